Source: an optimization exercise on an open RTL-to-GDS flow (aim: small area, a short achievable clock period and few clock cycles per item). Production flows keep margins and buffers that such runs may drop.
At most, simulation tests tie the RTL to the original design; equivalence was not proved.
Order is by start time. A run may have started before the one above it ended, and the first run may already hold edits.
Some runs may be left out. An edit can pass the tests and still lose a function that they never use.
Function not checked in runs 2 to 5, 8 to 11, 22 and 25: the RTL went through the layout flow alone.
Power is estimated from default activity; no workload was simulated.

**design/flow/run.sh**
```bash
#!/bin/bash
# synth_recipe.tcl (not shown) runs the flow's synth.tcl, then flattens the netlist and writes it again
# the make line also repeats each setting of config.mk as NAME=value (left out here)
make -C /OpenROAD-flow-scripts/flow DESIGN_CONFIG=/design/flow/config.mk WORK_HOME=/design/flow/orfs CLKGATE_MAP_FILE= SYNTH_SCRIPT=/design/flow/synth_recipe.tcl finish
```
**design/flow/config.mk**
```make
export PLATFORM = sky130hd
export DESIGN_NAME = mul_fu
export DESIGN_NICKNAME = mul_fu
export VERILOG_FILES = /design/flow/design.v
export SDC_FILE = /design/flow/constraint.sdc
export NUM_CORES = 4
export LEC_CHECK = 0
export CAP_MARGIN = 20
export CORE_MARGIN = 2
export CORE_UTILIZATION = 40
export SLEW_MARGIN = 20
```
**design/flow/constraint.sdc**
```tcl
create_clock -name core_clock -period 10.0 [get_ports {clk}]
set_input_delay 2.0000 -clock core_clock [delete_from_list [all_inputs] [get_ports {clk}]]
set_output_delay 2.0000 -clock core_clock [all_outputs]
set_load 0.01 [all_outputs]
```
**design/flow/design.v**
```verilog
module sequential_multiplier #(
    parameter WIDTH = 32
) (
    input  logic clk, rst_n,
    input  logic [WIDTH-1:0] op_a, op_b,
    input  logic en,
    output logic ready,
    output logic [2*WIDTH-1:0] res
);
    logic load, add, shift, decrement;
    logic [WIDTH-1:0] M, Q;  
    logic C;  
    logic [WIDTH-1:0] A;     
    logic [$clog2(WIDTH)-1:0] P;  
    always_ff @ (posedge clk) begin
        if (load) begin
            P <= WIDTH;
            A <= 0;
            C <= 0;
            M <= op_a;
            Q <= op_b;
        end
        if (add) {C, A} <= A + M;
        if (shift) {C, A, Q} <= {C, A, Q} >> 1;
        if (decrement) P <= P-1;
    end
    assign res = {A, Q};
    typedef enum logic [1:0] { S_IDLE, S_ADD, S_SHIFT } state_t;
    state_t [2: 0] state, next_state;
    always_ff @(posedge clk) begin
        if (!rst_n) 
            state <= S_IDLE;
        else        
            state <= next_state;
    end
    always_comb begin
        next_state = S_IDLE;
        load = '0;
        add = '0;
        shift = '0;
        decrement = '0;
        ready = '0;
        case (state)
            S_IDLE: begin
                ready = 1'b1;
                if (en) begin
                    load = 1'b1;
                    next_state = S_ADD;
                end else 
                    next_state = S_IDLE;
            end
            S_ADD: begin
                decrement = 1'b1;
                if (Q[0]) add = 1'b1;
                next_state = S_SHIFT;
            end
            S_SHIFT: begin
                shift = 1'b1;
                if (P == 0) 
                    next_state = S_IDLE;
                else 
                    next_state = S_ADD;
            end
            default: next_state = S_IDLE;
        endcase
    end
endmodule
module alu_mul #(
    parameter TAG_WIDTH = 7
) (
    input  logic clk, rst_n,
    input  logic                 in_valid,
    input  logic [3:0]           in_ctrl,
    input  logic [31:0]          in_a,
    input  logic [31:0]          in_b,
    input  logic [TAG_WIDTH-1:0] in_tag,
    output logic free,
    output logic                 cdb_req,
    output logic [TAG_WIDTH-1:0] cdb_tag,
    output logic [31:0]          cdb_data,
    input  logic                 cdb_grant
);
    localparam logic [3:0] ALU_MUL = 4'd1;
    logic [31:0] a, b;
    logic valid_i;
    always_comb begin : u_alias_block
        a = in_a;
        b = in_b;
        valid_i = in_valid;
    end
    logic [31:0] result, result_reg;
    logic [TAG_WIDTH-1:0] tag_out;
    logic valid_out;
    logic [3:0] ctrl_q;
    logic [TAG_WIDTH-1:0] tag_q;
    logic start, load, mul_rdy, busy;
    logic [63:0] product;
    sequential_multiplier #( .WIDTH(32)) u_multiplier (
        .clk(clk), .rst_n(rst_n),
        .op_a(a), .op_b(b),
        .en(start),
        .ready(mul_rdy),
        .res(product)
    );
    always_ff @(posedge clk) begin : r_issue_hold
        if (start) begin
            ctrl_q <= in_ctrl;
            tag_q  <= in_tag;
        end
    end
    always_comb begin : u_alu_mul
        case (ctrl_q)
            ALU_MUL:  result = product[31:0];
            default:  result = 32'b0;
        endcase
    end
    always_ff @(posedge clk) begin : r_result_out
        if (!rst_n) begin
            result_reg <= '0;
            tag_out <= '0;
        end else if (load) begin
            result_reg <= result;
            tag_out <= tag_q;
        end
    end
    always_ff @(posedge clk) begin
        if (!rst_n) begin
            valid_out <= '0;
        end else if (cdb_grant) begin
            valid_out <= '0;
        end else if (load) begin
            valid_out <= '1;
        end
    end
    typedef enum logic [1:0] { S_IDLE, S_EXEC, S_LOAD } state_t;
    state_t [2: 0] state, next_state;
    always_ff @(posedge clk) begin
        if (!rst_n)
            state <= S_IDLE;
        else
            state <= next_state;
    end
    always_comb begin
        next_state = S_IDLE;
        load = 1'b0;
        free = 1'b0;
        start = 1'b0;
        case (state)
            S_IDLE: begin
                free = 1'b1;
                if (valid_i) begin
                    start = 1'b1;
                    next_state = S_EXEC;
                end else begin
                    next_state = S_IDLE;
                end
            end
            S_EXEC: begin
                if (mul_rdy && valid_out == 1'b0) begin
                    next_state = S_LOAD;
                end else begin
                    next_state = S_EXEC;
                end
            end
            S_LOAD: begin
                load = 1'b1;
                next_state = S_IDLE;
            end
            default: next_state = S_IDLE;
        endcase
    end
    always_comb begin : u_cdb_input
        cdb_tag  = tag_out;
        cdb_data = result_reg;
        cdb_req  = valid_out;
    end
endmodule : alu_mul
module mul_fu (
    input  logic        clk,
    input  logic        rst_n,
    input  logic        in_valid,
    input  logic [3:0]  in_ctrl,
    input  logic [31:0] in_a,
    input  logic [31:0] in_b,
    input  logic [6:0]  in_tag,
    output logic        in_ready,
    output logic        out_req,
    output logic [6:0]  out_tag,
    output logic [31:0] out_data,
    input  logic        out_grant
);
    alu_mul #(.TAG_WIDTH(7)) u_alu_mul (
        .clk(clk), .rst_n(rst_n),
        .in_valid(in_valid), .in_ctrl(in_ctrl), .in_a(in_a), .in_b(in_b), .in_tag(in_tag),
        .free(in_ready),
        .cdb_req(out_req), .cdb_tag(out_tag), .cdb_data(out_data), .cdb_grant(out_grant)
    );
endmodule
```
==> impl_results.md, run 1 <==
- Non-Filler Instances: 1032
- Final antenna-violating net count: 0
- Vias in the first global route: 5495
- Simple-gate portion of the synthesized area: 0.119
- Die Ht: 141 um
- Port bufs: 119
- Endpoints failing hold: 0
- Lkg Pwr: 0.00344 uW
- Yosys warns: 2
- Compound-Gate Fraction of Synth Area: 0.151
- Setup TNS Final: 0 ns
- Clock sink count: 157
- WS Path Type: in2reg
- Global route total overflow: 0
- Ant diodes: 0
- Drt total wl: 17.5 mm
- Clk root buf: clkbuf_16
- Adder-cell share of the synthesized area: 0.0574
- Wire length per cell: 16.9 um
- # nets final: 898
- Post-cts sizing count: 0
- Multi-input logic area: 3120 um^2
- Hold-fix buffers, CTS: 0
- Avg Cell Area, Syn: 11.2 um^2
- CTS tree: yes
- # placed instances: 1000
- Clock latency (worst-skew pair): 0.43 ns
- EDFF count, synth: 112
- Yosys reg bits: 157
- Via/cell ratio: 5.34
- Pre-antenna DRT Iters: 5
- Slew margin rel.: 0.482
- Layout cells sized above 1: 0.110
- RSZ-0062 raised after global routing: no
- Most used DFF post-synth: edfxtp_1
- Slew Limit Fails: 0
- Worst-path cell chain: clkdlybuf4s50_1 > and2_1 > nor2_1 > or2_2 > nand2_1 > buf_4
- Req. time, crit path: 10.07 ns
- Worst Hold Class: reg2reg
- Final Wtd Congestion: 0.907
- Fill cells: 1641
- Post-synthesis sequential area ratio: 0.566
- Maximum vdd ir drop: 120 uV
- Worst EP arrival: 3.86 ns
- CP max FO: 32
- Worst-Margin Slew: 0.778 ns
- DR iter-0 viols: 334
- Cell variety after synth: 59
- Min Tclk post-route: 3.80 ns
- Post-DP HPWL: 12.2 mm
- Synth async-reset ratio: 0
- Worst path slowest cell: and2_1
- Number of post-CTS setup repair buffers: 0
- Num rows: 50
- Startpoint Class: primary input
- Layout Cell Area excl Fill: 9560 um^2
- DIE WIDTH: 141 um
- Largest family of logic cells by synthesized area: compound AO/OA/AOI/OAI gates
- Crit. End Element: flop
- Area after DPL: 8980 um^2
- Post-synthesis mux area share: 0.0511
- FF+latch area: 4260 um^2
- Initial core utilization: 0.406
- Ports: 120
- CTS buffer count: 17
- Synthesized cell area: 7540 um^2
- Maxcap violations: 0
- Outcome: no timing/DRC/antenna violations
- First-pass GRT wire length: 28.4 mm
- Largest net degree at the start of global routing: 65
- Maximum clock rate: 263 MHz
- Final period util: 0.380
- Vias: 5512
- Syn Inst Count: 671
- Clock buffer depth: 2
- Initial antenna violation count: 0
- GR Util All Layers: 0.179
- Clk slew on worst S/H paths: 0.06 ns
- Die area: 20000 um^2
- H-Tree Depth: 4
- Xor and xnor area share after synthesis: 0.0325
- Power per Cell Area: 191 nW/um^2
- # setup viols final: 0
- Clock Skews: 0.0132 ns
- Core footprint: 18600 um^2
- Area delta synth->final: 26.8%
- Max stage delay on crit path: 0.52 ns
- Final routed DRC violation total: 0
stage by stage:
stage               utilization  power (uW)  worst slack, ns  hold slack [ns]
floorplan                     -        1080             4.69            0.461
global placement          0.483        1190             5.75            0.444
detailed placement        0.483        1200             5.72            0.451
CTS                       0.514        1840             6.17            0.460
global route              0.514        1910             6.00            0.472
finish                    0.514        1820             6.20            0.457
routing by layer:
| layer | track usage | part of all wire |
|---|---|---|
| met5 | 0 | 0 |
| met3 | 0.0435 | 0.051 |
| met2 | 0.295 | 0.47 |
| met1 | 0.238 | 0.47 |
| met4 | 0.0468 | 0.011 |
synth_stat cells, types with 2 or more instances:
master    number  share of area
and3_1         2         0.0017
nand3_1       13         0.0086
o21a_1         4         0.0040
nor2_1        72          0.036
or2_2          2         0.0017
o21ai_2        2         0.0023
inv_1         11         0.0055
o31ai_1        2         0.0020
a221oi_1       2         0.0023
nor4_1         3         0.0025
nand2_1       73          0.036
buf_2          6         0.0040
a21oi_1       42          0.028
mux2_2        32          0.048
edfxtp_1     112           0.45
a22oi_1       33          0.033
clkbuf_1      26          0.013
a21o_1        12          0.012
o21bai_1       3         0.0030
nor2b_1        5         0.0041
nor3_1         8         0.0053
a31oi_1        4         0.0033
and2_1         3         0.0025
a32o_1         3         0.0040
a211oi_1       2         0.0020
nand4_1        7         0.0058
nand2b_1       6         0.0050
xnor2_1        9          0.010
o21ai_0       24          0.016
or3_1          5         0.0041
dfxtp_1       45           0.12
a41oi_1        3         0.0035
ha_1          33          0.055
o211ai_1       2         0.0020
a21oi_2        2         0.0023
o21ai_1       17          0.011
xor2_1        19          0.022
area by class of cell:
| type | count | share of cell area |
|---|---|---|
| Tap cell | 234 | 0.0306 |
| Clock inverter | 15 | 0.0156 |
| Multi-Input combinational cell | 470 | 0.327 |
| Clock buffer | 17 | 0.0445 |
| Inverter | 12 | 0.00471 |
| Sequential cell | 157 | 0.446 |
| Timing Repair Buffer | 127 | 0.132 |
path summary, 6_finish.rpt:
check                                               endpoint  depth (start not counted)  slack, ns                   startpoint
worst max register to register  u_alu_mul.u_multiplier.A[28]                         10       7.06  u_alu_mul.u_multiplier.M[0]
worst min-delay path                    u_alu_mul.tag_out[4]                          2       0.46         u_alu_mul.tag_out[4]
worst max-delay path            u_alu_mul.u_multiplier.A[29]                          6       6.20                     in_valid
worst min register to register          u_alu_mul.tag_out[4]                          2       0.46         u_alu_mul.tag_out[4]
worst max-delay path: cells and delay by family:
kind / cells / cell delay, ns
simple gates: 4 / 0.97
buf+inv: 2 / 0.88
report_power, final:
group	internal, uW	total (uW)	switching (uW)
Sequential	773	802	30.0
Clock	351	632	282
Combinational	160	387	227
Total	1280	1820	538
cell usage in the layout, fill, tap and decap left out, types with 9 or more instances in the layout:
cell	n
dfxtp_1	45
clkdlybuf4s50_1	119
clkbuf_16	17
nand3_1	13
a22oi_1	33
edfxtp_1	112
nor2_1	71
nand2_1	73
a21o_1	12
mux2_2	32
o21ai_0	24
inv_1	11
xnor2_1	9
o21ai_1	17
a21oi_1	42
ha_1	33
xor2_1	19
cell families (layout without fill, tap and decap cells):
kind of cell    after synthesis  in the layout
simple gates                203            203
compound gates              171            171
flops                       157            157
buf+inv                      44            171
fa+ha+maj                    34             34
mux                          34             34
xor+xnor                     28             28
Testbench counts, summed over its fixed seeds: cycles 137,225, items 2,048.
==> run 2, diff against run 1 <==
==> design/flow/design.v (replaced) <==
module mul_core (
    input  logic [31:0] a,
    input  logic [31:0] b,
    output logic [92-1:0] mid_d,
    input  logic [92-1:0] mid_q,
    output logic [31:0] row0,
    output logic [31:0] row1
);
    logic one0;
    logic two0;
    logic neg0;
    logic [31:0] pp0;
    logic one1;
    logic two1;
    logic neg1;
    logic [29:0] pp1;
    logic one2;
    logic two2;
    logic neg2;
    logic [27:0] pp2;
    logic one3;
    logic two3;
    logic neg3;
    logic [25:0] pp3;
    logic one4;
    logic two4;
    logic neg4;
    logic [23:0] pp4;
    logic one5;
    logic two5;
    logic neg5;
    logic [21:0] pp5;
    logic one6;
    logic two6;
    logic neg6;
    logic [19:0] pp6;
    logic one7;
    logic two7;
    logic neg7;
    logic [17:0] pp7;
    logic one8;
    logic two8;
    logic neg8;
    logic [15:0] pp8;
    logic one9;
    logic two9;
    logic neg9;
    logic [13:0] pp9;
    logic one10;
    logic two10;
    logic neg10;
    logic [11:0] pp10;
    logic one11;
    logic two11;
    logic neg11;
    logic [9:0] pp11;
    logic one12;
    logic two12;
    logic neg12;
    logic [7:0] pp12;
    logic one13;
    logic two13;
    logic neg13;
    logic [5:0] pp13;
    logic one14;
    logic two14;
    logic neg14;
    logic [3:0] pp14;
    logic one15;
    logic two15;
    logic neg15;
    logic [1:0] pp15;
    logic hs0;
    logic hc0;
    logic hs1;
    logic hc1;
    logic fs2;
    logic fc2;
    logic hs3;
    logic hc3;
    logic fs4;
    logic fc4;
    logic hs5;
    logic hc5;
    logic fs6;
    logic fc6;
    logic fs7;
    logic fc7;
    logic hs8;
    logic hc8;
    logic fs9;
    logic fc9;
    logic fs10;
    logic fc10;
    logic hs11;
    logic hc11;
    logic fs12;
    logic fc12;
    logic fs13;
    logic fc13;
    logic fs14;
    logic fc14;
    logic hs15;
    logic hc15;
    logic fs16;
    logic fc16;
    logic fs17;
    logic fc17;
    logic fs18;
    logic fc18;
    logic hs19;
    logic hc19;
    logic hs20;
    logic hc20;
    logic hs21;
    logic hc21;
    logic fs22;
    logic fc22;
    logic hs23;
    logic hc23;
    logic fs24;
    logic fc24;
    logic hs25;
    logic hc25;
    logic fs26;
    logic fc26;
    logic fs27;
    logic fc27;
    logic hs28;
    logic hc28;
    logic fs29;
    logic fc29;
    logic fs30;
    logic fc30;
    logic hs31;
    logic hc31;
    logic fs32;
    logic fc32;
    logic fs33;
    logic fc33;
    logic fs34;
    logic fc34;
    logic hs35;
    logic hc35;
    logic fs36;
    logic fc36;
    logic fs37;
    logic fc37;
    logic fs38;
    logic fc38;
    logic hs39;
    logic hc39;
    logic fs40;
    logic fc40;
    logic fs41;
    logic fc41;
    logic fs42;
    logic fc42;
    logic fs43;
    logic fc43;
    logic fs44;
    logic fc44;
    logic fs45;
    logic fc45;
    logic fs46;
    logic fc46;
    logic fs47;
    logic fc47;
    logic fs48;
    logic fc48;
    logic fs49;
    logic fc49;
    logic fs50;
    logic fc50;
    logic fs51;
    logic fc51;
    logic fs52;
    logic fc52;
    logic fs53;
    logic fc53;
    logic fs54;
    logic fc54;
    logic fs55;
    logic fc55;
    logic fs56;
    logic fc56;
    logic fs57;
    logic fc57;
    logic fs58;
    logic fc58;
    logic fs59;
    logic fc59;
    logic fs60;
    logic fc60;
    logic fs61;
    logic fc61;
    logic fs62;
    logic fc62;
    logic fs63;
    logic fc63;
    logic fs64;
    logic fc64;
    logic fs65;
    logic fc65;
    logic fs66;
    logic fc66;
    logic fs67;
    logic fc67;
    logic fs68;
    logic fc68;
    logic fs69;
    logic fc69;
    logic fs70;
    logic fc70;
    logic fs71;
    logic fc71;
    logic hs72;
    logic hc72;
    logic hs73;
    logic hc73;
    logic fs74;
    logic fc74;
    logic hs75;
    logic hc75;
    logic fs76;
    logic fc76;
    logic hs77;
    logic hc77;
    logic fs78;
    logic fc78;
    logic fs79;
    logic fc79;
    logic hs80;
    logic hc80;
    logic fs81;
    logic fc81;
    logic fs82;
    logic fc82;
    logic hs83;
    logic hc83;
    logic fs84;
    logic fc84;
    logic fs85;
    logic fc85;
    logic fs86;
    logic fc86;
    logic fs87;
    logic fc87;
    logic fs88;
    logic fc88;
    logic fs89;
    logic fc89;
    logic fs90;
    logic fc90;
    logic fs91;
    logic fc91;
    logic fs92;
    logic fc92;
    logic fs93;
    logic fc93;
    logic fs94;
    logic fc94;
    logic fs95;
    logic fc95;
    logic fs96;
    logic fc96;
    logic fs97;
    logic fc97;
    logic fs98;
    logic fc98;
    logic fs99;
    logic fc99;
    logic fs100;
    logic fc100;
    logic fs101;
    logic fc101;
    logic fs102;
    logic fc102;
    logic fs103;
    logic fc103;
    logic fs104;
    logic fc104;
    logic fs105;
    logic fc105;
    logic fs106;
    logic fc106;
    logic fs107;
    logic fc107;
    logic fs108;
    logic fc108;
    logic fs109;
    logic fc109;
    logic fs110;
    logic fc110;
    logic fs111;
    logic fc111;
    logic fs112;
    logic fc112;
    logic fs113;
    logic fc113;
    logic fs114;
    logic fc114;
    logic fs115;
    logic fc115;
    logic fs116;
    logic fc116;
    logic fs117;
    logic fc117;
    logic fs118;
    logic fc118;
    logic fs119;
    logic fc119;
    logic fs120;
    logic fc120;
    logic fs121;
    logic fc121;
    logic fs122;
    logic fc122;
    logic fs123;
    logic fc123;
    logic fs124;
    logic fc124;
    logic fs125;
    logic fc125;
    logic fs126;
    logic fc126;
    logic fs127;
    logic fc127;
    logic fs128;
    logic fc128;
    logic fs129;
    logic fc129;
    logic fs130;
    logic fc130;
    logic fs131;
    logic fc131;
    logic hs132;
    logic hc132;
    logic hs133;
    logic hc133;
    logic fs134;
    logic fc134;
    logic hs135;
    logic hc135;
    logic fs136;
    logic fc136;
    logic hs137;
    logic hc137;
    logic fs138;
    logic fc138;
    logic fs139;
    logic fc139;
    logic fs140;
    logic fc140;
    logic fs141;
    logic fc141;
    logic fs142;
    logic fc142;
    logic fs143;
    logic fc143;
    logic fs144;
    logic fc144;
    logic fs145;
    logic fc145;
    logic fs146;
    logic fc146;
    logic fs147;
    logic fc147;
    logic fs148;
    logic fc148;
    logic fs149;
    logic fc149;
    logic fs150;
    logic fc150;
    logic fs151;
    logic fc151;
    logic fs152;
    logic fc152;
    logic fs153;
    logic fc153;
    logic fs154;
    logic fc154;
    logic fs155;
    logic fc155;
    logic fs156;
    logic fc156;
    logic fs157;
    logic fc157;
    logic fs158;
    logic fc158;
    logic fs159;
    logic fc159;
    logic fs160;
    logic fc160;
    logic fs161;
    logic fc161;
    logic fs162;
    logic fc162;
    logic fs163;
    logic fc163;
    logic fs164;
    logic fc164;
    logic fs165;
    logic fc165;
    logic fs166;
    logic fc166;
    logic fs167;
    logic fc167;
    logic fs168;
    logic fc168;
    logic fs169;
    logic fc169;
    logic fs170;
    logic fc170;
    logic fs171;
    logic fc171;
    logic fs172;
    logic fc172;
    logic fs173;
    logic fc173;
    logic fs174;
    logic fc174;
    logic fs175;
    logic fc175;
    logic fs176;
    logic fc176;
    logic fs177;
    logic fc177;
    logic fs178;
    logic fc178;
    logic fs179;
    logic fc179;
    logic fs180;
    logic fc180;
    logic fs181;
    logic fc181;
    logic hs182;
    logic hc182;
    logic hs183;
    logic hc183;
    logic fs184;
    logic fc184;
    logic fs185;
    logic fc185;
    logic fs186;
    logic fc186;
    logic fs187;
    logic fc187;
    logic fs188;
    logic fc188;
    logic fs189;
    logic fc189;
    logic fs190;
    logic fc190;
    logic fs191;
    logic fc191;
    logic fs192;
    logic fc192;
    logic fs193;
    logic fc193;
    logic fs194;
    logic fc194;
    logic fs195;
    logic fc195;
    logic fs196;
    logic fc196;
    logic fs197;
    logic fc197;
    logic fs198;
    logic fc198;
    logic fs199;
    logic fc199;
    logic fs200;
    logic fc200;
    logic fs201;
    logic fc201;
    logic fs202;
    logic fc202;
    logic fs203;
    logic fc203;
    logic fs204;
    logic fc204;
    logic fs205;
    logic fc205;
    logic fs206;
    logic fc206;
    logic fs207;
    logic fc207;
    logic fs208;
    logic fc208;
    logic fs209;
    logic fc209;
    logic hs210;
    logic hc210;
    logic hs211;
    logic hc211;
    logic fs212;
    logic fc212;
    logic fs213;
    logic fc213;
    logic fs214;
    logic fc214;
    logic fs215;
    logic fc215;
    logic fs216;
    logic fc216;
    logic fs217;
    logic fc217;
    logic fs218;
    logic fc218;
    logic fs219;
    logic fc219;
    logic fs220;
    logic fc220;
    logic fs221;
    logic fc221;
    logic fs222;
    logic fc222;
    logic fs223;
    logic fc223;
    logic fs224;
    logic fc224;
    logic fs225;
    logic fc225;
    logic fs226;
    logic fc226;
    logic fs227;
    logic fc227;
    logic fs228;
    logic fc228;
    logic fs229;
    logic fc229;
    logic fs230;
    logic fc230;
    logic fs231;
    logic fc231;
    logic fs232;
    logic fc232;
    logic fs233;
    logic fc233;
    logic fs234;
    logic fc234;
    logic fs235;
    logic fc235;
    logic fs236;
    logic fc236;
    logic fs237;
    logic fc237;
    logic fs238;
    logic fc238;
    logic fs239;
    logic fc239;
    assign one0 = b[0] ^ 1'b0;
    assign two0 = (b[1] & ~b[0] & ~1'b0) | (~b[1] & b[0] & 1'b0);
    assign neg0 = b[1];
    assign pp0[0] = (one0 & a[0]) ^ neg0;
    assign pp0[1] = ((one0 & a[1]) | (two0 & a[0])) ^ neg0;
    assign pp0[2] = ((one0 & a[2]) | (two0 & a[1])) ^ neg0;
    assign pp0[3] = ((one0 & a[3]) | (two0 & a[2])) ^ neg0;
    assign pp0[4] = ((one0 & a[4]) | (two0 & a[3])) ^ neg0;
    assign pp0[5] = ((one0 & a[5]) | (two0 & a[4])) ^ neg0;
    assign pp0[6] = ((one0 & a[6]) | (two0 & a[5])) ^ neg0;
    assign pp0[7] = ((one0 & a[7]) | (two0 & a[6])) ^ neg0;
    assign pp0[8] = ((one0 & a[8]) | (two0 & a[7])) ^ neg0;
    assign pp0[9] = ((one0 & a[9]) | (two0 & a[8])) ^ neg0;
    assign pp0[10] = ((one0 & a[10]) | (two0 & a[9])) ^ neg0;
    assign pp0[11] = ((one0 & a[11]) | (two0 & a[10])) ^ neg0;
    assign pp0[12] = ((one0 & a[12]) | (two0 & a[11])) ^ neg0;
    assign pp0[13] = ((one0 & a[13]) | (two0 & a[12])) ^ neg0;
    assign pp0[14] = ((one0 & a[14]) | (two0 & a[13])) ^ neg0;
    assign pp0[15] = ((one0 & a[15]) | (two0 & a[14])) ^ neg0;
    assign pp0[16] = ((one0 & a[16]) | (two0 & a[15])) ^ neg0;
    assign pp0[17] = ((one0 & a[17]) | (two0 & a[16])) ^ neg0;
    assign pp0[18] = ((one0 & a[18]) | (two0 & a[17])) ^ neg0;
    assign pp0[19] = ((one0 & a[19]) | (two0 & a[18])) ^ neg0;
    assign pp0[20] = ((one0 & a[20]) | (two0 & a[19])) ^ neg0;
    assign pp0[21] = ((one0 & a[21]) | (two0 & a[20])) ^ neg0;
    assign pp0[22] = ((one0 & a[22]) | (two0 & a[21])) ^ neg0;
    assign pp0[23] = ((one0 & a[23]) | (two0 & a[22])) ^ neg0;
    assign pp0[24] = ((one0 & a[24]) | (two0 & a[23])) ^ neg0;
    assign pp0[25] = ((one0 & a[25]) | (two0 & a[24])) ^ neg0;
    assign pp0[26] = ((one0 & a[26]) | (two0 & a[25])) ^ neg0;
    assign pp0[27] = ((one0 & a[27]) | (two0 & a[26])) ^ neg0;
    assign pp0[28] = ((one0 & a[28]) | (two0 & a[27])) ^ neg0;
    assign pp0[29] = ((one0 & a[29]) | (two0 & a[28])) ^ neg0;
    assign pp0[30] = ((one0 & a[30]) | (two0 & a[29])) ^ neg0;
    assign pp0[31] = ((one0 & a[31]) | (two0 & a[30])) ^ neg0;
    assign one1 = b[2] ^ b[1];
    assign two1 = (b[3] & ~b[2] & ~b[1]) | (~b[3] & b[2] & b[1]);
    assign neg1 = b[3];
    assign pp1[0] = (one1 & a[0]) ^ neg1;
    assign pp1[1] = ((one1 & a[1]) | (two1 & a[0])) ^ neg1;
    assign pp1[2] = ((one1 & a[2]) | (two1 & a[1])) ^ neg1;
    assign pp1[3] = ((one1 & a[3]) | (two1 & a[2])) ^ neg1;
    assign pp1[4] = ((one1 & a[4]) | (two1 & a[3])) ^ neg1;
    assign pp1[5] = ((one1 & a[5]) | (two1 & a[4])) ^ neg1;
    assign pp1[6] = ((one1 & a[6]) | (two1 & a[5])) ^ neg1;
    assign pp1[7] = ((one1 & a[7]) | (two1 & a[6])) ^ neg1;
    assign pp1[8] = ((one1 & a[8]) | (two1 & a[7])) ^ neg1;
    assign pp1[9] = ((one1 & a[9]) | (two1 & a[8])) ^ neg1;
    assign pp1[10] = ((one1 & a[10]) | (two1 & a[9])) ^ neg1;
    assign pp1[11] = ((one1 & a[11]) | (two1 & a[10])) ^ neg1;
    assign pp1[12] = ((one1 & a[12]) | (two1 & a[11])) ^ neg1;
    assign pp1[13] = ((one1 & a[13]) | (two1 & a[12])) ^ neg1;
    assign pp1[14] = ((one1 & a[14]) | (two1 & a[13])) ^ neg1;
    assign pp1[15] = ((one1 & a[15]) | (two1 & a[14])) ^ neg1;
    assign pp1[16] = ((one1 & a[16]) | (two1 & a[15])) ^ neg1;
    assign pp1[17] = ((one1 & a[17]) | (two1 & a[16])) ^ neg1;
    assign pp1[18] = ((one1 & a[18]) | (two1 & a[17])) ^ neg1;
    assign pp1[19] = ((one1 & a[19]) | (two1 & a[18])) ^ neg1;
    assign pp1[20] = ((one1 & a[20]) | (two1 & a[19])) ^ neg1;
    assign pp1[21] = ((one1 & a[21]) | (two1 & a[20])) ^ neg1;
    assign pp1[22] = ((one1 & a[22]) | (two1 & a[21])) ^ neg1;
    assign pp1[23] = ((one1 & a[23]) | (two1 & a[22])) ^ neg1;
    assign pp1[24] = ((one1 & a[24]) | (two1 & a[23])) ^ neg1;
    assign pp1[25] = ((one1 & a[25]) | (two1 & a[24])) ^ neg1;
    assign pp1[26] = ((one1 & a[26]) | (two1 & a[25])) ^ neg1;
    assign pp1[27] = ((one1 & a[27]) | (two1 & a[26])) ^ neg1;
    assign pp1[28] = ((one1 & a[28]) | (two1 & a[27])) ^ neg1;
    assign pp1[29] = ((one1 & a[29]) | (two1 & a[28])) ^ neg1;
    assign one2 = b[4] ^ b[3];
    assign two2 = (b[5] & ~b[4] & ~b[3]) | (~b[5] & b[4] & b[3]);
    assign neg2 = b[5];
    assign pp2[0] = (one2 & a[0]) ^ neg2;
    assign pp2[1] = ((one2 & a[1]) | (two2 & a[0])) ^ neg2;
    assign pp2[2] = ((one2 & a[2]) | (two2 & a[1])) ^ neg2;
    assign pp2[3] = ((one2 & a[3]) | (two2 & a[2])) ^ neg2;
    assign pp2[4] = ((one2 & a[4]) | (two2 & a[3])) ^ neg2;
    assign pp2[5] = ((one2 & a[5]) | (two2 & a[4])) ^ neg2;
    assign pp2[6] = ((one2 & a[6]) | (two2 & a[5])) ^ neg2;
    assign pp2[7] = ((one2 & a[7]) | (two2 & a[6])) ^ neg2;
    assign pp2[8] = ((one2 & a[8]) | (two2 & a[7])) ^ neg2;
    assign pp2[9] = ((one2 & a[9]) | (two2 & a[8])) ^ neg2;
    assign pp2[10] = ((one2 & a[10]) | (two2 & a[9])) ^ neg2;
    assign pp2[11] = ((one2 & a[11]) | (two2 & a[10])) ^ neg2;
    assign pp2[12] = ((one2 & a[12]) | (two2 & a[11])) ^ neg2;
    assign pp2[13] = ((one2 & a[13]) | (two2 & a[12])) ^ neg2;
    assign pp2[14] = ((one2 & a[14]) | (two2 & a[13])) ^ neg2;
    assign pp2[15] = ((one2 & a[15]) | (two2 & a[14])) ^ neg2;
    assign pp2[16] = ((one2 & a[16]) | (two2 & a[15])) ^ neg2;
    assign pp2[17] = ((one2 & a[17]) | (two2 & a[16])) ^ neg2;
    assign pp2[18] = ((one2 & a[18]) | (two2 & a[17])) ^ neg2;
    assign pp2[19] = ((one2 & a[19]) | (two2 & a[18])) ^ neg2;
    assign pp2[20] = ((one2 & a[20]) | (two2 & a[19])) ^ neg2;
    assign pp2[21] = ((one2 & a[21]) | (two2 & a[20])) ^ neg2;
    assign pp2[22] = ((one2 & a[22]) | (two2 & a[21])) ^ neg2;
    assign pp2[23] = ((one2 & a[23]) | (two2 & a[22])) ^ neg2;
    assign pp2[24] = ((one2 & a[24]) | (two2 & a[23])) ^ neg2;
    assign pp2[25] = ((one2 & a[25]) | (two2 & a[24])) ^ neg2;
    assign pp2[26] = ((one2 & a[26]) | (two2 & a[25])) ^ neg2;
    assign pp2[27] = ((one2 & a[27]) | (two2 & a[26])) ^ neg2;
    assign one3 = b[6] ^ b[5];
    assign two3 = (b[7] & ~b[6] & ~b[5]) | (~b[7] & b[6] & b[5]);
    assign neg3 = b[7];
    assign pp3[0] = (one3 & a[0]) ^ neg3;
    assign pp3[1] = ((one3 & a[1]) | (two3 & a[0])) ^ neg3;
    assign pp3[2] = ((one3 & a[2]) | (two3 & a[1])) ^ neg3;
    assign pp3[3] = ((one3 & a[3]) | (two3 & a[2])) ^ neg3;
    assign pp3[4] = ((one3 & a[4]) | (two3 & a[3])) ^ neg3;
    assign pp3[5] = ((one3 & a[5]) | (two3 & a[4])) ^ neg3;
    assign pp3[6] = ((one3 & a[6]) | (two3 & a[5])) ^ neg3;
    assign pp3[7] = ((one3 & a[7]) | (two3 & a[6])) ^ neg3;
    assign pp3[8] = ((one3 & a[8]) | (two3 & a[7])) ^ neg3;
    assign pp3[9] = ((one3 & a[9]) | (two3 & a[8])) ^ neg3;
    assign pp3[10] = ((one3 & a[10]) | (two3 & a[9])) ^ neg3;
    assign pp3[11] = ((one3 & a[11]) | (two3 & a[10])) ^ neg3;
    assign pp3[12] = ((one3 & a[12]) | (two3 & a[11])) ^ neg3;
    assign pp3[13] = ((one3 & a[13]) | (two3 & a[12])) ^ neg3;
    assign pp3[14] = ((one3 & a[14]) | (two3 & a[13])) ^ neg3;
    assign pp3[15] = ((one3 & a[15]) | (two3 & a[14])) ^ neg3;
    assign pp3[16] = ((one3 & a[16]) | (two3 & a[15])) ^ neg3;
    assign pp3[17] = ((one3 & a[17]) | (two3 & a[16])) ^ neg3;
    assign pp3[18] = ((one3 & a[18]) | (two3 & a[17])) ^ neg3;
    assign pp3[19] = ((one3 & a[19]) | (two3 & a[18])) ^ neg3;
    assign pp3[20] = ((one3 & a[20]) | (two3 & a[19])) ^ neg3;
    assign pp3[21] = ((one3 & a[21]) | (two3 & a[20])) ^ neg3;
    assign pp3[22] = ((one3 & a[22]) | (two3 & a[21])) ^ neg3;
    assign pp3[23] = ((one3 & a[23]) | (two3 & a[22])) ^ neg3;
    assign pp3[24] = ((one3 & a[24]) | (two3 & a[23])) ^ neg3;
    assign pp3[25] = ((one3 & a[25]) | (two3 & a[24])) ^ neg3;
    assign one4 = b[8] ^ b[7];
    assign two4 = (b[9] & ~b[8] & ~b[7]) | (~b[9] & b[8] & b[7]);
    assign neg4 = b[9];
    assign pp4[0] = (one4 & a[0]) ^ neg4;
    assign pp4[1] = ((one4 & a[1]) | (two4 & a[0])) ^ neg4;
    assign pp4[2] = ((one4 & a[2]) | (two4 & a[1])) ^ neg4;
    assign pp4[3] = ((one4 & a[3]) | (two4 & a[2])) ^ neg4;
    assign pp4[4] = ((one4 & a[4]) | (two4 & a[3])) ^ neg4;
    assign pp4[5] = ((one4 & a[5]) | (two4 & a[4])) ^ neg4;
    assign pp4[6] = ((one4 & a[6]) | (two4 & a[5])) ^ neg4;
    assign pp4[7] = ((one4 & a[7]) | (two4 & a[6])) ^ neg4;
    assign pp4[8] = ((one4 & a[8]) | (two4 & a[7])) ^ neg4;
    assign pp4[9] = ((one4 & a[9]) | (two4 & a[8])) ^ neg4;
    assign pp4[10] = ((one4 & a[10]) | (two4 & a[9])) ^ neg4;
    assign pp4[11] = ((one4 & a[11]) | (two4 & a[10])) ^ neg4;
    assign pp4[12] = ((one4 & a[12]) | (two4 & a[11])) ^ neg4;
    assign pp4[13] = ((one4 & a[13]) | (two4 & a[12])) ^ neg4;
    assign pp4[14] = ((one4 & a[14]) | (two4 & a[13])) ^ neg4;
    assign pp4[15] = ((one4 & a[15]) | (two4 & a[14])) ^ neg4;
    assign pp4[16] = ((one4 & a[16]) | (two4 & a[15])) ^ neg4;
    assign pp4[17] = ((one4 & a[17]) | (two4 & a[16])) ^ neg4;
    assign pp4[18] = ((one4 & a[18]) | (two4 & a[17])) ^ neg4;
    assign pp4[19] = ((one4 & a[19]) | (two4 & a[18])) ^ neg4;
    assign pp4[20] = ((one4 & a[20]) | (two4 & a[19])) ^ neg4;
    assign pp4[21] = ((one4 & a[21]) | (two4 & a[20])) ^ neg4;
    assign pp4[22] = ((one4 & a[22]) | (two4 & a[21])) ^ neg4;
    assign pp4[23] = ((one4 & a[23]) | (two4 & a[22])) ^ neg4;
    assign one5 = b[10] ^ b[9];
    assign two5 = (b[11] & ~b[10] & ~b[9]) | (~b[11] & b[10] & b[9]);
    assign neg5 = b[11];
    assign pp5[0] = (one5 & a[0]) ^ neg5;
    assign pp5[1] = ((one5 & a[1]) | (two5 & a[0])) ^ neg5;
    assign pp5[2] = ((one5 & a[2]) | (two5 & a[1])) ^ neg5;
    assign pp5[3] = ((one5 & a[3]) | (two5 & a[2])) ^ neg5;
    assign pp5[4] = ((one5 & a[4]) | (two5 & a[3])) ^ neg5;
    assign pp5[5] = ((one5 & a[5]) | (two5 & a[4])) ^ neg5;
    assign pp5[6] = ((one5 & a[6]) | (two5 & a[5])) ^ neg5;
    assign pp5[7] = ((one5 & a[7]) | (two5 & a[6])) ^ neg5;
    assign pp5[8] = ((one5 & a[8]) | (two5 & a[7])) ^ neg5;
    assign pp5[9] = ((one5 & a[9]) | (two5 & a[8])) ^ neg5;
    assign pp5[10] = ((one5 & a[10]) | (two5 & a[9])) ^ neg5;
    assign pp5[11] = ((one5 & a[11]) | (two5 & a[10])) ^ neg5;
    assign pp5[12] = ((one5 & a[12]) | (two5 & a[11])) ^ neg5;
    assign pp5[13] = ((one5 & a[13]) | (two5 & a[12])) ^ neg5;
    assign pp5[14] = ((one5 & a[14]) | (two5 & a[13])) ^ neg5;
    assign pp5[15] = ((one5 & a[15]) | (two5 & a[14])) ^ neg5;
    assign pp5[16] = ((one5 & a[16]) | (two5 & a[15])) ^ neg5;
    assign pp5[17] = ((one5 & a[17]) | (two5 & a[16])) ^ neg5;
    assign pp5[18] = ((one5 & a[18]) | (two5 & a[17])) ^ neg5;
    assign pp5[19] = ((one5 & a[19]) | (two5 & a[18])) ^ neg5;
    assign pp5[20] = ((one5 & a[20]) | (two5 & a[19])) ^ neg5;
    assign pp5[21] = ((one5 & a[21]) | (two5 & a[20])) ^ neg5;
    assign one6 = b[12] ^ b[11];
    assign two6 = (b[13] & ~b[12] & ~b[11]) | (~b[13] & b[12] & b[11]);
    assign neg6 = b[13];
    assign pp6[0] = (one6 & a[0]) ^ neg6;
    assign pp6[1] = ((one6 & a[1]) | (two6 & a[0])) ^ neg6;
    assign pp6[2] = ((one6 & a[2]) | (two6 & a[1])) ^ neg6;
    assign pp6[3] = ((one6 & a[3]) | (two6 & a[2])) ^ neg6;
    assign pp6[4] = ((one6 & a[4]) | (two6 & a[3])) ^ neg6;
    assign pp6[5] = ((one6 & a[5]) | (two6 & a[4])) ^ neg6;
    assign pp6[6] = ((one6 & a[6]) | (two6 & a[5])) ^ neg6;
    assign pp6[7] = ((one6 & a[7]) | (two6 & a[6])) ^ neg6;
    assign pp6[8] = ((one6 & a[8]) | (two6 & a[7])) ^ neg6;
    assign pp6[9] = ((one6 & a[9]) | (two6 & a[8])) ^ neg6;
    assign pp6[10] = ((one6 & a[10]) | (two6 & a[9])) ^ neg6;
    assign pp6[11] = ((one6 & a[11]) | (two6 & a[10])) ^ neg6;
    assign pp6[12] = ((one6 & a[12]) | (two6 & a[11])) ^ neg6;
    assign pp6[13] = ((one6 & a[13]) | (two6 & a[12])) ^ neg6;
    assign pp6[14] = ((one6 & a[14]) | (two6 & a[13])) ^ neg6;
    assign pp6[15] = ((one6 & a[15]) | (two6 & a[14])) ^ neg6;
    assign pp6[16] = ((one6 & a[16]) | (two6 & a[15])) ^ neg6;
    assign pp6[17] = ((one6 & a[17]) | (two6 & a[16])) ^ neg6;
    assign pp6[18] = ((one6 & a[18]) | (two6 & a[17])) ^ neg6;
    assign pp6[19] = ((one6 & a[19]) | (two6 & a[18])) ^ neg6;
    assign one7 = b[14] ^ b[13];
    assign two7 = (b[15] & ~b[14] & ~b[13]) | (~b[15] & b[14] & b[13]);
    assign neg7 = b[15];
    assign pp7[0] = (one7 & a[0]) ^ neg7;
    assign pp7[1] = ((one7 & a[1]) | (two7 & a[0])) ^ neg7;
    assign pp7[2] = ((one7 & a[2]) | (two7 & a[1])) ^ neg7;
    assign pp7[3] = ((one7 & a[3]) | (two7 & a[2])) ^ neg7;
    assign pp7[4] = ((one7 & a[4]) | (two7 & a[3])) ^ neg7;
    assign pp7[5] = ((one7 & a[5]) | (two7 & a[4])) ^ neg7;
    assign pp7[6] = ((one7 & a[6]) | (two7 & a[5])) ^ neg7;
    assign pp7[7] = ((one7 & a[7]) | (two7 & a[6])) ^ neg7;
    assign pp7[8] = ((one7 & a[8]) | (two7 & a[7])) ^ neg7;
    assign pp7[9] = ((one7 & a[9]) | (two7 & a[8])) ^ neg7;
    assign pp7[10] = ((one7 & a[10]) | (two7 & a[9])) ^ neg7;
    assign pp7[11] = ((one7 & a[11]) | (two7 & a[10])) ^ neg7;
    assign pp7[12] = ((one7 & a[12]) | (two7 & a[11])) ^ neg7;
    assign pp7[13] = ((one7 & a[13]) | (two7 & a[12])) ^ neg7;
    assign pp7[14] = ((one7 & a[14]) | (two7 & a[13])) ^ neg7;
    assign pp7[15] = ((one7 & a[15]) | (two7 & a[14])) ^ neg7;
    assign pp7[16] = ((one7 & a[16]) | (two7 & a[15])) ^ neg7;
    assign pp7[17] = ((one7 & a[17]) | (two7 & a[16])) ^ neg7;
    assign one8 = b[16] ^ b[15];
    assign two8 = (b[17] & ~b[16] & ~b[15]) | (~b[17] & b[16] & b[15]);
    assign neg8 = b[17];
    assign pp8[0] = (one8 & a[0]) ^ neg8;
    assign pp8[1] = ((one8 & a[1]) | (two8 & a[0])) ^ neg8;
    assign pp8[2] = ((one8 & a[2]) | (two8 & a[1])) ^ neg8;
    assign pp8[3] = ((one8 & a[3]) | (two8 & a[2])) ^ neg8;
    assign pp8[4] = ((one8 & a[4]) | (two8 & a[3])) ^ neg8;
    assign pp8[5] = ((one8 & a[5]) | (two8 & a[4])) ^ neg8;
    assign pp8[6] = ((one8 & a[6]) | (two8 & a[5])) ^ neg8;
    assign pp8[7] = ((one8 & a[7]) | (two8 & a[6])) ^ neg8;
    assign pp8[8] = ((one8 & a[8]) | (two8 & a[7])) ^ neg8;
    assign pp8[9] = ((one8 & a[9]) | (two8 & a[8])) ^ neg8;
    assign pp8[10] = ((one8 & a[10]) | (two8 & a[9])) ^ neg8;
    assign pp8[11] = ((one8 & a[11]) | (two8 & a[10])) ^ neg8;
    assign pp8[12] = ((one8 & a[12]) | (two8 & a[11])) ^ neg8;
    assign pp8[13] = ((one8 & a[13]) | (two8 & a[12])) ^ neg8;
    assign pp8[14] = ((one8 & a[14]) | (two8 & a[13])) ^ neg8;
    assign pp8[15] = ((one8 & a[15]) | (two8 & a[14])) ^ neg8;
    assign one9 = b[18] ^ b[17];
    assign two9 = (b[19] & ~b[18] & ~b[17]) | (~b[19] & b[18] & b[17]);
    assign neg9 = b[19];
    assign pp9[0] = (one9 & a[0]) ^ neg9;
    assign pp9[1] = ((one9 & a[1]) | (two9 & a[0])) ^ neg9;
    assign pp9[2] = ((one9 & a[2]) | (two9 & a[1])) ^ neg9;
    assign pp9[3] = ((one9 & a[3]) | (two9 & a[2])) ^ neg9;
    assign pp9[4] = ((one9 & a[4]) | (two9 & a[3])) ^ neg9;
    assign pp9[5] = ((one9 & a[5]) | (two9 & a[4])) ^ neg9;
    assign pp9[6] = ((one9 & a[6]) | (two9 & a[5])) ^ neg9;
    assign pp9[7] = ((one9 & a[7]) | (two9 & a[6])) ^ neg9;
    assign pp9[8] = ((one9 & a[8]) | (two9 & a[7])) ^ neg9;
    assign pp9[9] = ((one9 & a[9]) | (two9 & a[8])) ^ neg9;
    assign pp9[10] = ((one9 & a[10]) | (two9 & a[9])) ^ neg9;
    assign pp9[11] = ((one9 & a[11]) | (two9 & a[10])) ^ neg9;
    assign pp9[12] = ((one9 & a[12]) | (two9 & a[11])) ^ neg9;
    assign pp9[13] = ((one9 & a[13]) | (two9 & a[12])) ^ neg9;
    assign one10 = b[20] ^ b[19];
    assign two10 = (b[21] & ~b[20] & ~b[19]) | (~b[21] & b[20] & b[19]);
    assign neg10 = b[21];
    assign pp10[0] = (one10 & a[0]) ^ neg10;
    assign pp10[1] = ((one10 & a[1]) | (two10 & a[0])) ^ neg10;
    assign pp10[2] = ((one10 & a[2]) | (two10 & a[1])) ^ neg10;
    assign pp10[3] = ((one10 & a[3]) | (two10 & a[2])) ^ neg10;
    assign pp10[4] = ((one10 & a[4]) | (two10 & a[3])) ^ neg10;
    assign pp10[5] = ((one10 & a[5]) | (two10 & a[4])) ^ neg10;
    assign pp10[6] = ((one10 & a[6]) | (two10 & a[5])) ^ neg10;
    assign pp10[7] = ((one10 & a[7]) | (two10 & a[6])) ^ neg10;
    assign pp10[8] = ((one10 & a[8]) | (two10 & a[7])) ^ neg10;
    assign pp10[9] = ((one10 & a[9]) | (two10 & a[8])) ^ neg10;
    assign pp10[10] = ((one10 & a[10]) | (two10 & a[9])) ^ neg10;
    assign pp10[11] = ((one10 & a[11]) | (two10 & a[10])) ^ neg10;
    assign one11 = b[22] ^ b[21];
    assign two11 = (b[23] & ~b[22] & ~b[21]) | (~b[23] & b[22] & b[21]);
    assign neg11 = b[23];
    assign pp11[0] = (one11 & a[0]) ^ neg11;
    assign pp11[1] = ((one11 & a[1]) | (two11 & a[0])) ^ neg11;
    assign pp11[2] = ((one11 & a[2]) | (two11 & a[1])) ^ neg11;
    assign pp11[3] = ((one11 & a[3]) | (two11 & a[2])) ^ neg11;
    assign pp11[4] = ((one11 & a[4]) | (two11 & a[3])) ^ neg11;
    assign pp11[5] = ((one11 & a[5]) | (two11 & a[4])) ^ neg11;
    assign pp11[6] = ((one11 & a[6]) | (two11 & a[5])) ^ neg11;
    assign pp11[7] = ((one11 & a[7]) | (two11 & a[6])) ^ neg11;
    assign pp11[8] = ((one11 & a[8]) | (two11 & a[7])) ^ neg11;
    assign pp11[9] = ((one11 & a[9]) | (two11 & a[8])) ^ neg11;
    assign one12 = b[24] ^ b[23];
    assign two12 = (b[25] & ~b[24] & ~b[23]) | (~b[25] & b[24] & b[23]);
    assign neg12 = b[25];
    assign pp12[0] = (one12 & a[0]) ^ neg12;
    assign pp12[1] = ((one12 & a[1]) | (two12 & a[0])) ^ neg12;
    assign pp12[2] = ((one12 & a[2]) | (two12 & a[1])) ^ neg12;
    assign pp12[3] = ((one12 & a[3]) | (two12 & a[2])) ^ neg12;
    assign pp12[4] = ((one12 & a[4]) | (two12 & a[3])) ^ neg12;
    assign pp12[5] = ((one12 & a[5]) | (two12 & a[4])) ^ neg12;
    assign pp12[6] = ((one12 & a[6]) | (two12 & a[5])) ^ neg12;
    assign pp12[7] = ((one12 & a[7]) | (two12 & a[6])) ^ neg12;
    assign one13 = b[26] ^ b[25];
    assign two13 = (b[27] & ~b[26] & ~b[25]) | (~b[27] & b[26] & b[25]);
    assign neg13 = b[27];
    assign pp13[0] = (one13 & a[0]) ^ neg13;
    assign pp13[1] = ((one13 & a[1]) | (two13 & a[0])) ^ neg13;
    assign pp13[2] = ((one13 & a[2]) | (two13 & a[1])) ^ neg13;
    assign pp13[3] = ((one13 & a[3]) | (two13 & a[2])) ^ neg13;
    assign pp13[4] = ((one13 & a[4]) | (two13 & a[3])) ^ neg13;
    assign pp13[5] = ((one13 & a[5]) | (two13 & a[4])) ^ neg13;
    assign one14 = b[28] ^ b[27];
    assign two14 = (b[29] & ~b[28] & ~b[27]) | (~b[29] & b[28] & b[27]);
    assign neg14 = b[29];
    assign pp14[0] = (one14 & a[0]) ^ neg14;
    assign pp14[1] = ((one14 & a[1]) | (two14 & a[0])) ^ neg14;
    assign pp14[2] = ((one14 & a[2]) | (two14 & a[1])) ^ neg14;
    assign pp14[3] = ((one14 & a[3]) | (two14 & a[2])) ^ neg14;
    assign one15 = b[30] ^ b[29];
    assign two15 = (b[31] & ~b[30] & ~b[29]) | (~b[31] & b[30] & b[29]);
    assign neg15 = b[31];
    assign pp15[0] = (one15 & a[0]) ^ neg15;
    assign pp15[1] = ((one15 & a[1]) | (two15 & a[0])) ^ neg15;
    assign hs0 = pp0[24] ^ pp1[22];
    assign hc0 = pp0[24] & pp1[22];
    assign hs1 = pp0[25] ^ pp1[23];
    assign hc1 = pp0[25] & pp1[23];
    assign fs2 = pp0[26] ^ pp1[24] ^ pp2[22];
    assign fc2 = (pp0[26] & pp1[24]) | (pp0[26] & pp2[22]) | (pp1[24] & pp2[22]);
    assign hs3 = pp3[20] ^ pp4[18];
    assign hc3 = pp3[20] & pp4[18];
    assign fs4 = pp0[27] ^ pp1[25] ^ pp2[23];
    assign fc4 = (pp0[27] & pp1[25]) | (pp0[27] & pp2[23]) | (pp1[25] & pp2[23]);
    assign hs5 = pp3[21] ^ pp4[19];
    assign hc5 = pp3[21] & pp4[19];
    assign fs6 = pp0[28] ^ pp1[26] ^ pp2[24];
    assign fc6 = (pp0[28] & pp1[26]) | (pp0[28] & pp2[24]) | (pp1[26] & pp2[24]);
    assign fs7 = pp3[22] ^ pp4[20] ^ pp5[18];
    assign fc7 = (pp3[22] & pp4[20]) | (pp3[22] & pp5[18]) | (pp4[20] & pp5[18]);
    assign hs8 = pp6[16] ^ pp7[14];
    assign hc8 = pp6[16] & pp7[14];
    assign fs9 = pp0[29] ^ pp1[27] ^ pp2[25];
    assign fc9 = (pp0[29] & pp1[27]) | (pp0[29] & pp2[25]) | (pp1[27] & pp2[25]);
    assign fs10 = pp3[23] ^ pp4[21] ^ pp5[19];
    assign fc10 = (pp3[23] & pp4[21]) | (pp3[23] & pp5[19]) | (pp4[21] & pp5[19]);
    assign hs11 = pp6[17] ^ pp7[15];
    assign hc11 = pp6[17] & pp7[15];
    assign fs12 = pp0[30] ^ pp1[28] ^ pp2[26];
    assign fc12 = (pp0[30] & pp1[28]) | (pp0[30] & pp2[26]) | (pp1[28] & pp2[26]);
    assign fs13 = pp3[24] ^ pp4[22] ^ pp5[20];
    assign fc13 = (pp3[24] & pp4[22]) | (pp3[24] & pp5[20]) | (pp4[22] & pp5[20]);
    assign fs14 = pp6[18] ^ pp7[16] ^ pp8[14];
    assign fc14 = (pp6[18] & pp7[16]) | (pp6[18] & pp8[14]) | (pp7[16] & pp8[14]);
    assign hs15 = pp9[12] ^ pp10[10];
    assign hc15 = pp9[12] & pp10[10];
    assign fs16 = pp0[31] ^ pp1[29] ^ pp2[27];
    assign fc16 = (pp0[31] & pp1[29]) | (pp0[31] & pp2[27]) | (pp1[29] & pp2[27]);
    assign fs17 = pp3[25] ^ pp4[23] ^ pp5[21];
    assign fc17 = (pp3[25] & pp4[23]) | (pp3[25] & pp5[21]) | (pp4[23] & pp5[21]);
    assign fs18 = pp6[19] ^ pp7[17] ^ pp8[15];
    assign fc18 = (pp6[19] & pp7[17]) | (pp6[19] & pp8[15]) | (pp7[17] & pp8[15]);
    assign hs19 = pp9[13] ^ pp10[11];
    assign hc19 = pp9[13] & pp10[11];
    assign hs20 = pp0[16] ^ pp1[14];
    assign hc20 = pp0[16] & pp1[14];
    assign hs21 = pp0[17] ^ pp1[15];
    assign hc21 = pp0[17] & pp1[15];
    assign fs22 = pp0[18] ^ pp1[16] ^ pp2[14];
    assign fc22 = (pp0[18] & pp1[16]) | (pp0[18] & pp2[14]) | (pp1[16] & pp2[14]);
    assign hs23 = pp3[12] ^ pp4[10];
    assign hc23 = pp3[12] & pp4[10];
    assign fs24 = pp0[19] ^ pp1[17] ^ pp2[15];
    assign fc24 = (pp0[19] & pp1[17]) | (pp0[19] & pp2[15]) | (pp1[17] & pp2[15]);
    assign hs25 = pp3[13] ^ pp4[11];
    assign hc25 = pp3[13] & pp4[11];
    assign fs26 = pp0[20] ^ pp1[18] ^ pp2[16];
    assign fc26 = (pp0[20] & pp1[18]) | (pp0[20] & pp2[16]) | (pp1[18] & pp2[16]);
    assign fs27 = pp3[14] ^ pp4[12] ^ pp5[10];
    assign fc27 = (pp3[14] & pp4[12]) | (pp3[14] & pp5[10]) | (pp4[12] & pp5[10]);
    assign hs28 = pp6[8] ^ pp7[6];
    assign hc28 = pp6[8] & pp7[6];
    assign fs29 = pp0[21] ^ pp1[19] ^ pp2[17];
    assign fc29 = (pp0[21] & pp1[19]) | (pp0[21] & pp2[17]) | (pp1[19] & pp2[17]);
    assign fs30 = pp3[15] ^ pp4[13] ^ pp5[11];
    assign fc30 = (pp3[15] & pp4[13]) | (pp3[15] & pp5[11]) | (pp4[13] & pp5[11]);
    assign hs31 = pp6[9] ^ pp7[7];
    assign hc31 = pp6[9] & pp7[7];
    assign fs32 = pp0[22] ^ pp1[20] ^ pp2[18];
    assign fc32 = (pp0[22] & pp1[20]) | (pp0[22] & pp2[18]) | (pp1[20] & pp2[18]);
    assign fs33 = pp3[16] ^ pp4[14] ^ pp5[12];
    assign fc33 = (pp3[16] & pp4[14]) | (pp3[16] & pp5[12]) | (pp4[14] & pp5[12]);
    assign fs34 = pp6[10] ^ pp7[8] ^ pp8[6];
    assign fc34 = (pp6[10] & pp7[8]) | (pp6[10] & pp8[6]) | (pp7[8] & pp8[6]);
    assign hs35 = pp9[4] ^ pp10[2];
    assign hc35 = pp9[4] & pp10[2];
    assign fs36 = pp0[23] ^ pp1[21] ^ pp2[19];
    assign fc36 = (pp0[23] & pp1[21]) | (pp0[23] & pp2[19]) | (pp1[21] & pp2[19]);
    assign fs37 = pp3[17] ^ pp4[15] ^ pp5[13];
    assign fc37 = (pp3[17] & pp4[15]) | (pp3[17] & pp5[13]) | (pp4[15] & pp5[13]);
    assign fs38 = pp6[11] ^ pp7[9] ^ pp8[7];
    assign fc38 = (pp6[11] & pp7[9]) | (pp6[11] & pp8[7]) | (pp7[9] & pp8[7]);
    assign hs39 = pp9[5] ^ pp10[3];
    assign hc39 = pp9[5] & pp10[3];
    assign fs40 = pp2[20] ^ pp3[18] ^ pp4[16];
    assign fc40 = (pp2[20] & pp3[18]) | (pp2[20] & pp4[16]) | (pp3[18] & pp4[16]);
    assign fs41 = pp5[14] ^ pp6[12] ^ pp7[10];
    assign fc41 = (pp5[14] & pp6[12]) | (pp5[14] & pp7[10]) | (pp6[12] & pp7[10]);
    assign fs42 = pp8[8] ^ pp9[6] ^ pp10[4];
    assign fc42 = (pp8[8] & pp9[6]) | (pp8[8] & pp10[4]) | (pp9[6] & pp10[4]);
    assign fs43 = pp11[2] ^ pp12[0] ^ neg12;
    assign fc43 = (pp11[2] & pp12[0]) | (pp11[2] & neg12) | (pp12[0] & neg12);
    assign fs44 = hc0 ^ pp2[21] ^ pp3[19];
    assign fc44 = (hc0 & pp2[21]) | (hc0 & pp3[19]) | (pp2[21] & pp3[19]);
    assign fs45 = pp4[17] ^ pp5[15] ^ pp6[13];
    assign fc45 = (pp4[17] & pp5[15]) | (pp4[17] & pp6[13]) | (pp5[15] & pp6[13]);
    assign fs46 = pp7[11] ^ pp8[9] ^ pp9[7];
    assign fc46 = (pp7[11] & pp8[9]) | (pp7[11] & pp9[7]) | (pp8[9] & pp9[7]);
    assign fs47 = pp10[5] ^ pp11[3] ^ pp12[1];
    assign fc47 = (pp10[5] & pp11[3]) | (pp10[5] & pp12[1]) | (pp11[3] & pp12[1]);
    assign fs48 = hc1 ^ pp5[16] ^ pp6[14];
    assign fc48 = (hc1 & pp5[16]) | (hc1 & pp6[14]) | (pp5[16] & pp6[14]);
    assign fs49 = pp7[12] ^ pp8[10] ^ pp9[8];
    assign fc49 = (pp7[12] & pp8[10]) | (pp7[12] & pp9[8]) | (pp8[10] & pp9[8]);
    assign fs50 = pp10[6] ^ pp11[4] ^ pp12[2];
    assign fc50 = (pp10[6] & pp11[4]) | (pp10[6] & pp12[2]) | (pp11[4] & pp12[2]);
    assign fs51 = pp13[0] ^ neg13 ^ fs2;
    assign fc51 = (pp13[0] & neg13) | (pp13[0] & fs2) | (neg13 & fs2);
    assign fs52 = fc2 ^ hc3 ^ pp5[17];
    assign fc52 = (fc2 & hc3) | (fc2 & pp5[17]) | (hc3 & pp5[17]);
    assign fs53 = pp6[15] ^ pp7[13] ^ pp8[11];
    assign fc53 = (pp6[15] & pp7[13]) | (pp6[15] & pp8[11]) | (pp7[13] & pp8[11]);
    assign fs54 = pp9[9] ^ pp10[7] ^ pp11[5];
    assign fc54 = (pp9[9] & pp10[7]) | (pp9[9] & pp11[5]) | (pp10[7] & pp11[5]);
    assign fs55 = pp12[3] ^ pp13[1] ^ fs4;
    assign fc55 = (pp12[3] & pp13[1]) | (pp12[3] & fs4) | (pp13[1] & fs4);
    assign fs56 = fc4 ^ hc5 ^ pp8[12];
    assign fc56 = (fc4 & hc5) | (fc4 & pp8[12]) | (hc5 & pp8[12]);
    assign fs57 = pp9[10] ^ pp10[8] ^ pp11[6];
    assign fc57 = (pp9[10] & pp10[8]) | (pp9[10] & pp11[6]) | (pp10[8] & pp11[6]);
    assign fs58 = pp12[4] ^ pp13[2] ^ pp14[0];
    assign fc58 = (pp12[4] & pp13[2]) | (pp12[4] & pp14[0]) | (pp13[2] & pp14[0]);
    assign fs59 = neg14 ^ fs6 ^ fs7;
    assign fc59 = (neg14 & fs6) | (neg14 & fs7) | (fs6 & fs7);
    assign fs60 = fc6 ^ fc7 ^ hc8;
    assign fc60 = (fc6 & fc7) | (fc6 & hc8) | (fc7 & hc8);
    assign fs61 = pp8[13] ^ pp9[11] ^ pp10[9];
    assign fc61 = (pp8[13] & pp9[11]) | (pp8[13] & pp10[9]) | (pp9[11] & pp10[9]);
    assign fs62 = pp11[7] ^ pp12[5] ^ pp13[3];
    assign fc62 = (pp11[7] & pp12[5]) | (pp11[7] & pp13[3]) | (pp12[5] & pp13[3]);
    assign fs63 = pp14[1] ^ fs9 ^ fs10;
    assign fc63 = (pp14[1] & fs9) | (pp14[1] & fs10) | (fs9 & fs10);
    assign fs64 = fc9 ^ fc10 ^ hc11;
    assign fc64 = (fc9 & fc10) | (fc9 & hc11) | (fc10 & hc11);
    assign fs65 = pp11[8] ^ pp12[6] ^ pp13[4];
    assign fc65 = (pp11[8] & pp12[6]) | (pp11[8] & pp13[4]) | (pp12[6] & pp13[4]);
    assign fs66 = pp14[2] ^ pp15[0] ^ neg15;
    assign fc66 = (pp14[2] & pp15[0]) | (pp14[2] & neg15) | (pp15[0] & neg15);
    assign fs67 = fs12 ^ fs13 ^ fs14;
    assign fc67 = (fs12 & fs13) | (fs12 & fs14) | (fs13 & fs14);
    assign fs68 = fc12 ^ fc13 ^ fc14;
    assign fc68 = (fc12 & fc13) | (fc12 & fc14) | (fc13 & fc14);
    assign fs69 = hc15 ^ pp11[9] ^ pp12[7];
    assign fc69 = (hc15 & pp11[9]) | (hc15 & pp12[7]) | (pp11[9] & pp12[7]);
    assign fs70 = pp13[5] ^ pp14[3] ^ pp15[1];
    assign fc70 = (pp13[5] & pp14[3]) | (pp13[5] & pp15[1]) | (pp14[3] & pp15[1]);
    assign fs71 = fs16 ^ fs17 ^ fs18;
    assign fc71 = (fs16 & fs17) | (fs16 & fs18) | (fs17 & fs18);
    assign hs72 = pp0[10] ^ pp1[8];
    assign hc72 = pp0[10] & pp1[8];
    assign hs73 = pp0[11] ^ pp1[9];
    assign hc73 = pp0[11] & pp1[9];
    assign fs74 = pp0[12] ^ pp1[10] ^ pp2[8];
    assign fc74 = (pp0[12] & pp1[10]) | (pp0[12] & pp2[8]) | (pp1[10] & pp2[8]);
    assign hs75 = pp3[6] ^ pp4[4];
    assign hc75 = pp3[6] & pp4[4];
    assign fs76 = pp0[13] ^ pp1[11] ^ pp2[9];
    assign fc76 = (pp0[13] & pp1[11]) | (pp0[13] & pp2[9]) | (pp1[11] & pp2[9]);
    assign hs77 = pp3[7] ^ pp4[5];
    assign hc77 = pp3[7] & pp4[5];
    assign fs78 = pp0[14] ^ pp1[12] ^ pp2[10];
    assign fc78 = (pp0[14] & pp1[12]) | (pp0[14] & pp2[10]) | (pp1[12] & pp2[10]);
    assign fs79 = pp3[8] ^ pp4[6] ^ pp5[4];
    assign fc79 = (pp3[8] & pp4[6]) | (pp3[8] & pp5[4]) | (pp4[6] & pp5[4]);
    assign hs80 = pp6[2] ^ pp7[0];
    assign hc80 = pp6[2] & pp7[0];
    assign fs81 = pp0[15] ^ pp1[13] ^ pp2[11];
    assign fc81 = (pp0[15] & pp1[13]) | (pp0[15] & pp2[11]) | (pp1[13] & pp2[11]);
    assign fs82 = pp3[9] ^ pp4[7] ^ pp5[5];
    assign fc82 = (pp3[9] & pp4[7]) | (pp3[9] & pp5[5]) | (pp4[7] & pp5[5]);
    assign hs83 = pp6[3] ^ pp7[1];
    assign hc83 = pp6[3] & pp7[1];
    assign fs84 = pp2[12] ^ pp3[10] ^ pp4[8];
    assign fc84 = (pp2[12] & pp3[10]) | (pp2[12] & pp4[8]) | (pp3[10] & pp4[8]);
    assign fs85 = pp5[6] ^ pp6[4] ^ pp7[2];
    assign fc85 = (pp5[6] & pp6[4]) | (pp5[6] & pp7[2]) | (pp6[4] & pp7[2]);
    assign fs86 = pp8[0] ^ neg8 ^ hs20;
    assign fc86 = (pp8[0] & neg8) | (pp8[0] & hs20) | (neg8 & hs20);
    assign fs87 = hc20 ^ pp2[13] ^ pp3[11];
    assign fc87 = (hc20 & pp2[13]) | (hc20 & pp3[11]) | (pp2[13] & pp3[11]);
    assign fs88 = pp4[9] ^ pp5[7] ^ pp6[5];
    assign fc88 = (pp4[9] & pp5[7]) | (pp4[9] & pp6[5]) | (pp5[7] & pp6[5]);
    assign fs89 = pp7[3] ^ pp8[1] ^ hs21;
    assign fc89 = (pp7[3] & pp8[1]) | (pp7[3] & hs21) | (pp8[1] & hs21);
    assign fs90 = hc21 ^ pp5[8] ^ pp6[6];
    assign fc90 = (hc21 & pp5[8]) | (hc21 & pp6[6]) | (pp5[8] & pp6[6]);
    assign fs91 = pp7[4] ^ pp8[2] ^ pp9[0];
    assign fc91 = (pp7[4] & pp8[2]) | (pp7[4] & pp9[0]) | (pp8[2] & pp9[0]);
    assign fs92 = neg9 ^ fs22 ^ hs23;
    assign fc92 = (neg9 & fs22) | (neg9 & hs23) | (fs22 & hs23);
    assign fs93 = fc22 ^ hc23 ^ pp5[9];
    assign fc93 = (fc22 & hc23) | (fc22 & pp5[9]) | (hc23 & pp5[9]);
    assign fs94 = pp6[7] ^ pp7[5] ^ pp8[3];
    assign fc94 = (pp6[7] & pp7[5]) | (pp6[7] & pp8[3]) | (pp7[5] & pp8[3]);
    assign fs95 = pp9[1] ^ fs24 ^ hs25;
    assign fc95 = (pp9[1] & fs24) | (pp9[1] & hs25) | (fs24 & hs25);
    assign fs96 = fc24 ^ hc25 ^ pp8[4];
    assign fc96 = (fc24 & hc25) | (fc24 & pp8[4]) | (hc25 & pp8[4]);
    assign fs97 = pp9[2] ^ pp10[0] ^ neg10;
    assign fc97 = (pp9[2] & pp10[0]) | (pp9[2] & neg10) | (pp10[0] & neg10);
    assign fs98 = fs26 ^ fs27 ^ hs28;
    assign fc98 = (fs26 & fs27) | (fs26 & hs28) | (fs27 & hs28);
    assign fs99 = fc26 ^ fc27 ^ hc28;
    assign fc99 = (fc26 & fc27) | (fc26 & hc28) | (fc27 & hc28);
    assign fs100 = pp8[5] ^ pp9[3] ^ pp10[1];
    assign fc100 = (pp8[5] & pp9[3]) | (pp8[5] & pp10[1]) | (pp9[3] & pp10[1]);
    assign fs101 = fs29 ^ fs30 ^ hs31;
    assign fc101 = (fs29 & fs30) | (fs29 & hs31) | (fs30 & hs31);
    assign fs102 = fc29 ^ fc30 ^ hc31;
    assign fc102 = (fc29 & fc30) | (fc29 & hc31) | (fc30 & hc31);
    assign fs103 = pp11[0] ^ neg11 ^ fs32;
    assign fc103 = (pp11[0] & neg11) | (pp11[0] & fs32) | (neg11 & fs32);
    assign fs104 = fs33 ^ fs34 ^ hs35;
    assign fc104 = (fs33 & fs34) | (fs33 & hs35) | (fs34 & hs35);
    assign fs105 = fc32 ^ fc33 ^ fc34;
    assign fc105 = (fc32 & fc33) | (fc32 & fc34) | (fc33 & fc34);
    assign fs106 = hc35 ^ pp11[1] ^ fs36;
    assign fc106 = (hc35 & pp11[1]) | (hc35 & fs36) | (pp11[1] & fs36);
    assign fs107 = fs37 ^ fs38 ^ hs39;
    assign fc107 = (fs37 & fs38) | (fs37 & hs39) | (fs38 & hs39);
    assign fs108 = fc36 ^ fc37 ^ fc38;
    assign fc108 = (fc36 & fc37) | (fc36 & fc38) | (fc37 & fc38);
    assign fs109 = hc39 ^ hs0 ^ fs40;
    assign fc109 = (hc39 & hs0) | (hc39 & fs40) | (hs0 & fs40);
    assign fs110 = fs41 ^ fs42 ^ fs43;
    assign fc110 = (fs41 & fs42) | (fs41 & fs43) | (fs42 & fs43);
    assign fs111 = fc40 ^ fc41 ^ fc42;
    assign fc111 = (fc40 & fc41) | (fc40 & fc42) | (fc41 & fc42);
    assign fs112 = fc43 ^ hs1 ^ fs44;
    assign fc112 = (fc43 & hs1) | (fc43 & fs44) | (hs1 & fs44);
    assign fs113 = fs45 ^ fs46 ^ fs47;
    assign fc113 = (fs45 & fs46) | (fs45 & fs47) | (fs46 & fs47);
    assign fs114 = fc44 ^ fc45 ^ fc46;
    assign fc114 = (fc44 & fc45) | (fc44 & fc46) | (fc45 & fc46);
    assign fs115 = fc47 ^ hs3 ^ fs48;
    assign fc115 = (fc47 & hs3) | (fc47 & fs48) | (hs3 & fs48);
    assign fs116 = fs49 ^ fs50 ^ fs51;
    assign fc116 = (fs49 & fs50) | (fs49 & fs51) | (fs50 & fs51);
    assign fs117 = fc48 ^ fc49 ^ fc50;
    assign fc117 = (fc48 & fc49) | (fc48 & fc50) | (fc49 & fc50);
    assign fs118 = fc51 ^ hs5 ^ fs52;
    assign fc118 = (fc51 & hs5) | (fc51 & fs52) | (hs5 & fs52);
    assign fs119 = fs53 ^ fs54 ^ fs55;
    assign fc119 = (fs53 & fs54) | (fs53 & fs55) | (fs54 & fs55);
    assign fs120 = fc52 ^ fc53 ^ fc54;
    assign fc120 = (fc52 & fc53) | (fc52 & fc54) | (fc53 & fc54);
    assign fs121 = fc55 ^ hs8 ^ fs56;
    assign fc121 = (fc55 & hs8) | (fc55 & fs56) | (hs8 & fs56);
    assign fs122 = fs57 ^ fs58 ^ fs59;
    assign fc122 = (fs57 & fs58) | (fs57 & fs59) | (fs58 & fs59);
    assign fs123 = fc56 ^ fc57 ^ fc58;
    assign fc123 = (fc56 & fc57) | (fc56 & fc58) | (fc57 & fc58);
    assign fs124 = fc59 ^ hs11 ^ fs60;
    assign fc124 = (fc59 & hs11) | (fc59 & fs60) | (hs11 & fs60);
    assign fs125 = fs61 ^ fs62 ^ fs63;
    assign fc125 = (fs61 & fs62) | (fs61 & fs63) | (fs62 & fs63);
    assign fs126 = fc60 ^ fc61 ^ fc62;
    assign fc126 = (fc60 & fc61) | (fc60 & fc62) | (fc61 & fc62);
    assign fs127 = fc63 ^ hs15 ^ fs64;
    assign fc127 = (fc63 & hs15) | (fc63 & fs64) | (hs15 & fs64);
    assign fs128 = fs65 ^ fs66 ^ fs67;
    assign fc128 = (fs65 & fs66) | (fs65 & fs67) | (fs66 & fs67);
    assign fs129 = fc64 ^ fc65 ^ fc66;
    assign fc129 = (fc64 & fc65) | (fc64 & fc66) | (fc65 & fc66);
    assign fs130 = fc67 ^ hs19 ^ fs68;
    assign fc130 = (fc67 & hs19) | (fc67 & fs68) | (hs19 & fs68);
    assign fs131 = fs69 ^ fs70 ^ fs71;
    assign fc131 = (fs69 & fs70) | (fs69 & fs71) | (fs70 & fs71);
    assign hs132 = pp0[6] ^ pp1[4];
    assign hc132 = pp0[6] & pp1[4];
    assign hs133 = pp0[7] ^ pp1[5];
    assign hc133 = pp0[7] & pp1[5];
    assign fs134 = pp0[8] ^ pp1[6] ^ pp2[4];
    assign fc134 = (pp0[8] & pp1[6]) | (pp0[8] & pp2[4]) | (pp1[6] & pp2[4]);
    assign hs135 = pp3[2] ^ pp4[0];
    assign hc135 = pp3[2] & pp4[0];
    assign fs136 = pp0[9] ^ pp1[7] ^ pp2[5];
    assign fc136 = (pp0[9] & pp1[7]) | (pp0[9] & pp2[5]) | (pp1[7] & pp2[5]);
    assign hs137 = pp3[3] ^ pp4[1];
    assign hc137 = pp3[3] & pp4[1];
    assign fs138 = pp2[6] ^ pp3[4] ^ pp4[2];
    assign fc138 = (pp2[6] & pp3[4]) | (pp2[6] & pp4[2]) | (pp3[4] & pp4[2]);
    assign fs139 = pp5[0] ^ neg5 ^ hs72;
    assign fc139 = (pp5[0] & neg5) | (pp5[0] & hs72) | (neg5 & hs72);
    assign fs140 = hc72 ^ pp2[7] ^ pp3[5];
    assign fc140 = (hc72 & pp2[7]) | (hc72 & pp3[5]) | (pp2[7] & pp3[5]);
    assign fs141 = pp4[3] ^ pp5[1] ^ hs73;
    assign fc141 = (pp4[3] & pp5[1]) | (pp4[3] & hs73) | (pp5[1] & hs73);
    assign fs142 = hc73 ^ pp5[2] ^ pp6[0];
    assign fc142 = (hc73 & pp5[2]) | (hc73 & pp6[0]) | (pp5[2] & pp6[0]);
    assign fs143 = neg6 ^ fs74 ^ hs75;
    assign fc143 = (neg6 & fs74) | (neg6 & hs75) | (fs74 & hs75);
    assign fs144 = fc74 ^ hc75 ^ pp5[3];
    assign fc144 = (fc74 & hc75) | (fc74 & pp5[3]) | (hc75 & pp5[3]);
    assign fs145 = pp6[1] ^ fs76 ^ hs77;
    assign fc145 = (pp6[1] & fs76) | (pp6[1] & hs77) | (fs76 & hs77);
    assign fs146 = fc76 ^ hc77 ^ neg7;
    assign fc146 = (fc76 & hc77) | (fc76 & neg7) | (hc77 & neg7);
    assign fs147 = fs78 ^ fs79 ^ hs80;
    assign fc147 = (fs78 & fs79) | (fs78 & hs80) | (fs79 & hs80);
    assign fs148 = fc78 ^ fc79 ^ hc80;
    assign fc148 = (fc78 & fc79) | (fc78 & hc80) | (fc79 & hc80);
    assign fs149 = fs81 ^ fs82 ^ hs83;
    assign fc149 = (fs81 & fs82) | (fs81 & hs83) | (fs82 & hs83);
    assign fs150 = fc81 ^ fc82 ^ hc83;
    assign fc150 = (fc81 & fc82) | (fc81 & hc83) | (fc82 & hc83);
    assign fs151 = fs84 ^ fs85 ^ fs86;
    assign fc151 = (fs84 & fs85) | (fs84 & fs86) | (fs85 & fs86);
    assign fs152 = fc84 ^ fc85 ^ fc86;
    assign fc152 = (fc84 & fc85) | (fc84 & fc86) | (fc85 & fc86);
    assign fs153 = fs87 ^ fs88 ^ fs89;
    assign fc153 = (fs87 & fs88) | (fs87 & fs89) | (fs88 & fs89);
    assign fs154 = fc87 ^ fc88 ^ fc89;
    assign fc154 = (fc87 & fc88) | (fc87 & fc89) | (fc88 & fc89);
    assign fs155 = fs90 ^ fs91 ^ fs92;
    assign fc155 = (fs90 & fs91) | (fs90 & fs92) | (fs91 & fs92);
    assign fs156 = fc90 ^ fc91 ^ fc92;
    assign fc156 = (fc90 & fc91) | (fc90 & fc92) | (fc91 & fc92);
    assign fs157 = fs93 ^ fs94 ^ fs95;
    assign fc157 = (fs93 & fs94) | (fs93 & fs95) | (fs94 & fs95);
    assign fs158 = fc93 ^ fc94 ^ fc95;
    assign fc158 = (fc93 & fc94) | (fc93 & fc95) | (fc94 & fc95);
    assign fs159 = fs96 ^ fs97 ^ fs98;
    assign fc159 = (fs96 & fs97) | (fs96 & fs98) | (fs97 & fs98);
    assign fs160 = fc96 ^ fc97 ^ fc98;
    assign fc160 = (fc96 & fc97) | (fc96 & fc98) | (fc97 & fc98);
    assign fs161 = fs99 ^ fs100 ^ fs101;
    assign fc161 = (fs99 & fs100) | (fs99 & fs101) | (fs100 & fs101);
    assign fs162 = fc99 ^ fc100 ^ fc101;
    assign fc162 = (fc99 & fc100) | (fc99 & fc101) | (fc100 & fc101);
    assign fs163 = fs102 ^ fs103 ^ fs104;
    assign fc163 = (fs102 & fs103) | (fs102 & fs104) | (fs103 & fs104);
    assign fs164 = fc102 ^ fc103 ^ fc104;
    assign fc164 = (fc102 & fc103) | (fc102 & fc104) | (fc103 & fc104);
    assign fs165 = fs105 ^ fs106 ^ fs107;
    assign fc165 = (fs105 & fs106) | (fs105 & fs107) | (fs106 & fs107);
    assign fs166 = fc105 ^ fc106 ^ fc107;
    assign fc166 = (fc105 & fc106) | (fc105 & fc107) | (fc106 & fc107);
    assign fs167 = fs108 ^ fs109 ^ fs110;
    assign fc167 = (fs108 & fs109) | (fs108 & fs110) | (fs109 & fs110);
    assign fs168 = fc108 ^ fc109 ^ fc110;
    assign fc168 = (fc108 & fc109) | (fc108 & fc110) | (fc109 & fc110);
    assign fs169 = fs111 ^ fs112 ^ fs113;
    assign fc169 = (fs111 & fs112) | (fs111 & fs113) | (fs112 & fs113);
    assign fs170 = fc111 ^ fc112 ^ fc113;
    assign fc170 = (fc111 & fc112) | (fc111 & fc113) | (fc112 & fc113);
    assign fs171 = fs114 ^ fs115 ^ fs116;
    assign fc171 = (fs114 & fs115) | (fs114 & fs116) | (fs115 & fs116);
    assign fs172 = fc114 ^ fc115 ^ fc116;
    assign fc172 = (fc114 & fc115) | (fc114 & fc116) | (fc115 & fc116);
    assign fs173 = fs117 ^ fs118 ^ fs119;
    assign fc173 = (fs117 & fs118) | (fs117 & fs119) | (fs118 & fs119);
    assign fs174 = fc117 ^ fc118 ^ fc119;
    assign fc174 = (fc117 & fc118) | (fc117 & fc119) | (fc118 & fc119);
    assign fs175 = fs120 ^ fs121 ^ fs122;
    assign fc175 = (fs120 & fs121) | (fs120 & fs122) | (fs121 & fs122);
    assign fs176 = fc120 ^ fc121 ^ fc122;
    assign fc176 = (fc120 & fc121) | (fc120 & fc122) | (fc121 & fc122);
    assign fs177 = fs123 ^ fs124 ^ fs125;
    assign fc177 = (fs123 & fs124) | (fs123 & fs125) | (fs124 & fs125);
    assign fs178 = fc123 ^ fc124 ^ fc125;
    assign fc178 = (fc123 & fc124) | (fc123 & fc125) | (fc124 & fc125);
    assign fs179 = fs126 ^ fs127 ^ fs128;
    assign fc179 = (fs126 & fs127) | (fs126 & fs128) | (fs127 & fs128);
    assign fs180 = fc126 ^ fc127 ^ fc128;
    assign fc180 = (fc126 & fc127) | (fc126 & fc128) | (fc127 & fc128);
    assign fs181 = fs129 ^ fs130 ^ fs131;
    assign fc181 = (fs129 & fs130) | (fs129 & fs131) | (fs130 & fs131);
    assign hs182 = pp0[4] ^ pp1[2];
    assign hc182 = pp0[4] & pp1[2];
    assign hs183 = pp0[5] ^ pp1[3];
    assign hc183 = pp0[5] & pp1[3];
    assign fs184 = pp2[2] ^ pp3[0] ^ neg3;
    assign fc184 = (pp2[2] & pp3[0]) | (pp2[2] & neg3) | (pp3[0] & neg3);
    assign fs185 = hc132 ^ pp2[3] ^ pp3[1];
    assign fc185 = (hc132 & pp2[3]) | (hc132 & pp3[1]) | (pp2[3] & pp3[1]);
    assign fs186 = hc133 ^ neg4 ^ fs134;
    assign fc186 = (hc133 & neg4) | (hc133 & fs134) | (neg4 & fs134);
    assign fs187 = fc134 ^ hc135 ^ fs136;
    assign fc187 = (fc134 & hc135) | (fc134 & fs136) | (hc135 & fs136);
    assign fs188 = fc136 ^ hc137 ^ fs138;
    assign fc188 = (fc136 & hc137) | (fc136 & fs138) | (hc137 & fs138);
    assign fs189 = fc138 ^ fc139 ^ fs140;
    assign fc189 = (fc138 & fc139) | (fc138 & fs140) | (fc139 & fs140);
    assign fs190 = fc140 ^ fc141 ^ fs142;
    assign fc190 = (fc140 & fc141) | (fc140 & fs142) | (fc141 & fs142);
    assign fs191 = fc142 ^ fc143 ^ fs144;
    assign fc191 = (fc142 & fc143) | (fc142 & fs144) | (fc143 & fs144);
    assign fs192 = fc144 ^ fc145 ^ fs146;
    assign fc192 = (fc144 & fc145) | (fc144 & fs146) | (fc145 & fs146);
    assign fs193 = fc146 ^ fc147 ^ fs148;
    assign fc193 = (fc146 & fc147) | (fc146 & fs148) | (fc147 & fs148);
    assign fs194 = fc148 ^ fc149 ^ fs150;
    assign fc194 = (fc148 & fc149) | (fc148 & fs150) | (fc149 & fs150);
    assign fs195 = fc150 ^ fc151 ^ fs152;
    assign fc195 = (fc150 & fc151) | (fc150 & fs152) | (fc151 & fs152);
    assign fs196 = fc152 ^ fc153 ^ fs154;
    assign fc196 = (fc152 & fc153) | (fc152 & fs154) | (fc153 & fs154);
    assign fs197 = fc154 ^ fc155 ^ fs156;
    assign fc197 = (fc154 & fc155) | (fc154 & fs156) | (fc155 & fs156);
    assign fs198 = fc156 ^ fc157 ^ fs158;
    assign fc198 = (fc156 & fc157) | (fc156 & fs158) | (fc157 & fs158);
    assign fs199 = fc158 ^ fc159 ^ fs160;
    assign fc199 = (fc158 & fc159) | (fc158 & fs160) | (fc159 & fs160);
    assign fs200 = fc160 ^ fc161 ^ fs162;
    assign fc200 = (fc160 & fc161) | (fc160 & fs162) | (fc161 & fs162);
    assign fs201 = fc162 ^ fc163 ^ fs164;
    assign fc201 = (fc162 & fc163) | (fc162 & fs164) | (fc163 & fs164);
    assign fs202 = fc164 ^ fc165 ^ fs166;
    assign fc202 = (fc164 & fc165) | (fc164 & fs166) | (fc165 & fs166);
    assign fs203 = fc166 ^ fc167 ^ fs168;
    assign fc203 = (fc166 & fc167) | (fc166 & fs168) | (fc167 & fs168);
    assign fs204 = fc168 ^ fc169 ^ fs170;
    assign fc204 = (fc168 & fc169) | (fc168 & fs170) | (fc169 & fs170);
    assign fs205 = fc170 ^ fc171 ^ fs172;
    assign fc205 = (fc170 & fc171) | (fc170 & fs172) | (fc171 & fs172);
    assign fs206 = fc172 ^ fc173 ^ fs174;
    assign fc206 = (fc172 & fc173) | (fc172 & fs174) | (fc173 & fs174);
    assign fs207 = fc174 ^ fc175 ^ fs176;
    assign fc207 = (fc174 & fc175) | (fc174 & fs176) | (fc175 & fs176);
    assign fs208 = fc176 ^ fc177 ^ fs178;
    assign fc208 = (fc176 & fc177) | (fc176 & fs178) | (fc177 & fs178);
    assign fs209 = fc178 ^ fc179 ^ fs180;
    assign fc209 = (fc178 & fc179) | (fc178 & fs180) | (fc179 & fs180);
    assign mid_d[0] = pp0[0];
    assign mid_d[1] = neg0;
    assign mid_d[2] = pp0[1];
    assign mid_d[3] = pp0[2];
    assign mid_d[4] = pp1[0];
    assign mid_d[5] = neg1;
    assign mid_d[6] = pp0[3];
    assign mid_d[7] = pp1[1];
    assign mid_d[8] = pp2[0];
    assign mid_d[9] = neg2;
    assign mid_d[10] = hs182;
    assign mid_d[11] = hc182;
    assign mid_d[12] = pp2[1];
    assign mid_d[13] = hs183;
    assign mid_d[14] = hc183;
    assign mid_d[15] = hs132;
    assign mid_d[16] = fs184;
    assign mid_d[17] = fc184;
    assign mid_d[18] = hs133;
    assign mid_d[19] = fs185;
    assign mid_d[20] = fc185;
    assign mid_d[21] = hs135;
    assign mid_d[22] = fs186;
    assign mid_d[23] = fc186;
    assign mid_d[24] = hs137;
    assign mid_d[25] = fs187;
    assign mid_d[26] = fc187;
    assign mid_d[27] = fs139;
    assign mid_d[28] = fs188;
    assign mid_d[29] = fc188;
    assign mid_d[30] = fs141;
    assign mid_d[31] = fs189;
    assign mid_d[32] = fc189;
    assign mid_d[33] = fs143;
    assign mid_d[34] = fs190;
    assign mid_d[35] = fc190;
    assign mid_d[36] = fs145;
    assign mid_d[37] = fs191;
    assign mid_d[38] = fc191;
    assign mid_d[39] = fs147;
    assign mid_d[40] = fs192;
    assign mid_d[41] = fc192;
    assign mid_d[42] = fs149;
    assign mid_d[43] = fs193;
    assign mid_d[44] = fc193;
    assign mid_d[45] = fs151;
    assign mid_d[46] = fs194;
    assign mid_d[47] = fc194;
    assign mid_d[48] = fs153;
    assign mid_d[49] = fs195;
    assign mid_d[50] = fc195;
    assign mid_d[51] = fs155;
    assign mid_d[52] = fs196;
    assign mid_d[53] = fc196;
    assign mid_d[54] = fs157;
    assign mid_d[55] = fs197;
    assign mid_d[56] = fc197;
    assign mid_d[57] = fs159;
    assign mid_d[58] = fs198;
    assign mid_d[59] = fc198;
    assign mid_d[60] = fs161;
    assign mid_d[61] = fs199;
    assign mid_d[62] = fc199;
    assign mid_d[63] = fs163;
    assign mid_d[64] = fs200;
    assign mid_d[65] = fc200;
    assign mid_d[66] = fs165;
    assign mid_d[67] = fs201;
    assign mid_d[68] = fc201;
    assign mid_d[69] = fs167;
    assign mid_d[70] = fs202;
    assign mid_d[71] = fc202;
    assign mid_d[72] = fs169;
    assign mid_d[73] = fs203;
    assign mid_d[74] = fc203;
    assign mid_d[75] = fs171;
    assign mid_d[76] = fs204;
    assign mid_d[77] = fc204;
    assign mid_d[78] = fs173;
    assign mid_d[79] = fs205;
    assign mid_d[80] = fc205;
    assign mid_d[81] = fs175;
    assign mid_d[82] = fs206;
    assign mid_d[83] = fc206;
    assign mid_d[84] = fs177;
    assign mid_d[85] = fs207;
    assign mid_d[86] = fc207;
    assign mid_d[87] = fs179;
    assign mid_d[88] = fs208;
    assign mid_d[89] = fc208;
    assign mid_d[90] = fs181;
    assign mid_d[91] = fs209;
    assign hs210 = mid_q[3] ^ mid_q[4];
    assign hc210 = mid_q[3] & mid_q[4];
    assign hs211 = mid_q[6] ^ mid_q[7];
    assign hc211 = mid_q[6] & mid_q[7];
    assign fs212 = mid_q[8] ^ mid_q[9] ^ mid_q[10];
    assign fc212 = (mid_q[8] & mid_q[9]) | (mid_q[8] & mid_q[10]) | (mid_q[9] & mid_q[10]);
    assign fs213 = mid_q[11] ^ mid_q[12] ^ mid_q[13];
    assign fc213 = (mid_q[11] & mid_q[12]) | (mid_q[11] & mid_q[13]) | (mid_q[12] & mid_q[13]);
    assign fs214 = mid_q[14] ^ mid_q[15] ^ mid_q[16];
    assign fc214 = (mid_q[14] & mid_q[15]) | (mid_q[14] & mid_q[16]) | (mid_q[15] & mid_q[16]);
    assign fs215 = mid_q[17] ^ mid_q[18] ^ mid_q[19];
    assign fc215 = (mid_q[17] & mid_q[18]) | (mid_q[17] & mid_q[19]) | (mid_q[18] & mid_q[19]);
    assign fs216 = mid_q[20] ^ mid_q[21] ^ mid_q[22];
    assign fc216 = (mid_q[20] & mid_q[21]) | (mid_q[20] & mid_q[22]) | (mid_q[21] & mid_q[22]);
    assign fs217 = mid_q[23] ^ mid_q[24] ^ mid_q[25];
    assign fc217 = (mid_q[23] & mid_q[24]) | (mid_q[23] & mid_q[25]) | (mid_q[24] & mid_q[25]);
    assign fs218 = mid_q[26] ^ mid_q[27] ^ mid_q[28];
    assign fc218 = (mid_q[26] & mid_q[27]) | (mid_q[26] & mid_q[28]) | (mid_q[27] & mid_q[28]);
    assign fs219 = mid_q[29] ^ mid_q[30] ^ mid_q[31];
    assign fc219 = (mid_q[29] & mid_q[30]) | (mid_q[29] & mid_q[31]) | (mid_q[30] & mid_q[31]);
    assign fs220 = mid_q[32] ^ mid_q[33] ^ mid_q[34];
    assign fc220 = (mid_q[32] & mid_q[33]) | (mid_q[32] & mid_q[34]) | (mid_q[33] & mid_q[34]);
    assign fs221 = mid_q[35] ^ mid_q[36] ^ mid_q[37];
    assign fc221 = (mid_q[35] & mid_q[36]) | (mid_q[35] & mid_q[37]) | (mid_q[36] & mid_q[37]);
    assign fs222 = mid_q[38] ^ mid_q[39] ^ mid_q[40];
    assign fc222 = (mid_q[38] & mid_q[39]) | (mid_q[38] & mid_q[40]) | (mid_q[39] & mid_q[40]);
    assign fs223 = mid_q[41] ^ mid_q[42] ^ mid_q[43];
    assign fc223 = (mid_q[41] & mid_q[42]) | (mid_q[41] & mid_q[43]) | (mid_q[42] & mid_q[43]);
    assign fs224 = mid_q[44] ^ mid_q[45] ^ mid_q[46];
    assign fc224 = (mid_q[44] & mid_q[45]) | (mid_q[44] & mid_q[46]) | (mid_q[45] & mid_q[46]);
    assign fs225 = mid_q[47] ^ mid_q[48] ^ mid_q[49];
    assign fc225 = (mid_q[47] & mid_q[48]) | (mid_q[47] & mid_q[49]) | (mid_q[48] & mid_q[49]);
    assign fs226 = mid_q[50] ^ mid_q[51] ^ mid_q[52];
    assign fc226 = (mid_q[50] & mid_q[51]) | (mid_q[50] & mid_q[52]) | (mid_q[51] & mid_q[52]);
    assign fs227 = mid_q[53] ^ mid_q[54] ^ mid_q[55];
    assign fc227 = (mid_q[53] & mid_q[54]) | (mid_q[53] & mid_q[55]) | (mid_q[54] & mid_q[55]);
    assign fs228 = mid_q[56] ^ mid_q[57] ^ mid_q[58];
    assign fc228 = (mid_q[56] & mid_q[57]) | (mid_q[56] & mid_q[58]) | (mid_q[57] & mid_q[58]);
    assign fs229 = mid_q[59] ^ mid_q[60] ^ mid_q[61];
    assign fc229 = (mid_q[59] & mid_q[60]) | (mid_q[59] & mid_q[61]) | (mid_q[60] & mid_q[61]);
    assign fs230 = mid_q[62] ^ mid_q[63] ^ mid_q[64];
    assign fc230 = (mid_q[62] & mid_q[63]) | (mid_q[62] & mid_q[64]) | (mid_q[63] & mid_q[64]);
    assign fs231 = mid_q[65] ^ mid_q[66] ^ mid_q[67];
    assign fc231 = (mid_q[65] & mid_q[66]) | (mid_q[65] & mid_q[67]) | (mid_q[66] & mid_q[67]);
    assign fs232 = mid_q[68] ^ mid_q[69] ^ mid_q[70];
    assign fc232 = (mid_q[68] & mid_q[69]) | (mid_q[68] & mid_q[70]) | (mid_q[69] & mid_q[70]);
    assign fs233 = mid_q[71] ^ mid_q[72] ^ mid_q[73];
    assign fc233 = (mid_q[71] & mid_q[72]) | (mid_q[71] & mid_q[73]) | (mid_q[72] & mid_q[73]);
    assign fs234 = mid_q[74] ^ mid_q[75] ^ mid_q[76];
    assign fc234 = (mid_q[74] & mid_q[75]) | (mid_q[74] & mid_q[76]) | (mid_q[75] & mid_q[76]);
    assign fs235 = mid_q[77] ^ mid_q[78] ^ mid_q[79];
    assign fc235 = (mid_q[77] & mid_q[78]) | (mid_q[77] & mid_q[79]) | (mid_q[78] & mid_q[79]);
    assign fs236 = mid_q[80] ^ mid_q[81] ^ mid_q[82];
    assign fc236 = (mid_q[80] & mid_q[81]) | (mid_q[80] & mid_q[82]) | (mid_q[81] & mid_q[82]);
    assign fs237 = mid_q[83] ^ mid_q[84] ^ mid_q[85];
    assign fc237 = (mid_q[83] & mid_q[84]) | (mid_q[83] & mid_q[85]) | (mid_q[84] & mid_q[85]);
    assign fs238 = mid_q[86] ^ mid_q[87] ^ mid_q[88];
    assign fc238 = (mid_q[86] & mid_q[87]) | (mid_q[86] & mid_q[88]) | (mid_q[87] & mid_q[88]);
    assign fs239 = mid_q[89] ^ mid_q[90] ^ mid_q[91];
    assign fc239 = (mid_q[89] & mid_q[90]) | (mid_q[89] & mid_q[91]) | (mid_q[90] & mid_q[91]);
    assign row0[0] = mid_q[0];
    assign row1[0] = mid_q[1];
    assign row0[1] = mid_q[2];
    assign row1[1] = 1'b0;
    assign row0[2] = mid_q[5];
    assign row1[2] = hs210;
    assign row0[3] = hc210;
    assign row1[3] = hs211;
    assign row0[4] = hc211;
    assign row1[4] = fs212;
    assign row0[5] = fc212;
    assign row1[5] = fs213;
    assign row0[6] = fc213;
    assign row1[6] = fs214;
    assign row0[7] = fc214;
    assign row1[7] = fs215;
    assign row0[8] = fc215;
    assign row1[8] = fs216;
    assign row0[9] = fc216;
    assign row1[9] = fs217;
    assign row0[10] = fc217;
    assign row1[10] = fs218;
    assign row0[11] = fc218;
    assign row1[11] = fs219;
    assign row0[12] = fc219;
    assign row1[12] = fs220;
    assign row0[13] = fc220;
    assign row1[13] = fs221;
    assign row0[14] = fc221;
    assign row1[14] = fs222;
    assign row0[15] = fc222;
    assign row1[15] = fs223;
    assign row0[16] = fc223;
    assign row1[16] = fs224;
    assign row0[17] = fc224;
    assign row1[17] = fs225;
    assign row0[18] = fc225;
    assign row1[18] = fs226;
    assign row0[19] = fc226;
    assign row1[19] = fs227;
    assign row0[20] = fc227;
    assign row1[20] = fs228;
    assign row0[21] = fc228;
    assign row1[21] = fs229;
    assign row0[22] = fc229;
    assign row1[22] = fs230;
    assign row0[23] = fc230;
    assign row1[23] = fs231;
    assign row0[24] = fc231;
    assign row1[24] = fs232;
    assign row0[25] = fc232;
    assign row1[25] = fs233;
    assign row0[26] = fc233;
    assign row1[26] = fs234;
    assign row0[27] = fc234;
    assign row1[27] = fs235;
    assign row0[28] = fc235;
    assign row1[28] = fs236;
    assign row0[29] = fc236;
    assign row1[29] = fs237;
    assign row0[30] = fc237;
    assign row1[30] = fs238;
    assign row0[31] = fc238;
    assign row1[31] = fs239;
endmodule
module mul_fu (
    input  logic        clk,
    input  logic        rst_n,
    input  logic        in_valid,
    input  logic [3:0]  in_ctrl,
    input  logic [31:0] in_a,
    input  logic [31:0] in_b,
    input  logic [6:0]  in_tag,
    output logic        in_ready,
    output logic        out_req,
    output logic [6:0]  out_tag,
    output logic [31:0] out_data,
    input  logic        out_grant
);
    localparam logic [3:0] ALU_MUL = 4'd1;
    localparam int MIDW = 92;
    logic              s1_v, s2_v, q0_v, q1_v;
    logic [31:0]       s1_a, s1_b;
    logic [6:0]        s1_tag, s2_tag, q0_tag, q1_tag;
    logic [MIDW-1:0]   s2_mid;
    logic [31:0]       q0_data, q1_data;
    logic [2:0]        cnt;
    logic              rdy;
    logic [MIDW-1:0]   mid_d;
    logic [31:0]       row0, row1, res;
    mul_core u_core (
        .a(s1_a), .b(s1_b), .mid_d(mid_d), .mid_q(s2_mid), .row0(row0), .row1(row1)
    );
    assign res = row0 + row1;
    logic acc, del, s2_move, s1_en, s2_en, q0_en;
    assign acc     = in_valid & rdy;
    assign del     = q0_v & out_grant;
    assign s2_move = s2_v & ~q1_v;            
    assign s2_en   = ~s2_v | s2_move;
    assign s1_en   = ~s1_v | s2_en;
    assign q0_en   = ~q0_v | del;
    always_ff @(posedge clk) begin
        if (!rst_n) begin
            s1_v <= 1'b0;
            s2_v <= 1'b0;
            q0_v <= 1'b0;
            q1_v <= 1'b0;
            cnt  <= 3'd0;
            rdy  <= 1'b1;
        end else begin
            if (s1_en) s1_v <= acc;
            if (s2_en) s2_v <= s1_v;
            if (q0_en) q0_v <= q1_v | s2_v;
            q1_v <= q1_v ? ~del : (s2_move & q0_v & ~del);
            cnt  <= cnt + {2'b0, acc} - {2'b0, del};
            rdy  <= (cnt + {2'b0, acc} - {2'b0, del}) != 3'd4;
        end
    end
    always_ff @(posedge clk) begin
        if (s1_en) begin
            s1_a   <= (in_ctrl == ALU_MUL) ? in_a : 32'd0;
            s1_b   <= in_b;
            s1_tag <= in_tag;
        end
        if (s2_en) begin
            s2_mid <= mid_d;
            s2_tag <= s1_tag;
        end
        if (!q1_v) begin
            q1_data <= res;
            q1_tag  <= s2_tag;
        end
        if (q0_en) begin
            q0_data <= q1_v ? q1_data : res;
            q0_tag  <= q1_v ? q1_tag  : s2_tag;
        end
    end
    assign in_ready = rdy;
    assign out_req  = q0_v;
    assign out_tag  = q0_tag;
    assign out_data = q0_data;
endmodule
==> run 2 against run 1 <==
Net effect:
- still clean on timing, DRC and antenna
- die area rose to 3.2 times the previous value
- critical path depth grew 8
- first-iteration DRC count increased to 7.4 times the previous value
- highest routed layer unchanged
==> impl_results.md, run 2 <==
- Cell variety after synth: 75 (+27%)
- CTS tree: yes
- Ant diodes: 0 (unchanged)
- Synth area leader: edfxtp_1
- Clk root buf: clkbuf_16
- Wire length per cell: 22.8 um (+35%)
- Xor and xnor area share after synthesis: 0.0471 (+0.0146)
- Avg Cell Area, Syn: 8.61 um^2 (-23%)
- Lkg Pwr: 0.00984 uW (+190%)
- GR Util All Layers: 0.252 (+0.0728)
- Largest net degree at the start of global routing: 91 (+40%)
- Most frequent cell after synthesis: a21oi_1
- Simple-gate portion of the synthesized area: 0.112 (-0.00708)
- Post-DP HPWL: 56.9 mm (+370%)
- Via/cell ratio: 6.07 (+14%)
- Min Tclk post-route: 5.57 ns (+1.77 ns)
- Crit. End Element: flop
- Area delta synth->final: 9.86%
- Worst Reg2Reg Path Length in Cells: 14 (+4)
- Worst setup margin: 4.43 ns (-1.77 ns)
- Largest reg by FF count: s2_mid
- Outcome: no timing/DRC/antenna violations
- # setup viols final: 0 (unchanged)
- Setup WS pre-CTS: 4.55 ns (-1.17 ns)
- Maximum vdd ir drop: 198 uV (+65%)
- Setup TNS Final: 0 ns (unchanged)
- Share of the synthesized area in the top cell type: 0.254 (-0.192)
- DR iter-0 viols: 2474 (+640%)
- Clock latency (worst-skew pair): 0.61 ns (+0.18 ns)
- Routed met3 length: 6.96 mm (+670%)
- WHS Endpoint: s2_tag[0]
- Met2 wire len: 37.1 mm (+350%)
- First-pass GRT wire length: 124 mm (+330%)
- Vias: 21700 (+290%)
- Initial core utilization: 0.403 (-0.00302)
- Clock Skews: 0.0131 ns (-0.0000699 ns)
- Reg-to-Reg End: s2_mid[91]
- Max reg flops: 92
- Worst EP arrival: 5.92 ns (+2.06 ns)
- Post-synthesis mux area share: 0.00800 (-0.0431)
- Adder-cell share of the synthesized area: 0.197 (+0.140)
- Clk slew on worst S/H paths: 0.06 ns (about the same)
- Num rows: 91 (+82%)
- Most used DFF post-synth: edfxtp_1
- Clock sink count: 256 (+63%)
- Die area: 63800 um^2 (+220%)
- Hold path startpoint: s1_tag[0]
- CTS buffer count: 31 (+14)
- Hold-fix buffers, CTS: 0 (unchanged)
- Initial antenna violation count: 0 (unchanged)
- Yosys reg bits: 256 (+63%)
- Final routed DRC violation total: 0 (unchanged)
- Clock buffer depth: 3 (+1)
- Final antenna-violating net count: 0 (unchanged)
- Ports: 120 (unchanged)
- # nets final: 3092 (+240%)
- Reg2reg setup slack: 4.43 ns (-2.63 ns)
- Hold Path Stages: 0 (-2)
- Port bufs: 119 (unchanged)
- Slew margin rel.: 0.170 (-0.312)
- Endpoints failing hold: 0 (unchanged)
- Req. time, crit path: 10.36 ns (+0.29 ns)
- Top Metal Used: met4
- Worst-Margin Slew: 1.24 ns (+0.460 ns)
- H-Tree Depth: 1 (-3)
- Largest cells by area after synthesis: edfxtp_1 (25%), fa_1 (15%), a21oi_1 (7.9%), dfxtp_1 (3.8%), nand2_1 (3.6%)
- Layout cells sized above 1: 0.0538 (-0.0565)
- Final Wtd Congestion: 0.909 (+0.23%)
- Post-synth top cells: a21oi_1 (388), nand2_1 (236), nor2_1 (231)
- Post-synthesis sequential area ratio: 0.292 (-0.274)
- Pre-antenna DRT Iters: 6 (+1)
- CP max FO: 53 (+66%)
- RSZ-0062 raised after global routing: no
- Maximum clock rate: 180 MHz (-32%)
- Final period util: 0.557 (+0.177)
- Core footprint: 61400 um^2 (+230%)
- Drt total wl: 81.6 mm (+370%)
- Global route total overflow: 0 (unchanged)
- WS Path Type: reg2reg
- Largest family of logic cells by synthesized area: compound AO/OA/AOI/OAI gates
- Slew Limit Fails: 0 (unchanged)
- EDFF count, synth: 209 (+87%)
- Worst Hold Class: reg2reg
- Reg-to-Reg Start: s1_b[5]
- Compound-Gate Fraction of Synth Area: 0.266 (+0.114)
- Synth async-reset ratio: 0 (unchanged)
- Power per Cell Area: 260 nW/um^2 (+36%)
- Startpoint Class: flop
- Worst hold margin: 0.416 ns (-0.0409 ns)
- Post-Route M1 WL: 33.9 mm (+320%)
- Die Ht: 253 um (+79%)
- Post-cts sizing count: 0 (unchanged)
- Number of post-CTS setup repair buffers: 0 (unchanged)
- Yosys warns: 1 (-1)
- Commonest non-fill, non-tap cell in the layout: a21oi_1
- Post-layout util: 0.442 (-0.0719)
- DIE WIDTH: 253 um (+79%)
- Most frequent cells in the layout: a21oi_1 (388), nand2_1 (235), nor2_1 (230)
- Syn Inst Count: 2871 (+330%)
- Synthesized cell area: 24700 um^2 (+230%)
- Maxcap violations: 0 (unchanged)
- Vias in the first global route: 19900 (+260%)
## run 2: cell count changes after synthesis, moves of 104 or more
cell | before | now
a211oi_1 | 2 | 106
clkbuf_1 | 26 | 214
o21ai_0 | 24 | 161
fa_1 | 1 | 189
a21oi_1 | 42 | 388
nor2_1 | 72 | 231
inv_1 | 11 | 177
nand2_1 | 73 | 236
## run 2: per-layer routing
layer | up-vias | GRT usage
li1 | 9999 | -
met4 | 0 | 0.101
met2 | 1135 | 0.401
met5 | - | 0
met1 | 10400 | 0.346
met3 | 175 | 0.0350
## run 2: worst max path at each step
stage	slack (ns)	startpoint	cells past startpoint	end
finish	4.43	s1_b[5]	14	s2_mid[91]
global route	4.11	s1_b[5]	14	s2_mid[91]
CTS	4.47	s1_b[5]	14	s2_mid[91]
detailed placement	4.55	s1_b[5]	14	s2_mid[91]
global placement	4.55	s1_b[5]	14	s2_mid[91]
floorplan	5.70	s1_b[1]	12	s2_mid[88]
## run 2: metrics by stage
step	power, uW	cell area [um^2]	cells
global route	7670	27200	3577
floorplan	4770	24700	2871
finish	7060	27200	3577
global placement	5820	26100	3519
detailed placement	5910	26100	3519
CTS	7100	27100	3577
## run 2: layout make-up
type | instances | area [um^2]
multi-input cells | 2114 | 15600
fillers | 5895 | 34200
clock inverters | 23 | 220
clock buffers | 35 | 832
well taps | 790 | 988
flip-flops and latches | 256 | 7220
inverters | 188 | 706
repair buffers | 171 | 1580
## run 2: report_power, final
part	total, uW	internal [uW]	leakage (uW)	switching [uW]
logic	4010	1710	0.00665	2300
clock network	1160	679	0.000521	484
registers	1880	1740	0.00266	146
total	7060	4130	0.00984	2930
## run 2: cell families after synthesis
| family | count (synthesis) |
|---|---|
| fa+ha+maj | 282 |
| compound gates | 1051 |
| buf+inv | 501 |
| xor+xnor | 133 |
| flops | 256 |
| mux | 18 |
| simple gates | 630 |
## run 2: worst max-delay path: stages (launching register included)
cell      delay (ns)
edfxtp_1        1.00
buf_4           0.60
buf_4           0.55
nor2b_1         0.36
nand2_1         0.08
o21ai_0         0.09
nand2_1         0.08
o221ai_1        0.13
fa_1            0.56
fa_1            0.59
fa_1            0.43
fa_1            0.39
xnor2_1         0.18
xnor2_1         0.16
xnor2_1         0.09
==> run 3, diff against run 2 <==
--- a/design/flow/design.v
+++ b/design/flow/design.v
@@ -2,6 +2,6 @@
     input  logic [31:0] a,
     input  logic [31:0] b,
-    output logic [92-1:0] mid_d,
-    input  logic [92-1:0] mid_q,
+    output logic [119-1:0] mid_d,
+    input  logic [119-1:0] mid_q,
     output logic [31:0] row0,
     output logic [31:0] row1
@@ -1235,60 +1235,4 @@
     assign fs181 = fs129 ^ fs130 ^ fs131;
     assign fc181 = (fs129 & fs130) | (fs129 & fs131) | (fs130 & fs131);
-    assign hs182 = pp0[4] ^ pp1[2];
-    assign hc182 = pp0[4] & pp1[2];
-    assign hs183 = pp0[5] ^ pp1[3];
-    assign hc183 = pp0[5] & pp1[3];
-    assign fs184 = pp2[2] ^ pp3[0] ^ neg3;
-    assign fc184 = (pp2[2] & pp3[0]) | (pp2[2] & neg3) | (pp3[0] & neg3);
-    assign fs185 = hc132 ^ pp2[3] ^ pp3[1];
-    assign fc185 = (hc132 & pp2[3]) | (hc132 & pp3[1]) | (pp2[3] & pp3[1]);
-    assign fs186 = hc133 ^ neg4 ^ fs134;
-    assign fc186 = (hc133 & neg4) | (hc133 & fs134) | (neg4 & fs134);
-    assign fs187 = fc134 ^ hc135 ^ fs136;
-    assign fc187 = (fc134 & hc135) | (fc134 & fs136) | (hc135 & fs136);
-    assign fs188 = fc136 ^ hc137 ^ fs138;
-    assign fc188 = (fc136 & hc137) | (fc136 & fs138) | (hc137 & fs138);
-    assign fs189 = fc138 ^ fc139 ^ fs140;
-    assign fc189 = (fc138 & fc139) | (fc138 & fs140) | (fc139 & fs140);
-    assign fs190 = fc140 ^ fc141 ^ fs142;
-    assign fc190 = (fc140 & fc141) | (fc140 & fs142) | (fc141 & fs142);
-    assign fs191 = fc142 ^ fc143 ^ fs144;
-    assign fc191 = (fc142 & fc143) | (fc142 & fs144) | (fc143 & fs144);
-    assign fs192 = fc144 ^ fc145 ^ fs146;
-    assign fc192 = (fc144 & fc145) | (fc144 & fs146) | (fc145 & fs146);
-    assign fs193 = fc146 ^ fc147 ^ fs148;
-    assign fc193 = (fc146 & fc147) | (fc146 & fs148) | (fc147 & fs148);
-    assign fs194 = fc148 ^ fc149 ^ fs150;
-    assign fc194 = (fc148 & fc149) | (fc148 & fs150) | (fc149 & fs150);
-    assign fs195 = fc150 ^ fc151 ^ fs152;
-    assign fc195 = (fc150 & fc151) | (fc150 & fs152) | (fc151 & fs152);
-    assign fs196 = fc152 ^ fc153 ^ fs154;
-    assign fc196 = (fc152 & fc153) | (fc152 & fs154) | (fc153 & fs154);
-    assign fs197 = fc154 ^ fc155 ^ fs156;
-    assign fc197 = (fc154 & fc155) | (fc154 & fs156) | (fc155 & fs156);
-    assign fs198 = fc156 ^ fc157 ^ fs158;
-    assign fc198 = (fc156 & fc157) | (fc156 & fs158) | (fc157 & fs158);
-    assign fs199 = fc158 ^ fc159 ^ fs160;
-    assign fc199 = (fc158 & fc159) | (fc158 & fs160) | (fc159 & fs160);
-    assign fs200 = fc160 ^ fc161 ^ fs162;
-    assign fc200 = (fc160 & fc161) | (fc160 & fs162) | (fc161 & fs162);
-    assign fs201 = fc162 ^ fc163 ^ fs164;
-    assign fc201 = (fc162 & fc163) | (fc162 & fs164) | (fc163 & fs164);
-    assign fs202 = fc164 ^ fc165 ^ fs166;
-    assign fc202 = (fc164 & fc165) | (fc164 & fs166) | (fc165 & fs166);
-    assign fs203 = fc166 ^ fc167 ^ fs168;
-    assign fc203 = (fc166 & fc167) | (fc166 & fs168) | (fc167 & fs168);
-    assign fs204 = fc168 ^ fc169 ^ fs170;
-    assign fc204 = (fc168 & fc169) | (fc168 & fs170) | (fc169 & fs170);
-    assign fs205 = fc170 ^ fc171 ^ fs172;
-    assign fc205 = (fc170 & fc171) | (fc170 & fs172) | (fc171 & fs172);
-    assign fs206 = fc172 ^ fc173 ^ fs174;
-    assign fc206 = (fc172 & fc173) | (fc172 & fs174) | (fc173 & fs174);
-    assign fs207 = fc174 ^ fc175 ^ fs176;
-    assign fc207 = (fc174 & fc175) | (fc174 & fs176) | (fc175 & fs176);
-    assign fs208 = fc176 ^ fc177 ^ fs178;
-    assign fc208 = (fc176 & fc177) | (fc176 & fs178) | (fc177 & fs178);
-    assign fs209 = fc178 ^ fc179 ^ fs180;
-    assign fc209 = (fc178 & fc179) | (fc178 & fs180) | (fc179 & fs180);
     assign mid_d[0] = pp0[0];
     assign mid_d[1] = neg0;
@@ -1299,148 +1243,231 @@
     assign mid_d[6] = pp0[3];
     assign mid_d[7] = pp1[1];
-    assign mid_d[8] = pp2[0];
-    assign mid_d[9] = neg2;
-    assign mid_d[10] = hs182;
-    assign mid_d[11] = hc182;
-    assign mid_d[12] = pp2[1];
-    assign mid_d[13] = hs183;
-    assign mid_d[14] = hc183;
-    assign mid_d[15] = hs132;
-    assign mid_d[16] = fs184;
-    assign mid_d[17] = fc184;
-    assign mid_d[18] = hs133;
-    assign mid_d[19] = fs185;
-    assign mid_d[20] = fc185;
-    assign mid_d[21] = hs135;
-    assign mid_d[22] = fs186;
-    assign mid_d[23] = fc186;
-    assign mid_d[24] = hs137;
-    assign mid_d[25] = fs187;
-    assign mid_d[26] = fc187;
-    assign mid_d[27] = fs139;
-    assign mid_d[28] = fs188;
-    assign mid_d[29] = fc188;
-    assign mid_d[30] = fs141;
-    assign mid_d[31] = fs189;
-    assign mid_d[32] = fc189;
-    assign mid_d[33] = fs143;
-    assign mid_d[34] = fs190;
-    assign mid_d[35] = fc190;
-    assign mid_d[36] = fs145;
-    assign mid_d[37] = fs191;
-    assign mid_d[38] = fc191;
-    assign mid_d[39] = fs147;
-    assign mid_d[40] = fs192;
-    assign mid_d[41] = fc192;
-    assign mid_d[42] = fs149;
-    assign mid_d[43] = fs193;
-    assign mid_d[44] = fc193;
-    assign mid_d[45] = fs151;
-    assign mid_d[46] = fs194;
-    assign mid_d[47] = fc194;
-    assign mid_d[48] = fs153;
-    assign mid_d[49] = fs195;
-    assign mid_d[50] = fc195;
-    assign mid_d[51] = fs155;
-    assign mid_d[52] = fs196;
-    assign mid_d[53] = fc196;
-    assign mid_d[54] = fs157;
-    assign mid_d[55] = fs197;
-    assign mid_d[56] = fc197;
-    assign mid_d[57] = fs159;
-    assign mid_d[58] = fs198;
-    assign mid_d[59] = fc198;
-    assign mid_d[60] = fs161;
-    assign mid_d[61] = fs199;
-    assign mid_d[62] = fc199;
-    assign mid_d[63] = fs163;
-    assign mid_d[64] = fs200;
-    assign mid_d[65] = fc200;
-    assign mid_d[66] = fs165;
-    assign mid_d[67] = fs201;
-    assign mid_d[68] = fc201;
-    assign mid_d[69] = fs167;
-    assign mid_d[70] = fs202;
-    assign mid_d[71] = fc202;
-    assign mid_d[72] = fs169;
-    assign mid_d[73] = fs203;
-    assign mid_d[74] = fc203;
-    assign mid_d[75] = fs171;
-    assign mid_d[76] = fs204;
-    assign mid_d[77] = fc204;
-    assign mid_d[78] = fs173;
-    assign mid_d[79] = fs205;
-    assign mid_d[80] = fc205;
-    assign mid_d[81] = fs175;
-    assign mid_d[82] = fs206;
-    assign mid_d[83] = fc206;
-    assign mid_d[84] = fs177;
-    assign mid_d[85] = fs207;
-    assign mid_d[86] = fc207;
-    assign mid_d[87] = fs179;
-    assign mid_d[88] = fs208;
-    assign mid_d[89] = fc208;
-    assign mid_d[90] = fs181;
-    assign mid_d[91] = fs209;
+    assign mid_d[8] = pp0[4];
+    assign mid_d[9] = pp1[2];
+    assign mid_d[10] = pp2[0];
+    assign mid_d[11] = neg2;
+    assign mid_d[12] = pp0[5];
+    assign mid_d[13] = pp1[3];
+    assign mid_d[14] = pp2[1];
+    assign mid_d[15] = pp2[2];
+    assign mid_d[16] = pp3[0];
+    assign mid_d[17] = neg3;
+    assign mid_d[18] = hs132;
+    assign mid_d[19] = hc132;
+    assign mid_d[20] = pp2[3];
+    assign mid_d[21] = pp3[1];
+    assign mid_d[22] = hs133;
+    assign mid_d[23] = hc133;
+    assign mid_d[24] = neg4;
+    assign mid_d[25] = fs134;
+    assign mid_d[26] = hs135;
+    assign mid_d[27] = fc134;
+    assign mid_d[28] = hc135;
+    assign mid_d[29] = fs136;
+    assign mid_d[30] = hs137;
+    assign mid_d[31] = fc136;
+    assign mid_d[32] = hc137;
+    assign mid_d[33] = fs138;
+    assign mid_d[34] = fs139;
+    assign mid_d[35] = fc138;
+    assign mid_d[36] = fc139;
+    assign mid_d[37] = fs140;
+    assign mid_d[38] = fs141;
+    assign mid_d[39] = fc140;
+    assign mid_d[40] = fc141;
+    assign mid_d[41] = fs142;
+    assign mid_d[42] = fs143;
+    assign mid_d[43] = fc142;
+    assign mid_d[44] = fc143;
+    assign mid_d[45] = fs144;
+    assign mid_d[46] = fs145;
+    assign mid_d[47] = fc144;
+    assign mid_d[48] = fc145;
+    assign mid_d[49] = fs146;
+    assign mid_d[50] = fs147;
+    assign mid_d[51] = fc146;
+    assign mid_d[52] = fc147;
+    assign mid_d[53] = fs148;
+    assign mid_d[54] = fs149;
+    assign mid_d[55] = fc148;
+    assign mid_d[56] = fc149;
+    assign mid_d[57] = fs150;
+    assign mid_d[58] = fs151;
+    assign mid_d[59] = fc150;
+    assign mid_d[60] = fc151;
+    assign mid_d[61] = fs152;
+    assign mid_d[62] = fs153;
+    assign mid_d[63] = fc152;
+    assign mid_d[64] = fc153;
+    assign mid_d[65] = fs154;
+    assign mid_d[66] = fs155;
+    assign mid_d[67] = fc154;
+    assign mid_d[68] = fc155;
+    assign mid_d[69] = fs156;
+    assign mid_d[70] = fs157;
+    assign mid_d[71] = fc156;
+    assign mid_d[72] = fc157;
+    assign mid_d[73] = fs158;
+    assign mid_d[74] = fs159;
+    assign mid_d[75] = fc158;
+    assign mid_d[76] = fc159;
+    assign mid_d[77] = fs160;
+    assign mid_d[78] = fs161;
+    assign mid_d[79] = fc160;
+    assign mid_d[80] = fc161;
+    assign mid_d[81] = fs162;
+    assign mid_d[82] = fs163;
+    assign mid_d[83] = fc162;
+    assign mid_d[84] = fc163;
+    assign mid_d[85] = fs164;
+    assign mid_d[86] = fs165;
+    assign mid_d[87] = fc164;
+    assign mid_d[88] = fc165;
+    assign mid_d[89] = fs166;
+    assign mid_d[90] = fs167;
+    assign mid_d[91] = fc166;
+    assign mid_d[92] = fc167;
+    assign mid_d[93] = fs168;
+    assign mid_d[94] = fs169;
+    assign mid_d[95] = fc168;
+    assign mid_d[96] = fc169;
+    assign mid_d[97] = fs170;
+    assign mid_d[98] = fs171;
+    assign mid_d[99] = fc170;
+    assign mid_d[100] = fc171;
+    assign mid_d[101] = fs172;
+    assign mid_d[102] = fs173;
+    assign mid_d[103] = fc172;
+    assign mid_d[104] = fc173;
+    assign mid_d[105] = fs174;
+    assign mid_d[106] = fs175;
+    assign mid_d[107] = fc174;
+    assign mid_d[108] = fc175;
+    assign mid_d[109] = fs176;
+    assign mid_d[110] = fs177;
+    assign mid_d[111] = fc176;
+    assign mid_d[112] = fc177;
+    assign mid_d[113] = fs178;
+    assign mid_d[114] = fs179;
+    assign mid_d[115] = fc178;
+    assign mid_d[116] = fc179;
+    assign mid_d[117] = fs180;
+    assign mid_d[118] = fs181;
+    assign hs182 = mid_q[8] ^ mid_q[9];
+    assign hc182 = mid_q[8] & mid_q[9];
+    assign hs183 = mid_q[12] ^ mid_q[13];
+    assign hc183 = mid_q[12] & mid_q[13];
+    assign fs184 = mid_q[15] ^ mid_q[16] ^ mid_q[17];
+    assign fc184 = (mid_q[15] & mid_q[16]) | (mid_q[15] & mid_q[17]) | (mid_q[16] & mid_q[17]);
+    assign fs185 = mid_q[19] ^ mid_q[20] ^ mid_q[21];
+    assign fc185 = (mid_q[19] & mid_q[20]) | (mid_q[19] & mid_q[21]) | (mid_q[20] & mid_q[21]);
+    assign fs186 = mid_q[23] ^ mid_q[24] ^ mid_q[25];
+    assign fc186 = (mid_q[23] & mid_q[24]) | (mid_q[23] & mid_q[25]) | (mid_q[24] & mid_q[25]);
+    assign fs187 = mid_q[27] ^ mid_q[28] ^ mid_q[29];
+    assign fc187 = (mid_q[27] & mid_q[28]) | (mid_q[27] & mid_q[29]) | (mid_q[28] & mid_q[29]);
+    assign fs188 = mid_q[31] ^ mid_q[32] ^ mid_q[33];
+    assign fc188 = (mid_q[31] & mid_q[32]) | (mid_q[31] & mid_q[33]) | (mid_q[32] & mid_q[33]);
+    assign fs189 = mid_q[35] ^ mid_q[36] ^ mid_q[37];
+    assign fc189 = (mid_q[35] & mid_q[36]) | (mid_q[35] & mid_q[37]) | (mid_q[36] & mid_q[37]);
+    assign fs190 = mid_q[39] ^ mid_q[40] ^ mid_q[41];
+    assign fc190 = (mid_q[39] & mid_q[40]) | (mid_q[39] & mid_q[41]) | (mid_q[40] & mid_q[41]);
+    assign fs191 = mid_q[43] ^ mid_q[44] ^ mid_q[45];
+    assign fc191 = (mid_q[43] & mid_q[44]) | (mid_q[43] & mid_q[45]) | (mid_q[44] & mid_q[45]);
+    assign fs192 = mid_q[47] ^ mid_q[48] ^ mid_q[49];
+    assign fc192 = (mid_q[47] & mid_q[48]) | (mid_q[47] & mid_q[49]) | (mid_q[48] & mid_q[49]);
+    assign fs193 = mid_q[51] ^ mid_q[52] ^ mid_q[53];
+    assign fc193 = (mid_q[51] & mid_q[52]) | (mid_q[51] & mid_q[53]) | (mid_q[52] & mid_q[53]);
+    assign fs194 = mid_q[55] ^ mid_q[56] ^ mid_q[57];
+    assign fc194 = (mid_q[55] & mid_q[56]) | (mid_q[55] & mid_q[57]) | (mid_q[56] & mid_q[57]);
+    assign fs195 = mid_q[59] ^ mid_q[60] ^ mid_q[61];
+    assign fc195 = (mid_q[59] & mid_q[60]) | (mid_q[59] & mid_q[61]) | (mid_q[60] & mid_q[61]);
+    assign fs196 = mid_q[63] ^ mid_q[64] ^ mid_q[65];
+    assign fc196 = (mid_q[63] & mid_q[64]) | (mid_q[63] & mid_q[65]) | (mid_q[64] & mid_q[65]);
+    assign fs197 = mid_q[67] ^ mid_q[68] ^ mid_q[69];
+    assign fc197 = (mid_q[67] & mid_q[68]) | (mid_q[67] & mid_q[69]) | (mid_q[68] & mid_q[69]);
+    assign fs198 = mid_q[71] ^ mid_q[72] ^ mid_q[73];
+    assign fc198 = (mid_q[71] & mid_q[72]) | (mid_q[71] & mid_q[73]) | (mid_q[72] & mid_q[73]);
+    assign fs199 = mid_q[75] ^ mid_q[76] ^ mid_q[77];
+    assign fc199 = (mid_q[75] & mid_q[76]) | (mid_q[75] & mid_q[77]) | (mid_q[76] & mid_q[77]);
+    assign fs200 = mid_q[79] ^ mid_q[80] ^ mid_q[81];
+    assign fc200 = (mid_q[79] & mid_q[80]) | (mid_q[79] & mid_q[81]) | (mid_q[80] & mid_q[81]);
+    assign fs201 = mid_q[83] ^ mid_q[84] ^ mid_q[85];
+    assign fc201 = (mid_q[83] & mid_q[84]) | (mid_q[83] & mid_q[85]) | (mid_q[84] & mid_q[85]);
+    assign fs202 = mid_q[87] ^ mid_q[88] ^ mid_q[89];
+    assign fc202 = (mid_q[87] & mid_q[88]) | (mid_q[87] & mid_q[89]) | (mid_q[88] & mid_q[89]);
+    assign fs203 = mid_q[91] ^ mid_q[92] ^ mid_q[93];
+    assign fc203 = (mid_q[91] & mid_q[92]) | (mid_q[91] & mid_q[93]) | (mid_q[92] & mid_q[93]);
+    assign fs204 = mid_q[95] ^ mid_q[96] ^ mid_q[97];
+    assign fc204 = (mid_q[95] & mid_q[96]) | (mid_q[95] & mid_q[97]) | (mid_q[96] & mid_q[97]);
+    assign fs205 = mid_q[99] ^ mid_q[100] ^ mid_q[101];
+    assign fc205 = (mid_q[99] & mid_q[100]) | (mid_q[99] & mid_q[101]) | (mid_q[100] & mid_q[101]);
+    assign fs206 = mid_q[103] ^ mid_q[104] ^ mid_q[105];
+    assign fc206 = (mid_q[103] & mid_q[104]) | (mid_q[103] & mid_q[105]) | (mid_q[104] & mid_q[105]);
+    assign fs207 = mid_q[107] ^ mid_q[108] ^ mid_q[109];
+    assign fc207 = (mid_q[107] & mid_q[108]) | (mid_q[107] & mid_q[109]) | (mid_q[108] & mid_q[109]);
+    assign fs208 = mid_q[111] ^ mid_q[112] ^ mid_q[113];
+    assign fc208 = (mid_q[111] & mid_q[112]) | (mid_q[111] & mid_q[113]) | (mid_q[112] & mid_q[113]);
+    assign fs209 = mid_q[115] ^ mid_q[116] ^ mid_q[117];
+    assign fc209 = (mid_q[115] & mid_q[116]) | (mid_q[115] & mid_q[117]) | (mid_q[116] & mid_q[117]);
     assign hs210 = mid_q[3] ^ mid_q[4];
     assign hc210 = mid_q[3] & mid_q[4];
     assign hs211 = mid_q[6] ^ mid_q[7];
     assign hc211 = mid_q[6] & mid_q[7];
-    assign fs212 = mid_q[8] ^ mid_q[9] ^ mid_q[10];
-    assign fc212 = (mid_q[8] & mid_q[9]) | (mid_q[8] & mid_q[10]) | (mid_q[9] & mid_q[10]);
-    assign fs213 = mid_q[11] ^ mid_q[12] ^ mid_q[13];
-    assign fc213 = (mid_q[11] & mid_q[12]) | (mid_q[11] & mid_q[13]) | (mid_q[12] & mid_q[13]);
-    assign fs214 = mid_q[14] ^ mid_q[15] ^ mid_q[16];
-    assign fc214 = (mid_q[14] & mid_q[15]) | (mid_q[14] & mid_q[16]) | (mid_q[15] & mid_q[16]);
-    assign fs215 = mid_q[17] ^ mid_q[18] ^ mid_q[19];
-    assign fc215 = (mid_q[17] & mid_q[18]) | (mid_q[17] & mid_q[19]) | (mid_q[18] & mid_q[19]);
-    assign fs216 = mid_q[20] ^ mid_q[21] ^ mid_q[22];
-    assign fc216 = (mid_q[20] & mid_q[21]) | (mid_q[20] & mid_q[22]) | (mid_q[21] & mid_q[22]);
-    assign fs217 = mid_q[23] ^ mid_q[24] ^ mid_q[25];
-    assign fc217 = (mid_q[23] & mid_q[24]) | (mid_q[23] & mid_q[25]) | (mid_q[24] & mid_q[25]);
-    assign fs218 = mid_q[26] ^ mid_q[27] ^ mid_q[28];
-    assign fc218 = (mid_q[26] & mid_q[27]) | (mid_q[26] & mid_q[28]) | (mid_q[27] & mid_q[28]);
-    assign fs219 = mid_q[29] ^ mid_q[30] ^ mid_q[31];
-    assign fc219 = (mid_q[29] & mid_q[30]) | (mid_q[29] & mid_q[31]) | (mid_q[30] & mid_q[31]);
-    assign fs220 = mid_q[32] ^ mid_q[33] ^ mid_q[34];
-    assign fc220 = (mid_q[32] & mid_q[33]) | (mid_q[32] & mid_q[34]) | (mid_q[33] & mid_q[34]);
-    assign fs221 = mid_q[35] ^ mid_q[36] ^ mid_q[37];
-    assign fc221 = (mid_q[35] & mid_q[36]) | (mid_q[35] & mid_q[37]) | (mid_q[36] & mid_q[37]);
-    assign fs222 = mid_q[38] ^ mid_q[39] ^ mid_q[40];
-    assign fc222 = (mid_q[38] & mid_q[39]) | (mid_q[38] & mid_q[40]) | (mid_q[39] & mid_q[40]);
-    assign fs223 = mid_q[41] ^ mid_q[42] ^ mid_q[43];
-    assign fc223 = (mid_q[41] & mid_q[42]) | (mid_q[41] & mid_q[43]) | (mid_q[42] & mid_q[43]);
-    assign fs224 = mid_q[44] ^ mid_q[45] ^ mid_q[46];
-    assign fc224 = (mid_q[44] & mid_q[45]) | (mid_q[44] & mid_q[46]) | (mid_q[45] & mid_q[46]);
-    assign fs225 = mid_q[47] ^ mid_q[48] ^ mid_q[49];
-    assign fc225 = (mid_q[47] & mid_q[48]) | (mid_q[47] & mid_q[49]) | (mid_q[48] & mid_q[49]);
-    assign fs226 = mid_q[50] ^ mid_q[51] ^ mid_q[52];
-    assign fc226 = (mid_q[50] & mid_q[51]) | (mid_q[50] & mid_q[52]) | (mid_q[51] & mid_q[52]);
-    assign fs227 = mid_q[53] ^ mid_q[54] ^ mid_q[55];
-    assign fc227 = (mid_q[53] & mid_q[54]) | (mid_q[53] & mid_q[55]) | (mid_q[54] & mid_q[55]);
-    assign fs228 = mid_q[56] ^ mid_q[57] ^ mid_q[58];
-    assign fc228 = (mid_q[56] & mid_q[57]) | (mid_q[56] & mid_q[58]) | (mid_q[57] & mid_q[58]);
-    assign fs229 = mid_q[59] ^ mid_q[60] ^ mid_q[61];
-    assign fc229 = (mid_q[59] & mid_q[60]) | (mid_q[59] & mid_q[61]) | (mid_q[60] & mid_q[61]);
-    assign fs230 = mid_q[62] ^ mid_q[63] ^ mid_q[64];
-    assign fc230 = (mid_q[62] & mid_q[63]) | (mid_q[62] & mid_q[64]) | (mid_q[63] & mid_q[64]);
-    assign fs231 = mid_q[65] ^ mid_q[66] ^ mid_q[67];
-    assign fc231 = (mid_q[65] & mid_q[66]) | (mid_q[65] & mid_q[67]) | (mid_q[66] & mid_q[67]);
-    assign fs232 = mid_q[68] ^ mid_q[69] ^ mid_q[70];
-    assign fc232 = (mid_q[68] & mid_q[69]) | (mid_q[68] & mid_q[70]) | (mid_q[69] & mid_q[70]);
-    assign fs233 = mid_q[71] ^ mid_q[72] ^ mid_q[73];
-    assign fc233 = (mid_q[71] & mid_q[72]) | (mid_q[71] & mid_q[73]) | (mid_q[72] & mid_q[73]);
-    assign fs234 = mid_q[74] ^ mid_q[75] ^ mid_q[76];
-    assign fc234 = (mid_q[74] & mid_q[75]) | (mid_q[74] & mid_q[76]) | (mid_q[75] & mid_q[76]);
-    assign fs235 = mid_q[77] ^ mid_q[78] ^ mid_q[79];
-    assign fc235 = (mid_q[77] & mid_q[78]) | (mid_q[77] & mid_q[79]) | (mid_q[78] & mid_q[79]);
-    assign fs236 = mid_q[80] ^ mid_q[81] ^ mid_q[82];
-    assign fc236 = (mid_q[80] & mid_q[81]) | (mid_q[80] & mid_q[82]) | (mid_q[81] & mid_q[82]);
-    assign fs237 = mid_q[83] ^ mid_q[84] ^ mid_q[85];
-    assign fc237 = (mid_q[83] & mid_q[84]) | (mid_q[83] & mid_q[85]) | (mid_q[84] & mid_q[85]);
-    assign fs238 = mid_q[86] ^ mid_q[87] ^ mid_q[88];
-    assign fc238 = (mid_q[86] & mid_q[87]) | (mid_q[86] & mid_q[88]) | (mid_q[87] & mid_q[88]);
-    assign fs239 = mid_q[89] ^ mid_q[90] ^ mid_q[91];
-    assign fc239 = (mid_q[89] & mid_q[90]) | (mid_q[89] & mid_q[91]) | (mid_q[90] & mid_q[91]);
+    assign fs212 = mid_q[10] ^ mid_q[11] ^ hs182;
+    assign fc212 = (mid_q[10] & mid_q[11]) | (mid_q[10] & hs182) | (mid_q[11] & hs182);
+    assign fs213 = hc182 ^ mid_q[14] ^ hs183;
+    assign fc213 = (hc182 & mid_q[14]) | (hc182 & hs183) | (mid_q[14] & hs183);
+    assign fs214 = hc183 ^ mid_q[18] ^ fs184;
+    assign fc214 = (hc183 & mid_q[18]) | (hc183 & fs184) | (mid_q[18] & fs184);
+    assign fs215 = fc184 ^ mid_q[22] ^ fs185;
+    assign fc215 = (fc184 & mid_q[22]) | (fc184 & fs185) | (mid_q[22] & fs185);
+    assign fs216 = fc185 ^ mid_q[26] ^ fs186;
+    assign fc216 = (fc185 & mid_q[26]) | (fc185 & fs186) | (mid_q[26] & fs186);
+    assign fs217 = fc186 ^ mid_q[30] ^ fs187;
+    assign fc217 = (fc186 & mid_q[30]) | (fc186 & fs187) | (mid_q[30] & fs187);
+    assign fs218 = fc187 ^ mid_q[34] ^ fs188;
+    assign fc218 = (fc187 & mid_q[34]) | (fc187 & fs188) | (mid_q[34] & fs188);
+    assign fs219 = fc188 ^ mid_q[38] ^ fs189;
+    assign fc219 = (fc188 & mid_q[38]) | (fc188 & fs189) | (mid_q[38] & fs189);
+    assign fs220 = fc189 ^ mid_q[42] ^ fs190;
+    assign fc220 = (fc189 & mid_q[42]) | (fc189 & fs190) | (mid_q[42] & fs190);
+    assign fs221 = fc190 ^ mid_q[46] ^ fs191;
+    assign fc221 = (fc190 & mid_q[46]) | (fc190 & fs191) | (mid_q[46] & fs191);
+    assign fs222 = fc191 ^ mid_q[50] ^ fs192;
+    assign fc222 = (fc191 & mid_q[50]) | (fc191 & fs192) | (mid_q[50] & fs192);
+    assign fs223 = fc192 ^ mid_q[54] ^ fs193;
+    assign fc223 = (fc192 & mid_q[54]) | (fc192 & fs193) | (mid_q[54] & fs193);
+    assign fs224 = fc193 ^ mid_q[58] ^ fs194;
+    assign fc224 = (fc193 & mid_q[58]) | (fc193 & fs194) | (mid_q[58] & fs194);
+    assign fs225 = fc194 ^ mid_q[62] ^ fs195;
+    assign fc225 = (fc194 & mid_q[62]) | (fc194 & fs195) | (mid_q[62] & fs195);
+    assign fs226 = fc195 ^ mid_q[66] ^ fs196;
+    assign fc226 = (fc195 & mid_q[66]) | (fc195 & fs196) | (mid_q[66] & fs196);
+    assign fs227 = fc196 ^ mid_q[70] ^ fs197;
+    assign fc227 = (fc196 & mid_q[70]) | (fc196 & fs197) | (mid_q[70] & fs197);
+    assign fs228 = fc197 ^ mid_q[74] ^ fs198;
+    assign fc228 = (fc197 & mid_q[74]) | (fc197 & fs198) | (mid_q[74] & fs198);
+    assign fs229 = fc198 ^ mid_q[78] ^ fs199;
+    assign fc229 = (fc198 & mid_q[78]) | (fc198 & fs199) | (mid_q[78] & fs199);
+    assign fs230 = fc199 ^ mid_q[82] ^ fs200;
+    assign fc230 = (fc199 & mid_q[82]) | (fc199 & fs200) | (mid_q[82] & fs200);
+    assign fs231 = fc200 ^ mid_q[86] ^ fs201;
+    assign fc231 = (fc200 & mid_q[86]) | (fc200 & fs201) | (mid_q[86] & fs201);
+    assign fs232 = fc201 ^ mid_q[90] ^ fs202;
+    assign fc232 = (fc201 & mid_q[90]) | (fc201 & fs202) | (mid_q[90] & fs202);
+    assign fs233 = fc202 ^ mid_q[94] ^ fs203;
+    assign fc233 = (fc202 & mid_q[94]) | (fc202 & fs203) | (mid_q[94] & fs203);
+    assign fs234 = fc203 ^ mid_q[98] ^ fs204;
+    assign fc234 = (fc203 & mid_q[98]) | (fc203 & fs204) | (mid_q[98] & fs204);
+    assign fs235 = fc204 ^ mid_q[102] ^ fs205;
+    assign fc235 = (fc204 & mid_q[102]) | (fc204 & fs205) | (mid_q[102] & fs205);
+    assign fs236 = fc205 ^ mid_q[106] ^ fs206;
+    assign fc236 = (fc205 & mid_q[106]) | (fc205 & fs206) | (mid_q[106] & fs206);
+    assign fs237 = fc206 ^ mid_q[110] ^ fs207;
+    assign fc237 = (fc206 & mid_q[110]) | (fc206 & fs207) | (mid_q[110] & fs207);
+    assign fs238 = fc207 ^ mid_q[114] ^ fs208;
+    assign fc238 = (fc207 & mid_q[114]) | (fc207 & fs208) | (mid_q[114] & fs208);
+    assign fs239 = fc208 ^ mid_q[118] ^ fs209;
+    assign fc239 = (fc208 & mid_q[118]) | (fc208 & fs209) | (mid_q[118] & fs209);
     assign row0[0] = mid_q[0];
     assign row1[0] = mid_q[1];
@@ -1523,5 +1550,5 @@
 );
     localparam logic [3:0] ALU_MUL = 4'd1;
-    localparam int MIDW = 92;
+    localparam int MIDW = 119;
     logic              s1_v, s2_v, q0_v, q1_v;
     logic [31:0]       s1_a, s1_b;
==> run 3 against run 2 <==
Net effect:
- still clean on timing, DRC and antenna
- clock power grew 21%
- synthesized area grew 5.5%
- sequential share of layout area grew 1.3 points
- largest cell class unchanged
- largest power group unchanged
==> impl_results.md, run 3 <==
- Outcome: no timing/DRC/antenna violations
- Hold-fix buffers, CTS: 0 (unchanged)
- Most frequent cells in the layout: nand2_1 (445), a21oi_1 (335), edfxtp_1 (236)
- Cell variety after synth: 69 (-8.0%)
- Worst Reg2Reg Path Length in Cells: 16 (+2)
- Share of the synthesized area in the top cell type: 0.272 (+0.0178)
- Post-synth top cells: nand2_1 (446), a21oi_1 (335), clkbuf_1 (245)
- Switch share: 0.425 (+0.00997)
- Worst Hold Class: reg2reg
- Post-DP HPWL: 55.5 mm (-2.6%)
- Largest reg by FF count: s2_mid
- Switching Power: 3490 uW (+19%)
- H-Tree Depth: 2 (+1)
- Clock sink count: 283 (+11%)
- Min Tclk post-route: 4.99 ns (-0.576 ns)
- Final period util: 0.499 (-0.0576)
- Post-layout util: 0.447 (+0.00473)
- Crit. End Element: flop
- Clock buffer depth: 3 (unchanged)
- Met3 GRT Util: 0.0265 (-0.00856)
- Reg-to-Reg End: s2_mid[118]
- GR Util All Layers: 0.232 (-0.0194)
- # setup viols final: 0 (unchanged)
- Power per Cell Area: 285 nW/um^2 (+9.5%)
- Endpoints failing hold: 0 (unchanged)
- Num rows: 93 (+2.2%)
- Final Wtd Congestion: 0.895 (-1.6%)
- Via/cell ratio: 5.81 (-4.4%)
- Synth area leader: edfxtp_1
- Post-cts sizing count: 0 (unchanged)
- CP max FO: 101 (+91%)
- DR iter-0 viols: 1965 (-21%)
- Setup TNS Final: 0 ns (unchanged)
- Number of post-CTS setup repair buffers: 0 (unchanged)
- Vias: 22200 (+2.0%)
- Final antenna-violating net count: 0 (unchanged)
- Register share of total power: 0.248 (-0.019)
- Vias in the first global route: 20800 (+4.3%)
- Fill cells: 6202 (+5.2%)
- Commonest non-fill, non-tap cell in the layout: nand2_1
- Clock latency (worst-skew pair): 0.58 ns (-0.03 ns)
- Hold Path Stages: 0 (unchanged)
- Synth async-reset ratio: 0 (unchanged)
- P_int: 4720 uW (+14%)
- WS Path Type: reg2reg
- Layout cells sized above 1: 0.0493 (-0.00451)
- Req. time, crit path: 10.32 ns (-0.04 ns)
- Clock power share: 0.171 (+0.006)
- Reg-to-Reg Start: s1_b[3]
- Die area: 67200 um^2 (+5.4%)
- Area delta synth->final: 10.6%
- Reg2reg setup slack: 5.01 ns (+0.58 ns)
- Core footprint: 64500 um^2 (+5.0%)
- Slew margin rel.: 0.322 (+0.152)
- Avg Cell Area, Syn: 8.55 um^2 (-0.66%)
- Startpoint Class: flop
- Die Ht: 259 um (+2.7%)
- Met2 Use GR: 0.383 (-0.0177)
- Clock Skews: 0.0226 ns (+0.00951 ns)
- Worst hold margin: 0.425 ns (+0.00952 ns)
- Hold path startpoint: s1_tag[6]
- GR Layer Usage met1: 0.316 (-0.0296)
- CTS buffer count: 37 (+19%)
- DIE WIDTH: 259 um (+2.7%)
- Worst-Margin Slew: 1.02 ns (-0.221 ns)
- CTS tree: yes
- Combinational group share of total power: 0.581 (+0.012)
- Initial antenna violation count: 0 (unchanged)
- Synthesized cell area: 26100 um^2 (+5.5%)
- Most used DFF post-synth: edfxtp_1
- Final routed DRC violation total: 0 (unchanged)
- Yosys warns: 1 (unchanged)
- Largest cells by area after synthesis: edfxtp_1 (27%), fa_1 (15%), a21oi_1 (6.4%), nand2_1 (6.4%), o21ai_0 (3.8%)
- Drt total wl: 78.6 mm (-3.6%)
- Yosys reg bits: 283 (+11%)
- Maxcap violations: 0 (unchanged)
- Initial core utilization: 0.404 (+0.00177)
- Ant diodes: 0 (unchanged)
- Worst EP arrival: 5.31 ns (-0.61 ns)
- EDFF count, synth: 236 (+13%)
- Maximum clock rate: 200 MHz (+12%)
- Clk slew on worst S/H paths: 0.06 ns (about the same)
- # nets final: 3264 (+5.6%)
- Port bufs: 119 (unchanged)
- Ports: 120 (unchanged)
- Syn Inst Count: 3049 (+6.2%)
- Post-synthesis sequential area ratio: 0.308 (+0.0159)
- Lkg Pwr: 0.0104 uW (+5.7%)
- Maximum vdd ir drop: 309 uV (+56%)
- WHS Endpoint: s2_tag[6]
- Wire length per cell: 20.6 um (-9.7%)
- Most frequent cell after synthesis: nand2_1
- Pre-antenna DRT Iters: 6 (unchanged)
- Largest net degree at the start of global routing: 183 (+100%)
- RSZ-0062 raised after global routing: no
- Slew Limit Fails: 0 (unchanged)
- Clk root buf: clkbuf_16
- Global route total overflow: 0 (unchanged)
- First-pass GRT wire length: 123 mm (-0.90%)
- Layer with the highest usage: met2
- Max reg flops: 119 (+29%)
## run 3: how the worst max path moves through the flow
stage / from / end / slack [ns] / cells after the start
finish: s1_b[3] / s2_mid[118] / 5.01 / 16
global route: s1_b[3] / s2_mid[118] / 4.64 / 16
CTS: s1_b[3] / s2_mid[118] / 5.05 / 16
detailed placement: s1_b[3] / s2_mid[118] / 5.07 / 16
global placement: s1_b[3] / s2_mid[118] / 5.10 / 16
floorplan: q1_v / s2_mid[0] / 5.70 / 4
## run 3: stage by stage
| stage | worst slack, ns | total power [uW] | cell area, um^2 | cells |
|---|---|---|---|---|
| final | 5.01 | 8210 | 28800 | 3816 |
| after global routing | 4.64 | 8920 | 28800 | 3816 |
| after CTS | 5.05 | 8250 | 28800 | 3815 |
| after detailed placement | 5.07 | 6810 | 27500 | 3748 |
| after global placement | 5.10 | 6650 | 27500 | 3748 |
| after floorplan | 5.70 | 5420 | 26100 | 3049 |
## run 3: final cells by class
cell class / count / area (um^2) / area share
multi-input cells: 2246 / 16100 / 0.559
flip-flops and latches: 283 / 8030 / 0.279
repair buffers: 168 / 1580 / 0.0548
well taps: 855 / 1070 / 0.0371
clock buffers: 45 / 996 / 0.0346
inverters: 197 / 739 / 0.0257
clock inverters: 22 / 302 / 0.0105
## run 3: metal layers
metal,wire length (um),share of wire,vias to the layer above
met4,2810,0.036,0
met5,0,0,-
met3,4610,0.059,141
met2,37000,0.47,824
met1,34200,0.44,10800
li1,-,-,10400
## run 3: worst max-delay path, cell delays in order (launching register included)
cell	delay, ns
edfxtp_1	0.31
buf_4	0.48
buf_4	0.84
and2_1	0.25
a21oi_1	0.08
o22ai_1	0.15
a21oi_1	0.09
fa_1	0.49
fa_1	0.45
xnor2_1	0.21
xnor2_1	0.11
xnor2_1	0.30
xnor2_1	0.18
xnor2_1	0.12
xnor2_1	0.23
xnor2_1	0.16
xnor3_1	0.23
## run 3: cell families after synthesis
kind of cell               share of synthesized area
AOI/OAI and AO/OA                              0.213
and+or+nand+nor                                0.148
buffers and inverters                         0.0755
adders and majority gates                      0.212
DFF                                            0.308
xor gates and xnor gates                      0.0334
muxes                                        0.00984
## run 3: power groups by stage
| stage | clock network [uW] | registers [uW] | logic, uW |
|---|---|---|---|
| 3_3_place_gp | 0 | 2050 | 4590 |
| 6_report | 1400 | 2030 | 4770 |
| 2_1_floorplan | 0 | 2040 | 3380 |
| 5_1_grt | 1490 | 2070 | 5360 |
| 3_5_place_dp | 0 | 2060 | 4750 |
| 4_1_cts | 1440 | 2040 | 4770 |
--- run 4: outline of the changes from run 3 ---
design/flow/design.v: 1613 -> 1276 lines; modules unchanged: 0
  mul_core: edited, 1536 -> 1175 lines, shown in part
  mul_fu: edited, 77 -> 90 lines, not shown
  fa_c: new, 4 lines
  ha_c: new, 4 lines
  bsel: new, 3 lines
==> module mul_core, changes in run 4, first 90 of 2679 lines <==
@@ -1,1473 +1,1112 @@
 module mul_core (
     input  logic [31:0] a,
-    input  logic [31:0] b,
-    output logic [119-1:0] mid_d,
-    input  logic [119-1:0] mid_q,
+    input  logic [15:0] one,
+    input  logic [15:0] two,
+    input  logic [15:0] neg,
+    output logic [92-1:0] mid_d,
+    input  logic [92-1:0] mid_q,
     output logic [31:0] row0,
     output logic [31:0] row1
 );
-    logic one0;
-    logic two0;
-    logic neg0;
     logic [31:0] pp0;
-    logic one1;
-    logic two1;
-    logic neg1;
     logic [29:0] pp1;
-    logic one2;
-    logic two2;
-    logic neg2;
     logic [27:0] pp2;
-    logic one3;
-    logic two3;
-    logic neg3;
     logic [25:0] pp3;
-    logic one4;
-    logic two4;
-    logic neg4;
     logic [23:0] pp4;
-    logic one5;
-    logic two5;
-    logic neg5;
     logic [21:0] pp5;
-    logic one6;
-    logic two6;
-    logic neg6;
     logic [19:0] pp6;
-    logic one7;
-    logic two7;
-    logic neg7;
     logic [17:0] pp7;
-    logic one8;
-    logic two8;
-    logic neg8;
     logic [15:0] pp8;
-    logic one9;
-    logic two9;
-    logic neg9;
     logic [13:0] pp9;
-    logic one10;
-    logic two10;
-    logic neg10;
     logic [11:0] pp10;
-    logic one11;
-    logic two11;
-    logic neg11;
     logic [9:0] pp11;
-    logic one12;
-    logic two12;
-    logic neg12;
     logic [7:0] pp12;
-    logic one13;
-    logic two13;
-    logic neg13;
     logic [5:0] pp13;
-    logic one14;
-    logic two14;
-    logic neg14;
     logic [3:0] pp14;
-    logic one15;
-    logic two15;
-    logic neg15;
     logic [1:0] pp15;
-    logic hs0;
-    logic hc0;
-    logic hs1;
-    logic hc1;
-    logic fs2;
-    logic fc2;
-    logic hs3;
-    logic hc3;
-    logic fs4;
-    logic fc4;
-    logic hs5;
-    logic hc5;
==> module fa_c as of run 4 <==
module fa_c (input logic x, y, z, output logic s, c);
    assign s = x ^ y ^ z;
    assign c = (x & y) | (x & z) | (y & z);
endmodule
==> module ha_c as of run 4 <==
module ha_c (input logic x, y, output logic s, c);
    assign s = x ^ y;
    assign c = x & y;
endmodule
==> module bsel as of run 4 <==
module bsel (input logic one, two, neg, a1, a0, output logic p);
    assign p = ((one & a1) | (two & a0)) ^ neg;
endmodule
--- a/design/flow/config.mk
+++ b/design/flow/config.mk
@@ -6,6 +6,9 @@
 export NUM_CORES = 4
 export LEC_CHECK = 0
+export ABC_CLOCK_PERIOD_IN_PS = 2500
 export CAP_MARGIN = 20
 export CORE_MARGIN = 2
 export CORE_UTILIZATION = 40
 export SLEW_MARGIN = 20
+export SYNTH_HIERARCHICAL = 1
+export SYNTH_MINIMUM_KEEP_SIZE = 0
==> run 4 against run 3 <==
Net effect:
- total power shrank 16%
- fmax rose by 18%
- register-to-register slack improved by 0.75 ns
- critical endpoint is now s2_mid[91]
- clock-buffer cell count is 5 lower
- largest power group unchanged
- still clean on timing, DRC and antenna
- via count shrank 40%
- worst setup slack gained 0.75 ns
- sequential share of layout area rose by 3.3 points
- highest routed layer is now met5
- combinational power fell by 22%
==> impl_results.md, run 4 <==
- Layer with the highest usage: met2
- Port bufs: 119 (unchanged)
- Initial antenna violation count: 1 (+1)
- Setup TNS Final: 0 ns (unchanged)
- Via/cell ratio: 5.36 (-7.6%)
- RSZ-0062 raised after global routing: no
- CTS buffer count: 31 (-16%)
- Yosys reg bits: 272 (-3.9%)
- Post-synthesis sequential area ratio: 0.346 (+0.0378)
- Avg Cell Area, Syn: 13.4 um^2 (+56%)
- Commonest non-fill, non-tap cell in the layout: xnor2_1
- Maxcap violations: 0 (unchanged)
- GR Util All Layers: 0.196 (-0.0370)
- Initial core utilization: 0.404 (about the same)
- Switching Power: 2800 uW (-20%)
- Slew margin rel.: 0.340 (+0.0174)
- Syn Inst Count: 1665 (-45%)
- Setup WS pre-CTS: 5.66 ns (+0.595 ns)
- Worst-Margin Slew: 0.990 ns (-0.0261 ns)
- Largest cells by area after synthesis: edfxtp_1 (30%), fa_1 (19%), a22oi_2 (15%), xnor2_1 (11%), buf_4 (5.3%)
- Most frequent cell after synthesis: xnor2_1
- Synthesized cell area: 22300 um^2 (-15%)
- Xor and xnor area share after synthesis: 0.122 (+0.0885)
- Largest net degree at the start of global routing: 93 (-49%)
- Die Ht: 240 um (-7.5%)
- Share of the synthesized area in the top cell type: 0.303 (+0.0316)
- Synth async-reset ratio: 0 (unchanged)
- Final Power: 6890 uW (-16%)
- First-pass GRT wire length: 85.5 mm (-30%)
- Clock sink count: 272 (-3.9%)
- Clk root buf: clkbuf_16
- P_int: 4090 uW (-13%)
- Clock buffer depth: 3 (unchanged)
- Final antenna-violating net count: 0 (unchanged)
- Most frequent cells in the layout: xnor2_1 (285), a22oi_2 (272), edfxtp_1 (225)
- Worst Reg2Reg Path Length in Cells: 7 (-9)
- Hold-fix buffers, CTS: 0 (unchanged)
- WS Path Type: reg2reg
- Most used DFF post-synth: edfxtp_1
- Layout cells sized above 1: 0.228 (+0.179)
- Power per Cell Area: 279 nW/um^2 (-2.1%)
- EDFF count, synth: 225 (-4.7%)
- Post-DP HPWL: 38.5 mm (-31%)
- Post-layout util: 0.448 (+0.00112)
- Endpoints failing hold: 0 (unchanged)
- Switch share: 0.406 (-0.0184)
- Maximum clock rate: 236 MHz (+18%)
- Min Tclk post-route: 4.25 ns (-0.748 ns)
- Final period util: 0.425 (-0.0748)
- Simple-gate portion of the synthesized area: 0.0467 (-0.101)
- Lkg Pwr: 0.00811 uW (-22%)
- Hold Path Stages: 0 (unchanged)
- Post-cts sizing count: 0 (unchanged)
- Maximum vdd ir drop: 178 uV (-43%)
- Synth area leader: edfxtp_1
- Num rows: 86 (-7.5%)
- Drt total wl: 55.2 mm (-30%)
- Register share of total power: 0.284 (+0.036)
- Met2 Use GR: 0.319 (-0.0637)
- Core footprint: 55100 um^2 (-15%)
- Vias: 13300 (-40%)
- Post-synthesis mux area share: 0.00500 (-0.00484)
- Largest reg by FF count: s2_mid
- Post-synth top cells: xnor2_1 (285), a22oi_2 (272), edfxtp_1 (225)
- Req. time, crit path: 10.34 ns (+0.02 ns)
- Worst setup margin: 5.75 ns (+0.748 ns)
- Final Wtd Congestion: 0.836 (-6.5%)
- Worst EP arrival: 4.58 ns (-0.73 ns)
- # setup viols final: 0 (unchanged)
- GR Layer Usage met1: 0.262 (-0.0543)
- DIE WIDTH: 240 um (-7.5%)
- Final routed DRC violation total: 0 (unchanged)
- Vias in the first global route: 14100 (-32%)
- Adder-cell share of the synthesized area: 0.226 (+0.0139)
- Clock latency (worst-skew pair): 0.61 ns (+0.03 ns)
- Compound-Gate Fraction of Synth Area: 0.196 (-0.0167)
- Largest family of logic cells by synthesized area: adder cells
- Worst Hold Class: reg2reg
- Ant diodes: 0 (unchanged)
- Clk slew on worst S/H paths: 0.07 ns (about the same)
- Cell variety after synth: 59 (-14%)
- Outcome: no timing/DRC/antenna violations
- Ports: 120 (unchanged)
- Max reg flops: 92 (-23%)
- Fill cells: 5057 (-18%)
- CP max FO: 18 (-82%)
- CTS tree: yes
- H-Tree Depth: 1 (-1)
- DR iter-0 viols: 840 (-57%)
- Pre-antenna DRT Iters: 5 (-1)
- Global route total overflow: 0 (unchanged)
- Met3 GRT Util: 0.0393 (+0.0128)
- Wire length per cell: 22.3 um (+8.3%)
- Area delta synth->final: 10.9%
- Yosys warns: 7 (+6)
- Worst hold margin: 0.407 ns (-0.0178 ns)
- Crit. End Element: flop
- Number of post-CTS setup repair buffers: 0 (unchanged)
- Startpoint Class: flop
- Combinational group share of total power: 0.541 (-0.040)
- # nets final: 2056 (-37%)
- Die area: 57600 um^2 (-14%)
- Slew Limit Fails: 0 (unchanged)
- Clock Skews: 0.0218 ns (-0.000863 ns)
- Clock power share: 0.175 (+0.004)
[run 4: cell count changes after synthesis, moves of 58 or more]
cell      change
nor2_1      -132
a21oi_1     -304
maj3_1       -95
clkbuf_1    -229
buf_4       +155
nand2_1     -397
a22oi_2     +272
a221oi_1     -58
xnor2_1     +222
o21ai_0     -162
nor2b_1      -69
buf_1        -62
o22ai_1     -101
inv_1       -181
[run 4: path summary, 6_finish.rpt]
check | from | end | slack, ns
setup / recovery | s1_one[7] | s2_mid[91] | 5.75
hold / removal | s1_tag[1] | s2_tag[1] | 0.41
setup reg to reg | s1_one[7] | s2_mid[91] | 5.75
hold reg to reg | s1_tag[1] | s2_tag[1] | 0.41
[run 4: stage by stage]
step	cells	area, um^2
after floorplan	1681	22300
after global placement	2414	23600
after detailed placement	2414	23600
after CTS	2472	24600
after global routing	2475	24700
final	2475	24700
[run 4: modules after synthesis, one instance, submodules excluded]
module	cells inside	copies in the design
mul_core	157	1
fa_c	1	210
bsel	2	272
ha_c	1	30
mul_fu	724	1
[run 4: worst max-delay path, cell delays in order, from the launching register on]
cell and delay (ns):
edfxtp_1 1.00, a22oi_2 0.19, xnor2_1 0.30, fa_1 0.47
fa_1 0.61, fa_1 0.47, fa_1 0.43, fa_1 0.49
[run 4: metal layers]
layer | vias up | part of all wire
li1 | 6009 | -
met1 | 6782 | 0.45
met2 | 384 | 0.46
met3 | 101 | 0.062
met4 | 2 | 0.031
met5 | - | 0.00016
[run 4: area by class of cell]
| class | instances | area, um^2 | area share |
|---|---|---|---|
| clock buffers | 40 | 860 | 0.0348 |
| clock inverters | 18 | 229 | 0.00927 |
| inverters | 13 | 48.8 | 0.00198 |
| multi-input cells | 1220 | 13400 | 0.541 |
| flip-flops and latches | 272 | 7700 | 0.312 |
| well taps | 748 | 936 | 0.0379 |
| repair buffers | 164 | 1560 | 0.0632 |
[run 4: power by group through the flow]
stage	sequential [uW]	clock, uW	combinational, uW
2_1_floorplan	2050	0	3180
3_3_place_gp	1980	0	3600
3_5_place_dp	1990	0	3690
4_1_cts	1970	1240	3710
5_1_grt	2000	1280	4170
6_report	1960	1200	3730
[run 4: kinds of logic (layout without fill, tap and decap cells)]
| group | after synthesis | after routing |
|---|---|---|
| AO/OA/AOI/OAI | 416 | 416 |
| XOR/XNOR | 310 | 310 |
| adder cells (fa/ha/maj) | 275 | 275 |
| buffers and inverters | 189 | 235 |
| flip-flops | 272 | 272 |
| multiplexers | 10 | 10 |
| other | 1 | 17 |
| AND/OR/NAND/NOR | 192 | 192 |
==> run 5, diff against run 4 <==
--- a/design/flow/design.v
+++ b/design/flow/design.v
@@ -4,6 +4,6 @@
     input  logic [15:0] two,
     input  logic [15:0] neg,
-    output logic [92-1:0] mid_d,
-    input  logic [92-1:0] mid_q,
+    output logic [119-1:0] mid_d,
+    input  logic [119-1:0] mid_q,
     output logic [31:0] row0,
     output logic [31:0] row1
@@ -959,32 +959,4 @@
     fa_c u_fa181 (.x(c127), .y(c128), .z(c129), .s(s181), .c(c181));
     fa_c u_fa182 (.x(s130), .y(s131), .z(s132), .s(s182), .c(c182));
-    ha_c u_ha183 (.x(pp0[4]), .y(pp1[2]), .s(s183), .c(c183));
-    ha_c u_ha184 (.x(pp0[5]), .y(pp1[3]), .s(s184), .c(c184));
-    fa_c u_fa185 (.x(pp2[2]), .y(pp3[0]), .z(neg[3]), .s(s185), .c(c185));
-    fa_c u_fa186 (.x(c133), .y(pp2[3]), .z(pp3[1]), .s(s186), .c(c186));
-    fa_c u_fa187 (.x(c134), .y(neg[4]), .z(s135), .s(s187), .c(c187));
-    fa_c u_fa188 (.x(c135), .y(c136), .z(s137), .s(s188), .c(c188));
-    fa_c u_fa189 (.x(c137), .y(c138), .z(s139), .s(s189), .c(c189));
-    fa_c u_fa190 (.x(c139), .y(c140), .z(s141), .s(s190), .c(c190));
-    fa_c u_fa191 (.x(c141), .y(c142), .z(s143), .s(s191), .c(c191));
-    fa_c u_fa192 (.x(c143), .y(c144), .z(s145), .s(s192), .c(c192));
-    fa_c u_fa193 (.x(c145), .y(c146), .z(s147), .s(s193), .c(c193));
-    fa_c u_fa194 (.x(c147), .y(c148), .z(s149), .s(s194), .c(c194));
-    fa_c u_fa195 (.x(c149), .y(c150), .z(s151), .s(s195), .c(c195));
-    fa_c u_fa196 (.x(c151), .y(c152), .z(s153), .s(s196), .c(c196));
-    fa_c u_fa197 (.x(c153), .y(c154), .z(s155), .s(s197), .c(c197));
-    fa_c u_fa198 (.x(c155), .y(c156), .z(s157), .s(s198), .c(c198));
-    fa_c u_fa199 (.x(c157), .y(c158), .z(s159), .s(s199), .c(c199));
-    fa_c u_fa200 (.x(c159), .y(c160), .z(s161), .s(s200), .c(c200));
-    fa_c u_fa201 (.x(c161), .y(c162), .z(s163), .s(s201), .c(c201));
-    fa_c u_fa202 (.x(c163), .y(c164), .z(s165), .s(s202), .c(c202));
-    fa_c u_fa203 (.x(c165), .y(c166), .z(s167), .s(s203), .c(c203));
-    fa_c u_fa204 (.x(c167), .y(c168), .z(s169), .s(s204), .c(c204));
-    fa_c u_fa205 (.x(c169), .y(c170), .z(s171), .s(s205), .c(c205));
-    fa_c u_fa206 (.x(c171), .y(c172), .z(s173), .s(s206), .c(c206));
-    fa_c u_fa207 (.x(c173), .y(c174), .z(s175), .s(s207), .c(c207));
-    fa_c u_fa208 (.x(c175), .y(c176), .z(s177), .s(s208), .c(c208));
-    fa_c u_fa209 (.x(c177), .y(c178), .z(s179), .s(s209), .c(c209));
-    fa_c u_fa210 (.x(c179), .y(c180), .z(s181), .s(s210), .c(c210));
     assign mid_d[0] = pp0[0];
     assign mid_d[1] = neg[0];
@@ -995,118 +967,173 @@
     assign mid_d[6] = pp0[3];
     assign mid_d[7] = pp1[1];
-    assign mid_d[8] = pp2[0];
-    assign mid_d[9] = neg[2];
-    assign mid_d[10] = s183;
-    assign mid_d[11] = c183;
-    assign mid_d[12] = pp2[1];
-    assign mid_d[13] = s184;
-    assign mid_d[14] = c184;
-    assign mid_d[15] = s133;
-    assign mid_d[16] = s185;
-    assign mid_d[17] = c185;
-    assign mid_d[18] = s134;
-    assign mid_d[19] = s186;
-    assign mid_d[20] = c186;
-    assign mid_d[21] = s136;
-    assign mid_d[22] = s187;
-    assign mid_d[23] = c187;
-    assign mid_d[24] = s138;
-    assign mid_d[25] = s188;
-    assign mid_d[26] = c188;
-    assign mid_d[27] = s140;
-    assign mid_d[28] = s189;
-    assign mid_d[29] = c189;
-    assign mid_d[30] = s142;
-    assign mid_d[31] = s190;
-    assign mid_d[32] = c190;
-    assign mid_d[33] = s144;
-    assign mid_d[34] = s191;
-    assign mid_d[35] = c191;
-    assign mid_d[36] = s146;
-    assign mid_d[37] = s192;
-    assign mid_d[38] = c192;
-    assign mid_d[39] = s148;
-    assign mid_d[40] = s193;
-    assign mid_d[41] = c193;
-    assign mid_d[42] = s150;
-    assign mid_d[43] = s194;
-    assign mid_d[44] = c194;
-    assign mid_d[45] = s152;
-    assign mid_d[46] = s195;
-    assign mid_d[47] = c195;
-    assign mid_d[48] = s154;
-    assign mid_d[49] = s196;
-    assign mid_d[50] = c196;
-    assign mid_d[51] = s156;
-    assign mid_d[52] = s197;
-    assign mid_d[53] = c197;
-    assign mid_d[54] = s158;
-    assign mid_d[55] = s198;
-    assign mid_d[56] = c198;
-    assign mid_d[57] = s160;
-    assign mid_d[58] = s199;
-    assign mid_d[59] = c199;
-    assign mid_d[60] = s162;
-    assign mid_d[61] = s200;
-    assign mid_d[62] = c200;
-    assign mid_d[63] = s164;
-    assign mid_d[64] = s201;
-    assign mid_d[65] = c201;
-    assign mid_d[66] = s166;
-    assign mid_d[67] = s202;
-    assign mid_d[68] = c202;
-    assign mid_d[69] = s168;
-    assign mid_d[70] = s203;
-    assign mid_d[71] = c203;
-    assign mid_d[72] = s170;
-    assign mid_d[73] = s204;
-    assign mid_d[74] = c204;
-    assign mid_d[75] = s172;
-    assign mid_d[76] = s205;
-    assign mid_d[77] = c205;
-    assign mid_d[78] = s174;
-    assign mid_d[79] = s206;
-    assign mid_d[80] = c206;
-    assign mid_d[81] = s176;
-    assign mid_d[82] = s207;
-    assign mid_d[83] = c207;
-    assign mid_d[84] = s178;
-    assign mid_d[85] = s208;
-    assign mid_d[86] = c208;
-    assign mid_d[87] = s180;
-    assign mid_d[88] = s209;
-    assign mid_d[89] = c209;
-    assign mid_d[90] = s182;
-    assign mid_d[91] = s210;
+    assign mid_d[8] = pp0[4];
+    assign mid_d[9] = pp1[2];
+    assign mid_d[10] = pp2[0];
+    assign mid_d[11] = neg[2];
+    assign mid_d[12] = pp0[5];
+    assign mid_d[13] = pp1[3];
+    assign mid_d[14] = pp2[1];
+    assign mid_d[15] = pp2[2];
+    assign mid_d[16] = pp3[0];
+    assign mid_d[17] = neg[3];
+    assign mid_d[18] = s133;
+    assign mid_d[19] = c133;
+    assign mid_d[20] = pp2[3];
+    assign mid_d[21] = pp3[1];
+    assign mid_d[22] = s134;
+    assign mid_d[23] = c134;
+    assign mid_d[24] = neg[4];
+    assign mid_d[25] = s135;
+    assign mid_d[26] = s136;
+    assign mid_d[27] = c135;
+    assign mid_d[28] = c136;
+    assign mid_d[29] = s137;
+    assign mid_d[30] = s138;
+    assign mid_d[31] = c137;
+    assign mid_d[32] = c138;
+    assign mid_d[33] = s139;
+    assign mid_d[34] = s140;
+    assign mid_d[35] = c139;
+    assign mid_d[36] = c140;
+    assign mid_d[37] = s141;
+    assign mid_d[38] = s142;
+    assign mid_d[39] = c141;
+    assign mid_d[40] = c142;
+    assign mid_d[41] = s143;
+    assign mid_d[42] = s144;
+    assign mid_d[43] = c143;
+    assign mid_d[44] = c144;
+    assign mid_d[45] = s145;
+    assign mid_d[46] = s146;
+    assign mid_d[47] = c145;
+    assign mid_d[48] = c146;
+    assign mid_d[49] = s147;
+    assign mid_d[50] = s148;
+    assign mid_d[51] = c147;
+    assign mid_d[52] = c148;
+    assign mid_d[53] = s149;
+    assign mid_d[54] = s150;
+    assign mid_d[55] = c149;
+    assign mid_d[56] = c150;
+    assign mid_d[57] = s151;
+    assign mid_d[58] = s152;
+    assign mid_d[59] = c151;
+    assign mid_d[60] = c152;
+    assign mid_d[61] = s153;
+    assign mid_d[62] = s154;
+    assign mid_d[63] = c153;
+    assign mid_d[64] = c154;
+    assign mid_d[65] = s155;
+    assign mid_d[66] = s156;
+    assign mid_d[67] = c155;
+    assign mid_d[68] = c156;
+    assign mid_d[69] = s157;
+    assign mid_d[70] = s158;
+    assign mid_d[71] = c157;
+    assign mid_d[72] = c158;
+    assign mid_d[73] = s159;
+    assign mid_d[74] = s160;
+    assign mid_d[75] = c159;
+    assign mid_d[76] = c160;
+    assign mid_d[77] = s161;
+    assign mid_d[78] = s162;
+    assign mid_d[79] = c161;
+    assign mid_d[80] = c162;
+    assign mid_d[81] = s163;
+    assign mid_d[82] = s164;
+    assign mid_d[83] = c163;
+    assign mid_d[84] = c164;
+    assign mid_d[85] = s165;
+    assign mid_d[86] = s166;
+    assign mid_d[87] = c165;
+    assign mid_d[88] = c166;
+    assign mid_d[89] = s167;
+    assign mid_d[90] = s168;
+    assign mid_d[91] = c167;
+    assign mid_d[92] = c168;
+    assign mid_d[93] = s169;
+    assign mid_d[94] = s170;
+    assign mid_d[95] = c169;
+    assign mid_d[96] = c170;
+    assign mid_d[97] = s171;
+    assign mid_d[98] = s172;
+    assign mid_d[99] = c171;
+    assign mid_d[100] = c172;
+    assign mid_d[101] = s173;
+    assign mid_d[102] = s174;
+    assign mid_d[103] = c173;
+    assign mid_d[104] = c174;
+    assign mid_d[105] = s175;
+    assign mid_d[106] = s176;
+    assign mid_d[107] = c175;
+    assign mid_d[108] = c176;
+    assign mid_d[109] = s177;
+    assign mid_d[110] = s178;
+    assign mid_d[111] = c177;
+    assign mid_d[112] = c178;
+    assign mid_d[113] = s179;
+    assign mid_d[114] = s180;
+    assign mid_d[115] = c179;
+    assign mid_d[116] = c180;
+    assign mid_d[117] = s181;
+    assign mid_d[118] = s182;
+    ha_c u_ha183 (.x(mid_q[8]), .y(mid_q[9]), .s(s183), .c(c183));
+    ha_c u_ha184 (.x(mid_q[12]), .y(mid_q[13]), .s(s184), .c(c184));
+    fa_c u_fa185 (.x(mid_q[15]), .y(mid_q[16]), .z(mid_q[17]), .s(s185), .c(c185));
+    fa_c u_fa186 (.x(mid_q[19]), .y(mid_q[20]), .z(mid_q[21]), .s(s186), .c(c186));
+    fa_c u_fa187 (.x(mid_q[23]), .y(mid_q[24]), .z(mid_q[25]), .s(s187), .c(c187));
+    fa_c u_fa188 (.x(mid_q[27]), .y(mid_q[28]), .z(mid_q[29]), .s(s188), .c(c188));
+    fa_c u_fa189 (.x(mid_q[31]), .y(mid_q[32]), .z(mid_q[33]), .s(s189), .c(c189));
+    fa_c u_fa190 (.x(mid_q[35]), .y(mid_q[36]), .z(mid_q[37]), .s(s190), .c(c190));
+    fa_c u_fa191 (.x(mid_q[39]), .y(mid_q[40]), .z(mid_q[41]), .s(s191), .c(c191));
+    fa_c u_fa192 (.x(mid_q[43]), .y(mid_q[44]), .z(mid_q[45]), .s(s192), .c(c192));
+    fa_c u_fa193 (.x(mid_q[47]), .y(mid_q[48]), .z(mid_q[49]), .s(s193), .c(c193));
+    fa_c u_fa194 (.x(mid_q[51]), .y(mid_q[52]), .z(mid_q[53]), .s(s194), .c(c194));
+    fa_c u_fa195 (.x(mid_q[55]), .y(mid_q[56]), .z(mid_q[57]), .s(s195), .c(c195));
+    fa_c u_fa196 (.x(mid_q[59]), .y(mid_q[60]), .z(mid_q[61]), .s(s196), .c(c196));
+    fa_c u_fa197 (.x(mid_q[63]), .y(mid_q[64]), .z(mid_q[65]), .s(s197), .c(c197));
+    fa_c u_fa198 (.x(mid_q[67]), .y(mid_q[68]), .z(mid_q[69]), .s(s198), .c(c198));
+    fa_c u_fa199 (.x(mid_q[71]), .y(mid_q[72]), .z(mid_q[73]), .s(s199), .c(c199));
+    fa_c u_fa200 (.x(mid_q[75]), .y(mid_q[76]), .z(mid_q[77]), .s(s200), .c(c200));
+    fa_c u_fa201 (.x(mid_q[79]), .y(mid_q[80]), .z(mid_q[81]), .s(s201), .c(c201));
+    fa_c u_fa202 (.x(mid_q[83]), .y(mid_q[84]), .z(mid_q[85]), .s(s202), .c(c202));
+    fa_c u_fa203 (.x(mid_q[87]), .y(mid_q[88]), .z(mid_q[89]), .s(s203), .c(c203));
+    fa_c u_fa204 (.x(mid_q[91]), .y(mid_q[92]), .z(mid_q[93]), .s(s204), .c(c204));
+    fa_c u_fa205 (.x(mid_q[95]), .y(mid_q[96]), .z(mid_q[97]), .s(s205), .c(c205));
+    fa_c u_fa206 (.x(mid_q[99]), .y(mid_q[100]), .z(mid_q[101]), .s(s206), .c(c206));
+    fa_c u_fa207 (.x(mid_q[103]), .y(mid_q[104]), .z(mid_q[105]), .s(s207), .c(c207));
+    fa_c u_fa208 (.x(mid_q[107]), .y(mid_q[108]), .z(mid_q[109]), .s(s208), .c(c208));
+    fa_c u_fa209 (.x(mid_q[111]), .y(mid_q[112]), .z(mid_q[113]), .s(s209), .c(c209));
+    fa_c u_fa210 (.x(mid_q[115]), .y(mid_q[116]), .z(mid_q[117]), .s(s210), .c(c210));
     ha_c u_ha211 (.x(mid_q[3]), .y(mid_q[4]), .s(s211), .c(c211));
     ha_c u_ha212 (.x(mid_q[6]), .y(mid_q[7]), .s(s212), .c(c212));
-    fa_c u_fa213 (.x(mid_q[8]), .y(mid_q[9]), .z(mid_q[10]), .s(s213), .c(c213));
-    fa_c u_fa214 (.x(mid_q[11]), .y(mid_q[12]), .z(mid_q[13]), .s(s214), .c(c214));
-    fa_c u_fa215 (.x(mid_q[14]), .y(mid_q[15]), .z(mid_q[16]), .s(s215), .c(c215));
-    fa_c u_fa216 (.x(mid_q[17]), .y(mid_q[18]), .z(mid_q[19]), .s(s216), .c(c216));
-    fa_c u_fa217 (.x(mid_q[20]), .y(mid_q[21]), .z(mid_q[22]), .s(s217), .c(c217));
-    fa_c u_fa218 (.x(mid_q[23]), .y(mid_q[24]), .z(mid_q[25]), .s(s218), .c(c218));
-    fa_c u_fa219 (.x(mid_q[26]), .y(mid_q[27]), .z(mid_q[28]), .s(s219), .c(c219));
-    fa_c u_fa220 (.x(mid_q[29]), .y(mid_q[30]), .z(mid_q[31]), .s(s220), .c(c220));
-    fa_c u_fa221 (.x(mid_q[32]), .y(mid_q[33]), .z(mid_q[34]), .s(s221), .c(c221));
-    fa_c u_fa222 (.x(mid_q[35]), .y(mid_q[36]), .z(mid_q[37]), .s(s222), .c(c222));
-    fa_c u_fa223 (.x(mid_q[38]), .y(mid_q[39]), .z(mid_q[40]), .s(s223), .c(c223));
-    fa_c u_fa224 (.x(mid_q[41]), .y(mid_q[42]), .z(mid_q[43]), .s(s224), .c(c224));
-    fa_c u_fa225 (.x(mid_q[44]), .y(mid_q[45]), .z(mid_q[46]), .s(s225), .c(c225));
-    fa_c u_fa226 (.x(mid_q[47]), .y(mid_q[48]), .z(mid_q[49]), .s(s226), .c(c226));
-    fa_c u_fa227 (.x(mid_q[50]), .y(mid_q[51]), .z(mid_q[52]), .s(s227), .c(c227));
-    fa_c u_fa228 (.x(mid_q[53]), .y(mid_q[54]), .z(mid_q[55]), .s(s228), .c(c228));
-    fa_c u_fa229 (.x(mid_q[56]), .y(mid_q[57]), .z(mid_q[58]), .s(s229), .c(c229));
-    fa_c u_fa230 (.x(mid_q[59]), .y(mid_q[60]), .z(mid_q[61]), .s(s230), .c(c230));
-    fa_c u_fa231 (.x(mid_q[62]), .y(mid_q[63]), .z(mid_q[64]), .s(s231), .c(c231));
-    fa_c u_fa232 (.x(mid_q[65]), .y(mid_q[66]), .z(mid_q[67]), .s(s232), .c(c232));
-    fa_c u_fa233 (.x(mid_q[68]), .y(mid_q[69]), .z(mid_q[70]), .s(s233), .c(c233));
-    fa_c u_fa234 (.x(mid_q[71]), .y(mid_q[72]), .z(mid_q[73]), .s(s234), .c(c234));
-    fa_c u_fa235 (.x(mid_q[74]), .y(mid_q[75]), .z(mid_q[76]), .s(s235), .c(c235));
-    fa_c u_fa236 (.x(mid_q[77]), .y(mid_q[78]), .z(mid_q[79]), .s(s236), .c(c236));
-    fa_c u_fa237 (.x(mid_q[80]), .y(mid_q[81]), .z(mid_q[82]), .s(s237), .c(c237));
-    fa_c u_fa238 (.x(mid_q[83]), .y(mid_q[84]), .z(mid_q[85]), .s(s238), .c(c238));
-    fa_c u_fa239 (.x(mid_q[86]), .y(mid_q[87]), .z(mid_q[88]), .s(s239), .c(c239));
-    fa_c u_fa240 (.x(mid_q[89]), .y(mid_q[90]), .z(mid_q[91]), .s(s240), .c(c240));
+    fa_c u_fa213 (.x(mid_q[10]), .y(mid_q[11]), .z(s183), .s(s213), .c(c213));
+    fa_c u_fa214 (.x(c183), .y(mid_q[14]), .z(s184), .s(s214), .c(c214));
+    fa_c u_fa215 (.x(c184), .y(mid_q[18]), .z(s185), .s(s215), .c(c215));
+    fa_c u_fa216 (.x(c185), .y(mid_q[22]), .z(s186), .s(s216), .c(c216));
+    fa_c u_fa217 (.x(c186), .y(mid_q[26]), .z(s187), .s(s217), .c(c217));
+    fa_c u_fa218 (.x(c187), .y(mid_q[30]), .z(s188), .s(s218), .c(c218));
+    fa_c u_fa219 (.x(c188), .y(mid_q[34]), .z(s189), .s(s219), .c(c219));
+    fa_c u_fa220 (.x(c189), .y(mid_q[38]), .z(s190), .s(s220), .c(c220));
+    fa_c u_fa221 (.x(c190), .y(mid_q[42]), .z(s191), .s(s221), .c(c221));
+    fa_c u_fa222 (.x(c191), .y(mid_q[46]), .z(s192), .s(s222), .c(c222));
+    fa_c u_fa223 (.x(c192), .y(mid_q[50]), .z(s193), .s(s223), .c(c223));
+    fa_c u_fa224 (.x(c193), .y(mid_q[54]), .z(s194), .s(s224), .c(c224));
+    fa_c u_fa225 (.x(c194), .y(mid_q[58]), .z(s195), .s(s225), .c(c225));
+    fa_c u_fa226 (.x(c195), .y(mid_q[62]), .z(s196), .s(s226), .c(c226));
+    fa_c u_fa227 (.x(c196), .y(mid_q[66]), .z(s197), .s(s227), .c(c227));
+    fa_c u_fa228 (.x(c197), .y(mid_q[70]), .z(s198), .s(s228), .c(c228));
+    fa_c u_fa229 (.x(c198), .y(mid_q[74]), .z(s199), .s(s229), .c(c229));
+    fa_c u_fa230 (.x(c199), .y(mid_q[78]), .z(s200), .s(s230), .c(c230));
+    fa_c u_fa231 (.x(c200), .y(mid_q[82]), .z(s201), .s(s231), .c(c231));
+    fa_c u_fa232 (.x(c201), .y(mid_q[86]), .z(s202), .s(s232), .c(c232));
+    fa_c u_fa233 (.x(c202), .y(mid_q[90]), .z(s203), .s(s233), .c(c233));
+    fa_c u_fa234 (.x(c203), .y(mid_q[94]), .z(s204), .s(s234), .c(c234));
+    fa_c u_fa235 (.x(c204), .y(mid_q[98]), .z(s205), .s(s235), .c(c235));
+    fa_c u_fa236 (.x(c205), .y(mid_q[102]), .z(s206), .s(s236), .c(c236));
+    fa_c u_fa237 (.x(c206), .y(mid_q[106]), .z(s207), .s(s237), .c(c237));
+    fa_c u_fa238 (.x(c207), .y(mid_q[110]), .z(s208), .s(s238), .c(c238));
+    fa_c u_fa239 (.x(c208), .y(mid_q[114]), .z(s209), .s(s239), .c(c239));
+    fa_c u_fa240 (.x(c209), .y(mid_q[118]), .z(s210), .s(s240), .c(c240));
     assign row0[0] = mid_q[0];
     assign row1[0] = mid_q[1];
@@ -1189,5 +1216,5 @@
 );
     localparam logic [3:0] ALU_MUL = 4'd1;
-    localparam int MIDW = 92;
+    localparam int MIDW = 119;
     logic              s1_v, s2_v, q0_v, q1_v;
     logic [31:0]       s1_a;
==> run 5 against run 4 <==
Net effect:
- worst hold slack better by 0.014 ns
- clock-buffer cell count up 5
- clock skew down 0.0011 ns
- routed wire length up 5.3%
- via count up 3.8%
- cell count up 2.0%
- fmax up 8.3%
- sequential share of layout area up 2.0 points
- largest power group unchanged
==> impl_results.md, run 5 <==
- Lkg Pwr: 0.00847 uW (+4.5%)
- Most frequent cells in the layout: xnor2_1 (285), a22oi_2 (272), edfxtp_1 (252)
- Setup TNS Final: 0 ns (unchanged)
- Final Wtd Congestion: 0.835 (-0.19%)
- Hold-fix buffers, CTS: 0 (unchanged)
- Pre-antenna DRT Iters: 6 (+1)
- RSZ-0062 raised after global routing: no
- DR iter-0 viols: 1149 (+37%)
- Yosys warns: 7 (unchanged)
- Reg-to-Reg End: s2_mid[114]
- Post-synthesis sequential area ratio: 0.365 (+0.0198)
- Post-layout util: 0.446 (-0.00272)
- First-pass GRT wire length: 89.8 mm (+5.1%)
- Die Ht: 245 um (+2.2%)
- Post-cts sizing count: 0 (unchanged)
- Maxcap violations: 0 (unchanged)
- Final period util: 0.392 (-0.0324)
- Hold Path Stages: 0 (unchanged)
- Most used DFF post-synth: edfxtp_1
- Endpoints failing hold: 0 (unchanged)
- Worst setup margin: 6.08 ns (+0.324 ns)
- Num rows: 88 (+2.3%)
- Clock sink count: 299 (+9.9%)
- Final antenna-violating net count: 0 (unchanged)
- DIE WIDTH: 245 um (+2.2%)
- Synth area leader: edfxtp_1
- Clock latency (worst-skew pair): 0.56 ns (-0.05 ns)
- Wire length per cell: 23.0 um (+3.2%)
- Ports: 120 (unchanged)
- Clock buffer depth: 3 (unchanged)
- Synthesized cell area: 23300 um^2 (+4.6%)
- Via/cell ratio: 5.46 (+1.7%)
- EDFF count, synth: 252 (+12%)
- Clock Skews: 0.0206 ns (-0.00114 ns)
- Port bufs: 119 (unchanged)
- Avg Cell Area, Syn: 13.5 um^2 (+1.3%)
- CTS tree: yes
- Outcome: no timing/DRC/antenna violations
- WS Path Type: reg2reg
- Vias: 13800 (+3.8%)
- Req. time, crit path: 10.29 ns (-0.05 ns)
- CP max FO: 18 (unchanged)
- Slew margin rel.: 0.185 (-0.155)
- Slew Limit Fails: 0 (unchanged)
- Worst Reg2Reg Path Length in Cells: 6 (-1)
- Drt total wl: 58.2 mm (+5.3%)
- # setup viols final: 0 (unchanged)
- Largest reg by FF count: s2_mid
- # nets final: 2087 (+1.5%)
- Worst-Margin Slew: 1.22 ns (+0.232 ns)
- Crit. End Element: flop
- Maximum clock rate: 255 MHz (+8.3%)
- Die area: 60100 um^2 (+4.5%)
- Worst Hold Class: reg2reg
- Ant diodes: 0 (unchanged)
- Layout Cell Area excl Fill: 25700 um^2 (+3.9%)
- Area after DPL: 24400 um^2 (+3.6%)
- Post-DP HPWL: 38.5 mm (-0.12%)
- P_int: 4800 uW (+17%)
- Reg2reg setup slack: 6.08 ns (+0.32 ns)
- Clock power share: 0.167 (-0.008)
- Power per Cell Area: 322 nW/um^2 (+16%)
- Area delta synth->final: 10.2%
- Switching Power: 3460 uW (+24%)
- Maximum vdd ir drop: 252 uV (+42%)
- Max reg flops: 119 (+29%)
- Final routed DRC violation total: 0 (unchanged)
- Synth async-reset ratio: 0 (unchanged)
- Clk root buf: clkbuf_16
- Hold path startpoint: s1_tag[0]
- Worst EP arrival: 4.21 ns (-0.37 ns)
- Largest cells by area after synthesis: edfxtp_1 (33%), fa_1 (18%), a22oi_2 (15%), xnor2_1 (11%), buf_4 (5.9%)
- Switch share: 0.419 (+0.0124)
- CTS buffer count: 36 (+16%)
- Global route total overflow: 0 (unchanged)
- Reg-to-Reg Start: s1_a[14]
- Syn Inst Count: 1719 (+3.2%)
- Vias in the first global route: 14600 (+3.9%)
- Largest net degree at the start of global routing: 78 (-16%)
- Register share of total power: 0.260 (-0.024)
- Clk slew on worst S/H paths: 0.07 ns (about the same)
- Most frequent cell after synthesis: xnor2_1
- Cell variety after synth: 59 (unchanged)
- Startpoint Class: flop
- Min Tclk post-route: 3.92 ns (-0.324 ns)
- Commonest non-fill, non-tap cell in the layout: xnor2_1
- Combinational group share of total power: 0.573 (+0.032)
- Yosys reg bits: 299 (+9.9%)
- Number of post-CTS setup repair buffers: 0 (unchanged)
- Core footprint: 57600 um^2 (+4.5%)
- Share of the synthesized area in the top cell type: 0.325 (+0.0216)
- Post-synth top cells: xnor2_1 (285), a22oi_2 (272), edfxtp_1 (252)
- Initial core utilization: 0.404 (about the same)
- Layout cells sized above 1: 0.225 (-0.00314)
- GR Util All Layers: 0.196 (+0.000856)
- Initial antenna violation count: 0 (-1)
- H-Tree Depth: 2 (+1)
- WHS Endpoint: s2_tag[0]
- Setup WS pre-CTS: 5.87 ns (+0.208 ns)
==> run 5: cell count changes after synthesis <==
cell      change
edfxtp_1     +27
buf_4        +27
==> run 5: worst max-delay path, cell delays in order (launching register included) <==
cell and delay, ns:
edfxtp_1 1.16, a22oi_2 0.19, xnor2_1 0.25, fa_1 0.48
fa_1 0.61, fa_1 0.47, fa_1 0.49
==> run 5: final cells by class <==
cell class,count,area (um^2)
fill,5155,31900
multi-input combinational,1220,13400
sequential,299,8510
timing repair buffer,163,1530
clock buffer,45,997
tap,765,957
clock inverter,20,246
inverter,13,48.8
==> run 5: power groups by stage <==
stage               Clock (uW)  Combinational, uW  Sequential (uW)
floorplan                    0               3960             2240
global placement             0               4570             2170
detailed placement           0               4700             2180
CTS                       1410               4730             2160
global route              1460               5320             2190
finish                    1380               4730             2150
==> run 5: worst max-delay path by stage <==
stage | from | end
final | s1_a[14] | s2_mid[114]
after global routing | s2_mid[32] | q0_data[25]
after CTS | s2_mid[32] | q0_data[29]
after detailed placement | out_grant | rdy
after global placement | out_grant | rdy
after floorplan | q1_v | s2_mid[0]
==> run 5: layer usage <==
metal	global-route usage	up-vias	routed length [um]
met5	0	-	0
met4	0.0621	0	1520
met3	0.0319	95	3420
met2	0.312	487	26700
met1	0.274	7060	26500
li1	-	6135	-
==> run 5: modules after synthesis, one instance, submodules excluded <==
module	flip-flops and latches	cells inside	times used	area [um^2]
mul_fu	299	751	1	11500
mul_core	0	184	1	1380
bsel	0	2	272	21.3
fa_c	0	1	210	20.0
ha_c	0	1	30	12.5
==> run 5: per-stage QoR <==
step | total power, uW | hold slack [ns] | std cells
5_1_grt | 8970 | 0.426 | 2525
6_report | 8260 | 0.422 | 2525
2_1_floorplan | 6200 | 0.400 | 1735
3_3_place_gp | 6740 | 0.404 | 2459
4_1_cts | 8300 | 0.418 | 2524
3_5_place_dp | 6880 | 0.405 | 2459
==> run 5: logic make-up (layout without fill, tap and decap cells) <==
group / after synthesis / after routing / share of synthesized area
compound gates: 416 / 416 / 0.188
xor+xnor: 310 / 310 / 0.117
flops: 299 / 299 / 0.365
fa+ha+maj: 275 / 275 / 0.216
buf+inv: 216 / 241 / 0.0643
simple gates: 192 / 192 / 0.0447
mux: 10 / 10 / 0.00478
other cells: 1 / 17 / 0.000161
==> run 6, diff against run 5 <==
--- a/design/flow/design.v
+++ b/design/flow/design.v
@@ -1223,5 +1223,5 @@
     logic [MIDW-1:0]   s2_mid;
     logic [31:0]       q0_data, q1_data;
-    logic [2:0]        cnt;
+    logic [3:0]        occ;     
     logic              rdy;
     logic [MIDW-1:0]   mid_d;
@@ -1248,4 +1248,10 @@
     assign s1_en   = ~s1_v | s2_en;
     assign q0_en   = ~q0_v | del;
+    logic [3:0] occ_next;
+    always_comb begin
+        occ_next = occ;
+        if (acc & ~del) occ_next = {occ[2:0], 1'b1};
+        if (del & ~acc) occ_next = {1'b0, occ[3:1]};
+    end
     always_ff @(posedge clk) begin
         if (!rst_n) begin
@@ -1254,5 +1260,5 @@
             q0_v <= 1'b0;
             q1_v <= 1'b0;
-            cnt  <= 3'd0;
+            occ  <= 4'd0;
             rdy  <= 1'b1;
         end else begin
@@ -1261,6 +1267,6 @@
             if (q0_en) q0_v <= q1_v | s2_v;
             q1_v <= q1_v ? ~del : (s2_move & q0_v & ~del);
-            cnt  <= cnt + {2'b0, acc} - {2'b0, del};
-            rdy  <= (cnt + {2'b0, acc} - {2'b0, del}) != 3'd4;
+            occ  <= occ_next;
+            rdy  <= ~occ_next[3];
         end
     end
--- a/design/flow/config.mk
+++ b/design/flow/config.mk
@@ -7,8 +7,8 @@
 export LEC_CHECK = 0
 export ABC_CLOCK_PERIOD_IN_PS = 2500
-export CAP_MARGIN = 20
+export CAP_MARGIN = 70
 export CORE_MARGIN = 2
 export CORE_UTILIZATION = 40
-export SLEW_MARGIN = 20
+export SLEW_MARGIN = 85
 export SYNTH_HIERARCHICAL = 1
 export SYNTH_MINIMUM_KEEP_SIZE = 0
==> run 6 against run 5 <==
Net effect:
- still clean
- clock skew decreased by 0.0024 ns
- cell count grew 14%
- total power increased by 45%
- sequential cell count increased by 1
- highest routed layer is now met5
==> impl_results.md, run 6 <==
- Outcome: no timing/DRC/antenna violations
- Yosys reg bits: 300 (+0.33%)
- Clk root buf: clkbuf_16
- Reg2reg setup slack: 0.79 ns (-5.29 ns)
- Ports: 120 (unchanged)
- Commonest non-fill, non-tap cell in the layout: a22oi_2
- Synth async-reset ratio: 0 (unchanged)
- Setup WS pre-CTS: 3.24 ns (-2.63 ns)
- GR Util All Layers: 0.221 (+0.0248)
- CP max FO: 6 (-12)
- Number of post-CTS setup repair buffers: 0 (unchanged)
- Yosys warns: 7 (unchanged)
- GR Layer Usage met1: 0.280 (+0.00517)
- Worst EP arrival: 9.71 ns (+5.50 ns)
- WS Path Type: reg2reg
- Via/cell ratio: 5.40 (-0.97%)
- Post-cts sizing count: 0 (unchanged)
- Post-synthesis mux area share: 0.00677 (+0.00198)
- Clock buffer depth: 3 (unchanged)
- Final routed DRC violation total: 0 (unchanged)
- Post-synth top cells: xnor2_1 (286), a22oi_2 (272), edfxtp_1 (252)
- Die area: 60700 um^2 (+0.87%)
- Req. time, crit path: 10.50 ns (+0.21 ns)
- Worst setup margin: 0.787 ns (-5.29 ns)
- Post-synthesis sequential area ratio: 0.363 (-0.00236)
- DR iter-0 viols: 1121 (-2.4%)
- Crit. End Element: flop
- Area delta synth->final: 33.2%
- Power per Cell Area: 383 nW/um^2 (+19%)
- DIE WIDTH: 246 um (+0.44%)
- RSZ-0062 raised after global routing: no
- Global route total overflow: 0 (unchanged)
- Maxcap violations: 0 (unchanged)
- Synthesized cell area: 23500 um^2 (+0.89%)
- Clk slew on worst S/H paths: 0.06 ns (about the same)
- Min Tclk post-route: 9.21 ns (+5.29 ns)
- Final Power: 12000 uW (+45%)
- Layer with the highest usage: met2
- Worst Reg2Reg Path Length in Cells: 22 (+16)
- Slew Limit Fails: 0 (unchanged)
- Met3 GRT Util: 0.0358 (+0.00391)
- Clock Skews: 0.0182 ns (-0.00243 ns)
- Layout cells sized above 1: 0.428 (+0.203)
- Most frequent cells in the layout: a22oi_2 (272), edfxtp_1 (252), fa_1 (208)
- Drt total wl: 67.2 mm (+15%)
- Simple-gate portion of the synthesized area: 0.0459 (+0.00121)
- Vias in the first global route: 16900 (+15%)
- Compound-Gate Fraction of Synth Area: 0.190 (+0.00213)
- Met2 Use GR: 0.385 (+0.0730)
- Share of the synthesized area in the top cell type: 0.322 (-0.00286)
- Maximum vdd ir drop: 468 uV (+85%)
- P_int: 6790 uW (+41%)
- Worst Hold Class: reg2reg
- Final antenna-violating net count: 0 (unchanged)
- CTS tree: yes
- Num rows: 88 (unchanged)
- Initial antenna violation count: 3 (+3)
- Non-Filler Instances: 2880 (+14%)
- Xor and xnor area share after synthesis: 0.116 (-0.00103)
- Switch share: 0.434 (+0.0151)
- First-pass GRT wire length: 101 mm (+13%)
- Final period util: 0.921 (+0.529)
- # nets final: 2439 (+17%)
- Combinational group share of total power: 0.711 (+0.138)
- Clock latency (worst-skew pair): 0.57 ns (about the same)
- Syn Inst Count: 1738 (+1.1%)
- Port bufs: 119 (unchanged)
- Most used DFF post-synth: edfxtp_1
- Maximum clock rate: 109 MHz (-57%)
- Adder-cell share of the synthesized area: 0.213 (-0.00275)
- Switching Power: 5200 uW (+50%)
- Final Wtd Congestion: 0.859 (+2.9%)
- Startpoint Class: flop
- Avg Cell Area, Syn: 13.5 um^2 (-0.22%)
- Largest family of logic cells by synthesized area: adder cells
- Largest net degree at the start of global routing: 33 (-58%)
- Wire length per cell: 23.3 um (+1.3%)
- Pre-antenna DRT Iters: 5 (-1)
- Endpoints failing hold: 0 (unchanged)
- EDFF count, synth: 252 (unchanged)
- Synth area leader: edfxtp_1
- Die Ht: 246 um (+0.44%)
- Core footprint: 57900 um^2 (+0.57%)
- Max reg flops: 119 (unchanged)
- # placed instances: 2792 (+14%)
- Clock sink count: 300 (+0.33%)
- Setup TNS Final: 0 ns (unchanged)
- Most frequent cell after synthesis: xnor2_1
- Clock power share: 0.111 (-0.056)
- Vias: 15600 (+13%)
- Largest cells by area after synthesis: edfxtp_1 (32%), fa_1 (18%), a22oi_2 (14%), xnor2_1 (11%), buf_4 (5.8%)
- # setup viols final: 0 (unchanged)
- Hold-fix buffers, CTS: 0 (unchanged)
- Post-DP HPWL: 54.1 mm (+41%)
- Register share of total power: 0.178 (-0.082)
- CTS buffer count: 37 (+2.8%)
- Initial core utilization: 0.406 (+0.00126)
- Largest reg by FF count: s2_mid
- Lkg Pwr: 0.0114 uW (+34%)
- H-Tree Depth: 2 (unchanged)
- Hold Path Stages: 0 (unchanged)
- Cell variety after synth: 73 (+24%)
run 6: changes by cell type after synthesis, sizes merged, moves of 4 or more:
cell / delta
nand3: -8
nand2: +8
nor4: +4
and3: +5
o21ai: +9
o21a: -5
nand4: -7
buf: +6
clkbuf: -4
run 6: critical path, cell delays in order (launching register included):
cell	delay [ns]
edfxtp_1	0.39
fa_1	0.53
fa_1	0.53
ha_2	0.34
and3_1	0.23
and3_4	0.23
a2111oi_4	0.35
clkdlybuf4s50_1	0.55
clkdlybuf4s50_1	0.50
clkdlybuf4s50_1	0.49
clkdlybuf4s50_1	0.50
clkdlybuf4s50_1	0.49
clkdlybuf4s50_1	0.48
clkdlybuf4s50_1	0.51
clkdlybuf4s50_1	0.48
clkdlybuf4s50_1	0.47
clkdlybuf4s50_1	0.50
clkdlybuf4s50_1	0.51
o21ai_2	0.08
o21ai_4	0.18
nand4b_1	0.17
o311ai_4	0.09
clkdlybuf4s50_1	0.54
run 6: cell type report:
cell class	count	area, um^2
flip-flops and latches	300	8530
clock inverters	16	141
well taps	765	957
clock buffers	51	1090
fillers	4705	26600
inverters	13	51.3
diodes	1	2.50
repair buffers	498	4820
multi-input cells	1236	15700
run 6: stage by stage:
step / hold slack, ns / area (um^2) / utilization
global route: 0.422 / 31300 / 0.540
detailed placement: 0.405 / 28900 / 0.498
finish: 0.417 / 31300 / 0.540
global placement: 0.404 / 24600 / 0.425
CTS: 0.419 / 30100 / 0.520
floorplan: 0.400 / 23500 / -
run 6: worst paths after layout:
path / start / endpoint
worst max register to register: s2_mid[20] / q1_data[28]
worst min register to register: s1_tag[3] / s2_tag[3]
worst min-delay path: s1_tag[3] / s2_tag[3]
worst max-delay path: s2_mid[20] / q1_data[28]
run 6: logic make-up (layout without fill, tap and decap cells):
| kind of cell | after synthesis | after routing |
|---|---|---|
| simple gates | 193 | 193 |
| compound gates | 428 | 428 |
| mux | 14 | 14 |
| flops | 300 | 300 |
| buf+inv | 218 | 578 |
| other cells | 1 | 18 |
| fa+ha+maj | 274 | 274 |
| xor+xnor | 310 | 310 |
run 6: modules after synthesis, one instance, submodules excluded:
module | cell area [um^2] | cells | copies in the design
bsel | 21.3 | 2 | 272
fa_c | 20.0 | 1 | 210
ha_c | 12.5 | 1 | 30
mul_fu | 11700 | 770 | 1
mul_core | 1380 | 184 | 1
run 6: power groups by stage:
stage                     Sequential, uW  Clock, uW  Combinational (uW)
final                               2130       1340                8530
after global routing                2170       1410                9110
after CTS                           2140       1360                7380
after detailed placement            2160          0                7350
after global placement              2170          0                5090
after floorplan                     2240          0                4230
run 6: routing by layer:
layer  vias up  part of all wire
li1       6886                 -
met1      7976              0.41
met2       554              0.50
met3       140             0.055
met4         6             0.030
met5         -           0.00076
Testbench counts for the RTL of run 6, summed over its fixed seeds: cycles 2,374, items 2,048.
==> run 7, diff against run 6 <==
--- a/design/flow/config.mk
+++ b/design/flow/config.mk
@@ -7,8 +7,8 @@
 export LEC_CHECK = 0
 export ABC_CLOCK_PERIOD_IN_PS = 2500
-export CAP_MARGIN = 70
+export CAP_MARGIN = 50
 export CORE_MARGIN = 2
 export CORE_UTILIZATION = 40
-export SLEW_MARGIN = 85
+export SLEW_MARGIN = 70
 export SYNTH_HIERARCHICAL = 1
 export SYNTH_MINIMUM_KEEP_SIZE = 0
==> run 7 against run 6 <==
Net effect:
- sequential cell count stayed put
- clock power is 5% lower
- sequential share of layout area is 4.9 points higher
- cell count is 9.7% lower
- first-iteration DRC count is 3.8% lower
- routed wire length is 5.0% lower
- worst setup slack better by 5.5 ns
- final area is 15% lower
- critical path depth is 12 lower
- combinational power is 37% lower
- clock-buffer cell count is 1 lower
- critical path type unchanged
==> impl_results.md, run 7 <==
- Combinational group share of total power: 0.612 (-0.099)
- Largest reg by FF count: s2_mid
- Req. time, crit path: 10.30 ns (-0.20 ns)
- Crit. End Element: flop
- # nets final: 2164 (-11%)
- Synth area leader: edfxtp_1
- Lkg Pwr: 0.00894 uW (-21%)
- Post-cts sizing count: 0 (unchanged)
- Worst Path Buf+Inv: 0 (-12)
- Outcome: no timing/DRC/antenna violations
- Yosys reg bits: 300 (unchanged)
- Clock buffer depth: 3 (unchanged)
- Global route total overflow: 0 (unchanged)
- Worst Hold Class: reg2reg
- Simple-gate portion of the synthesized area: 0.0459 (unchanged)
- Post-DP HPWL: 44.0 mm (-19%)
- Worst EP arrival: 4.04 ns (-5.67 ns)
- Switching Power: 3850 uW (-26%)
- Power per Cell Area: 331 nW/um^2 (-14%)
- Most frequent cells in the layout: xnor2_1 (283), a22oi_2 (272), edfxtp_1 (252)
- P_int: 4920 uW (-27%)
- CP max FO: 6 (unchanged)
- Via/cell ratio: 5.56 (+2.8%)
- Area delta synth->final: 12.8%
- Maxcap violations: 0 (unchanged)
- Xor and xnor area share after synthesis: 0.116 (unchanged)
- Initial core utilization: 0.406 (unchanged)
- Final Wtd Congestion: 0.859 (unchanged)
- Cell variety after synth: 73 (unchanged)
- Maximum clock rate: 267 MHz (+150%)
- Min Tclk post-route: 3.74 ns (-5.47 ns)
- Syn Inst Count: 1738 (unchanged)
- Largest net degree at the start of global routing: 56 (+70%)
- Adder-cell share of the synthesized area: 0.213 (unchanged)
- DR iter-0 viols: 1078 (-3.8%)
- Largest cells by area after synthesis: edfxtp_1 (32%), fa_1 (18%), a22oi_2 (14%), xnor2_1 (11%), buf_4 (5.8%)
- Vias in the first global route: 15800 (-6.3%)
- Final period util: 0.374 (-0.547)
- Pre-antenna DRT Iters: 5 (unchanged)
- Setup TNS Final: 0 ns (unchanged)
- FF+latch area: 8530 um^2 (about the same)
- Wire length per cell: 24.5 um (+5.2%)
- Ant diodes: 0 (-1)
- Drt total wl: 63.8 mm (-5.0%)
- Clock Skews: 0.0255 ns (+0.00728 ns)
- Crit path max-delay family: adder cells
- Port bufs: 119 (unchanged)
- Post-synth top cells: xnor2_1 (286), a22oi_2 (272), edfxtp_1 (252)
- Die area: 60700 um^2 (unchanged)
- CTS tree: yes
- H-Tree Depth: 2 (unchanged)
- Endpoints failing hold: 0 (unchanged)
- Hold-fix buffers, CTS: 0 (unchanged)
- # setup viols final: 0 (unchanged)
- GR Util All Layers: 0.215 (-0.00655)
- Clk slew on worst S/H paths: 0.06 ns (about the same)
- EDFF count, synth: 252 (unchanged)
- Clk root buf: clkbuf_16
- Worst hold margin: 0.414 ns (-0.00287 ns)
- Clock power share: 0.145 (+0.034)
- Most used DFF post-synth: edfxtp_1
- Maximum vdd ir drop: 238 uV (-49%)
- DIE WIDTH: 246 um (unchanged)
- Register share of total power: 0.243 (+0.065)
- Fill cells: 5237 (+11%)
- Setup WS pre-CTS: 6.34 ns (+3.10 ns)
- Largest family of logic cells by synthesized area: adder cells
- Worst setup margin: 6.26 ns (+5.47 ns)
- First-pass GRT wire length: 97.2 mm (-3.9%)
- Worst path slowest cell: fa_1
- Commonest non-fill, non-tap cell in the layout: xnor2_1
- CTS buffer count: 36 (-2.7%)
- Initial antenna violation count: 1 (-2)
- Vias: 14400 (-7.2%)
- Layout cells sized above 1: 0.260 (-0.168)
- Multi-input logic area: 13600 um^2 (-13%)
- Post-synthesis mux area share: 0.00677 (unchanged)
- Clock latency (worst-skew pair): 0.55 ns (-0.02 ns)
- Switch share: 0.439 (+0.00481)
- Compound-Gate Fraction of Synth Area: 0.190 (unchanged)
- Share of the synthesized area in the top cell type: 0.322 (unchanged)
- Die Ht: 246 um (unchanged)
- Yosys warns: 7 (unchanged)
- Max stage delay on crit path: 0.60 ns (+0.05 ns)
- Most Frequent Cell on Critical Path: fa_1
- Slew Limit Fails: 0 (unchanged)
- Avg Cell Area, Syn: 13.5 um^2 (unchanged)
- RSZ-0062 raised after global routing: no
- Most frequent cell after synthesis: xnor2_1
- Ports: 120 (unchanged)
- Final Power: 8770 uW (-27%)
- Number of post-CTS setup repair buffers: 0 (unchanged)
- WS Path Type: reg2reg
- Synthesized cell area: 23500 um^2 (unchanged)
- Post-synthesis sequential area ratio: 0.363 (unchanged)
- Num rows: 88 (unchanged)
- Core footprint: 57900 um^2 (unchanged)
- Synth async-reset ratio: 0 (unchanged)
- Final antenna-violating net count: 0 (unchanged)
- Clock sink count: 300 (unchanged)
- Max reg flops: 119 (unchanged)
- Final routed DRC violation total: 0 (unchanged)
- Startpoint Class: flop
- Worst-path cell chain: fa_1 > fa_1 > ha_1 > and3_1 > and3_4 > a211oi_2 > o311ai_2 > o21ai_1 > xnor2_1 > mux2_2
[run 7: power by group through the flow]
stage               registers (uW)  logic (uW)  clock network [uW]
detailed placement            2160        5260                   0
finish                        2130        5370                1270
global placement              2170        5090                   0
CTS                           2140        5290                1310
global route                  2170        5890                1350
floorplan                     2240        4230                   0
[run 7: worst paths after layout]
kind | start | endpoint | slack (ns) | cells after the start
max | s2_mid[20] | q0_data[20] | 6.26 | 10
min | s1_tag[4] | s2_tag[4] | 0.41 | 0
max reg2reg | s2_mid[20] | q0_data[20] | 6.26 | 10
min reg2reg | s1_tag[4] | s2_tag[4] | 0.41 | 0
[run 7: cell type report]
| type | count | area share |
|---|---|---|
| clock buffers | 50 | 0.0375 |
| flip-flops and latches | 300 | 0.322 |
| inverters | 13 | 0.00184 |
| well taps | 765 | 0.0361 |
| repair buffers | 224 | 0.0838 |
| multi-input cells | 1236 | 0.513 |
| clock inverters | 12 | 0.00534 |
[run 7: Yosys stat by module (local to each module, per instance)]
module / times used / cells inside
mul_fu: 1 / 770
mul_core: 1 / 184
bsel: 272 / 2
fa_c: 210 / 1
ha_c: 30 / 1
[run 7: metrics by stage]
stage	util	instance area (um^2)	std cells
4_1_cts	0.456	26400	2595
6_report	0.457	26500	2600
5_1_grt	0.457	26500	2600
3_3_place_gp	0.425	24600	2479
2_1_floorplan	-	23500	1754
3_5_place_dp	0.436	25300	2533
[run 7: logic make-up (layout without fill, tap and decap cells)]
group           count (synthesis)  count (layout)
mux                            14              14
xor+xnor                      310             310
other cells                     1              17
simple gates                  193             193
buf+inv                       218             299
compound gates                428             428
flops                         300             300
fa+ha+maj                     274             274
[run 7: layer usage]
| layer | part of all wire | GRT usage |
|---|---|---|
| met5 | 0.00017 | 0 |
| met4 | 0.034 | 0.0811 |
| met3 | 0.055 | 0.0337 |
| met2 | 0.49 | 0.366 |
| met1 | 0.42 | 0.275 |
==> run 8, diff against run 7 <==
--- a/design/flow/design.v
+++ b/design/flow/design.v
@@ -1226,9 +1226,9 @@
     logic              rdy;
     logic [MIDW-1:0]   mid_d;
-    logic [31:0]       row0, row1, res;
+    logic [31:0]       row0, row1, q0_d;
     mul_core u_core (
         .a(s1_a), .one(s1_one), .two(s1_two), .neg(s1_neg), .mid_d(mid_d), .mid_q(s2_mid), .row0(row0), .row1(row1)
     );
-    assign res = row0 + row1;
+    add_or_hold u_add (.x(row0), .y(row1), .hold(q1_v), .h(q1_data), .s(q0_d));
     logic [15:0] enc_one, enc_two, enc_neg;
     logic [32:0] bx;
@@ -1284,9 +1284,9 @@
         end
         if (!q1_v) begin
-            q1_data <= res;
+            q1_data <= q0_d;
             q1_tag  <= s2_tag;
         end
         if (q0_en) begin
-            q0_data <= q1_v ? q1_data : res;
+            q0_data <= q0_d;
             q0_tag  <= q1_v ? q1_tag  : s2_tag;
         end
@@ -1297,4 +1297,31 @@
     assign out_data = q0_data;
 endmodule
+module add_or_hold (
+    input  logic [31:0] x,
+    input  logic [31:0] y,
+    input  logic        hold,
+    input  logic [31:0] h,
+    output logic [31:0] s
+);
+    logic [31:0] p, g;
+    logic [31:0] gl [6];
+    logic [31:0] pl [6];
+    assign p = x ^ y;
+    assign g = x & y & {32{~hold}};
+    assign gl[0] = g;
+    assign pl[0] = p;
+    for (genvar l = 0; l < 5; l++) begin : g_lvl
+        for (genvar i = 0; i < 32; i++) begin : g_bit
+            if (i >= (1 << l)) begin : g_op
+                assign gl[l+1][i] = gl[l][i] | (pl[l][i] & gl[l][i - (1 << l)]);
+                assign pl[l+1][i] = pl[l][i] & pl[l][i - (1 << l)];
+            end else begin : g_pass
+                assign gl[l+1][i] = gl[l][i];
+                assign pl[l+1][i] = pl[l][i];
+            end
+        end
+    end
+    assign s = (hold ? h : p) ^ {gl[5][30:0], 1'b0};
+endmodule
 module fa_c (input logic x, y, z, output logic s, c);
     assign s = x ^ y ^ z;
==> design/flow/flow/run.sh (new file) <==
#!/bin/bash
# Standard ORFS layout (standard.sh), with the port buffers made plain
# buffers (buf_2) instead of the delay buffer buffer_ports picks by default.
set -euo pipefail
bash standard.sh synth > synth.log 2>&1
bash standard.sh BUFFER_PORTS_ARGS="-buffer_cell sky130_fd_sc_hd__buf_2" finish > layout.log 2>&1
==> design/flow/standard.sh (new file) <==
#!/bin/bash
# synth_recipe.tcl (not shown) runs the flow's synth.tcl, then flattens the netlist and writes it again
# the make line also repeats each setting of config.mk as NAME=value (left out here)
make -C /OpenROAD-flow-scripts/flow DESIGN_CONFIG=/design/flow/config.mk WORK_HOME=/design/flow/orfs CLKGATE_MAP_FILE= SYNTH_SCRIPT=/design/flow/synth_recipe.tcl "${@:-finish}"
removed: design/flow/run.sh
==> run 8 against run 7 <==
Net effect:
- sequential share of layout area up 1.5 points
- routed wire length down 7.0%
- first-iteration DRC count down 19%
- clock skew up 0.014 ns
- combinational power down 13%
- global-route usage down 1.9 points
- worst hold slack better by 0.0041 ns
- total power down 5.3%
- synthesized cell count down 1.6%
- die area up 0.95%
- sequential power up 8%
- final area down 0.97%
- largest cell class unchanged
- highest routed layer is now met4
==> impl_results.md, run 8 <==
- Setup TNS Final: 0 ns (unchanged)
- Number of post-CTS setup repair buffers: 0 (unchanged)
- Hold Path Stages: 0 (unchanged)
- Worst Hold Class: reg2reg
- Synth area leader: edfxtp_1
- Most frequent cell after synthesis: xnor2_1
- Largest net degree at the start of global routing: 62 (+11%)
- Reg2reg setup slack: 6.12 ns (-0.14 ns)
- EDFF count, synth: 284 (+13%)
- Vias: 14100 (-2.4%)
- Post-cts sizing count: 0 (unchanged)
- Crit. End Element: flop
- Final routed DRC violation total: 0 (unchanged)
- Layout Cell Area excl Fill: 26200 um^2 (-0.97%)
- Min Tclk post-route: 3.88 ns (+0.136 ns)
- Ant diodes: 0 (unchanged)
- CTS buffer count: 36 (unchanged)
- First-pass GRT wire length: 90.5 mm (-6.9%)
- Cell variety after synth: 58 (-21%)
- Global route total overflow: 0 (unchanged)
- Post-layout util: 0.446 (-0.0112)
- WS Path Type: reg2reg
- Worst EP arrival: 4.15 ns (+0.11 ns)
- Drt total wl: 59.3 mm (-7.0%)
- Power per Cell Area: 317 nW/um^2 (-4.4%)
- Worst path slowest cell: fa_1
- Commonest non-fill, non-tap cell in the layout: xnor2_1
- Yosys warns: 10 (+3)
- Vias in the first global route: 14900 (-6.1%)
- GR Util All Layers: 0.196 (-0.0186)
- # setup viols final: 0 (unchanged)
- Worst setup margin: 6.12 ns (-0.136 ns)
- Initial antenna violation count: 0 (-1)
- Share of the synthesized area in the top cell type: 0.360 (+0.0374)
- Reg-to-Reg Start: s2_mid[40]
- Core footprint: 58800 um^2 (+1.5%)
- Max stage delay on crit path: 0.57 ns (-0.03 ns)
- Slew Limit Fails: 0 (unchanged)
- Outcome: no timing/DRC/antenna violations
- Non-Filler Instances: 2597 (-0.12%)
- Initial core utilization: 0.403 (-0.00222)
- Post-DP HPWL: 41.6 mm (-5.5%)
- Most frequent cells in the layout: xnor2_1 (288), edfxtp_1 (284), a22oi_2 (272)
- Reg-to-Reg End: q0_data[31]
- Wire length per cell: 22.8 um (-6.9%)
- Post-synthesis sequential area ratio: 0.373 (+0.0100)
- # placed instances: 2527 (-0.24%)
- Largest reg by FF count: s2_mid
- WHS Endpoint: s2_tag[2]
- Port bufs: 119 (unchanged)
- Synth async-reset ratio: 0 (unchanged)
- CTS tree: yes
- Synthesized cell area: 23700 um^2 (+0.96%)
- Hold-fix buffers, CTS: 0 (unchanged)
- Maximum vdd ir drop: 210 uV (-12%)
- Yosys reg bits: 300 (unchanged)
- Syn Inst Count: 1711 (-1.6%)
- Maximum clock rate: 258 MHz (-3.5%)
- Max reg flops: 119 (unchanged)
- Die Ht: 247 um (+0.47%)
- Ports: 120 (unchanged)
- # nets final: 2151 (-0.60%)
- Final antenna-violating net count: 0 (unchanged)
- Most used DFF post-synth: edfxtp_1
- Layout cells sized above 1: 0.331 (+0.0712)
- Setup WS pre-CTS: 6.15 ns (-0.196 ns)
- Req. time, crit path: 10.28 ns (-0.02 ns)
- Pre-antenna DRT Iters: 5 (unchanged)
- Area delta synth->final: 10.6%
- Via/cell ratio: 5.43 (-2.3%)
- Num rows: 89 (+1.1%)
- Endpoints failing hold: 0 (unchanged)
- CP max FO: 8 (+2)
- Clk slew on worst S/H paths: 0.06 ns (about the same)
- Final Wtd Congestion: 0.843 (-1.9%)
- Hold path startpoint: s1_tag[2]
- Clock buffer depth: 3 (unchanged)
- Clock Skews: 0.0399 ns (+0.0145 ns)
- Avg Cell Area, Syn: 13.9 um^2 (+2.6%)
- RSZ-0062 raised after global routing: no
- DR iter-0 viols: 877 (-19%)
- Area after DPL: 24900 um^2 (-1.4%)
- Worst-path cell chain: fa_1 > fa_1 > ha_1 > a21oi_1 > o22ai_1 > a211oi_1 > o211ai_1 > buf_1 > o22ai_1 > mux2i_1 > xnor2_1
- DIE WIDTH: 247 um (+0.47%)
- H-Tree Depth: 2 (unchanged)
- Clk root buf: clkbuf_16
- Clock latency (worst-skew pair): 0.57 ns (+0.02 ns)
- Clock sink count: 300 (unchanged)
- Startpoint Class: flop
- Largest cells by area after synthesis: edfxtp_1 (36%), fa_1 (18%), a22oi_2 (14%), xnor2_1 (11%), buf_4 (5.8%)
- Post-synth top cells: xnor2_1 (291), edfxtp_1 (284), a22oi_2 (272)
- Worst Reg2Reg Path Length in Cells: 11 (+1)
- Die area: 61200 um^2 (+0.95%)
- Lkg Pwr: 0.00892 uW (-0.17%)
- Final period util: 0.388 (+0.0136)
- Maxcap violations: 0 (unchanged)
==> run 8: cell count changes after synthesis, sizes merged, moves of 10 or more <==
cell	delta
a21oi	+10
dfxtp	-32
edfxtp	+32
mux2i	+21
nand2	-23
o21ai	-10
==> run 8: cells by family after synthesis <==
group	share of synthesized area
compound gates	0.181
xor+xnor	0.118
fa+ha+maj	0.211
buf+inv	0.0631
flops	0.373
mux	0.0140
other cells	0.000158
simple gates	0.0395
==> run 8: per-stage QoR <==
step           hold slack [ns]  power (uW)
5_1_grt                  0.426        8930
3_3_place_gp             0.401        6810
3_5_place_dp             0.405        6960
2_1_floorplan            0.400        6270
4_1_cts                  0.420        8330
6_report                 0.418        8300
==> run 8: worst max-delay path: cells and delay by family, from the launching register on <==
kind | cells | cell delay, ns
buffers and inverters | 1 | 0.17
XOR/XNOR | 1 | 0.11
AO/OA/AOI/OAI | 5 | 1.24
adder cells (fa/ha/maj) | 3 | 1.42
flip-flops | 1 | 0.39
multiplexers | 1 | 0.26
==> run 8: layer usage <==
| metal | track usage | part of all wire | up-vias | routed length (um) |
|---|---|---|---|---|
| met5 | 0 | 0 | - | 0 |
| met4 | 0.0671 | 0.033 | 0 | 1930 |
| met3 | 0.0336 | 0.056 | 97 | 3330 |
| met2 | 0.319 | 0.47 | 450 | 27800 |
| met1 | 0.265 | 0.44 | 7264 | 26300 |
| li1 | - | - | 6289 | - |
==> run 8: report_power, final <==
group / leakage, uW / switching, uW / internal (uW)
clock: 0.000589 / 542 / 797
sequential: 0.00322 / 154 / 2160
combinational: 0.00512 / 2770 / 1890
==> run 8: final cells by class <==
| cell class | count | area [um^2] |
|---|---|---|
| clock buffers | 45 | 965 |
| clock inverters | 19 | 250 |
| fillers | 5301 | 32600 |
| inverters | 14 | 52.6 |
| multi-input cells | 1215 | 13500 |
| flip-flops and latches | 300 | 8850 |
| well taps | 773 | 967 |
| repair buffers | 231 | 1650 |
==> run 8: per-module statistics from Yosys, one instance, submodules excluded <==
module / flip-flops and latches / cell area (um^2)
add_or_hold: 0 / 2140
bsel: 0 / 21.3
mul_fu: 300 / 9830
ha_c: 0 / 12.5
mul_core: 0 / 1380
fa_c: 0 / 20.0
==> run 8: how the worst max path moves through the flow <==
stage	start	endpoint	slack, ns	cells after the start
3_5_place_dp	s2_mid[40]	q0_data[31]	6.15	11
3_3_place_gp	s2_mid[40]	q0_data[31]	6.25	10
4_1_cts	s2_mid[40]	q0_data[31]	6.12	11
5_1_grt	s2_mid[40]	q0_data[31]	5.95	11
2_1_floorplan	s1_one[0]	s2_mid[106]	6.09	7
6_report	s2_mid[40]	q0_data[31]	6.12	11
==> run 9, diff against run 8 <==
==> design/flow/run.sh (new file) <==
#!/bin/bash
# synth_recipe.tcl (not shown) runs the flow's synth.tcl, then flattens the netlist and writes it again
# the make line also repeats each setting of config.mk as NAME=value (left out here)
make -C /OpenROAD-flow-scripts/flow DESIGN_CONFIG=/design/flow/config.mk WORK_HOME=/design/flow/orfs CLKGATE_MAP_FILE= SYNTH_SCRIPT=/design/flow/synth_recipe.tcl finish
removed: design/flow/flow/run.sh
removed: design/flow/standard.sh
==> run 9 against run 8 <==
Net effect:
- still clean on timing, DRC and antenna
- fmax shrank 1.2%
- die area is the same
- routed wire length grew 0.60%
- combinational power grew 2%
- utilization grew 1.2 points
- register-to-register slack lost 0.05 ns
- cell count grew 0.27%
- worst setup slack lost 0.046 ns
- critical path type unchanged
==> impl_results.md, run 9 <==
- Syn Inst Count: 1711 (unchanged)
- Clock latency (worst-skew pair): 0.58 ns (about the same)
- First-pass GRT wire length: 92.1 mm (+1.8%)
- Setup WS pre-CTS: 6.18 ns (+0.0322 ns)
- DR iter-0 viols: 797 (-9.1%)
- Endpoints failing hold: 0 (unchanged)
- Cell variety after synth: 58 (unchanged)
- Maximum clock rate: 255 MHz (-1.2%)
- Share of the synthesized area in the top cell type: 0.360 (unchanged)
- DIE WIDTH: 247 um (unchanged)
- Final Wtd Congestion: 0.835 (-0.96%)
- Crit. End Element: flop
- RSZ-0062 raised after global routing: no
- CTS buffer count: 37 (+2.8%)
- Global route total overflow: 0 (unchanged)
- Avg Cell Area, Syn: 13.9 um^2 (unchanged)
- Die area: 61200 um^2 (unchanged)
- Reg-to-Reg Start: s2_mid[40]
- GR Util All Layers: 0.199 (+0.00316)
- Most used DFF post-synth: edfxtp_1
- Via/cell ratio: 5.41 (-0.38%)
- Largest cells by area after synthesis: edfxtp_1 (36%), fa_1 (18%), a22oi_2 (14%), xnor2_1 (11%), buf_4 (5.8%)
- Post-synth top cells: xnor2_1 (291), edfxtp_1 (284), a22oi_2 (272)
- Critical Path Source: s2_mid[40]
- Outcome: no timing/DRC/antenna violations
- Lkg Pwr: 0.00899 uW (+0.69%)
- Final period util: 0.392 (+0.00458)
- Clk root buf: clkbuf_16
- Post-DP HPWL: 41.8 mm (+0.52%)
- EDFF count, synth: 284 (unchanged)
- Num rows: 89 (unchanged)
- Final routed DRC violation total: 0 (unchanged)
- Number of post-CTS setup repair buffers: 0 (unchanged)
- Max reg flops: 119 (unchanged)
- Power per Cell Area: 311 nW/um^2 (-1.7%)
- Ports: 120 (unchanged)
- Port bufs: 119 (unchanged)
- CTS tree: yes
- Worst Hold Class: reg2reg
- Drt total wl: 59.7 mm (+0.60%)
- Most frequent cell after synthesis: xnor2_1
- Largest reg by FF count: s2_mid
- Max stage delay on crit path: 0.57 ns (about the same)
- FF+latch area: 8850 um^2 (unchanged)
- Fill cells: 5269 (-0.60%)
- Post-synthesis sequential area ratio: 0.373 (unchanged)
- Vias in the first global route: 15200 (+2.1%)
- Layout cells sized above 1: 0.268 (-0.0635)
- Vias: 14100 (-0.11%)
- WS Path Type: reg2reg
- Worst EP arrival: 4.19 ns (+0.04 ns)
- Hold-fix buffers, CTS: 0 (unchanged)
- Req. time, crit path: 10.27 ns (about the same)
- # setup viols final: 0 (unchanged)
- Min Tclk post-route: 3.92 ns (+0.0458 ns)
- Synthesized cell area: 23700 um^2 (unchanged)
- Largest net degree at the start of global routing: 58 (-6.5%)
- Die Ht: 247 um (unchanged)
- Initial core utilization: 0.403 (unchanged)
- Yosys reg bits: 300 (unchanged)
- Wire length per cell: 22.9 um (+0.33%)
- Commonest non-fill, non-tap cell in the layout: xnor2_1
- Maximum vdd ir drop: 284 uV (+35%)
- Clock Skews: 0.0542 ns (+0.0142 ns)
- Synth area leader: edfxtp_1
- Pre-antenna DRT Iters: 5 (unchanged)
- # nets final: 2155 (+0.19%)
- Clock sink count: 300 (unchanged)
- Worst-path cell chain: fa_1 > fa_1 > ha_1 > a21oi_1 > o22ai_1 > a211oi_1 > o211ai_1 > buf_1 > o22ai_1 > mux2i_1 > xnor2_1
- Area delta synth->final: 13.6%
- Post-layout util: 0.458 (+0.0121)
- Post-cts sizing count: 0 (unchanged)
- Synth async-reset ratio: 0 (unchanged)
- Worst hold margin: 0.419 ns (+0.00101 ns)
- Slew Limit Fails: 0 (unchanged)
- Yosys warns: 10 (unchanged)
- CP max FO: 8 (unchanged)
- Clk slew on worst S/H paths: 0.06 ns (about the same)
- Worst setup margin: 6.08 ns (-0.0458 ns)
- Maxcap violations: 0 (unchanged)
- Setup TNS Final: 0 ns (unchanged)
- Hold path startpoint: s1_tag[4]
- Core footprint: 58800 um^2 (unchanged)
- Non-Filler Instances: 2604 (+0.27%)
- Ant diodes: 0 (unchanged)
- Initial antenna violation count: 1 (+1)
- Startpoint Class: flop
- Multi-input logic area: 13500 um^2 (unchanged)
- # placed instances: 2531 (+0.16%)
- H-Tree Depth: 2 (unchanged)
- Final antenna-violating net count: 0 (unchanged)
- Worst path slowest cell: fa_1
- Most frequent cells in the layout: xnor2_1 (288), edfxtp_1 (284), a22oi_2 (272)
- Clock buffer depth: 3 (unchanged)
run 9: per-module statistics from Yosys (local to each module, per instance):
module,area (um^2),cells,flip-flops and latches
add_or_hold,2140,304,0
bsel,21.3,2,0
fa_c,20.0,1,0
ha_c,12.5,1,0
mul_fu,9830,439,300
mul_core,1380,184,0
run 9: layout make-up:
cell class | instances | area share
Clock buffer | 48 | 0.0374
Tap cell | 773 | 0.0359
Multi-Input combinational cell | 1215 | 0.501
Inverter | 14 | 0.00195
Timing Repair Buffer | 234 | 0.0870
Sequential cell | 300 | 0.329
Clock inverter | 20 | 0.00845
run 9: worst max-delay path, delay by kind of cell, from the launching register on:
family                     cells  cell delay [ns]
buffers and inverters          1             0.19
AOI/OAI and AO/OA              5             1.26
adders and majority gates      3             1.41
xor gates and xnor gates       1             0.10
muxes                          1             0.27
DFF                            1             0.40
run 9: power by group:
part	total, uW	switching [uW]	internal, uW
Combinational	4730	2760	1960
Clock	1350	552	797
Sequential	2310	157	2160
Total	8390	3470	4920
run 9: cells by family (layout without fill, tap and decap cells):
kind of cell               Yosys count  after routing  share of synthesized area
AOI/OAI and AO/OA                  411            411                      0.181
xor gates and xnor gates           320            320                      0.118
adders and majority gates          274            274                      0.211
buffers and inverters              212            316                     0.0631
DFF                                300            300                      0.373
muxes                               32             32                     0.0140
other                                1             17                   0.000158
and+or+nand+nor                    161            161                     0.0395
run 9: layer usage:
layer  GRT usage  vias up  routed length [um]
met2       0.326      372               28200
met5           0        -                   0
met4      0.0717        0                1850
met1       0.265     7306               26700
li1            -     6305                   -
met3      0.0354      101                2960
run 9: final timing paths:
check / end / slack [ns] / depth (start not counted)
max: q0_data[31] / 6.08 / 11
min: s2_tag[4] / 0.42 / 0
max reg2reg: q0_data[31] / 6.08 / 11
min reg2reg: s2_tag[4] / 0.42 / 0
run 9: stage by stage:
step | area [um^2] | power (uW)
after floorplan | 23800 | 6270
after global placement | 24800 | 6880
after detailed placement | 25600 | 7030
after CTS | 26800 | 8410
after global routing | 26900 | 9020
final | 26900 | 8390
--- run 10: outline of the changes from run 9 ---
design/flow/design.v: 1336 -> 1627 lines; modules unchanged: 3
  mul_core: edited, 1202 -> 1490 lines, shown in part
  mul_fu: edited, 96 -> 96 lines, not shown
  oai22: new, 3 lines
  xor2: new, 3 lines
  removed: bsel
==> module mul_core, changes in run 10, first 53 of 867 lines <==
@@ -1,6 +1,6 @@
 module mul_core (
-    input  logic [31:0] a,
-    input  logic [15:0] one,
-    input  logic [15:0] two,
+    input  logic [31:0] an,
+    input  logic [15:0] onen,
+    input  logic [15:0] twon,
     input  logic [15:0] neg,
     output logic [119-1:0] mid_d,
@@ -9,19 +9,35 @@
     output logic [31:0] row1
 );
+    logic [31:0] sel0;
     logic [31:0] pp0;
+    logic [29:0] sel1;
     logic [29:0] pp1;
+    logic [27:0] sel2;
     logic [27:0] pp2;
+    logic [25:0] sel3;
     logic [25:0] pp3;
+    logic [23:0] sel4;
     logic [23:0] pp4;
+    logic [21:0] sel5;
     logic [21:0] pp5;
+    logic [19:0] sel6;
     logic [19:0] pp6;
+    logic [17:0] sel7;
     logic [17:0] pp7;
+    logic [15:0] sel8;
     logic [15:0] pp8;
+    logic [13:0] sel9;
     logic [13:0] pp9;
+    logic [11:0] sel10;
     logic [11:0] pp10;
+    logic [9:0] sel11;
     logic [9:0] pp11;
+    logic [7:0] sel12;
     logic [7:0] pp12;
+    logic [5:0] sel13;
     logic [5:0] pp13;
+    logic [3:0] sel14;
     logic [3:0] pp14;
+    logic [1:0] sel15;
     logic [1:0] pp15;
     logic s1;
@@ -505,276 +521,548 @@
     logic s240;
     logic c240;
-    bsel u_bs0_0 (.one(one[0]), .two(two[0]), .neg(neg[0]), .a1(a[0]), .a0(1'b0), .p(pp0[0]));
-    bsel u_bs0_1 (.one(one[0]), .two(two[0]), .neg(neg[0]), .a1(a[1]), .a0(a[0]), .p(pp0[1]));
-    bsel u_bs0_2 (.one(one[0]), .two(two[0]), .neg(neg[0]), .a1(a[2]), .a0(a[1]), .p(pp0[2]));
-    bsel u_bs0_3 (.one(one[0]), .two(two[0]), .neg(neg[0]), .a1(a[3]), .a0(a[2]), .p(pp0[3]));
==> module oai22 as of run 10 <==
module oai22 (input logic a, b, c, d, output logic y);
    assign y = ~((a | b) & (c | d));
endmodule
==> module xor2 as of run 10 <==
module xor2 (input logic a, b, output logic y);
    assign y = a ^ b;
endmodule
removed: design/flow/run.sh
==> design/flow/flow/run.sh (new file) <==
#!/bin/bash
# Standard ORFS layout (standard.sh), with the port buffers made plain
# buffers (buf_2) instead of the delay buffer buffer_ports picks by default.
set -euo pipefail
bash standard.sh synth > synth.log 2>&1
bash standard.sh BUFFER_PORTS_ARGS="-buffer_cell sky130_fd_sc_hd__buf_2" finish > layout.log 2>&1
==> design/flow/standard.sh (new file) <==
#!/bin/bash
# synth_recipe.tcl (not shown) runs the flow's synth.tcl, then flattens the netlist and writes it again
# the make line also repeats each setting of config.mk as NAME=value (left out here)
make -C /OpenROAD-flow-scripts/flow DESIGN_CONFIG=/design/flow/config.mk WORK_HOME=/design/flow/orfs CLKGATE_MAP_FILE= SYNTH_SCRIPT=/design/flow/synth_recipe.tcl "${@:-finish}"
--- a/design/flow/config.mk
+++ b/design/flow/config.mk
@@ -10,4 +10,5 @@
 export CORE_MARGIN = 2
 export CORE_UTILIZATION = 40
+export CTS_BUF_LIST = sky130_fd_sc_hd__clkbuf_4 sky130_fd_sc_hd__clkbuf_8
 export SLEW_MARGIN = 70
 export SYNTH_HIERARCHICAL = 1
==> run 10 against run 9 <==
Net effect:
- clock power fell by 13%
- first-iteration DRC count rose by 56%
- utilization fell by 1.6 points
- synthesized area fell by 8.3%
- sequential share of layout area rose by 3.0 points
- non-clock buffer count fell by 12
- final area fell by 12%
- sequential cell count did not move
- worst hold slack improved by 0.0013 ns
- combinational power fell by 1%
- critical path type unchanged
- largest power group unchanged
==> impl_results.md, run 10 <==
- Outcome: no timing/DRC/antenna violations
- Num rows: 85 (-4.5%)
- Lkg Pwr: 0.00938 uW (+4.4%)
- Drt total wl: 57.3 mm (-3.9%)
- Clock Skews: 0.0511 ns (-0.00308 ns)
- EDFF count, synth: 252 (-11%)
- Power per Cell Area: 335 nW/um^2 (+7.7%)
- Post-synthesis sequential area ratio: 0.392 (+0.0190)
- Worst Hold Class: reg2reg
- Number of post-CTS setup repair buffers: 0 (unchanged)
- DIE WIDTH: 237 um (-4.2%)
- Yosys warns: 10 (unchanged)
- Ant diodes: 0 (unchanged)
- Post-cts sizing count: 0 (unchanged)
- Avg Cell Area, Syn: 12.5 um^2 (-10%)
- Max reg flops: 119 (unchanged)
- Maximum vdd ir drop: 247 uV (-13%)
- Synthesized cell area: 21700 um^2 (-8.3%)
- Die Ht: 237 um (-4.2%)
- Vias in the first global route: 15100 (-0.31%)
- Maximum clock rate: 277 MHz (+8.6%)
- Hold Path Stages: 0 (unchanged)
- Setup WS pre-CTS: 6.38 ns (+0.204 ns)
- # nets final: 2170 (+0.70%)
- Core footprint: 53800 um^2 (-8.5%)
- CTS tree: yes
- Wire length per cell: 22.5 um (-2.0%)
- Via/cell ratio: 5.61 (+3.7%)
- Hold-fix buffers, CTS: 0 (unchanged)
- Worst setup margin: 6.39 ns (+0.309 ns)
- Yosys reg bits: 300 (unchanged)
- Post-DP HPWL: 41.2 mm (-1.4%)
- Most frequent cells in the layout: xor2_1 (287), o22ai_1 (265), edfxtp_1 (252)
- Endpoints failing hold: 0 (unchanged)
- Slew Limit Fails: 0 (unchanged)
- Final routed DRC violation total: 0 (unchanged)
- Clock latency (worst-skew pair): 0.68 ns (+0.10 ns)
- Worst EP arrival: 4.09 ns (-0.10 ns)
- Cell variety after synth: 65 (+12%)
- Synth async-reset ratio: 0 (unchanged)
- Maxcap violations: 0 (unchanged)
- Startpoint Class: flop
- Final Power: 7970 uW (-5.0%)
- First-pass GRT wire length: 88.5 mm (-4.0%)
- Req. time, crit path: 10.47 ns (+0.20 ns)
- Min Tclk post-route: 3.61 ns (-0.309 ns)
- Initial core utilization: 0.404 (+0.000791)
- Ports: 120 (unchanged)
- Final antenna-violating net count: 0 (unchanged)
- Clock sink count: 300 (unchanged)
- Worst Reg2Reg Path Length in Cells: 9 (-2)
- GR Util All Layers: 0.205 (+0.00545)
- Largest cells by area after synthesis: edfxtp_1 (35%), fa_1 (19%), xor2_1 (12%), o22ai_1 (7.6%), buf_4 (6.3%)
- Share of the synthesized area in the top cell type: 0.348 (-0.0117)
- Port bufs: 119 (unchanged)
- H-Tree Depth: 2 (unchanged)
- CP max FO: 8 (unchanged)
- Die area: 56200 um^2 (-8.2%)
- Most used DFF post-synth: edfxtp_1
- Worst path slowest cell: fa_1
- Most frequent cell after synthesis: xor2_1
- Most Frequent Cell on Critical Path: fa_1
- Clk root buf: clkbuf_8
- Final Wtd Congestion: 0.893 (+7.0%)
- Largest reg by FF count: s2_mid
- Crit. End Element: flop
- Area delta synth->final: 9.36%
- # setup viols final: 0 (unchanged)
- Commonest non-fill, non-tap cell in the layout: xor2_1
- Synth area leader: edfxtp_1
- Vias: 14300 (+1.6%)
- Post-synth top cells: xor2_1 (287), o22ai_1 (265), edfxtp_1 (252)
- Worst-path cell chain: fa_1 > fa_1 > ha_1 > a21oi_1 > o22ai_1 > nor2_1 > a2111o_1 > and4_1 > a211oi_2
- WS Path Type: reg2reg
- Global route total overflow: 0 (unchanged)
- Initial antenna violation count: 2 (+1)
- Layout cells sized above 1: 0.183 (-0.0844)
- RSZ-0062 raised after global routing: no
- Clk slew on worst S/H paths: 0.06 ns (about the same)
- Largest net degree at the start of global routing: 42 (-28%)
- DR iter-0 viols: 1247 (+56%)
- Syn Inst Count: 1745 (+2.0%)
- Final period util: 0.361 (-0.0309)
- CTS buffer count: 53 (+43%)
- Setup TNS Final: 0 ns (unchanged)
- Max stage delay on crit path: 0.57 ns (about the same)
- Pre-antenna DRT Iters: 5 (unchanged)
- Clock buffer depth: 3 (unchanged)
-- run 10: cell types whose count changed in the layout (fill, tap and decap cells not counted), sizes merged, moves of 107 or more --
cell	change
buf	+107
o22ai	+259
clkdlybuf4s50	-119
a22oi	-271
xor2	+258
xnor2	-257
-- run 10: final timing paths --
check	startpoint	end	slack, ns
max	s2_mid[36]	q0_data[20]	6.39
min	s1_tag[0]	s2_tag[0]	0.42
max reg2reg	s2_mid[36]	q0_data[20]	6.39
min reg2reg	s1_tag[0]	s2_tag[0]	0.42
-- run 10: cell type report --
cell class / instances / area [um^2]
fill: 5031 / 30000
clock buffer: 66 / 846
multi-input combinational: 1227 / 11800
inverter: 13 / 48.8
clock inverter: 28 / 236
timing repair buffer: 222 / 1490
sequential: 300 / 8530
tap: 696 / 871
-- run 10: through the flow --
stage	std cells	cell area (um^2)	util	hold slack [ns]
4_1_cts	2547	23600	0.439	0.422
3_5_place_dp	2453	22600	0.419	0.405
6_report	2552	23800	0.442	0.421
5_1_grt	2552	23800	0.442	0.434
3_3_place_gp	2390	22000	0.409	0.403
2_1_floorplan	1745	21700	-	0.400
-- run 10: cells by family (layout without fill, tap and decap cells) --
logic type / after synthesis / in the layout / share of synthesized area
simple gates: 211 / 211 / 0.0482
buf+inv: 218 / 329 / 0.0717
xor+xnor: 321 / 321 / 0.129
mux: 36 / 36 / 0.0171
fa+ha+maj: 274 / 274 / 0.230
other cells: 1 / 1 / 0.000172
compound gates: 384 / 384 / 0.111
flops: 300 / 300 / 0.392
-- run 10: Yosys stat by module, one instance, submodules excluded --
module / cells inside / area [um^2] / flip-flops and latches / copies in the design
ha_c: 1 / 12.5 / 0 / 30
mul_fu: 439 / 9410 / 300 / 1
oai22: 1 / 6.26 / 0 / 256
add_or_hold: 336 / 2300 / 0 / 1
xor2: 1 / 8.76 / 0 / 272
mul_core: 202 / 1470 / 0 / 1
fa_c: 1 / 20.0 / 0 / 210
-- run 10: layer usage --
| metal | share of wire | vias up | GRT usage |
|---|---|---|---|
| met5 | 0.00023 | - | 0 |
| met4 | 0.042 | 2 | 0.0947 |
| met3 | 0.072 | 149 | 0.0417 |
| met2 | 0.45 | 672 | 0.320 |
| met1 | 0.44 | 7134 | 0.275 |
| li1 | - | 6359 | - |
-- run 10: report_power, final --
group          internal (uW)  switching, uW  leakage [uW]
Combinational           1890           2780       0.00583
Sequential              1980            149       0.00298
Clock                    640            536      0.000567
-- run 10: worst max-delay path: cells and delay by family (launching register included) --
kind                     cells  cell delay [ns]
AO/OA/AOI/OAI                4             1.22
flip-flops                   1             0.39
AND/OR/NAND/NOR              2             0.33
adder cells (fa/ha/maj)      3             1.48
==> run 11, diff against run 10 <==
--- a/design/flow/config.mk
+++ b/design/flow/config.mk
@@ -10,5 +10,4 @@
 export CORE_MARGIN = 2
 export CORE_UTILIZATION = 40
-export CTS_BUF_LIST = sky130_fd_sc_hd__clkbuf_4 sky130_fd_sc_hd__clkbuf_8
 export SLEW_MARGIN = 70
 export SYNTH_HIERARCHICAL = 1
==> run 11 against run 10 <==
Net effect:
- combinational power is essentially flat
- synthesized cell count is the same
- non-clock buffer count is the same
- first-iteration DRC count grew 7.7%
- cell count shrank 1.2%
- sequential share of layout area shrank 0.098 points
- via count shrank 0.40%
- global-route usage is essentially flat
- fmax shrank 0.27%
- critical path type unchanged
- clock-buffer cell count shrank 23
- still clean on timing, DRC and antenna
==> impl_results.md, run 11 <==
- Outcome: no timing/DRC/antenna violations
- Slew Limit Fails: 0 (unchanged)
- Ant diodes: 0 (unchanged)
- Fill cells: 4997 (-0.68%)
- Met2 Use GR: 0.324 (+0.00374)
- Ports: 120 (unchanged)
- GR Layer Usage met1: 0.276 (+0.00117)
- Cell variety after synth: 65 (unchanged)
- Startpoint Class: flop
- Largest cells by area after synthesis: edfxtp_1 (35%), fa_1 (19%), xor2_1 (12%), o22ai_1 (7.6%), buf_4 (6.3%)
- Largest reg by FF count: s2_mid
- WS Path Type: reg2reg
- Clock latency (worst-skew pair): 0.56 ns (-0.12 ns)
- Most frequent cells in the layout: xor2_1 (287), o22ai_1 (265), edfxtp_1 (252)
- Commonest non-fill, non-tap cell in the layout: xor2_1
- Die area: 56200 um^2 (unchanged)
- Wire length per cell: 22.7 um (+1.3%)
- Most Frequent Cell on Critical Path: fa_1
- Worst path slowest cell: fa_1
- Syn Inst Count: 1745 (unchanged)
- # setup viols final: 0 (unchanged)
- Most frequent cell after synthesis: xor2_1
- RSZ-0062 raised after global routing: no
- Via/cell ratio: 5.66 (+0.83%)
- Vias: 14300 (-0.40%)
- Switch share: 0.429 (-0.00534)
- Pre-antenna DRT Iters: 5 (unchanged)
- Core footprint: 53800 um^2 (unchanged)
- Post-synthesis sequential area ratio: 0.392 (unchanged)
- # placed instances: 2453 (unchanged)
- Final period util: 0.362 (+0.000981)
- Final routed DRC violation total: 0 (unchanged)
- Max reg flops: 119 (unchanged)
- Layout cells sized above 1: 0.170 (-0.0133)
- Worst-path cell chain: buf_2 > o22ai_1 > xor2_1 > fa_1 > fa_1 > fa_1 > fa_1
- First-pass GRT wire length: 88.3 mm (-0.16%)
- CP max FO: 6 (-2)
- Hold-fix buffers, CTS: 0 (unchanged)
- Met3 GRT Util: 0.0346 (-0.00708)
- Synth async-reset ratio: 0 (unchanged)
- Synth area leader: edfxtp_1
- Combinational group share of total power: 0.578 (-0.007)
- Global route total overflow: 0 (unchanged)
- Register share of total power: 0.264 (-0.003)
- Vias in the first global route: 15000 (-1.1%)
- Clock sink count: 300 (unchanged)
- Layer with the highest usage: met2
- Clk slew on worst S/H paths: 0.06 ns (about the same)
- Endpoints failing hold: 0 (unchanged)
- Largest net degree at the start of global routing: 42 (unchanged)
- Yosys reg bits: 300 (unchanged)
- Num rows: 85 (unchanged)
- Final Wtd Congestion: 0.893 (unchanged)
- Final Power: 8060 uW (+1.2%)
- Clock buffer depth: 3 (unchanged)
- Maximum clock rate: 276 MHz (-0.27%)
- Clk root buf: clkbuf_16
- DR iter-0 viols: 1343 (+7.7%)
- # nets final: 2152 (-0.83%)
- Clock power share: 0.158 (+0.010)
- Worst Hold Class: reg2reg
- Max stage delay on crit path: 0.55 ns (-0.02 ns)
- Maximum vdd ir drop: 248 uV (+0.30%)
- Number of post-CTS setup repair buffers: 0 (unchanged)
- Yosys warns: 10 (unchanged)
- DIE WIDTH: 237 um (unchanged)
- Clock Skews: 0.0169 ns (-0.0343 ns)
- Drt total wl: 57.3 mm (about the same)
- Port bufs: 119 (unchanged)
- Avg Cell Area, Syn: 12.5 um^2 (unchanged)
- Worst setup margin: 6.38 ns (-0.00981 ns)
- Lkg Pwr: 0.00937 uW (about the same)
- Non-Filler Instances: 2521 (-1.2%)
- Setup WS pre-CTS: 6.38 ns (unchanged)
- Final antenna-violating net count: 0 (unchanged)
- Min Tclk post-route: 3.62 ns (+0.00981 ns)
- Post-synth top cells: xor2_1 (287), o22ai_1 (265), edfxtp_1 (252)
- Switching Power: 3460 uW (about the same)
- Maxcap violations: 0 (unchanged)
- Area delta synth->final: 9.65%
- Setup TNS Final: 0 ns (unchanged)
- Initial core utilization: 0.404 (unchanged)
- Post-cts sizing count: 0 (unchanged)
- Power per Cell Area: 338 nW/um^2 (+0.88%)
- Req. time, crit path: 10.29 ns (-0.18 ns)
- EDFF count, synth: 252 (unchanged)
- Synthesized cell area: 21700 um^2 (unchanged)
- CTS tree: yes
- H-Tree Depth: 2 (unchanged)
- Worst Path Buf+Inv: 1 (+1)
- Die Ht: 237 um (unchanged)
- Post-DP HPWL: 41.2 mm (unchanged)
- Worst EP arrival: 3.91 ns (-0.18 ns)
- CTS buffer count: 35 (-34%)
- Crit path max-delay family: adder cells
- Initial antenna violation count: 2 (unchanged)
- Share of the synthesized area in the top cell type: 0.348 (unchanged)
- Most used DFF post-synth: edfxtp_1
- GR Util All Layers: 0.204 (-0.000254)
- P_int: 4600 uW (+2.1%)
- Crit. End Element: flop
-- run 11: cell counts after synthesis --
Identical to the previous run, type by type.
-- run 11: through the flow --
step,hold WS [ns],cell area [um^2],util
floorplan,0.400,21700,-
global route,0.430,23800,0.443
CTS,0.420,23700,0.440
detailed placement,0.405,22600,0.419
finish,0.418,23800,0.443
global placement,0.403,22000,0.409
-- run 11: layout make-up --
class | instances | area [um^2] | area share
multi-input combinational | 1227 | 11800 | 0.493
sequential | 300 | 8530 | 0.358
timing repair buffer | 222 | 1510 | 0.0631
clock buffer | 43 | 946 | 0.0397
tap | 696 | 871 | 0.0365
clock inverter | 20 | 189 | 0.00792
inverter | 13 | 48.8 | 0.00205
-- run 11: power by group through the flow --
stage                     Combinational (uW)  Clock, uW  Sequential, uW
after floorplan                         3860          0            2210
after CTS                               4620       1310            2140
after global routing                    5270       1340            2170
after detailed placement                4600          0            2160
final                                   4660       1270            2130
after global placement                  4440          0            2180
-- run 11: worst reg2reg max path, stage by stage (launching register included) --
cell      delay (ns)
edfxtp_1        0.52
buf_2           0.23
o22ai_1         0.20
xor2_1          0.39
fa_1            0.52
fa_1            0.50
fa_1            0.55
fa_1            0.45
-- run 11: worst paths after layout --
kind              startpoint           to  slack (ns)  cells past startpoint
setup / recovery   s1_an[23]  s2_mid[110]        6.38                      7
hold / removal     s1_tag[0]    s2_tag[0]        0.42                      0
setup reg to reg   s1_an[23]  s2_mid[110]        6.38                      7
hold reg to reg    s1_tag[0]    s2_tag[0]        0.42                      0
-- run 11: cell families after synthesis --
logic type / share of synthesized area
AOI/OAI and AO/OA: 0.111
xor gates and xnor gates: 0.129
DFF: 0.392
adders and majority gates: 0.230
buffers and inverters: 0.0717
and+or+nand+nor: 0.0482
muxes: 0.0171
other: 0.000172
-- run 11: per-module statistics from Yosys (local to each module, per instance) --
module | flops+latches | cell area, um^2 | cells | copies in the design
ha_c | 0 | 12.5 | 1 | 30
xor2 | 0 | 8.76 | 1 | 272
mul_core | 0 | 1470 | 202 | 1
fa_c | 0 | 20.0 | 1 | 210
mul_fu | 300 | 9410 | 439 | 1
oai22 | 0 | 6.26 | 1 | 256
add_or_hold | 0 | 2300 | 336 | 1
-- run 11: layer usage --
layer | up-vias | wire (um)
met2 | 657 | 26100
met4 | 2 | 2240
met1 | 7154 | 25000
li1 | 6316 | -
met3 | 130 | 3970
met5 | - | 13
==> run 12, diff against run 11 <==
--- a/design/flow/design.v
+++ b/design/flow/design.v
@@ -1592,23 +1592,678 @@
     output logic [31:0] s
 );
-    logic [31:0] p, g;
-    logic [31:0] gl [6];
-    logic [31:0] pl [6];
-    assign p = x ^ y;
-    assign g = x & y & {32{~hold}};
-    assign gl[0] = g;
-    assign pl[0] = p;
-    for (genvar l = 0; l < 5; l++) begin : g_lvl
-        for (genvar i = 0; i < 32; i++) begin : g_bit
-            if (i >= (1 << l)) begin : g_op
-                assign gl[l+1][i] = gl[l][i] | (pl[l][i] & gl[l][i - (1 << l)]);
-                assign pl[l+1][i] = pl[l][i] & pl[l][i - (1 << l)];
-            end else begin : g_pass
-                assign gl[l+1][i] = gl[l][i];
-                assign pl[l+1][i] = pl[l][i];
-            end
-        end
-    end
-    assign s = (hold ? h : p) ^ {gl[5][30:0], 1'b0};
+    logic n1;
+    logic n2;
+    logic n3;
+    logic n4;
+    logic n5;
+    logic n6;
+    logic n7;
+    logic n8;
+    logic n9;
+    logic n10;
+    logic n11;
+    logic n12;
+    logic n13;
+    logic n14;
+    logic n15;
+    logic n16;
+    logic n17;
+    logic n18;
+    logic n19;
+    logic n20;
+    logic n21;
+    logic n22;
+    logic n23;
+    logic n24;
+    logic n25;
+    logic n26;
+    logic n27;
+    logic n28;
+    logic n29;
+    logic n30;
+    logic n31;
+    logic n32;
+    logic n33;
+    logic n34;
+    logic n35;
+    logic n36;
+    logic n37;
+    logic n38;
+    logic n39;
+    logic n40;
+    logic n41;
+    logic n42;
+    logic n43;
+    logic n44;
+    logic n45;
+    logic n46;
+    logic n47;
+    logic n48;
+    logic n49;
+    logic n50;
+    logic n51;
+    logic n52;
+    logic n53;
+    logic n54;
+    logic n55;
+    logic n56;
+    logic n57;
+    logic n58;
+    logic n59;
+    logic n60;
+    logic n61;
+    logic n62;
+    logic n63;
+    logic n64;
+    logic n65;
+    logic n66;
+    logic n67;
+    logic n68;
+    logic n69;
+    logic n70;
+    logic n71;
+    logic n72;
+    logic n73;
+    logic n74;
+    logic n75;
+    logic n76;
+    logic n77;
+    logic n78;
+    logic n79;
+    logic n80;
+    logic n81;
+    logic n82;
+    logic n83;
+    logic n84;
+    logic n85;
+    logic n86;
+    logic n87;
+    logic n88;
+    logic n89;
+    logic n90;
+    logic n91;
+    logic n92;
+    logic n93;
+    logic n94;
+    logic n95;
+    logic n96;
+    logic n97;
+    logic n98;
+    logic n99;
+    logic n100;
+    logic n101;
+    logic n102;
+    logic n103;
+    logic n104;
+    logic n105;
+    logic n106;
+    logic n107;
+    logic n108;
+    logic n109;
+    logic n110;
+    logic n111;
+    logic n112;
+    logic n113;
+    logic n114;
+    logic n115;
+    logic n116;
+    logic n117;
+    logic n118;
+    logic n119;
+    logic n120;
+    logic n121;
+    logic n122;
+    logic n123;
+    logic n124;
+    logic n125;
+    logic n126;
+    logic n127;
+    logic n128;
+    logic n129;
+    logic n130;
+    logic n131;
+    logic n132;
+    logic n133;
+    logic n134;
+    logic n135;
+    logic n136;
+    logic n137;
+    logic n138;
+    logic n139;
+    logic n140;
+    logic n141;
+    logic n142;
+    logic n143;
+    logic n144;
+    logic n145;
+    logic n146;
+    logic n147;
+    logic n148;
+    logic n149;
+    logic n150;
+    logic n151;
+    logic n152;
+    logic n153;
+    logic n154;
+    logic n155;
+    logic n156;
+    logic n157;
+    logic n158;
+    logic n159;
+    logic n160;
+    logic n161;
+    logic n162;
+    logic n163;
+    logic n164;
+    logic n165;
+    logic n166;
+    logic n167;
+    logic n168;
+    logic n169;
+    logic n170;
+    logic n171;
+    logic n172;
+    logic n173;
+    logic n174;
+    logic n175;
+    logic n176;
+    logic n177;
+    logic n178;
+    logic n179;
+    logic n180;
+    logic n181;
+    logic n182;
+    logic n183;
+    logic n184;
+    logic n185;
+    logic n186;
+    logic n187;
+    logic n188;
+    logic n189;
+    logic n190;
+    logic n191;
+    logic n192;
+    logic n193;
+    logic n194;
+    logic n195;
+    logic n196;
+    logic n197;
+    logic n198;
+    logic n199;
+    logic n200;
+    logic n201;
+    logic n202;
+    logic n203;
+    logic n204;
+    logic n205;
+    logic n206;
+    logic n207;
+    logic n208;
+    logic n209;
+    logic n210;
+    logic n211;
+    logic n212;
+    logic n213;
+    logic n214;
+    logic n215;
+    logic n216;
+    logic n217;
+    logic n218;
+    logic n219;
+    logic n220;
+    logic n221;
+    logic n222;
+    logic n223;
+    logic n224;
+    logic n225;
+    logic n226;
+    logic n227;
+    logic n228;
+    logic n229;
+    logic n230;
+    logic n231;
+    logic n232;
+    logic n233;
+    logic n234;
+    logic n235;
+    logic n236;
+    logic n237;
+    logic n238;
+    logic n239;
+    logic n240;
+    logic n241;
+    logic n242;
+    logic n243;
+    logic n244;
+    logic n245;
+    logic n246;
+    logic n247;
+    logic n248;
+    logic n249;
+    logic n250;
+    logic n251;
+    logic n252;
+    logic n253;
+    logic n254;
+    logic n255;
+    logic n256;
+    logic n257;
+    logic n258;
+    logic n259;
+    logic n260;
+    logic n261;
+    logic n262;
+    logic n263;
+    logic n264;
+    logic n265;
+    logic n266;
+    logic n267;
+    logic n268;
+    logic n269;
+    logic n270;
+    logic n271;
+    logic n272;
+    logic n273;
+    logic n274;
+    logic n275;
+    logic n276;
+    logic n277;
+    logic n278;
+    logic n279;
+    logic n280;
+    logic n281;
+    logic n282;
+    logic n283;
+    logic n284;
+    logic n285;
+    logic n286;
+    logic n287;
+    logic n288;
+    logic n289;
+    logic n290;
+    logic n291;
+    logic n292;
+    logic n293;
+    logic n294;
+    logic n295;
+    logic n296;
+    logic n297;
+    logic n298;
+    logic n299;
+    logic n300;
+    logic n301;
+    logic n302;
+    logic n303;
+    logic n304;
+    logic n305;
+    logic n306;
+    logic n307;
+    logic n308;
+    logic n309;
+    logic n310;
+    logic n311;
+    logic n312;
+    logic n313;
+    logic n314;
+    logic n315;
+    logic n316;
+    logic n317;
+    logic n318;
+    logic n319;
+    logic n320;
+    logic n321;
+    gen_g u_g0 (.x(x[0]), .y(y[0]), .hold(hold), .g(n1));
+    xor2 u_p0 (.a(x[0]), .b(y[0]), .y(n2));
+    gen_g u_g1 (.x(x[1]), .y(y[1]), .hold(hold), .g(n3));
+    xor2 u_p1 (.a(x[1]), .b(y[1]), .y(n4));
+    gen_g u_g2 (.x(x[2]), .y(y[2]), .hold(hold), .g(n5));
+    xor2 u_p2 (.a(x[2]), .b(y[2]), .y(n6));
+    gen_g u_g3 (.x(x[3]), .y(y[3]), .hold(hold), .g(n7));
+    xor2 u_p3 (.a(x[3]), .b(y[3]), .y(n8));
+    gen_g u_g4 (.x(x[4]), .y(y[4]), .hold(hold), .g(n9));
+    xor2 u_p4 (.a(x[4]), .b(y[4]), .y(n10));
+    gen_g u_g5 (.x(x[5]), .y(y[5]), .hold(hold), .g(n11));
+    xor2 u_p5 (.a(x[5]), .b(y[5]), .y(n12));
+    gen_g u_g6 (.x(x[6]), .y(y[6]), .hold(hold), .g(n13));
+    xor2 u_p6 (.a(x[6]), .b(y[6]), .y(n14));
+    gen_g u_g7 (.x(x[7]), .y(y[7]), .hold(hold), .g(n15));
+    xor2 u_p7 (.a(x[7]), .b(y[7]), .y(n16));
+    gen_g u_g8 (.x(x[8]), .y(y[8]), .hold(hold), .g(n17));
+    xor2 u_p8 (.a(x[8]), .b(y[8]), .y(n18));
+    gen_g u_g9 (.x(x[9]), .y(y[9]), .hold(hold), .g(n19));
+    xor2 u_p9 (.a(x[9]), .b(y[9]), .y(n20));
+    gen_g u_g10 (.x(x[10]), .y(y[10]), .hold(hold), .g(n21));
+    xor2 u_p10 (.a(x[10]), .b(y[10]), .y(n22));
+    gen_g u_g11 (.x(x[11]), .y(y[11]), .hold(hold), .g(n23));
+    xor2 u_p11 (.a(x[11]), .b(y[11]), .y(n24));
+    gen_g u_g12 (.x(x[12]), .y(y[12]), .hold(hold), .g(n25));
+    xor2 u_p12 (.a(x[12]), .b(y[12]), .y(n26));
+    gen_g u_g13 (.x(x[13]), .y(y[13]), .hold(hold), .g(n27));
+    xor2 u_p13 (.a(x[13]), .b(y[13]), .y(n28));
+    gen_g u_g14 (.x(x[14]), .y(y[14]), .hold(hold), .g(n29));
+    xor2 u_p14 (.a(x[14]), .b(y[14]), .y(n30));
+    gen_g u_g15 (.x(x[15]), .y(y[15]), .hold(hold), .g(n31));
+    xor2 u_p15 (.a(x[15]), .b(y[15]), .y(n32));
+    gen_g u_g16 (.x(x[16]), .y(y[16]), .hold(hold), .g(n33));
+    xor2 u_p16 (.a(x[16]), .b(y[16]), .y(n34));
+    gen_g u_g17 (.x(x[17]), .y(y[17]), .hold(hold), .g(n35));
+    xor2 u_p17 (.a(x[17]), .b(y[17]), .y(n36));
+    gen_g u_g18 (.x(x[18]), .y(y[18]), .hold(hold), .g(n37));
+    xor2 u_p18 (.a(x[18]), .b(y[18]), .y(n38));
+    gen_g u_g19 (.x(x[19]), .y(y[19]), .hold(hold), .g(n39));
+    xor2 u_p19 (.a(x[19]), .b(y[19]), .y(n40));
+    gen_g u_g20 (.x(x[20]), .y(y[20]), .hold(hold), .g(n41));
+    xor2 u_p20 (.a(x[20]), .b(y[20]), .y(n42));
+    gen_g u_g21 (.x(x[21]), .y(y[21]), .hold(hold), .g(n43));
+    xor2 u_p21 (.a(x[21]), .b(y[21]), .y(n44));
+    gen_g u_g22 (.x(x[22]), .y(y[22]), .hold(hold), .g(n45));
+    xor2 u_p22 (.a(x[22]), .b(y[22]), .y(n46));
+    gen_g u_g23 (.x(x[23]), .y(y[23]), .hold(hold), .g(n47));
+    xor2 u_p23 (.a(x[23]), .b(y[23]), .y(n48));
+    gen_g u_g24 (.x(x[24]), .y(y[24]), .hold(hold), .g(n49));
+    xor2 u_p24 (.a(x[24]), .b(y[24]), .y(n50));
+    gen_g u_g25 (.x(x[25]), .y(y[25]), .hold(hold), .g(n51));
+    xor2 u_p25 (.a(x[25]), .b(y[25]), .y(n52));
+    gen_g u_g26 (.x(x[26]), .y(y[26]), .hold(hold), .g(n53));
+    xor2 u_p26 (.a(x[26]), .b(y[26]), .y(n54));
+    gen_g u_g27 (.x(x[27]), .y(y[27]), .hold(hold), .g(n55));
+    xor2 u_p27 (.a(x[27]), .b(y[27]), .y(n56));
+    gen_g u_g28 (.x(x[28]), .y(y[28]), .hold(hold), .g(n57));
+    xor2 u_p28 (.a(x[28]), .b(y[28]), .y(n58));
+    gen_g u_g29 (.x(x[29]), .y(y[29]), .hold(hold), .g(n59));
+    xor2 u_p29 (.a(x[29]), .b(y[29]), .y(n60));
+    gen_g u_g30 (.x(x[30]), .y(y[30]), .hold(hold), .g(n61));
+    xor2 u_p30 (.a(x[30]), .b(y[30]), .y(n62));
+    gen_g u_g31 (.x(x[31]), .y(y[31]), .hold(hold), .g(n63));
+    xor2 u_p31 (.a(x[31]), .b(y[31]), .y(n64));
+    aoi21 u_n65 (.a(n3), .b(n4), .c(n1), .y(n65));
+    aoi21 u_n66 (.a(n5), .b(n6), .c(n3), .y(n66));
+    nand2c u_n67 (.a(n6), .b(n4), .y(n67));
+    aoi21 u_n68 (.a(n7), .b(n8), .c(n5), .y(n68));
+    nand2c u_n69 (.a(n8), .b(n6), .y(n69));
+    aoi21 u_n70 (.a(n9), .b(n10), .c(n7), .y(n70));
+    nand2c u_n71 (.a(n10), .b(n8), .y(n71));
+    aoi21 u_n72 (.a(n11), .b(n12), .c(n9), .y(n72));
+    nand2c u_n73 (.a(n12), .b(n10), .y(n73));
+    aoi21 u_n74 (.a(n13), .b(n14), .c(n11), .y(n74));
+    nand2c u_n75 (.a(n14), .b(n12), .y(n75));
+    aoi21 u_n76 (.a(n15), .b(n16), .c(n13), .y(n76));
+    nand2c u_n77 (.a(n16), .b(n14), .y(n77));
+    aoi21 u_n78 (.a(n17), .b(n18), .c(n15), .y(n78));
+    nand2c u_n79 (.a(n18), .b(n16), .y(n79));
+    aoi21 u_n80 (.a(n19), .b(n20), .c(n17), .y(n80));
+    nand2c u_n81 (.a(n20), .b(n18), .y(n81));
+    aoi21 u_n82 (.a(n21), .b(n22), .c(n19), .y(n82));
+    nand2c u_n83 (.a(n22), .b(n20), .y(n83));
+    aoi21 u_n84 (.a(n23), .b(n24), .c(n21), .y(n84));
+    nand2c u_n85 (.a(n24), .b(n22), .y(n85));
+    aoi21 u_n86 (.a(n25), .b(n26), .c(n23), .y(n86));
+    nand2c u_n87 (.a(n26), .b(n24), .y(n87));
+    aoi21 u_n88 (.a(n27), .b(n28), .c(n25), .y(n88));
+    nand2c u_n89 (.a(n28), .b(n26), .y(n89));
+    aoi21 u_n90 (.a(n29), .b(n30), .c(n27), .y(n90));
+    nand2c u_n91 (.a(n30), .b(n28), .y(n91));
+    aoi21 u_n92 (.a(n31), .b(n32), .c(n29), .y(n92));
+    nand2c u_n93 (.a(n32), .b(n30), .y(n93));
+    aoi21 u_n94 (.a(n33), .b(n34), .c(n31), .y(n94));
+    nand2c u_n95 (.a(n34), .b(n32), .y(n95));
+    aoi21 u_n96 (.a(n35), .b(n36), .c(n33), .y(n96));
+    nand2c u_n97 (.a(n36), .b(n34), .y(n97));
+    aoi21 u_n98 (.a(n37), .b(n38), .c(n35), .y(n98));
+    nand2c u_n99 (.a(n38), .b(n36), .y(n99));
+    aoi21 u_n100 (.a(n39), .b(n40), .c(n37), .y(n100));
+    nand2c u_n101 (.a(n40), .b(n38), .y(n101));
+    aoi21 u_n102 (.a(n41), .b(n42), .c(n39), .y(n102));
+    nand2c u_n103 (.a(n42), .b(n40), .y(n103));
+    aoi21 u_n104 (.a(n43), .b(n44), .c(n41), .y(n104));
+    nand2c u_n105 (.a(n44), .b(n42), .y(n105));
+    aoi21 u_n106 (.a(n45), .b(n46), .c(n43), .y(n106));
+    nand2c u_n107 (.a(n46), .b(n44), .y(n107));
+    aoi21 u_n108 (.a(n47), .b(n48), .c(n45), .y(n108));
+    nand2c u_n109 (.a(n48), .b(n46), .y(n109));
+    aoi21 u_n110 (.a(n49), .b(n50), .c(n47), .y(n110));
+    nand2c u_n111 (.a(n50), .b(n48), .y(n111));
+    aoi21 u_n112 (.a(n51), .b(n52), .c(n49), .y(n112));
+    nand2c u_n113 (.a(n52), .b(n50), .y(n113));
+    aoi21 u_n114 (.a(n53), .b(n54), .c(n51), .y(n114));
+    nand2c u_n115 (.a(n54), .b(n52), .y(n115));
+    aoi21 u_n116 (.a(n55), .b(n56), .c(n53), .y(n116));
+    nand2c u_n117 (.a(n56), .b(n54), .y(n117));
+    aoi21 u_n118 (.a(n57), .b(n58), .c(n55), .y(n118));
+    nand2c u_n119 (.a(n58), .b(n56), .y(n119));
+    aoi21 u_n120 (.a(n59), .b(n60), .c(n57), .y(n120));
+    nand2c u_n121 (.a(n60), .b(n58), .y(n121));
+    aoi21 u_n122 (.a(n61), .b(n62), .c(n59), .y(n122));
+    nand2c u_n123 (.a(n62), .b(n60), .y(n123));
+    inv1 u_n125 (.a(n1), .y(n125));
+    oai21 u_n124 (.a(n66), .b(n67), .c(n125), .y(n124));
+    oai21 u_n126 (.a(n68), .b(n69), .c(n65), .y(n126));
+    oai21 u_n127 (.a(n70), .b(n71), .c(n66), .y(n127));
+    nor2c u_n128 (.a(n71), .b(n67), .y(n128));
+    oai21 u_n129 (.a(n72), .b(n73), .c(n68), .y(n129));
+    nor2c u_n130 (.a(n73), .b(n69), .y(n130));
+    oai21 u_n131 (.a(n74), .b(n75), .c(n70), .y(n131));
+    nor2c u_n132 (.a(n75), .b(n71), .y(n132));
+    oai21 u_n133 (.a(n76), .b(n77), .c(n72), .y(n133));
+    nor2c u_n134 (.a(n77), .b(n73), .y(n134));
+    oai21 u_n135 (.a(n78), .b(n79), .c(n74), .y(n135));
+    nor2c u_n136 (.a(n79), .b(n75), .y(n136));
+    oai21 u_n137 (.a(n80), .b(n81), .c(n76), .y(n137));
+    nor2c u_n138 (.a(n81), .b(n77), .y(n138));
+    oai21 u_n139 (.a(n82), .b(n83), .c(n78), .y(n139));
+    nor2c u_n140 (.a(n83), .b(n79), .y(n140));
+    oai21 u_n141 (.a(n84), .b(n85), .c(n80), .y(n141));
+    nor2c u_n142 (.a(n85), .b(n81), .y(n142));
+    oai21 u_n143 (.a(n86), .b(n87), .c(n82), .y(n143));
+    nor2c u_n144 (.a(n87), .b(n83), .y(n144));
+    oai21 u_n145 (.a(n88), .b(n89), .c(n84), .y(n145));
+    nor2c u_n146 (.a(n89), .b(n85), .y(n146));
+    oai21 u_n147 (.a(n90), .b(n91), .c(n86), .y(n147));
+    nor2c u_n148 (.a(n91), .b(n87), .y(n148));
+    oai21 u_n149 (.a(n92), .b(n93), .c(n88), .y(n149));
+    nor2c u_n150 (.a(n93), .b(n89), .y(n150));
+    oai21 u_n151 (.a(n94), .b(n95), .c(n90), .y(n151));
+    nor2c u_n152 (.a(n95), .b(n91), .y(n152));
+    oai21 u_n153 (.a(n96), .b(n97), .c(n92), .y(n153));
+    nor2c u_n154 (.a(n97), .b(n93), .y(n154));
+    oai21 u_n155 (.a(n98), .b(n99), .c(n94), .y(n155));
+    nor2c u_n156 (.a(n99), .b(n95), .y(n156));
+    oai21 u_n157 (.a(n100), .b(n101), .c(n96), .y(n157));
+    nor2c u_n158 (.a(n101), .b(n97), .y(n158));
+    oai21 u_n159 (.a(n102), .b(n103), .c(n98), .y(n159));
+    nor2c u_n160 (.a(n103), .b(n99), .y(n160));
+    oai21 u_n161 (.a(n104), .b(n105), .c(n100), .y(n161));
+    nor2c u_n162 (.a(n105), .b(n101), .y(n162));
+    oai21 u_n163 (.a(n106), .b(n107), .c(n102), .y(n163));
+    nor2c u_n164 (.a(n107), .b(n103), .y(n164));
+    oai21 u_n165 (.a(n108), .b(n109), .c(n104), .y(n165));
+    nor2c u_n166 (.a(n109), .b(n105), .y(n166));
+    oai21 u_n167 (.a(n110), .b(n111), .c(n106), .y(n167));
+    nor2c u_n168 (.a(n111), .b(n107), .y(n168));
+    oai21 u_n169 (.a(n112), .b(n113), .c(n108), .y(n169));
+    nor2c u_n170 (.a(n113), .b(n109), .y(n170));
+    oai21 u_n171 (.a(n114), .b(n115), .c(n110), .y(n171));
+    nor2c u_n172 (.a(n115), .b(n111), .y(n172));
+    oai21 u_n173 (.a(n116), .b(n117), .c(n112), .y(n173));
+    nor2c u_n174 (.a(n117), .b(n113), .y(n174));
+    oai21 u_n175 (.a(n118), .b(n119), .c(n114), .y(n175));
+    nor2c u_n176 (.a(n119), .b(n115), .y(n176));
+    oai21 u_n177 (.a(n120), .b(n121), .c(n116), .y(n177));
+    nor2c u_n178 (.a(n121), .b(n117), .y(n178));
+    oai21 u_n179 (.a(n122), .b(n123), .c(n118), .y(n179));
+    nor2c u_n180 (.a(n123), .b(n119), .y(n180));
+    aoi21 u_n181 (.a(n127), .b(n128), .c(n1), .y(n181));
+    inv1 u_n183 (.a(n65), .y(n183));
+    aoi21 u_n182 (.a(n129), .b(n130), .c(n183), .y(n182));
+    aoi21 u_n184 (.a(n131), .b(n132), .c(n124), .y(n184));
+    aoi21 u_n185 (.a(n133), .b(n134), .c(n126), .y(n185));
+    aoi21 u_n186 (.a(n135), .b(n136), .c(n127), .y(n186));
+    nand2c u_n187 (.a(n136), .b(n128), .y(n187));
+    aoi21 u_n188 (.a(n137), .b(n138), .c(n129), .y(n188));
+    nand2c u_n189 (.a(n138), .b(n130), .y(n189));
+    aoi21 u_n190 (.a(n139), .b(n140), .c(n131), .y(n190));
+    nand2c u_n191 (.a(n140), .b(n132), .y(n191));
+    aoi21 u_n192 (.a(n141), .b(n142), .c(n133), .y(n192));
+    nand2c u_n193 (.a(n142), .b(n134), .y(n193));
+    aoi21 u_n194 (.a(n143), .b(n144), .c(n135), .y(n194));
+    nand2c u_n195 (.a(n144), .b(n136), .y(n195));
+    aoi21 u_n196 (.a(n145), .b(n146), .c(n137), .y(n196));
+    nand2c u_n197 (.a(n146), .b(n138), .y(n197));
+    aoi21 u_n198 (.a(n147), .b(n148), .c(n139), .y(n198));
+    nand2c u_n199 (.a(n148), .b(n140), .y(n199));
+    aoi21 u_n200 (.a(n149), .b(n150), .c(n141), .y(n200));
+    nand2c u_n201 (.a(n150), .b(n142), .y(n201));
+    aoi21 u_n202 (.a(n151), .b(n152), .c(n143), .y(n202));
+    nand2c u_n203 (.a(n152), .b(n144), .y(n203));
+    aoi21 u_n204 (.a(n153), .b(n154), .c(n145), .y(n204));
+    nand2c u_n205 (.a(n154), .b(n146), .y(n205));
+    aoi21 u_n206 (.a(n155), .b(n156), .c(n147), .y(n206));
+    nand2c u_n207 (.a(n156), .b(n148), .y(n207));
+    aoi21 u_n208 (.a(n157), .b(n158), .c(n149), .y(n208));
+    nand2c u_n209 (.a(n158), .b(n150), .y(n209));
+    aoi21 u_n210 (.a(n159), .b(n160), .c(n151), .y(n210));
+    nand2c u_n211 (.a(n160), .b(n152), .y(n211));
+    aoi21 u_n212 (.a(n161), .b(n162), .c(n153), .y(n212));
+    nand2c u_n213 (.a(n162), .b(n154), .y(n213));
+    aoi21 u_n214 (.a(n163), .b(n164), .c(n155), .y(n214));
+    nand2c u_n215 (.a(n164), .b(n156), .y(n215));
+    aoi21 u_n216 (.a(n165), .b(n166), .c(n157), .y(n216));
+    nand2c u_n217 (.a(n166), .b(n158), .y(n217));
+    aoi21 u_n218 (.a(n167), .b(n168), .c(n159), .y(n218));
+    nand2c u_n219 (.a(n168), .b(n160), .y(n219));
+    aoi21 u_n220 (.a(n169), .b(n170), .c(n161), .y(n220));
+    nand2c u_n221 (.a(n170), .b(n162), .y(n221));
+    aoi21 u_n222 (.a(n171), .b(n172), .c(n163), .y(n222));
+    nand2c u_n223 (.a(n172), .b(n164), .y(n223));
+    aoi21 u_n224 (.a(n173), .b(n174), .c(n165), .y(n224));
+    nand2c u_n225 (.a(n174), .b(n166), .y(n225));
+    aoi21 u_n226 (.a(n175), .b(n176), .c(n167), .y(n226));
+    nand2c u_n227 (.a(n176), .b(n168), .y(n227));
+    aoi21 u_n228 (.a(n177), .b(n178), .c(n169), .y(n228));
+    nand2c u_n229 (.a(n178), .b(n170), .y(n229));
+    aoi21 u_n230 (.a(n179), .b(n180), .c(n171), .y(n230));
+    nand2c u_n231 (.a(n180), .b(n172), .y(n231));
+    oai21 u_n232 (.a(n186), .b(n187), .c(n125), .y(n232));
+    oai21 u_n233 (.a(n188), .b(n189), .c(n65), .y(n233));
+    inv1 u_n235 (.a(n124), .y(n235));
+    oai21 u_n234 (.a(n190), .b(n191), .c(n235), .y(n234));
+    inv1 u_n237 (.a(n126), .y(n237));
+    oai21 u_n236 (.a(n192), .b(n193), .c(n237), .y(n236));
+    oai21 u_n238 (.a(n194), .b(n195), .c(n181), .y(n238));
+    oai21 u_n239 (.a(n196), .b(n197), .c(n182), .y(n239));
+    oai21 u_n240 (.a(n198), .b(n199), .c(n184), .y(n240));
+    oai21 u_n241 (.a(n200), .b(n201), .c(n185), .y(n241));
+    oai21 u_n242 (.a(n202), .b(n203), .c(n186), .y(n242));
+    nor2c u_n243 (.a(n203), .b(n187), .y(n243));
+    oai21 u_n244 (.a(n204), .b(n205), .c(n188), .y(n244));
+    nor2c u_n245 (.a(n205), .b(n189), .y(n245));
+    oai21 u_n246 (.a(n206), .b(n207), .c(n190), .y(n246));
+    nor2c u_n247 (.a(n207), .b(n191), .y(n247));
+    oai21 u_n248 (.a(n208), .b(n209), .c(n192), .y(n248));
+    nor2c u_n249 (.a(n209), .b(n193), .y(n249));
+    oai21 u_n250 (.a(n210), .b(n211), .c(n194), .y(n250));
+    nor2c u_n251 (.a(n211), .b(n195), .y(n251));
+    oai21 u_n252 (.a(n212), .b(n213), .c(n196), .y(n252));
+    nor2c u_n253 (.a(n213), .b(n197), .y(n253));
+    oai21 u_n254 (.a(n214), .b(n215), .c(n198), .y(n254));
+    nor2c u_n255 (.a(n215), .b(n199), .y(n255));
+    oai21 u_n256 (.a(n216), .b(n217), .c(n200), .y(n256));
+    nor2c u_n257 (.a(n217), .b(n201), .y(n257));
+    oai21 u_n258 (.a(n218), .b(n219), .c(n202), .y(n258));
+    nor2c u_n259 (.a(n219), .b(n203), .y(n259));
+    oai21 u_n260 (.a(n220), .b(n221), .c(n204), .y(n260));
+    nor2c u_n261 (.a(n221), .b(n205), .y(n261));
+    oai21 u_n262 (.a(n222), .b(n223), .c(n206), .y(n262));
+    nor2c u_n263 (.a(n223), .b(n207), .y(n263));
+    oai21 u_n264 (.a(n224), .b(n225), .c(n208), .y(n264));
+    nor2c u_n265 (.a(n225), .b(n209), .y(n265));
+    oai21 u_n266 (.a(n226), .b(n227), .c(n210), .y(n266));
+    nor2c u_n267 (.a(n227), .b(n211), .y(n267));
+    oai21 u_n268 (.a(n228), .b(n229), .c(n212), .y(n268));
+    nor2c u_n269 (.a(n229), .b(n213), .y(n269));
+    oai21 u_n270 (.a(n230), .b(n231), .c(n214), .y(n270));
+    nor2c u_n271 (.a(n231), .b(n215), .y(n271));
+    aoi21 u_n272 (.a(n242), .b(n243), .c(n1), .y(n272));
+    aoi21 u_n273 (.a(n244), .b(n245), .c(n183), .y(n273));
+    aoi21 u_n274 (.a(n246), .b(n247), .c(n124), .y(n274));
+    aoi21 u_n275 (.a(n248), .b(n249), .c(n126), .y(n275));
+    inv1 u_n277 (.a(n181), .y(n277));
+    aoi21 u_n276 (.a(n250), .b(n251), .c(n277), .y(n276));
+    inv1 u_n279 (.a(n182), .y(n279));
+    aoi21 u_n278 (.a(n252), .b(n253), .c(n279), .y(n278));
+    inv1 u_n281 (.a(n184), .y(n281));
+    aoi21 u_n280 (.a(n254), .b(n255), .c(n281), .y(n280));
+    inv1 u_n283 (.a(n185), .y(n283));
+    aoi21 u_n282 (.a(n256), .b(n257), .c(n283), .y(n282));
+    aoi21 u_n284 (.a(n258), .b(n259), .c(n232), .y(n284));
+    aoi21 u_n285 (.a(n260), .b(n261), .c(n233), .y(n285));
+    aoi21 u_n286 (.a(n262), .b(n263), .c(n234), .y(n286));
+    aoi21 u_n287 (.a(n264), .b(n265), .c(n236), .y(n287));
+    aoi21 u_n288 (.a(n266), .b(n267), .c(n238), .y(n288));
+    aoi21 u_n289 (.a(n268), .b(n269), .c(n239), .y(n289));
+    aoi21 u_n290 (.a(n270), .b(n271), .c(n240), .y(n290));
+    mux2c u_x0 (.s(hold), .a(n2), .b(h[0]), .y(s[0]));
+    mux2i u_x1 (.s(hold), .a(n4), .b(h[1]), .y(n291));
+    xnor2 u_s1 (.a(n291), .b(n1), .y(s[1]));
+    mux2i u_x2 (.s(hold), .a(n6), .b(h[2]), .y(n292));
+    xor2 u_s2 (.a(n292), .b(n65), .y(s[2]));
+    mux2i u_x3 (.s(hold), .a(n8), .b(h[3]), .y(n293));
+    xnor2 u_s3 (.a(n293), .b(n124), .y(s[3]));
+    mux2i u_x4 (.s(hold), .a(n10), .b(h[4]), .y(n294));
+    xnor2 u_s4 (.a(n294), .b(n126), .y(s[4]));
+    mux2i u_x5 (.s(hold), .a(n12), .b(h[5]), .y(n295));
+    xor2 u_s5 (.a(n295), .b(n181), .y(s[5]));
+    mux2i u_x6 (.s(hold), .a(n14), .b(h[6]), .y(n296));
+    xor2 u_s6 (.a(n296), .b(n182), .y(s[6]));
+    mux2i u_x7 (.s(hold), .a(n16), .b(h[7]), .y(n297));
+    xor2 u_s7 (.a(n297), .b(n184), .y(s[7]));
+    mux2i u_x8 (.s(hold), .a(n18), .b(h[8]), .y(n298));
+    xor2 u_s8 (.a(n298), .b(n185), .y(s[8]));
+    mux2i u_x9 (.s(hold), .a(n20), .b(h[9]), .y(n299));
+    xnor2 u_s9 (.a(n299), .b(n232), .y(s[9]));
+    mux2i u_x10 (.s(hold), .a(n22), .b(h[10]), .y(n300));
+    xnor2 u_s10 (.a(n300), .b(n233), .y(s[10]));
+    mux2i u_x11 (.s(hold), .a(n24), .b(h[11]), .y(n301));
+    xnor2 u_s11 (.a(n301), .b(n234), .y(s[11]));
+    mux2i u_x12 (.s(hold), .a(n26), .b(h[12]), .y(n302));
+    xnor2 u_s12 (.a(n302), .b(n236), .y(s[12]));
+    mux2i u_x13 (.s(hold), .a(n28), .b(h[13]), .y(n303));
+    xnor2 u_s13 (.a(n303), .b(n238), .y(s[13]));
+    mux2i u_x14 (.s(hold), .a(n30), .b(h[14]), .y(n304));
+    xnor2 u_s14 (.a(n304), .b(n239), .y(s[14]));
+    mux2i u_x15 (.s(hold), .a(n32), .b(h[15]), .y(n305));
+    xnor2 u_s15 (.a(n305), .b(n240), .y(s[15]));
+    mux2i u_x16 (.s(hold), .a(n34), .b(h[16]), .y(n306));
+    xnor2 u_s16 (.a(n306), .b(n241), .y(s[16]));
+    mux2i u_x17 (.s(hold), .a(n36), .b(h[17]), .y(n307));
+    xor2 u_s17 (.a(n307), .b(n272), .y(s[17]));
+    mux2i u_x18 (.s(hold), .a(n38), .b(h[18]), .y(n308));
+    xor2 u_s18 (.a(n308), .b(n273), .y(s[18]));
+    mux2i u_x19 (.s(hold), .a(n40), .b(h[19]), .y(n309));
+    xor2 u_s19 (.a(n309), .b(n274), .y(s[19]));
+    mux2i u_x20 (.s(hold), .a(n42), .b(h[20]), .y(n310));
+    xor2 u_s20 (.a(n310), .b(n275), .y(s[20]));
+    mux2i u_x21 (.s(hold), .a(n44), .b(h[21]), .y(n311));
+    xor2 u_s21 (.a(n311), .b(n276), .y(s[21]));
+    mux2i u_x22 (.s(hold), .a(n46), .b(h[22]), .y(n312));
+    xor2 u_s22 (.a(n312), .b(n278), .y(s[22]));
+    mux2i u_x23 (.s(hold), .a(n48), .b(h[23]), .y(n313));
+    xor2 u_s23 (.a(n313), .b(n280), .y(s[23]));
+    mux2i u_x24 (.s(hold), .a(n50), .b(h[24]), .y(n314));
+    xor2 u_s24 (.a(n314), .b(n282), .y(s[24]));
+    mux2i u_x25 (.s(hold), .a(n52), .b(h[25]), .y(n315));
+    xor2 u_s25 (.a(n315), .b(n284), .y(s[25]));
+    mux2i u_x26 (.s(hold), .a(n54), .b(h[26]), .y(n316));
+    xor2 u_s26 (.a(n316), .b(n285), .y(s[26]));
+    mux2i u_x27 (.s(hold), .a(n56), .b(h[27]), .y(n317));
+    xor2 u_s27 (.a(n317), .b(n286), .y(s[27]));
+    mux2i u_x28 (.s(hold), .a(n58), .b(h[28]), .y(n318));
+    xor2 u_s28 (.a(n318), .b(n287), .y(s[28]));
+    mux2i u_x29 (.s(hold), .a(n60), .b(h[29]), .y(n319));
+    xor2 u_s29 (.a(n319), .b(n288), .y(s[29]));
+    mux2i u_x30 (.s(hold), .a(n62), .b(h[30]), .y(n320));
+    xor2 u_s30 (.a(n320), .b(n289), .y(s[30]));
+    mux2i u_x31 (.s(hold), .a(n64), .b(h[31]), .y(n321));
+    xor2 u_s31 (.a(n321), .b(n290), .y(s[31]));
 endmodule
 module fa_c (input logic x, y, z, output logic s, c);
@@ -1626,2 +2281,29 @@
     assign y = a ^ b;
 endmodule
+module xnor2 (input logic a, b, output logic y);
+    assign y = ~(a ^ b);
+endmodule
+module inv1 (input logic a, output logic y);
+    assign y = ~a;
+endmodule
+module nand2c (input logic a, b, output logic y);
+    assign y = ~(a & b);
+endmodule
+module nor2c (input logic a, b, output logic y);
+    assign y = ~(a | b);
+endmodule
+module aoi21 (input logic a, b, c, output logic y);
+    assign y = ~(a | (b & c));
+endmodule
+module oai21 (input logic a, b, c, output logic y);
+    assign y = ~(a & (b | c));
+endmodule
+module gen_g (input logic x, y, hold, output logic g);
+    assign g = x & y & ~hold;
+endmodule
+module mux2c (input logic s, a, b, output logic y);
+    assign y = s ? b : a;
+endmodule
+module mux2i (input logic s, a, b, output logic y);
+    assign y = ~(s ? b : a);
+endmodule
--- a/design/flow/config.mk
+++ b/design/flow/config.mk
@@ -10,4 +10,5 @@
 export CORE_MARGIN = 2
 export CORE_UTILIZATION = 40
+export CTS_BUF_LIST = sky130_fd_sc_hd__clkbuf_4 sky130_fd_sc_hd__clkbuf_8
 export SLEW_MARGIN = 70
 export SYNTH_HIERARCHICAL = 1
==> run 12 against run 11 <==
Net effect:
- register-to-register slack better by 0.05 ns
- global-route usage is 0.60 points higher
- fmax is 1.5% higher
- synthesized cell count is 0.92% higher
- critical path depth stayed put
- total power is 1.5% higher
- sequential cell count stayed put
==> impl_results.md, run 12 <==
- First-pass GRT wire length: 90.6 mm (+2.6%)
- Clock buffer depth: 3 (unchanged)
- GR Util All Layers: 0.210 (+0.00599)
- Die area: 56500 um^2 (+0.53%)
- Worst EP arrival: 3.95 ns (+0.04 ns)
- Most frequent cell after synthesis: xor2_1
- Final Power: 8180 uW (+1.5%)
- WS Path Type: reg2reg
- Die Ht: 238 um (+0.27%)
- Worst Hold Class: reg2reg
- Post-layout util: 0.446 (+0.00268)
- Maximum vdd ir drop: 211 uV (-15%)
- Maximum clock rate: 280 MHz (+1.5%)
- EDFF count, synth: 252 (unchanged)
- Synth area leader: edfxtp_1
- Final routed DRC violation total: 0 (unchanged)
- Setup TNS Final: 0 ns (unchanged)
- # placed instances: 2483 (+1.2%)
- Post-DP HPWL: 42.5 mm (+3.2%)
- CTS tree: yes
- # setup viols final: 0 (unchanged)
- CTS buffer count: 52 (+49%)
- H-Tree Depth: 2 (unchanged)
- Worst path slowest cell: fa_1
- Cell variety after synth: 34 (-48%)
- # nets final: 2167 (+0.70%)
- Clock latency (worst-skew pair): 0.65 ns (+0.09 ns)
- Endpoints failing hold: 0 (unchanged)
- Avg Cell Area, Syn: 12.4 um^2 (-0.37%)
- Yosys reg bits: 300 (unchanged)
- Wire length per cell: 22.8 um (+0.15%)
- Global route total overflow: 0 (unchanged)
- Clock Skews: 0.0334 ns (+0.0165 ns)
- Share of the synthesized area in the top cell type: 0.346 (-0.00187)
- Final Wtd Congestion: 0.904 (+1.2%)
- Final period util: 0.357 (-0.00531)
- Core footprint: 53900 um^2 (+0.20%)
- Initial core utilization: 0.405 (+0.00138)
- Clock sink count: 300 (unchanged)
- Worst-path cell chain: buf_2 > o22ai_1 > xor2_1 > fa_1 > fa_1 > fa_1 > fa_1
- Startpoint Class: flop
- Most frequent cells in the layout: xor2_1 (299), o22ai_1 (256), edfxtp_1 (252)
- Commonest non-fill, non-tap cell in the layout: xor2_1
- Largest net degree at the start of global routing: 50 (+19%)
- DIE WIDTH: 238 um (+0.27%)
- RSZ-0062 raised after global routing: no
- CP Capture Point: s2_mid[114]
- Fill cells: 4969 (-0.56%)
- Post-synth top cells: xor2_1 (324), o22ai_1 (256), edfxtp_1 (252)
- Power per Cell Area: 340 nW/um^2 (+0.69%)
- Largest cells by area after synthesis: edfxtp_1 (35%), fa_1 (19%), xor2_1 (13%), o22ai_1 (7.3%), buf_4 (6.3%)
- Drt total wl: 58.9 mm (+2.7%)
- Worst hold margin: 0.412 ns (-0.00598 ns)
- Via/cell ratio: 5.54 (-2.1%)
- Reg-to-Reg End: s2_mid[114]
- Worst Path Buf+Inv: 1 (unchanged)
- Ports: 120 (unchanged)
- Vias in the first global route: 15200 (+1.6%)
- Crit. End Element: flop
- Logic depth of the worst path, buffers included: 7 (unchanged)
- Initial antenna violation count: 2 (unchanged)
- Synthesized cell area: 21900 um^2 (+0.54%)
- Largest reg by FF count: s2_mid
- Max reg flops: 119 (unchanged)
- Min Tclk post-route: 3.57 ns (-0.0531 ns)
- Hold-fix buffers, CTS: 0 (unchanged)
- Hold Path Stages: 0 (unchanged)
- Reg2reg setup slack: 6.43 ns (+0.05 ns)
- Port bufs: 119 (unchanged)
- Slew Limit Fails: 0 (unchanged)
- Post-cts sizing count: 0 (unchanged)
- Lkg Pwr: 0.00931 uW (-0.63%)
- Area delta synth->final: 9.94%
- Reg-to-Reg Start: s1_an[13]
- Syn Inst Count: 1761 (+0.92%)
- Clk root buf: clkbuf_8
- Yosys warns: 7 (-3)
- Req. time, crit path: 10.38 ns (+0.09 ns)
- Final antenna-violating net count: 0 (unchanged)
- Max stage delay on crit path: 0.60 ns (+0.05 ns)
- Synth async-reset ratio: 0 (unchanged)
- Num rows: 85 (unchanged)
- Number of post-CTS setup repair buffers: 0 (unchanged)
- Crit path max-delay family: adder cells
- Worst Reg2Reg Path Length in Cells: 7 (unchanged)
- Outcome: no timing/DRC/antenna violations
- Pre-antenna DRT Iters: 6 (+1)
- Layout cells sized above 1: 0.224 (+0.0542)
- Critical Path Source: s1_an[13]
- CP max FO: 10 (+4)
- Maxcap violations: 0 (unchanged)
- Clk slew on worst S/H paths: 0.06 ns (about the same)
- Post-synthesis sequential area ratio: 0.390 (-0.00211)
- Most Frequent Cell on Critical Path: fa_1
- DR iter-0 viols: 1139 (-15%)
- Non-Filler Instances: 2585 (+2.5%)
- Vias: 14300 (+0.38%)
- Most used DFF post-synth: edfxtp_1
-- run 12: cell count changes after synthesis, sizes merged, moves of 12 or more --
cell / delta
nand2: +12
nor2: +13
and3b: +31
a21oi: +39
o21ai: +31
ha: -31
xor2: +37
-- run 12: area by class of cell --
| type | count | area (um^2) | area share |
|---|---|---|---|
| Sequential cell | 300 | 8530 | 0.355 |
| Clock inverter | 25 | 175 | 0.00729 |
| Inverter | 15 | 56.3 | 0.00234 |
| Clock buffer | 72 | 885 | 0.0368 |
| Tap cell | 696 | 871 | 0.0362 |
| Antenna cell | 1 | 2.50 | 0.000104 |
| Multi-Input combinational cell | 1257 | 12100 | 0.502 |
| Timing Repair Buffer | 219 | 1440 | 0.0601 |
-- run 12: kinds of logic after synthesis --
group | Yosys count | synth area share
buf+inv | 204 | 0.0684
mux | 41 | 0.0195
flops | 300 | 0.390
compound gates | 404 | 0.120
other cells | 1 | 0.000172
xor+xnor | 350 | 0.140
simple gates | 218 | 0.0506
fa+ha+maj | 243 | 0.211
-- run 12: per-stage QoR --
step                      cell area [um^2]  setup slack, ns
final                                24000             6.43
after CTS                            23900             6.46
after global placement               22200             6.35
after floorplan                      21900             4.74
after global routing                 24000             6.29
after detailed placement             22800             6.48
-- run 12: power by group --
group	total, uW	switching (uW)	internal, uW
Sequential	2130	155	1980
Combinational	4900	3120	1780
Clock	1150	530	625
-- run 12: Yosys stat by module (local to each module, per instance), excerpt --
module	area (um^2)	copies in the design	cells	flops+latches
xnor2	8.76	11	1	0
nor2c	3.75	42	1	0
mux2c	15.0	1	1	0
gen_g	8.76	31	1	0
mul_fu	9410	1	439	300
mul_core	1470	1	202	0
oai22	6.26	256	1	0
-- run 12: layer usage --
layer  part of all wire  global-route usage  wire length, um
met1               0.43               0.282            25100
met2               0.46               0.335            27000
met3              0.077              0.0411             4520
met4              0.038              0.0871             2240
met5            0.00022                   0               13
-- run 12: worst reg2reg max path, stage by stage (launching register included) --
cell and delay [ns]:
edfxtp_1 0.53, buf_2 0.26, o22ai_1 0.19, xor2_1 0.28
fa_1 0.50, fa_1 0.60, fa_1 0.46, fa_1 0.48
-- run 12: how the worst min path moves through the flow --
stage / to / startpoint
5_1_grt: s2_tag[2] / s1_tag[2]
3_5_place_dp: s2_tag[6] / s1_tag[6]
4_1_cts: s2_tag[6] / s1_tag[6]
3_3_place_gp: s2_tag[5] / s1_tag[5]
6_report: s2_tag[6] / s1_tag[6]
2_1_floorplan: s2_tag[0] / s1_tag[0]
Testbench counts for the RTL of run 12, summed over its fixed seeds: cycles 2,374, items 2,048.
==> run 13, diff against run 12 <==
--- a/design/flow/config.mk
+++ b/design/flow/config.mk
@@ -9,5 +9,5 @@
 export CAP_MARGIN = 50
 export CORE_MARGIN = 2
-export CORE_UTILIZATION = 40
+export CORE_UTILIZATION = 60
 export CTS_BUF_LIST = sky130_fd_sc_hd__clkbuf_4 sky130_fd_sc_hd__clkbuf_8
 export SLEW_MARGIN = 70
==> run 13 against run 12 <==
Net effect:
- fmax fell by 3.6%
- non-clock buffer count stayed put
- final area decreased by 1.6%
- cell count fell by 9.4%
- worst setup slack worse by 0.13 ns
- worst hold slack improved by 0.0065 ns
- sequential cell count stayed put
- combinational power decreased by 4%
- largest power group unchanged
==> impl_results.md, run 13 <==
- Register share of total power: 0.264 (+0.004)
- Pre-antenna DRT Iters: 5 (-1)
- CTS tree: yes
- First-pass GRT wire length: 85.0 mm (-6.2%)
- Maximum clock rate: 270 MHz (-3.6%)
- Combinational group share of total power: 0.587 (-0.011)
- Worst Reg2Reg Path Length in Cells: 9 (+2)
- Synth area leader: edfxtp_1
- FF+latch area: 8530 um^2 (unchanged)
- Multi-input logic area: 12000 um^2 (-0.56%)
- DIE WIDTH: 195 um (-18%)
- Share of the synthesized area in the top cell type: 0.346 (unchanged)
- GR Util All Layers: 0.294 (+0.0831)
- Die area: 38000 um^2 (-33%)
- Worst path slowest cell: fa_1
- Post-synth top cells: xor2_1 (324), o22ai_1 (256), edfxtp_1 (252)
- Most frequent cells in the layout: xor2_1 (308), o22ai_1 (256), edfxtp_1 (252)
- Clock buffer depth: 3 (unchanged)
- Lkg Pwr: 0.00930 uW (-0.13%)
- Switching Power: 3640 uW (-4.2%)
- Syn Inst Count: 1761 (unchanged)
- Fill cells: 2757 (-45%)
- Global route total overflow: 0 (unchanged)
- Req. time, crit path: 10.36 ns (-0.02 ns)
- Post-DP HPWL: 39.3 mm (-7.6%)
- CP Capture Point: s2_mid[114]
- CTS buffer count: 50 (-3.8%)
- Slew Limit Fails: 0 (unchanged)
- Clock power share: 0.148 (+0.007)
- Reg-to-Reg End: s2_mid[114]
- Synth async-reset ratio: 0 (unchanged)
- Yosys warns: 7 (unchanged)
- Number of post-CTS setup repair buffers: 0 (unchanged)
- # nets final: 2165 (-0.092%)
- Wire length per cell: 23.6 um (+3.7%)
- Area delta synth->final: 8.17%
- H-Tree Depth: 2 (unchanged)
- Ports: 120 (unchanged)
- Initial core utilization: 0.612 (+0.206)
- Worst EP arrival: 4.07 ns (+0.12 ns)
- Ant diodes: 0 (-1)
- Synthesized cell area: 21900 um^2 (unchanged)
- Power per Cell Area: 339 nW/um^2 (-0.37%)
- DR iter-0 viols: 1356 (+19%)
- P_int: 4380 uW (about the same)
- Vias: 14400 (+0.69%)
- Worst-path cell chain: buf_2 > buf_4 > buf_2 > o22ai_1 > xor2_1 > fa_1 > fa_1 > fa_1 > fa_1
- Final Wtd Congestion: 0.944 (+4.5%)
- Startpoint Class: flop
- CP max FO: 8 (-2)
- Cell variety after synth: 34 (unchanged)
- WS Path Type: reg2reg
- Core footprint: 35700 um^2 (-34%)
- Layout cells sized above 1: 0.220 (-0.00395)
- Largest net degree at the start of global routing: 48 (-4.0%)
- Endpoints failing hold: 0 (unchanged)
- Clk root buf: clkbuf_8
- Worst setup margin: 6.30 ns (-0.133 ns)
- Largest reg by FF count: s2_mid
- Max reg flops: 119 (unchanged)
- Maxcap violations: 0 (unchanged)
- Post-synthesis sequential area ratio: 0.390 (unchanged)
- Most used DFF post-synth: edfxtp_1
- Clock sink count: 300 (unchanged)
- Port bufs: 119 (unchanged)
- Worst Hold Class: reg2reg
- Reg-to-Reg Start: s1_twon[5]
- Vias in the first global route: 14900 (-1.8%)
- Num rows: 69 (-19%)
- Min Tclk post-route: 3.70 ns (+0.133 ns)
- Via/cell ratio: 6.15 (+11%)
- Commonest non-fill, non-tap cell in the layout: xor2_1
- Crit path max-delay family: adder cells
- Hold path startpoint: s1_tag[3]
- Post-cts sizing count: 0 (unchanged)
- Switch share: 0.454 (-0.0106)
- Die Ht: 195 um (-18%)
- Largest cells by area after synthesis: edfxtp_1 (35%), fa_1 (19%), xor2_1 (13%), o22ai_1 (7.3%), buf_4 (6.3%)
- Drt total wl: 55.3 mm (-6.1%)
- Setup WS pre-CTS: 6.32 ns (-0.155 ns)
- Outcome: no timing/DRC/antenna violations
- Clock Skews: 0.0184 ns (-0.0150 ns)
- Final routed DRC violation total: 0 (unchanged)
- Clock latency (worst-skew pair): 0.64 ns (about the same)
- Maximum vdd ir drop: 227 uV (+7.6%)
- Hold-fix buffers, CTS: 0 (unchanged)
- Crit. End Element: flop
- # setup viols final: 0 (unchanged)
- Clk slew on worst S/H paths: 0.06 ns (about the same)
- Final antenna-violating net count: 0 (unchanged)
- Reg2reg setup slack: 6.30 ns (-0.13 ns)
- Setup TNS Final: 0 ns (unchanged)
- Critical Path Source: s1_twon[5]
- Most frequent cell after synthesis: xor2_1
- Most Frequent Cell on Critical Path: fa_1
- Max stage delay on crit path: 0.63 ns (+0.03 ns)
- Yosys reg bits: 300 (unchanged)
- Avg Cell Area, Syn: 12.4 um^2 (unchanged)
- Logic depth of the worst path, buffers included: 9 (+2)
- Worst Path Buf+Inv: 3 (+2)
- RSZ-0062 raised after global routing: no
- EDFF count, synth: 252 (unchanged)
- Initial antenna violation count: 0 (-2)
- Final period util: 0.370 (+0.0133)
==> run 13: cell types whose count changed in the layout (fill, tap and decap cells not counted), sizes merged <==
cell / change
clkinv: -8
clkdlybuf4s18: +1
clkbuf: -1
inv: +1
diode: -1
bufinv: +2
clkinvlp: -2
==> run 13: through the flow <==
step            util  hold slack [ns]  instances  area, um^2  total power, uW
2_1_floorplan      -            0.400       1761       21900             6030
3_3_place_gp   0.612            0.402       2187       21900             6620
3_5_place_dp   0.629            0.410       2249       22500             6800
4_1_cts        0.660            0.422       2339       23600             8020
5_1_grt        0.662            0.421       2342       23700             8620
6_report       0.662            0.418       2342       23700             8020
==> run 13: layout make-up <==
| class | count | share of cell area |
|---|---|---|
| multi-input cells | 1257 | 0.508 |
| flip-flops and latches | 300 | 0.361 |
| repair buffers | 219 | 0.0586 |
| clock buffers | 72 | 0.0379 |
| well taps | 461 | 0.0244 |
| clock inverters | 18 | 0.00831 |
| inverters | 15 | 0.00238 |
==> run 13: worst reg2reg max path, stage by stage, from the launching register on <==
cell	delay, ns
edfxtp_1	0.46
buf_2	0.22
buf_4	0.17
buf_2	0.18
o22ai_1	0.16
xor2_1	0.21
fa_1	0.47
fa_1	0.63
fa_1	0.46
fa_1	0.48
==> run 13: cells by family (layout without fill, tap and decap cells) <==
group                    after synthesis  after routing  share of synthesized area
XOR/XNOR                             350            350                      0.140
AO/OA/AOI/OAI                        404            404                      0.120
multiplexers                          41             41                     0.0195
flip-flops                           300            300                      0.390
AND/OR/NAND/NOR                      218            218                     0.0506
adder cells (fa/ha/maj)              243            243                      0.211
buffers and inverters                204            324                     0.0684
other                                  1              1                   0.000172
==> run 13: power by group through the flow <==
stage               registers (uW)  clock network (uW)  logic (uW)
global placement              2170                   0        4450
finish                        2120                1190        4710
floorplan                     2200                   0        3830
detailed placement            2150                   0        4650
CTS                           2130                1220        4670
global route                  2160                1270        5190
==> run 13: worst min-delay path by stage <==
stage,to,depth (start not counted)
floorplan,s2_tag[0],0
global placement,s2_tag[4],0
detailed placement,s2_tag[0],0
CTS,s2_tag[3],0
global route,s2_tag[3],0
finish,s2_tag[3],0
==> run 13: per-module statistics from Yosys (local to each module, per instance), excerpt <==
module | flops+latches | copies in the design
aoi21 | 0 | 72
gen_g | 0 | 31
ha_c | 0 | 30
mul_fu | 300 | 1
mux2i | 0 | 31
nor2c | 0 | 42
oai22 | 0 | 256
xnor2 | 0 | 11
xor2 | 0 | 324
==> run 13: per-layer routing <==
metal | track usage | routed length, um | up-vias
met1 | 0.401 | 23100 | 7214
met5 | 0 | 0 | -
met3 | 0.0566 | 4500 | 120
li1 | - | - | 6352
met2 | 0.472 | 26000 | 726
met4 | 0.107 | 1700 | 0
==> run 14, diff against run 13 <==
--- a/design/flow/config.mk
+++ b/design/flow/config.mk
@@ -7,9 +7,9 @@
 export LEC_CHECK = 0
 export ABC_CLOCK_PERIOD_IN_PS = 2500
-export CAP_MARGIN = 50
+export CAP_MARGIN = 30
 export CORE_MARGIN = 2
-export CORE_UTILIZATION = 60
+export CORE_UTILIZATION = 40
 export CTS_BUF_LIST = sky130_fd_sc_hd__clkbuf_4 sky130_fd_sc_hd__clkbuf_8
-export SLEW_MARGIN = 70
+export SLEW_MARGIN = 50
 export SYNTH_HIERARCHICAL = 1
 export SYNTH_MINIMUM_KEEP_SIZE = 0
==> run 14 against run 13 <==
Net effect:
- worst setup slack gained 0.16 ns
- clock skew rose by 0.015 ns
- critical path type unchanged
- sequential power about the same
- first-iteration DRC count shrank 12%
- worst hold slack got worse by 0.0052 ns
- still clean
==> impl_results.md, run 14 <==
- Worst path slowest cell: edfxtp_1
- Crit. End Element: flop
- Commonest non-fill, non-tap cell in the layout: xor2_1
- CP Capture Point: s2_mid[114]
- Most Frequent Cell on Critical Path: fa_1
- Reg2reg setup slack: 6.46 ns (+0.16 ns)
- Area delta synth->final: 6.75%
- Worst EP arrival: 3.91 ns (-0.16 ns)
- First-pass GRT wire length: 89.0 mm (+4.8%)
- Num rows: 85 (+23%)
- Setup TNS Final: 0 ns (unchanged)
- Outcome: no timing/DRC/antenna violations
- Worst-Margin Slew: 0.731 ns
- Final Wtd Congestion: 0.904 (-4.3%)
- Wire length per cell: 23.0 um (-2.7%)
- Yosys reg bits: 300 (unchanged)
- Most frequent cell after synthesis: xor2_1
- Vias: 14000 (-2.6%)
- Ports: 120 (unchanged)
- DIE WIDTH: 238 um (+22%)
- Worst Reg2Reg Path Length in Cells: 6 (-3)
- Largest cells by area after synthesis: edfxtp_1 (35%), fa_1 (19%), xor2_1 (13%), o22ai_1 (7.3%), buf_4 (6.3%)
- Initial core utilization: 0.405 (-0.206)
- Slew Limit Fails: 0 (unchanged)
- Yosys warns: 7 (unchanged)
- Reg-to-Reg End: s2_mid[114]
- GR Util All Layers: 0.207 (-0.0864)
- Global route total overflow: 0 (unchanged)
- Layout cells sized above 1: 0.183 (-0.0374)
- Final routed DRC violation total: 0 (unchanged)
- Req. time, crit path: 10.37 ns (about the same)
- Power per Cell Area: 340 nW/um^2 (+0.30%)
- Post-synthesis sequential area ratio: 0.390 (unchanged)
- Largest reg by FF count: s2_mid
- Vias in the first global route: 14800 (-0.76%)
- Clock buffer depth: 3 (unchanged)
- Number of post-CTS setup repair buffers: 0 (unchanged)
- H-Tree Depth: 2 (unchanged)
- Maxcap violations: 0 (unchanged)
- CTS tree: yes
- Clock latency (worst-skew pair): 0.65 ns (about the same)
- Worst Path Buf+Inv: 0 (-3)
- Post-cts sizing count: 0 (unchanged)
- Die Ht: 238 um (+22%)
- Most frequent cells in the layout: xor2_1 (324), o22ai_1 (256), edfxtp_1 (252)
- Logic depth of the worst path, buffers included: 6 (-3)
- Final antenna-violating net count: 0 (unchanged)
- Clock sink count: 300 (unchanged)
- # setup viols final: 0 (unchanged)
- Clk slew on worst S/H paths: 0.06 ns (about the same)
- Synthesized cell area: 21900 um^2 (unchanged)
- Via/cell ratio: 5.56 (-9.7%)
- Reg-to-Reg Start: s1_an[19]
- Final period util: 0.354 (-0.0163)
- Drt total wl: 58.0 mm (+4.9%)
- Maximum clock rate: 282 MHz (+4.6%)
- DR iter-0 viols: 1189 (-12%)
- RSZ-0062 raised after global routing: no
- Post-DP HPWL: 41.1 mm (+4.8%)
- Pre-antenna DRT Iters: 5 (unchanged)
- WS Path Type: reg2reg
- CTS buffer count: 54 (+8.0%)
- Initial antenna violation count: 2 (+2)
- Lkg Pwr: 0.00900 uW (-3.2%)
- Clk root buf: clkbuf_8
- Max reg flops: 119 (unchanged)
- EDFF count, synth: 252 (unchanged)
- Maximum vdd ir drop: 206 uV (-9.0%)
- Min Tclk post-route: 3.54 ns (-0.163 ns)
- Clock Skews: 0.0333 ns (+0.0149 ns)
- Synth area leader: edfxtp_1
- Avg Cell Area, Syn: 12.4 um^2 (unchanged)
- Die area: 56500 um^2 (+49%)
- Max stage delay on crit path: 0.78 ns (+0.15 ns)
- Slew margin rel.: 0.513
- Hold-fix buffers, CTS: 0 (unchanged)
- Port bufs: 119 (unchanged)
- Crit path max-delay family: adder cells
- Most used DFF post-synth: edfxtp_1
- Share of the synthesized area in the top cell type: 0.346 (unchanged)
- Worst Hold Class: reg2reg
- CP max FO: 13 (+5)
- Final Power: 7940 uW (-1.0%)
- # nets final: 2114 (-2.4%)
- Core footprint: 53900 um^2 (+51%)
- Syn Inst Count: 1761 (unchanged)
- Worst hold margin: 0.413 ns (-0.00521 ns)
- Endpoints failing hold: 0 (unchanged)
- Synth async-reset ratio: 0 (unchanged)
- Post-synth top cells: xor2_1 (324), o22ai_1 (256), edfxtp_1 (252)
- Largest net degree at the start of global routing: 84 (+75%)
- Cell variety after synth: 34 (unchanged)
- Critical Path Source: s1_an[19]
- Worst-path cell chain: o22ai_1 > xor2_1 > fa_1 > fa_1 > fa_1 > fa_1
- Startpoint Class: flop
run 14: cell count changes in the layout (fill, tap and decap cells not counted), sizes merged:
cell	change
diode	+2
clkdlybuf4s18	-1
bufinv	-2
clkbuf	-3
clkinv	+7
buf	-53
inv	-1
run 14: routing by layer:
metal	GRT usage	wire length, um	share of wire
met3	0.0485	4420	0.076
met1	0.280	25200	0.43
met5	0	0	0
met2	0.317	26100	0.45
met4	0.0921	2270	0.039
run 14: how the worst min path moves through the flow:
stage / cells past startpoint / to / startpoint / slack [ns]
3_3_place_gp: 0 / s2_tag[5] / s1_tag[5] / 0.40
3_5_place_dp: 0 / s2_tag[6] / s1_tag[6] / 0.40
4_1_cts: 0 / s2_tag[1] / s1_tag[1] / 0.41
5_1_grt: 0 / s2_tag[1] / s1_tag[1] / 0.43
6_report: 0 / s2_tag[1] / s1_tag[1] / 0.41
2_1_floorplan: 0 / s2_tag[0] / s1_tag[0] / 0.40
run 14: cell families (layout without fill, tap and decap cells):
family | after synthesis | count (layout) | synth area share
simple gates | 218 | 218 | 0.0506
mux | 41 | 41 | 0.0195
other cells | 1 | 3 | 0.000172
xor+xnor | 350 | 350 | 0.140
buf+inv | 204 | 271 | 0.0684
fa+ha+maj | 243 | 243 | 0.211
flops | 300 | 300 | 0.390
compound gates | 404 | 404 | 0.120
run 14: cell type report:
type / instances / area (um^2)
Multi-Input combinational cell: 1257 / 11900
Tap cell: 696 / 871
Clock inverter: 22 / 149
Inverter: 15 / 56.3
Antenna cell: 2 / 5.00
Sequential cell: 300 / 8530
Clock buffer: 70 / 876
Timing Repair Buffer: 164 / 975
Fill cell: 5042 / 30600
run 14: Yosys stat by module (local to each module, per instance), a selection:
module	times used	cell area [um^2]	cells inside
mul_fu	1	9410	439
aoi21	72	8.76	1
mux2i	31	10.0	1
mux2c	1	15.0	1
mul_core	1	1470	202
inv1	8	3.75	1
xnor2	11	8.76	1
nor2c	42	3.75	1
ha_c	30	12.5	1
oai22	256	6.26	1
fa_c	210	20.0	1
run 14: per-stage QoR:
step                std cells  instance area [um^2]  utilization  setup WS [ns]
global placement         2419                 22200        0.411           6.35
finish                   2526                 23300        0.433           6.46
global route             2525                 23300        0.433           6.34
detailed placement       2429                 22300        0.413           6.54
CTS                      2521                 23300        0.432           6.50
floorplan                1761                 21900            -           4.74
run 14: where the power goes:
group,internal [uW],switching (uW),leakage (uW)
Sequential,1980,173,0.00298
Clock,616,513,0.000536
Combinational,1660,3000,0.00549
Total,4260,3680,0.00900
==> run 15, diff against run 14 <==
--- a/design/flow/config.mk
+++ b/design/flow/config.mk
@@ -7,9 +7,9 @@
 export LEC_CHECK = 0
 export ABC_CLOCK_PERIOD_IN_PS = 2500
-export CAP_MARGIN = 30
+export CAP_MARGIN = 20
 export CORE_MARGIN = 2
-export CORE_UTILIZATION = 40
+export CORE_UTILIZATION = 60
 export CTS_BUF_LIST = sky130_fd_sc_hd__clkbuf_4 sky130_fd_sc_hd__clkbuf_8
-export SLEW_MARGIN = 50
+export SLEW_MARGIN = 20
 export SYNTH_HIERARCHICAL = 1
 export SYNTH_MINIMUM_KEEP_SIZE = 0
==> run 15 against run 14 <==
Net effect:
- worst setup slack worse by 0.092 ns
- cell count down 10%
- synthesized cell count is the same
- via count grew 0.46%
- clock-buffer cell count is 6 higher
- utilization rose by 21 points
- sequential power barely moved
- clock power is 7% lower
- critical endpoint unchanged
- critical path type unchanged
==> impl_results.md, run 15 <==
- Clk slew on worst S/H paths: 0.06 ns (about the same)
- Number of post-CTS setup repair buffers: 0 (unchanged)
- Most frequent cells in the layout: xor2_1 (324), o22ai_1 (256), edfxtp_1 (252)
- Die area: 38000 um^2 (-33%)
- Xor and xnor area share after synthesis: 0.140 (unchanged)
- Setup TNS Final: 0 ns (unchanged)
- Simple-gate portion of the synthesized area: 0.0506 (unchanged)
- Post-synth top cells: xor2_1 (324), o22ai_1 (256), edfxtp_1 (252)
- Worst Hold Class: reg2reg
- RSZ-0062 raised after global routing: no
- Layout cells sized above 1: 0.182 (-0.00115)
- Cell variety after synth: 34 (unchanged)
- Switch share: 0.459 (-0.00472)
- H-Tree Depth: 2 (unchanged)
- Final routed DRC violation total: 0 (unchanged)
- GR Util All Layers: 0.291 (+0.0843)
- Clock sink count: 300 (unchanged)
- Combinational group share of total power: 0.588 (about the same)
- Post-synthesis mux area share: 0.0195 (unchanged)
- P_int: 4210 uW (-1.2%)
- Worst-Margin Slew: 1.08 ns (+0.350 ns)
- CTS buffer count: 48 (-11%)
- Outcome: no timing/DRC/antenna violations
- Reg-to-Reg End: s2_mid[114]
- Ports: 120 (unchanged)
- Commonest non-fill, non-tap cell in the layout: xor2_1
- Area delta synth->final: 4.51%
- Clock buffer depth: 3 (unchanged)
- Worst hold margin: 0.419 ns (+0.00579 ns)
- Reg2reg setup slack: 6.37 ns (-0.09 ns)
- Num rows: 69 (-19%)
- First-pass GRT wire length: 84.4 mm (-5.3%)
- EDFF count, synth: 252 (unchanged)
- Hold Path Stages: 0 (unchanged)
- Synth async-reset ratio: 0 (unchanged)
- Maximum clock rate: 275 MHz (-2.5%)
- Final Wtd Congestion: 0.944 (+4.5%)
- # setup viols final: 0 (unchanged)
- Vias in the first global route: 14600 (-1.2%)
- Compound-Gate Fraction of Synth Area: 0.120 (unchanged)
- WS Path Type: reg2reg
- Post-DP HPWL: 37.6 mm (-8.7%)
- Layout Cell Area excl Fill: 22900 um^2 (-2.1%)
- Largest reg by FF count: s2_mid
- Worst Reg2Reg Path Length in Cells: 6 (unchanged)
- Min Tclk post-route: 3.63 ns (+0.0915 ns)
- # nets final: 2098 (-0.76%)
- Maxcap violations: 0 (unchanged)
- Clock power share: 0.135 (-0.007)
- Crit. End Element: flop
- Max stage delay on crit path: 0.94 ns (+0.16 ns)
- Post-layout util: 0.639 (+0.206)
- Syn Inst Count: 1761 (unchanged)
- Clk root buf: clkbuf_8
- Hold path startpoint: s1_tag[6]
- Initial core utilization: 0.612 (+0.206)
- CP max FO: 21 (+8)
- Worst EP arrival: 3.98 ns (+0.07 ns)
- Slew margin rel.: 0.279 (-0.233)
- Worst-path cell chain: o22ai_1 > xor2_1 > fa_1 > fa_1 > fa_1 > fa_1
- Most frequent cell after synthesis: xor2_1
- Power per Cell Area: 340 nW/um^2 (about the same)
- Initial antenna violation count: 0 (-2)
- Share of the synthesized area in the top cell type: 0.346 (unchanged)
- Pre-antenna DRT Iters: 6 (+1)
- Core footprint: 35700 um^2 (-34%)
- Vias: 14100 (+0.46%)
- Final period util: 0.363 (+0.00915)
- Endpoints failing hold: 0 (unchanged)
- Drt total wl: 54.6 mm (-6.0%)
- Largest family of logic cells by synthesized area: adder cells
- Req. time, crit path: 10.35 ns (-0.02 ns)
- Register share of total power: 0.277 (+0.006)
- Avg Cell Area, Syn: 12.4 um^2 (unchanged)
- Wire length per cell: 24.0 um (+4.5%)
- CTS tree: yes
- Startpoint Class: flop
- Synthesized cell area: 21900 um^2 (unchanged)
- Yosys reg bits: 300 (unchanged)
- Synth area leader: edfxtp_1
- Hold-fix buffers, CTS: 0 (unchanged)
- Die Ht: 195 um (-18%)
- Yosys warns: 7 (unchanged)
- Fill cells: 2822 (-44%)
- Switching Power: 3570 uW (-3.1%)
- DR iter-0 viols: 1434 (+21%)
- Worst path slowest cell: edfxtp_1
- Post-synthesis sequential area ratio: 0.390 (unchanged)
- Max reg flops: 119 (unchanged)
- Via/cell ratio: 6.20 (+12%)
- Most Frequent Cell on Critical Path: fa_1
- Lkg Pwr: 0.00893 uW (-0.84%)
- Slew Limit Fails: 0 (unchanged)
- Most used DFF post-synth: edfxtp_1
- Reg-to-Reg Start: s1_twon[5]
- Adder-cell share of the synthesized area: 0.211 (unchanged)
- Clock latency (worst-skew pair): 0.62 ns (-0.03 ns)
- Maximum vdd ir drop: 231 uV (+12%)
- Area after DPL: 21900 um^2 (-1.6%)
- Final antenna-violating net count: 0 (unchanged)
- Largest cells by area after synthesis: edfxtp_1 (35%), fa_1 (19%), xor2_1 (13%), o22ai_1 (7.3%), buf_4 (6.3%)
- Port bufs: 119 (unchanged)
- Clock Skews: 0.0323 ns (-0.00107 ns)
- DIE WIDTH: 195 um (-18%)
- WHS Endpoint: s2_tag[6]
- Post-cts sizing count: 0 (unchanged)
- Global route total overflow: 0 (unchanged)
- Ant diodes: 0 (-2)
- Largest net degree at the start of global routing: 81 (-3.6%)
## run 15: cell types whose count changed in the layout (fill, tap and decap cells not counted), moves of 2 or more
cell,before,now
bufinv_16,2,0
buf_6,2,0
clkbuf_4,14,22
buf_4,40,35
diode_2,2,0
clkbuf_8,57,54
clkinv_1,13,2
## run 15: power by group through the flow
stage	Combinational [uW]	Sequential [uW]	Clock, uW
final	4570	2150	1050
after CTS	4550	2160	1080
after global placement	4450	2170	0
after global routing	5020	2190	1140
after detailed placement	4540	2180	0
after floorplan	3830	2200	0
## run 15: worst max-delay path, delay by kind of cell (launching register included)
family	cells	cell delay, ns
xor gates and xnor gates	1	0.21
DFF	1	0.94
AOI/OAI and AO/OA	1	0.17
adders and majority gates	4	2.05
## run 15: worst max path at each step
stage	startpoint	end	slack (ns)	depth (start not counted)
global placement	s1_neg[7]	s2_mid[114]	6.42	5
CTS	s1_onen[4]	s2_mid[114]	6.40	6
floorplan	q1_v	s2_mid[0]	4.74	2
finish	s1_twon[5]	s2_mid[114]	6.37	6
detailed placement	s1_onen[4]	s2_mid[114]	6.38	6
global route	s1_twon[5]	s2_mid[106]	6.27	6
## run 15: Yosys stat by module (local to each module, per instance), excerpt
module | flops+latches | area (um^2) | cells inside
inv1 | 0 | 3.75 | 1
mux2i | 0 | 10.0 | 1
oai21 | 0 | 5.00 | 1
nand2c | 0 | 3.75 | 1
fa_c | 0 | 20.0 | 1
oai22 | 0 | 6.26 | 1
mul_core | 0 | 1470 | 202
## run 15: per-stage QoR
step / std cells / worst slack, ns / total power, uW
floorplan: 1761 / 4.74 / 6030
global placement: 2187 / 6.42 / 6620
detailed placement: 2187 / 6.38 / 6730
CTS: 2273 / 6.40 / 7790
global route: 2273 / 6.27 / 8350
finish: 2273 / 6.37 / 7780
## run 15: cell families (layout without fill, tap and decap cells)
group	Yosys count	in the layout
adders and majority gates	243	243
xor gates and xnor gates	350	350
DFF	300	300
AOI/OAI and AO/OA	404	404
muxes	41	41
other	1	1
and+or+nand+nor	218	218
buffers and inverters	204	255
## run 15: area by class of cell
class / instances / area [um^2] / area share
clock buffers: 76 / 908 / 0.0398
clock inverters: 10 / 56.3 / 0.00246
well taps: 461 / 577 / 0.0252
inverters: 15 / 56.3 / 0.00246
flip-flops and latches: 300 / 8530 / 0.373
multi-input cells: 1257 / 11900 / 0.519
repair buffers: 154 / 858 / 0.0376
## run 15: per-layer routing
layer	vias to the layer above	track usage	wire length (um)
met1	7078	0.401	23400
met5	-	0	0
met2	685	0.464	25500
met4	0	0.110	1590
met3	117	0.0547	4050
li1	6220	-	-
==> run 16, diff against run 15 <==
--- a/design/flow/config.mk
+++ b/design/flow/config.mk
@@ -7,9 +7,10 @@
 export LEC_CHECK = 0
 export ABC_CLOCK_PERIOD_IN_PS = 2500
-export CAP_MARGIN = 20
+export CAP_MARGIN = 30
 export CORE_MARGIN = 2
-export CORE_UTILIZATION = 60
+export CORE_UTILIZATION = 70
 export CTS_BUF_LIST = sky130_fd_sc_hd__clkbuf_4 sky130_fd_sc_hd__clkbuf_8
-export SLEW_MARGIN = 20
+export PLACE_DENSITY = 0.75
+export SLEW_MARGIN = 50
 export SYNTH_HIERARCHICAL = 1
 export SYNTH_MINIMUM_KEEP_SIZE = 0
==> run 16 against run 15 <==
Net effect:
- non-clock buffer count rose by 9
- final area rose by 0.31%
- largest cell class unchanged
- still clean on timing, DRC and antenna
- global-route usage rose by 3.9 points
==> impl_results.md, run 16 <==
- Adder-cell share of the synthesized area: 0.211 (unchanged)
- DIE WIDTH: 181 um (-7.3%)
- Yosys reg bits: 300 (unchanged)
- Critical Path Source: s1_onen[0]
- Req. time, crit path: 10.30 ns (-0.05 ns)
- Crit path max-delay family: adder cells
- Worst setup margin: 6.42 ns (+0.0548 ns)
- Synth area leader: edfxtp_1
- Reg-to-Reg End: s2_mid[98]
- Synthesized cell area: 21900 um^2 (unchanged)
- Via/cell ratio: 6.49 (+4.6%)
- Die Ht: 181 um (-7.3%)
- # nets final: 2108 (+0.48%)
- Post-layout util: 0.747 (+0.108)
- Die area: 32700 um^2 (-14%)
- Max reg flops: 119 (unchanged)
- Vias: 14400 (+2.0%)
- Largest reg by FF count: s2_mid
- DR iter-0 viols: 1587 (+11%)
- Worst Hold Class: reg2reg
- EDFF count, synth: 252 (unchanged)
- Most used DFF post-synth: edfxtp_1
- Most frequent cell after synthesis: xor2_1
- Routed met3 length: 4.84 mm (+20%)
- Setup WS pre-CTS: 6.44 ns (+0.0626 ns)
- Setup TNS Final: 0 ns (unchanged)
- Top Metal Used: met4
- Ports: 120 (unchanged)
- Slew Limit Fails: 0 (unchanged)
- FF+latch area: 8530 um^2 (unchanged)
- Xor and xnor area share after synthesis: 0.140 (unchanged)
- Met2 wire len: 25.1 mm (-1.8%)
- Slew margin rel.: 0.503 (+0.224)
- # setup viols final: 0 (unchanged)
- Num rows: 64 (-7.2%)
- Maximum clock rate: 280 MHz (+1.5%)
- Post-DP HPWL: 36.7 mm (-2.3%)
- Post-Route M1 WL: 21.0 mm (-10%)
- Drt total wl: 53.2 mm (-2.4%)
- Pre-antenna DRT Iters: 6 (unchanged)
- Largest family of logic cells by synthesized area: adder cells
- Wire length per cell: 24.0 um (about the same)
- Ant diodes: 0 (unchanged)
- CP Capture Point: s2_mid[98]
- RSZ-0062 raised after global routing: no
- Final antenna-violating net count: 0 (unchanged)
- Startpoint Class: flop
- Power per Cell Area: 341 nW/um^2 (+0.17%)
- Worst path slowest cell: fa_1
- Worst Path Buf+Inv: 1 (+1)
- Post-cts sizing count: 0 (unchanged)
- Multi-input logic area: 11900 um^2 (about the same)
- Post-synthesis mux area share: 0.0195 (unchanged)
- Clk slew on worst S/H paths: 0.06 ns (about the same)
- Avg Cell Area, Syn: 12.4 um^2 (unchanged)
- Clk root buf: clkbuf_8
- Most Frequent Cell on Critical Path: fa_1
- Global route total overflow: 0 (unchanged)
- Most frequent cells in the layout: xor2_1 (324), o22ai_1 (256), edfxtp_1 (252)
- Yosys warns: 7 (unchanged)
- Clock latency (worst-skew pair): 0.59 ns (-0.03 ns)
- Largest cells by area after synthesis: edfxtp_1 (35%), fa_1 (19%), xor2_1 (13%), o22ai_1 (7.3%), buf_4 (6.3%)
- Worst EP arrival: 3.88 ns (-0.10 ns)
- Max stage delay on crit path: 0.58 ns (-0.36 ns)
- Worst-Margin Slew: 0.745 ns (-0.336 ns)
- Worst hold margin: 0.423 ns (+0.00389 ns)
- Outcome: no timing/DRC/antenna violations
- Final Wtd Congestion: 0.940 (-0.43%)
- Clock buffer depth: 3 (unchanged)
- Area delta synth->final: 4.84%
- First-pass GRT wire length: 83.3 mm (-1.3%)
- CTS buffer count: 49 (+2.1%)
- Logic depth of the worst path, buffers included: 7 (+1)
- Clock sink count: 300 (unchanged)
- WS Path Type: reg2reg
- Number of post-CTS setup repair buffers: 0 (unchanged)
- Initial core utilization: 0.713 (+0.101)
- Simple-gate portion of the synthesized area: 0.0506 (unchanged)
- Post-synth top cells: xor2_1 (324), o22ai_1 (256), edfxtp_1 (252)
- Commonest non-fill, non-tap cell in the layout: xor2_1
- CP max FO: 32 (+52%)
- Hold-fix buffers, CTS: 0 (unchanged)
- Final period util: 0.358 (-0.00548)
- Lkg Pwr: 0.00900 uW (+0.85%)
- Clock Skews: 0.0225 ns (-0.00974 ns)
- Compound-Gate Fraction of Synth Area: 0.120 (unchanged)
- Endpoints failing hold: 0 (unchanged)
- Worst Reg2Reg Path Length in Cells: 7 (+1)
- Cell variety after synth: 34 (unchanged)
- Post-synthesis sequential area ratio: 0.390 (unchanged)
- Reg2reg setup slack: 6.42 ns (+0.05 ns)
- Syn Inst Count: 1761 (unchanged)
- H-Tree Depth: 2 (unchanged)
- Synth async-reset ratio: 0 (unchanged)
- Layout cells sized above 1: 0.183 (+0.00120)
- Worst-path cell chain: buf_4 > o22ai_1 > xor2_1 > fa_1 > fa_1 > fa_1 > fa_1
- Min Tclk post-route: 3.58 ns (-0.0548 ns)
- Crit. End Element: flop
- CTS tree: yes
- Maxcap violations: 0 (unchanged)
- Core footprint: 30700 um^2 (-14%)
- Vias in the first global route: 15200 (+3.8%)
- Maximum vdd ir drop: 270 uV (+17%)
- Share of the synthesized area in the top cell type: 0.346 (unchanged)
- Port bufs: 119 (unchanged)
- Initial antenna violation count: 1 (+1)
- Fill cells: 2110 (-25%)
- GR Util All Layers: 0.330 (+0.0388)
- Largest net degree at the start of global routing: 86 (+6.2%)
- Final routed DRC violation total: 0 (unchanged)
- Reg-to-Reg Start: s1_onen[0]
run 16: cells by family after synthesis:
kind of cell,count (synthesis)
adder cells (fa/ha/maj),243
AND/OR/NAND/NOR,218
AO/OA/AOI/OAI,404
multiplexers,41
flip-flops,300
XOR/XNOR,350
other,1
buffers and inverters,204
run 16: worst min-delay path by stage:
stage                     startpoint        end  slack (ns)  depth (start not counted)
after CTS                  s1_tag[4]  s2_tag[4]        0.42                          0
final                      s1_tag[5]  s2_tag[5]        0.42                          0
after global placement     s1_tag[2]  s2_tag[2]        0.40                          0
after global routing       s1_tag[1]  s2_tag[1]        0.44                          0
after detailed placement   s1_tag[4]  s2_tag[4]        0.40                          0
after floorplan            s1_tag[0]  s2_tag[0]        0.40                          0
run 16: final cells by class:
cell class | count | share of cell area
Timing Repair Buffer | 163 | 0.0416
Clock buffer | 73 | 0.0403
Multi-Input combinational cell | 1257 | 0.518
Tap cell | 396 | 0.0216
Inverter | 15 | 0.00246
Sequential cell | 300 | 0.372
Clock inverter | 14 | 0.00398
run 16: stage by stage:
step	power, uW	instances	area [um^2]
2_1_floorplan	6030	1761	21900
3_3_place_gp	6550	2119	21800
3_5_place_dp	6720	2126	21900
4_1_cts	7810	2213	22900
5_1_grt	8360	2218	22900
6_report	7810	2218	22900
run 16: power breakdown:
group          switching (uW)  internal [uW]
Combinational            2920           1660
Sequential                166           1980
Clock                     480            614
run 16: metal layers:
layer  global-route usage  vias up
li1                     -     6250
met5                    0        -
met1                0.443     7069
met4                0.150        0
met2                0.527      865
met3               0.0653      201
run 16: per-module statistics from Yosys (local to each module, per instance), a selection:
module / cells inside / flip-flops and latches
mux2i: 1 / 0
mul_core: 202 / 0
aoi21: 1 / 0
oai21: 1 / 0
gen_g: 1 / 0
inv1: 1 / 0
xnor2: 1 / 0
mux2c: 1 / 0
mul_fu: 439 / 300
xor2: 1 / 0
oai22: 1 / 0
ha_c: 1 / 0
==> run 17, diff against run 16 <==
--- a/design/flow/config.mk
+++ b/design/flow/config.mk
@@ -9,7 +9,8 @@
 export CAP_MARGIN = 30
 export CORE_MARGIN = 2
-export CORE_UTILIZATION = 70
+export CORE_UTILIZATION = 60
 export CTS_BUF_LIST = sky130_fd_sc_hd__clkbuf_4 sky130_fd_sc_hd__clkbuf_8
-export PLACE_DENSITY = 0.75
+export CTS_CLUSTER_DIAMETER = 50
+export CTS_CLUSTER_SIZE = 16
 export SLEW_MARGIN = 50
 export SYNTH_HIERARCHICAL = 1
==> run 17 against run 16 <==
Net effect:
- still clean on timing, DRC and antenna
- critical path depth stayed put
- global-route usage is 4.0 points lower
- fmax grew 1.4%
- combinational power about the same
- non-clock buffer count up 4
- final area is 0.55% lower
- via count shrank 1.5%
- cell count up 2.0%
- synthesized area did not move
- critical path type unchanged
- largest cell class unchanged
- largest power group unchanged
==> impl_results.md, run 17 <==
- Outcome: no timing/DRC/antenna violations
- Initial antenna violation count: 0 (-1)
- Num rows: 69 (+7.8%)
- Initial core utilization: 0.612 (-0.101)
- Max reg flops: 119 (unchanged)
- Yosys reg bits: 300 (unchanged)
- Max stage delay on crit path: 0.62 ns (+0.04 ns)
- Vias: 14200 (-1.5%)
- Req. time, crit path: 10.33 ns (+0.03 ns)
- Area delta synth->final: 4.26%
- Pre-antenna DRT Iters: 6 (unchanged)
- Clk slew on worst S/H paths: 0.10 ns (+0.04 ns)
- CTS tree: yes
- Maxcap violations: 0 (unchanged)
- Most used DFF post-synth: edfxtp_1
- Crit path max-delay family: adder cells
- Syn Inst Count: 1761 (unchanged)
- GR Util All Layers: 0.291 (-0.0396)
- Power per Cell Area: 337 nW/um^2 (-1.3%)
- Largest family of logic cells by synthesized area: adder cells
- Via/cell ratio: 6.26 (-3.4%)
- Wire length per cell: 24.0 um (-0.20%)
- Post-synth top cells: xor2_1 (324), o22ai_1 (256), edfxtp_1 (252)
- H-Tree Depth: 2 (unchanged)
- DR iter-0 viols: 1512 (-4.7%)
- DIE WIDTH: 195 um (+7.8%)
- Share of the synthesized area in the top cell type: 0.346 (unchanged)
- Synth area leader: edfxtp_1
- Final antenna-violating net count: 0 (unchanged)
- Port bufs: 119 (unchanged)
- Hold-fix buffers, CTS: 0 (unchanged)
- Layer with the highest usage: met2
- Setup TNS Final: 0 ns (unchanged)
- Worst-Margin Slew: 0.728 ns (-0.0169 ns)
- Synthesized cell area: 21900 um^2 (unchanged)
- Xor and xnor area share after synthesis: 0.140 (unchanged)
- Yosys warns: 7 (unchanged)
- RSZ-0062 raised after global routing: no
- Min Tclk post-route: 3.53 ns (-0.0498 ns)
- Lkg Pwr: 0.00889 uW (-1.3%)
- Final routed DRC violation total: 0 (unchanged)
- Ports: 120 (unchanged)
- Clock Skews: 0.0296 ns (+0.00711 ns)
- Final period util: 0.353 (-0.00498)
- Final Wtd Congestion: 0.944 (+0.44%)
- EDFF count, synth: 252 (unchanged)
- Compound-Gate Fraction of Synth Area: 0.120 (unchanged)
- Slew Limit Fails: 0 (unchanged)
- Met2 Use GR: 0.458 (-0.0695)
- Ant diodes: 0 (unchanged)
- Clock sink count: 300 (unchanged)
- Crit. End Element: flop
- Global route total overflow: 0 (unchanged)
- Post-synthesis sequential area ratio: 0.390 (unchanged)
- Post-DP HPWL: 37.8 mm (+3.1%)
- GR Layer Usage met1: 0.406 (-0.0368)
- Most Frequent Cell on Critical Path: fa_1
- Worst Path Buf+Inv: 1 (unchanged)
- Worst-path cell chain: buf_4 > o22ai_1 > xor2_1 > fa_1 > fa_1 > fa_1 > fa_1
- Post-cts sizing count: 0 (unchanged)
- Vias in the first global route: 14600 (-3.9%)
- First-pass GRT wire length: 83.9 mm (+0.77%)
- Synth async-reset ratio: 0 (unchanged)
- Slew margin rel.: 0.514 (+0.0112)
- Worst path slowest cell: fa_1
- Most frequent cell after synthesis: xor2_1
- Post-synthesis mux area share: 0.0195 (unchanged)
- Largest net degree at the start of global routing: 81 (-5.8%)
- Number of post-CTS setup repair buffers: 0 (unchanged)
- Adder-cell share of the synthesized area: 0.211 (unchanged)
- Commonest non-fill, non-tap cell in the layout: xor2_1
- Most frequent cells in the layout: xor2_1 (324), o22ai_1 (256), edfxtp_1 (252)
- WS Path Type: reg2reg
- Cell variety after synth: 34 (unchanged)
- Largest reg by FF count: s2_mid
- Die Ht: 195 um (+7.8%)
- Largest cells by area after synthesis: edfxtp_1 (35%), fa_1 (19%), xor2_1 (13%), o22ai_1 (7.3%), buf_4 (6.3%)
- # nets final: 2098 (-0.47%)
- Worst setup margin: 6.47 ns (+0.0498 ns)
- Clock latency (worst-skew pair): 0.61 ns (+0.02 ns)
- Maximum vdd ir drop: 230 uV (-15%)
- # setup viols final: 0 (unchanged)
- Clock buffer depth: 3 (unchanged)
- Core footprint: 35700 um^2 (+17%)
- Drt total wl: 54.2 mm (+1.8%)
- Worst EP arrival: 3.86 ns (-0.02 ns)
- Setup WS pre-CTS: 6.41 ns (-0.0296 ns)
- Startpoint Class: flop
- CTS buffer count: 35 (-29%)
- CP max FO: 13 (-59%)
- Worst Hold Class: reg2reg
- Maximum clock rate: 283 MHz (+1.4%)
- Endpoints failing hold: 0 (unchanged)
- Layout cells sized above 1: 0.176 (-0.00630)
- Simple-gate portion of the synthesized area: 0.0506 (unchanged)
- Final Power: 7670 uW (-1.8%)
- Die area: 38000 um^2 (+16%)
- Met3 GRT Util: 0.0423 (-0.0230)
- Clk root buf: clkbuf_8
- Avg Cell Area, Syn: 12.4 um^2 (unchanged)
[run 17: cell counts after synthesis]
Identical to the previous run, type by type.
[run 17: worst paths after layout]
| kind | slack, ns | end | cells past startpoint | startpoint |
|---|---|---|---|---|
| worst min register to register | 0.43 | s2_tag[6] | 0 | s1_tag[6] |
| worst max register to register | 6.47 | s2_mid[114] | 7 | s1_twon[5] |
| worst min-delay path | 0.43 | s2_tag[6] | 0 | s1_tag[6] |
| worst max-delay path | 6.47 | s2_mid[114] | 7 | s1_twon[5] |
[run 17: cells by family (layout without fill, tap and decap cells)]
| group | count (synthesis) | in the layout |
|---|---|---|
| AO/OA/AOI/OAI | 404 | 404 |
| XOR/XNOR | 350 | 350 |
| adder cells (fa/ha/maj) | 243 | 243 |
| buffers and inverters | 204 | 245 |
| flip-flops | 300 | 300 |
| multiplexers | 41 | 41 |
| other | 1 | 1 |
| AND/OR/NAND/NOR | 218 | 218 |
[run 17: modules after synthesis, one instance, submodules excluded, excerpt]
module    times used  cells  flip-flops and latches
xnor2             11      1                       0
mul_core           1    202                       0
ha_c              30      1                       0
oai22            256      1                       0
mux2c              1      1                       0
aoi21             72      1                       0
oai21             52      1                       0
mux2i             31      1                       0
gen_g             31      1                       0
[run 17: cell type report]
type	instances	area (um^2)
clock inverters	24	269
fillers	2772	12900
well taps	461	577
repair buffers	167	970
flip-flops and latches	300	8530
inverters	15	56.3
clock buffers	39	524
multi-input cells	1257	11900
[run 17: power breakdown]
group / switching [uW] / leakage, uW / internal [uW]
logic: 2920 / 0.00550 / 1650
clock network: 503 / 0.000407 / 459
registers: 165 / 0.00298 / 1970
total: 3590 / 0.00889 / 4080
[run 17: stage by stage]
| stage | instance area, um^2 | utilization | hold slack, ns | instances |
|---|---|---|---|---|
| 4_1_cts | 22800 | 0.637 | 0.436 | 2260 |
| 6_report | 22800 | 0.638 | 0.431 | 2263 |
| 3_5_place_dp | 22000 | 0.615 | 0.410 | 2197 |
| 2_1_floorplan | 21900 | - | 0.400 | 1761 |
| 5_1_grt | 22800 | 0.638 | 0.438 | 2263 |
| 3_3_place_gp | 21900 | 0.612 | 0.402 | 2187 |
[run 17: routing by layer]
metal / up-vias / share of wire
met1: 7066 / 0.42
met2: 733 / 0.47
met5: - / 0
met3: 139 / 0.075
li1: 6233 / -
met4: 0 / 0.036
==> run 18, diff against run 17 <==
--- a/design/flow/config.mk
+++ b/design/flow/config.mk
@@ -10,7 +10,7 @@
 export CORE_MARGIN = 2
 export CORE_UTILIZATION = 60
-export CTS_BUF_LIST = sky130_fd_sc_hd__clkbuf_4 sky130_fd_sc_hd__clkbuf_8
-export CTS_CLUSTER_DIAMETER = 50
-export CTS_CLUSTER_SIZE = 16
+export CTS_BUF_LIST = sky130_fd_sc_hd__clkbuf_8 sky130_fd_sc_hd__clkbuf_16
+export CTS_CLUSTER_DIAMETER = 60
+export CTS_CLUSTER_SIZE = 20
 export SLEW_MARGIN = 50
 export SYNTH_HIERARCHICAL = 1
==> run 18 against run 17 <==
Net effect:
- still clean
- utilization grew 0.17 points
- via count shrank 0.65%
- worst setup slack lost 0.0085 ns
- critical path depth is the same
- sequential power is essentially flat
- non-clock buffer count is the same
- final area grew 0.27%
- clock power grew 5%
- clock skew shrank 0.016 ns
- synthesized area is the same
- first-iteration DRC count shrank 3.6%
- register-to-register slack is essentially flat
- critical path type unchanged
==> impl_results.md, run 18 <==
- DR iter-0 viols: 1458 (-3.6%)
- Share of the synthesized area in the top cell type: 0.346 (unchanged)
- Num rows: 69 (unchanged)
- Largest net degree at the start of global routing: 81 (unchanged)
- WS Path Type: reg2reg
- Post-synthesis sequential area ratio: 0.390 (unchanged)
- Ant diodes: 0 (unchanged)
- EDFF count, synth: 252 (unchanged)
- Startpoint Class: flop
- Reg-to-Reg Start: s1_twon[5]
- Die Ht: 195 um (unchanged)
- GR Util All Layers: 0.288 (-0.00266)
- Reg-to-Reg End: s2_mid[114]
- Synthesized cell area: 21900 um^2 (unchanged)
- Req. time, crit path: 10.30 ns (-0.03 ns)
- Multi-input logic area: 11900 um^2 (unchanged)
- Maximum vdd ir drop: 239 uV (+3.9%)
- Clk slew on worst S/H paths: 0.08 ns (-0.02 ns)
- RSZ-0062 raised after global routing: no
- First-pass GRT wire length: 83.8 mm (-0.17%)
- Ports: 120 (unchanged)
- Slew Limit Fails: 0 (unchanged)
- Yosys warns: 7 (unchanged)
- Largest cells by area after synthesis: edfxtp_1 (35%), fa_1 (19%), xor2_1 (13%), o22ai_1 (7.3%), buf_4 (6.3%)
- FF+latch area: 8530 um^2 (unchanged)
- Most used DFF post-synth: edfxtp_1
- Area delta synth->final: 4.54%
- Initial antenna violation count: 0 (unchanged)
- Clock latency (worst-skew pair): 0.56 ns (-0.05 ns)
- # setup viols final: 0 (unchanged)
- Setup TNS Final: 0 ns (unchanged)
- Number of post-CTS setup repair buffers: 0 (unchanged)
- Worst-path cell chain: buf_4 > o22ai_1 > xor2_1 > fa_1 > fa_1 > fa_1 > fa_1
- Clock sink count: 300 (unchanged)
- Port bufs: 119 (unchanged)
- Largest reg by FF count: s2_mid
- Most Frequent Cell on Critical Path: fa_1
- Reg2reg setup slack: 6.46 ns (about the same)
- Synth area leader: edfxtp_1
- Non-Filler Instances: 2246 (-0.75%)
- Power per Cell Area: 338 nW/um^2 (+0.46%)
- Maxcap violations: 0 (unchanged)
- CP Capture Point: s2_mid[114]
- # nets final: 2088 (-0.48%)
- Via/cell ratio: 6.27 (+0.10%)
- Synth async-reset ratio: 0 (unchanged)
- Lkg Pwr: 0.00890 uW (+0.15%)
- Clk root buf: clkbuf_16
- Post-DP HPWL: 37.8 mm (unchanged)
- CP max FO: 13 (unchanged)
- DIE WIDTH: 195 um (unchanged)
- Worst Hold Class: reg2reg
- Global route total overflow: 0 (unchanged)
- Post-synth top cells: xor2_1 (324), o22ai_1 (256), edfxtp_1 (252)
- Max stage delay on crit path: 0.62 ns (about the same)
- Vias in the first global route: 14500 (-0.71%)
- Endpoints failing hold: 0 (unchanged)
- Crit. End Element: flop
- H-Tree Depth: 1 (-1)
- Worst Reg2Reg Path Length in Cells: 7 (unchanged)
- Final period util: 0.354 (+0.000854)
- Hold-fix buffers, CTS: 0 (unchanged)
- Drt total wl: 54.1 mm (-0.26%)
- Maximum clock rate: 283 MHz (-0.24%)
- Cell variety after synth: 34 (unchanged)
- Worst-Margin Slew: 0.725 ns (-0.00300 ns)
- Final routed DRC violation total: 0 (unchanged)
- CTS tree: yes
- Vias: 14100 (-0.65%)
- Die area: 38000 um^2 (unchanged)
- Max reg flops: 119 (unchanged)
- Initial core utilization: 0.612 (unchanged)
- Syn Inst Count: 1761 (unchanged)
- Slew margin rel.: 0.516 (+0.00200)
- CTS buffer count: 25 (-29%)
- Worst path slowest cell: edfxtp_1
- Outcome: no timing/DRC/antenna violations
- Fill cells: 2756 (-0.58%)
- Most frequent cells in the layout: xor2_1 (324), o22ai_1 (256), edfxtp_1 (252)
- Avg Cell Area, Syn: 12.4 um^2 (unchanged)
- Yosys reg bits: 300 (unchanged)
- Most frequent cell after synthesis: xor2_1
- # placed instances: 2197 (unchanged)
- Layout cells sized above 1: 0.170 (-0.00672)
- Worst EP arrival: 3.84 ns (-0.02 ns)
- Final Wtd Congestion: 0.944 (unchanged)
- Post-layout util: 0.640 (+0.00172)
- Post-cts sizing count: 0 (unchanged)
- Clock Skews: 0.0136 ns (-0.0160 ns)
- Core footprint: 35700 um^2 (unchanged)
- Wire length per cell: 24.1 um (+0.50%)
- Final antenna-violating net count: 0 (unchanged)
- Pre-antenna DRT Iters: 5 (-1)
- Min Tclk post-route: 3.54 ns (+0.00854 ns)
- Final Power: 7730 uW (+0.73%)
- Critical Path Source: s1_twon[5]
- Commonest non-fill, non-tap cell in the layout: xor2_1
- Clock buffer depth: 3 (unchanged)
==> run 18: cell counts after synthesis <==
Identical to the previous run, type by type.
==> run 18: modules after synthesis (local to each module, per instance), a selection <==
module  cells inside  times used  flip-flops and latches
mux2c              1           1                       0
nand2c             1          52                       0
ha_c               1          30                       0
nor2c              1          42                       0
fa_c               1         210                       0
mul_fu           439           1                     300
==> run 18: layout make-up <==
| class | instances | area share |
|---|---|---|
| Clock buffer | 27 | 0.0291 |
| Clock inverter | 19 | 0.00832 |
| Timing Repair Buffer | 167 | 0.0424 |
| Multi-Input combinational cell | 1257 | 0.519 |
| Tap cell | 461 | 0.0252 |
| Sequential cell | 300 | 0.373 |
| Inverter | 15 | 0.00246 |
==> run 18: worst min path at each step <==
stage | start | endpoint | slack (ns) | cells past startpoint
after floorplan | s1_tag[0] | s2_tag[0] | 0.40 | 0
after global placement | s1_tag[4] | s2_tag[4] | 0.40 | 0
after detailed placement | s1_tag[0] | s2_tag[0] | 0.41 | 0
after CTS | s1_tag[3] | s2_tag[3] | 0.43 | 0
after global routing | s1_tag[3] | s2_tag[3] | 0.43 | 0
final | s1_tag[6] | s2_tag[6] | 0.42 | 0
==> run 18: cells by family (layout without fill, tap and decap cells) <==
kind of cell	count (synthesis)	in the layout	synth area share
AO/OA/AOI/OAI	404	404	0.120
XOR/XNOR	350	350	0.140
adder cells (fa/ha/maj)	243	243	0.211
buffers and inverters	204	228	0.0684
flip-flops	300	300	0.390
multiplexers	41	41	0.0195
other	1	1	0.000172
AND/OR/NAND/NOR	218	218	0.0506
==> run 18: power by group <==
group / internal, uW / switching [uW]
sequential: 1970 / 165
clock: 507 / 504
combinational: 1650 / 2930
==> run 18: metal layers <==
metal / vias to the layer above / global-route usage / share of wire
met5: - / 0 / 0
met4: 0 / 0.0930 / 0.033
met3: 119 / 0.0382 / 0.076
met2: 735 / 0.465 / 0.47
met1: 7025 / 0.408 / 0.42
li1: 6200 / - / -
==> run 18: metrics by stage <==
stage	hold WS [ns]	cell area (um^2)	setup slack [ns]
6_report	0.424	22900	6.46
5_1_grt	0.427	22900	6.35
4_1_cts	0.426	22800	6.38
3_5_place_dp	0.410	22000	6.41
3_3_place_gp	0.402	21900	6.42
2_1_floorplan	0.400	21900	4.74
==> run 18: critical path: cells and delay by family (launching register included) <==
family / cells / cell delay (ns)
AOI/OAI and AO/OA: 1 / 0.10
adders and majority gates: 4 / 2.05
buffers and inverters: 1 / 0.29
xor gates and xnor gates: 1 / 0.19
DFF: 1 / 0.62
==> run 19, diff against run 18 <==
--- a/design/flow/config.mk
+++ b/design/flow/config.mk
@@ -10,7 +10,5 @@
 export CORE_MARGIN = 2
 export CORE_UTILIZATION = 60
-export CTS_BUF_LIST = sky130_fd_sc_hd__clkbuf_8 sky130_fd_sc_hd__clkbuf_16
-export CTS_CLUSTER_DIAMETER = 60
-export CTS_CLUSTER_SIZE = 20
+export CTS_BUF_LIST = sky130_fd_sc_hd__clkbuf_4 sky130_fd_sc_hd__clkbuf_8
 export SLEW_MARGIN = 50
 export SYNTH_HIERARCHICAL = 1
==> run 19 against run 18 <==
Net effect:
- clock-buffer cell count increased by 49
- first-iteration DRC count decreased by 4.1%
- non-clock buffer count unchanged
- register-to-register slack improved by 0.04 ns
- sequential cell count unchanged
- cell count increased by 1.9%
- synthesized cell count unchanged
- final area increased by 0.59%
==> impl_results.md, run 19 <==
- Port bufs: 119 (unchanged)
- Hold Path Stages: 0 (unchanged)
- Wire length per cell: 23.7 um (-1.4%)
- Global route total overflow: 0 (unchanged)
- EDFF count, synth: 252 (unchanged)
- Worst hold margin: 0.418 ns (-0.00573 ns)
- Most used DFF post-synth: edfxtp_1
- Worst Reg2Reg Path Length in Cells: 7 (unchanged)
- Req. time, crit path: 10.37 ns (+0.07 ns)
- # nets final: 2113 (+1.2%)
- Cell variety after synth: 34 (unchanged)
- Ant diodes: 0 (unchanged)
- Final routed DRC violation total: 0 (unchanged)
- Setup WS pre-CTS: 6.41 ns (unchanged)
- Clock sink count: 300 (unchanged)
- CTS buffer count: 50 (+100%)
- Initial core utilization: 0.612 (unchanged)
- Hold-fix buffers, CTS: 0 (unchanged)
- Pre-antenna DRT Iters: 6 (+1)
- Die area: 38000 um^2 (unchanged)
- Number of post-CTS setup repair buffers: 0 (unchanged)
- Final Wtd Congestion: 0.944 (unchanged)
- Worst Hold Class: reg2reg
- H-Tree Depth: 2 (+1)
- # setup viols final: 0 (unchanged)
- Drt total wl: 54.4 mm (+0.51%)
- Lkg Pwr: 0.00901 uW (+1.2%)
- Worst setup margin: 6.50 ns (+0.0382 ns)
- First-pass GRT wire length: 84.0 mm (+0.23%)
- Ports: 120 (unchanged)
- Maximum vdd ir drop: 242 uV (+1.2%)
- Avg Cell Area, Syn: 12.4 um^2 (unchanged)
- Clock power share: 0.138 (+0.007)
- Crit. End Element: flop
- Power per Cell Area: 338 nW/um^2 (about the same)
- # placed instances: 2197 (unchanged)
- Clock buffer depth: 3 (unchanged)
- Core footprint: 35700 um^2 (unchanged)
- Largest cells by area after synthesis: edfxtp_1 (35%), fa_1 (19%), xor2_1 (13%), o22ai_1 (7.3%), buf_4 (6.3%)
- Clock latency (worst-skew pair): 0.63 ns (+0.07 ns)
- Outcome: no timing/DRC/antenna violations
- GR Util All Layers: 0.291 (+0.00265)
- Startpoint Class: flop
- Maximum clock rate: 286 MHz (+1.1%)
- Most Frequent Cell on Critical Path: fa_1
- Num rows: 69 (unchanged)
- Slew margin rel.: 0.510 (-0.00666)
- Most frequent cell after synthesis: xor2_1
- DR iter-0 viols: 1398 (-4.1%)
- Worst-path cell chain: buf_4 > o22ai_1 > xor2_1 > fa_1 > fa_1 > fa_1 > fa_1
- Clk slew on worst S/H paths: 0.06 ns (-0.02 ns)
- Worst path slowest cell: fa_1
- Slew Limit Fails: 0 (unchanged)
- CTS tree: yes
- Layout cells sized above 1: 0.185 (+0.0152)
- Most frequent cells in the layout: xor2_1 (324), o22ai_1 (256), edfxtp_1 (252)
- Min Tclk post-route: 3.50 ns (-0.0382 ns)
- Initial antenna violation count: 0 (unchanged)
- Commonest non-fill, non-tap cell in the layout: xor2_1
- Die Ht: 195 um (unchanged)
- Yosys warns: 7 (unchanged)
- Final period util: 0.350 (-0.00382)
- DIE WIDTH: 195 um (unchanged)
- Non-Filler Instances: 2289 (+1.9%)
- Synthesized cell area: 21900 um^2 (unchanged)
- Vias: 14200 (+0.77%)
- Max reg flops: 119 (unchanged)
- Clk root buf: clkbuf_8
- Worst EP arrival: 3.86 ns (+0.02 ns)
- Share of the synthesized area in the top cell type: 0.346 (unchanged)
- Final antenna-violating net count: 0 (unchanged)
- Largest net degree at the start of global routing: 81 (unchanged)
- Endpoints failing hold: 0 (unchanged)
- Setup TNS Final: 0 ns (unchanged)
- Switching Power: 3560 uW (-0.95%)
- Worst-Margin Slew: 0.735 ns (+0.0100 ns)
- Synth async-reset ratio: 0 (unchanged)
- Max stage delay on crit path: 0.62 ns (about the same)
- Post-DP HPWL: 37.8 mm (unchanged)
- Maxcap violations: 0 (unchanged)
- Synth area leader: edfxtp_1
- Area delta synth->final: 5.16%
- Clock Skews: 0.0405 ns (+0.0269 ns)
- Post-cts sizing count: 0 (unchanged)
- Via/cell ratio: 6.20 (-1.1%)
- WS Path Type: reg2reg
- Post-layout util: 0.643 (+0.00374)
- P_int: 4220 uW (+2.0%)
- Largest reg by FF count: s2_mid
- Register share of total power: 0.275 (-0.002)
- RSZ-0062 raised after global routing: no
- CP max FO: 13 (unchanged)
- Post-synthesis sequential area ratio: 0.390 (unchanged)
- Syn Inst Count: 1761 (unchanged)
- Switch share: 0.458 (-0.00729)
- Yosys reg bits: 300 (unchanged)
- Post-synth top cells: xor2_1 (324), o22ai_1 (256), edfxtp_1 (252)
- Combinational group share of total power: 0.587 (-0.005)
- Vias in the first global route: 14700 (+1.5%)
## run 19: metrics by stage
step                area, um^2  power, uW
finish                   23000       7780
detailed placement       22000       6720
global route             23000       8380
CTS                      23000       7820
floorplan                21900       6030
global placement         21900       6620
## run 19: per-module statistics from Yosys (local to each module, per instance), a selection
| module | copies in the design | cell area, um^2 | flip-flops and latches |
|---|---|---|---|
| mux2i | 31 | 10.0 | 0 |
| mul_core | 1 | 1470 | 0 |
| nor2c | 42 | 3.75 | 0 |
| xor2 | 324 | 8.76 | 0 |
| gen_g | 31 | 8.76 | 0 |
| aoi21 | 72 | 8.76 | 0 |
| xnor2 | 11 | 8.76 | 0 |
| oai22 | 256 | 6.26 | 0 |
| oai21 | 52 | 5.00 | 0 |
| mul_fu | 1 | 9410 | 300 |
| mux2c | 1 | 15.0 | 0 |
| inv1 | 8 | 3.75 | 0 |
| ha_c | 30 | 12.5 | 0 |
| fa_c | 210 | 20.0 | 0 |
## run 19: worst max-delay path: cells and delay by family (launching register included)
family | cells | cell delay (ns)
adder cells (fa/ha/maj) | 4 | 2.05
flip-flops | 1 | 0.61
buffers and inverters | 1 | 0.29
XOR/XNOR | 1 | 0.19
AO/OA/AOI/OAI | 1 | 0.10
## run 19: power by group through the flow
stage	registers [uW]	clock network (uW)	logic, uW
after floorplan	2200	0	3830
after global placement	2170	0	4450
after detailed placement	2170	0	4550
after CTS	2150	1100	4570
after global routing	2180	1150	5060
final	2140	1070	4570
## run 19: path summary, 6_finish.rpt
path                    from           to  slack [ns]
setup / recovery  s1_twon[5]  s2_mid[114]        6.50
hold / removal     s1_tag[1]    s2_tag[1]        0.42
setup reg to reg  s1_twon[5]  s2_mid[114]        6.50
hold reg to reg    s1_tag[1]    s2_tag[1]        0.42
## run 19: final cells by class
cell class,instances,area [um^2]
clock buffer,76,927
clock inverter,13,61.3
fill,2773,12700
inverter,15,56.3
multi-input combinational,1257,11900
sequential,300,8530
tap,461,577
timing repair buffer,167,970
## run 19: logic make-up (layout without fill, tap and decap cells)
group / count (synthesis) / count (layout) / synth area share
other cells: 1 / 1 / 0.000172
compound gates: 404 / 404 / 0.120
flops: 300 / 300 / 0.390
mux: 41 / 41 / 0.0195
buf+inv: 204 / 271 / 0.0684
fa+ha+maj: 243 / 243 / 0.211
simple gates: 218 / 218 / 0.0506
xor+xnor: 350 / 350 / 0.140
## run 19: routing by layer
metal | up-vias | track usage | wire length (um)
li1 | 6262 | - | -
met2 | 759 | 0.461 | 25400
met3 | 126 | 0.0486 | 4520
met4 | 0 | 0.119 | 1780
met1 | 7040 | 0.402 | 22700
met5 | - | 0 | 0
==> run 20, diff against run 19 <==
--- a/design/flow/config.mk
+++ b/design/flow/config.mk
@@ -10,5 +10,7 @@
 export CORE_MARGIN = 2
 export CORE_UTILIZATION = 60
-export CTS_BUF_LIST = sky130_fd_sc_hd__clkbuf_4 sky130_fd_sc_hd__clkbuf_8
+export CTS_BUF_LIST = sky130_fd_sc_hd__clkbuf_16
+export CTS_CLUSTER_DIAMETER = 60
+export CTS_CLUSTER_SIZE = 24
 export SLEW_MARGIN = 50
 export SYNTH_HIERARCHICAL = 1
==> run 20 against run 19 <==
Net effect:
- total power is 0.37% lower
- critical path depth is 1 lower
- routed wire length is 0.47% lower
- global-route usage is 0.34 points lower
- die area stayed put
- utilization is 0.31 points lower
- register-to-register slack worse by 0.02 ns
- via count is 0.90% lower
- non-clock buffer count stayed put
- critical endpoint is now s2_mid[102]
- highest routed layer unchanged
==> impl_results.md, run 20 <==
- Ports: 120 (unchanged)
- Final routed DRC violation total: 0 (unchanged)
- Setup WS pre-CTS: 6.41 ns (unchanged)
- Port bufs: 119 (unchanged)
- Power per Cell Area: 339 nW/um^2 (+0.11%)
- Most used DFF post-synth: edfxtp_1
- Met3 GRT Util: 0.0382 (-0.0104)
- Register share of total power: 0.276 (about the same)
- Slew margin rel.: 0.502 (-0.00773)
- Largest family of logic cells by synthesized area: adder cells
- Worst-Margin Slew: 0.747 ns (+0.0116 ns)
- Maximum clock rate: 285 MHz (-0.48%)
- Vias in the first global route: 14500 (-1.6%)
- Initial antenna violation count: 0 (unchanged)
- Switching Power: 3600 uW (+1.1%)
- Core footprint: 35700 um^2 (unchanged)
- Ant diodes: 0 (unchanged)
- First-pass GRT wire length: 83.6 mm (-0.47%)
- Synth area leader: edfxtp_1
- Cell variety after synth: 34 (unchanged)
- Hold-fix buffers, CTS: 0 (unchanged)
- GR Layer Usage met1: 0.407 (+0.00496)
- Final Wtd Congestion: 0.944 (unchanged)
- Layout cells sized above 1: 0.169 (-0.0157)
- WS Path Type: reg2reg
- Setup TNS Final: 0 ns (unchanged)
- Critical Path Source: s1_neg[0]
- Switch share: 0.465 (+0.00694)
- CTS buffer count: 25 (-50%)
- Hold Path Stages: 0 (unchanged)
- Largest cells by area after synthesis: edfxtp_1 (35%), fa_1 (19%), xor2_1 (13%), o22ai_1 (7.3%), buf_4 (6.3%)
- Min Tclk post-route: 3.51 ns (+0.0167 ns)
- Non-Filler Instances: 2246 (-1.9%)
- Reg-to-Reg Start: s1_neg[0]
- Simple-gate portion of the synthesized area: 0.0506 (unchanged)
- Via/cell ratio: 6.26 (+1.0%)
- Outcome: no timing/DRC/antenna violations
- Combinational group share of total power: 0.591 (+0.004)
- Clock power share: 0.134 (-0.004)
- Maxcap violations: 0 (unchanged)
- Reg-to-Reg End: s2_mid[102]
- GR Util All Layers: 0.287 (-0.00345)
- Post-synthesis sequential area ratio: 0.390 (unchanged)
- Avg Cell Area, Syn: 12.4 um^2 (unchanged)
- Max reg flops: 119 (unchanged)
- Drt total wl: 54.1 mm (-0.47%)
- Xor and xnor area share after synthesis: 0.140 (unchanged)
- Slew Limit Fails: 0 (unchanged)
- # placed instances: 2197 (unchanged)
- H-Tree Depth: 1 (-1)
- # nets final: 2088 (-1.2%)
- Final Power: 7750 uW (-0.37%)
- DIE WIDTH: 195 um (unchanged)
- Post-synth top cells: xor2_1 (324), o22ai_1 (256), edfxtp_1 (252)
- Hold path startpoint: s1_tag[3]
- Initial core utilization: 0.612 (unchanged)
- Startpoint Class: flop
- Lkg Pwr: 0.00891 uW (-1.1%)
- Maximum vdd ir drop: 239 uV (-1.4%)
- Endpoints failing hold: 0 (unchanged)
- Wire length per cell: 24.1 um (+1.4%)
- Synthesized cell area: 21900 um^2 (unchanged)
- Clock latency (worst-skew pair): 0.56 ns (-0.07 ns)
- WHS Endpoint: s2_tag[3]
- Compound-Gate Fraction of Synth Area: 0.120 (unchanged)
- Final period util: 0.351 (+0.00167)
- Clock Skews: 0.0203 ns (-0.0203 ns)
- Yosys warns: 7 (unchanged)
- Share of the synthesized area in the top cell type: 0.346 (unchanged)
- Yosys reg bits: 300 (unchanged)
- Die Ht: 195 um (unchanged)
- Most frequent cell after synthesis: xor2_1
- Post-cts sizing count: 0 (unchanged)
- Clk slew on worst S/H paths: 0.08 ns (+0.02 ns)
- Post-DP HPWL: 37.8 mm (unchanged)
- Worst EP arrival: 3.81 ns (-0.05 ns)
- Die area: 38000 um^2 (unchanged)
- Num rows: 69 (unchanged)
- Vias: 14100 (-0.90%)
- DR iter-0 viols: 1407 (+0.64%)
- Adder-cell share of the synthesized area: 0.211 (unchanged)
- Crit. End Element: flop
- CTS tree: yes
- Largest net degree at the start of global routing: 81 (unchanged)
- Synth async-reset ratio: 0 (unchanged)
- Met2 Use GR: 0.462 (+0.00159)
- Global route total overflow: 0 (unchanged)
- EDFF count, synth: 252 (unchanged)
- Worst setup margin: 6.49 ns (-0.0167 ns)
- Reg2reg setup slack: 6.49 ns (-0.02 ns)
- Syn Inst Count: 1761 (unchanged)
- Clock buffer depth: 3 (unchanged)
- Largest reg by FF count: s2_mid
- # setup viols final: 0 (unchanged)
- Worst Hold Class: reg2reg
- Worst Reg2Reg Path Length in Cells: 6 (-1)
- Most frequent cells in the layout: xor2_1 (324), o22ai_1 (256), edfxtp_1 (252)
- Post-synthesis mux area share: 0.0195 (unchanged)
- Area delta synth->final: 4.65%
- Post-layout util: 0.640 (-0.00308)
- Final antenna-violating net count: 0 (unchanged)
- Clock sink count: 300 (unchanged)
- CP max FO: 33 (+20)
- Pre-antenna DRT Iters: 7 (+1)
- Commonest non-fill, non-tap cell in the layout: xor2_1
- Req. time, crit path: 10.30 ns (-0.07 ns)
- Number of post-CTS setup repair buffers: 0 (unchanged)
- Clk root buf: clkbuf_16
- Layer with the highest usage: met2
- RSZ-0062 raised after global routing: no
- P_int: 4150 uW (-1.6%)
==> run 20: cell counts after synthesis <==
Identical to the previous run, type by type.
==> run 20: worst max-delay path by stage <==
stage	endpoint	slack (ns)	cells past startpoint
2_1_floorplan	s2_mid[0]	4.74	2
3_3_place_gp	s2_mid[114]	6.42	5
3_5_place_dp	s2_mid[114]	6.41	6
4_1_cts	s2_mid[114]	6.39	6
5_1_grt	s2_mid[114]	6.38	6
6_report	s2_mid[102]	6.49	6
==> run 20: kinds of logic after synthesis <==
kind of cell | Yosys count
buf+inv | 204
compound gates | 404
flops | 300
xor+xnor | 350
fa+ha+maj | 243
simple gates | 218
mux | 41
other cells | 1
==> run 20: final cells by class <==
type                            count  area (um^2)
Sequential cell                   300         8530
Fill cell                        2759        12900
Tap cell                          461          577
Timing Repair Buffer              167          970
Clock buffer                       25          626
Inverter                           15         56.3
Multi-Input combinational cell   1257        11900
Clock inverter                     21          253
==> run 20: Yosys stat by module, one instance, submodules excluded, a selection <==
| module | flops+latches | times used |
|---|---|---|
| inv1 | 0 | 8 |
| nand2c | 0 | 52 |
| mul_fu | 300 | 1 |
| xor2 | 0 | 324 |
| oai21 | 0 | 52 |
| gen_g | 0 | 31 |
| nor2c | 0 | 42 |
==> run 20: per-stage QoR <==
step                area [um^2]  hold WS (ns)
floorplan                 21900         0.400
global placement          21900         0.402
finish                    22900         0.420
CTS                       22900         0.423
global route              22900         0.426
detailed placement        22000         0.410
==> run 20: worst max-delay path: stages, from the launching register on <==
cell and delay [ns]:
edfxtp_1 0.33, buf_4 0.57, xor2_1 0.32, fa_1 0.51, fa_1 0.51, fa_1 0.55
fa_1 0.44
==> run 20: routing by layer <==
| layer | wire (um) | part of all wire |
|---|---|---|
| met5 | 0 | 0 |
| met4 | 1840 | 0.034 |
| met3 | 3880 | 0.072 |
| met2 | 25300 | 0.47 |
| met1 | 23100 | 0.43 |
==> run 20: power by group through the flow <==
stage,clock (uW),sequential (uW),combinational (uW)
finish,1030,2140,4580
global placement,0,2170,4450
floorplan,0,2200,3830
CTS,1060,2140,4570
global route,1100,2170,5050
detailed placement,0,2170,4550
==> run 21, diff against run 20 <==
--- a/design/flow/config.mk
+++ b/design/flow/config.mk
@@ -10,7 +10,7 @@
 export CORE_MARGIN = 2
 export CORE_UTILIZATION = 60
-export CTS_BUF_LIST = sky130_fd_sc_hd__clkbuf_16
-export CTS_CLUSTER_DIAMETER = 60
-export CTS_CLUSTER_SIZE = 24
+export CTS_BUF_LIST = sky130_fd_sc_hd__clkbuf_8 sky130_fd_sc_hd__clkbuf_16
+export CTS_CLUSTER_DIAMETER = 80
+export CTS_CLUSTER_SIZE = 30
 export SLEW_MARGIN = 50
 export SYNTH_HIERARCHICAL = 1
==> run 21 against run 20 <==
Net effect:
- still clean
- non-clock buffer count stayed put
- sequential share of layout area up 0.52 points
- sequential power barely moved
- clock power decreased by 23%
- total power decreased by 3.5%
- final area shrank 1.4%
- largest power group unchanged
- synthesized cell count is the same
- global-route usage is 0.23 points lower
- first-iteration DRC count up 1.6%
==> impl_results.md, run 21 <==
- Clock sink count: 300 (unchanged)
- Switch share: 0.468 (+0.00281)
- EDFF count, synth: 252 (unchanged)
- Synthesized cell area: 21900 um^2 (unchanged)
- Post-Route M1 WL: 22.6 mm (-2.1%)
- Slew margin rel.: 0.517 (+0.0152)
- Final period util: 0.354 (+0.00278)
- Number of post-CTS setup repair buffers: 0 (unchanged)
- GR Util All Layers: 0.285 (-0.00230)
- DR iter-0 viols: 1430 (+1.6%)
- Commonest non-fill, non-tap cell in the layout: xor2_1
- Met2 wire len: 25.1 mm (-0.68%)
- Vias in the first global route: 14400 (-0.61%)
- Maximum clock rate: 282 MHz (-0.78%)
- Clk root buf: clkbuf_16
- Worst Hold Class: reg2reg
- CP max FO: 33 (unchanged)
- Ant diodes: 0 (unchanged)
- WS Path Type: reg2reg
- Endpoints failing hold: 0 (unchanged)
- Hold Path Stages: 0 (unchanged)
- Syn Inst Count: 1761 (unchanged)
- Lkg Pwr: 0.00876 uW (-1.7%)
- Clk slew on worst S/H paths: 0.11 ns (+0.03 ns)
- Clock power share: 0.105 (-0.029)
- Combinational group share of total power: 0.609 (+0.018)
- Area after DPL: 22000 um^2 (unchanged)
- First-pass GRT wire length: 83.1 mm (-0.52%)
- Most frequent cells in the layout: xor2_1 (324), o22ai_1 (256), edfxtp_1 (252)
- Synth async-reset ratio: 0 (unchanged)
- Initial core utilization: 0.612 (unchanged)
- Worst Reg2Reg Path Length in Cells: 6 (unchanged)
- Slew Limit Fails: 0 (unchanged)
- Post-synth top cells: xor2_1 (324), o22ai_1 (256), edfxtp_1 (252)
- # nets final: 2079 (-0.43%)
- Wire length per cell: 24.1 um (about the same)
- Largest cells by area after synthesis: edfxtp_1 (35%), fa_1 (19%), xor2_1 (13%), o22ai_1 (7.3%), buf_4 (6.3%)
- Ports: 120 (unchanged)
- Most used DFF post-synth: edfxtp_1
- FF+latch area: 8530 um^2 (unchanged)
- Clock latency (worst-skew pair): 0.54 ns (-0.02 ns)
- Largest reg by FF count: s2_mid
- Vias: 14000 (-0.13%)
- Share of the synthesized area in the top cell type: 0.346 (unchanged)
- Most frequent cell after synthesis: xor2_1
- Clock buffer depth: 3 (unchanged)
- Power per Cell Area: 331 nW/um^2 (-2.2%)
- P_int: 3980 uW (-4.0%)
- Drt total wl: 53.7 mm (-0.74%)
- Final Wtd Congestion: 0.944 (unchanged)
- Routed met3 length: 4.17 mm (+7.4%)
- Post-DP HPWL: 37.8 mm (unchanged)
- Via/cell ratio: 6.30 (+0.68%)
- Maxcap violations: 0 (unchanged)
- Hold-fix buffers, CTS: 0 (unchanged)
- Die Ht: 195 um (unchanged)
- Switching Power: 3490 uW (-2.9%)
- Cell variety after synth: 34 (unchanged)
- Avg Cell Area, Syn: 12.4 um^2 (unchanged)
- Post-synthesis sequential area ratio: 0.390 (unchanged)
- Multi-input logic area: 11900 um^2 (unchanged)
- # setup viols final: 0 (unchanged)
- Startpoint Class: flop
- Outcome: no timing/DRC/antenna violations
- Global route total overflow: 0 (unchanged)
- Worst-Margin Slew: 0.724 ns (-0.0228 ns)
- Post-cts sizing count: 0 (unchanged)
- Req. time, crit path: 10.25 ns (-0.05 ns)
- Yosys reg bits: 300 (unchanged)
- CTS buffer count: 16 (-36%)
- Max reg flops: 119 (unchanged)
- Initial antenna violation count: 0 (unchanged)
- Core footprint: 35700 um^2 (unchanged)
- Layout Cell Area excl Fill: 22600 um^2 (-1.4%)
- RSZ-0062 raised after global routing: no
- Clock Skews: 0.0342 ns (+0.0139 ns)
- DIE WIDTH: 195 um (unchanged)
- Final routed DRC violation total: 0 (unchanged)
- Port bufs: 119 (unchanged)
- Yosys warns: 7 (unchanged)
- Top Metal Used: met4
- CTS tree: yes
- Die area: 38000 um^2 (unchanged)
- Layout cells sized above 1: 0.160 (-0.00903)
- Final antenna-violating net count: 0 (unchanged)
- Post-layout util: 0.631 (-0.00875)
- Setup TNS Final: 0 ns (unchanged)
- Worst EP arrival: 3.80 ns (about the same)
- Pre-antenna DRT Iters: 5 (-2)
- Maximum vdd ir drop: 235 uV (-1.5%)
- Register share of total power: 0.286 (+0.010)
- Min Tclk post-route: 3.54 ns (+0.0278 ns)
- Largest net degree at the start of global routing: 81 (unchanged)
- H-Tree Depth: 1 (unchanged)
- Synth area leader: edfxtp_1
- Fill cells: 2784 (+0.91%)
- Crit. End Element: flop
- Num rows: 69 (unchanged)
- Area delta synth->final: 3.22%
## run 21: changes by cell type in the layout (fill, tap and decap cells not counted)
cell	delta
clkinv_4	-2
clkinv_8	-3
inv_1	+1
inv_6	-1
clkinv_2	-1
clkbuf_16	-8
inv_16	-1
inv_8	-2
inv_12	-1
clkinvlp_4	-1
clkinv_16	+1
## run 21: cell families after synthesis
kind of cell | share of synthesized area
mux | 0.0195
compound gates | 0.120
simple gates | 0.0506
xor+xnor | 0.140
buf+inv | 0.0684
fa+ha+maj | 0.211
other cells | 0.000172
flops | 0.390
## run 21: power by group through the flow
stage          logic, uW  clock network, uW  registers, uW
6_report            4550                788           2140
5_1_grt             5050                850           2170
4_1_cts             4560                810           2140
3_5_place_dp        4550                  0           2170
3_3_place_gp        4450                  0           2170
2_1_floorplan       3830                  0           2200
## run 21: worst max-delay path: stages (launching register included)
cell and delay [ns]:
edfxtp_1 0.34, buf_4 0.56, xor2_1 0.32, fa_1 0.51, fa_1 0.52, fa_1 0.55
fa_1 0.44
## run 21: area by class of cell
type	instances	area share
clock inverter	11	0.00621
clock buffer	17	0.0188
inverter	15	0.00249
multi-input combinational	1257	0.526
tap	461	0.0256
sequential	300	0.378
timing repair buffer	167	0.0430
## run 21: stage by stage
step / hold slack [ns] / power [uW] / worst slack (ns) / std cells
global placement: 0.402 / 6620 / 6.42 / 2187
global route: 0.440 / 8070 / 6.34 / 2228
CTS: 0.435 / 7520 / 6.38 / 2225
finish: 0.431 / 7480 / 6.46 / 2228
detailed placement: 0.410 / 6720 / 6.41 / 2197
floorplan: 0.400 / 6030 / 4.74 / 1761
## run 21: path summary, 6_finish.rpt
check / start / end / slack (ns)
worst min-delay path: s1_tag[6] / s2_tag[6] / 0.43
worst max-delay path: s1_neg[0] / s2_mid[102] / 6.46
worst max register to register: s1_neg[0] / s2_mid[102] / 6.46
worst min register to register: s1_tag[6] / s2_tag[6] / 0.43
## run 21: Yosys stat by module (local to each module, per instance), excerpt
module,cells inside,times used
mul_fu,439,1
oai21,1,52
nand2c,1,52
gen_g,1,31
mux2i,1,31
nor2c,1,42
xor2,1,324
xnor2,1,11
mul_core,202,1
ha_c,1,30
aoi21,1,72
mux2c,1,1
inv1,1,8
oai22,1,256
## run 21: metal layers
layer | global-route usage | vias up
met4 | 0.0944 | 0
met1 | 0.405 | 7025
met5 | 0 | -
met3 | 0.0356 | 126
met2 | 0.459 | 725
li1 | - | 6166
==> run 22: too many edits to list; what changed since run 21 <==
design/flow/design.v: 2309 -> 2280 lines; modules unchanged: 14
  mul_core: edited, 1490 -> 1461 lines, shown in part
  mul_fu: edited, 96 -> 96 lines
==> module mul_core, changes in run 22, first 35 of 830 lines <==
@@ -4,6 +4,6 @@
     input  logic [15:0] twon,
     input  logic [15:0] neg,
-    output logic [119-1:0] mid_d,
-    input  logic [119-1:0] mid_q,
+    output logic [87-1:0] mid_d,
+    input  logic [87-1:0] mid_q,
     output logic [31:0] row0,
     output logic [31:0] row1
@@ -521,4 +521,6 @@
     logic s240;
     logic c240;
+    logic s241;
+    logic c241;
     assign sel0[0] = ~(onen[0] | an[0]);
     oai22 u_sel0_1 (.a(onen[0]), .b(an[1]), .c(twon[0]), .d(an[0]), .y(sel0[1]));
@@ -1065,426 +1067,395 @@
     xor2 u_neg15_0 (.a(sel15[0]), .b(neg[15]), .y(pp15[0]));
     xor2 u_neg15_1 (.a(sel15[1]), .b(neg[15]), .y(pp15[1]));
-    ha_c u_ha1 (.x(pp0[24]), .y(pp1[22]), .s(s1), .c(c1));
-    ha_c u_ha2 (.x(pp0[25]), .y(pp1[23]), .s(s2), .c(c2));
-    fa_c u_fa3 (.x(pp0[26]), .y(pp1[24]), .z(pp2[22]), .s(s3), .c(c3));
-    ha_c u_ha4 (.x(pp3[20]), .y(pp4[18]), .s(s4), .c(c4));
-    fa_c u_fa5 (.x(pp0[27]), .y(pp1[25]), .z(pp2[23]), .s(s5), .c(c5));
-    ha_c u_ha6 (.x(pp3[21]), .y(pp4[19]), .s(s6), .c(c6));
-    fa_c u_fa7 (.x(pp0[28]), .y(pp1[26]), .z(pp2[24]), .s(s7), .c(c7));
-    fa_c u_fa8 (.x(pp3[22]), .y(pp4[20]), .z(pp5[18]), .s(s8), .c(c8));
-    ha_c u_ha9 (.x(pp6[16]), .y(pp7[14]), .s(s9), .c(c9));
-    fa_c u_fa10 (.x(pp0[29]), .y(pp1[27]), .z(pp2[25]), .s(s10), .c(c10));
-    fa_c u_fa11 (.x(pp3[23]), .y(pp4[21]), .z(pp5[19]), .s(s11), .c(c11));
-    ha_c u_ha12 (.x(pp6[17]), .y(pp7[15]), .s(s12), .c(c12));
-    fa_c u_fa13 (.x(pp0[30]), .y(pp1[28]), .z(pp2[26]), .s(s13), .c(c13));
-    fa_c u_fa14 (.x(pp3[24]), .y(pp4[22]), .z(pp5[20]), .s(s14), .c(c14));
-    fa_c u_fa15 (.x(pp6[18]), .y(pp7[16]), .z(pp8[14]), .s(s15), .c(c15));
-    ha_c u_ha16 (.x(pp9[12]), .y(pp10[10]), .s(s16), .c(c16));
==> module mul_fu, changes in run 22 <==
@@ -14,5 +14,5 @@
 );
     localparam logic [3:0] ALU_MUL = 4'd1;
-    localparam int MIDW = 119;
+    localparam int MIDW = 87;
     logic              s1_v, s2_v, q0_v, q1_v;
     logic [31:0]       s1_an;
--- a/design/flow/config.mk
+++ b/design/flow/config.mk
@@ -10,7 +10,5 @@
 export CORE_MARGIN = 2
 export CORE_UTILIZATION = 60
-export CTS_BUF_LIST = sky130_fd_sc_hd__clkbuf_8 sky130_fd_sc_hd__clkbuf_16
-export CTS_CLUSTER_DIAMETER = 80
-export CTS_CLUSTER_SIZE = 30
+export CTS_BUF_LIST = sky130_fd_sc_hd__clkbuf_4 sky130_fd_sc_hd__clkbuf_8
 export SLEW_MARGIN = 50
 export SYNTH_HIERARCHICAL = 1
==> run 22 against run 21 <==
Net effect:
- cell count is 1.7% higher
- via count is 1.4% higher
- synthesized cell count is 3.6% lower
- final area is 1.5% lower
- routed wire length is 0.56% higher
- critical path depth stayed put
- combinational power is 9.0% lower
- critical endpoint is now s2_mid[36]
- largest cell class unchanged
- global-route usage is 2.4 points higher
- worst hold slack worse by 0.013 ns
==> impl_results.md, run 22 <==
- Outcome: no timing/DRC/antenna violations
- DR iter-0 viols: 1809 (+27%)
- Switching Power: 3240 uW (-7.2%)
- CP max FO: 14 (-58%)
- H-Tree Depth: 2 (+1)
- Clock latency (worst-skew pair): 0.64 ns (+0.10 ns)
- Lkg Pwr: 0.00877 uW (+0.16%)
- Area delta synth->final: 7.49%
- Post-cts sizing count: 0 (unchanged)
- Slew Limit Fails: 0 (unchanged)
- Synth async-reset ratio: 0 (unchanged)
- Die area: 36000 um^2 (-5.3%)
- Non-Filler Instances: 2266 (+1.7%)
- # setup viols final: 0 (unchanged)
- CTS tree: yes
- Avg Cell Area, Syn: 12.2 um^2 (-1.9%)
- Worst Reg2Reg Path Length in Cells: 6 (unchanged)
- Post-synth top cells: xor2_1 (324), o22ai_1 (256), edfxtp_1 (220)
- Final period util: 0.353 (-0.000899)
- Worst Hold Class: reg2reg
- Final antenna-violating net count: 0 (unchanged)
- Post-layout util: 0.649 (+0.0172)
- Maximum clock rate: 283 MHz (+0.25%)
- Largest net degree at the start of global routing: 93 (+15%)
- First-pass GRT wire length: 83.9 mm (+0.96%)
- Maxcap violations: 0 (unchanged)
- Largest reg by FF count: s2_mid
- Wire length per cell: 23.8 um (-1.1%)
- WS Path Type: reg2reg
- Req. time, crit path: 10.37 ns (+0.12 ns)
- Num rows: 68 (-1.4%)
- Register share of total power: 0.280 (-0.006)
- Switch share: 0.454 (-0.0137)
- CTS buffer count: 45 (+29)
- Number of post-CTS setup repair buffers: 0 (unchanged)
- Via/cell ratio: 6.28 (-0.34%)
- Hold Path Stages: 0 (unchanged)
- Maximum vdd ir drop: 298 uV (+27%)
- DIE WIDTH: 190 um (-2.7%)
- Layout cells sized above 1: 0.195 (+0.0353)
- Clock power share: 0.140 (+0.035)
- Pre-antenna DRT Iters: 6 (+1)
- Post-DP HPWL: 37.3 mm (-1.4%)
- Final Power: 7140 uW (-4.4%)
- Global route total overflow: 0 (unchanged)
- Share of the synthesized area in the top cell type: 0.319 (-0.0268)
- Most frequent cells in the layout: xor2_1 (324), o22ai_1 (256), edfxtp_1 (220)
- Core footprint: 34300 um^2 (-4.1%)
- Combinational group share of total power: 0.580 (-0.029)
- Worst-Margin Slew: 0.752 ns (+0.0279 ns)
- Final Wtd Congestion: 0.895 (-5.2%)
- GR Util All Layers: 0.308 (+0.0236)
- Startpoint Class: flop
- Drt total wl: 54.0 mm (+0.56%)
- EDFF count, synth: 220 (-13%)
- Crit. End Element: flop
- Post-synthesis sequential area ratio: 0.366 (-0.0243)
- Clk slew on worst S/H paths: 0.06 ns (-0.05 ns)
- RSZ-0062 raised after global routing: no
- Power per Cell Area: 321 nW/um^2 (-3.0%)
- Worst hold margin: 0.419 ns (-0.0128 ns)
- Synthesized cell area: 20700 um^2 (-5.4%)
- Vias in the first global route: 14900 (+3.5%)
- Die Ht: 190 um (-2.7%)
- Yosys warns: 7 (unchanged)
- Slew margin rel.: 0.499 (-0.0186)
- Vias: 14200 (+1.4%)
- Clock sink count: 268 (-11%)
- Hold-fix buffers, CTS: 0 (unchanged)
- Most used DFF post-synth: edfxtp_1
- Final routed DRC violation total: 0 (unchanged)
- Ant diodes: 0 (unchanged)
- Clock Skews: 0.0211 ns (-0.0131 ns)
- Initial core utilization: 0.603 (-0.00829)
- Cell variety after synth: 34 (unchanged)
- Syn Inst Count: 1698 (-3.6%)
- Most frequent cell after synthesis: xor2_1
- Largest cells by area after synthesis: edfxtp_1 (32%), fa_1 (21%), xor2_1 (14%), o22ai_1 (7.7%), buf_4 (5.5%)
- Worst EP arrival: 3.90 ns (+0.10 ns)
- P_int: 3900 uW (-2.0%)
- Max reg flops: 87 (-27%)
- Port bufs: 119 (unchanged)
- Endpoints failing hold: 0 (unchanged)
- Setup TNS Final: 0 ns (unchanged)
- Ports: 120 (unchanged)
- Clock buffer depth: 3 (unchanged)
- Synth area leader: edfxtp_1
- Commonest non-fill, non-tap cell in the layout: xor2_1
- Min Tclk post-route: 3.53 ns (-0.00899 ns)
- Clk root buf: clkbuf_8
- Fill cells: 2634 (-5.4%)
- Initial antenna violation count: 0 (unchanged)
- # placed instances: 2179 (-0.82%)
- Yosys reg bits: 268 (-11%)
- # nets final: 2099 (+0.96%)
==> run 22: final timing paths <==
path | start | endpoint | slack [ns]
min | s1_tag[6] | s2_tag[6] | 0.42
max | s1_an[18] | s2_mid[36] | 6.47
min reg2reg | s1_tag[6] | s2_tag[6] | 0.42
max reg2reg | s1_an[18] | s2_mid[36] | 6.47
==> run 22: layout make-up <==
| class | instances | area, um^2 | share of cell area |
|---|---|---|---|
| multi-input cells | 1260 | 11900 | 0.535 |
| flip-flops and latches | 268 | 7570 | 0.340 |
| repair buffers | 186 | 1210 | 0.0546 |
| clock buffers | 68 | 817 | 0.0367 |
| well taps | 455 | 569 | 0.0256 |
| clock inverters | 14 | 109 | 0.00489 |
| inverters | 15 | 56.3 | 0.00253 |
==> run 22: power by group through the flow <==
stage | registers (uW) | clock network [uW] | logic (uW)
floorplan | 2040 | 0 | 3560
global placement | 2040 | 0 | 4000
detailed placement | 2020 | 0 | 4120
CTS | 2000 | 1030 | 4140
global route | 2030 | 1070 | 4610
finish | 2000 | 999 | 4140
==> run 22: critical path, cell delays in order, from the launching register on <==
cell and delay, ns:
edfxtp_1 0.80, o22ai_1 0.21, xor2_1 0.19, fa_1 0.62, fa_1 0.46, fa_1 0.56, fa_1 0.43
==> run 22: logic make-up after synthesis <==
group                      after synthesis  synth area share
DFF                                    268             0.366
other                                    1          0.000181
adders and majority gates              244             0.224
buffers and inverters                  172            0.0607
muxes                                   41            0.0206
AOI/OAI and AO/OA                      404             0.127
xor gates and xnor gates               350             0.148
and+or+nand+nor                        218            0.0535
==> run 22: per-module statistics from Yosys (local to each module, per instance), a selection <==
module | cells | times used | flops+latches
fa_c | 1 | 212 | 0
oai21 | 1 | 52 | 0
mux2c | 1 | 1 | 0
xor2 | 1 | 324 | 0
xnor2 | 1 | 11 | 0
aoi21 | 1 | 72 | 0
nor2c | 1 | 42 | 0
ha_c | 1 | 29 | 0
nand2c | 1 | 52 | 0
gen_g | 1 | 31 | 0
==> run 22: routing by layer <==
layer | up-vias | routed length [um] | share of wire | GRT usage
met5 | - | 0 | 0 | 0
met4 | 0 | 2200 | 0.041 | 0.133
met3 | 195 | 5570 | 0.10 | 0.0884
met2 | 931 | 24400 | 0.45 | 0.477
met1 | 6935 | 21800 | 0.40 | 0.410
li1 | 6172 | - | - | -
==> run 22: per-stage QoR <==
stage,area [um^2],setup slack (ns)
6_report,22200,6.47
5_1_grt,22200,6.39
4_1_cts,22200,6.43
3_5_place_dp,21200,6.47
3_3_place_gp,20900,6.29
2_1_floorplan,20700,4.88
==> run 23, diff against run 22 <==
--- a/design/flow/design.v
+++ b/design/flow/design.v
@@ -4,6 +4,6 @@
     input  logic [15:0] twon,
     input  logic [15:0] neg,
-    output logic [87-1:0] mid_d,
-    input  logic [87-1:0] mid_q,
+    output logic [97-1:0] mid_d,
+    input  logic [97-1:0] mid_q,
     output logic [31:0] row0,
     output logic [31:0] row1
@@ -1096,185 +1096,177 @@
     fa_c u_fa28 (.x(c21), .y(c22), .z(s26), .s(s28), .c(c28));
     ha_c u_ha29 (.x(s27), .y(c23), .s(s29), .c(c29));
-    fa_c u_fa30 (.x(c24), .y(s28), .z(s29), .s(s30), .c(c30));
-    fa_c u_fa31 (.x(neg[6]), .y(pp0[12]), .z(pp1[10]), .s(s31), .c(c31));
-    fa_c u_fa32 (.x(pp2[8]), .y(pp3[6]), .z(pp4[4]), .s(s32), .c(c32));
-    fa_c u_fa33 (.x(pp5[2]), .y(pp6[0]), .z(c26), .s(s33), .c(c33));
-    fa_c u_fa34 (.x(c27), .y(s31), .z(s32), .s(s34), .c(c34));
-    ha_c u_ha35 (.x(c28), .y(s33), .s(s35), .c(c35));
-    fa_c u_fa36 (.x(s34), .y(c29), .z(s35), .s(s36), .c(c36));
-    fa_c u_fa37 (.x(pp0[13]), .y(pp1[11]), .z(pp2[9]), .s(s37), .c(c37));
-    fa_c u_fa38 (.x(pp3[7]), .y(pp4[5]), .z(pp5[3]), .s(s38), .c(c38));
-    fa_c u_fa39 (.x(pp6[1]), .y(c31), .z(c32), .s(s39), .c(c39));
-    fa_c u_fa40 (.x(s37), .y(s38), .z(c33), .s(s40), .c(c40));
-    ha_c u_ha41 (.x(c34), .y(s39), .s(s41), .c(c41));
-    fa_c u_fa42 (.x(c35), .y(s41), .z(s40), .s(s42), .c(c42));
-    fa_c u_fa43 (.x(neg[7]), .y(pp0[14]), .z(pp1[12]), .s(s43), .c(c43));
-    fa_c u_fa44 (.x(pp2[10]), .y(pp3[8]), .z(pp4[6]), .s(s44), .c(c44));
-    fa_c u_fa45 (.x(pp5[4]), .y(pp6[2]), .z(pp7[0]), .s(s45), .c(c45));
-    fa_c u_fa46 (.x(c37), .y(c38), .z(s43), .s(s46), .c(c46));
-    fa_c u_fa47 (.x(s44), .y(s45), .z(c39), .s(s47), .c(c47));
-    ha_c u_ha48 (.x(s46), .y(c41), .s(s48), .c(c48));
-    fa_c u_fa49 (.x(pp0[15]), .y(pp1[13]), .z(pp2[11]), .s(s49), .c(c49));
-    fa_c u_fa50 (.x(pp3[9]), .y(pp4[7]), .z(pp5[5]), .s(s50), .c(c50));
-    fa_c u_fa51 (.x(pp6[3]), .y(pp7[1]), .z(c43), .s(s51), .c(c51));
-    fa_c u_fa52 (.x(c44), .y(c45), .z(s49), .s(s52), .c(c52));
-    fa_c u_fa53 (.x(s50), .y(c46), .z(s51), .s(s53), .c(c53));
-    fa_c u_fa54 (.x(s52), .y(c47), .z(c48), .s(s54), .c(c54));
-    fa_c u_fa55 (.x(neg[8]), .y(pp0[16]), .z(pp1[14]), .s(s55), .c(c55));
-    fa_c u_fa56 (.x(pp2[12]), .y(pp3[10]), .z(pp4[8]), .s(s56), .c(c56));
-    fa_c u_fa57 (.x(pp5[6]), .y(pp6[4]), .z(pp7[2]), .s(s57), .c(c57));
-    fa_c u_fa58 (.x(pp8[0]), .y(c49), .z(c50), .s(s58), .c(c58));
-    fa_c u_fa59 (.x(s55), .y(s56), .z(s57), .s(s59), .c(c59));
-    fa_c u_fa60 (.x(c51), .y(c52), .z(s58), .s(s60), .c(c60));
-    fa_c u_fa61 (.x(s59), .y(c53), .z(s60), .s(s61), .c(c61));
-    fa_c u_fa62 (.x(pp0[17]), .y(pp1[15]), .z(pp2[13]), .s(s62), .c(c62));
-    fa_c u_fa63 (.x(pp3[11]), .y(pp4[9]), .z(pp5[7]), .s(s63), .c(c63));
-    fa_c u_fa64 (.x(pp6[5]), .y(pp7[3]), .z(pp8[1]), .s(s64), .c(c64));
-    fa_c u_fa65 (.x(c55), .y(c56), .z(c57), .s(s65), .c(c65));
-    fa_c u_fa66 (.x(s62), .y(s63), .z(s64), .s(s66), .c(c66));
-    fa_c u_fa67 (.x(c58), .y(c59), .z(s65), .s(s67), .c(c67));
-    fa_c u_fa68 (.x(s66), .y(c60), .z(s67), .s(s68), .c(c68));
-    fa_c u_fa69 (.x(neg[9]), .y(pp0[18]), .z(pp1[16]), .s(s69), .c(c69));
-    fa_c u_fa70 (.x(pp2[14]), .y(pp3[12]), .z(pp4[10]), .s(s70), .c(c70));
-    fa_c u_fa71 (.x(pp5[8]), .y(pp6[6]), .z(pp7[4]), .s(s71), .c(c71));
-    fa_c u_fa72 (.x(pp8[2]), .y(pp9[0]), .z(c62), .s(s72), .c(c72));
-    fa_c u_fa73 (.x(c63), .y(c64), .z(s69), .s(s73), .c(c73));
-    fa_c u_fa74 (.x(s70), .y(s71), .z(c65), .s(s74), .c(c74));
-    fa_c u_fa75 (.x(c66), .y(s72), .z(s73), .s(s75), .c(c75));
-    fa_c u_fa76 (.x(c67), .y(s74), .z(s75), .s(s76), .c(c76));
-    fa_c u_fa77 (.x(pp0[19]), .y(pp1[17]), .z(pp2[15]), .s(s77), .c(c77));
-    fa_c u_fa78 (.x(pp3[13]), .y(pp4[11]), .z(pp5[9]), .s(s78), .c(c78));
-    fa_c u_fa79 (.x(pp6[7]), .y(pp7[5]), .z(pp8[3]), .s(s79), .c(c79));
-    fa_c u_fa80 (.x(pp9[1]), .y(c69), .z(c70), .s(s80), .c(c80));
-    fa_c u_fa81 (.x(c71), .y(s77), .z(s78), .s(s81), .c(c81));
-    fa_c u_fa82 (.x(s79), .y(c72), .z(c73), .s(s82), .c(c82));
-    fa_c u_fa83 (.x(s80), .y(s81), .z(c74), .s(s83), .c(c83));
-    fa_c u_fa84 (.x(neg[10]), .y(pp0[20]), .z(pp1[18]), .s(s84), .c(c84));
-    fa_c u_fa85 (.x(pp2[16]), .y(pp3[14]), .z(pp4[12]), .s(s85), .c(c85));
-    fa_c u_fa86 (.x(pp5[10]), .y(pp6[8]), .z(pp7[6]), .s(s86), .c(c86));
-    fa_c u_fa87 (.x(pp8[4]), .y(pp9[2]), .z(pp10[0]), .s(s87), .c(c87));
-    fa_c u_fa88 (.x(c77), .y(c78), .z(c79), .s(s88), .c(c88));
-    fa_c u_fa89 (.x(s84), .y(s85), .z(s86), .s(s89), .c(c89));
-    fa_c u_fa90 (.x(s87), .y(c80), .z(c81), .s(s90), .c(c90));
-    ha_c u_ha91 (.x(s88), .y(s89), .s(s91), .c(c91));
-    fa_c u_fa92 (.x(s91), .y(c82), .z(s90), .s(s92), .c(c92));
-    fa_c u_fa93 (.x(pp0[21]), .y(pp1[19]), .z(pp2[17]), .s(s93), .c(c93));
-    fa_c u_fa94 (.x(pp3[15]), .y(pp4[13]), .z(pp5[11]), .s(s94), .c(c94));
-    fa_c u_fa95 (.x(pp6[9]), .y(pp7[7]), .z(pp8[5]), .s(s95), .c(c95));
-    fa_c u_fa96 (.x(pp9[3]), .y(pp10[1]), .z(c84), .s(s96), .c(c96));
-    fa_c u_fa97 (.x(c85), .y(c86), .z(c87), .s(s97), .c(c97));
-    fa_c u_fa98 (.x(s93), .y(s94), .z(s95), .s(s98), .c(c98));
-    fa_c u_fa99 (.x(c88), .y(c89), .z(s96), .s(s99), .c(c99));
-    fa_c u_fa100 (.x(s97), .y(s98), .z(c91), .s(s100), .c(c100));
-    fa_c u_fa101 (.x(neg[11]), .y(pp0[22]), .z(pp1[20]), .s(s101), .c(c101));
-    fa_c u_fa102 (.x(pp2[18]), .y(pp3[16]), .z(pp4[14]), .s(s102), .c(c102));
-    fa_c u_fa103 (.x(pp5[12]), .y(pp6[10]), .z(pp7[8]), .s(s103), .c(c103));
-    fa_c u_fa104 (.x(pp8[6]), .y(pp9[4]), .z(pp10[2]), .s(s104), .c(c104));
-    fa_c u_fa105 (.x(pp11[0]), .y(c93), .z(c94), .s(s105), .c(c105));
-    fa_c u_fa106 (.x(c95), .y(s101), .z(s102), .s(s106), .c(c106));
-    fa_c u_fa107 (.x(s103), .y(s104), .z(c96), .s(s107), .c(c107));
-    fa_c u_fa108 (.x(c97), .y(c98), .z(s105), .s(s108), .c(c108));
-    ha_c u_ha109 (.x(s106), .y(c99), .s(s109), .c(c109));
-    fa_c u_fa110 (.x(pp0[23]), .y(pp1[21]), .z(pp2[19]), .s(s110), .c(c110));
-    fa_c u_fa111 (.x(pp3[17]), .y(pp4[15]), .z(pp5[13]), .s(s111), .c(c111));
-    fa_c u_fa112 (.x(pp6[11]), .y(pp7[9]), .z(pp8[7]), .s(s112), .c(c112));
-    fa_c u_fa113 (.x(pp9[5]), .y(pp10[3]), .z(pp11[1]), .s(s113), .c(c113));
-    fa_c u_fa114 (.x(c101), .y(c102), .z(c103), .s(s114), .c(c114));
-    fa_c u_fa115 (.x(c104), .y(s110), .z(s111), .s(s115), .c(c115));
-    fa_c u_fa116 (.x(s112), .y(s113), .z(c105), .s(s116), .c(c116));
-    fa_c u_fa117 (.x(c106), .y(s114), .z(s115), .s(s117), .c(c117));
-    ha_c u_ha118 (.x(c107), .y(c108), .s(s118), .c(c118));
-    fa_c u_fa119 (.x(neg[12]), .y(pp0[24]), .z(pp1[22]), .s(s119), .c(c119));
-    fa_c u_fa120 (.x(pp2[20]), .y(pp3[18]), .z(pp4[16]), .s(s120), .c(c120));
-    fa_c u_fa121 (.x(pp5[14]), .y(pp6[12]), .z(pp7[10]), .s(s121), .c(c121));
-    fa_c u_fa122 (.x(pp8[8]), .y(pp9[6]), .z(pp10[4]), .s(s122), .c(c122));
-    fa_c u_fa123 (.x(pp11[2]), .y(pp12[0]), .z(c110), .s(s123), .c(c123));
-    fa_c u_fa124 (.x(c111), .y(c112), .z(c113), .s(s124), .c(c124));
-    fa_c u_fa125 (.x(s119), .y(s120), .z(s121), .s(s125), .c(c125));
-    fa_c u_fa126 (.x(s122), .y(c114), .z(c115), .s(s126), .c(c126));
-    fa_c u_fa127 (.x(s123), .y(s124), .z(s125), .s(s127), .c(c127));
-    ha_c u_ha128 (.x(c116), .y(c117), .s(s128), .c(c128));
-    fa_c u_fa129 (.x(pp0[25]), .y(pp1[23]), .z(pp2[21]), .s(s129), .c(c129));
-    fa_c u_fa130 (.x(pp3[19]), .y(pp4[17]), .z(pp5[15]), .s(s130), .c(c130));
-    fa_c u_fa131 (.x(pp6[13]), .y(pp7[11]), .z(pp8[9]), .s(s131), .c(c131));
-    fa_c u_fa132 (.x(pp9[7]), .y(pp10[5]), .z(pp11[3]), .s(s132), .c(c132));
-    fa_c u_fa133 (.x(pp12[1]), .y(c119), .z(c120), .s(s133), .c(c133));
-    fa_c u_fa134 (.x(c121), .y(c122), .z(s129), .s(s134), .c(c134));
-    fa_c u_fa135 (.x(s130), .y(s131), .z(s132), .s(s135), .c(c135));
-    fa_c u_fa136 (.x(c123), .y(c124), .z(c125), .s(s136), .c(c136));
-    fa_c u_fa137 (.x(s133), .y(s134), .z(s135), .s(s137), .c(c137));
-    ha_c u_ha138 (.x(c126), .y(c127), .s(s138), .c(c138));
-    fa_c u_fa139 (.x(neg[13]), .y(pp0[26]), .z(pp1[24]), .s(s139), .c(c139));
-    fa_c u_fa140 (.x(pp2[22]), .y(pp3[20]), .z(pp4[18]), .s(s140), .c(c140));
-    fa_c u_fa141 (.x(pp5[16]), .y(pp6[14]), .z(pp7[12]), .s(s141), .c(c141));
-    fa_c u_fa142 (.x(pp8[10]), .y(pp9[8]), .z(pp10[6]), .s(s142), .c(c142));
-    fa_c u_fa143 (.x(pp11[4]), .y(pp12[2]), .z(pp13[0]), .s(s143), .c(c143));
-    fa_c u_fa144 (.x(c129), .y(c130), .z(c131), .s(s144), .c(c144));
-    fa_c u_fa145 (.x(c132), .y(s139), .z(s140), .s(s145), .c(c145));
-    fa_c u_fa146 (.x(s141), .y(s142), .z(s143), .s(s146), .c(c146));
-    fa_c u_fa147 (.x(c133), .y(c134), .z(c135), .s(s147), .c(c147));
-    fa_c u_fa148 (.x(s144), .y(s145), .z(s146), .s(s148), .c(c148));
-    ha_c u_ha149 (.x(c136), .y(c137), .s(s149), .c(c149));
-    fa_c u_fa150 (.x(pp0[27]), .y(pp1[25]), .z(pp2[23]), .s(s150), .c(c150));
-    fa_c u_fa151 (.x(pp3[21]), .y(pp4[19]), .z(pp5[17]), .s(s151), .c(c151));
-    fa_c u_fa152 (.x(pp6[15]), .y(pp7[13]), .z(pp8[11]), .s(s152), .c(c152));
-    fa_c u_fa153 (.x(pp9[9]), .y(pp10[7]), .z(pp11[5]), .s(s153), .c(c153));
-    fa_c u_fa154 (.x(pp12[3]), .y(pp13[1]), .z(c139), .s(s154), .c(c154));
-    fa_c u_fa155 (.x(c140), .y(c141), .z(c142), .s(s155), .c(c155));
-    fa_c u_fa156 (.x(c143), .y(s150), .z(s151), .s(s156), .c(c156));
-    fa_c u_fa157 (.x(s152), .y(s153), .z(c144), .s(s157), .c(c157));
-    fa_c u_fa158 (.x(c145), .y(c146), .z(s154), .s(s158), .c(c158));
-    fa_c u_fa159 (.x(s155), .y(s156), .z(c147), .s(s159), .c(c159));
-    ha_c u_ha160 (.x(s157), .y(c148), .s(s160), .c(c160));
-    fa_c u_fa161 (.x(neg[14]), .y(pp0[28]), .z(pp1[26]), .s(s161), .c(c161));
-    fa_c u_fa162 (.x(pp2[24]), .y(pp3[22]), .z(pp4[20]), .s(s162), .c(c162));
-    fa_c u_fa163 (.x(pp5[18]), .y(pp6[16]), .z(pp7[14]), .s(s163), .c(c163));
-    fa_c u_fa164 (.x(pp8[12]), .y(pp9[10]), .z(pp10[8]), .s(s164), .c(c164));
-    fa_c u_fa165 (.x(pp11[6]), .y(pp12[4]), .z(pp13[2]), .s(s165), .c(c165));
-    fa_c u_fa166 (.x(pp14[0]), .y(c150), .z(c151), .s(s166), .c(c166));
-    fa_c u_fa167 (.x(c152), .y(c153), .z(s161), .s(s167), .c(c167));
-    fa_c u_fa168 (.x(s162), .y(s163), .z(s164), .s(s168), .c(c168));
-    fa_c u_fa169 (.x(s165), .y(c154), .z(c155), .s(s169), .c(c169));
-    fa_c u_fa170 (.x(c156), .y(s166), .z(s167), .s(s170), .c(c170));
-    fa_c u_fa171 (.x(s168), .y(c157), .z(c158), .s(s171), .c(c171));
-    ha_c u_ha172 (.x(s169), .y(s170), .s(s172), .c(c172));
-    fa_c u_fa173 (.x(pp0[29]), .y(pp1[27]), .z(pp2[25]), .s(s173), .c(c173));
-    fa_c u_fa174 (.x(pp3[23]), .y(pp4[21]), .z(pp5[19]), .s(s174), .c(c174));
-    fa_c u_fa175 (.x(pp6[17]), .y(pp7[15]), .z(pp8[13]), .s(s175), .c(c175));
-    fa_c u_fa176 (.x(pp9[11]), .y(pp10[9]), .z(pp11[7]), .s(s176), .c(c176));
-    fa_c u_fa177 (.x(pp12[5]), .y(pp13[3]), .z(pp14[1]), .s(s177), .c(c177));
-    fa_c u_fa178 (.x(c161), .y(c162), .z(c163), .s(s178), .c(c178));
-    fa_c u_fa179 (.x(c164), .y(c165), .z(s173), .s(s179), .c(c179));
-    fa_c u_fa180 (.x(s174), .y(s175), .z(s176), .s(s180), .c(c180));
-    fa_c u_fa181 (.x(s177), .y(c166), .z(c167), .s(s181), .c(c181));
-    fa_c u_fa182 (.x(c168), .y(s178), .z(s179), .s(s182), .c(c182));
-    fa_c u_fa183 (.x(s180), .y(c169), .z(c170), .s(s183), .c(c183));
-    ha_c u_ha184 (.x(s181), .y(s182), .s(s184), .c(c184));
-    fa_c u_fa185 (.x(neg[15]), .y(pp0[30]), .z(pp1[28]), .s(s185), .c(c185));
-    fa_c u_fa186 (.x(pp2[26]), .y(pp3[24]), .z(pp4[22]), .s(s186), .c(c186));
-    fa_c u_fa187 (.x(pp5[20]), .y(pp6[18]), .z(pp7[16]), .s(s187), .c(c187));
-    fa_c u_fa188 (.x(pp8[14]), .y(pp9[12]), .z(pp10[10]), .s(s188), .c(c188));
-    fa_c u_fa189 (.x(pp11[8]), .y(pp12[6]), .z(pp13[4]), .s(s189), .c(c189));
-    fa_c u_fa190 (.x(pp14[2]), .y(pp15[0]), .z(c173), .s(s190), .c(c190));
-    fa_c u_fa191 (.x(c174), .y(c175), .z(c176), .s(s191), .c(c191));
-    fa_c u_fa192 (.x(c177), .y(s185), .z(s186), .s(s192), .c(c192));
-    fa_c u_fa193 (.x(s187), .y(s188), .z(s189), .s(s193), .c(c193));
-    fa_c u_fa194 (.x(c178), .y(c179), .z(c180), .s(s194), .c(c194));
-    fa_c u_fa195 (.x(s190), .y(s191), .z(s192), .s(s195), .c(c195));
-    fa_c u_fa196 (.x(s193), .y(c181), .z(c182), .s(s196), .c(c196));
-    ha_c u_ha197 (.x(s194), .y(s195), .s(s197), .c(c197));
-    fa_c u_fa198 (.x(pp0[31]), .y(pp1[29]), .z(pp2[27]), .s(s198), .c(c198));
-    fa_c u_fa199 (.x(pp3[25]), .y(pp4[23]), .z(pp5[21]), .s(s199), .c(c199));
-    fa_c u_fa200 (.x(pp6[19]), .y(pp7[17]), .z(pp8[15]), .s(s200), .c(c200));
-    fa_c u_fa201 (.x(pp9[13]), .y(pp10[11]), .z(pp11[9]), .s(s201), .c(c201));
-    fa_c u_fa202 (.x(pp12[7]), .y(pp13[5]), .z(pp14[3]), .s(s202), .c(c202));
-    fa_c u_fa203 (.x(pp15[1]), .y(c185), .z(c186), .s(s203), .c(c203));
-    fa_c u_fa204 (.x(c187), .y(c188), .z(c189), .s(s204), .c(c204));
-    fa_c u_fa205 (.x(s198), .y(s199), .z(s200), .s(s205), .c(c205));
-    fa_c u_fa206 (.x(s201), .y(s202), .z(c190), .s(s206), .c(c206));
-    fa_c u_fa207 (.x(c191), .y(c192), .z(c193), .s(s207), .c(c207));
-    fa_c u_fa208 (.x(s203), .y(s204), .z(s205), .s(s208), .c(c208));
-    fa_c u_fa209 (.x(c194), .y(s206), .z(c195), .s(s209), .c(c209));
-    ha_c u_ha210 (.x(s207), .y(s208), .s(s210), .c(c210));
+    fa_c u_fa30 (.x(neg[6]), .y(pp0[12]), .z(pp1[10]), .s(s30), .c(c30));
+    fa_c u_fa31 (.x(pp2[8]), .y(pp3[6]), .z(pp4[4]), .s(s31), .c(c31));
+    fa_c u_fa32 (.x(pp5[2]), .y(pp6[0]), .z(c26), .s(s32), .c(c32));
+    fa_c u_fa33 (.x(c27), .y(s30), .z(s31), .s(s33), .c(c33));
+    fa_c u_fa34 (.x(c28), .y(s32), .z(s33), .s(s34), .c(c34));
+    fa_c u_fa35 (.x(pp0[13]), .y(pp1[11]), .z(pp2[9]), .s(s35), .c(c35));
+    fa_c u_fa36 (.x(pp3[7]), .y(pp4[5]), .z(pp5[3]), .s(s36), .c(c36));
+    fa_c u_fa37 (.x(pp6[1]), .y(c30), .z(c31), .s(s37), .c(c37));
+    fa_c u_fa38 (.x(s35), .y(s36), .z(c32), .s(s38), .c(c38));
+    fa_c u_fa39 (.x(neg[7]), .y(pp0[14]), .z(pp1[12]), .s(s39), .c(c39));
+    fa_c u_fa40 (.x(pp2[10]), .y(pp3[8]), .z(pp4[6]), .s(s40), .c(c40));
+    fa_c u_fa41 (.x(pp5[4]), .y(pp6[2]), .z(pp7[0]), .s(s41), .c(c41));
+    fa_c u_fa42 (.x(c35), .y(c36), .z(s39), .s(s42), .c(c42));
+    ha_c u_ha43 (.x(s40), .y(s41), .s(s43), .c(c43));
+    fa_c u_fa44 (.x(s43), .y(c37), .z(s42), .s(s44), .c(c44));
+    fa_c u_fa45 (.x(pp0[15]), .y(pp1[13]), .z(pp2[11]), .s(s45), .c(c45));
+    fa_c u_fa46 (.x(pp3[9]), .y(pp4[7]), .z(pp5[5]), .s(s46), .c(c46));
+    fa_c u_fa47 (.x(pp6[3]), .y(pp7[1]), .z(c39), .s(s47), .c(c47));
+    fa_c u_fa48 (.x(c40), .y(c41), .z(s45), .s(s48), .c(c48));
+    fa_c u_fa49 (.x(s46), .y(c43), .z(c42), .s(s49), .c(c49));
+    fa_c u_fa50 (.x(neg[8]), .y(pp0[16]), .z(pp1[14]), .s(s50), .c(c50));
+    fa_c u_fa51 (.x(pp2[12]), .y(pp3[10]), .z(pp4[8]), .s(s51), .c(c51));
+    fa_c u_fa52 (.x(pp5[6]), .y(pp6[4]), .z(pp7[2]), .s(s52), .c(c52));
+    fa_c u_fa53 (.x(pp8[0]), .y(c45), .z(c46), .s(s53), .c(c53));
+    fa_c u_fa54 (.x(s50), .y(s51), .z(s52), .s(s54), .c(c54));
+    ha_c u_ha55 (.x(c47), .y(c48), .s(s55), .c(c55));
+    fa_c u_fa56 (.x(pp0[17]), .y(pp1[15]), .z(pp2[13]), .s(s56), .c(c56));
+    fa_c u_fa57 (.x(pp3[11]), .y(pp4[9]), .z(pp5[7]), .s(s57), .c(c57));
+    fa_c u_fa58 (.x(pp6[5]), .y(pp7[3]), .z(pp8[1]), .s(s58), .c(c58));
+    fa_c u_fa59 (.x(c50), .y(c51), .z(c52), .s(s59), .c(c59));
+    fa_c u_fa60 (.x(s56), .y(s57), .z(s58), .s(s60), .c(c60));
+    ha_c u_ha61 (.x(c53), .y(c54), .s(s61), .c(c61));
+    fa_c u_fa62 (.x(s59), .y(s60), .z(c55), .s(s62), .c(c62));
+    fa_c u_fa63 (.x(neg[9]), .y(pp0[18]), .z(pp1[16]), .s(s63), .c(c63));
+    fa_c u_fa64 (.x(pp2[14]), .y(pp3[12]), .z(pp4[10]), .s(s64), .c(c64));
+    fa_c u_fa65 (.x(pp5[8]), .y(pp6[6]), .z(pp7[4]), .s(s65), .c(c65));
+    fa_c u_fa66 (.x(pp8[2]), .y(pp9[0]), .z(c56), .s(s66), .c(c66));
+    fa_c u_fa67 (.x(c57), .y(c58), .z(s63), .s(s67), .c(c67));
+    fa_c u_fa68 (.x(s64), .y(s65), .z(c59), .s(s68), .c(c68));
+    fa_c u_fa69 (.x(c60), .y(s66), .z(s67), .s(s69), .c(c69));
+    fa_c u_fa70 (.x(pp0[19]), .y(pp1[17]), .z(pp2[15]), .s(s70), .c(c70));
+    fa_c u_fa71 (.x(pp3[13]), .y(pp4[11]), .z(pp5[9]), .s(s71), .c(c71));
+    fa_c u_fa72 (.x(pp6[7]), .y(pp7[5]), .z(pp8[3]), .s(s72), .c(c72));
+    fa_c u_fa73 (.x(pp9[1]), .y(c63), .z(c64), .s(s73), .c(c73));
+    fa_c u_fa74 (.x(c65), .y(s70), .z(s71), .s(s74), .c(c74));
+    fa_c u_fa75 (.x(s72), .y(c66), .z(c67), .s(s75), .c(c75));
+    ha_c u_ha76 (.x(s73), .y(s74), .s(s76), .c(c76));
+    fa_c u_fa77 (.x(neg[10]), .y(pp0[20]), .z(pp1[18]), .s(s77), .c(c77));
+    fa_c u_fa78 (.x(pp2[16]), .y(pp3[14]), .z(pp4[12]), .s(s78), .c(c78));
+    fa_c u_fa79 (.x(pp5[10]), .y(pp6[8]), .z(pp7[6]), .s(s79), .c(c79));
+    fa_c u_fa80 (.x(pp8[4]), .y(pp9[2]), .z(pp10[0]), .s(s80), .c(c80));
+    fa_c u_fa81 (.x(c70), .y(c71), .z(c72), .s(s81), .c(c81));
+    fa_c u_fa82 (.x(s77), .y(s78), .z(s79), .s(s82), .c(c82));
+    fa_c u_fa83 (.x(s80), .y(c73), .z(c74), .s(s83), .c(c83));
+    ha_c u_ha84 (.x(s81), .y(s82), .s(s84), .c(c84));
+    fa_c u_fa85 (.x(pp0[21]), .y(pp1[19]), .z(pp2[17]), .s(s85), .c(c85));
+    fa_c u_fa86 (.x(pp3[15]), .y(pp4[13]), .z(pp5[11]), .s(s86), .c(c86));
+    fa_c u_fa87 (.x(pp6[9]), .y(pp7[7]), .z(pp8[5]), .s(s87), .c(c87));
+    fa_c u_fa88 (.x(pp9[3]), .y(pp10[1]), .z(c77), .s(s88), .c(c88));
+    fa_c u_fa89 (.x(c78), .y(c79), .z(c80), .s(s89), .c(c89));
+    fa_c u_fa90 (.x(s85), .y(s86), .z(s87), .s(s90), .c(c90));
+    fa_c u_fa91 (.x(c81), .y(c82), .z(s88), .s(s91), .c(c91));
+    ha_c u_ha92 (.x(s89), .y(s90), .s(s92), .c(c92));
+    fa_c u_fa93 (.x(neg[11]), .y(pp0[22]), .z(pp1[20]), .s(s93), .c(c93));
+    fa_c u_fa94 (.x(pp2[18]), .y(pp3[16]), .z(pp4[14]), .s(s94), .c(c94));
+    fa_c u_fa95 (.x(pp5[12]), .y(pp6[10]), .z(pp7[8]), .s(s95), .c(c95));
+    fa_c u_fa96 (.x(pp8[6]), .y(pp9[4]), .z(pp10[2]), .s(s96), .c(c96));
+    fa_c u_fa97 (.x(pp11[0]), .y(c85), .z(c86), .s(s97), .c(c97));
+    fa_c u_fa98 (.x(c87), .y(s93), .z(s94), .s(s98), .c(c98));
+    fa_c u_fa99 (.x(s95), .y(s96), .z(c88), .s(s99), .c(c99));
+    fa_c u_fa100 (.x(c89), .y(c90), .z(s97), .s(s100), .c(c100));
+    ha_c u_ha101 (.x(s98), .y(c92), .s(s101), .c(c101));
+    fa_c u_fa102 (.x(pp0[23]), .y(pp1[21]), .z(pp2[19]), .s(s102), .c(c102));
+    fa_c u_fa103 (.x(pp3[17]), .y(pp4[15]), .z(pp5[13]), .s(s103), .c(c103));
+    fa_c u_fa104 (.x(pp6[11]), .y(pp7[9]), .z(pp8[7]), .s(s104), .c(c104));
+    fa_c u_fa105 (.x(pp9[5]), .y(pp10[3]), .z(pp11[1]), .s(s105), .c(c105));
+    fa_c u_fa106 (.x(c93), .y(c94), .z(c95), .s(s106), .c(c106));
+    fa_c u_fa107 (.x(c96), .y(s102), .z(s103), .s(s107), .c(c107));
+    fa_c u_fa108 (.x(s104), .y(s105), .z(c97), .s(s108), .c(c108));
+    fa_c u_fa109 (.x(c98), .y(s106), .z(s107), .s(s109), .c(c109));
+    ha_c u_ha110 (.x(c99), .y(c100), .s(s110), .c(c110));
+    fa_c u_fa111 (.x(neg[12]), .y(pp0[24]), .z(pp1[22]), .s(s111), .c(c111));
+    fa_c u_fa112 (.x(pp2[20]), .y(pp3[18]), .z(pp4[16]), .s(s112), .c(c112));
+    fa_c u_fa113 (.x(pp5[14]), .y(pp6[12]), .z(pp7[10]), .s(s113), .c(c113));
+    fa_c u_fa114 (.x(pp8[8]), .y(pp9[6]), .z(pp10[4]), .s(s114), .c(c114));
+    fa_c u_fa115 (.x(pp11[2]), .y(pp12[0]), .z(c102), .s(s115), .c(c115));
+    fa_c u_fa116 (.x(c103), .y(c104), .z(c105), .s(s116), .c(c116));
+    fa_c u_fa117 (.x(s111), .y(s112), .z(s113), .s(s117), .c(c117));
+    fa_c u_fa118 (.x(s114), .y(c106), .z(c107), .s(s118), .c(c118));
+    fa_c u_fa119 (.x(s115), .y(s116), .z(s117), .s(s119), .c(c119));
+    ha_c u_ha120 (.x(c108), .y(c109), .s(s120), .c(c120));
+    fa_c u_fa121 (.x(pp0[25]), .y(pp1[23]), .z(pp2[21]), .s(s121), .c(c121));
+    fa_c u_fa122 (.x(pp3[19]), .y(pp4[17]), .z(pp5[15]), .s(s122), .c(c122));
+    fa_c u_fa123 (.x(pp6[13]), .y(pp7[11]), .z(pp8[9]), .s(s123), .c(c123));
+    fa_c u_fa124 (.x(pp9[7]), .y(pp10[5]), .z(pp11[3]), .s(s124), .c(c124));
+    fa_c u_fa125 (.x(pp12[1]), .y(c111), .z(c112), .s(s125), .c(c125));
+    fa_c u_fa126 (.x(c113), .y(c114), .z(s121), .s(s126), .c(c126));
+    fa_c u_fa127 (.x(s122), .y(s123), .z(s124), .s(s127), .c(c127));
+    fa_c u_fa128 (.x(c115), .y(c116), .z(c117), .s(s128), .c(c128));
+    fa_c u_fa129 (.x(s125), .y(s126), .z(s127), .s(s129), .c(c129));
+    ha_c u_ha130 (.x(c118), .y(c119), .s(s130), .c(c130));
+    fa_c u_fa131 (.x(neg[13]), .y(pp0[26]), .z(pp1[24]), .s(s131), .c(c131));
+    fa_c u_fa132 (.x(pp2[22]), .y(pp3[20]), .z(pp4[18]), .s(s132), .c(c132));
+    fa_c u_fa133 (.x(pp5[16]), .y(pp6[14]), .z(pp7[12]), .s(s133), .c(c133));
+    fa_c u_fa134 (.x(pp8[10]), .y(pp9[8]), .z(pp10[6]), .s(s134), .c(c134));
+    fa_c u_fa135 (.x(pp11[4]), .y(pp12[2]), .z(pp13[0]), .s(s135), .c(c135));
+    fa_c u_fa136 (.x(c121), .y(c122), .z(c123), .s(s136), .c(c136));
+    fa_c u_fa137 (.x(c124), .y(s131), .z(s132), .s(s137), .c(c137));
+    fa_c u_fa138 (.x(s133), .y(s134), .z(s135), .s(s138), .c(c138));
+    fa_c u_fa139 (.x(c125), .y(c126), .z(c127), .s(s139), .c(c139));
+    fa_c u_fa140 (.x(s136), .y(s137), .z(s138), .s(s140), .c(c140));
+    ha_c u_ha141 (.x(c128), .y(c129), .s(s141), .c(c141));
+    fa_c u_fa142 (.x(pp0[27]), .y(pp1[25]), .z(pp2[23]), .s(s142), .c(c142));
+    fa_c u_fa143 (.x(pp3[21]), .y(pp4[19]), .z(pp5[17]), .s(s143), .c(c143));
+    fa_c u_fa144 (.x(pp6[15]), .y(pp7[13]), .z(pp8[11]), .s(s144), .c(c144));
+    fa_c u_fa145 (.x(pp9[9]), .y(pp10[7]), .z(pp11[5]), .s(s145), .c(c145));
+    fa_c u_fa146 (.x(pp12[3]), .y(pp13[1]), .z(c131), .s(s146), .c(c146));
+    fa_c u_fa147 (.x(c132), .y(c133), .z(c134), .s(s147), .c(c147));
+    fa_c u_fa148 (.x(c135), .y(s142), .z(s143), .s(s148), .c(c148));
+    fa_c u_fa149 (.x(s144), .y(s145), .z(c136), .s(s149), .c(c149));
+    fa_c u_fa150 (.x(c137), .y(c138), .z(s146), .s(s150), .c(c150));
+    fa_c u_fa151 (.x(s147), .y(s148), .z(c139), .s(s151), .c(c151));
+    ha_c u_ha152 (.x(s149), .y(c140), .s(s152), .c(c152));
+    fa_c u_fa153 (.x(neg[14]), .y(pp0[28]), .z(pp1[26]), .s(s153), .c(c153));
+    fa_c u_fa154 (.x(pp2[24]), .y(pp3[22]), .z(pp4[20]), .s(s154), .c(c154));
+    fa_c u_fa155 (.x(pp5[18]), .y(pp6[16]), .z(pp7[14]), .s(s155), .c(c155));
+    fa_c u_fa156 (.x(pp8[12]), .y(pp9[10]), .z(pp10[8]), .s(s156), .c(c156));
+    fa_c u_fa157 (.x(pp11[6]), .y(pp12[4]), .z(pp13[2]), .s(s157), .c(c157));
+    fa_c u_fa158 (.x(pp14[0]), .y(c142), .z(c143), .s(s158), .c(c158));
+    fa_c u_fa159 (.x(c144), .y(c145), .z(s153), .s(s159), .c(c159));
+    fa_c u_fa160 (.x(s154), .y(s155), .z(s156), .s(s160), .c(c160));
+    fa_c u_fa161 (.x(s157), .y(c146), .z(c147), .s(s161), .c(c161));
+    fa_c u_fa162 (.x(c148), .y(s158), .z(s159), .s(s162), .c(c162));
+    fa_c u_fa163 (.x(s160), .y(c149), .z(c150), .s(s163), .c(c163));
+    ha_c u_ha164 (.x(s161), .y(s162), .s(s164), .c(c164));
+    fa_c u_fa165 (.x(pp0[29]), .y(pp1[27]), .z(pp2[25]), .s(s165), .c(c165));
+    fa_c u_fa166 (.x(pp3[23]), .y(pp4[21]), .z(pp5[19]), .s(s166), .c(c166));
+    fa_c u_fa167 (.x(pp6[17]), .y(pp7[15]), .z(pp8[13]), .s(s167), .c(c167));
+    fa_c u_fa168 (.x(pp9[11]), .y(pp10[9]), .z(pp11[7]), .s(s168), .c(c168));
+    fa_c u_fa169 (.x(pp12[5]), .y(pp13[3]), .z(pp14[1]), .s(s169), .c(c169));
+    fa_c u_fa170 (.x(c153), .y(c154), .z(c155), .s(s170), .c(c170));
+    fa_c u_fa171 (.x(c156), .y(c157), .z(s165), .s(s171), .c(c171));
+    fa_c u_fa172 (.x(s166), .y(s167), .z(s168), .s(s172), .c(c172));
+    fa_c u_fa173 (.x(s169), .y(c158), .z(c159), .s(s173), .c(c173));
+    fa_c u_fa174 (.x(c160), .y(s170), .z(s171), .s(s174), .c(c174));
+    fa_c u_fa175 (.x(s172), .y(c161), .z(c162), .s(s175), .c(c175));
+    ha_c u_ha176 (.x(s173), .y(s174), .s(s176), .c(c176));
+    fa_c u_fa177 (.x(neg[15]), .y(pp0[30]), .z(pp1[28]), .s(s177), .c(c177));
+    fa_c u_fa178 (.x(pp2[26]), .y(pp3[24]), .z(pp4[22]), .s(s178), .c(c178));
+    fa_c u_fa179 (.x(pp5[20]), .y(pp6[18]), .z(pp7[16]), .s(s179), .c(c179));
+    fa_c u_fa180 (.x(pp8[14]), .y(pp9[12]), .z(pp10[10]), .s(s180), .c(c180));
+    fa_c u_fa181 (.x(pp11[8]), .y(pp12[6]), .z(pp13[4]), .s(s181), .c(c181));
+    fa_c u_fa182 (.x(pp14[2]), .y(pp15[0]), .z(c165), .s(s182), .c(c182));
+    fa_c u_fa183 (.x(c166), .y(c167), .z(c168), .s(s183), .c(c183));
+    fa_c u_fa184 (.x(c169), .y(s177), .z(s178), .s(s184), .c(c184));
+    fa_c u_fa185 (.x(s179), .y(s180), .z(s181), .s(s185), .c(c185));
+    fa_c u_fa186 (.x(c170), .y(c171), .z(c172), .s(s186), .c(c186));
+    fa_c u_fa187 (.x(s182), .y(s183), .z(s184), .s(s187), .c(c187));
+    fa_c u_fa188 (.x(s185), .y(c173), .z(c174), .s(s188), .c(c188));
+    ha_c u_ha189 (.x(s186), .y(s187), .s(s189), .c(c189));
+    fa_c u_fa190 (.x(pp0[31]), .y(pp1[29]), .z(pp2[27]), .s(s190), .c(c190));
+    fa_c u_fa191 (.x(pp3[25]), .y(pp4[23]), .z(pp5[21]), .s(s191), .c(c191));
+    fa_c u_fa192 (.x(pp6[19]), .y(pp7[17]), .z(pp8[15]), .s(s192), .c(c192));
+    fa_c u_fa193 (.x(pp9[13]), .y(pp10[11]), .z(pp11[9]), .s(s193), .c(c193));
+    fa_c u_fa194 (.x(pp12[7]), .y(pp13[5]), .z(pp14[3]), .s(s194), .c(c194));
+    fa_c u_fa195 (.x(pp15[1]), .y(c177), .z(c178), .s(s195), .c(c195));
+    fa_c u_fa196 (.x(c179), .y(c180), .z(c181), .s(s196), .c(c196));
+    fa_c u_fa197 (.x(s190), .y(s191), .z(s192), .s(s197), .c(c197));
+    fa_c u_fa198 (.x(s193), .y(s194), .z(c182), .s(s198), .c(c198));
+    fa_c u_fa199 (.x(c183), .y(c184), .z(c185), .s(s199), .c(c199));
+    fa_c u_fa200 (.x(s195), .y(s196), .z(s197), .s(s200), .c(c200));
+    fa_c u_fa201 (.x(c186), .y(s198), .z(c187), .s(s201), .c(c201));
+    ha_c u_ha202 (.x(s199), .y(s200), .s(s202), .c(c202));
     assign mid_d[0] = neg[0];
     assign mid_d[1] = pp0[0];
@@ -1296,103 +1288,121 @@
     assign mid_d[17] = c20;
     assign mid_d[18] = s25;
-    assign mid_d[19] = c25;
-    assign mid_d[20] = s30;
-    assign mid_d[21] = c30;
-    assign mid_d[22] = s36;
-    assign mid_d[23] = c36;
-    assign mid_d[24] = s42;
-    assign mid_d[25] = c40;
-    assign mid_d[26] = s47;
-    assign mid_d[27] = s48;
-    assign mid_d[28] = c42;
-    assign mid_d[29] = s53;
-    assign mid_d[30] = s54;
-    assign mid_d[31] = c54;
-    assign mid_d[32] = s61;
-    assign mid_d[33] = c61;
-    assign mid_d[34] = s68;
-    assign mid_d[35] = c68;
-    assign mid_d[36] = s76;
-    assign mid_d[37] = c75;
-    assign mid_d[38] = s82;
-    assign mid_d[39] = s83;
-    assign mid_d[40] = c76;
-    assign mid_d[41] = c83;
-    assign mid_d[42] = s92;
-    assign mid_d[43] = c90;
-    assign mid_d[44] = s99;
-    assign mid_d[45] = s100;
-    assign mid_d[46] = c92;
-    assign mid_d[47] = s107;
-    assign mid_d[48] = s108;
-    assign mid_d[49] = c100;
-    assign mid_d[50] = s109;
-    assign mid_d[51] = s116;
-    assign mid_d[52] = s117;
-    assign mid_d[53] = c109;
-    assign mid_d[54] = s118;
-    assign mid_d[55] = s126;
-    assign mid_d[56] = s127;
-    assign mid_d[57] = c118;
-    assign mid_d[58] = s128;
-    assign mid_d[59] = s136;
-    assign mid_d[60] = s137;
-    assign mid_d[61] = c128;
-    assign mid_d[62] = s138;
-    assign mid_d[63] = s147;
-    assign mid_d[64] = s148;
-    assign mid_d[65] = c138;
-    assign mid_d[66] = s149;
-    assign mid_d[67] = s158;
-    assign mid_d[68] = c149;
-    assign mid_d[69] = s160;
-    assign mid_d[70] = s159;
-    assign mid_d[71] = c160;
-    assign mid_d[72] = s172;
-    assign mid_d[73] = c159;
-    assign mid_d[74] = s171;
-    assign mid_d[75] = c172;
-    assign mid_d[76] = s184;
-    assign mid_d[77] = c171;
-    assign mid_d[78] = s183;
-    assign mid_d[79] = c184;
-    assign mid_d[80] = s197;
-    assign mid_d[81] = c183;
-    assign mid_d[82] = s196;
-    assign mid_d[83] = c197;
-    assign mid_d[84] = s210;
-    assign mid_d[85] = c196;
-    assign mid_d[86] = s209;
-    ha_c u_ha211 (.x(mid_q[25]), .y(mid_q[26]), .s(s211), .c(c211));
-    ha_c u_ha212 (.x(mid_q[37]), .y(mid_q[38]), .s(s212), .c(c212));
-    ha_c u_ha213 (.x(mid_q[43]), .y(mid_q[44]), .s(s213), .c(c213));
-    fa_c u_fa214 (.x(mid_q[47]), .y(mid_q[48]), .z(mid_q[49]), .s(s214), .c(c214));
-    fa_c u_fa215 (.x(mid_q[51]), .y(mid_q[52]), .z(mid_q[53]), .s(s215), .c(c215));
-    fa_c u_fa216 (.x(mid_q[55]), .y(mid_q[56]), .z(mid_q[57]), .s(s216), .c(c216));
-    fa_c u_fa217 (.x(mid_q[59]), .y(mid_q[60]), .z(mid_q[61]), .s(s217), .c(c217));
-    fa_c u_fa218 (.x(mid_q[63]), .y(mid_q[64]), .z(mid_q[65]), .s(s218), .c(c218));
-    fa_c u_fa219 (.x(mid_q[67]), .y(mid_q[68]), .z(mid_q[69]), .s(s219), .c(c219));
-    fa_c u_fa220 (.x(mid_q[71]), .y(mid_q[72]), .z(mid_q[73]), .s(s220), .c(c220));
-    fa_c u_fa221 (.x(mid_q[75]), .y(mid_q[76]), .z(mid_q[77]), .s(s221), .c(c221));
-    fa_c u_fa222 (.x(mid_q[79]), .y(mid_q[80]), .z(mid_q[81]), .s(s222), .c(c222));
-    fa_c u_fa223 (.x(mid_q[83]), .y(mid_q[84]), .z(mid_q[85]), .s(s223), .c(c223));
-    ha_c u_ha224 (.x(mid_q[27]), .y(mid_q[28]), .s(s224), .c(c224));
-    fa_c u_fa225 (.x(c211), .y(mid_q[29]), .z(mid_q[30]), .s(s225), .c(c225));
-    ha_c u_ha226 (.x(mid_q[31]), .y(mid_q[32]), .s(s226), .c(c226));
-    ha_c u_ha227 (.x(mid_q[33]), .y(mid_q[34]), .s(s227), .c(c227));
-    ha_c u_ha228 (.x(mid_q[35]), .y(mid_q[36]), .s(s228), .c(c228));
-    fa_c u_fa229 (.x(mid_q[39]), .y(mid_q[40]), .z(s212), .s(s229), .c(c229));
-    fa_c u_fa230 (.x(c212), .y(mid_q[41]), .z(mid_q[42]), .s(s230), .c(c230));
-    fa_c u_fa231 (.x(mid_q[45]), .y(mid_q[46]), .z(s213), .s(s231), .c(c231));
-    fa_c u_fa232 (.x(c213), .y(mid_q[50]), .z(s214), .s(s232), .c(c232));
-    fa_c u_fa233 (.x(c214), .y(mid_q[54]), .z(s215), .s(s233), .c(c233));
-    fa_c u_fa234 (.x(c215), .y(mid_q[58]), .z(s216), .s(s234), .c(c234));
-    fa_c u_fa235 (.x(c216), .y(mid_q[62]), .z(s217), .s(s235), .c(c235));
-    fa_c u_fa236 (.x(c217), .y(mid_q[66]), .z(s218), .s(s236), .c(c236));
-    fa_c u_fa237 (.x(c218), .y(mid_q[70]), .z(s219), .s(s237), .c(c237));
-    fa_c u_fa238 (.x(c219), .y(mid_q[74]), .z(s220), .s(s238), .c(c238));
-    fa_c u_fa239 (.x(c220), .y(mid_q[78]), .z(s221), .s(s239), .c(c239));
-    fa_c u_fa240 (.x(c221), .y(mid_q[82]), .z(s222), .s(s240), .c(c240));
-    fa_c u_fa241 (.x(c222), .y(mid_q[86]), .z(s223), .s(s241), .c(c241));
+    assign mid_d[19] = c24;
+    assign mid_d[20] = s28;
+    assign mid_d[21] = s29;
+    assign mid_d[22] = c25;
+    assign mid_d[23] = c29;
+    assign mid_d[24] = s34;
+    assign mid_d[25] = c33;
+    assign mid_d[26] = s37;
+    assign mid_d[27] = s38;
+    assign mid_d[28] = c34;
+    assign mid_d[29] = c38;
+    assign mid_d[30] = s44;
+    assign mid_d[31] = s47;
+    assign mid_d[32] = s48;
+    assign mid_d[33] = c44;
+    assign mid_d[34] = s49;
+    assign mid_d[35] = s53;
+    assign mid_d[36] = s54;
+    assign mid_d[37] = s55;
+    assign mid_d[38] = c49;
+    assign mid_d[39] = s61;
+    assign mid_d[40] = s62;
+    assign mid_d[41] = c61;
+    assign mid_d[42] = s68;
+    assign mid_d[43] = s69;
+    assign mid_d[44] = c62;
+    assign mid_d[45] = s76;
+    assign mid_d[46] = c68;
+    assign mid_d[47] = c69;
+    assign mid_d[48] = s75;
+    assign mid_d[49] = c76;
+    assign mid_d[50] = s84;
+    assign mid_d[51] = c75;
+    assign mid_d[52] = s83;
+    assign mid_d[53] = c84;
+    assign mid_d[54] = s92;
+    assign mid_d[55] = c83;
+    assign mid_d[56] = s91;
+    assign mid_d[57] = c91;
+    assign mid_d[58] = s99;
+    assign mid_d[59] = s100;
+    assign mid_d[60] = s101;
+    assign mid_d[61] = s108;
+    assign mid_d[62] = c101;
+    assign mid_d[63] = s109;
+    assign mid_d[64] = s110;
+    assign mid_d[65] = s118;
+    assign mid_d[66] = s119;
+    assign mid_d[67] = c110;
+    assign mid_d[68] = s120;
+    assign mid_d[69] = s128;
+    assign mid_d[70] = s129;
+    assign mid_d[71] = c120;
+    assign mid_d[72] = s130;
+    assign mid_d[73] = s139;
+    assign mid_d[74] = s140;
+    assign mid_d[75] = c130;
+    assign mid_d[76] = s141;
+    assign mid_d[77] = s150;
+    assign mid_d[78] = c141;
+    assign mid_d[79] = s152;
+    assign mid_d[80] = s151;
+    assign mid_d[81] = c152;
+    assign mid_d[82] = s164;
+    assign mid_d[83] = c151;
+    assign mid_d[84] = s163;
+    assign mid_d[85] = c164;
+    assign mid_d[86] = s176;
+    assign mid_d[87] = c163;
+    assign mid_d[88] = s175;
+    assign mid_d[89] = c176;
+    assign mid_d[90] = s189;
+    assign mid_d[91] = c175;
+    assign mid_d[92] = s188;
+    assign mid_d[93] = c189;
+    assign mid_d[94] = s202;
+    assign mid_d[95] = c188;
+    assign mid_d[96] = s201;
+    ha_c u_ha203 (.x(mid_q[19]), .y(mid_q[20]), .s(s203), .c(c203));
+    ha_c u_ha204 (.x(mid_q[25]), .y(mid_q[26]), .s(s204), .c(c204));
+    ha_c u_ha205 (.x(mid_q[31]), .y(mid_q[32]), .s(s205), .c(c205));
+    fa_c u_fa206 (.x(mid_q[35]), .y(mid_q[36]), .z(mid_q[37]), .s(s206), .c(c206));
+    ha_c u_ha207 (.x(mid_q[41]), .y(mid_q[42]), .s(s207), .c(c207));
+    fa_c u_fa208 (.x(mid_q[45]), .y(mid_q[46]), .z(mid_q[47]), .s(s208), .c(c208));
+    fa_c u_fa209 (.x(mid_q[49]), .y(mid_q[50]), .z(mid_q[51]), .s(s209), .c(c209));
+    fa_c u_fa210 (.x(mid_q[53]), .y(mid_q[54]), .z(mid_q[55]), .s(s210), .c(c210));
+    fa_c u_fa211 (.x(mid_q[57]), .y(mid_q[58]), .z(mid_q[59]), .s(s211), .c(c211));
+    fa_c u_fa212 (.x(mid_q[61]), .y(mid_q[62]), .z(mid_q[63]), .s(s212), .c(c212));
+    fa_c u_fa213 (.x(mid_q[65]), .y(mid_q[66]), .z(mid_q[67]), .s(s213), .c(c213));
+    fa_c u_fa214 (.x(mid_q[69]), .y(mid_q[70]), .z(mid_q[71]), .s(s214), .c(c214));
+    fa_c u_fa215 (.x(mid_q[73]), .y(mid_q[74]), .z(mid_q[75]), .s(s215), .c(c215));
+    fa_c u_fa216 (.x(mid_q[77]), .y(mid_q[78]), .z(mid_q[79]), .s(s216), .c(c216));
+    fa_c u_fa217 (.x(mid_q[81]), .y(mid_q[82]), .z(mid_q[83]), .s(s217), .c(c217));
+    fa_c u_fa218 (.x(mid_q[85]), .y(mid_q[86]), .z(mid_q[87]), .s(s218), .c(c218));
+    fa_c u_fa219 (.x(mid_q[89]), .y(mid_q[90]), .z(mid_q[91]), .s(s219), .c(c219));
+    fa_c u_fa220 (.x(mid_q[93]), .y(mid_q[94]), .z(mid_q[95]), .s(s220), .c(c220));
+    ha_c u_ha221 (.x(mid_q[21]), .y(mid_q[22]), .s(s221), .c(c221));
+    fa_c u_fa222 (.x(c203), .y(mid_q[23]), .z(mid_q[24]), .s(s222), .c(c222));
+    fa_c u_fa223 (.x(mid_q[27]), .y(mid_q[28]), .z(s204), .s(s223), .c(c223));
+    fa_c u_fa224 (.x(c204), .y(mid_q[29]), .z(mid_q[30]), .s(s224), .c(c224));
+    fa_c u_fa225 (.x(mid_q[33]), .y(mid_q[34]), .z(s205), .s(s225), .c(c225));
+    fa_c u_fa226 (.x(c205), .y(mid_q[38]), .z(s206), .s(s226), .c(c226));
+    fa_c u_fa227 (.x(c206), .y(mid_q[39]), .z(mid_q[40]), .s(s227), .c(c227));
+    fa_c u_fa228 (.x(mid_q[43]), .y(mid_q[44]), .z(s207), .s(s228), .c(c228));
+    fa_c u_fa229 (.x(c207), .y(mid_q[48]), .z(s208), .s(s229), .c(c229));
+    fa_c u_fa230 (.x(c208), .y(mid_q[52]), .z(s209), .s(s230), .c(c230));
+    fa_c u_fa231 (.x(c209), .y(mid_q[56]), .z(s210), .s(s231), .c(c231));
+    fa_c u_fa232 (.x(c210), .y(mid_q[60]), .z(s211), .s(s232), .c(c232));
+    fa_c u_fa233 (.x(c211), .y(mid_q[64]), .z(s212), .s(s233), .c(c233));
+    fa_c u_fa234 (.x(c212), .y(mid_q[68]), .z(s213), .s(s234), .c(c234));
+    fa_c u_fa235 (.x(c213), .y(mid_q[72]), .z(s214), .s(s235), .c(c235));
+    fa_c u_fa236 (.x(c214), .y(mid_q[76]), .z(s215), .s(s236), .c(c236));
+    fa_c u_fa237 (.x(c215), .y(mid_q[80]), .z(s216), .s(s237), .c(c237));
+    fa_c u_fa238 (.x(c216), .y(mid_q[84]), .z(s217), .s(s238), .c(c238));
+    fa_c u_fa239 (.x(c217), .y(mid_q[88]), .z(s218), .s(s239), .c(c239));
+    fa_c u_fa240 (.x(c218), .y(mid_q[92]), .z(s219), .s(s240), .c(c240));
+    fa_c u_fa241 (.x(c219), .y(mid_q[96]), .z(s220), .s(s241), .c(c241));
     assign row0[0] = mid_q[0];
     assign row1[0] = mid_q[1];
@@ -1417,11 +1427,11 @@
     assign row0[10] = mid_q[17];
     assign row1[10] = mid_q[18];
-    assign row0[11] = mid_q[19];
-    assign row1[11] = mid_q[20];
-    assign row0[12] = mid_q[21];
-    assign row1[12] = mid_q[22];
-    assign row0[13] = mid_q[23];
-    assign row1[13] = mid_q[24];
-    assign row0[14] = s211;
+    assign row0[11] = s203;
+    assign row1[11] = s221;
+    assign row0[12] = c221;
+    assign row1[12] = s222;
+    assign row0[13] = c222;
+    assign row1[13] = s223;
+    assign row0[14] = c223;
     assign row1[14] = s224;
     assign row0[15] = c224;
@@ -1475,5 +1485,5 @@
 );
     localparam logic [3:0] ALU_MUL = 4'd1;
-    localparam int MIDW = 87;
+    localparam int MIDW = 97;
     logic              s1_v, s2_v, q0_v, q1_v;
     logic [31:0]       s1_an;
==> run 23 against run 22 <==
Net effect:
- synthesized cell count is 1.2% higher
- critical endpoint is now s2_mid[84]
- fmax is 1.3% higher
- cell count hardly changed
- combinational power is about 10% higher
- highest routed layer unchanged
- largest cell class unchanged
- die area is 1.8% higher
- total power is 7.6% higher
==> impl_results.md, run 23 <==
- Critical Path Source: s1_an[10]
- H-Tree Depth: 2 (unchanged)
- Die Ht: 191 um (+0.89%)
- Drt total wl: 53.4 mm (-1.1%)
- Commonest non-fill, non-tap cell in the layout: xor2_1
- Port bufs: 119 (unchanged)
- Share of the synthesized area in the top cell type: 0.328 (+0.00857)
- Final routed DRC violation total: 0 (unchanged)
- Slew Limit Fails: 0 (unchanged)
- Area delta synth->final: 6.29%
- Maximum clock rate: 287 MHz (+1.3%)
- Worst path slowest cell: edfxtp_1
- Hold-fix buffers, CTS: 0 (unchanged)
- Largest reg by FF count: s2_mid
- Post-synthesis sequential area ratio: 0.373 (+0.00774)
- WS Path Type: reg2reg
- EDFF count, synth: 230 (+4.5%)
- Logic depth of the worst path, buffers included: 7 (+1)
- Final antenna-violating net count: 0 (unchanged)
- Yosys reg bits: 278 (+3.7%)
- Layout cells sized above 1: 0.189 (-0.00697)
- Multi-input logic area: 11900 um^2 (unchanged)
- Initial antenna violation count: 0 (unchanged)
- Maximum vdd ir drop: 334 uV (+12%)
- Setup WS pre-CTS: 6.48 ns (+0.0103 ns)
- Lkg Pwr: 0.00881 uW (+0.40%)
- Syn Inst Count: 1718 (+1.2%)
- Ports: 120 (unchanged)
- Max stage delay on crit path: 0.61 ns (-0.19 ns)
- RSZ-0062 raised after global routing: no
- Reg-to-Reg End: s2_mid[84]
- Post-synth top cells: xor2_1 (324), o22ai_1 (256), edfxtp_1 (230)
- Slew margin rel.: 0.508 (+0.00928)
- Maxcap violations: 0 (unchanged)
- Vias: 14100 (-0.68%)
- Clock buffer depth: 3 (unchanged)
- Post-layout util: 0.648 (about the same)
- Worst-path cell chain: buf_4 > o22ai_1 > xor2_1 > fa_1 > fa_1 > fa_1 > fa_1
- Final period util: 0.349 (-0.00463)
- Most used DFF post-synth: edfxtp_1
- Core footprint: 34500 um^2 (+0.74%)
- Vias in the first global route: 14700 (-1.4%)
- Synth area leader: edfxtp_1
- Synthesized cell area: 21100 um^2 (+1.8%)
- Clock sink count: 278 (+3.7%)
- Pre-antenna DRT Iters: 6 (unchanged)
- Worst EP arrival: 3.84 ns (-0.06 ns)
- Most frequent cells in the layout: xor2_1 (324), o22ai_1 (256), edfxtp_1 (230)
- CTS buffer count: 46 (+2.2%)
- Via/cell ratio: 6.24 (-0.59%)
- Crit. End Element: flop
- Ant diodes: 0 (unchanged)
- # nets final: 2096 (-0.14%)
- Synth async-reset ratio: 0 (unchanged)
- Worst Path Buf+Inv: 1 (+1)
- Min Tclk post-route: 3.49 ns (-0.0463 ns)
- FF+latch area: 7870 um^2 (+4.0%)
- Reg2reg setup slack: 6.51 ns (+0.05 ns)
- CP Capture Point: s2_mid[84]
- Req. time, crit path: 10.35 ns (-0.02 ns)
- Reg-to-Reg Start: s1_an[10]
- Final Wtd Congestion: 0.912 (+1.9%)
- Fill cells: 2744 (+4.2%)
- Startpoint Class: flop
- First-pass GRT wire length: 83.1 mm (-1.0%)
- Global route total overflow: 0 (unchanged)
- Initial core utilization: 0.610 (+0.00641)
- Avg Cell Area, Syn: 12.3 um^2 (+0.63%)
- Largest net degree at the start of global routing: 79 (-15%)
- Worst-Margin Slew: 0.738 ns (-0.0139 ns)
- Endpoints failing hold: 0 (unchanged)
- Largest cells by area after synthesis: edfxtp_1 (33%), fa_1 (20%), xor2_1 (13%), o22ai_1 (7.6%), buf_4 (5.7%)
- Yosys warns: 7 (unchanged)
- Most frequent cell after synthesis: xor2_1
- Wire length per cell: 23.6 um (-1.0%)
- Post-cts sizing count: 0 (unchanged)
- Crit path max-delay family: adder cells
- Die area: 36600 um^2 (+1.8%)
- Most Frequent Cell on Critical Path: fa_1
- Worst Reg2Reg Path Length in Cells: 7 (+1)
- Post-DP HPWL: 36.9 mm (-1.1%)
- Worst setup margin: 6.51 ns (+0.0463 ns)
- CP max FO: 12 (-2)
- Clk slew on worst S/H paths: 0.06 ns (about the same)
- Max reg flops: 97 (+11%)
- DIE WIDTH: 191 um (+0.89%)
- CTS tree: yes
- # setup viols final: 0 (unchanged)
- Clock Skews: 0.0209 ns (-0.000181 ns)
- Hold path startpoint: s1_tag[3]
- GR Util All Layers: 0.301 (-0.00763)
- Setup TNS Final: 0 ns (unchanged)
- Outcome: no timing/DRC/antenna violations
- Worst Hold Class: reg2reg
- Clock latency (worst-skew pair): 0.63 ns (about the same)
- Num rows: 68 (unchanged)
- Clk root buf: clkbuf_8
- Number of post-CTS setup repair buffers: 0 (unchanged)
- Power per Cell Area: 343 nW/um^2 (+6.9%)
- DR iter-0 viols: 1488 (-18%)
- Cell variety after synth: 34 (unchanged)
-- run 23: final cells by class --
class	count	share of cell area
sequential	278	0.352
multi-input combinational	1260	0.532
clock inverter	17	0.00648
tap	455	0.0254
inverter	15	0.00251
timing repair buffer	172	0.0460
clock buffer	67	0.0364
-- run 23: routing by layer --
metal  GRT usage  vias to the layer above  wire [um]
li1            -                     6178          -
met1       0.403                     7018      22400
met2       0.467                      777      24200
met3      0.0694                      163       4710
met4       0.140                        0       2070
met5           0                        -          0
-- run 23: worst register-to-register path, cell delays in order (launching register included) --
cell and delay (ns):
edfxtp_1 0.61, buf_4 0.31, o22ai_1 0.21, xor2_1 0.21
fa_1 0.47, fa_1 0.47, fa_1 0.47, fa_1 0.47
-- run 23: modules after synthesis (local to each module, per instance), a selection --
| module | cells | copies in the design | flops+latches | area, um^2 |
|---|---|---|---|---|
| xor2 | 1 | 324 | 0 | 8.76 |
| mux2c | 1 | 1 | 0 | 15.0 |
| nor2c | 1 | 42 | 0 | 3.75 |
| fa_c | 1 | 212 | 0 | 20.0 |
| mul_fu | 417 | 1 | 278 | 8750 |
| aoi21 | 1 | 72 | 0 | 8.76 |
| oai22 | 1 | 256 | 0 | 6.26 |
| mux2i | 1 | 31 | 0 | 10.0 |
| nand2c | 1 | 52 | 0 | 3.75 |
-- run 23: worst min path at each step --
stage                     slack [ns]  cells after the start   endpoint
after CTS                       0.42                      0  s2_tag[3]
after floorplan                 0.40                      0  s2_tag[0]
final                           0.42                      0  s2_tag[3]
after global routing            0.42                      0  s2_tag[5]
after global placement          0.40                      0  s2_tag[1]
after detailed placement        0.41                      0  s2_tag[5]
-- run 23: report_power, final --
part | switching (uW) | internal [uW]
Combinational | 2920 | 1660
Clock | 463 | 580
Sequential | 168 | 1900
Total | 3550 | 4140
-- run 23: cells by family (layout without fill, tap and decap cells) --
kind of cell,Yosys count,in the layout,synth area share
buffers and inverters,182,271,0.0631
adder cells (fa/ha/maj),244,244,0.220
other,1,3,0.000178
AO/OA/AOI/OAI,404,404,0.124
AND/OR/NAND/NOR,218,218,0.0526
flip-flops,278,278,0.373
multiplexers,41,41,0.0202
XOR/XNOR,350,350,0.146
-- run 23: stage by stage --
step           total power (uW)  instance area, um^2  hold WS (ns)  cells
3_5_place_dp               6640                21400         0.406   2176
2_1_floorplan              5990                21100         0.400   1720
3_3_place_gp               6560                21300         0.401   2163
5_1_grt                    8300                22400         0.424   2264
4_1_cts                    7720                22400         0.425   2260
6_report                   7690                22400         0.422   2264
Testbench counts for the RTL of run 23, summed over its fixed seeds: cycles 2,374, items 2,048.
==> run 24, diff against run 23 <==
--- a/design/flow/config.mk
+++ b/design/flow/config.mk
@@ -11,4 +11,6 @@
 export CORE_UTILIZATION = 60
 export CTS_BUF_LIST = sky130_fd_sc_hd__clkbuf_4 sky130_fd_sc_hd__clkbuf_8
+export CTS_CLUSTER_DIAMETER = 50
+export CTS_CLUSTER_SIZE = 16
 export SLEW_MARGIN = 50
 export SYNTH_HIERARCHICAL = 1
==> run 24 against run 23 <==
Net effect:
- via count is essentially flat
- first-iteration DRC count shrank 5.4%
- clock-buffer cell count shrank 30
- combinational power is essentially flat
- sequential power is essentially flat
- sequential cell count is the same
- highest routed layer unchanged
- fmax shrank 0.57%
- utilization shrank 0.51 points
- synthesized cell count is the same
- critical path depth is the same
- worst setup slack lost 0.020 ns
==> impl_results.md, run 24 <==
- CTS tree: yes
- Share of the synthesized area in the top cell type: 0.328 (unchanged)
- Met3 GRT Util: 0.0696 (+0.000184)
- Maximum vdd ir drop: 328 uV (-1.7%)
- Cell variety after synth: 34 (unchanged)
- # nets final: 2085 (-0.52%)
- Synth area leader: edfxtp_1
- Worst Hold Class: reg2reg
- Max reg flops: 97 (unchanged)
- Crit. End Element: flop
- Initial core utilization: 0.610 (unchanged)
- Non-Filler Instances: 2243 (-0.93%)
- Min Tclk post-route: 3.51 ns (+0.0200 ns)
- Clock Skews: 0.0302 ns (+0.00934 ns)
- Yosys reg bits: 278 (unchanged)
- # placed instances: 2176 (unchanged)
- Clock power share: 0.119 (-0.017)
- Clk root buf: clkbuf_8
- Vias in the first global route: 14700 (-0.22%)
- Area delta synth->final: 5.45%
- CTS buffer count: 34 (-26%)
- Req. time, crit path: 10.33 ns (-0.02 ns)
- Port bufs: 119 (unchanged)
- Global route total overflow: 0 (unchanged)
- Most frequent cells in the layout: xor2_1 (324), o22ai_1 (256), edfxtp_1 (230)
- Worst hold margin: 0.428 ns (+0.00598 ns)
- Post-synth top cells: xor2_1 (324), o22ai_1 (256), edfxtp_1 (230)
- Slew margin rel.: 0.524 (+0.0161)
- GR Layer Usage met1: 0.402 (-0.00141)
- Pre-antenna DRT Iters: 6 (unchanged)
- Final antenna-violating net count: 0 (unchanged)
- Layer with the highest usage: met2
- Setup WS pre-CTS: 6.48 ns (unchanged)
- Worst-Margin Slew: 0.714 ns (-0.0242 ns)
- Startpoint Class: flop
- Hold-fix buffers, CTS: 0 (unchanged)
- Vias: 14100 (+0.042%)
- Layout cells sized above 1: 0.181 (-0.00785)
- Endpoints failing hold: 0 (unchanged)
- Switch share: 0.474 (+0.0130)
- Post-synthesis sequential area ratio: 0.373 (unchanged)
- Clock buffer depth: 3 (unchanged)
- Core footprint: 34500 um^2 (unchanged)
- Wire length per cell: 23.7 um (+0.50%)
- RSZ-0062 raised after global routing: no
- Multi-input logic area: 11900 um^2 (unchanged)
- Outcome: no timing/DRC/antenna violations
- Synth async-reset ratio: 0 (unchanged)
- DIE WIDTH: 191 um (unchanged)
- DR iter-0 viols: 1407 (-5.4%)
- Final routed DRC violation total: 0 (unchanged)
- Worst setup margin: 6.49 ns (-0.0200 ns)
- Yosys warns: 7 (unchanged)
- Initial antenna violation count: 0 (unchanged)
- Syn Inst Count: 1718 (unchanged)
- Final Power: 7530 uW (-2.0%)
- Final Wtd Congestion: 0.912 (unchanged)
- Ant diodes: 0 (unchanged)
- FF+latch area: 7870 um^2 (unchanged)
- Ports: 120 (unchanged)
- Post-DP HPWL: 36.9 mm (unchanged)
- Avg Cell Area, Syn: 12.3 um^2 (unchanged)
- Largest reg by FF count: s2_mid
- Slew Limit Fails: 0 (unchanged)
- Commonest non-fill, non-tap cell in the layout: xor2_1
- Drt total wl: 53.2 mm (-0.43%)
- GR Util All Layers: 0.300 (-0.00126)
- Lkg Pwr: 0.00870 uW (-1.3%)
- H-Tree Depth: 2 (unchanged)
- Post-cts sizing count: 0 (unchanged)
- Maximum clock rate: 285 MHz (-0.57%)
- # setup viols final: 0 (unchanged)
- Largest cells by area after synthesis: edfxtp_1 (33%), fa_1 (20%), xor2_1 (13%), o22ai_1 (7.6%), buf_4 (5.7%)
- Clk slew on worst S/H paths: 0.10 ns (+0.04 ns)
- Most frequent cell after synthesis: xor2_1
- WS Path Type: reg2reg
- Register share of total power: 0.274 (+0.005)
- Switching Power: 3570 uW (+0.77%)
- Reg2reg setup slack: 6.49 ns (-0.02 ns)
- Setup TNS Final: 0 ns (unchanged)
- Number of post-CTS setup repair buffers: 0 (unchanged)
- First-pass GRT wire length: 82.9 mm (-0.27%)
- WHS Endpoint: s2_tag[3]
- Power per Cell Area: 339 nW/um^2 (-1.2%)
- Most used DFF post-synth: edfxtp_1
- Clock sink count: 278 (unchanged)
- Hold Path Stages: 0 (unchanged)
- Die area: 36600 um^2 (unchanged)
- Fill cells: 2758 (+0.51%)
- EDFF count, synth: 230 (unchanged)
- CP max FO: 12 (unchanged)
- Reg-to-Reg Start: s1_an[10]
- Hold path startpoint: s1_tag[3]
- Reg-to-Reg End: s2_mid[84]
- Combinational group share of total power: 0.607 (+0.012)
- Die Ht: 191 um (unchanged)
- Worst EP arrival: 3.83 ns (about the same)
- Num rows: 68 (unchanged)
- Via/cell ratio: 6.30 (+0.98%)
- Maxcap violations: 0 (unchanged)
- Met2 Use GR: 0.466 (-0.000833)
- Largest net degree at the start of global routing: 79 (unchanged)
- P_int: 3960 uW (-4.4%)
- Worst Reg2Reg Path Length in Cells: 7 (unchanged)
- Final period util: 0.351 (+0.00200)
- Synthesized cell area: 21100 um^2 (unchanged)
- Clock latency (worst-skew pair): 0.61 ns (-0.02 ns)
run 24: cell counts after synthesis:
No cell type changed its count.
run 24: cell type report:
class                      instances  share of cell area
timing repair buffer             173              0.0467
clock buffer                      37              0.0226
tap                              455              0.0256
multi-input combinational       1260               0.536
sequential                       278               0.354
inverter                          15             0.00253
clock inverter                    25              0.0123
run 24: Yosys stat by module (local to each module, per instance), excerpt:
| module | cells inside | flops+latches | copies in the design |
|---|---|---|---|
| mul_fu | 417 | 278 | 1 |
| ha_c | 1 | 0 | 29 |
| fa_c | 1 | 0 | 212 |
| xor2 | 1 | 0 | 324 |
| mul_core | 180 | 0 | 1 |
| oai22 | 1 | 0 | 256 |
| mux2i | 1 | 0 | 31 |
| inv1 | 1 | 0 | 8 |
| nand2c | 1 | 0 | 52 |
| mux2c | 1 | 0 | 1 |
| xnor2 | 1 | 0 | 11 |
run 24: metal layers:
layer / wire length (um) / part of all wire / vias to the layer above
met5: 0 / 0 / -
met2: 24100 / 0.45 / 837
li1: - / - / 6145
met1: 22100 / 0.42 / 6986
met3: 4830 / 0.091 / 174
met4: 2090 / 0.039 / 0
run 24: cell families after synthesis:
family / synth area share
AO/OA/AOI/OAI: 0.124
XOR/XNOR: 0.146
adder cells (fa/ha/maj): 0.220
buffers and inverters: 0.0631
flip-flops: 0.373
multiplexers: 0.0202
other: 0.000178
AND/OR/NAND/NOR: 0.0526
run 24: worst max path at each step:
| stage | from | to | slack (ns) | depth (start not counted) |
|---|---|---|---|---|
| CTS | s1_an[10] | s2_mid[84] | 6.54 | 7 |
| global placement | s1_an[10] | s2_mid[80] | 6.47 | 6 |
| detailed placement | in_ctrl[1] | s1_an[20] | 6.48 | 4 |
| floorplan | q1_v | s1_an[0] | 4.88 | 2 |
| finish | s1_an[10] | s2_mid[84] | 6.49 | 7 |
| global route | s1_an[10] | s2_mid[84] | 6.41 | 7 |
run 24: power by group through the flow:
stage	sequential, uW	clock, uW	combinational, uW
2_1_floorplan	2120	0	3860
3_3_place_gp	2100	0	4460
3_5_place_dp	2100	0	4540
4_1_cts	2070	925	4560
5_1_grt	2100	968	5080
6_report	2060	899	4570
run 24: critical path, stage by stage (launching register included):
cell      delay (ns)
edfxtp_1        0.62
buf_4           0.30
o22ai_1         0.20
xor2_1          0.21
fa_1            0.47
fa_1            0.47
fa_1            0.47
fa_1            0.48
run 24: stage by stage:
step	util	area, um^2
final	0.643	22200
after global routing	0.643	22200
after detailed placement	0.619	21400
after CTS	0.642	22200
after global placement	0.616	21300
after floorplan	-	21100
--- run 25: outline of the changes from run 24 ---
design/flow/design.v: 2290 -> 2512 lines; modules unchanged: 15
  mul_core: edited, 1471 -> 1690 lines, shown in part
  maj3: new, 3 lines
==> module mul_core, changes in run 25, first 107 of 966 lines <==
@@ -63,4 +63,5 @@
     logic s11;
     logic c11;
+    logic t12;
     logic s12;
     logic c12;
@@ -71,4 +72,5 @@
     logic s15;
     logic c15;
+    logic t16;
     logic s16;
     logic c16;
@@ -79,4 +81,5 @@
     logic s19;
     logic c19;
+    logic t20;
     logic s20;
     logic c20;
@@ -89,4 +92,5 @@
     logic s24;
     logic c24;
+    logic t25;
     logic s25;
     logic c25;
@@ -107,4 +111,5 @@
     logic s33;
     logic c33;
+    logic t34;
     logic s34;
     logic c34;
@@ -115,6 +120,8 @@
     logic s37;
     logic c37;
+    logic t38;
     logic s38;
     logic c38;
+    logic t39;
     logic s39;
     logic c39;
@@ -127,4 +134,5 @@
     logic s43;
     logic c43;
+    logic t44;
     logic s44;
     logic c44;
@@ -151,4 +159,5 @@
     logic s55;
     logic c55;
+    logic t56;
     logic s56;
     logic c56;
@@ -163,4 +172,5 @@
     logic s61;
     logic c61;
+    logic t62;
     logic s62;
     logic c62;
@@ -175,4 +185,5 @@
     logic s67;
     logic c67;
+    logic t68;
     logic s68;
     logic c68;
@@ -189,4 +200,5 @@
     logic s74;
     logic c74;
+    logic t75;
     logic s75;
     logic c75;
@@ -205,4 +217,5 @@
     logic s82;
     logic c82;
+    logic t83;
     logic s83;
     logic c83;
@@ -221,4 +234,5 @@
     logic s90;
     logic c90;
+    logic t91;
     logic s91;
     logic c91;
@@ -237,6 +251,8 @@
     logic s98;
     logic c98;
+    logic t99;
     logic s99;
     logic c99;
+    logic t100;
     logic s100;
     logic c100;
@@ -255,6 +271,8 @@
     logic s107;
     logic c107;
+    logic t108;
     logic s108;
     logic c108;
+    logic t109;
     logic s109;
     logic c109;
@@ -275,6 +293,8 @@
     logic s117;
     logic c117;
+    logic t118;
     logic s118;
     logic c118;
+    logic t119;
     logic s119;
==> module maj3 as of run 25 <==
module maj3 (input logic a, b, c, output logic y);
    assign y = (a & b) | (a & c) | (b & c);
endmodule
--- a/design/flow/config.mk
+++ b/design/flow/config.mk
@@ -11,6 +11,4 @@
 export CORE_UTILIZATION = 60
 export CTS_BUF_LIST = sky130_fd_sc_hd__clkbuf_4 sky130_fd_sc_hd__clkbuf_8
-export CTS_CLUSTER_DIAMETER = 50
-export CTS_CLUSTER_SIZE = 16
 export SLEW_MARGIN = 50
 export SYNTH_HIERARCHICAL = 1
==> run 25 against run 24 <==
Net effect:
- synthesized cell count rose by 8.2%
- clock power rose by 16%
- register-to-register slack better by 0.17 ns
- largest cell class unchanged
==> impl_results.md, run 25 <==
- Outcome: no timing/DRC/antenna violations
- Core footprint: 35600 um^2 (+3.0%)
- Slew margin rel.: 0.484 (-0.0401)
- Num rows: 69 (+1.5%)
- Req. time, crit path: 10.35 ns (+0.02 ns)
- CTS buffer count: 47 (+38%)
- Post-layout util: 0.646 (+0.00315)
- H-Tree Depth: 2 (unchanged)
- Cell variety after synth: 35 (+2.9%)
- Final Power: 7980 uW (+6.0%)
- WS Path Type: reg2reg
- Clk slew on worst S/H paths: 0.06 ns (-0.04 ns)
- Largest family of logic cells by synthesized area: XOR/XNOR gates
- Clock Skews: 0.0301 ns (-0.000184 ns)
- Clock latency (worst-skew pair): 0.63 ns (+0.02 ns)
- Die Ht: 194 um (+1.3%)
- Commonest non-fill, non-tap cell in the layout: xor2_1
- Compound-Gate Fraction of Synth Area: 0.121 (-0.00327)
- Xor and xnor area share after synthesis: 0.202 (+0.0561)
- Clock buffer depth: 3 (unchanged)
- Worst setup margin: 6.67 ns (+0.175 ns)
- Adder-cell share of the synthesized area: 0.181 (-0.0394)
- Lkg Pwr: 0.00913 uW (+4.9%)
- Setup TNS Final: 0 ns (unchanged)
- Slew Limit Fails: 0 (unchanged)
- Area delta synth->final: 6.25%
- Ant diodes: 0 (unchanged)
- First-pass GRT wire length: 85.9 mm (+3.7%)
- EDFF count, synth: 230 (unchanged)
- Min Tclk post-route: 3.33 ns (-0.175 ns)
- Clk root buf: clkbuf_8
- DIE WIDTH: 194 um (+1.3%)
- Vias in the first global route: 15400 (+4.8%)
- Final Wtd Congestion: 0.903 (-0.94%)
- Crit. End Element: flop
- Share of the synthesized area in the top cell type: 0.319 (-0.00861)
- Syn Inst Count: 1859 (+8.2%)
- Yosys reg bits: 278 (unchanged)
- Power per Cell Area: 347 nW/um^2 (+2.4%)
- RSZ-0062 raised after global routing: no
- Post-synth top cells: xor2_1 (472), o22ai_1 (256), edfxtp_1 (230)
- Max stage delay on crit path: 0.84 ns (+0.22 ns)
- Maximum clock rate: 300 MHz (+5.2%)
- Clock sink count: 278 (unchanged)
- CTS tree: yes
- Layout cells sized above 1: 0.208 (+0.0273)
- Global route total overflow: 0 (unchanged)
- Largest reg by FF count: s2_mid
- Initial core utilization: 0.608 (-0.00162)
- Worst EP arrival: 3.68 ns (-0.15 ns)
- Post-DP HPWL: 37.7 mm (+2.2%)
- Final period util: 0.333 (-0.0175)
- Drt total wl: 55.5 mm (+4.5%)
- Endpoints failing hold: 0 (unchanged)
- Via/cell ratio: 6.22 (-1.4%)
- Worst path slowest cell: edfxtp_1
- Max reg flops: 97 (unchanged)
- Most frequent cell after synthesis: xor2_1
- Most frequent cells in the layout: xor2_1 (472), o22ai_1 (256), edfxtp_1 (230)
- Startpoint Class: flop
- CP max FO: 14 (+2)
- # setup viols final: 0 (unchanged)
- Worst-Margin Slew: 0.774 ns (+0.0602 ns)
- Maxcap violations: 0 (unchanged)
- Final antenna-violating net count: 0 (unchanged)
- Most used DFF post-synth: edfxtp_1
- Ports: 120 (unchanged)
- Worst-path cell chain: o22ai_1 > xor2_1 > fa_1 > fa_1 > xor2_1 > xor2_1 > ha_1
- Worst Hold Class: reg2reg
- Setup WS pre-CTS: 6.80 ns (+0.321 ns)
- Maximum vdd ir drop: 356 uV (+8.3%)
- Post-cts sizing count: 0 (unchanged)
- # nets final: 2162 (+3.7%)
- DR iter-0 viols: 1418 (+0.78%)
- Yosys warns: 7 (unchanged)
- Fill cells: 2817 (+2.1%)
- Post-synthesis sequential area ratio: 0.364 (-0.00981)
- Synth async-reset ratio: 0 (unchanged)
- Hold-fix buffers, CTS: 0 (unchanged)
- Pre-antenna DRT Iters: 5 (-1)
- Synth area leader: edfxtp_1
- Avg Cell Area, Syn: 11.6 um^2 (-5.1%)
- Synthesized cell area: 21600 um^2 (+2.7%)
- Simple-gate portion of the synthesized area: 0.0512 (-0.00138)
- Largest net degree at the start of global routing: 89 (+13%)
- GR Util All Layers: 0.294 (-0.00594)
- Die area: 37600 um^2 (+2.6%)
- Final routed DRC violation total: 0 (unchanged)
- Wire length per cell: 23.0 um (-2.9%)
- Number of post-CTS setup repair buffers: 0 (unchanged)
- Vias: 15000 (+6.1%)
- Largest cells by area after synthesis: edfxtp_1 (32%), xor2_1 (19%), fa_1 (13%), o22ai_1 (7.4%), buf_4 (5.6%)
- Post-synthesis mux area share: 0.0197 (-0.000530)
- Most Frequent Cell on Critical Path: xor2_1
- Initial antenna violation count: 0 (unchanged)
- Port bufs: 119 (unchanged)
## run 25: changes by cell type in the layout (fill, tap and decap cells not counted), sizes merged
| cell | previous run | this run |
|---|---|---|
| bufinv | 1 | 2 |
| clkbuf | 39 | 62 |
| clkinv | 16 | 20 |
| clkinvlp | 0 | 1 |
| fa | 212 | 138 |
| ha | 32 | 31 |
| inv | 23 | 17 |
| maj3 | 0 | 68 |
| xor2 | 324 | 472 |
## run 25: layout make-up
cell class	instances	area (um^2)	share of cell area
timing repair buffer	171	1040	0.0454
clock inverter	25	183	0.00795
tap	461	577	0.0251
inverter	15	56.3	0.00245
multi-input combinational	1401	12500	0.543
clock buffer	62	785	0.0341
sequential	278	7870	0.342
## run 25: power breakdown
part	switching [uW]	total (uW)	internal (uW)
Sequential	200	2110	1910
Clock	475	1040	569
Combinational	3080	4830	1750
## run 25: critical path: cells and delay by family, from the launching register on
family          cells  cell delay, ns
compound gates      1            0.21
xor+xnor            3            0.69
fa+ha+maj           3            1.34
flops               1            0.84
## run 25: cells by family (layout without fill, tap and decap cells)
logic type / after synthesis / after routing
buffers and inverters: 182 / 273
flip-flops: 278 / 278
XOR/XNOR: 498 / 498
other: 1 / 3
AND/OR/NAND/NOR: 218 / 218
adder cells (fa/ha/maj): 237 / 237
AO/OA/AOI/OAI: 404 / 404
multiplexers: 41 / 41
## run 25: metal layers
metal	track usage	share of wire
met5	0.00511	0
met4	0.132	0.041
met3	0.0524	0.079
met2	0.469	0.46
met1	0.393	0.42
## run 25: worst paths after layout
check                           startpoint          to  slack (ns)  cells past startpoint
worst max-delay path             s1_an[18]  s2_mid[84]        6.67                      7
worst min-delay path             s1_tag[6]   s2_tag[6]        0.42                      0
worst max register to register   s1_an[18]  s2_mid[84]        6.67                      7
worst min register to register   s1_tag[6]   s2_tag[6]        0.42                      0
## run 25: modules after synthesis (local to each module, per instance), excerpt
| module | cells inside | flip-flops and latches |
|---|---|---|
| gen_g | 1 | 0 |
| fa_c | 1 | 0 |
| mux2c | 1 | 0 |
| nand2c | 1 | 0 |
| nor2c | 1 | 0 |
| oai22 | 1 | 0 |
| mul_core | 180 | 0 |
| xor2 | 1 | 0 |
| ha_c | 1 | 0 |
| mul_fu | 417 | 278 |
| aoi21 | 1 | 0 |
| maj3 | 1 | 0 |
| mux2i | 1 | 0 |
| oai21 | 1 | 0 |
## run 25: stage by stage
stage | instances | hold WS (ns) | instance area [um^2]
floorplan | 1861 | 0.400 | 21600
global placement | 2307 | 0.400 | 21800
detailed placement | 2320 | 0.406 | 21900
CTS | 2407 | 0.420 | 22900
global route | 2413 | 0.433 | 23000
finish | 2413 | 0.422 | 23000
==> run 26: too many edits to list; what changed since run 25 <==
design/flow/design.v: 2512 -> 2679 lines; modules unchanged: 15
  mul_core: edited, 1690 -> 1857 lines, shown in part
  mul_fu: edited, 96 -> 96 lines
==> module mul_core, changes in run 26, first 104 of 1542 lines <==
@@ -4,6 +4,6 @@
     input  logic [15:0] twon,
     input  logic [15:0] neg,
-    output logic [97-1:0] mid_d,
-    input  logic [97-1:0] mid_q,
+    output logic [99-1:0] mid_d,
+    input  logic [99-1:0] mid_q,
     output logic [31:0] row0,
     output logic [31:0] row1
@@ -43,12 +43,15 @@
     logic s1;
     logic c1;
+    logic t2;
     logic s2;
     logic c2;
     logic s3;
     logic c3;
+    logic t4;
     logic s4;
     logic c4;
     logic s5;
     logic c5;
+    logic t6;
     logic s6;
     logic c6;
@@ -57,4 +60,5 @@
     logic s8;
     logic c8;
+    logic t9;
     logic s9;
     logic c9;
@@ -77,4 +81,5 @@
     logic s17;
     logic c17;
+    logic t18;
     logic s18;
     logic c18;
@@ -88,15 +93,17 @@
     logic s22;
     logic c22;
+    logic t23;
     logic s23;
     logic c23;
     logic s24;
     logic c24;
-    logic t25;
     logic s25;
     logic c25;
     logic s26;
     logic c26;
+    logic t27;
     logic s27;
     logic c27;
+    logic t28;
     logic s28;
     logic c28;
@@ -105,42 +112,48 @@
     logic s30;
     logic c30;
+    logic t31;
     logic s31;
     logic c31;
+    logic t32;
     logic s32;
     logic c32;
+    logic t33;
     logic s33;
     logic c33;
-    logic t34;
     logic s34;
     logic c34;
     logic s35;
     logic c35;
+    logic t36;
     logic s36;
     logic c36;
+    logic t37;
     logic s37;
     logic c37;
-    logic t38;
     logic s38;
     logic c38;
-    logic t39;
     logic s39;
     logic c39;
     logic s40;
     logic c40;
+    logic t41;
     logic s41;
     logic c41;
     logic s42;
     logic c42;
+    logic t43;
     logic s43;
     logic c43;
-    logic t44;
     logic s44;
     logic c44;
     logic s45;
     logic c45;
+    logic t46;
     logic s46;
     logic c46;
+    logic t47;
==> module mul_fu, changes in run 26 <==
@@ -14,5 +14,5 @@
 );
     localparam logic [3:0] ALU_MUL = 4'd1;
-    localparam int MIDW = 97;
+    localparam int MIDW = 99;
     logic              s1_v, s2_v, q0_v, q1_v;
     logic [31:0]       s1_an;
==> run 26 against run 25 <==
Net effect:
- clock skew up 0.011 ns
- total power up 2.0%
- final area up 2.1%
- sequential power about the same
- synthesized cell count up 6.0%
- still clean
- via count up 2.8%
- cell count up 4.6%
- fmax up 4.4%
- clock power up 4%
- sequential share of layout area down 0.45 points
==> impl_results.md, run 26 <==
- Outcome: no timing/DRC/antenna violations
- Slew margin rel.: 0.475 (-0.00881)
- Die Ht: 196 um (+1.2%)
- Worst EP arrival: 1.19 ns (-2.49 ns)
- Logic depth of the worst path, buffers included: 1 (-6)
- Largest cells by area after synthesis: edfxtp_1 (31%), xor2_1 (23%), fa_1 (7.5%), o22ai_1 (7.2%), maj3_2 (6.1%)
- EDFF count, synth: 232 (+0.87%)
- Maximum clock rate: 313 MHz (+4.4%)
- Req. time, crit path: 8.00 ns (-2.35 ns)
- Worst Path Buf+Inv: 1 (+1)
- Via/cell ratio: 6.11 (-1.8%)
- Avg Cell Area, Syn: 11.2 um^2 (-3.4%)
- Worst-Margin Slew: 0.787 ns (+0.0132 ns)
- Final period util: 0.319 (-0.0141)
- Slew Limit Fails: 0 (unchanged)
- Initial antenna violation count: 0 (unchanged)
- Worst path slowest cell: dfxtp_1
- Syn Inst Count: 1970 (+6.0%)
- CTS buffer count: 49 (+4.3%)
- Min Tclk post-route: 3.19 ns (-0.141 ns)
- # nets final: 2215 (+2.5%)
- First-pass GRT wire length: 87.6 mm (+1.9%)
- Maxcap violations: 0 (unchanged)
- Yosys warns: 7 (unchanged)
- CP Capture Point: out_req
- Cell variety after synth: 35 (unchanged)
- Clk root buf: clkbuf_8
- Port bufs: 119 (unchanged)
- Post-synthesis sequential area ratio: 0.358 (-0.00587)
- DR iter-0 viols: 1429 (+0.78%)
- GR Util All Layers: 0.294 (about the same)
- DIE WIDTH: 196 um (+1.2%)
- Crit. End Element: primary output
- Synthesized cell area: 22200 um^2 (+2.4%)
- Commonest non-fill, non-tap cell in the layout: xor2_1
- Worst Reg2Reg Path Length in Cells: 8 (+1)
- Drt total wl: 55.7 mm (+0.23%)
- Layout Cell Area excl Fill: 23500 um^2 (+2.1%)
- Most used DFF post-synth: edfxtp_1
- Reg2reg setup slack: 6.86 ns (+0.19 ns)
- Vias in the first global route: 15500 (+1.1%)
- Startpoint Class: flop
- Core footprint: 36500 um^2 (+2.7%)
- Num rows: 70 (+1.4%)
- Most frequent cells in the layout: xor2_1 (582), o22ai_1 (256), edfxtp_1 (232)
- Number of post-CTS setup repair buffers: 0 (unchanged)
- CP max FO: 4 (-10)
- Reg-to-Reg Start: s1_twon[8]
- Setup TNS Final: 0 ns (unchanged)
- Area delta synth->final: 5.92%
- Hold-fix buffers, CTS: 0 (unchanged)
- Ports: 120 (unchanged)
- Global route total overflow: 0 (unchanged)
- Worst Hold Class: reg2reg
- Power per Cell Area: 347 nW/um^2 (-0.14%)
- Lkg Pwr: 0.00938 uW (+2.7%)
- Worst hold margin: 0.417 ns (-0.00509 ns)
- Share of the synthesized area in the top cell type: 0.314 (-0.00482)
- Reg-to-Reg End: s2_mid[94]
- Post-synth top cells: xor2_1 (582), o22ai_1 (256), edfxtp_1 (232)
- Post-DP HPWL: 37.6 mm (-0.28%)
- Setup WS pre-CTS: 6.82 ns (+0.0260 ns)
- WS Path Type: reg2out
- Wire length per cell: 22.1 um (-4.2%)
- Worst-path cell chain: buf_2
- Synth async-reset ratio: 0 (unchanged)
- Clock latency (worst-skew pair): 0.64 ns (about the same)
- Hold path startpoint: s1_tag[2]
- Vias: 15400 (+2.8%)
- Endpoints failing hold: 0 (unchanged)
- Final antenna-violating net count: 0 (unchanged)
- Initial core utilization: 0.607 (-0.00156)
- Post-cts sizing count: 0 (unchanged)
- Ant diodes: 0 (unchanged)
- Final Wtd Congestion: 0.896 (-0.74%)
- Post-layout util: 0.643 (-0.00368)
- Die area: 38500 um^2 (+2.4%)
- Clock sink count: 280 (+0.72%)
- Clock buffer depth: 3 (unchanged)
- CTS tree: yes
- Area after DPL: 22400 um^2 (+2.2%)
- Maximum vdd ir drop: 206 uV (-42%)
- Crit path max-delay family: flip-flops
- Largest net degree at the start of global routing: 80 (-10%)
- # setup viols final: 0 (unchanged)
- RSZ-0062 raised after global routing: no
- Max stage delay on crit path: 0.41 ns (-0.43 ns)
- Yosys reg bits: 280 (+0.72%)
- Clock Skews: 0.0408 ns (+0.0107 ns)
- Layout cells sized above 1: 0.224 (+0.0157)
- Critical Path Source: q0_v
- Final routed DRC violation total: 0 (unchanged)
- Largest reg by FF count: s2_mid
- Worst setup margin: 6.81 ns (+0.141 ns)
- Pre-antenna DRT Iters: 8 (+3)
- Most frequent cell after synthesis: xor2_1
- Synth area leader: edfxtp_1
- Max reg flops: 99 (+2.1%)
- H-Tree Depth: 2 (unchanged)
- Clk slew on worst S/H paths: 0.06 ns (about the same)
run 26: metrics by stage:
stage / std cells / total power, uW
floorplan: 1972 / 6490
global placement: 2430 / 7000
detailed placement: 2435 / 7070
CTS: 2520 / 8180
global route: 2524 / 8770
finish: 2524 / 8140
run 26: cells by family after synthesis:
logic type	Yosys count	synth area share
xor+xnor	608	0.240
compound gates	404	0.118
flops	280	0.358
fa+ha+maj	234	0.153
simple gates	218	0.0500
buf+inv	184	0.0607
mux	41	0.0192
other cells	1	0.000169
run 26: final cells by class:
type | count | area [um^2]
Clock buffer | 72 | 897
Inverter | 15 | 56.3
Sequential cell | 280 | 7930
Clock inverter | 13 | 95.1
Multi-Input combinational cell | 1508 | 12900
Timing Repair Buffer | 168 | 983
Fill cell | 2982 | 13100
Tap cell | 468 | 586
run 26: layer usage:
metal | track usage | wire [um] | up-vias
li1 | - | - | 7083
met1 | 0.394 | 23800 | 7415
met2 | 0.464 | 25400 | 758
met3 | 0.0619 | 4410 | 166
met4 | 0.126 | 1990 | 0
met5 | 0 | 0 | -
run 26: report_power, final:
group / total [uW] / internal, uW / switching, uW
sequential: 2100 / 1920 / 184
clock: 1080 / 598 / 478
combinational: 4960 / 1800 / 3170
run 26: Yosys stat by module, one instance, submodules excluded, excerpt:
module	flops+latches	area, um^2
inv1	0	3.75
maj3	0	11.3
oai21	0	5.00
gen_g	0	8.76
nand2c	0	3.75
mul_fu	280	8810
xnor2	0	8.76
mul_core	0	1320
aoi21	0	8.76
mux2i	0	10.0
nor2c	0	3.75
run 26: worst min-delay path by stage:
stage	end	slack, ns	cells past startpoint
global placement	s2_tag[0]	0.40	0
floorplan	s2_tag[0]	0.40	0
global route	s2_tag[2]	0.42	0
finish	s2_tag[2]	0.42	0
detailed placement	s2_tag[6]	0.41	0
CTS	s2_tag[6]	0.42	0
Testbench counts for the RTL of run 26, summed over its fixed seeds: cycles 2,374, items 2,048.
## Run 27: large edit since run 26, in outline
design/flow/design.v: 2679 -> 2671 lines; modules unchanged: 15
  mul_core: edited, 1857 -> 1849 lines, shown in part
  mul_fu: edited, 96 -> 96 lines
==> module mul_core, changes in run 27, first 101 of 1501 lines <==
@@ -4,6 +4,6 @@
     input  logic [15:0] twon,
     input  logic [15:0] neg,
-    output logic [99-1:0] mid_d,
-    input  logic [99-1:0] mid_q,
+    output logic [91-1:0] mid_d,
+    input  logic [91-1:0] mid_q,
     output logic [31:0] row0,
     output logic [31:0] row1
@@ -98,9 +98,9 @@
     logic s24;
     logic c24;
+    logic t25;
     logic s25;
     logic c25;
     logic s26;
     logic c26;
-    logic t27;
     logic s27;
     logic c27;
@@ -110,10 +110,9 @@
     logic s29;
     logic c29;
+    logic t30;
     logic s30;
     logic c30;
-    logic t31;
     logic s31;
     logic c31;
-    logic t32;
     logic s32;
     logic c32;
@@ -121,4 +120,5 @@
     logic s33;
     logic c33;
+    logic t34;
     logic s34;
     logic c34;
@@ -128,19 +128,19 @@
     logic s36;
     logic c36;
-    logic t37;
     logic s37;
     logic c37;
     logic s38;
     logic c38;
+    logic t39;
     logic s39;
     logic c39;
+    logic t40;
     logic s40;
     logic c40;
-    logic t41;
     logic s41;
     logic c41;
+    logic t42;
     logic s42;
     logic c42;
-    logic t43;
     logic s43;
     logic c43;
@@ -155,5 +155,4 @@
     logic s47;
     logic c47;
-    logic t48;
     logic s48;
     logic c48;
@@ -162,4 +161,5 @@
     logic s50;
     logic c50;
+    logic t51;
     logic s51;
     logic c51;
@@ -170,4 +170,5 @@
     logic s53;
     logic c53;
+    logic t54;
     logic s54;
     logic c54;
@@ -184,4 +185,5 @@
     logic s59;
     logic c59;
+    logic t60;
     logic s60;
     logic c60;
@@ -198,7 +200,7 @@
     logic s65;
     logic c65;
-    logic t66;
     logic s66;
     logic c66;
+    logic t67;
     logic s67;
     logic c67;
@@ -218,4 +220,5 @@
     logic s73;
     logic c73;
+    logic t74;
     logic s74;
     logic c74;
@@ -226,4 +229,5 @@
==> module mul_fu, changes in run 27 <==
@@ -14,5 +14,5 @@
 );
     localparam logic [3:0] ALU_MUL = 4'd1;
-    localparam int MIDW = 99;
+    localparam int MIDW = 91;
     logic              s1_v, s2_v, q0_v, q1_v;
     logic [31:0]       s1_an;
==> run 27 against run 26 <==
Net effect:
- critical path depth unchanged
- clock power about the same
- largest power group unchanged
- cell count about the same
- worst hold slack better by 0.0036 ns
- highest routed layer unchanged
- synthesized cell count down 0.81%
- still clean
- clock skew down 0.0068 ns
- largest cell class unchanged
- non-clock buffer count up 12
- sequential share of layout area down 0.91 points
- via count up 1.3%
==> impl_results.md, run 27 <==
- Most frequent cells in the layout: xor2_1 (582), o22ai_1 (256), edfxtp_1 (224)
- Clk slew on worst S/H paths: 0.06 ns (about the same)
- Largest reg by FF count: s2_mid
- H-Tree Depth: 2 (unchanged)
- Clock sink count: 272 (-2.9%)
- Largest net degree at the start of global routing: 91 (+14%)
- Worst path slowest cell: dfxtp_1
- Req. time, crit path: 8.00 ns (about the same)
- Worst Path Buf+Inv: 1 (unchanged)
- CTS buffer count: 46 (-6.1%)
- Commonest non-fill, non-tap cell in the layout: xor2_1
- Synthesized cell area: 21900 um^2 (-1.4%)
- Max reg flops: 91 (-8.1%)
- Startpoint Class: flop
- # setup viols final: 0 (unchanged)
- Yosys reg bits: 272 (-2.9%)
- Die area: 38000 um^2 (-1.3%)
- CTS tree: yes
- Ports: 120 (unchanged)
- Maxcap violations: 0 (unchanged)
- Vias in the first global route: 15700 (+1.3%)
- Maximum clock rate: 312 MHz (-0.31%)
- Worst hold margin: 0.420 ns (+0.00357 ns)
- Initial core utilization: 0.612 (+0.00485)
- Drt total wl: 56.5 mm (+1.5%)
- Pre-antenna DRT Iters: 5 (-3)
- RSZ-0062 raised after global routing: no
- Num rows: 69 (-1.4%)
- Largest cells by area after synthesis: edfxtp_1 (31%), xor2_1 (23%), fa_1 (7.6%), o22ai_1 (7.3%), maj3_2 (6.2%)
- Post-layout util: 0.654 (+0.0117)
- WS Path Type: reg2out
- Worst-Margin Slew: 0.774 ns (-0.0130 ns)
- Layout cells sized above 1: 0.226 (+0.00237)
- Clock buffer depth: 3 (unchanged)
- Final routed DRC violation total: 0 (unchanged)
- Share of the synthesized area in the top cell type: 0.308 (-0.00667)
- Power per Cell Area: 330 nW/um^2 (-4.8%)
- Area delta synth->final: 6.99%
- Crit. End Element: primary output
- Crit path max-delay family: flip-flops
- Final Wtd Congestion: 0.915 (+2.1%)
- Global route total overflow: 0 (unchanged)
- Endpoints failing hold: 0 (unchanged)
- Syn Inst Count: 1954 (-0.81%)
- Fill cells: 2896 (-2.9%)
- Ant diodes: 0 (unchanged)
- Yosys warns: 7 (unchanged)
- EDFF count, synth: 224 (-3.4%)
- Hold-fix buffers, CTS: 0 (unchanged)
- Clk root buf: clkbuf_8
- Synth async-reset ratio: 0 (unchanged)
- FF+latch area: 7690 um^2 (-3.0%)
- GR Util All Layers: 0.298 (+0.00432)
- Multi-input logic area: 12900 um^2 (unchanged)
- Clock latency (worst-skew pair): 0.64 ns (about the same)
- Synth area leader: edfxtp_1
- DIE WIDTH: 195 um (-0.67%)
- Most used DFF post-synth: edfxtp_1
- Post-DP HPWL: 38.9 mm (+3.6%)
- Via/cell ratio: 6.19 (+1.3%)
- Post-synthesis sequential area ratio: 0.352 (-0.00608)
- Max stage delay on crit path: 0.42 ns (about the same)
- Port bufs: 119 (unchanged)
- Maximum vdd ir drop: 229 uV (+11%)
- Post-synth top cells: xor2_1 (582), o22ai_1 (256), edfxtp_1 (224)
- Lkg Pwr: 0.00935 uW (-0.30%)
- Worst Hold Class: reg2reg
- Final antenna-violating net count: 0 (unchanged)
- Most frequent cell after synthesis: xor2_1
- Setup TNS Final: 0 ns (unchanged)
- Cell variety after synth: 35 (unchanged)
- Final period util: 0.320 (+0.00100)
- Wire length per cell: 22.4 um (+1.6%)
- Core footprint: 35700 um^2 (-2.1%)
- Initial antenna violation count: 0 (unchanged)
- Clock Skews: 0.0339 ns (-0.00685 ns)
- # nets final: 2216 (+0.045%)
- CP max FO: 4 (unchanged)
- Slew Limit Fails: 0 (unchanged)
- Number of post-CTS setup repair buffers: 0 (unchanged)
- Worst EP arrival: 1.20 ns (about the same)
- Min Tclk post-route: 3.20 ns (+0.0100 ns)
- Avg Cell Area, Syn: 11.2 um^2 (-0.55%)
- Worst-path cell chain: buf_2
- Post-cts sizing count: 0 (unchanged)
- Outcome: no timing/DRC/antenna violations
- Vias: 15600 (+1.3%)
- DR iter-0 viols: 1597 (+12%)
- Die Ht: 195 um (-0.67%)
- First-pass GRT wire length: 88.2 mm (+0.73%)
- Slew margin rel.: 0.484 (+0.00865)
==> run 27: logic make-up after synthesis <==
group | Yosys count | synth area share
other cells | 1 | 0.000172
xor+xnor | 608 | 0.244
fa+ha+maj | 234 | 0.156
compound gates | 404 | 0.120
flops | 272 | 0.352
mux | 41 | 0.0195
buf+inv | 176 | 0.0588
simple gates | 218 | 0.0507
==> run 27: final timing paths <==
kind	cells past startpoint	to	slack (ns)	startpoint
setup / recovery	1	out_req	6.80	q0_v
hold / removal	0	s2_tag[2]	0.42	s1_tag[2]
setup reg to reg	8	s2_mid[42]	6.86	s1_an[14]
hold reg to reg	0	s2_tag[2]	0.42	s1_tag[2]
==> run 27: Yosys stat by module, one instance, submodules excluded, excerpt <==
module | copies in the design | cell area, um^2 | cells inside
mul_fu | 1 | 8570 | 411
nand2c | 52 | 3.75 | 1
gen_g | 31 | 8.76 | 1
oai22 | 256 | 6.26 | 1
aoi21 | 72 | 8.76 | 1
nor2c | 42 | 3.75 | 1
inv1 | 8 | 3.75 | 1
mul_core | 1 | 1260 | 174
==> run 27: power breakdown <==
group / total [uW] / switching (uW) / leakage [uW] / internal [uW]
clock: 1080 / 475 / 0.000512 / 608
combinational: 4590 / 2900 / 0.00614 / 1680
sequential: 2050 / 194 / 0.00269 / 1860
==> run 27: cell type report <==
cell class	instances	area share
multi-input combinational	1508	0.552
tap	461	0.0247
sequential	272	0.329
clock inverter	27	0.0109
timing repair buffer	180	0.0483
inverter	15	0.00241
clock buffer	59	0.0323
==> run 27: stage by stage <==
step | power (uW) | setup WS (ns) | instance area [um^2] | cells
6_report | 7730 | 6.80 | 23400 | 2522
2_1_floorplan | 6150 | 4.88 | 21900 | 1956
5_1_grt | 8290 | 6.75 | 23400 | 2522
3_3_place_gp | 6540 | 6.69 | 22100 | 2406
3_5_place_dp | 6650 | 6.78 | 22300 | 2433
4_1_cts | 7760 | 6.76 | 23300 | 2519
==> run 27: layer usage <==
layer / wire [um] / vias up / GRT usage
met3: 4510 / 208 / 0.0595
met2: 26000 / 823 / 0.482
met5: 0 / - / 0
met1: 23400 / 7523 / 0.385
met4: 2620 / 0 / 0.146
li1: - / 7063 / -
Testbench counts for the RTL of run 27, summed over its fixed seeds: cycles 2,374, items 2,048.
==> run 28, diff against run 27 <==
--- a/design/flow/config.mk
+++ b/design/flow/config.mk
@@ -11,4 +11,6 @@
 export CORE_UTILIZATION = 60
 export CTS_BUF_LIST = sky130_fd_sc_hd__clkbuf_4 sky130_fd_sc_hd__clkbuf_8
+export CTS_CLUSTER_DIAMETER = 50
+export CTS_CLUSTER_SIZE = 16
 export SLEW_MARGIN = 50
 export SYNTH_HIERARCHICAL = 1
==> run 28 against run 27 <==
Net effect:
- sequential power hardly changed
- combinational power is essentially flat
- clock-buffer cell count decreased by 23
- largest cell class unchanged
- still clean
==> impl_results.md, run 28 <==
- Clock buffer depth: 3 (unchanged)
- Reg2reg setup slack: 6.86 ns (about the same)
- Worst path slowest cell: dfxtp_1
- Vias in the first global route: 15500 (-1.4%)
- Final Wtd Congestion: 0.915 (unchanged)
- WS Path Type: reg2out
- Max reg flops: 91 (unchanged)
- Clock sink count: 272 (unchanged)
- DR iter-0 viols: 1412 (-12%)
- Clk slew on worst S/H paths: 0.10 ns (+0.04 ns)
- Commonest non-fill, non-tap cell in the layout: xor2_1
- Worst-path cell chain: buf_2
- Setup TNS Final: 0 ns (unchanged)
- Maxcap violations: 0 (unchanged)
- Switch share: 0.473 (+0.0107)
- DIE WIDTH: 195 um (unchanged)
- Worst Path Buf+Inv: 1 (unchanged)
- Drt total wl: 56.0 mm (-0.95%)
- Yosys warns: 7 (unchanged)
- CP max FO: 4 (unchanged)
- Final antenna-violating net count: 0 (unchanged)
- Hold-fix buffers, CTS: 0 (unchanged)
- Combinational group share of total power: 0.609 (+0.015)
- Endpoints failing hold: 0 (unchanged)
- Clock latency (worst-skew pair): 0.64 ns (about the same)
- Pre-antenna DRT Iters: 6 (+1)
- Most used DFF post-synth: edfxtp_1
- Post-synth top cells: xor2_1 (582), o22ai_1 (256), edfxtp_1 (224)
- Maximum vdd ir drop: 228 uV (-0.78%)
- Hold path startpoint: s1_tag[2]
- Most frequent cells in the layout: xor2_1 (582), o22ai_1 (256), edfxtp_1 (224)
- Clock Skews: 0.0240 ns (-0.00989 ns)
- Layout cells sized above 1: 0.220 (-0.00612)
- Avg Cell Area, Syn: 11.2 um^2 (unchanged)
- Post-synthesis sequential area ratio: 0.352 (unchanged)
- EDFF count, synth: 224 (unchanged)
- Worst Reg2Reg Path Length in Cells: 8 (unchanged)
- Post-DP HPWL: 38.9 mm (unchanged)
- Die area: 38000 um^2 (unchanged)
- Post-cts sizing count: 0 (unchanged)
- Largest cells by area after synthesis: edfxtp_1 (31%), xor2_1 (23%), fa_1 (7.6%), o22ai_1 (7.3%), maj3_2 (6.2%)
- Slew Limit Fails: 0 (unchanged)
- Share of the synthesized area in the top cell type: 0.308 (unchanged)
- Worst-Margin Slew: 0.771 ns (-0.00363 ns)
- WHS Endpoint: s2_tag[2]
- # nets final: 2201 (-0.68%)
- Global route total overflow: 0 (unchanged)
- Power per Cell Area: 326 nW/um^2 (-1.5%)
- Reg-to-Reg Start: s1_an[16]
- Synth area leader: edfxtp_1
- Outcome: no timing/DRC/antenna violations
- Synthesized cell area: 21900 um^2 (unchanged)
- Yosys reg bits: 272 (unchanged)
- Maximum clock rate: 309 MHz (-1.1%)
- Cell variety after synth: 35 (unchanged)
- Wire length per cell: 22.5 um (+0.20%)
- First-pass GRT wire length: 87.5 mm (-0.76%)
- Area delta synth->final: 5.84%
- Slew margin rel.: 0.486 (+0.00242)
- Port bufs: 119 (unchanged)
- Most frequent cell after synthesis: xor2_1
- H-Tree Depth: 1 (-1)
- Ant diodes: 0 (unchanged)
- Startpoint Class: flop
- Crit path max-delay family: flip-flops
- Final period util: 0.324 (+0.00353)
- Ports: 120 (unchanged)
- Final Power: 7530 uW (-2.5%)
- Register share of total power: 0.272 (+0.006)
- Largest net degree at the start of global routing: 91 (unchanged)
- Clock power share: 0.119 (-0.021)
- Reg-to-Reg End: s2_mid[86]
- CTS tree: yes
- Hold Path Stages: 0 (unchanged)
- Initial antenna violation count: 0 (unchanged)
- Synth async-reset ratio: 0 (unchanged)
- Worst Hold Class: reg2reg
- # setup viols final: 0 (unchanged)
- RSZ-0062 raised after global routing: no
- Lkg Pwr: 0.00922 uW (-1.4%)
- Via/cell ratio: 6.20 (+0.19%)
- Largest reg by FF count: s2_mid
- Clk root buf: clkbuf_8
- Final routed DRC violation total: 0 (unchanged)
- Min Tclk post-route: 3.24 ns (+0.0353 ns)
- Worst EP arrival: 1.24 ns (+0.04 ns)
- P_int: 3970 uW (-4.5%)
- CTS buffer count: 31 (-33%)
- Num rows: 69 (unchanged)
- Syn Inst Count: 1954 (unchanged)
- Max stage delay on crit path: 0.43 ns (about the same)
- Vias: 15500 (-0.97%)
- Core footprint: 35700 um^2 (unchanged)
- Crit. End Element: primary output
- Die Ht: 195 um (unchanged)
- GR Util All Layers: 0.294 (-0.00457)
- Req. time, crit path: 8.00 ns (about the same)
- Initial core utilization: 0.612 (unchanged)
- Switching Power: 3560 uW (-0.27%)
- Number of post-CTS setup repair buffers: 0 (unchanged)
==> run 28: area by class of cell <==
cell class                      instances  area [um^2]
Multi-Input combinational cell       1508        12900
Sequential cell                       272         7690
Clock inverter                         21          290
Timing Repair Buffer                  180         1130
Fill cell                            2929        12600
Clock buffer                           36          470
Tap cell                              461          577
Inverter                               15         56.3
==> run 28: per-layer routing <==
| metal | global-route usage | vias to the layer above | routed length, um |
|---|---|---|---|
| li1 | - | 7024 | - |
| met1 | 0.386 | 7460 | 23100 |
| met2 | 0.482 | 799 | 26000 |
| met3 | 0.0430 | 183 | 4480 |
| met4 | 0.136 | 0 | 2430 |
| met5 | 0 | - | 0 |
==> run 28: per-stage QoR <==
step	cells	worst slack, ns	cell area, um^2	util	hold WS, ns
3_3_place_gp	2406	6.69	22100	0.617	0.400
6_report	2493	6.76	23100	0.647	0.427
5_1_grt	2493	6.73	23100	0.647	0.441
2_1_floorplan	1956	4.88	21900	-	0.400
3_5_place_dp	2433	6.78	22300	0.625	0.407
4_1_cts	2490	6.72	23100	0.646	0.429
==> run 28: how the worst max path moves through the flow <==
stage / endpoint / slack, ns / cells past startpoint / start
6_report: out_req / 6.76 / 1 / q0_v
3_3_place_gp: s2_mid[86] / 6.69 / 8 / s1_an[12]
3_5_place_dp: s2_mid[86] / 6.78 / 8 / s1_an[15]
4_1_cts: out_req / 6.72 / 1 / q0_v
5_1_grt: out_req / 6.73 / 1 / q0_v
2_1_floorplan: s1_an[0] / 4.88 / 2 / q1_v
==> run 28: power groups by stage <==
stage / logic (uW) / registers (uW) / clock network (uW)
finish: 4580 / 2050 / 898
global route: 5040 / 2090 / 964
CTS: 4590 / 2050 / 925
detailed placement: 4570 / 2080 / 0
global placement: 4450 / 2090 / 0
floorplan: 4060 / 2090 / 0
==> run 28: cell families after synthesis <==
logic type / share of synthesized area
adders and majority gates: 0.156
and+or+nand+nor: 0.0507
AOI/OAI and AO/OA: 0.120
xor gates and xnor gates: 0.244
other: 0.000172
DFF: 0.352
muxes: 0.0195
buffers and inverters: 0.0588
==> run 28: modules after synthesis, one instance, submodules excluded, excerpt <==
module    times used  area (um^2)
aoi21             72         8.76
inv1               8         3.75
fa_c              83         20.0
ha_c              28         12.5
mul_core           1         1260
gen_g             31         8.76
nor2c             42         3.75
xnor2             11         8.76
oai22            256         6.26
oai21             52         5.00
mux2i             31         10.0
nand2c            52         3.75
==> run 29, diff against run 28 <==
--- a/design/flow/config.mk
+++ b/design/flow/config.mk
@@ -7,11 +7,9 @@
 export LEC_CHECK = 0
 export ABC_CLOCK_PERIOD_IN_PS = 2500
-export CAP_MARGIN = 30
+export CAP_MARGIN = 20
 export CORE_MARGIN = 2
 export CORE_UTILIZATION = 60
 export CTS_BUF_LIST = sky130_fd_sc_hd__clkbuf_4 sky130_fd_sc_hd__clkbuf_8
-export CTS_CLUSTER_DIAMETER = 50
-export CTS_CLUSTER_SIZE = 16
-export SLEW_MARGIN = 50
+export SLEW_MARGIN = 35
 export SYNTH_HIERARCHICAL = 1
 export SYNTH_MINIMUM_KEEP_SIZE = 0
==> run 29 against run 28 <==
Net effect:
- clock skew increased by 0.0013 ns
- total power rose by 2.8%
- via count rose by 0.69%
- routed wire length increased by 1.6%
- final area up 0.52%
- still clean on timing, DRC and antenna
- highest routed layer unchanged
- largest cell class unchanged
- sequential power hardly changed
- die area unchanged
- worst hold slack lost 0.0051 ns
- synthesized area stayed put
- global-route usage rose by 0.69 points
- largest power group unchanged
==> impl_results.md, run 29 <==
- Ant diodes: 0 (unchanged)
- Worst hold margin: 0.422 ns (-0.00514 ns)
- Min Tclk post-route: 3.42 ns (+0.185 ns)
- Post-synthesis sequential area ratio: 0.352 (unchanged)
- WS Path Type: reg2reg
- Via/cell ratio: 6.22 (+0.20%)
- Share of the synthesized area in the top cell type: 0.308 (unchanged)
- Crit. End Element: flop
- Die area: 38000 um^2 (unchanged)
- Commonest non-fill, non-tap cell in the layout: xor2_1
- Most frequent cells in the layout: xor2_1 (582), o22ai_1 (256), edfxtp_1 (224)
- Drt total wl: 56.9 mm (+1.6%)
- Reg2reg setup slack: 6.58 ns (-0.28 ns)
- Worst path slowest cell: edfxtp_1
- CTS tree: yes
- Area after DPL: 22200 um^2 (-0.59%)
- DR iter-0 viols: 1409 (-0.21%)
- Slew margin rel.: 0.324 (-0.162)
- Critical Path Source: s1_twon[7]
- Max reg flops: 91 (unchanged)
- Power per Cell Area: 333 nW/um^2 (+2.3%)
- Lkg Pwr: 0.00927 uW (+0.51%)
- CP Capture Point: s2_mid[86]
- # setup viols final: 0 (unchanged)
- Crit path max-delay family: XOR/XNOR gates
- Maximum clock rate: 292 MHz (-5.4%)
- Post-cts sizing count: 0 (unchanged)
- Post-synth top cells: xor2_1 (582), o22ai_1 (256), edfxtp_1 (224)
- Startpoint Class: flop
- Most used DFF post-synth: edfxtp_1
- Final Power: 7740 uW (+2.8%)
- Die Ht: 195 um (unchanged)
- Most frequent cell after synthesis: xor2_1
- Yosys reg bits: 272 (unchanged)
- First-pass GRT wire length: 88.4 mm (+0.93%)
- Global route total overflow: 0 (unchanged)
- GR Util All Layers: 0.300 (+0.00689)
- CP max FO: 17 (+13)
- Worst Hold Class: reg2reg
- Worst Reg2Reg Path Length in Cells: 8 (unchanged)
- Slew Limit Fails: 0 (unchanged)
- Worst EP arrival: 3.80 ns (+2.56 ns)
- Outcome: no timing/DRC/antenna violations
- Pre-antenna DRT Iters: 6 (unchanged)
- Syn Inst Count: 1954 (unchanged)
- Cell variety after synth: 35 (unchanged)
- Logic depth of the worst path, buffers included: 8 (+7)
- Wire length per cell: 22.7 um (+1.1%)
- Core footprint: 35700 um^2 (unchanged)
- Most Frequent Cell on Critical Path: xor2_1
- Req. time, crit path: 10.38 ns (+2.38 ns)
- RSZ-0062 raised after global routing: no
- Yosys warns: 7 (unchanged)
- Vias: 15600 (+0.69%)
- Ports: 120 (unchanged)
- Post-DP HPWL: 38.1 mm (-2.2%)
- Hold-fix buffers, CTS: 0 (unchanged)
- Worst-path cell chain: o22ai_1 > xor2_1 > fa_1 > xor2_1 > xor2_1 > xor2_1 > xor2_1 > ha_1
- Worst-Margin Slew: 1.01 ns (+0.244 ns)
- Final antenna-violating net count: 0 (unchanged)
- # nets final: 2199 (-0.091%)
- Reg-to-Reg Start: s1_twon[7]
- Maximum vdd ir drop: 220 uV (-3.4%)
- Clk slew on worst S/H paths: 0.06 ns (-0.04 ns)
- EDFF count, synth: 224 (unchanged)
- Synth area leader: edfxtp_1
- Synthesized cell area: 21900 um^2 (unchanged)
- Clock latency (worst-skew pair): 0.63 ns (about the same)
- CTS buffer count: 48 (+55%)
- Worst Path Buf+Inv: 0 (-1)
- Number of post-CTS setup repair buffers: 0 (unchanged)
- Initial core utilization: 0.612 (unchanged)
- Clk root buf: clkbuf_8
- Num rows: 69 (unchanged)
- Clock buffer depth: 3 (unchanged)
- Clock sink count: 272 (unchanged)
- H-Tree Depth: 2 (+1)
- Final Wtd Congestion: 0.915 (unchanged)
- Avg Cell Area, Syn: 11.2 um^2 (unchanged)
- Setup TNS Final: 0 ns (unchanged)
- DIE WIDTH: 195 um (unchanged)
- Synth async-reset ratio: 0 (unchanged)
- Largest reg by FF count: s2_mid
- Endpoints failing hold: 0 (unchanged)
- Initial antenna violation count: 0 (unchanged)
- Port bufs: 119 (unchanged)
- Reg-to-Reg End: s2_mid[86]
- Largest cells by area after synthesis: edfxtp_1 (31%), xor2_1 (23%), fa_1 (7.6%), o22ai_1 (7.3%), maj3_2 (6.2%)
- Max stage delay on crit path: 1.01 ns (+0.58 ns)
- Vias in the first global route: 15700 (+1.5%)
- Layout cells sized above 1: 0.221 (+0.000665)
- Final routed DRC violation total: 0 (unchanged)
- Clock Skews: 0.0254 ns (+0.00135 ns)
- Largest net degree at the start of global routing: 91 (unchanged)
- Maxcap violations: 0 (unchanged)
- Final period util: 0.342 (+0.0185)
- Area delta synth->final: 6.39%
- Layout Cell Area excl Fill: 23300 um^2 (+0.52%)
[run 29: cell count changes in the layout (fill, tap and decap cells not counted), moves of 4 or more]
cell	change
buf_8	+4
clkinv_1	+8
clkinvlp_4	+4
clkinv_2	+5
buf_6	-4
clkbuf_4	+4
buf_4	-18
clkbuf_8	+22
inv_12	-5
[run 29: layout make-up]
type	count	area [um^2]
clock inverters	26	225
well taps	461	577
inverters	15	56.3
clock buffers	62	803
flip-flops and latches	272	7690
fillers	2942	12500
multi-input cells	1508	12900
repair buffers	161	982
[run 29: per-module statistics from Yosys (local to each module, per instance), excerpt]
module | copies in the design | flops+latches | cell area (um^2) | cells inside
nand2c | 52 | 0 | 3.75 | 1
xor2 | 582 | 0 | 8.76 | 1
gen_g | 31 | 0 | 8.76 | 1
oai22 | 256 | 0 | 6.26 | 1
mux2c | 1 | 0 | 15.0 | 1
mul_core | 1 | 0 | 1260 | 174
oai21 | 52 | 0 | 5.00 | 1
mul_fu | 1 | 272 | 8570 | 411
[run 29: worst min-delay path by stage]
stage              start        end  depth (start not counted)
2_1_floorplan  s1_tag[0]  s2_tag[0]                          0
3_3_place_gp   s1_tag[0]  s2_tag[0]                          0
3_5_place_dp   s1_tag[2]  s2_tag[2]                          0
4_1_cts        s1_tag[2]  s2_tag[2]                          0
5_1_grt        s1_tag[2]  s2_tag[2]                          0
6_report       s1_tag[2]  s2_tag[2]                          0
[run 29: logic make-up after synthesis]
kind of cell,Yosys count,share of synthesized area
buf+inv,176,0.0588
flops,272,0.352
compound gates,404,0.120
xor+xnor,608,0.244
fa+ha+maj,234,0.156
other cells,1,0.000172
simple gates,218,0.0507
mux,41,0.0195
[run 29: worst reg2reg max path: stages, from the launching register on]
cell	delay (ns)
edfxtp_1	1.01
o22ai_1	0.18
xor2_1	0.21
fa_1	0.50
xor2_1	0.24
xor2_1	0.27
xor2_1	0.23
xor2_1	0.26
ha_1	0.27
[run 29: report_power, final]
part | leakage (uW) | internal [uW] | switching [uW]
logic | 0.00606 | 1680 | 2900
clock network | 0.000521 | 609 | 485
registers | 0.00269 | 1860 | 209
total | 0.00927 | 4150 | 3590
[run 29: stage by stage]
stage                     setup slack [ns]  instances  utilization
after floorplan                       4.88       1956            -
after global placement                6.69       2406        0.617
after detailed placement              6.69       2415        0.621
after CTS                             6.63       2503        0.650
after global routing                  6.51       2505        0.651
final                                 6.58       2505        0.651
[run 29: layer usage]
metal  wire [um]  up-vias  global-route usage
met4        2640        0               0.147
met2       25900      879               0.487
met3        4400      230              0.0475
li1            -     7028                   -
met1       24000     7435               0.395
met5           0        -                   0
==> run 30, diff against run 29 <==
--- a/design/flow/config.mk
+++ b/design/flow/config.mk
@@ -7,9 +7,9 @@
 export LEC_CHECK = 0
 export ABC_CLOCK_PERIOD_IN_PS = 2500
-export CAP_MARGIN = 20
+export CAP_MARGIN = 30
 export CORE_MARGIN = 2
-export CORE_UTILIZATION = 60
+export CORE_UTILIZATION = 50
 export CTS_BUF_LIST = sky130_fd_sc_hd__clkbuf_4 sky130_fd_sc_hd__clkbuf_8
-export SLEW_MARGIN = 35
+export SLEW_MARGIN = 50
 export SYNTH_HIERARCHICAL = 1
 export SYNTH_MINIMUM_KEEP_SIZE = 0
==> run 30 against run 29 <==
Net effect:
- synthesized area unchanged
- die area rose by 20%
- cell count increased by 5.5%
- sequential cell count is the same
- first-iteration DRC count decreased by 8.2%
==> impl_results.md, run 30 <==
- Outcome: no timing/DRC/antenna violations
- Ant diodes: 0 (unchanged)
- Hold-fix buffers, CTS: 0 (unchanged)
- Endpoints failing hold: 0 (unchanged)
- Power per Cell Area: 327 nW/um^2 (-1.8%)
- DR iter-0 viols: 1294 (-8.2%)
- Clock sink count: 272 (unchanged)
- Most frequent cells in the layout: xor2_1 (582), o22ai_1 (256), edfxtp_1 (224)
- Num rows: 76 (+10%)
- Area delta synth->final: 7.36%
- Final period util: 0.320 (-0.0225)
- RSZ-0062 raised after global routing: no
- Req. time, crit path: 8.00 ns (-2.38 ns)
- Reg-to-Reg End: s2_mid[86]
- WS Path Type: reg2out
- Clock buffer depth: 3 (unchanged)
- Worst Path Buf+Inv: 1 (+1)
- Number of post-CTS setup repair buffers: 0 (unchanged)
- Global route total overflow: 0 (unchanged)
- Reg2reg setup slack: 6.82 ns (+0.24 ns)
- Die Ht: 213 um (+9.3%)
- Logic depth of the worst path, buffers included: 1 (-7)
- Crit path max-delay family: flip-flops
- Clk slew on worst S/H paths: 0.06 ns (about the same)
- Vias: 15200 (-2.2%)
- Ports: 120 (unchanged)
- Min Tclk post-route: 3.20 ns (-0.225 ns)
- Final routed DRC violation total: 0 (unchanged)
- First-pass GRT wire length: 88.0 mm (-0.38%)
- Largest reg by FF count: s2_mid
- Worst Hold Class: reg2reg
- Avg Cell Area, Syn: 11.2 um^2 (unchanged)
- Largest cells by area after synthesis: edfxtp_1 (31%), xor2_1 (23%), fa_1 (7.6%), o22ai_1 (7.3%), maj3_2 (6.2%)
- Post-synthesis sequential area ratio: 0.352 (unchanged)
- Adder-cell share of the synthesized area: 0.156 (unchanged)
- Syn Inst Count: 1954 (unchanged)
- Largest family of logic cells by synthesized area: XOR/XNOR gates
- Clk root buf: clkbuf_8
- EDFF count, synth: 224 (unchanged)
- Wire length per cell: 21.3 um (-6.0%)
- Startpoint Class: flop
- Compound-Gate Fraction of Synth Area: 0.120 (unchanged)
- Clock latency (worst-skew pair): 0.64 ns (about the same)
- Fill cells: 3839 (+30%)
- Final antenna-violating net count: 0 (unchanged)
- Hold path startpoint: s1_tag[3]
- Synth async-reset ratio: 0 (unchanged)
- CTS buffer count: 46 (-4.2%)
- Initial antenna violation count: 0 (unchanged)
- DIE WIDTH: 213 um (+9.3%)
- Lkg Pwr: 0.00933 uW (+0.69%)
- Core footprint: 43100 um^2 (+21%)
- Post-cts sizing count: 0 (unchanged)
- Maximum vdd ir drop: 218 uV (-1.0%)
- Post-DP HPWL: 39.0 mm (+2.3%)
- Synth area leader: edfxtp_1
- Simple-gate portion of the synthesized area: 0.0507 (unchanged)
- Most used DFF post-synth: edfxtp_1
- Pre-antenna DRT Iters: 5 (-1)
- Slew Limit Fails: 0 (unchanged)
- Final Wtd Congestion: 0.921 (+0.64%)
- Vias in the first global route: 15500 (-1.4%)
- Maxcap violations: 0 (unchanged)
- Max reg flops: 91 (unchanged)
- H-Tree Depth: 2 (unchanged)
- Worst-path cell chain: buf_2
- Cell variety after synth: 35 (unchanged)
- Reg-to-Reg Start: s1_twon[6]
- # setup viols final: 0 (unchanged)
- Post-synthesis mux area share: 0.0195 (unchanged)
- Layout cells sized above 1: 0.228 (+0.00762)
- Setup TNS Final: 0 ns (unchanged)
- Yosys reg bits: 272 (unchanged)
- Worst hold margin: 0.420 ns (-0.00154 ns)
- Drt total wl: 56.4 mm (-0.75%)
- Die area: 45400 um^2 (+20%)
- Crit. End Element: primary output
- Yosys warns: 7 (unchanged)
- Via/cell ratio: 5.76 (-7.3%)
- Worst Reg2Reg Path Length in Cells: 9 (+1)
- Port bufs: 119 (unchanged)
- GR Util All Layers: 0.253 (-0.0471)
- Hold Path Stages: 0 (unchanged)
- CTS tree: yes
- Most frequent cell after synthesis: xor2_1
- WHS Endpoint: s2_tag[3]
- Max stage delay on crit path: 0.40 ns (-0.61 ns)
- Initial core utilization: 0.507 (-0.104)
- Post-synth top cells: xor2_1 (582), o22ai_1 (256), edfxtp_1 (224)
- Worst path slowest cell: edfxtp_1
- # nets final: 2214 (+0.68%)
- CP max FO: 1 (-16)
- Worst-Margin Slew: 0.752 ns (-0.263 ns)
- Slew margin rel.: 0.499 (+0.175)
- Worst EP arrival: 1.20 ns (-2.60 ns)
- Clock Skews: 0.0366 ns (+0.0112 ns)
- Maximum clock rate: 313 MHz (+7.0%)
- Synthesized cell area: 21900 um^2 (unchanged)
- Commonest non-fill, non-tap cell in the layout: xor2_1
- Largest net degree at the start of global routing: 76 (-16%)
- Xor and xnor area share after synthesis: 0.244 (unchanged)
- Share of the synthesized area in the top cell type: 0.308 (unchanged)
run 30: changes by cell type in the layout (fill, tap and decap cells not counted), moves of 2 or more:
cell / before / now
buf_6: 7 / 9
clkinvlp_4: 5 / 2
bufinv_16: 3 / 1
buf_4: 29 / 46
buf_8: 6 / 2
clkbuf_4: 8 / 19
clkinv_1: 9 / 5
clkbuf_8: 54 / 51
run 30: modules after synthesis (local to each module, per instance), excerpt:
module    cells inside  cell area, um^2
mul_fu             411             8570
mul_core           174             1260
fa_c                 1             20.0
ha_c                 1             12.5
maj3                 1             11.3
mux2i                1             10.0
gen_g                1             8.76
xor2                 1             8.76
aoi21                1             8.76
oai22                1             6.26
oai21                1             5.00
nand2c               1             3.75
nor2c                1             3.75
inv1                 1             3.75
run 30: worst register-to-register path, delay by kind of cell, from the launching register on:
kind,cells,cell delay (ns)
flops,1,0.65
xor+xnor,5,1.13
buf+inv,1,0.31
compound gates,1,0.12
fa+ha+maj,2,0.71
run 30: stage by stage:
step	instance area, um^2	utilization	worst slack, ns	cells	total power [uW]
global placement	22300	0.517	6.52	2534	6590
finish	23500	0.545	6.80	2644	7670
detailed placement	22500	0.521	6.47	2554	6660
floorplan	21900	-	4.88	1956	6150
CTS	23400	0.544	6.75	2640	7730
global route	23500	0.545	6.74	2644	8260
run 30: area by class of cell:
type                       count  area [um^2]  share of cell area
multi-input combinational   1508        12900               0.551
inverter                      15         56.3             0.00240
sequential                   272         7690               0.328
timing repair buffer         178         1100              0.0469
clock buffer                  69          837              0.0357
tap                          585          732              0.0312
clock inverter                17          130             0.00555
run 30: logic make-up after synthesis:
logic type               after synthesis
XOR/XNOR                             608
AO/OA/AOI/OAI                        404
flip-flops                           272
adder cells (fa/ha/maj)              234
AND/OR/NAND/NOR                      218
buffers and inverters                176
multiplexers                          41
other                                  1
run 30: per-layer routing:
metal | GRT usage | wire [um] | vias to the layer above
li1 | - | - | 7064
met1 | 0.339 | 24600 | 7359
met2 | 0.408 | 26000 | 674
met3 | 0.0437 | 4030 | 136
met4 | 0.102 | 1820 | 0
met5 | 0 | 0 | -
run 30: worst max-delay path by stage:
stage          startpoint          end  slack [ns]
2_1_floorplan        q1_v     s1_an[0]        4.88
3_3_place_gp   in_ctrl[1]    s1_an[26]        6.52
3_5_place_dp   in_ctrl[1]    s1_an[21]        6.47
4_1_cts              q0_v      out_req        6.75
5_1_grt        s1_twon[6]   s2_mid[86]        6.74
6_report       q0_data[0]  out_data[0]        6.80
run 30: power breakdown:
part	switching [uW]	total (uW)	leakage, uW	internal, uW
combinational	2920	4600	0.00613	1680
clock	462	1030	0.000512	567
sequential	181	2040	0.00269	1860

afterwards: timing with drivers on the ports:
The results above use ideal ports. As a check the final layouts listed here were re-extracted and re-timed, cells and wires unchanged.
Step 1 (the two cells are an assumption about what drives the block):
set clk [get_ports {clk}]
set_driving_cell -lib_cell sky130_fd_sc_hd__clkbuf_16 $clk
set_driving_cell -lib_cell sky130_fd_sc_hd__buf_2 [delete_from_list [all_inputs] $clk]
Step 2, shift: input delay + t, output delay - t, t = (earliest + latest rising clock arrival at the registers) / 2. This alone moves slack from input paths to output paths.
Three values: ideal ports, drivers, drivers and shift; two values: the first two.
run | shift t [ns] | slack for setup (ns) | clock arrival spread, ns
run 1 | 0.469 | 6.204 / 6.208 / 5.739 | 0.014 / 0.014
run 2 | 0.668 | 4.430 / 4.430 / 4.430 | 0.015 / 0.014
run 3 | 0.626 | 5.006 / 5.006 / 5.006 | 0.023 / 0.022
run 4 | 0.655 | 5.754 / 5.754 / 5.754 | 0.022 / 0.023
run 5 | 0.602 | 6.078 / 6.078 / 5.856 | 0.022 / 0.022
run 6 | 0.624 | 0.787 / 0.787 / 0.787 | 0.022 / 0.022
run 7 | 0.601 | 6.260 / 6.260 / 6.260 | 0.026 / 0.026
run 8 | 0.609 | 6.123 / 6.123 / 6.123 | 0.040 / 0.040
run 9 | 0.609 | 6.078 / 6.078 / 6.078 | 0.054 / 0.055
run 10 | 0.706 | 6.387 / 6.387 / 6.387 | 0.052 / 0.051
run 11 | 0.611 | 6.377 / 6.377 / 6.377 | 0.018 / 0.017
run 12 | 0.685 | 6.430 / 6.430 / 6.430 | 0.035 / 0.035
run 13 | 0.680 | 6.297 / 6.297 / 6.297 | 0.022 / 0.023
run 14 | 0.679 | 6.459 / 6.459 / 6.459 | 0.041 / 0.040
run 15 | 0.659 | 6.368 / 6.368 / 6.368 | 0.036 / 0.036
run 16 | 0.625 | 6.423 / 6.423 / 6.423 | 0.023 / 0.023
run 17 | 0.643 | 6.473 / 6.473 / 6.473 | 0.034 / 0.035
run 18 | 0.614 | 6.464 / 6.464 / 6.464 | 0.014 / 0.014
run 19 | 0.665 | 6.502 / 6.502 / 6.502 | 0.040 / 0.040
run 20 | 0.611 | 6.485 / 6.485 / 6.485 | 0.021 / 0.021
run 21 | 0.581 | 6.458 / 6.458 / 6.458 | 0.035 / 0.035
run 22 | 0.678 | 6.467 / 6.467 / 6.467 | 0.028 / 0.028
run 23 | 0.675 | 6.513 / 6.513 / 6.513 | 0.026 / 0.026
run 24 | 0.649 | 6.493 / 6.493 / 6.493 | 0.034 / 0.034
run 25 | 0.670 | 6.667 / 6.667 / 6.667 | 0.032 / 0.032
run 26 | 0.672 | 6.808 / 6.754 / 6.800 | 0.046 / 0.047
run 27 | 0.673 | 6.798 / 6.746 / 6.801 | 0.038 / 0.038
run 28 | 0.685 | 6.763 / 6.711 / 6.818 | 0.024 / 0.024
run 29 | 0.671 | 6.578 / 6.578 / 6.578 | 0.025 / 0.025
run 30 | 0.682 | 6.803 / 6.747 / 6.784 | 0.037 / 0.036
After both steps every run listed still meets setup and hold. For run 1, which loses most, drivers alone change the setup slack by +0.004 ns; drivers and shift together by -0.465 ns.
